This design comes from an exercise in tuning for small area and a short achievable clock period on the open sky130 flow, not from production work. Only simulation tests tie the RTL to the original design; equivalence was not proved. The runs stand in the order in which they began. Some may have run side by side, so a run need not build on the results above it, and the first need not be the original design. Some runs may be left out. An edit can pass the tests and still lose a function that they never use.

--- config.mk ---
export PLATFORM = sky130hd
export DESIGN_NAME = alu_operations_five
export DESIGN_NICKNAME = alu_operations_five
export VERILOG_FILES = /design/flow/design.v
export SDC_FILE = /design/flow/constraint.sdc
export NUM_CORES = 4
export LEC_CHECK = 0
export CAP_MARGIN = 20
export CORE_MARGIN = 2
export CORE_UTILIZATION = 40
export SLEW_MARGIN = 20
--- constraint.sdc ---
create_clock -name core_clock -period 8.5 [get_ports {clk}]
set_input_delay 1.7000 -clock core_clock [delete_from_list [all_inputs] [get_ports {clk}]]
set_output_delay 1.7000 -clock core_clock [all_outputs]
set_load 0.01 [all_outputs]
--- design.v ---
`timescale 1ns / 1ps
module alu_operations_five (
    input  clk,
    input  rst_n,
    input  load,      
    input  signed [31:0]  ID_EX_A,
    input  signed [31:0]  ID_EX_B,
    input  signed [5:0]   opcode,
    output reg signed [31:0] ALU_result
);
    reg signed [31:0] rA;
    reg signed [31:0] rB;
    reg [5:0] rop;
    localparam ADD = 6'b000000;
    localparam SUB = 6'b000001;
    localparam AND = 6'b000010;
    localparam OR  = 6'b000011;
    localparam SLT = 6'b000100;
    localparam MUL = 6'b000101;
    wire valid_op = (opcode == ADD) || (opcode == SUB) || (opcode == AND) || (opcode == OR)  || (opcode == SLT) || (opcode == MUL);
    wire signed [31:0] gated_a = valid_op ? ID_EX_A : 32'sd0;
    wire signed [31:0] gated_b = valid_op ? ID_EX_B : 32'sd0;
    always @(posedge clk or negedge rst_n) 
    begin
        if (!rst_n) 
        begin
            rA  <= 32'sd0;
            rB  <= 32'sd0;
            rop <= 6'd0;
            ALU_result <= 32'sd0;
        end 
        else 
        begin
            if (load) 
            begin
                rA  <= gated_a;
                rB  <= gated_b;
                rop <= opcode;
            end
            if (load) 
            begin
                case (rop)
                    ADD: ALU_result <= rA + rB;
                    SUB: ALU_result <= rA - rB;
                    AND: ALU_result <= rA & rB;
                    OR : ALU_result <= rA | rB;
                    SLT: ALU_result <= ($signed(rA) < $signed(rB)) ? 32'sd1 : 32'sd0;
                    MUL: ALU_result <= $signed(rA) * $signed(rB);
                    default: ALU_result <= 32'sd0;
                endcase
            end
        end
    end
endmodule
--- run.sh ---
#!/bin/bash
# synth_recipe.tcl (not shown) runs the flow's synth.tcl, then flattens the netlist and writes it again
# the make line also repeats each setting of config.mk as NAME=value (left out here)
make -C /OpenROAD-flow-scripts/flow DESIGN_CONFIG=/design/flow/config.mk WORK_HOME=/design/flow/orfs CLKGATE_MAP_FILE= SYNTH_SCRIPT=/design/flow/synth_recipe.tcl finish
==> results.tsv, run 1 <==
stage	metric	value	unit
status	result of the run	no timing/DRC/antenna violations	
worst_setup_path	CP delay by family, top	adder cells	
global_route	largest net degree at the start of global routing	81	
logic_synthesis	cell with the most instances after synthesis	inv_1	
timing	Worst Max-Slew Pin Slew	1.01	ns
global_route	Tot GR Track Use	30.3	%
cts	H-tree lvl count	3	
logic_synthesis	Synth area leaders	fa_1 35%, ha_1 13%, dfrtp_1 11%	
logic_synthesis	Synth area leader	fa_1	
worst_setup_path	Worst Setup SP	rA[11]	
worst_setup_path	Worst R2R Path Depth	24	
logic_synthesis	Yosys warning total	1	
placed_design	Post-DP HPWL	73500	um
cells_and_area	share of cells above drive strength 1	4.73	%
worst_setup_path	CP endpoint	ALU_result[31]	
cts	Post-CTS Setup Bufs	0	
logic_synthesis	Post-synth EDFFs	0	
worst_setup_path	buffer and inverter count on the worst path	5	
cells_and_area	fin nets	3602	
timing	Final Critical Period	7.91	ns
floorplan	Starting Density	40.3	%
worst_setup_path	Slowest-stage cell, CP	dfrtp_1	
logic_synthesis	area share of the leading cell type in the synthesized netlist	34.7	%
logic_synthesis	sequential share of the synthesized area	10.8	%
placed_design	placed insts	3635	
floorplan	Die Span X	247	um
timing	slew margin rel.	32.9	%
timing	RSZ-0062 raised after global routing	false	
worst_setup_path	signal arrival time at the worst endpoint	8.18	ns
worst_setup_path	RR Endpoint	ALU_result[31]	
worst_setup_path	Required @ worst endpoint	8.77	ns
worst_setup_path	R2R setup slack	0.59	ns
placed_design	GP Congestion	1.01	
worst_setup_path	r2r startpoint	rA[11]	
cts	Num CTS Buffers	9	
worst_setup_path	Setup crit end kind	register	
worst_setup_path	maximum fanout along the worst path	10	
cts	cts hold-fix bufs	0	
routing	routed vias	20700	
worst_setup_path	WS Path Type	register to register	
cts	CTS resizes	0	
routing	WL/cell	24.7	um
cts	clk sinks	102	
logic_synthesis	syn avg cell area	8.43	sq um
worst_setup_path	CP max stage delay	0.81	ns
routing	# DRC	0	
logic_synthesis	ys async rst share	100	%
cts	Root Buffer	clkbuf_16	
global_route	grt ovf	0	
job	Max Cap Viol	0	
cells_and_area	synthesis-to-finish area growth	10.6	%
routing	DRT Pass-1 Iters	6	
routing	drt via density	5.68	
cts	CTS tree	done	
floorplan	io pins	105	
floorplan	Die Ht	247	um
timing	final setup vio count	0	
logic_synthesis	Syn Inst Count	2808	
timing	Max Slew Vio Count	0	
floorplan	FP Rows	89	
worst_setup_path	Critical Path Most Common Cell	fa_1	
logic_synthesis	Post-Syn Area	23700	sq um
worst_setup_path	crit-path cells	inv_1 > nor2_1 > fa_1 > fa_1 > fa_1 > inv_1 > fa_1 > inv_1 > fa_1 > inv_1 > fa_1 > inv_1 > fa_1 > fa_1 > ha_1 > a21oi_1 > o21ai_0 > a21o_1 > a31o_2 > a31o_2 > o21ai_0 > xnor2_1 > nor3_1 > nand4b_1	
timing	final hold viol count	0	
routing	Initial DRC Count	1923	
logic_synthesis	Top FF cell, synth	dfrtp_1	
cts	Reg clk slew, reported paths	0.10	ns
worst_setup_path	total stage count of the critical path	24	
placed_design	dpl ws	0.770	ns
timing	period utilization	93.0	%
cells_and_area	Final Util	44.6	%
global_route	first-pass GRT wire length	136000	um
logic_synthesis	Seq cells post-synth	102	
logic_synthesis	Yosys cell types	79	
timing	setup TNS	0	ns
cts	Clock Latency Late Sink	0.41	ns
worst_setup_path	crit path launch type	register	
timing	Final WS setup	0.593	ns
logic_synthesis	synth cell count leaders	503 x inv_1, 421 x nor2_1, 410 x fa_1	
routing	Total Routed Length	90200	um
timing	Max Fclk	126	MHz
floorplan	Die Area	61200	sq um
routing	remaining antenna violation count	0	
floorplan	core area	58800	sq um
cells_and_area	final std cells w/o fill	3652	
hold_path	worst hold path class	register to register	
cts	Max Buffers Root-to-Sink	2	
placed_design	Port Buffers	104	
global_route	initial antenna violation count	2	
global_route	vias in the first global route	21500	
timing	Layout Skew	0.0158	ns
[state kept, by name (all words and copies together), names as in the netlist]
signal,count
ALU_result,32
rA,32
rB,32
rop,6
[stage by stage]
step | hold WS [ns] | instance area, sq um
after detailed placement | 0.472 | 25900
final | 0.498 | 26200
after global routing | 0.509 | 26200
after global placement | 0.471 | 25900
after floorplan | 0.505 | 23700
after CTS | 0.497 | 26200
[cell usage in the layout, fill, tap and decap left out, types with 17 or more instances in the layout]
cell type        synthesis  final
nand3_1                 19     18
o21ai_0                129    129
o221ai_1                21     21
inv_1                  503    503
a21oi_1                 93     92
fa_1                   410    410
buf_4                    0     83
a211oi_1                17     17
a31oi_1                 17     17
ha_1                   246    246
a21o_1                  20     20
dfrtp_1                102    102
xnor2_1                 62     62
nor3_1                  22     20
nor2_1                 421    421
xor2_1                  24     24
clkdlybuf4s50_1          0    102
nand2_1                305    305
[cells by family (layout without fill, tap and decap cells)]
family | after synthesis | count (layout) | share of synthesized area (%)
other cells | 0 | 1 | 0
xor+xnor | 87 | 87 | 3.28
fa+ha+maj | 656 | 656 | 47.7
simple gates | 861 | 861 | 15.0
flops | 102 | 102 | 10.8
compound gates | 443 | 443 | 12.5
buf+inv | 650 | 720 | 10.3
mux | 9 | 9 | 0.407
[routing by layer]
| layer | vias to the layer above | global-route usage, % | share of wire (%) |
|---|---|---|---|
| li1 | 8955 | - | - |
| met1 | 10500 | 39.7 | 40 |
| met2 | 1084 | 48.3 | 46 |
| met3 | 214 | 5.72 | 8.8 |
| met4 | 0 | 14.4 | 5.6 |
| met5 | - | 0 | 0 |
[how the worst min path moves through the flow]
stage,from,endpoint,slack [ns],depth (start not counted)
6_report,ALU_result[10],ALU_result[10],0.50,1
5_1_grt,ALU_result[7],ALU_result[7],0.51,1
4_1_cts,ALU_result[7],ALU_result[7],0.50,1
3_5_place_dp,ALU_result[12],ALU_result[12],0.47,1
3_3_place_gp,ALU_result[16],ALU_result[16],0.47,1
2_1_floorplan,rop[3],rop[3],0.51,1
[cell type report]
cell class                      count  area, sq um
Timing Repair Buffer              188         1690
Sequential cell                   102         2550
Multi-Input combinational cell   2056        18700
Antenna cell                        1         2.50
Inverter                          516         1940
Fill cell                        5879        32600
Clock inverter                      7          109
Clock buffer                        9          225
Tap cell                          773          967
Power of run 1 is not shown: the default activity estimate is doubtful for this run.
==> run 2: too many edits to list; what changed since run 1 <==
design.v: 54 -> 2616 lines; modules unchanged: 0
  alu_operations_five: edited, 53 -> 2580 lines, shown in part
  alu_fa: new, 4 lines
  alu_ha: new, 4 lines
  alu_a21o: new, 3 lines
  alu_a221o: new, 3 lines
  alu_and2: new, 3 lines
  alu_inv: new, 3 lines
  alu_nand2: new, 3 lines
  alu_nor2: new, 3 lines
  alu_o22ai: new, 3 lines
  alu_xnor2: new, 3 lines
  alu_xor2: new, 3 lines
==> module alu_operations_five, changes in run 2, first 69 of 2622 lines <==
@@ -1,53 +1,2580 @@
 module alu_operations_five (
     input  clk,
     input  rst_n,
-    input  load,      
+    input  load,
     input  signed [31:0]  ID_EX_A,
     input  signed [31:0]  ID_EX_B,
     input  signed [5:0]   opcode,
     output reg signed [31:0] ALU_result
 );
-    reg signed [31:0] rA;
-    reg signed [31:0] rB;
-    reg [5:0] rop;
-    localparam ADD = 6'b000000;
-    localparam SUB = 6'b000001;
-    localparam AND = 6'b000010;
-    localparam OR  = 6'b000011;
-    localparam SLT = 6'b000100;
-    localparam MUL = 6'b000101;
-    wire valid_op = (opcode == ADD) || (opcode == SUB) || (opcode == AND) || (opcode == OR)  || (opcode == SLT) || (opcode == MUL);
-    wire signed [31:0] gated_a = valid_op ? ID_EX_A : 32'sd0;
-    wire signed [31:0] gated_b = valid_op ? ID_EX_B : 32'sd0;
-    always @(posedge clk or negedge rst_n) 
-    begin
-        if (!rst_n) 
-        begin
-            rA  <= 32'sd0;
-            rB  <= 32'sd0;
-            rop <= 6'd0;
+    wire [31:0] A = ID_EX_A;
+    wire [31:0] B = ID_EX_B;
+    wire [5:0]  op = opcode;
+    wire valid = (op[5:3] == 3'b000) && (op[2:1] != 2'b11);
+    wire m = op[2] & op[0];               
+    wire cAND = ~m & op[1] & ~op[0];
+    wire cOR = ~m & op[1] & op[0];
+    wire cAOR = ~m & (~op[1] | op[0]);
+    wire cC = ~m & ~op[1];
+    wire inv = op[0] | op[2];
+    wire [31:0] nAg;
+    wire g1;
+    wire g2;
+    wire g3;
+    wire neg0_4;
+    wire g5;
+    wire g6;
+    wire g7;
+    wire g8;
+    wire g9;
+    wire g10;
+    wire g11;
+    wire g12;
+    wire g13;
+    wire g14;
+    wire g15;
+    wire g16;
+    wire g17;
+    wire g18;
+    wire g19;
+    wire g20;
+    wire g21;
+    wire g22;
+    wire g23;
+    wire g24;
+    wire g25;
+    wire g26;
+    wire g27;
+    wire g28;
==> module alu_fa as of run 2 <==
module alu_fa (input a, input b, input c, output s, output co);
    assign s = a ^ b ^ c;
    assign co = (a & b) | (a & c) | (b & c);
endmodule
==> module alu_ha as of run 2 <==
module alu_ha (input a, input b, output s, output co);
    assign s = a ^ b;
    assign co = a & b;
endmodule
==> module alu_a21o as of run 2 <==
module alu_a21o (input a, input b, input c, output y);
    assign y = (a & b) | c;
endmodule
==> module alu_a221o as of run 2 <==
module alu_a221o (input a, input b, input c, input d, input e, output y);
    assign y = (a & b) | (c & d) | e;
endmodule
==> module alu_and2 as of run 2 <==
module alu_and2 (input a, input b, output y);
    assign y = a & b;
endmodule
==> module alu_inv as of run 2 <==
module alu_inv (input a, output y);
    assign y = ~a;
endmodule
==> module alu_nand2 as of run 2 <==
module alu_nand2 (input a, input b, output y);
    assign y = ~(a & b);
endmodule
==> module alu_nor2 as of run 2 <==
module alu_nor2 (input a, input b, output y);
    assign y = ~(a | b);
endmodule
==> module alu_o22ai as of run 2 <==
module alu_o22ai (input a, input b, input c, input d, output y);
    assign y = ~((a | b) & (c | d));
endmodule
==> module alu_xnor2 as of run 2 <==
module alu_xnor2 (input a, input b, output y);
    assign y = ~(a ^ b);
endmodule
==> module alu_xor2 as of run 2 <==
module alu_xor2 (input a, input b, output y);
    assign y = a ^ b;
endmodule
--- a/config.mk
+++ b/config.mk
@@ -9,3 +9,4 @@
 export CORE_MARGIN = 2
 export CORE_UTILIZATION = 40
 export SLEW_MARGIN = 20
+export SYNTH_HIERARCHICAL = 1
==> results.tsv, run 2 <==
stage	metric	value	unit	change
status	result of the run	no timing/DRC/antenna violations		
worst_setup_path	Setup crit end kind	register		
routing	routed vias	12300		-41%
floorplan	io pins	105		unchanged
logic_synthesis	Post-synth EDFFs	65		+65
cts	CTS resizes	0		unchanged
cts	Post-CTS Setup Bufs	0		unchanged
floorplan	Starting Density	40.7	%	+0.38 points
routing	drt via density	6.15		+8.3%
cts	Clock Latency Late Sink	0.37	ns	-0.04 ns
floorplan	core area	36700	sq um	-38%
global_route	first-pass GRT wire length	77600	um	-43%
timing	period utilization	82.4	%	-11 points
global_route	initial antenna violation count	0		-2
worst_setup_path	R2R setup slack	4.42	ns	+3.83 ns
cts	Num CTS Buffers	9		unchanged
logic_synthesis	Synth area leaders	fa_1 28%, xor2_1 21%, edfxtp_1 13%		
cts	clk sinks	99		-2.9%
timing	RSZ-0062 raised after global routing	false		
logic_synthesis	sequential share of the synthesized area	18.8	%	+8.0 points
logic_synthesis	cell with the most instances after synthesis	xor2_1		
timing	setup TNS	0	ns	unchanged
logic_synthesis	Seq cells post-synth	99		-2.9%
timing	Max Fclk	143	MHz	+13%
routing	WL/cell	24.9	um	+0.95%
placed_design	Post-DP HPWL	36600	um	-50%
global_route	largest net degree at the start of global routing	73		-9.9%
hold_path	worst hold path class	register to register		
worst_setup_path	CP delay by family, top	adder cells		
timing	Final Critical Period	7.01	ns	-0.899 ns
timing	final setup vio count	0		unchanged
cts	H-tree lvl count	3		unchanged
worst_setup_path	r2r startpoint	q0[1]		
worst_setup_path	Worst Setup SP	opcode[2]		
logic_synthesis	area share of the leading cell type in the synthesized netlist	28.2	%	-6.5 points
cells_and_area	fin nets	1876		-48%
logic_synthesis	syn avg cell area	10.9	sq um	+29%
timing	final hold viol count	0		unchanged
routing	remaining antenna violation count	0		unchanged
worst_setup_path	CP max stage delay	0.60	ns	-0.21 ns
cells_and_area	commonest cells after routing, fill and taps aside	352 x xor2_1, 256 x o22ai_1, 210 x fa_1, 116 x a21o_1, 102 x clkdlybuf4s50_1		
logic_synthesis	Top FF cell, synth	edfxtp_1		
global_route	grt ovf	0		unchanged
cells_and_area	synthesis-to-finish area growth	15.4	%	
timing	Max Slew Vio Count	0		unchanged
floorplan	Die Ht	197	um	-20%
cts	Max Buffers Root-to-Sink	2		unchanged
worst_setup_path	maximum fanout along the worst path	28		+18
worst_setup_path	crit-path cells	clkdlybuf4s50_1 > and2_2 > buf_4 > nand2_1 > o22ai_1 > xor2_1 > fa_1 > fa_1 > fa_1 > fa_1 > fa_1 > fa_1 > a221o_1		
floorplan	Die Span X	197	um	-20%
cts	Reg clk slew, reported paths	0.08	ns	-0.02 ns
logic_synthesis	Yosys cell types	30		-62%
worst_setup_path	Required @ worst endpoint	8.62	ns	-0.15 ns
routing	DRT Pass-1 Iters	5		-1
logic_synthesis	synth cell count leaders	352 x xor2_1, 256 x o22ai_1, 210 x fa_1		
worst_setup_path	crit path launch type	primary input		
global_route	Tot GR Track Use	26.2	%	-4.1 points
job	Max Cap Viol	0		unchanged
worst_setup_path	CP endpoint	q0[29]		
global_route	vias in the first global route	12600		-41%
timing	slew margin rel.	31.7	%	-1.2 points
logic_synthesis	Synth area leader	fa_1		
logic_synthesis	Post-Syn Area	14900	sq um	-37%
logic_synthesis	Syn Inst Count	1372		-51%
cells_and_area	Largest regs	ALU_result (32), q0 (32), q1 (32)		
cells_and_area	ant diodes	0		-1
logic_synthesis	ys async rst share	34.3	%	-66 points
placed_design	dpl ws	1.18	ns	+0.413 ns
routing	Total Routed Length	50000	um	-45%
timing	Layout Skew	0.0146	ns	-0.00120 ns
cts	Root Buffer	clkbuf_16		
timing	Worst Max-Slew Pin Slew	1.02	ns	+0.0156 ns
cts	cts hold-fix bufs	0		unchanged
worst_setup_path	Slowest-stage cell, CP	and2_2		
cts	CTS tree	done		
logic_synthesis	Yosys warning total	7		+6
worst_setup_path	signal arrival time at the worst endpoint	7.13	ns	-1.05 ns
placed_design	Port Buffers	104		unchanged
worst_setup_path	buffer and inverter count on the worst path	2		-3
cells_and_area	share of cells above drive strength 1	5.53	%	+0.81 points
placed_design	GP Congestion	0.910		-10%
worst_setup_path	WS Path Type	primary input to register		
timing	Final WS setup	1.49	ns	+0.899 ns
floorplan	Die Area	38900	sq um	-36%
worst_setup_path	total stage count of the critical path	13		-46%
worst_setup_path	RR Endpoint	ALU_result[0]		
worst_setup_path	Critical Path Most Common Cell	fa_1		
routing	Initial DRC Count	1365		-29%
floorplan	FP Rows	70		-21%
cells_and_area	commonest non-fill, non-tap cell in the layout	xor2_1		
routing	# DRC	0		unchanged
worst_setup_path	Worst R2R Path Depth	17		-29%
run 2: how the worst min path moves through the flow:
stage / start / endpoint / slack [ns] / cells after the start
3_3_place_gp: ALU_result[20] / ALU_result[20] / 0.50 / 2
6_report: ALU_result[20] / ALU_result[20] / 0.51 / 2
3_5_place_dp: ALU_result[20] / ALU_result[20] / 0.51 / 2
5_1_grt: ALU_result[14] / ALU_result[14] / 0.55 / 2
4_1_cts: ALU_result[20] / ALU_result[20] / 0.52 / 2
2_1_floorplan: ALU_result[20] / ALU_result[20] / 0.54 / 2
run 2: final cells by class:
cell class | count | area (sq um)
fill | 3482 | 19500
multi-input combinational | 1229 | 12000
sequential | 99 | 2800
timing repair buffer | 158 | 1440
tap | 468 | 586
clock buffer | 9 | 225
inverter | 34 | 128
clock inverter | 7 | 81.3
run 2: per-stage QoR:
stage          area (sq um)  hold slack [ns]  utilization [%]  cells
3_3_place_gp          16900            0.499             46.1   1988
2_1_floorplan         14900            0.540                -   1373
6_report              17200            0.511             46.9   2004
3_5_place_dp          16900            0.508             46.1   1988
5_1_grt               17200            0.547             46.9   2004
4_1_cts               17200            0.517             46.9   2004
run 2: kinds of logic after synthesis:
kind of cell | Yosys count | share of synthesized area, %
xor gates and xnor gates | 367 | 21.5
other | 1 | 0.0251
DFF | 99 | 18.8
AOI/OAI and AO/OA | 441 | 20.1
adders and majority gates | 272 | 33.4
buffers and inverters | 45 | 1.43
and+or+nand+nor | 147 | 4.78
run 2: tightest hold or removal path: cells and delay by family (launching register included):
kind	cells	cell delay, ns
AOI/OAI and AO/OA	1	0.05
buffers and inverters	1	0.05
DFF	1	0.37
run 2: modules after synthesis (local to each module, per instance), excerpt:
module	cells inside	flip-flops and latches	area [sq um]
alu_operations_five	227	99	3460
alu_fa	1	0	20.0
alu_xor2	1	0	8.76
alu_xnor2	1	0	8.76
alu_a21o	1	0	7.51
alu_o22ai	1	0	6.26
alu_and2	1	0	6.26
alu_inv	1	0	3.75
alu_nand2	1	0	3.75
alu_nor2	1	0	3.75
run 2: layer usage:
metal	track usage, %	wire [um]	vias to the layer above
met1	36.2	21800	6298
met3	4.37	3670	92
met2	42.4	23100	608
li1	-	-	5336
met5	0	0	-
met4	7.60	1360	0
Power of run 2 is not shown: the default activity estimate is doubtful for this run.
==> run 3, diff against run 2 <==
--- a/design.v
+++ b/design.v
@@ -991,122 +991,122 @@
     wire c970;
     wire s971;
     wire c972;
-    wire s973;
-    wire c974;
-    wire s975;
-    wire c976;
-    wire s977;
-    wire c978;
-    wire s979;
-    wire c980;
-    wire s981;
-    wire c982;
-    wire s983;
-    wire c984;
-    wire s985;
-    wire c986;
-    wire s987;
-    wire c988;
-    wire s989;
-    wire c990;
-    wire s991;
-    wire c992;
-    wire s993;
-    wire c994;
-    wire s995;
-    wire c996;
-    wire s997;
-    wire c998;
-    wire s999;
-    wire c1000;
-    wire s1001;
-    wire c1002;
-    wire s1003;
-    wire c1004;
-    wire s1005;
-    wire c1006;
-    wire s1007;
-    wire c1008;
-    wire s1009;
-    wire c1010;
-    wire s1011;
-    wire c1012;
-    wire s1013;
-    wire c1014;
-    wire s1015;
-    wire c1016;
-    wire s1017;
-    wire c1018;
-    wire s1019;
-    wire c1020;
-    wire s1021;
-    wire c1022;
-    wire s1023;
-    wire c1024;
-    wire s1025;
-    wire c1026;
-    wire s1027;
-    wire c1028;
-    wire s1029;
-    wire c1030;
-    wire s1031;
-    wire c1032;
-    wire s1033;
-    wire c1034;
-    wire s1035;
-    wire c1036;
-    wire s1037;
-    wire c1038;
-    wire s1039;
-    wire c1040;
-    wire s1041;
-    wire c1042;
-    wire s1043;
-    wire c1044;
-    wire s1045;
-    wire c1046;
-    wire s1047;
-    wire c1048;
-    wire s1049;
-    wire c1050;
-    wire s1051;
-    wire c1052;
-    wire s1053;
-    wire c1054;
-    wire s1055;
-    wire c1056;
-    wire s1057;
-    wire c1058;
-    wire s1059;
-    wire c1060;
-    wire s1061;
-    wire c1062;
-    wire s1063;
-    wire c1064;
-    wire s1065;
-    wire c1066;
-    wire s1067;
-    wire c1068;
-    wire s1069;
-    wire c1070;
-    wire s1071;
-    wire c1072;
-    wire s1073;
-    wire c1074;
-    wire s1075;
-    wire c1076;
-    wire s1077;
-    wire c1078;
-    wire s1079;
-    wire c1080;
-    wire s1081;
-    wire c1082;
-    wire s1083;
-    wire c1084;
-    wire s1085;
-    wire c1086;
-    wire s1087;
-    wire c1088;
+    wire g973;
+    wire g974;
+    wire g975;
+    wire g976;
+    wire g977;
+    wire g978;
+    wire g979;
+    wire g980;
+    wire g981;
+    wire g982;
+    wire g983;
+    wire g984;
+    wire g985;
+    wire g986;
+    wire g987;
+    wire g988;
+    wire g989;
+    wire g990;
+    wire g991;
+    wire g992;
+    wire g993;
+    wire g994;
+    wire g995;
+    wire g996;
+    wire g997;
+    wire g998;
+    wire g999;
+    wire g1000;
+    wire g1001;
+    wire g1002;
+    wire g1003;
+    wire g1004;
+    wire g1005;
+    wire g1006;
+    wire g1007;
+    wire g1008;
+    wire g1009;
+    wire g1010;
+    wire g1011;
+    wire g1012;
+    wire g1013;
+    wire g1014;
+    wire g1015;
+    wire g1016;
+    wire g1017;
+    wire g1018;
+    wire g1019;
+    wire g1020;
+    wire g1021;
+    wire g1022;
+    wire g1023;
+    wire g1024;
+    wire g1025;
+    wire g1026;
+    wire g1027;
+    wire g1028;
+    wire g1029;
+    wire g1030;
+    wire g1031;
+    wire g1032;
+    wire g1033;
+    wire g1034;
+    wire g1035;
+    wire g1036;
+    wire g1037;
+    wire g1038;
+    wire g1039;
+    wire g1040;
+    wire g1041;
+    wire g1042;
+    wire g1043;
+    wire g1044;
+    wire g1045;
+    wire g1046;
+    wire g1047;
+    wire g1048;
+    wire g1049;
+    wire g1050;
+    wire g1051;
+    wire g1052;
+    wire g1053;
+    wire g1054;
+    wire g1055;
+    wire g1056;
+    wire g1057;
+    wire g1058;
+    wire g1059;
+    wire g1060;
+    wire g1061;
+    wire g1062;
+    wire g1063;
+    wire g1064;
+    wire g1065;
+    wire g1066;
+    wire g1067;
+    wire g1068;
+    wire g1069;
+    wire g1070;
+    wire g1071;
+    wire g1072;
+    wire g1073;
+    wire g1074;
+    wire g1075;
+    wire g1076;
+    wire g1077;
+    wire g1078;
+    wire g1079;
+    wire g1080;
+    wire g1081;
+    wire g1082;
+    wire g1083;
+    wire g1084;
+    wire g1085;
+    wire g1086;
+    wire g1087;
+    wire g1088;
     wire g1089;
     wire g1090;
     wire g1091;
@@ -1119,158 +1119,42 @@
     wire g1098;
     wire g1099;
     wire g1100;
-    wire g1101;
-    wire g1102;
-    wire g1103;
-    wire g1104;
-    wire g1105;
-    wire g1106;
-    wire g1107;
-    wire g1108;
-    wire g1109;
-    wire g1110;
-    wire g1111;
-    wire g1112;
-    wire g1113;
-    wire g1114;
-    wire g1115;
-    wire g1116;
-    wire g1117;
-    wire g1118;
-    wire g1119;
-    wire g1120;
-    wire g1121;
-    wire g1122;
-    wire g1123;
-    wire g1124;
-    wire g1125;
-    wire g1126;
-    wire g1127;
-    wire g1128;
-    wire g1129;
-    wire g1130;
-    wire g1131;
-    wire g1132;
-    wire g1133;
-    wire g1134;
-    wire g1135;
-    wire g1136;
-    wire g1137;
-    wire g1138;
-    wire g1139;
-    wire g1140;
-    wire g1141;
-    wire g1142;
-    wire g1143;
-    wire g1144;
-    wire g1145;
-    wire g1146;
-    wire g1147;
-    wire g1148;
-    wire g1149;
-    wire g1150;
-    wire g1151;
-    wire g1152;
-    wire g1153;
-    wire g1154;
-    wire g1155;
-    wire g1156;
-    wire g1157;
-    wire g1158;
-    wire g1159;
-    wire g1160;
-    wire g1161;
-    wire g1162;
-    wire g1163;
-    wire g1164;
-    wire g1165;
-    wire g1166;
-    wire g1167;
-    wire g1168;
-    wire g1169;
-    wire g1170;
-    wire g1171;
-    wire g1172;
-    wire g1173;
-    wire g1174;
-    wire g1175;
-    wire g1176;
-    wire g1177;
-    wire g1178;
-    wire g1179;
-    wire g1180;
-    wire g1181;
-    wire g1182;
-    wire g1183;
-    wire g1184;
-    wire g1185;
-    wire g1186;
-    wire g1187;
-    wire g1188;
-    wire g1189;
-    wire g1190;
-    wire g1191;
-    wire g1192;
-    wire g1193;
-    wire g1194;
-    wire g1195;
-    wire g1196;
-    wire g1197;
-    wire g1198;
-    wire g1199;
-    wire g1200;
-    wire g1201;
-    wire g1202;
-    wire g1203;
-    wire g1204;
-    wire g1205;
-    wire g1206;
-    wire g1207;
-    wire g1208;
-    wire g1209;
-    wire g1210;
-    wire g1211;
-    wire g1212;
-    wire g1213;
-    wire g1214;
-    wire g1215;
-    wire g1216;
-    alu_nand2 u_nAg_0 (.a(A[0]), .b(m), .y(nAg[0]));
-    alu_nand2 u_nAg_1 (.a(A[1]), .b(m), .y(nAg[1]));
-    alu_nand2 u_nAg_2 (.a(A[2]), .b(m), .y(nAg[2]));
-    alu_nand2 u_nAg_3 (.a(A[3]), .b(m), .y(nAg[3]));
-    alu_nand2 u_nAg_4 (.a(A[4]), .b(m), .y(nAg[4]));
-    alu_nand2 u_nAg_5 (.a(A[5]), .b(m), .y(nAg[5]));
-    alu_nand2 u_nAg_6 (.a(A[6]), .b(m), .y(nAg[6]));
-    alu_nand2 u_nAg_7 (.a(A[7]), .b(m), .y(nAg[7]));
-    alu_nand2 u_nAg_8 (.a(A[8]), .b(m), .y(nAg[8]));
-    alu_nand2 u_nAg_9 (.a(A[9]), .b(m), .y(nAg[9]));
-    alu_nand2 u_nAg_10 (.a(A[10]), .b(m), .y(nAg[10]));
-    alu_nand2 u_nAg_11 (.a(A[11]), .b(m), .y(nAg[11]));
-    alu_nand2 u_nAg_12 (.a(A[12]), .b(m), .y(nAg[12]));
-    alu_nand2 u_nAg_13 (.a(A[13]), .b(m), .y(nAg[13]));
-    alu_nand2 u_nAg_14 (.a(A[14]), .b(m), .y(nAg[14]));
-    alu_nand2 u_nAg_15 (.a(A[15]), .b(m), .y(nAg[15]));
-    alu_nand2 u_nAg_16 (.a(A[16]), .b(m), .y(nAg[16]));
-    alu_nand2 u_nAg_17 (.a(A[17]), .b(m), .y(nAg[17]));
-    alu_nand2 u_nAg_18 (.a(A[18]), .b(m), .y(nAg[18]));
-    alu_nand2 u_nAg_19 (.a(A[19]), .b(m), .y(nAg[19]));
-    alu_nand2 u_nAg_20 (.a(A[20]), .b(m), .y(nAg[20]));
-    alu_nand2 u_nAg_21 (.a(A[21]), .b(m), .y(nAg[21]));
-    alu_nand2 u_nAg_22 (.a(A[22]), .b(m), .y(nAg[22]));
-    alu_nand2 u_nAg_23 (.a(A[23]), .b(m), .y(nAg[23]));
-    alu_nand2 u_nAg_24 (.a(A[24]), .b(m), .y(nAg[24]));
-    alu_nand2 u_nAg_25 (.a(A[25]), .b(m), .y(nAg[25]));
-    alu_nand2 u_nAg_26 (.a(A[26]), .b(m), .y(nAg[26]));
-    alu_nand2 u_nAg_27 (.a(A[27]), .b(m), .y(nAg[27]));
-    alu_nand2 u_nAg_28 (.a(A[28]), .b(m), .y(nAg[28]));
-    alu_nand2 u_nAg_29 (.a(A[29]), .b(m), .y(nAg[29]));
-    alu_nand2 u_nAg_30 (.a(A[30]), .b(m), .y(nAg[30]));
-    alu_nand2 u_nAg_31 (.a(A[31]), .b(m), .y(nAg[31]));
+    alu_nand3 u_nAg_0 (.a(A[0]), .b(op[0]), .c(op[2]), .y(nAg[0]));
+    alu_nand3 u_nAg_1 (.a(A[1]), .b(op[0]), .c(op[2]), .y(nAg[1]));
+    alu_nand3 u_nAg_2 (.a(A[2]), .b(op[0]), .c(op[2]), .y(nAg[2]));
+    alu_nand3 u_nAg_3 (.a(A[3]), .b(op[0]), .c(op[2]), .y(nAg[3]));
+    alu_nand3 u_nAg_4 (.a(A[4]), .b(op[0]), .c(op[2]), .y(nAg[4]));
+    alu_nand3 u_nAg_5 (.a(A[5]), .b(op[0]), .c(op[2]), .y(nAg[5]));
+    alu_nand3 u_nAg_6 (.a(A[6]), .b(op[0]), .c(op[2]), .y(nAg[6]));
+    alu_nand3 u_nAg_7 (.a(A[7]), .b(op[0]), .c(op[2]), .y(nAg[7]));
+    alu_nand3 u_nAg_8 (.a(A[8]), .b(op[0]), .c(op[2]), .y(nAg[8]));
+    alu_nand3 u_nAg_9 (.a(A[9]), .b(op[0]), .c(op[2]), .y(nAg[9]));
+    alu_nand3 u_nAg_10 (.a(A[10]), .b(op[0]), .c(op[2]), .y(nAg[10]));
+    alu_nand3 u_nAg_11 (.a(A[11]), .b(op[0]), .c(op[2]), .y(nAg[11]));
+    alu_nand3 u_nAg_12 (.a(A[12]), .b(op[0]), .c(op[2]), .y(nAg[12]));
+    alu_nand3 u_nAg_13 (.a(A[13]), .b(op[0]), .c(op[2]), .y(nAg[13]));
+    alu_nand3 u_nAg_14 (.a(A[14]), .b(op[0]), .c(op[2]), .y(nAg[14]));
+    alu_nand3 u_nAg_15 (.a(A[15]), .b(op[0]), .c(op[2]), .y(nAg[15]));
+    alu_nand3 u_nAg_16 (.a(A[16]), .b(op[0]), .c(op[2]), .y(nAg[16]));
+    alu_nand3 u_nAg_17 (.a(A[17]), .b(op[0]), .c(op[2]), .y(nAg[17]));
+    alu_nand3 u_nAg_18 (.a(A[18]), .b(op[0]), .c(op[2]), .y(nAg[18]));
+    alu_nand3 u_nAg_19 (.a(A[19]), .b(op[0]), .c(op[2]), .y(nAg[19]));
+    alu_nand3 u_nAg_20 (.a(A[20]), .b(op[0]), .c(op[2]), .y(nAg[20]));
+    alu_nand3 u_nAg_21 (.a(A[21]), .b(op[0]), .c(op[2]), .y(nAg[21]));
+    alu_nand3 u_nAg_22 (.a(A[22]), .b(op[0]), .c(op[2]), .y(nAg[22]));
+    alu_nand3 u_nAg_23 (.a(A[23]), .b(op[0]), .c(op[2]), .y(nAg[23]));
+    alu_nand3 u_nAg_24 (.a(A[24]), .b(op[0]), .c(op[2]), .y(nAg[24]));
+    alu_nand3 u_nAg_25 (.a(A[25]), .b(op[0]), .c(op[2]), .y(nAg[25]));
+    alu_nand3 u_nAg_26 (.a(A[26]), .b(op[0]), .c(op[2]), .y(nAg[26]));
+    alu_nand3 u_nAg_27 (.a(A[27]), .b(op[0]), .c(op[2]), .y(nAg[27]));
+    alu_nand3 u_nAg_28 (.a(A[28]), .b(op[0]), .c(op[2]), .y(nAg[28]));
+    alu_nand3 u_nAg_29 (.a(A[29]), .b(op[0]), .c(op[2]), .y(nAg[29]));
+    alu_nand3 u_nAg_30 (.a(A[30]), .b(op[0]), .c(op[2]), .y(nAg[30]));
+    alu_nand3 u_nAg_31 (.a(A[31]), .b(op[0]), .c(op[2]), .y(nAg[31]));
     alu_inv u_g1 (.a(B[0]), .y(g1));
     alu_xor2 u_g2 (.a(B[1]), .b(B[0]), .y(g2));
     alu_nand2 u_g3 (.a(g2), .b(g1), .y(g3));
-    alu_and2 u_neg0_4 (.a(B[1]), .b(m), .y(neg0_4));
+    alu_and3 u_neg0_4 (.a(B[1]), .b(op[0]), .c(op[2]), .y(neg0_4));
     alu_nor2 u_g5 (.a(g1), .b(nAg[0]), .y(g5));
     alu_xor2 u_g6 (.a(g5), .b(neg0_4), .y(g6));
     alu_o22ai u_g7 (.a(g1), .b(nAg[1]), .c(g3), .d(nAg[0]), .y(g7));
@@ -1338,7 +1222,7 @@
     alu_xnor2 u_g69 (.a(B[2]), .b(B[1]), .y(g69));
     alu_xor2 u_g70 (.a(B[3]), .b(B[2]), .y(g70));
     alu_nand2 u_g71 (.a(g70), .b(g69), .y(g71));
-    alu_and2 u_neg1_72 (.a(B[3]), .b(m), .y(neg1_72));
+    alu_and3 u_neg1_72 (.a(B[3]), .b(op[0]), .c(op[2]), .y(neg1_72));
     alu_nor2 u_g73 (.a(g69), .b(nAg[0]), .y(g73));
     alu_xor2 u_g74 (.a(g73), .b(neg1_72), .y(g74));
     alu_o22ai u_g75 (.a(g69), .b(nAg[1]), .c(g71), .d(nAg[0]), .y(g75));
@@ -1402,7 +1286,7 @@
     alu_xnor2 u_g133 (.a(B[4]), .b(B[3]), .y(g133));
     alu_xor2 u_g134 (.a(B[5]), .b(B[4]), .y(g134));
     alu_nand2 u_g135 (.a(g134), .b(g133), .y(g135));
-    alu_and2 u_neg2_136 (.a(B[5]), .b(m), .y(neg2_136));
+    alu_and3 u_neg2_136 (.a(B[5]), .b(op[0]), .c(op[2]), .y(neg2_136));
     alu_nor2 u_g137 (.a(g133), .b(nAg[0]), .y(g137));
     alu_xor2 u_g138 (.a(g137), .b(neg2_136), .y(g138));
     alu_o22ai u_g139 (.a(g133), .b(nAg[1]), .c(g135), .d(nAg[0]), .y(g139));
@@ -1462,7 +1346,7 @@
     alu_xnor2 u_g193 (.a(B[6]), .b(B[5]), .y(g193));
     alu_xor2 u_g194 (.a(B[7]), .b(B[6]), .y(g194));
     alu_nand2 u_g195 (.a(g194), .b(g193), .y(g195));
-    alu_and2 u_neg3_196 (.a(B[7]), .b(m), .y(neg3_196));
+    alu_and3 u_neg3_196 (.a(B[7]), .b(op[0]), .c(op[2]), .y(neg3_196));
     alu_nor2 u_g197 (.a(g193), .b(nAg[0]), .y(g197));
     alu_xor2 u_g198 (.a(g197), .b(neg3_196), .y(g198));
     alu_o22ai u_g199 (.a(g193), .b(nAg[1]), .c(g195), .d(nAg[0]), .y(g199));
@@ -1518,7 +1402,7 @@
     alu_xnor2 u_g249 (.a(B[8]), .b(B[7]), .y(g249));
     alu_xor2 u_g250 (.a(B[9]), .b(B[8]), .y(g250));
     alu_nand2 u_g251 (.a(g250), .b(g249), .y(g251));
-    alu_and2 u_neg4_252 (.a(B[9]), .b(m), .y(neg4_252));
+    alu_and3 u_neg4_252 (.a(B[9]), .b(op[0]), .c(op[2]), .y(neg4_252));
     alu_nor2 u_g253 (.a(g249), .b(nAg[0]), .y(g253));
     alu_xor2 u_g254 (.a(g253), .b(neg4_252), .y(g254));
     alu_o22ai u_g255 (.a(g249), .b(nAg[1]), .c(g251), .d(nAg[0]), .y(g255));
@@ -1570,7 +1454,7 @@
     alu_xnor2 u_g301 (.a(B[10]), .b(B[9]), .y(g301));
     alu_xor2 u_g302 (.a(B[11]), .b(B[10]), .y(g302));
     alu_nand2 u_g303 (.a(g302), .b(g301), .y(g303));
-    alu_and2 u_neg5_304 (.a(B[11]), .b(m), .y(neg5_304));
+    alu_and3 u_neg5_304 (.a(B[11]), .b(op[0]), .c(op[2]), .y(neg5_304));
     alu_nor2 u_g305 (.a(g301), .b(nAg[0]), .y(g305));
     alu_xor2 u_g306 (.a(g305), .b(neg5_304), .y(g306));
     alu_o22ai u_g307 (.a(g301), .b(nAg[1]), .c(g303), .d(nAg[0]), .y(g307));
@@ -1618,7 +1502,7 @@
     alu_xnor2 u_g349 (.a(B[12]), .b(B[11]), .y(g349));
     alu_xor2 u_g350 (.a(B[13]), .b(B[12]), .y(g350));
     alu_nand2 u_g351 (.a(g350), .b(g349), .y(g351));
-    alu_and2 u_neg6_352 (.a(B[13]), .b(m), .y(neg6_352));
+    alu_and3 u_neg6_352 (.a(B[13]), .b(op[0]), .c(op[2]), .y(neg6_352));
     alu_nor2 u_g353 (.a(g349), .b(nAg[0]), .y(g353));
     alu_xor2 u_g354 (.a(g353), .b(neg6_352), .y(g354));
     alu_o22ai u_g355 (.a(g349), .b(nAg[1]), .c(g351), .d(nAg[0]), .y(g355));
@@ -1662,7 +1546,7 @@
     alu_xnor2 u_g393 (.a(B[14]), .b(B[13]), .y(g393));
     alu_xor2 u_g394 (.a(B[15]), .b(B[14]), .y(g394));
     alu_nand2 u_g395 (.a(g394), .b(g393), .y(g395));
-    alu_and2 u_neg7_396 (.a(B[15]), .b(m), .y(neg7_396));
+    alu_and3 u_neg7_396 (.a(B[15]), .b(op[0]), .c(op[2]), .y(neg7_396));
     alu_nor2 u_g397 (.a(g393), .b(nAg[0]), .y(g397));
     alu_xor2 u_g398 (.a(g397), .b(neg7_396), .y(g398));
     alu_o22ai u_g399 (.a(g393), .b(nAg[1]), .c(g395), .d(nAg[0]), .y(g399));
@@ -1702,7 +1586,7 @@
     alu_xnor2 u_g433 (.a(B[16]), .b(B[15]), .y(g433));
     alu_xor2 u_g434 (.a(B[17]), .b(B[16]), .y(g434));
     alu_nand2 u_g435 (.a(g434), .b(g433), .y(g435));
-    alu_and2 u_neg8_436 (.a(B[17]), .b(m), .y(neg8_436));
+    alu_and3 u_neg8_436 (.a(B[17]), .b(op[0]), .c(op[2]), .y(neg8_436));
     alu_nor2 u_g437 (.a(g433), .b(nAg[0]), .y(g437));
     alu_xor2 u_g438 (.a(g437), .b(neg8_436), .y(g438));
     alu_o22ai u_g439 (.a(g433), .b(nAg[1]), .c(g435), .d(nAg[0]), .y(g439));
@@ -1738,7 +1622,7 @@
     alu_xnor2 u_g469 (.a(B[18]), .b(B[17]), .y(g469));
     alu_xor2 u_g470 (.a(B[19]), .b(B[18]), .y(g470));
     alu_nand2 u_g471 (.a(g470), .b(g469), .y(g471));
-    alu_and2 u_neg9_472 (.a(B[19]), .b(m), .y(neg9_472));
+    alu_and3 u_neg9_472 (.a(B[19]), .b(op[0]), .c(op[2]), .y(neg9_472));
     alu_nor2 u_g473 (.a(g469), .b(nAg[0]), .y(g473));
     alu_xor2 u_g474 (.a(g473), .b(neg9_472), .y(g474));
     alu_o22ai u_g475 (.a(g469), .b(nAg[1]), .c(g471), .d(nAg[0]), .y(g475));
@@ -1770,7 +1654,7 @@
     alu_xnor2 u_g501 (.a(B[20]), .b(B[19]), .y(g501));
     alu_xor2 u_g502 (.a(B[21]), .b(B[20]), .y(g502));
     alu_nand2 u_g503 (.a(g502), .b(g501), .y(g503));
-    alu_and2 u_neg10_504 (.a(B[21]), .b(m), .y(neg10_504));
+    alu_and3 u_neg10_504 (.a(B[21]), .b(op[0]), .c(op[2]), .y(neg10_504));
     alu_nor2 u_g505 (.a(g501), .b(nAg[0]), .y(g505));
     alu_xor2 u_g506 (.a(g505), .b(neg10_504), .y(g506));
     alu_o22ai u_g507 (.a(g501), .b(nAg[1]), .c(g503), .d(nAg[0]), .y(g507));
@@ -1798,7 +1682,7 @@
     alu_xnor2 u_g529 (.a(B[22]), .b(B[21]), .y(g529));
     alu_xor2 u_g530 (.a(B[23]), .b(B[22]), .y(g530));
     alu_nand2 u_g531 (.a(g530), .b(g529), .y(g531));
-    alu_and2 u_neg11_532 (.a(B[23]), .b(m), .y(neg11_532));
+    alu_and3 u_neg11_532 (.a(B[23]), .b(op[0]), .c(op[2]), .y(neg11_532));
     alu_nor2 u_g533 (.a(g529), .b(nAg[0]), .y(g533));
     alu_xor2 u_g534 (.a(g533), .b(neg11_532), .y(g534));
     alu_o22ai u_g535 (.a(g529), .b(nAg[1]), .c(g531), .d(nAg[0]), .y(g535));
@@ -1822,7 +1706,7 @@
     alu_xnor2 u_g553 (.a(B[24]), .b(B[23]), .y(g553));
     alu_xor2 u_g554 (.a(B[25]), .b(B[24]), .y(g554));
     alu_nand2 u_g555 (.a(g554), .b(g553), .y(g555));
-    alu_and2 u_neg12_556 (.a(B[25]), .b(m), .y(neg12_556));
+    alu_and3 u_neg12_556 (.a(B[25]), .b(op[0]), .c(op[2]), .y(neg12_556));
     alu_nor2 u_g557 (.a(g553), .b(nAg[0]), .y(g557));
     alu_xor2 u_g558 (.a(g557), .b(neg12_556), .y(g558));
     alu_o22ai u_g559 (.a(g553), .b(nAg[1]), .c(g555), .d(nAg[0]), .y(g559));
@@ -1842,7 +1726,7 @@
     alu_xnor2 u_g573 (.a(B[26]), .b(B[25]), .y(g573));
     alu_xor2 u_g574 (.a(B[27]), .b(B[26]), .y(g574));
     alu_nand2 u_g575 (.a(g574), .b(g573), .y(g575));
-    alu_and2 u_neg13_576 (.a(B[27]), .b(m), .y(neg13_576));
+    alu_and3 u_neg13_576 (.a(B[27]), .b(op[0]), .c(op[2]), .y(neg13_576));
     alu_nor2 u_g577 (.a(g573), .b(nAg[0]), .y(g577));
     alu_xor2 u_g578 (.a(g577), .b(neg13_576), .y(g578));
     alu_o22ai u_g579 (.a(g573), .b(nAg[1]), .c(g575), .d(nAg[0]), .y(g579));
@@ -1858,7 +1742,7 @@
     alu_xnor2 u_g589 (.a(B[28]), .b(B[27]), .y(g589));
     alu_xor2 u_g590 (.a(B[29]), .b(B[28]), .y(g590));
     alu_nand2 u_g591 (.a(g590), .b(g589), .y(g591));
-    alu_and2 u_neg14_592 (.a(B[29]), .b(m), .y(neg14_592));
+    alu_and3 u_neg14_592 (.a(B[29]), .b(op[0]), .c(op[2]), .y(neg14_592));
     alu_nor2 u_g593 (.a(g589), .b(nAg[0]), .y(g593));
     alu_xor2 u_g594 (.a(g593), .b(neg14_592), .y(g594));
     alu_o22ai u_g595 (.a(g589), .b(nAg[1]), .c(g591), .d(nAg[0]), .y(g595));
@@ -1870,7 +1754,7 @@
     alu_xnor2 u_g601 (.a(B[30]), .b(B[29]), .y(g601));
     alu_xor2 u_g602 (.a(B[31]), .b(B[30]), .y(g602));
     alu_nand2 u_g603 (.a(g602), .b(g601), .y(g603));
-    alu_and2 u_neg15_604 (.a(B[31]), .b(m), .y(neg15_604));
+    alu_and3 u_neg15_604 (.a(B[31]), .b(op[0]), .c(op[2]), .y(neg15_604));
     alu_nor2 u_g605 (.a(g601), .b(nAg[0]), .y(g605));
     alu_xor2 u_g606 (.a(g605), .b(neg15_604), .y(g606));
     alu_o22ai u_g607 (.a(g601), .b(nAg[1]), .c(g603), .d(nAg[0]), .y(g607));
@@ -2057,207 +1941,325 @@
     alu_fa u_s967 (.a(c860), .b(s863), .c(s865), .s(s967), .co(c968));
     alu_fa u_s969 (.a(c862), .b(s867), .c(c864), .s(s969), .co(c970));
     alu_fa u_s971 (.a(c866), .b(s869), .c(s871), .s(s971), .co(c972));
-    alu_ha u_s973 (.a(neg2_136), .b(g138), .s(s973), .co(c974));
-    alu_ha u_s975 (.a(g140), .b(g16), .s(s975), .co(c976));
-    alu_fa u_s977 (.a(g18), .b(g198), .c(g82), .s(s977), .co(c978));
-    alu_fa u_s979 (.a(g200), .b(g84), .c(c874), .s(s979), .co(c980));
-    alu_fa u_s981 (.a(g86), .b(c876), .c(s877), .s(s981), .co(c982));
-    alu_fa u_s983 (.a(c878), .b(c880), .c(s881), .s(s983), .co(c984));
-    alu_fa u_s985 (.a(c882), .b(c884), .c(s885), .s(s985), .co(c986));
-    alu_fa u_s987 (.a(c886), .b(s889), .c(c888), .s(s987), .co(c988));
-    alu_fa u_s989 (.a(c890), .b(s893), .c(c892), .s(s989), .co(c990));
-    alu_fa u_s991 (.a(c894), .b(c896), .c(s897), .s(s991), .co(c992));
-    alu_fa u_s993 (.a(c898), .b(c900), .c(s901), .s(s993), .co(c994));
-    alu_fa u_s995 (.a(c902), .b(c904), .c(s905), .s(s995), .co(c996));
-    alu_fa u_s997 (.a(c906), .b(c908), .c(s909), .s(s997), .co(c998));
-    alu_fa u_s999 (.a(c910), .b(s913), .c(c912), .s(s999), .co(c1000));
-    alu_fa u_s1001 (.a(c914), .b(s917), .c(c916), .s(s1001), .co(c1002));
-    alu_fa u_s1003 (.a(c918), .b(s921), .c(c920), .s(s1003), .co(c1004));
-    alu_fa u_s1005 (.a(c922), .b(c924), .c(s925), .s(s1005), .co(c1006));
-    alu_fa u_s1007 (.a(c926), .b(c928), .c(s929), .s(s1007), .co(c1008));
-    alu_fa u_s1009 (.a(c930), .b(c932), .c(s933), .s(s1009), .co(c1010));
-    alu_fa u_s1011 (.a(c934), .b(c936), .c(s937), .s(s1011), .co(c1012));
-    alu_fa u_s1013 (.a(c938), .b(c940), .c(s941), .s(s1013), .co(c1014));
-    alu_fa u_s1015 (.a(c942), .b(c944), .c(s945), .s(s1015), .co(c1016));
-    alu_fa u_s1017 (.a(c946), .b(s949), .c(c948), .s(s1017), .co(c1018));
-    alu_fa u_s1019 (.a(c950), .b(s953), .c(c952), .s(s1019), .co(c1020));
-    alu_fa u_s1021 (.a(c954), .b(s957), .c(c956), .s(s1021), .co(c1022));
-    alu_fa u_s1023 (.a(c958), .b(s961), .c(c960), .s(s1023), .co(c1024));
-    alu_fa u_s1025 (.a(c962), .b(c964), .c(s965), .s(s1025), .co(c1026));
-    alu_fa u_s1027 (.a(c966), .b(c968), .c(s969), .s(s1027), .co(c1028));
-    alu_ha u_s1029 (.a(neg1_72), .b(g10), .s(s1029), .co(c1030));
-    alu_ha u_s1031 (.a(g12), .b(g76), .s(s1031), .co(c1032));
-    alu_fa u_s1033 (.a(g14), .b(g78), .c(s973), .s(s1033), .co(c1034));
-    alu_fa u_s1035 (.a(g80), .b(c974), .c(s975), .s(s1035), .co(c1036));
-    alu_fa u_s1037 (.a(c976), .b(s873), .c(s977), .s(s1037), .co(c1038));
-    alu_fa u_s1039 (.a(c978), .b(s875), .c(s979), .s(s1039), .co(c1040));
-    alu_fa u_s1041 (.a(s879), .b(c980), .c(s981), .s(s1041), .co(c1042));
-    alu_fa u_s1043 (.a(s883), .b(c982), .c(s983), .s(s1043), .co(c1044));
-    alu_fa u_s1045 (.a(c984), .b(s887), .c(s985), .s(s1045), .co(c1046));
-    alu_fa u_s1047 (.a(c986), .b(s891), .c(s987), .s(s1047), .co(c1048));
-    alu_fa u_s1049 (.a(s895), .b(c988), .c(s989), .s(s1049), .co(c1050));
-    alu_fa u_s1051 (.a(s899), .b(c990), .c(s991), .s(s1051), .co(c1052));
-    alu_fa u_s1053 (.a(s903), .b(c992), .c(s993), .s(s1053), .co(c1054));
-    alu_fa u_s1055 (.a(s907), .b(c994), .c(s995), .s(s1055), .co(c1056));
-    alu_fa u_s1057 (.a(c996), .b(s911), .c(s997), .s(s1057), .co(c1058));
-    alu_fa u_s1059 (.a(c998), .b(s915), .c(s999), .s(s1059), .co(c1060));
-    alu_fa u_s1061 (.a(s919), .b(c1000), .c(s1001), .s(s1061), .co(c1062));
-    alu_fa u_s1063 (.a(s923), .b(c1002), .c(s1003), .s(s1063), .co(c1064));
-    alu_fa u_s1065 (.a(s927), .b(c1004), .c(s1005), .s(s1065), .co(c1066));
-    alu_fa u_s1067 (.a(s931), .b(c1006), .c(s1007), .s(s1067), .co(c1068));
-    alu_fa u_s1069 (.a(s935), .b(c1008), .c(s1009), .s(s1069), .co(c1070));
-    alu_fa u_s1071 (.a(s939), .b(c1010), .c(s1011), .s(s1071), .co(c1072));
-    alu_fa u_s1073 (.a(s943), .b(c1012), .c(s1013), .s(s1073), .co(c1074));
-    alu_fa u_s1075 (.a(c1014), .b(s1015), .c(s947), .s(s1075), .co(c1076));
-    alu_fa u_s1077 (.a(c1016), .b(s951), .c(s1017), .s(s1077), .co(c1078));
-    alu_fa u_s1079 (.a(s955), .b(c1018), .c(s1019), .s(s1079), .co(c1080));
-    alu_fa u_s1081 (.a(s959), .b(c1020), .c(s1021), .s(s1081), .co(c1082));
-    alu_fa u_s1083 (.a(s963), .b(c1022), .c(s1023), .s(s1083), .co(c1084));
-    alu_fa u_s1085 (.a(s967), .b(c1024), .c(s1025), .s(s1085), .co(c1086));
-    alu_fa u_s1087 (.a(s971), .b(c1026), .c(s1027), .s(s1087), .co(c1088));
-    alu_a21o u_g1089 (.a(cAND), .b(B[0]), .c(cAOR), .y(g1089));
-    alu_a221o u_g1090 (.a(A[0]), .b(g1089), .c(cOR), .d(B[0]), .e(g6), .y(g1090));
-    alu_xor2 u_g1091 (.a(B[0]), .b(inv), .y(g1091));
-    alu_a21o u_g1092 (.a(g1091), .b(cC), .c(1'b0), .y(g1092));
-    alu_a21o u_g1093 (.a(cAND), .b(B[1]), .c(cAOR), .y(g1093));
-    alu_a221o u_g1094 (.a(A[1]), .b(g1093), .c(cOR), .d(B[1]), .e(g8), .y(g1094));
-    alu_xor2 u_g1095 (.a(B[1]), .b(inv), .y(g1095));
-    alu_a21o u_g1096 (.a(g1095), .b(cC), .c(1'b0), .y(g1096));
-    alu_a21o u_g1097 (.a(cAND), .b(B[2]), .c(cAOR), .y(g1097));
-    alu_a221o u_g1098 (.a(A[2]), .b(g1097), .c(cOR), .d(B[2]), .e(g74), .y(g1098));
-    alu_xor2 u_g1099 (.a(B[2]), .b(inv), .y(g1099));
-    alu_a21o u_g1100 (.a(g1099), .b(cC), .c(s1029), .y(g1100));
-    alu_a21o u_g1101 (.a(cAND), .b(B[3]), .c(cAOR), .y(g1101));
-    alu_a221o u_g1102 (.a(A[3]), .b(g1101), .c(cOR), .d(B[3]), .e(c1030), .y(g1102));
-    alu_xor2 u_g1103 (.a(B[3]), .b(inv), .y(g1103));
-    alu_a21o u_g1104 (.a(g1103), .b(cC), .c(s1031), .y(g1104));
-    alu_a21o u_g1105 (.a(cAND), .b(B[4]), .c(cAOR), .y(g1105));
-    alu_a221o u_g1106 (.a(A[4]), .b(g1105), .c(cOR), .d(B[4]), .e(c1032), .y(g1106));
-    alu_xor2 u_g1107 (.a(B[4]), .b(inv), .y(g1107));
-    alu_a21o u_g1108 (.a(g1107), .b(cC), .c(s1033), .y(g1108));
-    alu_a21o u_g1109 (.a(cAND), .b(B[5]), .c(cAOR), .y(g1109));
-    alu_a221o u_g1110 (.a(A[5]), .b(g1109), .c(cOR), .d(B[5]), .e(c1034), .y(g1110));
-    alu_xor2 u_g1111 (.a(B[5]), .b(inv), .y(g1111));
-    alu_a21o u_g1112 (.a(g1111), .b(cC), .c(s1035), .y(g1112));
-    alu_a21o u_g1113 (.a(cAND), .b(B[6]), .c(cAOR), .y(g1113));
-    alu_a221o u_g1114 (.a(A[6]), .b(g1113), .c(cOR), .d(B[6]), .e(c1036), .y(g1114));
-    alu_xor2 u_g1115 (.a(B[6]), .b(inv), .y(g1115));
-    alu_a21o u_g1116 (.a(g1115), .b(cC), .c(s1037), .y(g1116));
-    alu_a21o u_g1117 (.a(cAND), .b(B[7]), .c(cAOR), .y(g1117));
-    alu_a221o u_g1118 (.a(A[7]), .b(g1117), .c(cOR), .d(B[7]), .e(c1038), .y(g1118));
-    alu_xor2 u_g1119 (.a(B[7]), .b(inv), .y(g1119));
-    alu_a21o u_g1120 (.a(g1119), .b(cC), .c(s1039), .y(g1120));
-    alu_a21o u_g1121 (.a(cAND), .b(B[8]), .c(cAOR), .y(g1121));
-    alu_a221o u_g1122 (.a(A[8]), .b(g1121), .c(cOR), .d(B[8]), .e(c1040), .y(g1122));
-    alu_xor2 u_g1123 (.a(B[8]), .b(inv), .y(g1123));
-    alu_a21o u_g1124 (.a(g1123), .b(cC), .c(s1041), .y(g1124));
-    alu_a21o u_g1125 (.a(cAND), .b(B[9]), .c(cAOR), .y(g1125));
-    alu_a221o u_g1126 (.a(A[9]), .b(g1125), .c(cOR), .d(B[9]), .e(c1042), .y(g1126));
-    alu_xor2 u_g1127 (.a(B[9]), .b(inv), .y(g1127));
-    alu_a21o u_g1128 (.a(g1127), .b(cC), .c(s1043), .y(g1128));
-    alu_a21o u_g1129 (.a(cAND), .b(B[10]), .c(cAOR), .y(g1129));
-    alu_a221o u_g1130 (.a(A[10]), .b(g1129), .c(cOR), .d(B[10]), .e(c1044), .y(g1130));
-    alu_xor2 u_g1131 (.a(B[10]), .b(inv), .y(g1131));
-    alu_a21o u_g1132 (.a(g1131), .b(cC), .c(s1045), .y(g1132));
-    alu_a21o u_g1133 (.a(cAND), .b(B[11]), .c(cAOR), .y(g1133));
-    alu_a221o u_g1134 (.a(A[11]), .b(g1133), .c(cOR), .d(B[11]), .e(c1046), .y(g1134));
-    alu_xor2 u_g1135 (.a(B[11]), .b(inv), .y(g1135));
-    alu_a21o u_g1136 (.a(g1135), .b(cC), .c(s1047), .y(g1136));
-    alu_a21o u_g1137 (.a(cAND), .b(B[12]), .c(cAOR), .y(g1137));
-    alu_a221o u_g1138 (.a(A[12]), .b(g1137), .c(cOR), .d(B[12]), .e(c1048), .y(g1138));
-    alu_xor2 u_g1139 (.a(B[12]), .b(inv), .y(g1139));
-    alu_a21o u_g1140 (.a(g1139), .b(cC), .c(s1049), .y(g1140));
-    alu_a21o u_g1141 (.a(cAND), .b(B[13]), .c(cAOR), .y(g1141));
-    alu_a221o u_g1142 (.a(A[13]), .b(g1141), .c(cOR), .d(B[13]), .e(c1050), .y(g1142));
-    alu_xor2 u_g1143 (.a(B[13]), .b(inv), .y(g1143));
-    alu_a21o u_g1144 (.a(g1143), .b(cC), .c(s1051), .y(g1144));
-    alu_a21o u_g1145 (.a(cAND), .b(B[14]), .c(cAOR), .y(g1145));
-    alu_a221o u_g1146 (.a(A[14]), .b(g1145), .c(cOR), .d(B[14]), .e(c1052), .y(g1146));
-    alu_xor2 u_g1147 (.a(B[14]), .b(inv), .y(g1147));
-    alu_a21o u_g1148 (.a(g1147), .b(cC), .c(s1053), .y(g1148));
-    alu_a21o u_g1149 (.a(cAND), .b(B[15]), .c(cAOR), .y(g1149));
-    alu_a221o u_g1150 (.a(A[15]), .b(g1149), .c(cOR), .d(B[15]), .e(c1054), .y(g1150));
-    alu_xor2 u_g1151 (.a(B[15]), .b(inv), .y(g1151));
-    alu_a21o u_g1152 (.a(g1151), .b(cC), .c(s1055), .y(g1152));
-    alu_a21o u_g1153 (.a(cAND), .b(B[16]), .c(cAOR), .y(g1153));
-    alu_a221o u_g1154 (.a(A[16]), .b(g1153), .c(cOR), .d(B[16]), .e(c1056), .y(g1154));
-    alu_xor2 u_g1155 (.a(B[16]), .b(inv), .y(g1155));
-    alu_a21o u_g1156 (.a(g1155), .b(cC), .c(s1057), .y(g1156));
-    alu_a21o u_g1157 (.a(cAND), .b(B[17]), .c(cAOR), .y(g1157));
-    alu_a221o u_g1158 (.a(A[17]), .b(g1157), .c(cOR), .d(B[17]), .e(c1058), .y(g1158));
-    alu_xor2 u_g1159 (.a(B[17]), .b(inv), .y(g1159));
-    alu_a21o u_g1160 (.a(g1159), .b(cC), .c(s1059), .y(g1160));
-    alu_a21o u_g1161 (.a(cAND), .b(B[18]), .c(cAOR), .y(g1161));
-    alu_a221o u_g1162 (.a(A[18]), .b(g1161), .c(cOR), .d(B[18]), .e(c1060), .y(g1162));
-    alu_xor2 u_g1163 (.a(B[18]), .b(inv), .y(g1163));
-    alu_a21o u_g1164 (.a(g1163), .b(cC), .c(s1061), .y(g1164));
-    alu_a21o u_g1165 (.a(cAND), .b(B[19]), .c(cAOR), .y(g1165));
-    alu_a221o u_g1166 (.a(A[19]), .b(g1165), .c(cOR), .d(B[19]), .e(c1062), .y(g1166));
-    alu_xor2 u_g1167 (.a(B[19]), .b(inv), .y(g1167));
-    alu_a21o u_g1168 (.a(g1167), .b(cC), .c(s1063), .y(g1168));
-    alu_a21o u_g1169 (.a(cAND), .b(B[20]), .c(cAOR), .y(g1169));
-    alu_a221o u_g1170 (.a(A[20]), .b(g1169), .c(cOR), .d(B[20]), .e(c1064), .y(g1170));
-    alu_xor2 u_g1171 (.a(B[20]), .b(inv), .y(g1171));
-    alu_a21o u_g1172 (.a(g1171), .b(cC), .c(s1065), .y(g1172));
-    alu_a21o u_g1173 (.a(cAND), .b(B[21]), .c(cAOR), .y(g1173));
-    alu_a221o u_g1174 (.a(A[21]), .b(g1173), .c(cOR), .d(B[21]), .e(c1066), .y(g1174));
-    alu_xor2 u_g1175 (.a(B[21]), .b(inv), .y(g1175));
-    alu_a21o u_g1176 (.a(g1175), .b(cC), .c(s1067), .y(g1176));
-    alu_a21o u_g1177 (.a(cAND), .b(B[22]), .c(cAOR), .y(g1177));
-    alu_a221o u_g1178 (.a(A[22]), .b(g1177), .c(cOR), .d(B[22]), .e(c1068), .y(g1178));
-    alu_xor2 u_g1179 (.a(B[22]), .b(inv), .y(g1179));
-    alu_a21o u_g1180 (.a(g1179), .b(cC), .c(s1069), .y(g1180));
-    alu_a21o u_g1181 (.a(cAND), .b(B[23]), .c(cAOR), .y(g1181));
-    alu_a221o u_g1182 (.a(A[23]), .b(g1181), .c(cOR), .d(B[23]), .e(c1070), .y(g1182));
-    alu_xor2 u_g1183 (.a(B[23]), .b(inv), .y(g1183));
-    alu_a21o u_g1184 (.a(g1183), .b(cC), .c(s1071), .y(g1184));
-    alu_a21o u_g1185 (.a(cAND), .b(B[24]), .c(cAOR), .y(g1185));
-    alu_a221o u_g1186 (.a(A[24]), .b(g1185), .c(cOR), .d(B[24]), .e(c1072), .y(g1186));
-    alu_xor2 u_g1187 (.a(B[24]), .b(inv), .y(g1187));
-    alu_a21o u_g1188 (.a(g1187), .b(cC), .c(s1073), .y(g1188));
-    alu_a21o u_g1189 (.a(cAND), .b(B[25]), .c(cAOR), .y(g1189));
-    alu_a221o u_g1190 (.a(A[25]), .b(g1189), .c(cOR), .d(B[25]), .e(c1074), .y(g1190));
-    alu_xor2 u_g1191 (.a(B[25]), .b(inv), .y(g1191));
-    alu_a21o u_g1192 (.a(g1191), .b(cC), .c(s1075), .y(g1192));
-    alu_a21o u_g1193 (.a(cAND), .b(B[26]), .c(cAOR), .y(g1193));
-    alu_a221o u_g1194 (.a(A[26]), .b(g1193), .c(cOR), .d(B[26]), .e(c1076), .y(g1194));
-    alu_xor2 u_g1195 (.a(B[26]), .b(inv), .y(g1195));
-    alu_a21o u_g1196 (.a(g1195), .b(cC), .c(s1077), .y(g1196));
-    alu_a21o u_g1197 (.a(cAND), .b(B[27]), .c(cAOR), .y(g1197));
-    alu_a221o u_g1198 (.a(A[27]), .b(g1197), .c(cOR), .d(B[27]), .e(c1078), .y(g1198));
-    alu_xor2 u_g1199 (.a(B[27]), .b(inv), .y(g1199));
-    alu_a21o u_g1200 (.a(g1199), .b(cC), .c(s1079), .y(g1200));
-    alu_a21o u_g1201 (.a(cAND), .b(B[28]), .c(cAOR), .y(g1201));
-    alu_a221o u_g1202 (.a(A[28]), .b(g1201), .c(cOR), .d(B[28]), .e(c1080), .y(g1202));
-    alu_xor2 u_g1203 (.a(B[28]), .b(inv), .y(g1203));
-    alu_a21o u_g1204 (.a(g1203), .b(cC), .c(s1081), .y(g1204));
-    alu_a21o u_g1205 (.a(cAND), .b(B[29]), .c(cAOR), .y(g1205));
-    alu_a221o u_g1206 (.a(A[29]), .b(g1205), .c(cOR), .d(B[29]), .e(c1082), .y(g1206));
-    alu_xor2 u_g1207 (.a(B[29]), .b(inv), .y(g1207));
-    alu_a21o u_g1208 (.a(g1207), .b(cC), .c(s1083), .y(g1208));
-    alu_a21o u_g1209 (.a(cAND), .b(B[30]), .c(cAOR), .y(g1209));
-    alu_a221o u_g1210 (.a(A[30]), .b(g1209), .c(cOR), .d(B[30]), .e(c1084), .y(g1210));
-    alu_xor2 u_g1211 (.a(B[30]), .b(inv), .y(g1211));
-    alu_a21o u_g1212 (.a(g1211), .b(cC), .c(s1085), .y(g1212));
-    alu_a21o u_g1213 (.a(cAND), .b(B[31]), .c(cAOR), .y(g1213));
-    alu_a221o u_g1214 (.a(A[31]), .b(g1213), .c(cOR), .d(B[31]), .e(c1086), .y(g1214));
-    alu_xor2 u_g1215 (.a(B[31]), .b(inv), .y(g1215));
-    alu_a21o u_g1216 (.a(g1215), .b(cC), .c(s1087), .y(g1216));
-    wire [31:0] n0 = {g1214, g1210, g1206, g1202, g1198, g1194, g1190, g1186, g1182, g1178, g1174, g1170, g1166, g1162, g1158, g1154, g1150, g1146, g1142, g1138, g1134, g1130, g1126, g1122, g1118, g1114, g1110, g1106, g1102, g1098, g1094, g1090};
-    wire [31:0] n1 = {g1216, g1212, g1208, g1204, g1200, g1196, g1192, g1188, g1184, g1180, g1176, g1172, g1168, g1164, g1160, g1156, g1152, g1148, g1144, g1140, g1136, g1132, g1128, g1124, g1120, g1116, g1112, g1108, g1104, g1100, g1096, g1092};
+    alu_a21o u_g973 (.a(cAND), .b(B[0]), .c(cAOR), .y(g973));
+    alu_a221o u_g974 (.a(A[0]), .b(g973), .c(cOR), .d(B[0]), .e(g6), .y(g974));
+    alu_xor2 u_g975 (.a(B[0]), .b(inv), .y(g975));
+    alu_a21o u_g976 (.a(g975), .b(cC), .c(1'b0), .y(g976));
+    alu_a21o u_g977 (.a(cAND), .b(B[1]), .c(cAOR), .y(g977));
+    alu_a221o u_g978 (.a(A[1]), .b(g977), .c(cOR), .d(B[1]), .e(g8), .y(g978));
+    alu_xor2 u_g979 (.a(B[1]), .b(inv), .y(g979));
+    alu_a21o u_g980 (.a(g979), .b(cC), .c(1'b0), .y(g980));
+    alu_a21o u_g981 (.a(cAND), .b(B[2]), .c(cAOR), .y(g981));
+    alu_a221o u_g982 (.a(A[2]), .b(g981), .c(cOR), .d(B[2]), .e(neg1_72), .y(g982));
+    alu_xor2 u_g983 (.a(B[2]), .b(inv), .y(g983));
+    alu_a21o u_g984 (.a(g983), .b(cC), .c(g10), .y(g984));
+    alu_a21o u_g985 (.a(cAND), .b(B[3]), .c(cAOR), .y(g985));
+    alu_a221o u_g986 (.a(A[3]), .b(g985), .c(cOR), .d(B[3]), .e(g12), .y(g986));
+    alu_xor2 u_g987 (.a(B[3]), .b(inv), .y(g987));
+    alu_a21o u_g988 (.a(g987), .b(cC), .c(g76), .y(g988));
+    alu_a21o u_g989 (.a(cAND), .b(B[4]), .c(cAOR), .y(g989));
+    alu_a221o u_g990 (.a(A[4]), .b(g989), .c(cOR), .d(B[4]), .e(neg2_136), .y(g990));
+    alu_xor2 u_g991 (.a(B[4]), .b(inv), .y(g991));
+    alu_a21o u_g992 (.a(g991), .b(cC), .c(g138), .y(g992));
+    alu_a21o u_g993 (.a(cAND), .b(B[5]), .c(cAOR), .y(g993));
+    alu_a221o u_g994 (.a(A[5]), .b(g993), .c(cOR), .d(B[5]), .e(g140), .y(g994));
+    alu_xor2 u_g995 (.a(B[5]), .b(inv), .y(g995));
+    alu_a21o u_g996 (.a(g995), .b(cC), .c(g16), .y(g996));
+    alu_a21o u_g997 (.a(cAND), .b(B[6]), .c(cAOR), .y(g997));
+    alu_a221o u_g998 (.a(A[6]), .b(g997), .c(cOR), .d(B[6]), .e(g18), .y(g998));
+    alu_xor2 u_g999 (.a(B[6]), .b(inv), .y(g999));
+    alu_a21o u_g1000 (.a(g999), .b(cC), .c(g198), .y(g1000));
+    alu_a21o u_g1001 (.a(cAND), .b(B[7]), .c(cAOR), .y(g1001));
+    alu_a221o u_g1002 (.a(A[7]), .b(g1001), .c(cOR), .d(B[7]), .e(g200), .y(g1002));
+    alu_xor2 u_g1003 (.a(B[7]), .b(inv), .y(g1003));
+    alu_a21o u_g1004 (.a(g1003), .b(cC), .c(g84), .y(g1004));
+    alu_a21o u_g1005 (.a(cAND), .b(B[8]), .c(cAOR), .y(g1005));
+    alu_a221o u_g1006 (.a(A[8]), .b(g1005), .c(cOR), .d(B[8]), .e(g86), .y(g1006));
+    alu_xor2 u_g1007 (.a(B[8]), .b(inv), .y(g1007));
+    alu_a21o u_g1008 (.a(g1007), .b(cC), .c(c876), .y(g1008));
+    alu_a21o u_g1009 (.a(cAND), .b(B[9]), .c(cAOR), .y(g1009));
+    alu_a221o u_g1010 (.a(A[9]), .b(g1009), .c(cOR), .d(B[9]), .e(c878), .y(g1010));
+    alu_xor2 u_g1011 (.a(B[9]), .b(inv), .y(g1011));
+    alu_a21o u_g1012 (.a(g1011), .b(cC), .c(c880), .y(g1012));
+    alu_a21o u_g1013 (.a(cAND), .b(B[10]), .c(cAOR), .y(g1013));
+    alu_a221o u_g1014 (.a(A[10]), .b(g1013), .c(cOR), .d(B[10]), .e(c882), .y(g1014));
+    alu_xor2 u_g1015 (.a(B[10]), .b(inv), .y(g1015));
+    alu_a21o u_g1016 (.a(g1015), .b(cC), .c(c884), .y(g1016));
+    alu_a21o u_g1017 (.a(cAND), .b(B[11]), .c(cAOR), .y(g1017));
+    alu_a221o u_g1018 (.a(A[11]), .b(g1017), .c(cOR), .d(B[11]), .e(c886), .y(g1018));
+    alu_xor2 u_g1019 (.a(B[11]), .b(inv), .y(g1019));
+    alu_a21o u_g1020 (.a(g1019), .b(cC), .c(s889), .y(g1020));
+    alu_a21o u_g1021 (.a(cAND), .b(B[12]), .c(cAOR), .y(g1021));
+    alu_a221o u_g1022 (.a(A[12]), .b(g1021), .c(cOR), .d(B[12]), .e(c890), .y(g1022));
+    alu_xor2 u_g1023 (.a(B[12]), .b(inv), .y(g1023));
+    alu_a21o u_g1024 (.a(g1023), .b(cC), .c(s893), .y(g1024));
+    alu_a21o u_g1025 (.a(cAND), .b(B[13]), .c(cAOR), .y(g1025));
+    alu_a221o u_g1026 (.a(A[13]), .b(g1025), .c(cOR), .d(B[13]), .e(c894), .y(g1026));
+    alu_xor2 u_g1027 (.a(B[13]), .b(inv), .y(g1027));
+    alu_a21o u_g1028 (.a(g1027), .b(cC), .c(c896), .y(g1028));
+    alu_a21o u_g1029 (.a(cAND), .b(B[14]), .c(cAOR), .y(g1029));
+    alu_a221o u_g1030 (.a(A[14]), .b(g1029), .c(cOR), .d(B[14]), .e(c898), .y(g1030));
+    alu_xor2 u_g1031 (.a(B[14]), .b(inv), .y(g1031));
+    alu_a21o u_g1032 (.a(g1031), .b(cC), .c(c900), .y(g1032));
+    alu_a21o u_g1033 (.a(cAND), .b(B[15]), .c(cAOR), .y(g1033));
+    alu_a221o u_g1034 (.a(A[15]), .b(g1033), .c(cOR), .d(B[15]), .e(c902), .y(g1034));
+    alu_xor2 u_g1035 (.a(B[15]), .b(inv), .y(g1035));
+    alu_a21o u_g1036 (.a(g1035), .b(cC), .c(c904), .y(g1036));
+    alu_a21o u_g1037 (.a(cAND), .b(B[16]), .c(cAOR), .y(g1037));
+    alu_a221o u_g1038 (.a(A[16]), .b(g1037), .c(cOR), .d(B[16]), .e(c906), .y(g1038));
+    alu_xor2 u_g1039 (.a(B[16]), .b(inv), .y(g1039));
+    alu_a21o u_g1040 (.a(g1039), .b(cC), .c(c908), .y(g1040));
+    alu_a21o u_g1041 (.a(cAND), .b(B[17]), .c(cAOR), .y(g1041));
+    alu_a221o u_g1042 (.a(A[17]), .b(g1041), .c(cOR), .d(B[17]), .e(c910), .y(g1042));
+    alu_xor2 u_g1043 (.a(B[17]), .b(inv), .y(g1043));
+    alu_a21o u_g1044 (.a(g1043), .b(cC), .c(s913), .y(g1044));
+    alu_a21o u_g1045 (.a(cAND), .b(B[18]), .c(cAOR), .y(g1045));
+    alu_a221o u_g1046 (.a(A[18]), .b(g1045), .c(cOR), .d(B[18]), .e(c914), .y(g1046));
+    alu_xor2 u_g1047 (.a(B[18]), .b(inv), .y(g1047));
+    alu_a21o u_g1048 (.a(g1047), .b(cC), .c(s917), .y(g1048));
+    alu_a21o u_g1049 (.a(cAND), .b(B[19]), .c(cAOR), .y(g1049));
+    alu_a221o u_g1050 (.a(A[19]), .b(g1049), .c(cOR), .d(B[19]), .e(c918), .y(g1050));
+    alu_xor2 u_g1051 (.a(B[19]), .b(inv), .y(g1051));
+    alu_a21o u_g1052 (.a(g1051), .b(cC), .c(s921), .y(g1052));
+    alu_a21o u_g1053 (.a(cAND), .b(B[20]), .c(cAOR), .y(g1053));
+    alu_a221o u_g1054 (.a(A[20]), .b(g1053), .c(cOR), .d(B[20]), .e(c922), .y(g1054));
+    alu_xor2 u_g1055 (.a(B[20]), .b(inv), .y(g1055));
+    alu_a21o u_g1056 (.a(g1055), .b(cC), .c(c924), .y(g1056));
+    alu_a21o u_g1057 (.a(cAND), .b(B[21]), .c(cAOR), .y(g1057));
+    alu_a221o u_g1058 (.a(A[21]), .b(g1057), .c(cOR), .d(B[21]), .e(c926), .y(g1058));
+    alu_xor2 u_g1059 (.a(B[21]), .b(inv), .y(g1059));
+    alu_a21o u_g1060 (.a(g1059), .b(cC), .c(c928), .y(g1060));
+    alu_a21o u_g1061 (.a(cAND), .b(B[22]), .c(cAOR), .y(g1061));
+    alu_a221o u_g1062 (.a(A[22]), .b(g1061), .c(cOR), .d(B[22]), .e(c930), .y(g1062));
+    alu_xor2 u_g1063 (.a(B[22]), .b(inv), .y(g1063));
+    alu_a21o u_g1064 (.a(g1063), .b(cC), .c(c932), .y(g1064));
+    alu_a21o u_g1065 (.a(cAND), .b(B[23]), .c(cAOR), .y(g1065));
+    alu_a221o u_g1066 (.a(A[23]), .b(g1065), .c(cOR), .d(B[23]), .e(c934), .y(g1066));
+    alu_xor2 u_g1067 (.a(B[23]), .b(inv), .y(g1067));
+    alu_a21o u_g1068 (.a(g1067), .b(cC), .c(c936), .y(g1068));
+    alu_a21o u_g1069 (.a(cAND), .b(B[24]), .c(cAOR), .y(g1069));
+    alu_a221o u_g1070 (.a(A[24]), .b(g1069), .c(cOR), .d(B[24]), .e(c938), .y(g1070));
+    alu_xor2 u_g1071 (.a(B[24]), .b(inv), .y(g1071));
+    alu_a21o u_g1072 (.a(g1071), .b(cC), .c(c940), .y(g1072));
+    alu_a21o u_g1073 (.a(cAND), .b(B[25]), .c(cAOR), .y(g1073));
+    alu_a221o u_g1074 (.a(A[25]), .b(g1073), .c(cOR), .d(B[25]), .e(c942), .y(g1074));
+    alu_xor2 u_g1075 (.a(B[25]), .b(inv), .y(g1075));
+    alu_a21o u_g1076 (.a(g1075), .b(cC), .c(c944), .y(g1076));
+    alu_a21o u_g1077 (.a(cAND), .b(B[26]), .c(cAOR), .y(g1077));
+    alu_a221o u_g1078 (.a(A[26]), .b(g1077), .c(cOR), .d(B[26]), .e(c946), .y(g1078));
+    alu_xor2 u_g1079 (.a(B[26]), .b(inv), .y(g1079));
+    alu_a21o u_g1080 (.a(g1079), .b(cC), .c(s949), .y(g1080));
+    alu_a21o u_g1081 (.a(cAND), .b(B[27]), .c(cAOR), .y(g1081));
+    alu_a221o u_g1082 (.a(A[27]), .b(g1081), .c(cOR), .d(B[27]), .e(c950), .y(g1082));
+    alu_xor2 u_g1083 (.a(B[27]), .b(inv), .y(g1083));
+    alu_a21o u_g1084 (.a(g1083), .b(cC), .c(s953), .y(g1084));
+    alu_a21o u_g1085 (.a(cAND), .b(B[28]), .c(cAOR), .y(g1085));
+    alu_a221o u_g1086 (.a(A[28]), .b(g1085), .c(cOR), .d(B[28]), .e(c954), .y(g1086));
+    alu_xor2 u_g1087 (.a(B[28]), .b(inv), .y(g1087));
+    alu_a21o u_g1088 (.a(g1087), .b(cC), .c(s957), .y(g1088));
+    alu_a21o u_g1089 (.a(cAND), .b(B[29]), .c(cAOR), .y(g1089));
+    alu_a221o u_g1090 (.a(A[29]), .b(g1089), .c(cOR), .d(B[29]), .e(c958), .y(g1090));
+    alu_xor2 u_g1091 (.a(B[29]), .b(inv), .y(g1091));
+    alu_a21o u_g1092 (.a(g1091), .b(cC), .c(s961), .y(g1092));
+    alu_a21o u_g1093 (.a(cAND), .b(B[30]), .c(cAOR), .y(g1093));
+    alu_a221o u_g1094 (.a(A[30]), .b(g1093), .c(cOR), .d(B[30]), .e(c962), .y(g1094));
+    alu_xor2 u_g1095 (.a(B[30]), .b(inv), .y(g1095));
+    alu_a21o u_g1096 (.a(g1095), .b(cC), .c(c964), .y(g1096));
+    alu_a21o u_g1097 (.a(cAND), .b(B[31]), .c(cAOR), .y(g1097));
+    alu_a221o u_g1098 (.a(A[31]), .b(g1097), .c(cOR), .d(B[31]), .e(c966), .y(g1098));
+    alu_xor2 u_g1099 (.a(B[31]), .b(inv), .y(g1099));
+    alu_a21o u_g1100 (.a(g1099), .b(cC), .c(c968), .y(g1100));
+    wire [31:0] n0 = {g1098, g1094, g1090, g1086, g1082, g1078, g1074, g1070, g1066, g1062, g1058, g1054, g1050, g1046, g1042, g1038, g1034, g1030, g1026, g1022, g1018, g1014, g1010, g1006, g1002, g998, g994, g990, g986, g982, g978, g974};
+    wire [31:0] n1 = {g1100, g1096, g1092, g1088, g1084, g1080, g1076, g1072, g1068, g1064, g1060, g1056, g1052, g1048, g1044, g1040, g1036, g1032, g1028, g1024, g1020, g1016, g1012, g1008, g1004, g1000, g996, g992, g988, g984, g980, g976};
+    wire [31:0] t2 = {s969, s965, c960, c956, c952, c948, s945, s941, s937, s933, s929, s925, c920, c916, c912, s909, s905, s901, s897, c892, c888, s885, s881, s877, c874, g82, g80, g14, 1'b0, g74, 1'b0, 1'b0};
+    wire [31:0] t3 = {s971, s967, s963, s959, s955, s951, s947, s943, s939, s935, s931, s927, s923, s919, s915, s911, s907, s903, s899, s895, s891, s887, s883, s879, s875, s873, 1'b0, g78, 1'b0, 1'b0, 1'b0, 1'b0};
     wire ncin = m ? neg0_4 : (~op[1] & (op[0] | op[2]));
     wire nkz = valid & ~(op[2] & ~op[0]);    
     wire nslt = valid & op[2] & ~op[0];
     reg [31:0] q0;
     reg [31:0] q1;
+    reg [31:0] q2;
+    reg [31:0] q3;
     reg qcin, qkz, qslt;
     always @(posedge clk) begin
         if (load) begin
             q0 <= n0;
             q1 <= n1;
+            q2[2] <= t2[2];
+            q2[4] <= t2[4];
+            q2[5] <= t2[5];
+            q2[6] <= t2[6];
+            q2[7] <= t2[7];
+            q2[8] <= t2[8];
+            q2[9] <= t2[9];
+            q2[10] <= t2[10];
+            q2[11] <= t2[11];
+            q2[12] <= t2[12];
+            q2[13] <= t2[13];
+            q2[14] <= t2[14];
+            q2[15] <= t2[15];
+            q2[16] <= t2[16];
+            q2[17] <= t2[17];
+            q2[18] <= t2[18];
+            q2[19] <= t2[19];
+            q2[20] <= t2[20];
+            q2[21] <= t2[21];
+            q2[22] <= t2[22];
+            q2[23] <= t2[23];
+            q2[24] <= t2[24];
+            q2[25] <= t2[25];
+            q2[26] <= t2[26];
+            q2[27] <= t2[27];
+            q2[28] <= t2[28];
+            q2[29] <= t2[29];
+            q2[30] <= t2[30];
+            q2[31] <= t2[31];
+            q3[4] <= t3[4];
+            q3[6] <= t3[6];
+            q3[7] <= t3[7];
+            q3[8] <= t3[8];
+            q3[9] <= t3[9];
+            q3[10] <= t3[10];
+            q3[11] <= t3[11];
+            q3[12] <= t3[12];
+            q3[13] <= t3[13];
+            q3[14] <= t3[14];
+            q3[15] <= t3[15];
+            q3[16] <= t3[16];
+            q3[17] <= t3[17];
+            q3[18] <= t3[18];
+            q3[19] <= t3[19];
+            q3[20] <= t3[20];
+            q3[21] <= t3[21];
+            q3[22] <= t3[22];
+            q3[23] <= t3[23];
+            q3[24] <= t3[24];
+            q3[25] <= t3[25];
+            q3[26] <= t3[26];
+            q3[27] <= t3[27];
+            q3[28] <= t3[28];
+            q3[29] <= t3[29];
+            q3[30] <= t3[30];
+            q3[31] <= t3[31];
             qcin <= ncin;
         end
     end
+    wire s1101;
+    wire c1102;
+    wire s1103;
+    wire c1104;
+    wire s1105;
+    wire c1106;
+    wire s1107;
+    wire c1108;
+    wire s1109;
+    wire c1110;
+    wire s1111;
+    wire c1112;
+    wire s1113;
+    wire c1114;
+    wire s1115;
+    wire c1116;
+    wire s1117;
+    wire c1118;
+    wire s1119;
+    wire c1120;
+    wire s1121;
+    wire c1122;
+    wire s1123;
+    wire c1124;
+    wire s1125;
+    wire c1126;
+    wire s1127;
+    wire c1128;
+    wire s1129;
+    wire c1130;
+    wire s1131;
+    wire c1132;
+    wire s1133;
+    wire c1134;
+    wire s1135;
+    wire c1136;
+    wire s1137;
+    wire c1138;
+    wire s1139;
+    wire c1140;
+    wire s1141;
+    wire c1142;
+    wire s1143;
+    wire c1144;
+    wire s1145;
+    wire c1146;
+    wire s1147;
+    wire c1148;
+    wire s1149;
+    wire c1150;
+    wire s1151;
+    wire c1152;
+    wire s1153;
+    wire c1154;
+    wire s1155;
+    wire c1156;
+    wire s1157;
+    wire c1158;
+    wire s1159;
+    wire c1160;
+    wire s1161;
+    wire c1162;
+    wire s1163;
+    wire c1164;
+    wire s1165;
+    wire c1166;
+    wire s1167;
+    wire c1168;
+    wire s1169;
+    wire c1170;
+    wire s1171;
+    wire c1172;
+    wire s1173;
+    wire c1174;
+    wire s1175;
+    wire c1176;
+    wire s1177;
+    wire c1178;
+    wire s1179;
+    wire c1180;
+    wire s1181;
+    wire c1182;
+    wire s1183;
+    wire c1184;
+    wire s1185;
+    wire c1186;
+    wire s1187;
+    wire c1188;
+    wire s1189;
+    wire c1190;
+    wire s1191;
+    wire c1192;
+    wire s1193;
+    wire c1194;
+    wire s1195;
+    wire c1196;
+    wire s1197;
+    wire c1198;
+    wire s1199;
+    wire c1200;
+    wire s1201;
+    wire c1202;
+    wire s1203;
+    wire c1204;
+    wire s1205;
+    wire c1206;
+    wire s1207;
+    wire c1208;
+    wire s1209;
+    wire c1210;
+    wire s1211;
+    wire c1212;
+    wire s1213;
+    wire c1214;
+    wire s1215;
+    wire c1216;
     wire s1217;
     wire c1218;
     wire s1219;
@@ -2427,38 +2429,96 @@
     wire g1383;
     wire g1384;
     wire g1385;
+    alu_ha u_s1101 (.a(q0[4]), .b(q1[4]), .s(s1101), .co(c1102));
+    alu_ha u_s1103 (.a(q0[5]), .b(q1[5]), .s(s1103), .co(c1104));
+    alu_fa u_s1105 (.a(q0[6]), .b(q1[6]), .c(q2[6]), .s(s1105), .co(c1106));
+    alu_fa u_s1107 (.a(q0[7]), .b(q1[7]), .c(q2[7]), .s(s1107), .co(c1108));
+    alu_fa u_s1109 (.a(q0[8]), .b(q1[8]), .c(q2[8]), .s(s1109), .co(c1110));
+    alu_fa u_s1111 (.a(q0[9]), .b(q1[9]), .c(q2[9]), .s(s1111), .co(c1112));
+    alu_fa u_s1113 (.a(q0[10]), .b(q1[10]), .c(q2[10]), .s(s1113), .co(c1114));
+    alu_fa u_s1115 (.a(q0[11]), .b(q1[11]), .c(q2[11]), .s(s1115), .co(c1116));
+    alu_fa u_s1117 (.a(q0[12]), .b(q1[12]), .c(q2[12]), .s(s1117), .co(c1118));
+    alu_fa u_s1119 (.a(q0[13]), .b(q1[13]), .c(q2[13]), .s(s1119), .co(c1120));
+    alu_fa u_s1121 (.a(q0[14]), .b(q1[14]), .c(q2[14]), .s(s1121), .co(c1122));
+    alu_fa u_s1123 (.a(q0[15]), .b(q1[15]), .c(q2[15]), .s(s1123), .co(c1124));
+    alu_fa u_s1125 (.a(q0[16]), .b(q1[16]), .c(q2[16]), .s(s1125), .co(c1126));
+    alu_fa u_s1127 (.a(q0[17]), .b(q1[17]), .c(q2[17]), .s(s1127), .co(c1128));
+    alu_fa u_s1129 (.a(q0[18]), .b(q1[18]), .c(q2[18]), .s(s1129), .co(c1130));
+    alu_fa u_s1131 (.a(q0[19]), .b(q1[19]), .c(q2[19]), .s(s1131), .co(c1132));
+    alu_fa u_s1133 (.a(q0[20]), .b(q1[20]), .c(q2[20]), .s(s1133), .co(c1134));
+    alu_fa u_s1135 (.a(q0[21]), .b(q1[21]), .c(q2[21]), .s(s1135), .co(c1136));
+    alu_fa u_s1137 (.a(q0[22]), .b(q1[22]), .c(q2[22]), .s(s1137), .co(c1138));
+    alu_fa u_s1139 (.a(q0[23]), .b(q1[23]), .c(q2[23]), .s(s1139), .co(c1140));
+    alu_fa u_s1141 (.a(q0[24]), .b(q1[24]), .c(q2[24]), .s(s1141), .co(c1142));
+    alu_fa u_s1143 (.a(q0[25]), .b(q1[25]), .c(q2[25]), .s(s1143), .co(c1144));
+    alu_fa u_s1145 (.a(q0[26]), .b(q1[26]), .c(q2[26]), .s(s1145), .co(c1146));
+    alu_fa u_s1147 (.a(q0[27]), .b(q1[27]), .c(q2[27]), .s(s1147), .co(c1148));
+    alu_fa u_s1149 (.a(q0[28]), .b(q1[28]), .c(q2[28]), .s(s1149), .co(c1150));
+    alu_fa u_s1151 (.a(q0[29]), .b(q1[29]), .c(q2[29]), .s(s1151), .co(c1152));
+    alu_fa u_s1153 (.a(q0[30]), .b(q1[30]), .c(q2[30]), .s(s1153), .co(c1154));
+    alu_fa u_s1155 (.a(q0[31]), .b(q1[31]), .c(q2[31]), .s(s1155), .co(c1156));
+    alu_ha u_s1157 (.a(q0[2]), .b(q1[2]), .s(s1157), .co(c1158));
+    alu_ha u_s1159 (.a(q0[3]), .b(q1[3]), .s(s1159), .co(c1160));
+    alu_fa u_s1161 (.a(q2[4]), .b(q3[4]), .c(s1101), .s(s1161), .co(c1162));
+    alu_fa u_s1163 (.a(q2[5]), .b(c1102), .c(s1103), .s(s1163), .co(c1164));
+    alu_fa u_s1165 (.a(q3[6]), .b(c1104), .c(s1105), .s(s1165), .co(c1166));
+    alu_fa u_s1167 (.a(q3[7]), .b(c1106), .c(s1107), .s(s1167), .co(c1168));
+    alu_fa u_s1169 (.a(q3[8]), .b(c1108), .c(s1109), .s(s1169), .co(c1170));
+    alu_fa u_s1171 (.a(q3[9]), .b(c1110), .c(s1111), .s(s1171), .co(c1172));
+    alu_fa u_s1173 (.a(q3[10]), .b(c1112), .c(s1113), .s(s1173), .co(c1174));
+    alu_fa u_s1175 (.a(q3[11]), .b(c1114), .c(s1115), .s(s1175), .co(c1176));
+    alu_fa u_s1177 (.a(q3[12]), .b(c1116), .c(s1117), .s(s1177), .co(c1178));
+    alu_fa u_s1179 (.a(q3[13]), .b(c1118), .c(s1119), .s(s1179), .co(c1180));
+    alu_fa u_s1181 (.a(q3[14]), .b(c1120), .c(s1121), .s(s1181), .co(c1182));
+    alu_fa u_s1183 (.a(q3[15]), .b(c1122), .c(s1123), .s(s1183), .co(c1184));
+    alu_fa u_s1185 (.a(q3[16]), .b(c1124), .c(s1125), .s(s1185), .co(c1186));
+    alu_fa u_s1187 (.a(q3[17]), .b(c1126), .c(s1127), .s(s1187), .co(c1188));
+    alu_fa u_s1189 (.a(q3[18]), .b(c1128), .c(s1129), .s(s1189), .co(c1190));
+    alu_fa u_s1191 (.a(q3[19]), .b(c1130), .c(s1131), .s(s1191), .co(c1192));
+    alu_fa u_s1193 (.a(q3[20]), .b(c1132), .c(s1133), .s(s1193), .co(c1194));
+    alu_fa u_s1195 (.a(q3[21]), .b(c1134), .c(s1135), .s(s1195), .co(c1196));
+    alu_fa u_s1197 (.a(q3[22]), .b(c1136), .c(s1137), .s(s1197), .co(c1198));
+    alu_fa u_s1199 (.a(q3[23]), .b(c1138), .c(s1139), .s(s1199), .co(c1200));
+    alu_fa u_s1201 (.a(q3[24]), .b(c1140), .c(s1141), .s(s1201), .co(c1202));
+    alu_fa u_s1203 (.a(q3[25]), .b(c1142), .c(s1143), .s(s1203), .co(c1204));
+    alu_fa u_s1205 (.a(q3[26]), .b(c1144), .c(s1145), .s(s1205), .co(c1206));
+    alu_fa u_s1207 (.a(q3[27]), .b(c1146), .c(s1147), .s(s1207), .co(c1208));
+    alu_fa u_s1209 (.a(q3[28]), .b(c1148), .c(s1149), .s(s1209), .co(c1210));
+    alu_fa u_s1211 (.a(q3[29]), .b(c1150), .c(s1151), .s(s1211), .co(c1212));
+    alu_fa u_s1213 (.a(q3[30]), .b(c1152), .c(s1153), .s(s1213), .co(c1214));
+    alu_fa u_s1215 (.a(q3[31]), .b(c1154), .c(s1155), .s(s1215), .co(c1216));
     alu_ha u_s1217 (.a(q0[0]), .b(q1[0]), .s(s1217), .co(c1218));
     alu_ha u_s1219 (.a(q0[1]), .b(q1[1]), .s(s1219), .co(c1220));
-    alu_ha u_s1221 (.a(q0[2]), .b(q1[2]), .s(s1221), .co(c1222));
-    alu_ha u_s1223 (.a(q0[3]), .b(q1[3]), .s(s1223), .co(c1224));
-    alu_ha u_s1225 (.a(q0[4]), .b(q1[4]), .s(s1225), .co(c1226));
-    alu_ha u_s1227 (.a(q0[5]), .b(q1[5]), .s(s1227), .co(c1228));
-    alu_ha u_s1229 (.a(q0[6]), .b(q1[6]), .s(s1229), .co(c1230));
-    alu_ha u_s1231 (.a(q0[7]), .b(q1[7]), .s(s1231), .co(c1232));
-    alu_ha u_s1233 (.a(q0[8]), .b(q1[8]), .s(s1233), .co(c1234));
-    alu_ha u_s1235 (.a(q0[9]), .b(q1[9]), .s(s1235), .co(c1236));
-    alu_ha u_s1237 (.a(q0[10]), .b(q1[10]), .s(s1237), .co(c1238));
-    alu_ha u_s1239 (.a(q0[11]), .b(q1[11]), .s(s1239), .co(c1240));
-    alu_ha u_s1241 (.a(q0[12]), .b(q1[12]), .s(s1241), .co(c1242));
-    alu_ha u_s1243 (.a(q0[13]), .b(q1[13]), .s(s1243), .co(c1244));
-    alu_ha u_s1245 (.a(q0[14]), .b(q1[14]), .s(s1245), .co(c1246));
-    alu_ha u_s1247 (.a(q0[15]), .b(q1[15]), .s(s1247), .co(c1248));
-    alu_ha u_s1249 (.a(q0[16]), .b(q1[16]), .s(s1249), .co(c1250));
-    alu_ha u_s1251 (.a(q0[17]), .b(q1[17]), .s(s1251), .co(c1252));
-    alu_ha u_s1253 (.a(q0[18]), .b(q1[18]), .s(s1253), .co(c1254));
-    alu_ha u_s1255 (.a(q0[19]), .b(q1[19]), .s(s1255), .co(c1256));
-    alu_ha u_s1257 (.a(q0[20]), .b(q1[20]), .s(s1257), .co(c1258));
-    alu_ha u_s1259 (.a(q0[21]), .b(q1[21]), .s(s1259), .co(c1260));
-    alu_ha u_s1261 (.a(q0[22]), .b(q1[22]), .s(s1261), .co(c1262));
-    alu_ha u_s1263 (.a(q0[23]), .b(q1[23]), .s(s1263), .co(c1264));
-    alu_ha u_s1265 (.a(q0[24]), .b(q1[24]), .s(s1265), .co(c1266));
-    alu_ha u_s1267 (.a(q0[25]), .b(q1[25]), .s(s1267), .co(c1268));
-    alu_ha u_s1269 (.a(q0[26]), .b(q1[26]), .s(s1269), .co(c1270));
-    alu_ha u_s1271 (.a(q0[27]), .b(q1[27]), .s(s1271), .co(c1272));
-    alu_ha u_s1273 (.a(q0[28]), .b(q1[28]), .s(s1273), .co(c1274));
-    alu_ha u_s1275 (.a(q0[29]), .b(q1[29]), .s(s1275), .co(c1276));
-    alu_ha u_s1277 (.a(q0[30]), .b(q1[30]), .s(s1277), .co(c1278));
-    alu_ha u_s1279 (.a(q0[31]), .b(q1[31]), .s(s1279), .co(c1280));
+    alu_ha u_s1221 (.a(q2[2]), .b(s1157), .s(s1221), .co(c1222));
+    alu_ha u_s1223 (.a(c1158), .b(s1159), .s(s1223), .co(c1224));
+    alu_ha u_s1225 (.a(c1160), .b(s1161), .s(s1225), .co(c1226));
+    alu_ha u_s1227 (.a(c1162), .b(s1163), .s(s1227), .co(c1228));
+    alu_ha u_s1229 (.a(c1164), .b(s1165), .s(s1229), .co(c1230));
+    alu_ha u_s1231 (.a(c1166), .b(s1167), .s(s1231), .co(c1232));
+    alu_ha u_s1233 (.a(c1168), .b(s1169), .s(s1233), .co(c1234));
+    alu_ha u_s1235 (.a(c1170), .b(s1171), .s(s1235), .co(c1236));
+    alu_ha u_s1237 (.a(c1172), .b(s1173), .s(s1237), .co(c1238));
+    alu_ha u_s1239 (.a(c1174), .b(s1175), .s(s1239), .co(c1240));
+    alu_ha u_s1241 (.a(c1176), .b(s1177), .s(s1241), .co(c1242));
+    alu_ha u_s1243 (.a(c1178), .b(s1179), .s(s1243), .co(c1244));
+    alu_ha u_s1245 (.a(c1180), .b(s1181), .s(s1245), .co(c1246));
+    alu_ha u_s1247 (.a(c1182), .b(s1183), .s(s1247), .co(c1248));
+    alu_ha u_s1249 (.a(c1184), .b(s1185), .s(s1249), .co(c1250));
+    alu_ha u_s1251 (.a(c1186), .b(s1187), .s(s1251), .co(c1252));
+    alu_ha u_s1253 (.a(c1188), .b(s1189), .s(s1253), .co(c1254));
+    alu_ha u_s1255 (.a(c1190), .b(s1191), .s(s1255), .co(c1256));
+    alu_ha u_s1257 (.a(c1192), .b(s1193), .s(s1257), .co(c1258));
+    alu_ha u_s1259 (.a(c1194), .b(s1195), .s(s1259), .co(c1260));
+    alu_ha u_s1261 (.a(c1196), .b(s1197), .s(s1261), .co(c1262));
+    alu_ha u_s1263 (.a(c1198), .b(s1199), .s(s1263), .co(c1264));
+    alu_ha u_s1265 (.a(c1200), .b(s1201), .s(s1265), .co(c1266));
+    alu_ha u_s1267 (.a(c1202), .b(s1203), .s(s1267), .co(c1268));
+    alu_ha u_s1269 (.a(c1204), .b(s1205), .s(s1269), .co(c1270));
+    alu_ha u_s1271 (.a(c1206), .b(s1207), .s(s1271), .co(c1272));
+    alu_ha u_s1273 (.a(c1208), .b(s1209), .s(s1273), .co(c1274));
+    alu_ha u_s1275 (.a(c1210), .b(s1211), .s(s1275), .co(c1276));
+    alu_ha u_s1277 (.a(c1212), .b(s1213), .s(s1277), .co(c1278));
+    alu_ha u_s1279 (.a(c1214), .b(s1215), .s(s1279), .co(c1280));
     alu_a21o u_g1281 (.a(s1219), .b(c1218), .c(c1220), .y(g1281));
     alu_a21o u_g1282 (.a(s1221), .b(g1281), .c(c1222), .y(g1282));
     alu_a21o u_g1283 (.a(s1223), .b(g1282), .c(c1224), .y(g1283));
@@ -2596,12 +2656,18 @@
 module alu_and2 (input a, input b, output y);
     assign y = a & b;
 endmodule
+module alu_and3 (input a, input b, input c, output y);
+    assign y = a & b & c;
+endmodule
 module alu_inv (input a, output y);
     assign y = ~a;
 endmodule
 module alu_nand2 (input a, input b, output y);
     assign y = ~(a & b);
 endmodule
+module alu_nand3 (input a, input b, input c, output y);
+    assign y = ~(a & b & c);
+endmodule
 module alu_nor2 (input a, input b, output y);
     assign y = ~(a | b);
 endmodule
==> results.tsv, run 3 <==
stage	metric	value	unit	change
cts	clk sinks	155		+57%
global_route	grt ovf	0		unchanged
worst_setup_path	Setup crit end kind	register		
worst_setup_path	Required @ worst endpoint	8.72	ns	+0.10 ns
routing	DRT Pass-1 Iters	6		+1
timing	setup TNS	0	ns	unchanged
timing	Final Critical Period	5.62	ns	-1.39 ns
cells_and_area	fin nets	1939		+3.4%
routing	drt via density	6.17		+0.21%
floorplan	Starting Density	40.6	%	about the same
global_route	Tot GR Track Use	25.3	%	-0.92 points
worst_setup_path	CP delay by family, top	adder cells		
global_route	GR Layer Usage met2	40.4	%	-1.9 points
routing	WL/cell	25.1	um	+0.84%
cells_and_area	share of cells above drive strength 1	6.35	%	+0.81 points
timing	final setup vio count	0		unchanged
global_route	most crowded layer after global routing	met2		
logic_synthesis	Seq cells post-synth	155		+57%
logic_synthesis	Yosys cell types	31		+3.3%
global_route	GRT met3 Usage	4.69	%	+0.32 points
worst_setup_path	crit path launch type	primary input		
floorplan	Die Area	43200	sq um	+11%
worst_setup_path	maximum fanout along the worst path	19		-32%
timing	final hold viol count	0		unchanged
cells_and_area	Fillers	3719		+6.8%
cells_and_area	commonest non-fill, non-tap cell in the layout	xor2_1		
placed_design	Post-DP HPWL	37700	um	+2.9%
worst_setup_path	Critical Path Most Common Cell	fa_1		
timing	slew margin rel.	23.4	%	-8.3 points
cts	Max Buffers Root-to-Sink	2		unchanged
timing	Layout Skew	0.0115	ns	-0.00308 ns
floorplan	io pins	105		unchanged
floorplan	core area	40900	sq um	+12%
timing	Max Slew Vio Count	0		unchanged
logic_synthesis	Synth area leaders	fa_1 25%, edfxtp_1 22%, xor2_1 19%		
logic_synthesis	Synth area leader	fa_1		
routing	# DRC	0		unchanged
logic_synthesis	synth cell count leaders	352 x xor2_1, 256 x o22ai_1, 210 x fa_1		
job	Max Cap Viol	0		unchanged
floorplan	Die Ht	208	um	+5.5%
worst_setup_path	Slowest-stage cell, CP	clkdlybuf4s50_1		
timing	Max Fclk	178	MHz	+25%
cts	Reg clk slew, reported paths	0.07	ns	about the same
cts	Num CTS Buffers	17		+8
logic_synthesis	Post-Syn Area	16600	sq um	+11%
routing	Total Routed Length	53800	um	+7.6%
logic_synthesis	sequential share of the synthesized area	27.0	%	+8.2 points
logic_synthesis	Syn Inst Count	1429		+4.2%
logic_synthesis	cell with the most instances after synthesis	xor2_1		
placed_design	GP Congestion	0.902		-0.94%
cts	H-tree lvl count	4		+1
logic_synthesis	Yosys warning total	7		unchanged
worst_setup_path	CP max stage delay	0.65	ns	+0.05 ns
floorplan	Die Span X	208	um	+5.5%
worst_setup_path	WS Path Type	primary input to register		
status	result of the run	no timing/DRC/antenna violations		
global_route	initial antenna violation count	0		unchanged
logic_synthesis	area share of the leading cell type in the synthesized netlist	25.3	%	-2.9 points
global_route	met1 usage	33.4	%	-2.8 points
placed_design	Port Buffers	104		unchanged
cts	cts hold-fix bufs	0		unchanged
cells_and_area	synthesis-to-finish area growth	16.4	%	
cts	CTS tree	done		
logic_synthesis	syn avg cell area	11.6	sq um	+7.0%
logic_synthesis	Post-synth EDFFs	121		+86%
timing	Worst Max-Slew Pin Slew	1.15	ns	+0.124 ns
logic_synthesis	ys async rst share	21.9	%	-12 points
cells_and_area	ant diodes	0		unchanged
timing	RSZ-0062 raised after global routing	false		
global_route	vias in the first global route	13600		+7.6%
worst_setup_path	crit-path cells	clkdlybuf4s50_1 > xnor2_1 > buf_4 > nand2_1 > o22ai_1 > xor2_1 > fa_1 > fa_1 > fa_1 > fa_1 > a21o_1		
cts	CTS resizes	0		unchanged
routing	remaining antenna violation count	0		unchanged
worst_setup_path	buffer and inverter count on the worst path	2		unchanged
cts	Post-CTS Setup Bufs	0		unchanged
logic_synthesis	Top FF cell, synth	edfxtp_1		
floorplan	FP Rows	74		+5.7%
cells_and_area	commonest cells after routing, fill and taps aside	352 x xor2_1, 256 x o22ai_1, 210 x fa_1, 121 x edfxtp_1, 116 x a21o_1		
routing	routed vias	13200		+7.0%
cts	Clock Latency Late Sink	0.46	ns	+0.09 ns
cts	Root Buffer	clkbuf_16		
timing	period utilization	66.1	%	-16 points
hold_path	worst hold path class	register to register		
global_route	first-pass GRT wire length	83100	um	+7.0%
worst_setup_path	signal arrival time at the worst endpoint	5.84	ns	-1.29 ns
global_route	largest net degree at the start of global routing	76		+4.1%
routing	Initial DRC Count	1461		+7.0%
cells_and_area	Largest regs	ALU_result (32), q0 (32), q1 (32)		
run 3: final timing paths:
path / from / to / slack [ns] / cells after the start
worst max-delay path: ID_EX_B[13] / q1[31] / 2.88 / 11
worst min-delay path: ALU_result[23] / ALU_result[23] / 0.51 / 2
worst max register to register: q0[6] / ALU_result[0] / 3.58 / 18
worst min register to register: ALU_result[23] / ALU_result[23] / 0.51 / 2
max in group asynchronous: rst_n / ALU_result[18] / 6.59 / 1
min in group asynchronous: rst_n / ALU_result[4] / 1.36 / 1
run 3: area by class of cell:
class                      count  area (sq um)  share of cell area (%)
inverter                      33           124                   0.640
clock inverter                13           190                   0.983
timing repair buffer         157          1430                    7.36
sequential                   155          4480                    23.2
tap                          532           666                    3.44
multi-input combinational   1230         12000                    62.1
clock buffer                  19           443                    2.29
run 3: metrics by stage:
stage	area, sq um	instances	utilization (%)	hold slack [ns]	setup WS (ns)
3_5_place_dp	18700	2107	45.8	0.502	2.49
2_1_floorplan	16600	1430	-	0.489	1.93
3_3_place_gp	18700	2107	45.8	0.492	2.53
6_report	19400	2139	47.3	0.507	2.88
5_1_grt	19400	2139	47.3	0.528	2.81
4_1_cts	19400	2139	47.3	0.513	2.98
run 3: Yosys stat by module, one instance, submodules excluded, a selection:
module / times used / cell area, sq um / cells
alu_nand3: 32 / 5.00 / 1
alu_xnor2: 15 / 8.76 / 1
alu_o22ai: 256 / 6.26 / 1
alu_a21o: 116 / 7.51 / 1
alu_and3: 16 / 6.26 / 1
alu_and2: 21 / 6.26 / 1
alu_inv: 1 / 3.75 / 1
alu_nor2: 16 / 3.75 / 1
alu_nand2: 16 / 3.75 / 1
alu_operations_five: 1 / 5130 / 284
alu_ha: 62 / 12.5 / 1
alu_a221o: 32 / 10.0 / 1
alu_xor2: 352 / 8.76 / 1
run 3: kinds of logic after synthesis:
kind of cell | share of synthesized area, %
compound gates | 18.1
xor+xnor | 19.3
fa+ha+maj | 29.9
buf+inv | 1.22
flops | 27.0
other cells | 0.0225
simple gates | 4.40
run 3: tightest hold or removal path: stages, from the launching register on:
cell and delay, ns:
dfrtp_1 0.37, inv_1 0.05, o21ai_1 0.05
run 3: metal layers:
layer  routed length (um)  up-vias  part of all wire [%]
li1                     -     5647                     -
met3                 4770      138                   8.9
met4                 2310        0                   4.3
met2                25400      769                    47
met1                21400     6639                    40
met5                    0        -                     0
Power of run 3 is not shown: the default activity estimate is doubtful for this run.
==> run 4, diff against run 3 <==
==> design.v: back to that of run 2 <==
--- a/config.mk
+++ b/config.mk
@@ -8,5 +8,6 @@
 export CAP_MARGIN = 20
 export CORE_MARGIN = 2
 export CORE_UTILIZATION = 40
+export SETUP_SLACK_MARGIN = 2.0
 export SLEW_MARGIN = 20
 export SYNTH_HIERARCHICAL = 1
==> results.tsv, run 4 <==
stage	metric	value	unit	change
status	result of the run	no timing/DRC/antenna violations		
cts	H-tree lvl count	3		-1
hold_path	min-delay src	ALU_result[21]		
logic_synthesis	Post-synth EDFFs	65		-46%
cts	Root Buffer	clkbuf_16		
timing	Max Fclk	156	MHz	-12%
floorplan	FP Rows	70		-5.4%
timing	setup TNS	0	ns	unchanged
routing	WL/cell	25.7	um	+2.4%
timing	final hold viol count	0		unchanged
hold_path	hold endpoint	ALU_result[21]		
routing	# DRC	0		unchanged
worst_setup_path	R2R setup slack	4.31	ns	+0.73 ns
floorplan	Die Ht	197	um	-5.2%
logic_synthesis	sequential share of the synthesized area	18.8	%	-8.2 points
timing	Worst Max-Slew Pin Slew	0.956	ns	-0.192 ns
cts	clk sinks	99		-36%
worst_setup_path	Required @ worst endpoint	8.63	ns	-0.09 ns
routing	drt via density	6.23		+1.0%
global_route	first-pass GRT wire length	79100	um	-4.8%
worst_setup_path	signal arrival time at the worst endpoint	6.54	ns	+0.70 ns
timing	RSZ-0062 raised after global routing	false		
routing	wl on met1	21400	um	+0.40%
worst_setup_path	Worst R2R Path Depth	17		-1
logic_synthesis	area share of the leading cell type in the synthesized netlist	28.2	%	+2.9 points
routing	routed vias	12500		-5.4%
global_route	largest net degree at the start of global routing	83		+9.2%
timing	final setup vio count	0		unchanged
floorplan	io pins	105		unchanged
floorplan	Starting Density	40.7	%	about the same
worst_setup_path	CP max stage delay	0.76	ns	+0.11 ns
placed_design	GP Congestion	0.951		+5.4%
worst_setup_path	maximum fanout along the worst path	30		+11
cells_and_area	commonest cells after routing, fill and taps aside	352 x xor2_1, 256 x o22ai_1, 210 x fa_1, 116 x a21o_1, 97 x clkdlybuf4s50_1		
cells_and_area	commonest non-fill, non-tap cell in the layout	xor2_1		
timing	Final WS setup	2.09	ns	-0.794 ns
cts	Post-CTS Setup Bufs	0		unchanged
worst_setup_path	Critical Path Most Common Cell	fa_1		
routing	remaining antenna violation count	0		unchanged
timing	Final Critical Period	6.41	ns	+0.794 ns
routing	metal2 WL	23400	um	-7.7%
cts	CTS tree	done		
logic_synthesis	cell with the most instances after synthesis	xor2_1		
logic_synthesis	Seq cells post-synth	99		-36%
floorplan	Die Span X	197	um	-5.2%
logic_synthesis	Yosys warning total	7		unchanged
global_route	grt ovf	0		unchanged
logic_synthesis	Top FF cell, synth	edfxtp_1		
routing	top sig layer	met4		
cts	cts hold-fix bufs	0		unchanged
worst_setup_path	RR Endpoint	ALU_result[0]		
cts	Max Buffers Root-to-Sink	2		unchanged
placed_design	Port Buffers	104		unchanged
logic_synthesis	syn avg cell area	10.9	sq um	-6.6%
cts	Clock Latency Late Sink	0.38	ns	-0.08 ns
logic_synthesis	Synth area leader	fa_1		
worst_setup_path	Slowest-stage cell, CP	clkdlybuf4s50_1		
cts	Reg clk slew, reported paths	0.08	ns	about the same
worst_setup_path	WS Path Type	primary input to register		
routing	DRT Pass-1 Iters	6		unchanged
routing	Total Routed Length	51600	um	-4.1%
placed_design	Post-DP HPWL	37400	um	-0.87%
job	Max Cap Viol	0		unchanged
timing	slew margin rel.	36.3	%	+13 points
logic_synthesis	synth cell count leaders	352 x xor2_1, 256 x o22ai_1, 210 x fa_1		
logic_synthesis	Synth area leaders	fa_1 28%, xor2_1 21%, edfxtp_1 13%		
logic_synthesis	Yosys cell types	30		-3.2%
global_route	Tot GR Track Use	27.1	%	+1.8 points
floorplan	core area	36700	sq um	-10%
cells_and_area	fin nets	1875		-3.3%
timing	period utilization	75.4	%	+9.3 points
worst_setup_path	r2r startpoint	q0[1]		
routing	met3 WL post-DR	4720	um	-0.94%
worst_setup_path	Setup crit end kind	register		
logic_synthesis	Post-Syn Area	14900	sq um	-10%
hold_path	worst hold path class	register to register		
global_route	initial antenna violation count	0		unchanged
timing	Layout Skew	0.0159	ns	+0.00438 ns
cells_and_area	Largest regs	ALU_result (32), q0 (32), q1 (32)		
logic_synthesis	ys async rst share	34.3	%	+12 points
worst_setup_path	crit path launch type	primary input		
routing	Initial DRC Count	1363		-6.7%
cells_and_area	Final Util	47.2	%	-0.086 points
hold_path	WHS Path Cells	2		unchanged
floorplan	Die Area	38900	sq um	-10%
cells_and_area	share of cells above drive strength 1	7.10	%	+0.75 points
logic_synthesis	Syn Inst Count	1372		-4.0%
cells_and_area	ant diodes	0		unchanged
global_route	vias in the first global route	12600		-7.2%
timing	Max Slew Vio Count	0		unchanged
placed_design	dpl ws	1.00	ns	-1.49 ns
worst_setup_path	crit-path cells	clkdlybuf4s50_1 > xnor2_4 > buf_4 > o22ai_1 > xor2_1 > fa_1 > fa_1 > fa_1 > fa_1 > fa_1 > fa_1 > a221o_1		
cts	Num CTS Buffers	9		-8
cells_and_area	synthesis-to-finish area growth	16.1	%	
## run 4: changes by cell type after synthesis, moves of 16 or more
cell	delta
edfxtp_1	-56
and2_1	+17
nand2_1	+31
nand3_1	-32
o21ai_0	+26
o21ai_1	-27
and3_1	-16
## run 4: area by class of cell
type | instances | area (sq um)
Clock inverter | 7 | 70.1
Sequential cell | 99 | 2800
Inverter | 34 | 128
Multi-Input combinational cell | 1231 | 12100
Fill cell | 3362 | 19400
Timing Repair Buffer | 155 | 1430
Clock buffer | 9 | 225
Tap cell | 468 | 586
## run 4: modules after synthesis, one instance, submodules excluded, excerpt
module | cells inside | times used | area [sq um] | flops+latches
alu_a221o | 1 | 32 | 10.0 | 0
alu_fa | 1 | 210 | 20.0 | 0
alu_nand2 | 1 | 48 | 3.75 | 0
alu_o22ai | 1 | 256 | 6.26 | 0
alu_operations_five | 227 | 1 | 3460 | 99
alu_xnor2 | 1 | 15 | 8.76 | 0
alu_xor2 | 1 | 352 | 8.76 | 0
## run 4: worst max-delay path, delay by kind of cell
kind | cells | cell delay (ns)
adders and majority gates | 6 | 2.87
buffers and inverters | 2 | 1.16
AOI/OAI and AO/OA | 2 | 0.42
xor gates and xnor gates | 2 | 0.36
## run 4: worst max path at each step
stage	slack, ns	depth (start not counted)	to	start
4_1_cts	1.99	13	q0[31]	ID_EX_B[8]
6_report	2.09	12	q0[31]	ID_EX_B[1]
5_1_grt	2.00	12	q0[31]	ID_EX_B[2]
2_1_floorplan	2.05	11	q1[31]	ID_EX_B[7]
3_3_place_gp	1.10	12	q0[31]	opcode[2]
3_5_place_dp	1.00	12	q0[31]	opcode[2]
## run 4: metal layers
| layer | vias to the layer above | track usage [%] |
|---|---|---|
| met5 | - | 0 |
| met4 | 0 | 9.69 |
| met3 | 156 | 6.42 |
| met2 | 724 | 42.1 |
| met1 | 6248 | 36.9 |
| li1 | 5351 | - |
## run 4: cells by family (layout without fill, tap and decap cells)
kind of cell / count (synthesis) / count (layout) / synth area share, %
buffers and inverters: 45 / 205 / 1.43
and+or+nand+nor: 147 / 149 / 4.78
xor gates and xnor gates: 367 / 367 / 21.5
other: 1 / 2 / 0.0251
adders and majority gates: 272 / 272 / 33.4
AOI/OAI and AO/OA: 441 / 441 / 20.1
DFF: 99 / 99 / 18.8
## run 4: stage by stage
stage | instance area (sq um) | hold slack [ns] | cells
after CTS | 17300 | 0.514 | 2003
after floorplan | 15000 | 0.540 | 1373
final | 17300 | 0.512 | 2003
after global placement | 16900 | 0.499 | 1985
after detailed placement | 16900 | 0.504 | 1985
after global routing | 17300 | 0.540 | 2003
## run 4: repair_timing
item	CTS	global route
endpoints found under the setup margin	37	23
resized for setup	13	15
gates cloned	2	0
pin swaps	1	0
Power of run 4 is not shown: the default activity estimate is doubtful for this run.
## Run 5: large edit since run 4, in outline
design.v: 2616 -> 2710 lines; modules unchanged: 11
  alu_operations_five: edited, 2580 -> 2668 lines, shown in part
  alu_and3: new, 3 lines
  alu_nand3: new, 3 lines
==> module alu_operations_five, changes in run 5, first 107 of 1447 lines <==
@@ -990,122 +990,122 @@
     wire c970;
     wire s971;
     wire c972;
-    wire s973;
-    wire c974;
-    wire s975;
-    wire c976;
-    wire s977;
-    wire c978;
-    wire s979;
-    wire c980;
-    wire s981;
-    wire c982;
-    wire s983;
-    wire c984;
-    wire s985;
-    wire c986;
-    wire s987;
-    wire c988;
-    wire s989;
-    wire c990;
-    wire s991;
-    wire c992;
-    wire s993;
-    wire c994;
-    wire s995;
-    wire c996;
-    wire s997;
-    wire c998;
-    wire s999;
-    wire c1000;
-    wire s1001;
-    wire c1002;
-    wire s1003;
-    wire c1004;
-    wire s1005;
-    wire c1006;
-    wire s1007;
-    wire c1008;
-    wire s1009;
-    wire c1010;
-    wire s1011;
-    wire c1012;
-    wire s1013;
-    wire c1014;
-    wire s1015;
-    wire c1016;
-    wire s1017;
-    wire c1018;
-    wire s1019;
-    wire c1020;
-    wire s1021;
-    wire c1022;
-    wire s1023;
-    wire c1024;
-    wire s1025;
-    wire c1026;
-    wire s1027;
-    wire c1028;
-    wire s1029;
-    wire c1030;
-    wire s1031;
-    wire c1032;
-    wire s1033;
-    wire c1034;
-    wire s1035;
-    wire c1036;
-    wire s1037;
-    wire c1038;
-    wire s1039;
-    wire c1040;
-    wire s1041;
-    wire c1042;
-    wire s1043;
-    wire c1044;
-    wire s1045;
-    wire c1046;
-    wire s1047;
-    wire c1048;
-    wire s1049;
-    wire c1050;
-    wire s1051;
-    wire c1052;
-    wire s1053;
-    wire c1054;
-    wire s1055;
-    wire c1056;
-    wire s1057;
-    wire c1058;
-    wire s1059;
-    wire c1060;
-    wire s1061;
-    wire c1062;
-    wire s1063;
-    wire c1064;
-    wire s1065;
-    wire c1066;
-    wire s1067;
-    wire c1068;
-    wire s1069;
-    wire c1070;
-    wire s1071;
-    wire c1072;
-    wire s1073;
-    wire c1074;
-    wire s1075;
==> module alu_and3 as of run 5 <==
module alu_and3 (input a, input b, input c, output y);
    assign y = a & b & c;
endmodule
==> module alu_nand3 as of run 5 <==
module alu_nand3 (input a, input b, input c, output y);
    assign y = ~(a & b & c);
endmodule
--- a/config.mk
+++ b/config.mk
@@ -8,6 +8,6 @@
 export CAP_MARGIN = 20
 export CORE_MARGIN = 2
 export CORE_UTILIZATION = 40
-export SETUP_SLACK_MARGIN = 2.0
+export SETUP_SLACK_MARGIN = 3.2
 export SLEW_MARGIN = 20
 export SYNTH_HIERARCHICAL = 1
==> results.tsv, run 5 <==
stage	metric	value	unit	change
routing	routed vias	13000		+3.9%
global_route	largest net degree at the start of global routing	119		+43%
worst_setup_path	Required @ worst endpoint	8.73	ns	+0.10 ns
placed_design	GP Congestion	0.918		-3.4%
status	result of the run	no timing/DRC/antenna violations		
logic_synthesis	syn avg cell area	11.6	sq um	+7.0%
placed_design	Port Buffers	104		unchanged
floorplan	core area	41000	sq um	+12%
logic_synthesis	area share of the leading cell type in the synthesized netlist	25.2	%	-3.0 points
cells_and_area	fin nets	1935		+3.2%
placed_design	Post-DP HPWL	37500	um	+0.37%
logic_synthesis	Synth area leader	fa_1		
logic_synthesis	Post-Syn Area	16700	sq um	+12%
routing	Initial DRC Count	1329		-2.5%
logic_synthesis	ys async rst share	21.9	%	-12 points
global_route	Tot GR Track Use	25.3	%	-1.8 points
cells_and_area	commonest non-fill, non-tap cell in the layout	xor2_1		
routing	Total Routed Length	53100	um	+2.9%
timing	Max Slew Vio Count	0		unchanged
logic_synthesis	cell with the most instances after synthesis	xor2_1		
cells_and_area	multi-input combinational cell area	12300	sq um	+1.6%
routing	remaining antenna violation count	0		unchanged
floorplan	io pins	105		unchanged
global_route	vias in the first global route	13300		+5.5%
cts	CTS tree	done		
routing	DRT Pass-1 Iters	5		-1
timing	final setup vio count	0		unchanged
cells_and_area	Fillers	3709		+10%
worst_setup_path	signal arrival time at the worst endpoint	5.47	ns	-1.07 ns
timing	final hold viol count	0		unchanged
floorplan	Starting Density	40.7	%	about the same
hold_path	worst hold path class	register to register		
cells_and_area	synthesis-to-finish area growth	17.0	%	
routing	# DRC	0		unchanged
cells_and_area	Largest regs	ALU_result (32), q0 (32), q1 (32)		
cts	Max Buffers Root-to-Sink	2		unchanged
cells_and_area	ant diodes	0		unchanged
global_route	first-pass GRT wire length	83200	um	+5.2%
logic_synthesis	sequential share of the synthesized area	26.9	%	+8.1 points
timing	Layout Skew	0.0105	ns	-0.00539 ns
logic_synthesis	Synth area leaders	fa_1 25%, edfxtp_1 22%, xor2_1 18%		
cells_and_area	share of cells above drive strength 1	7.49	%	+0.38 points
timing	setup TNS	0	ns	unchanged
timing	Worst Max-Slew Pin Slew	1.17	ns	+0.211 ns
worst_setup_path	WS Path Type	primary input to register		
routing	drt via density	6.07		-2.5%
timing	Final WS setup	3.26	ns	+1.17 ns
logic_synthesis	synth cell count leaders	352 x xor2_1, 257 x o22ai_1, 210 x fa_1		
timing	slew margin rel.	22.1	%	-14 points
worst_setup_path	Setup crit end kind	register		
cts	cts hold-fix bufs	0		unchanged
floorplan	Die Area	43300	sq um	+11%
global_route	initial antenna violation count	0		unchanged
cts	Num CTS Buffers	17		+8
floorplan	Die Span X	208	um	+5.6%
cts	clk sinks	155		+57%
worst_setup_path	maximum fanout along the worst path	9		-70%
logic_synthesis	Syn Inst Count	1433		+4.4%
timing	period utilization	61.6	%	-14 points
worst_setup_path	crit path launch type	primary input		
logic_synthesis	Yosys warning total	7		unchanged
logic_synthesis	Post-synth EDFFs	121		+86%
floorplan	Die Ht	208	um	+5.6%
cts	H-tree lvl count	4		+1
logic_synthesis	Yosys cell types	30		unchanged
cts	Root Buffer	clkbuf_16		
cts	Reg clk slew, reported paths	0.07	ns	about the same
cells_and_area	FF+latch area	4480	sq um	+60%
floorplan	FP Rows	74		+5.7%
timing	Max Fclk	191	MHz	+22%
cells_and_area	commonest cells after routing, fill and taps aside	352 x xor2_1, 257 x o22ai_1, 210 x fa_1, 121 x edfxtp_1, 119 x a21o_1		
timing	RSZ-0062 raised after global routing	true		
global_route	grt ovf	0		unchanged
logic_synthesis	Top FF cell, synth	edfxtp_1		
job	Max Cap Viol	0		unchanged
timing	Final Critical Period	5.24	ns	-1.17 ns
routing	WL/cell	24.9	um	-3.5%
logic_synthesis	Seq cells post-synth	155		+57%
placed_design	dpl ws	2.00	ns	+1.00 ns
cts	Clock Latency Late Sink	0.48	ns	+0.10 ns
[run 5: cell types whose count changed in the layout (fill, tap and decap cells not counted), moves of 6 or more]
| cell | before | now |
|---|---|---|
| nand2_2 | 13 | 5 |
| clkbuf_16 | 9 | 19 |
| nand3_2 | 0 | 9 |
| and3_1 | 0 | 10 |
| and3_2 | 0 | 6 |
| nand2_1 | 36 | 12 |
| and2_1 | 30 | 21 |
| clkdlybuf4s50_1 | 97 | 87 |
| nand3_1 | 32 | 55 |
| buf_4 | 51 | 40 |
| edfxtp_1 | 65 | 121 |
[run 5: timing repair]
item / in CTS / in global routing
endpoints found under the setup margin: 45 / 19
gates cloned: 3 / 0
gates resized for setup: 29 / 19
setup buffers: 2 / 1
pin swaps: 3 / 1
[run 5: path summary, 6_finish.rpt]
kind / slack, ns / cells past startpoint / end / start
max in group asynchronous: 6.54 / 1 / ALU_result[23] / rst_n
worst min register to register: 0.51 / 2 / ALU_result[15] / ALU_result[15]
worst max register to register: 4.27 / 15 / ALU_result[0] / q0[13]
worst max-delay path: 3.26 / 9 / q1[31] / ID_EX_B[24]
min in group asynchronous: 1.37 / 1 / ALU_result[3] / rst_n
worst min-delay path: 0.51 / 2 / ALU_result[15] / ALU_result[15]
[run 5: cells by family after synthesis]
logic type | count (synthesis) | synth area share [%]
and+or+nand+nor | 146 | 4.50
adders and majority gates | 272 | 29.9
other | 1 | 0.0225
xor gates and xnor gates | 367 | 19.3
buffers and inverters | 46 | 1.31
AOI/OAI and AO/OA | 446 | 18.1
DFF | 155 | 26.9
[run 5: layer usage]
layer	track usage (%)	up-vias	share of wire, %
li1	-	5654	-
met1	34.7	6658	42
met2	41.7	579	49
met3	3.53	74	6.6
met4	7.47	0	2.4
met5	0	-	0
[run 5: worst max-delay path, stage by stage]
cell and delay, ns:
clkdlybuf4s50_1 0.58, xnor2_1 0.70, nand2_1 0.33, o22ai_1 0.29, xor2_1 0.24, fa_1 0.52
fa_1 0.53, fa_1 0.41, a21o_1 0.16
[run 5: modules after synthesis (local to each module, per instance), a selection]
| module | cells inside | copies in the design |
|---|---|---|
| alu_operations_five | 285 | 1 |
| alu_fa | 1 | 210 |
| alu_ha | 1 | 62 |
| alu_xnor2 | 1 | 15 |
| alu_xor2 | 1 | 352 |
| alu_a21o | 1 | 119 |
| alu_o22ai | 1 | 256 |
| alu_and2 | 1 | 21 |
| alu_and3 | 1 | 16 |
| alu_nor2 | 1 | 16 |
[run 5: final cells by class]
| cell class | instances | area share [%] |
|---|---|---|
| Clock buffer | 22 | 2.60 |
| Clock inverter | 10 | 0.442 |
| Inverter | 34 | 0.654 |
| Multi-Input combinational cell | 1236 | 62.9 |
| Sequential cell | 155 | 23.0 |
| Tap cell | 532 | 3.41 |
| Timing Repair Buffer | 146 | 7.03 |
[run 5: stage by stage]
step,instances,cell area (sq um),util (%),hold slack [ns]
floorplan,1434,16800,-,0.532
global placement,2097,18700,45.7,0.500
detailed placement,2097,18700,45.7,0.504
CTS,2134,19500,47.5,0.515
global route,2135,19500,47.6,0.542
finish,2135,19500,47.6,0.507
Power of run 5 is not shown: the default activity estimate is doubtful for this run.
==> run 6, diff against run 5 <==
--- a/config.mk
+++ b/config.mk
@@ -8,6 +8,6 @@
 export CAP_MARGIN = 20
 export CORE_MARGIN = 2
 export CORE_UTILIZATION = 40
-export SETUP_SLACK_MARGIN = 3.2
+export SETUP_SLACK_MARGIN = 3.7
 export SLEW_MARGIN = 20
 export SYNTH_HIERARCHICAL = 1
==> results.tsv, run 6 <==
stage	metric	value	unit	change
timing	Layout Skew	0.0152	ns	+0.00470 ns
logic_synthesis	Synth area leader	fa_1		
logic_synthesis	Yosys warning total	7		unchanged
routing	remaining antenna violation count	0		unchanged
logic_synthesis	Syn Inst Count	1433		unchanged
cells_and_area	Fillers	3612		-2.6%
routing	Initial DRC Count	1304		-1.9%
worst_setup_path	crit-path cells	clkdlybuf4s50_1 > nand3_4 > o22ai_1 > xor2_1 > fa_1 > fa_1 > fa_1 > fa_1 > a21o_1		
floorplan	Starting Density	40.7	%	unchanged
logic_synthesis	syn avg cell area	11.6	sq um	unchanged
floorplan	io pins	105		unchanged
timing	Worst Max-Slew Pin Slew	0.933	ns	-0.233 ns
cts	cts hold-fix bufs	0		unchanged
worst_setup_path	Worst Setup SP	ID_EX_A[18]		
routing	routed vias	13300		+2.2%
logic_synthesis	Synth area leaders	fa_1 25%, edfxtp_1 22%, xor2_1 18%		
worst_setup_path	crit path launch type	primary input		
cells_and_area	commonest cells after routing, fill and taps aside	339 x xor2_1, 241 x o22ai_1, 206 x fa_1, 121 x edfxtp_1, 119 x a21o_1		
logic_synthesis	Post-Syn Area	16700	sq um	unchanged
routing	drt via density	6.09		+0.24%
global_route	grt ovf	0		unchanged
hold_path	worst hold path class	register to register		
logic_synthesis	sequential share of the synthesized area	26.9	%	unchanged
global_route	vias in the first global route	13500		+1.3%
worst_setup_path	Setup crit end kind	register		
routing	WL/cell	24.8	um	-0.30%
worst_setup_path	Required @ worst endpoint	8.73	ns	about the same
logic_synthesis	Seq cells post-synth	155		unchanged
placed_design	Port Buffers	104		unchanged
timing	slew margin rel.	37.8	%	+16 points
logic_synthesis	Yosys cell types	30		unchanged
logic_synthesis	Top FF cell, synth	edfxtp_1		
floorplan	core area	41000	sq um	unchanged
timing	setup TNS	0	ns	unchanged
timing	Final Critical Period	4.78	ns	-0.453 ns
timing	period utilization	56.3	%	-5.3 points
cts	CTS tree	done		
floorplan	Die Span X	208	um	unchanged
worst_setup_path	Critical Path Most Common Cell	fa_1		
global_route	met1 usage	34.1	%	-0.56 points
cells_and_area	commonest non-fill, non-tap cell in the layout	xor2_1		
logic_synthesis	Post-synth EDFFs	121		unchanged
worst_setup_path	CP delay by family, top	adder cells		
cts	Reg clk slew, reported paths	0.07	ns	about the same
routing	# DRC	0		unchanged
worst_setup_path	maximum fanout along the worst path	14		+5
global_route	largest net degree at the start of global routing	82		-31%
cts	Clock Latency Late Sink	0.47	ns	about the same
cts	clk sinks	155		unchanged
worst_setup_path	buffer and inverter count on the worst path	1		unchanged
global_route	initial antenna violation count	0		unchanged
logic_synthesis	area share of the leading cell type in the synthesized netlist	25.2	%	unchanged
logic_synthesis	ys async rst share	21.9	%	unchanged
timing	RSZ-0062 raised after global routing	true		
hold_path	min-delay src	ALU_result[15]		
routing	DRT Pass-1 Iters	5		unchanged
logic_synthesis	synth cell count leaders	352 x xor2_1, 257 x o22ai_1, 210 x fa_1		
worst_setup_path	CP max stage delay	0.57	ns	-0.13 ns
cts	Max Buffers Root-to-Sink	2		unchanged
timing	Max Fclk	209	MHz	+9.5%
floorplan	FP Rows	74		unchanged
status	result of the run	no timing/DRC/antenna violations		
timing	final setup vio count	0		unchanged
cts	H-tree lvl count	4		unchanged
worst_setup_path	WS Path Type	primary input to register		
job	Max Cap Viol	0		unchanged
timing	Max Slew Vio Count	0		unchanged
placed_design	GP Congestion	0.892		-2.9%
global_route	GRT met3 Usage	4.26	%	+0.72 points
floorplan	Die Area	43300	sq um	unchanged
global_route	Tot GR Track Use	25.3	%	+0.084 points
cells_and_area	Largest regs	ALU_result (32), q0 (32), q1 (32)		
floorplan	Die Ht	208	um	unchanged
logic_synthesis	cell with the most instances after synthesis	xor2_1		
cts	Num CTS Buffers	17		unchanged
global_route	GR Layer Usage met2	41.2	%	-0.54 points
cells_and_area	fin nets	1976		+2.1%
placed_design	Area after DPL	18800	sq um	+0.60%
worst_setup_path	Slowest-stage cell, CP	fa_1		
global_route	most crowded layer after global routing	met2		
global_route	first-pass GRT wire length	83300	um	+0.15%
cts	Root Buffer	clkbuf_16		
worst_setup_path	r2r startpoint	q0[6]		
timing	final hold viol count	0		unchanged
cells_and_area	post-route cell area	20500	sq um	+5.2%
worst_setup_path	signal arrival time at the worst endpoint	5.01	ns	-0.46 ns
cells_and_area	synthesis-to-finish area growth	23.2	%	
routing	Total Routed Length	54000	um	+1.7%
placed_design	Post-DP HPWL	37400	um	-0.39%
cells_and_area	share of cells above drive strength 1	13.5	%	+6.0 points
run 6: stage by stage:
step                util [%]  std cells  setup WS [ns]  hold slack [ns]
CTS                     48.7       2140           3.68            0.513
detailed placement      45.9       2094           2.31            0.503
finish                  50.1       2177           3.72            0.507
global route            50.1       2176           3.60            0.532
floorplan                  -       1434           3.52            0.532
global placement        45.9       2094           2.35            0.500
run 6: cell families after synthesis:
| family | synth area share (%) |
|---|---|
| AO/OA/AOI/OAI | 18.1 |
| other | 0.0225 |
| AND/OR/NAND/NOR | 4.50 |
| buffers and inverters | 1.31 |
| adder cells (fa/ha/maj) | 29.9 |
| XOR/XNOR | 19.3 |
| flip-flops | 26.9 |
run 6: path summary, 6_finish.rpt:
check	cells after the start	end	slack, ns
worst max-delay path	9	q1[31]	3.72
worst min-delay path	2	ALU_result[15]	0.51
worst max register to register	14	ALU_result[0]	4.20
worst min register to register	2	ALU_result[15]	0.51
max in group asynchronous	1	ALU_result[22]	6.54
min in group asynchronous	1	ALU_result[5]	1.36
run 6: cell type report:
cell class	count	area, sq um	area share, %
diodes	1	2.50	0.0122
clock buffers	23	510	2.49
clock inverters	9	109	0.530
inverters	34	128	0.621
multi-input cells	1241	12900	62.8
flip-flops and latches	155	4480	21.8
well taps	532	666	3.24
repair buffers	182	1740	8.49
run 6: modules after synthesis, one instance, submodules excluded, excerpt:
module / flip-flops and latches / times used / cell area (sq um)
alu_o22ai: 0 / 256 / 6.26
alu_nand2: 0 / 16 / 3.75
alu_operations_five: 155 / 1 / 5150
alu_and2: 0 / 21 / 6.26
alu_inv: 0 / 1 / 3.75
alu_xor2: 0 / 352 / 8.76
alu_fa: 0 / 210 / 20.0
alu_and3: 0 / 16 / 6.26
alu_nand3: 0 / 32 / 5.00
run 6: worst register-to-register path, delay by kind of cell (launching register included):
| family | cells | cell delay [ns] |
|---|---|---|
| xor+xnor | 1 | 0.23 |
| compound gates | 10 | 2.25 |
| fa+ha+maj | 3 | 1.34 |
| flops | 1 | 0.41 |
run 6: timing repair:
item,in CTS,in global routing
setup endpoints to repair,65,20
pin swaps,8,10
cloned,7,4
buffers inserted,7,32
resized for setup,109,68
run 6: per-layer routing:
metal,wire (um),part of all wire (%)
met1,22700,42
met2,26100,48
met3,3530,6.5
met4,1690,3.1
met5,0,0
Power of run 6 is not shown: the default activity estimate is doubtful for this run.
==> run 7, diff against run 6 <==
--- a/config.mk
+++ b/config.mk
@@ -7,7 +7,7 @@
 export LEC_CHECK = 0
 export CAP_MARGIN = 20
 export CORE_MARGIN = 2
-export CORE_UTILIZATION = 40
+export CORE_UTILIZATION = 55
 export SETUP_SLACK_MARGIN = 3.7
 export SLEW_MARGIN = 20
 export SYNTH_HIERARCHICAL = 1
==> results.tsv, run 7 <==
stage	metric	value	unit	change
cells_and_area	Fillers	2292		-37%
logic_synthesis	Post-synth EDFFs	121		unchanged
worst_setup_path	crit path launch type	primary input		
logic_synthesis	Yosys cell types	30		unchanged
timing	Layout Skew	0.0104	ns	-0.00479 ns
routing	Initial DRC Count	1491		+14%
routing	remaining antenna violation count	0		unchanged
cts	Clock Latency Late Sink	0.46	ns	about the same
placed_design	GP Congestion	0.933		+4.7%
timing	slew margin rel.	31.6	%	-6.2 points
cts	CTS tree	done		
floorplan	Starting Density	56.1	%	+15 points
logic_synthesis	Synth area leader	fa_1		
routing	routed vias	13200		-0.40%
logic_synthesis	ys async rst share	21.9	%	unchanged
worst_setup_path	r2r startpoint	q0[9]		
logic_synthesis	syn avg cell area	11.6	sq um	unchanged
logic_synthesis	cell with the most instances after synthesis	xor2_1		
status	result of the run	no timing/DRC/antenna violations		
worst_setup_path	Critical Path Most Common Cell	fa_1		
cts	Root Buffer	clkbuf_16		
hold_path	hold endpoint	ALU_result[15]		
cells_and_area	multi-input combinational cell area	12800	sq um	-0.68%
worst_setup_path	WS Path Type	primary input to register		
hold_path	WHS Path Cells	2		unchanged
logic_synthesis	Yosys warning total	7		unchanged
floorplan	Die Span X	178	um	-14%
global_route	GRT met3 Usage	6.20	%	+1.9 points
routing	WL/cell	26.2	um	+5.9%
timing	final setup vio count	0		unchanged
cts	Reg clk slew, reported paths	0.07	ns	about the same
cells_and_area	commonest cells after routing, fill and taps aside	344 x xor2_1, 251 x o22ai_1, 206 x fa_1, 121 x edfxtp_1, 119 x a21o_1		
logic_synthesis	sequential share of the synthesized area	26.9	%	unchanged
timing	final hold viol count	0		unchanged
worst_setup_path	Setup crit end kind	register		
logic_synthesis	Seq cells post-synth	155		unchanged
cts	clk sinks	155		unchanged
timing	Worst Max-Slew Pin Slew	1.03	ns	+0.0929 ns
global_route	met1 usage	49.4	%	+15 points
floorplan	Die Ht	178	um	-14%
timing	Final Critical Period	4.81	ns	+0.0303 ns
timing	Max Slew Vio Count	0		unchanged
hold_path	min-delay src	ALU_result[15]		
placed_design	Post-DP HPWL	36300	um	-2.8%
worst_setup_path	crit-path cells	clkdlybuf4s50_1 > xor2_1 > nand2_1 > o22ai_1 > xor2_1 > fa_1 > fa_1 > fa_1 > a21o_1		
global_route	vias in the first global route	13100		-2.5%
floorplan	Die Area	31700	sq um	-27%
worst_setup_path	RR Endpoint	ALU_result[0]		
cells_and_area	ant diodes	0		-1
worst_setup_path	signal arrival time at the worst endpoint	5.03	ns	+0.02 ns
routing	# DRC	0		unchanged
cts	cts hold-fix bufs	0		unchanged
cells_and_area	FF+latch area	4480	sq um	unchanged
cells_and_area	Final Util	67.9	%	+18 points
global_route	initial antenna violation count	0		unchanged
timing	Max Fclk	208	MHz	-0.63%
logic_synthesis	Post-Syn Area	16700	sq um	unchanged
worst_setup_path	Required @ worst endpoint	8.72	ns	about the same
floorplan	FP Rows	63		-15%
hold_path	worst hold path class	register to register		
global_route	GR Layer Usage met2	52.8	%	+12 points
placed_design	Port Buffers	104		unchanged
timing	RSZ-0062 raised after global routing	true		
logic_synthesis	Synth area leaders	fa_1 25%, edfxtp_1 22%, xor2_1 18%		
routing	drt via density	6.52		+7.1%
logic_synthesis	Compound-Gate Fraction of Synth Area	18.1	%	unchanged
cts	Num CTS Buffers	17		unchanged
global_route	largest net degree at the start of global routing	92		+12%
routing	Total Routed Length	53100	um	-1.5%
cells_and_area	fin nets	1966		-0.51%
global_route	most crowded layer after global routing	met2		
global_route	first-pass GRT wire length	80600	um	-3.3%
logic_synthesis	area share of the leading cell type in the synthesized netlist	25.2	%	unchanged
job	Max Cap Viol	0		unchanged
floorplan	core area	29700	sq um	-28%
cts	Max Buffers Root-to-Sink	2		unchanged
logic_synthesis	main combinational cell family by area after synthesis	adder cells		
cells_and_area	commonest non-fill, non-tap cell in the layout	xor2_1		
routing	DRT Pass-1 Iters	5		unchanged
timing	period utilization	56.6	%	+0.36 points
logic_synthesis	Top FF cell, synth	edfxtp_1		
logic_synthesis	Post-Synth XOR/XNOR Area	19.3	%	unchanged
logic_synthesis	synth cell count leaders	352 x xor2_1, 257 x o22ai_1, 210 x fa_1		
worst_setup_path	Worst R2R Path Depth	15		+1
worst_setup_path	CP max stage delay	0.70	ns	+0.13 ns
logic_synthesis	post-synthesis mux area share	0	%	unchanged
global_route	Tot GR Track Use	34.6	%	+9.3 points
logic_synthesis	post-synthesis adder-cell area fraction	29.9	%	unchanged
cts	H-tree lvl count	4		unchanged
cells_and_area	synthesis-to-finish area growth	21.0	%	
logic_synthesis	Synth Area in Simple Gates	4.50	%	unchanged
global_route	grt ovf	0		unchanged
cells_and_area	Largest regs	ALU_result (32), q0 (32), q1 (32)		
worst_setup_path	Slowest-stage cell, CP	clkdlybuf4s50_1		
timing	setup TNS	0	ns	unchanged
cells_and_area	share of cells above drive strength 1	12.2	%	-1.3 points
floorplan	io pins	105		unchanged
logic_synthesis	Syn Inst Count	1433		unchanged
worst_setup_path	R2R setup slack	4.17	ns	-0.03 ns
worst_setup_path	maximum fanout along the worst path	9		-5
run 7: layout make-up:
cell class / count / area share [%]
inverter: 34 / 0.633
tap: 390 / 2.42
clock buffer: 18 / 2.18
timing repair buffer: 173 / 8.34
clock inverter: 14 / 0.713
multi-input combinational: 1240 / 63.5
sequential: 155 / 22.2
run 7: worst max-delay path, delay by kind of cell:
family,cells,cell delay (ns)
buf+inv,1,0.70
simple gates,1,0.26
xor+xnor,2,0.54
compound gates,2,0.38
fa+ha+maj,3,1.45
run 7: how the worst max path moves through the flow:
stage | endpoint | from
2_1_floorplan | q1[31] | ID_EX_B[2]
3_3_place_gp | q1[31] | ID_EX_B[14]
3_5_place_dp | q1[31] | ID_EX_B[11]
4_1_cts | q1[31] | ID_EX_B[15]
5_1_grt | q1[31] | ID_EX_B[16]
6_report | q1[31] | ID_EX_B[22]
run 7: per-module statistics from Yosys, one instance, submodules excluded, a selection:
| module | cells | flip-flops and latches | cell area (sq um) |
|---|---|---|---|
| alu_a21o | 1 | 0 | 7.51 |
| alu_a221o | 1 | 0 | 10.0 |
| alu_and2 | 1 | 0 | 6.26 |
| alu_and3 | 1 | 0 | 6.26 |
| alu_inv | 1 | 0 | 3.75 |
| alu_nand2 | 1 | 0 | 3.75 |
| alu_nand3 | 1 | 0 | 5.00 |
| alu_nor2 | 1 | 0 | 3.75 |
| alu_operations_five | 285 | 155 | 5150 |
| alu_xnor2 | 1 | 0 | 8.76 |
| alu_xor2 | 1 | 0 | 8.76 |
run 7: repair_timing:
item,in CTS,in global routing
setup buffers,10,28
endpoints found under the setup margin,59,27
gates cloned,7,2
resized for setup,109,48
pin swaps,10,5
run 7: cells by family (layout without fill, tap and decap cells):
| group | count (synthesis) | after routing |
|---|---|---|
| DFF | 155 | 155 |
| and+or+nand+nor | 146 | 148 |
| buffers and inverters | 46 | 239 |
| xor gates and xnor gates | 367 | 372 |
| adders and majority gates | 272 | 272 |
| other | 1 | 2 |
| AOI/OAI and AO/OA | 446 | 446 |
run 7: per-layer routing:
metal | part of all wire (%) | vias up | routed length, um
li1 | - | 5724 | -
met1 | 42 | 6630 | 22300
met2 | 46 | 744 | 24300
met3 | 8.7 | 101 | 4620
met4 | 3.5 | 0 | 1860
met5 | 0 | - | 0
run 7: stage by stage:
stage / hold WS [ns] / worst slack (ns) / area (sq um) / instances
2_1_floorplan: 0.532 / 3.52 / 16900 / 1434
3_3_place_gp: 0.499 / 2.39 / 18600 / 1944
3_5_place_dp: 0.504 / 2.34 / 18600 / 1945
4_1_cts: 0.513 / 3.63 / 19700 / 1994
5_1_grt: 0.532 / 3.62 / 20200 / 2024
6_report: 0.509 / 3.69 / 20200 / 2024
Power of run 7 is not shown: the default activity estimate is doubtful for this run.
==> run 8, diff against run 7 <==
--- a/config.mk
+++ b/config.mk
@@ -7,7 +7,7 @@
 export LEC_CHECK = 0
 export CAP_MARGIN = 20
 export CORE_MARGIN = 2
-export CORE_UTILIZATION = 55
-export SETUP_SLACK_MARGIN = 3.7
+export CORE_UTILIZATION = 40
+export SETUP_SLACK_MARGIN = 4.1
 export SLEW_MARGIN = 20
 export SYNTH_HIERARCHICAL = 1
==> results.tsv, run 8 <==
stage	metric	value	unit	change
status	result of the run	no timing/DRC/antenna violations		
timing	Max Slew Vio Count	0		unchanged
cells_and_area	share of cells above drive strength 1	24.0	%	+12 points
global_route	initial antenna violation count	0		unchanged
worst_setup_path	signal arrival time at the worst endpoint	4.71	ns	-0.32 ns
floorplan	Starting Density	40.7	%	-15 points
timing	slew margin rel.	34.4	%	+2.9 points
routing	Initial DRC Count	1835		+23%
cells_and_area	fin nets	2071		+5.3%
cts	Root Buffer	clkbuf_16		
cells_and_area	commonest non-fill, non-tap cell in the layout	xor2_1		
routing	DRT Pass-1 Iters	6		+1
logic_synthesis	sequential share of the synthesized area	26.9	%	unchanged
routing	Total Routed Length	64400	um	+21%
cts	Max Buffers Root-to-Sink	2		unchanged
floorplan	Die Area	43300	sq um	+37%
logic_synthesis	ys async rst share	21.9	%	unchanged
job	Max Cap Viol	0		unchanged
routing	drt via density	6.37		-2.4%
placed_design	Port Buffers	104		unchanged
cts	CTS tree	done		
cts	cts hold-fix bufs	0		unchanged
floorplan	Die Span X	208	um	+17%
routing	wl on met1	25400	um	+14%
cts	clk sinks	155		unchanged
logic_synthesis	area share of the leading cell type in the synthesized netlist	25.2	%	unchanged
worst_setup_path	Worst Setup SP	opcode[0]		
routing	routed vias	14400		+9.5%
logic_synthesis	Yosys cell types	30		unchanged
cells_and_area	synthesis-to-finish area growth	35.5	%	
global_route	grt ovf	0		unchanged
global_route	first-pass GRT wire length	96600	um	+20%
cells_and_area	Largest regs	ALU_result (32), q0 (32), q1 (32)		
global_route	Tot GR Track Use	30.1	%	-4.5 points
timing	Max Fclk	222	MHz	+7.0%
timing	period utilization	52.9	%	-3.7 points
timing	Final Critical Period	4.50	ns	-0.313 ns
logic_synthesis	Seq cells post-synth	155		unchanged
logic_synthesis	Post-synth EDFFs	121		unchanged
timing	final hold viol count	0		unchanged
logic_synthesis	synth cell count leaders	352 x xor2_1, 257 x o22ai_1, 210 x fa_1		
global_route	vias in the first global route	15100		+15%
logic_synthesis	Synth area leader	fa_1		
worst_setup_path	crit path launch type	primary input		
placed_design	Post-DP HPWL	38400	um	+5.7%
placed_design	GP Congestion	0.924		-1.0%
logic_synthesis	Yosys warning total	7		unchanged
routing	WL/cell	28.4	um	+8.1%
worst_setup_path	Required @ worst endpoint	8.71	ns	about the same
hold_path	min-delay src	ALU_result[22]		
timing	Layout Skew	0.0112	ns	+0.000766 ns
routing	met3 WL post-DR	6900	um	+49%
routing	# DRC	0		unchanged
cells_and_area	ant diodes	0		unchanged
logic_synthesis	Top FF cell, synth	edfxtp_1		
cts	Reg clk slew, reported paths	0.07	ns	about the same
cells_and_area	Fillers	3504		+53%
cts	Clock Latency Late Sink	0.47	ns	about the same
global_route	largest net degree at the start of global routing	109		+18%
hold_path	worst hold path class	register to register		
worst_setup_path	Setup crit end kind	register		
cells_and_area	commonest cells after routing, fill and taps aside	321 x xor2_1, 213 x o22ai_1, 192 x fa_1, 121 x edfxtp_1, 118 x a21o_1		
worst_setup_path	WS Path Type	primary input to register		
worst_setup_path	r2r startpoint	q0[12]		
cts	Num CTS Buffers	17		unchanged
floorplan	Die Ht	208	um	+17%
routing	metal2 WL	28600	um	+18%
logic_synthesis	Syn Inst Count	1433		unchanged
routing	top sig layer	met5		
timing	final setup vio count	0		unchanged
worst_setup_path	maximum fanout along the worst path	7		-2
timing	RSZ-0062 raised after global routing	true		
logic_synthesis	cell with the most instances after synthesis	xor2_1		
timing	Worst Max-Slew Pin Slew	0.983	ns	-0.0429 ns
floorplan	io pins	105		unchanged
timing	setup TNS	0	ns	unchanged
routing	remaining antenna violation count	0		unchanged
logic_synthesis	syn avg cell area	11.6	sq um	unchanged
logic_synthesis	Post-Syn Area	16700	sq um	unchanged
cts	H-tree lvl count	4		unchanged
floorplan	FP Rows	74		+17%
logic_synthesis	Synth area leaders	fa_1 25%, edfxtp_1 22%, xor2_1 18%		
floorplan	core area	41000	sq um	+38%
## run 8: critical path, cell delays in order
cell and delay, ns:
buf_16 0.14, buf_16 0.17, nand3_4 0.16, buf_4 0.19, o22ai_1 0.20, xor2_1 0.20, fa_1 0.48, fa_2 0.57
fa_1 0.43, fa_1 0.44
## run 8: cell families (layout without fill, tap and decap cells)
family                     Yosys count  count (layout)  synth area share (%)
xor gates and xnor gates           367             369                  19.3
adders and majority gates          272             272                  29.9
buffers and inverters               46             329                  1.31
other                                1               2                0.0225
AOI/OAI and AO/OA                  446             446                  18.1
and+or+nand+nor                    146             165                  4.50
DFF                                155             155                  26.9
## run 8: worst paths after layout
check,end,slack [ns],cells past startpoint
worst max register to register,ALU_result[0],4.30,15
max in group asynchronous,ALU_result[1],6.58,1
worst min register to register,ALU_result[22],0.50,2
min in group asynchronous,ALU_result[14],1.36,1
worst min-delay path,ALU_result[22],0.50,2
worst max-delay path,q3[27],4.00,10
## run 8: metrics by stage
stage               cells  hold slack, ns  setup slack, ns  cell area [sq um]  util (%)
CTS                  2256           0.513             4.07              22200      54.1
detailed placement   2086           0.503             2.17              19000      46.2
finish               2270           0.505             4.00              22600      55.1
floorplan            1434           0.532             3.52              17100         -
global route         2270           0.531             3.99              22600      55.1
global placement     2085           0.497             2.22              18900      46.1
## run 8: final cells by class
type,instances,area [sq um],share of cell area [%]
multi-input combinational,1254,13700,60.7
tap,532,666,2.95
sequential,155,4480,19.9
clock inverter,13,225,0.997
inverter,34,131,0.582
clock buffer,18,429,1.90
timing repair buffer,264,2950,13.1
## run 8: layer usage
| layer | vias to the layer above | track usage, % |
|---|---|---|
| li1 | 5946 | - |
| met1 | 7280 | 39.9 |
| met2 | 956 | 45.5 |
| met3 | 265 | 8.44 |
| met4 | 2 | 14.6 |
| met5 | - | 0 |
## run 8: repair_timing
action / in CTS / in global routing
setup buffers: 107 / 13
setup endpoints to repair: 90 / 36
pin swaps: 75 / 35
cloned: 32 / 1
gates resized for setup: 361 / 75
## run 8: Yosys stat by module, one instance, submodules excluded
module	cells inside	flip-flops and latches	cell area, sq um	copies in the design
alu_operations_five	285	155	5150	1
alu_fa	1	0	20.0	210
alu_ha	1	0	12.5	62
alu_a221o	1	0	10.0	32
alu_xnor2	1	0	8.76	15
alu_xor2	1	0	8.76	352
alu_a21o	1	0	7.51	119
alu_and2	1	0	6.26	21
alu_and3	1	0	6.26	16
alu_o22ai	1	0	6.26	256
alu_nand3	1	0	5.00	32
alu_inv	1	0	3.75	1
alu_nand2	1	0	3.75	16
alu_nor2	1	0	3.75	16
Power of run 8 is not shown: the default activity estimate is doubtful for this run.
==> run 9: too many edits to list; what changed since run 8 <==
design.v: 2710 -> 2772 lines; modules unchanged: 13
  alu_operations_five: edited, 2668 -> 2730 lines, shown in part
==> module alu_operations_five, changes in run 9, first 108 of 2825 lines <==
@@ -25,7 +25,7 @@
     wire g5;
     wire g6;
     wire g7;
-    wire g8;
+    wire neg0_8;
     wire g9;
     wire g10;
     wire g11;
@@ -89,15 +89,15 @@
     wire g69;
     wire g70;
     wire g71;
-    wire neg1_72;
+    wire g72;
     wire g73;
     wire g74;
     wire g75;
-    wire g76;
+    wire neg1_76;
     wire g77;
     wire g78;
     wire g79;
-    wire g80;
+    wire neg1_80;
     wire g81;
     wire g82;
     wire g83;
@@ -153,7 +153,7 @@
     wire g133;
     wire g134;
     wire g135;
-    wire neg2_136;
+    wire g136;
     wire g137;
     wire g138;
     wire g139;
@@ -161,11 +161,11 @@
     wire g141;
     wire g142;
     wire g143;
-    wire g144;
+    wire neg2_144;
     wire g145;
     wire g146;
     wire g147;
-    wire g148;
+    wire neg2_148;
     wire g149;
     wire g150;
     wire g151;
@@ -213,7 +213,7 @@
     wire g193;
     wire g194;
     wire g195;
-    wire neg3_196;
+    wire g196;
     wire g197;
     wire g198;
     wire g199;
@@ -225,11 +225,11 @@
     wire g205;
     wire g206;
     wire g207;
-    wire g208;
+    wire neg3_208;
     wire g209;
     wire g210;
     wire g211;
-    wire g212;
+    wire neg3_212;
     wire g213;
     wire g214;
     wire g215;
@@ -269,7 +269,7 @@
     wire g249;
     wire g250;
     wire g251;
-    wire neg4_252;
+    wire g252;
     wire g253;
     wire g254;
     wire g255;
@@ -285,11 +285,11 @@
     wire g265;
     wire g266;
     wire g267;
-    wire g268;
+    wire neg4_268;
     wire g269;
     wire g270;
     wire g271;
-    wire g272;
+    wire neg4_272;
     wire g273;
     wire g274;
     wire g275;
@@ -321,7 +321,7 @@
     wire g301;
     wire g302;
     wire g303;
-    wire neg5_304;
+    wire g304;
     wire g305;
     wire g306;
     wire g307;
@@ -341,11 +341,11 @@
     wire g321;
--- a/config.mk
+++ b/config.mk
@@ -8,6 +8,6 @@
 export CAP_MARGIN = 20
 export CORE_MARGIN = 2
 export CORE_UTILIZATION = 40
-export SETUP_SLACK_MARGIN = 4.1
+export SETUP_SLACK_MARGIN = 3.7
 export SLEW_MARGIN = 20
 export SYNTH_HIERARCHICAL = 1
==> results.tsv, run 9 <==
stage	metric	value	unit	change
status	result of the run	no timing/DRC/antenna violations		
hold_path	worst hold path class	register to register		
routing	Initial DRC Count	1594		-13%
timing	worst hold margin	0.507	ns	+0.00203 ns
timing	final hold viol count	0		unchanged
routing	remaining antenna violation count	0		unchanged
timing	Layout Skew	0.0151	ns	+0.00386 ns
timing	setup TNS	0	ns	unchanged
logic_synthesis	synth cell count leaders	360 x xor2_1, 257 x o22ai_1, 210 x fa_1		
worst_setup_path	Slowest-stage cell, CP	clkdlybuf4s50_1		
timing	final setup vio count	0		unchanged
floorplan	io pins	105		unchanged
placed_design	Area after DPL	19000	sq um	+0.13%
job	Max Cap Viol	0		unchanged
global_route	vias in the first global route	13500		-10%
cts	Root Buffer	clkbuf_16		
cts	cts hold-fix bufs	0		unchanged
logic_synthesis	Synth area leaders	fa_1 25%, edfxtp_1 21%, xor2_1 19%		
timing	Max Slew Vio Count	0		unchanged
worst_setup_path	Critical Path Most Common Cell	fa_1		
cells_and_area	Largest regs	ALU_result (32), q0 (32), q1 (32)		
cells_and_area	fin nets	2016		-2.7%
worst_setup_path	crit-path cells	clkdlybuf4s50_1 > nand3_4 > o22ai_1 > xor2_1 > fa_1 > fa_1 > fa_1 > fa_1 > a221o_1		
routing	# DRC	0		unchanged
worst_setup_path	CP max stage delay	0.58	ns	about the same
global_route	met1 usage	36.3	%	-3.6 points
logic_synthesis	cell with the most instances after synthesis	xor2_1		
worst_setup_path	Setup crit end kind	register		
timing	RSZ-0062 raised after global routing	false		
timing	Worst Max-Slew Pin Slew	0.944	ns	-0.0398 ns
logic_synthesis	Seq cells post-synth	155		unchanged
logic_synthesis	Post-synth EDFFs	121		unchanged
floorplan	Die Area	44000	sq um	+1.5%
worst_setup_path	maximum fanout along the worst path	7		unchanged
worst_setup_path	crit path launch type	primary input		
cts	Reg clk slew, reported paths	0.07	ns	about the same
worst_setup_path	Required @ worst endpoint	8.71	ns	about the same
cts	H-tree lvl count	4		unchanged
routing	Total Routed Length	57600	um	-11%
logic_synthesis	Yosys warning total	7		unchanged
timing	slew margin rel.	37.1	%	+2.6 points
floorplan	core area	41900	sq um	+2.0%
global_route	most crowded layer after global routing	met2		
routing	routed vias	13500		-6.3%
logic_synthesis	sequential share of the synthesized area	26.5	%	-0.40 points
logic_synthesis	Synth area leader	fa_1		
placed_design	Post-DP HPWL	40900	um	+6.6%
global_route	first-pass GRT wire length	84900	um	-12%
routing	WL/cell	25.9	um	-8.8%
timing	period utilization	55.7	%	+2.7 points
placed_design	Port Buffers	104		unchanged
cts	clk sinks	155		unchanged
cts	CTS tree	done		
worst_setup_path	signal arrival time at the worst endpoint	4.94	ns	+0.23 ns
floorplan	FP Rows	75		+1.4%
cts	Clock Latency Late Sink	0.46	ns	about the same
cells_and_area	post-route cell area	20700	sq um	-8.3%
logic_synthesis	area share of the leading cell type in the synthesized netlist	24.8	%	-0.37 points
placed_design	GP Congestion	0.938		+1.6%
floorplan	Die Span X	210	um	+0.73%
logic_synthesis	Post-Syn Area	16900	sq um	+1.5%
cells_and_area	commonest cells after routing, fill and taps aside	354 x xor2_1, 252 x o22ai_1, 210 x fa_1, 121 x a21o_1, 121 x edfxtp_1		
timing	Final Critical Period	4.73	ns	+0.234 ns
cells_and_area	Fillers	3718		+6.1%
cts	Max Buffers Root-to-Sink	2		unchanged
global_route	largest net degree at the start of global routing	102		-6.4%
global_route	grt ovf	0		unchanged
global_route	Tot GR Track Use	25.9	%	-4.2 points
worst_setup_path	WS Path Type	primary input to register		
cells_and_area	commonest non-fill, non-tap cell in the layout	xor2_1		
global_route	GR Layer Usage met2	39.1	%	-6.4 points
logic_synthesis	Syn Inst Count	1470		+2.6%
floorplan	Starting Density	40.4	%	-0.22 points
timing	Max Fclk	211	MHz	-4.9%
logic_synthesis	syn avg cell area	11.5	sq um	-1.1%
floorplan	Die Ht	210	um	+0.73%
logic_synthesis	ys async rst share	21.9	%	unchanged
cells_and_area	synthesis-to-finish area growth	22.4	%	
global_route	GRT met3 Usage	6.69	%	-1.7 points
routing	drt via density	6.09		-4.3%
logic_synthesis	Top FF cell, synth	edfxtp_1		
logic_synthesis	Yosys cell types	30		unchanged
global_route	initial antenna violation count	1		+1
cells_and_area	share of cells above drive strength 1	12.9	%	-11 points
routing	DRT Pass-1 Iters	7		+1
cts	Num CTS Buffers	17		unchanged
[run 9: metal layers]
metal / part of all wire (%) / vias to the layer above
met1: 43 / 6851
met3: 8.8 / 126
met4: 3.5 / 0
li1: - / 5858
met2: 45 / 709
met5: 0 / -
[run 9: path summary, 6_finish.rpt]
check,start,endpoint,slack [ns],cells past startpoint
max,ID_EX_A[14],q0[31],3.77,9
min,ALU_result[22],ALU_result[22],0.51,2
min in group asynchronous,rst_n,ALU_result[28],1.33,1
min reg2reg,ALU_result[22],ALU_result[22],0.51,2
max in group asynchronous,rst_n,qkz,6.62,1
max reg2reg,q0[10],ALU_result[0],4.51,13
[run 9: cell families after synthesis]
logic type / after synthesis / synth area share [%]
buffers and inverters: 47 / 1.31
adders and majority gates: 272 / 29.4
other: 1 / 0.0222
DFF: 155 / 26.5
xor gates and xnor gates: 382 / 19.8
AOI/OAI and AO/OA: 448 / 18.0
and+or+nand+nor: 165 / 5.02
[run 9: final cells by class]
type / instances / area, sq um / area share, %
multi-input combinational: 1269 / 12900 / 62.5
clock inverter: 8 / 81.3 / 0.393
timing repair buffer: 193 / 1860 / 8.99
antenna: 1 / 2.50 / 0.0121
clock buffer: 24 / 524 / 2.53
sequential: 155 / 4490 / 21.7
inverter: 35 / 135 / 0.653
tap: 539 / 674 / 3.26
[run 9: modules after synthesis, one instance, submodules excluded, a selection]
module     cell area (sq um)  flip-flops and latches  cells
alu_nor2                3.75                       0      1
alu_nand2               3.75                       0      1
alu_xnor2               8.76                       0      1
alu_and2                6.26                       0      1
alu_fa                  20.0                       0      1
alu_ha                  12.5                       0      1
alu_nand3               5.00                       0      1
[run 9: stage by stage]
step,std cells,setup slack (ns),utilization (%)
after floorplan,1471,3.63,-
after global placement,2136,2.12,45.3
after detailed placement,2136,2.09,45.3
after CTS,2190,3.60,48.1
after global routing,2224,3.67,49.5
final,2224,3.77,49.5
[run 9: critical path: cells and delay by family]
family,cells,cell delay [ns]
adders and majority gates,4,1.82
AOI/OAI and AO/OA,2,0.48
and+or+nand+nor,1,0.14
buffers and inverters,1,0.58
xor gates and xnor gates,1,0.20
[run 9: repair_timing]
item / CTS / global route
setup buffers: 22 / 29
cloned: 0 / 4
pin swaps: 14 / 14
setup endpoints to repair: 72 / 31
gates resized for setup: 115 / 106
Power of run 9 is not shown: the default activity estimate is doubtful for this run.
==> run 10, diff against run 9 <==
==> flow/run.sh (new file) <==
#!/bin/bash
set -euo pipefail
bash standard.sh BUFFER_PORTS_ARGS="-buffer_cell sky130_fd_sc_hd__buf_1" finish > standard.log 2>&1
==> standard.sh (new file) <==
#!/bin/bash
# synth_recipe.tcl (not shown) runs the flow's synth.tcl, then flattens the netlist and writes it again
# the make line also repeats each setting of config.mk as NAME=value (left out here)
make -C /OpenROAD-flow-scripts/flow DESIGN_CONFIG=/design/flow/config.mk WORK_HOME=/design/flow/orfs CLKGATE_MAP_FILE= SYNTH_SCRIPT=/design/flow/synth_recipe.tcl "${@:-finish}"
removed: run.sh
==> results.tsv, run 10 <==
stage	metric	value	unit	change
floorplan	core area	41900	sq um	unchanged
logic_synthesis	Synth area leader	fa_1		
logic_synthesis	Synth area leaders	fa_1 25%, edfxtp_1 21%, xor2_1 19%		
timing	Layout Skew	0.0126	ns	-0.00247 ns
placed_design	Area after DPL	18400	sq um	-3.2%
routing	# DRC	0		unchanged
timing	period utilization	55.6	%	about the same
logic_synthesis	area share of the leading cell type in the synthesized netlist	24.8	%	unchanged
cells_and_area	share of cells above drive strength 1	11.9	%	-1.0 points
logic_synthesis	Post-synth EDFFs	121		unchanged
worst_setup_path	crit path launch type	primary input		
timing	final setup vio count	0		unchanged
global_route	initial antenna violation count	0		-1
worst_setup_path	Setup crit end kind	register		
floorplan	Die Span X	210	um	unchanged
global_route	first-pass GRT wire length	85200	um	+0.29%
hold_path	worst hold path class	register to register		
global_route	largest net degree at the start of global routing	92		-9.8%
routing	drt via density	6.03		-1.0%
worst_setup_path	signal arrival time at the worst endpoint	4.94	ns	about the same
timing	Final Critical Period	4.73	ns	-0.00299 ns
logic_synthesis	Top FF cell, synth	edfxtp_1		
timing	final hold viol count	0		unchanged
floorplan	Die Ht	210	um	unchanged
placed_design	Port Buffers	104		unchanged
cts	Num CTS Buffers	17		unchanged
placed_design	GP Congestion	0.907		-3.4%
timing	Max Slew Vio Count	0		unchanged
cells_and_area	ant diodes	0		-1
logic_synthesis	Seq cells post-synth	155		unchanged
logic_synthesis	sequential share of the synthesized area	26.5	%	unchanged
cts	CTS tree	done		
cells_and_area	post-route cell area	19900	sq um	-4.0%
cells_and_area	synthesis-to-finish area growth	17.5	%	
routing	Total Routed Length	55900	um	-2.9%
cts	H-tree lvl count	4		unchanged
cts	Reg clk slew, reported paths	0.07	ns	about the same
logic_synthesis	Yosys cell types	30		unchanged
global_route	Tot GR Track Use	25.7	%	-0.20 points
job	Max Cap Viol	0		unchanged
cells_and_area	Largest regs	ALU_result (32), q0 (32), q1 (32)		
cells_and_area	commonest non-fill, non-tap cell in the layout	xor2_1		
worst_setup_path	Required @ worst endpoint	8.71	ns	about the same
worst_setup_path	maximum fanout along the worst path	15		+8
routing	routed vias	13400		-1.3%
floorplan	io pins	105		unchanged
floorplan	Die Area	44000	sq um	unchanged
timing	setup TNS	0	ns	unchanged
timing	Max Fclk	211	MHz	about the same
logic_synthesis	synth cell count leaders	360 x xor2_1, 257 x o22ai_1, 210 x fa_1		
timing	Worst Max-Slew Pin Slew	1.05	ns	+0.106 ns
cts	Root Buffer	clkbuf_16		
routing	remaining antenna violation count	0		unchanged
logic_synthesis	Yosys warning total	7		unchanged
cells_and_area	fin nets	2010		-0.30%
timing	worst hold margin	0.505	ns	-0.00152 ns
cts	clk sinks	155		unchanged
logic_synthesis	syn avg cell area	11.5	sq um	unchanged
floorplan	Starting Density	40.4	%	unchanged
floorplan	FP Rows	75		unchanged
timing	slew margin rel.	30.0	%	-7.1 points
cts	Clock Latency Late Sink	0.46	ns	about the same
global_route	grt ovf	0		unchanged
logic_synthesis	Syn Inst Count	1470		unchanged
status	result of the run	no timing/DRC/antenna violations		
cells_and_area	commonest cells after routing, fill and taps aside	356 x xor2_1, 255 x o22ai_1, 210 x fa_1, 121 x a21o_1, 121 x edfxtp_1		
cells_and_area	Final Util	47.5	%	-2.0 points
logic_synthesis	ys async rst share	21.9	%	unchanged
routing	DRT Pass-1 Iters	5		-2
cts	Max Buffers Root-to-Sink	2		unchanged
timing	RSZ-0062 raised after global routing	false		
logic_synthesis	Post-Syn Area	16900	sq um	unchanged
routing	WL/cell	25.2	um	-2.6%
worst_setup_path	WS Path Type	primary input to register		
placed_design	Post-DP HPWL	41000	um	about the same
logic_synthesis	cell with the most instances after synthesis	xor2_1		
global_route	vias in the first global route	13500		-0.43%
routing	Initial DRC Count	1511		-5.2%
==> run 10: cell counts after synthesis <==
No cell type changed its count.
==> run 10: critical path, stage by stage <==
cell     delay [ns]
buf_1          0.07
buf_4          0.20
xnor2_4        0.16
buf_6          0.19
o22ai_1        0.22
xor2_1         0.20
fa_1           0.48
fa_1           0.57
fa_1           0.45
fa_1           0.39
a221o_1        0.29
==> run 10: cells by family after synthesis <==
logic type	after synthesis	synth area share, %
AND/OR/NAND/NOR	165	5.02
XOR/XNOR	382	19.8
adder cells (fa/ha/maj)	272	29.4
buffers and inverters	47	1.31
AO/OA/AOI/OAI	448	18.0
other	1	0.0222
flip-flops	155	26.5
==> run 10: timing repair <==
item	CTS	global route
hold buffers	0	0
resized for setup	68	45
pin swaps	11	8
setup endpoints to repair	69	4
cloned	0	4
setup buffers	11	32
==> run 10: path summary, 6_finish.rpt <==
check	slack (ns)	to	cells after the start	start
setup reg to reg	4.31	ALU_result[0]	13	q0[12]
max in group asynchronous	6.56	ALU_result[12]	1	rst_n
hold / removal	0.51	ALU_result[15]	2	ALU_result[15]
hold reg to reg	0.51	ALU_result[15]	2	ALU_result[15]
min in group asynchronous	1.36	ALU_result[30]	1	rst_n
setup / recovery	3.77	q0[31]	11	ID_EX_B[1]
==> run 10: layer usage <==
metal / vias to the layer above / GRT usage (%) / wire (um) / share of wire [%]
met5: - / 0 / 0 / 0
met4: 0 / 6.38 / 1110 / 2.0
met3: 67 / 4.35 / 4400 / 7.9
met2: 611 / 39.1 / 25300 / 45
met1: 6835 / 38.3 / 25100 / 45
li1: 5850 / - / - / -
==> run 10: Yosys stat by module (local to each module, per instance), excerpt <==
module | cells inside | cell area (sq um) | copies in the design
alu_fa | 1 | 20.0 | 210
alu_a221o | 1 | 10.0 | 32
alu_xor2 | 1 | 8.76 | 360
alu_xnor2 | 1 | 8.76 | 22
alu_and2 | 1 | 6.26 | 24
alu_and3 | 1 | 6.26 | 24
alu_nand2 | 1 | 3.75 | 24
alu_nor2 | 1 | 3.75 | 16
alu_inv | 1 | 3.75 | 2
==> run 10: stage by stage <==
stage	setup WS, ns	instances
floorplan	3.63	1471
global placement	2.21	2137
detailed placement	2.07	2138
CTS	3.71	2181
global route	3.70	2217
finish	3.77	2217
==> run 10: final cells by class <==
class / count / area, sq um
clock buffer: 17 / 425
clock inverter: 15 / 174
fill: 3823 / 22000
inverter: 35 / 135
multi-input combinational: 1271 / 12800
sequential: 155 / 4480
tap: 539 / 674
timing repair buffer: 185 / 1170
Power of run 10 is not shown: the default activity estimate is doubtful for this run.
--- run 11: outline of the changes from run 10 ---
design.v: 2772 -> 2752 lines; modules unchanged: 13
  alu_operations_five: edited, 2730 -> 2710 lines, shown in part
==> module alu_operations_five, changes in run 11, first 105 of 1451 lines <==
@@ -1022,82 +1022,82 @@
     wire c1002;
     wire s1003;
     wire c1004;
-    wire g1005;
-    wire g1006;
-    wire g1007;
-    wire g1008;
-    wire g1009;
-    wire g1010;
-    wire g1011;
-    wire g1012;
-    wire g1013;
-    wire g1014;
-    wire g1015;
-    wire g1016;
-    wire g1017;
-    wire g1018;
-    wire g1019;
-    wire g1020;
-    wire g1021;
-    wire g1022;
-    wire g1023;
-    wire g1024;
-    wire g1025;
-    wire g1026;
-    wire g1027;
-    wire g1028;
-    wire g1029;
-    wire g1030;
-    wire g1031;
-    wire g1032;
-    wire g1033;
-    wire g1034;
-    wire g1035;
-    wire g1036;
-    wire g1037;
-    wire g1038;
-    wire g1039;
-    wire g1040;
-    wire g1041;
-    wire g1042;
-    wire g1043;
-    wire g1044;
-    wire g1045;
-    wire g1046;
-    wire g1047;
-    wire g1048;
-    wire g1049;
-    wire g1050;
-    wire g1051;
-    wire g1052;
-    wire g1053;
-    wire g1054;
-    wire g1055;
-    wire g1056;
-    wire g1057;
-    wire g1058;
-    wire g1059;
-    wire g1060;
-    wire g1061;
-    wire g1062;
-    wire g1063;
-    wire g1064;
-    wire g1065;
-    wire g1066;
-    wire g1067;
-    wire g1068;
-    wire g1069;
-    wire g1070;
-    wire g1071;
-    wire g1072;
-    wire g1073;
-    wire g1074;
-    wire g1075;
-    wire g1076;
-    wire g1077;
-    wire g1078;
-    wire g1079;
-    wire g1080;
+    wire s1005;
+    wire c1006;
+    wire s1007;
+    wire c1008;
+    wire s1009;
+    wire c1010;
+    wire s1011;
+    wire c1012;
+    wire s1013;
+    wire c1014;
+    wire s1015;
+    wire c1016;
+    wire s1017;
+    wire c1018;
+    wire s1019;
+    wire c1020;
+    wire s1021;
+    wire c1022;
+    wire s1023;
+    wire c1024;
+    wire s1025;
+    wire c1026;
+    wire s1027;
+    wire c1028;
+    wire s1029;
==> results.tsv, run 11 <==
stage	metric	value	unit	change
global_route	largest net degree at the start of global routing	78		-15%
placed_design	GP Congestion	0.917		+1.2%
timing	Worst Max-Slew Pin Slew	0.932	ns	-0.118 ns
routing	routed vias	13600		+2.1%
cells_and_area	fin nets	1998		-0.60%
routing	drt via density	6.24		+3.5%
logic_synthesis	Syn Inst Count	1442		-1.9%
logic_synthesis	Post-synth EDFFs	89		-26%
logic_synthesis	Top FF cell, synth	edfxtp_1		
floorplan	Die Area	41600	sq um	-5.3%
routing	remaining antenna violation count	0		unchanged
timing	final hold viol count	0		unchanged
cells_and_area	FF+latch area	3520	sq um	-21%
logic_synthesis	ys async rst share	27.6	%	+5.7 points
routing	WL/cell	26.0	um	+3.3%
cells_and_area	Largest regs	ALU_result (32), q0 (32), q1 (32)		
worst_setup_path	Required @ worst endpoint	8.71	ns	about the same
placed_design	Area after DPL	17500	sq um	-5.0%
floorplan	io pins	105		unchanged
floorplan	core area	39600	sq um	-5.3%
logic_synthesis	Yosys warning total	7		unchanged
placed_design	Port Buffers	104		unchanged
cells_and_area	multi-input combinational cell area	13200	sq um	+3.0%
logic_synthesis	cell with the most instances after synthesis	xor2_1		
global_route	first-pass GRT wire length	85400	um	+0.23%
worst_setup_path	crit path launch type	primary input		
cts	H-tree lvl count	4		unchanged
cts	clk sinks	123		-21%
routing	Initial DRC Count	1583		+4.8%
cells_and_area	post-route cell area	19300	sq um	-2.8%
timing	period utilization	56.0	%	+0.32 points
job	Max Cap Viol	0		unchanged
cts	Clock Latency Late Sink	0.47	ns	about the same
logic_synthesis	Synth area leader	fa_1		
cells_and_area	share of cells above drive strength 1	14.6	%	+2.7 points
cts	Root Buffer	clkbuf_16		
global_route	vias in the first global route	13700		+1.7%
cts	Num CTS Buffers	17		unchanged
cts	Reg clk slew, reported paths	0.06	ns	about the same
timing	slew margin rel.	37.9	%	+7.9 points
logic_synthesis	area share of the leading cell type in the synthesized netlist	26.3	%	+1.4 points
status	result of the run	no timing/DRC/antenna violations		
cells_and_area	commonest non-fill, non-tap cell in the layout	xor2_1		
floorplan	Die Ht	204	um	-2.7%
cells_and_area	Final Util	48.7	%	+1.2 points
floorplan	FP Rows	73		-2.7%
routing	Total Routed Length	57000	um	+1.9%
global_route	Tot GR Track Use	27.5	%	+1.8 points
worst_setup_path	WS Path Type	primary input to register		
timing	final setup vio count	0		unchanged
worst_setup_path	signal arrival time at the worst endpoint	4.97	ns	+0.03 ns
logic_synthesis	synth cell count leaders	360 x xor2_1, 257 x o22ai_1, 210 x fa_1		
worst_setup_path	Setup crit end kind	register		
global_route	initial antenna violation count	2		+2
timing	Final Critical Period	4.76	ns	+0.0274 ns
routing	# DRC	0		unchanged
logic_synthesis	sequential share of the synthesized area	22.0	%	-4.5 points
timing	Max Fclk	210	MHz	-0.58%
logic_synthesis	syn avg cell area	11.1	sq um	-3.5%
timing	setup TNS	0	ns	unchanged
global_route	grt ovf	0		unchanged
logic_synthesis	Yosys cell types	30		unchanged
routing	DRT Pass-1 Iters	8		+3
worst_setup_path	maximum fanout along the worst path	25		+10
cts	CTS tree	done		
timing	RSZ-0062 raised after global routing	false		
hold_path	worst hold path class	register to register		
floorplan	Starting Density	40.4	%	-0.041 points
cts	Max Buffers Root-to-Sink	2		unchanged
logic_synthesis	Post-Syn Area	16000	sq um	-5.4%
timing	Max Slew Vio Count	0		unchanged
logic_synthesis	Seq cells post-synth	123		-21%
logic_synthesis	Synth area leaders	fa_1 26%, xor2_1 20%, edfxtp_1 17%		
timing	Layout Skew	0.0237	ns	+0.0111 ns
cells_and_area	Fillers	3662		-4.2%
floorplan	Die Span X	204	um	-2.7%
placed_design	Post-DP HPWL	38100	um	-6.9%
cells_and_area	synthesis-to-finish area growth	20.7	%	
cells_and_area	commonest cells after routing, fill and taps aside	358 x xor2_1, 253 x o22ai_1, 210 x fa_1, 121 x a21o_1, 89 x edfxtp_1		
run 11: cell count changes after synthesis, sizes merged:
cell    before  now
edfxtp     121   89
ha          62   66
run 11: area by class of cell:
type | count | area share, %
clock inverters | 13 | 0.602
clock buffers | 19 | 2.40
multi-input cells | 1284 | 68.3
repair buffers | 188 | 6.30
diodes | 1 | 0.0130
well taps | 525 | 3.40
inverters | 35 | 0.719
flip-flops and latches | 123 | 18.2
run 11: per-stage QoR:
step           hold slack, ns  std cells  worst slack (ns)
2_1_floorplan           0.532       1443              3.62
3_3_place_gp            0.496       2077              2.30
3_5_place_dp            0.501       2077              2.18
4_1_cts                 0.512       2137              3.69
5_1_grt                 0.532       2187              3.69
6_report                0.506       2188              3.74
run 11: cell families (layout without fill, tap and decap cells):
group,Yosys count,in the layout,share of synthesized area [%]
other,1,3,0.0234
xor gates and xnor gates,382,382,20.9
and+or+nand+nor,165,176,5.31
AOI/OAI and AO/OA,448,448,19.0
DFF,123,123,22.0
adders and majority gates,276,276,31.4
buffers and inverters,47,255,1.38
run 11: final timing paths:
kind	end	slack, ns	from	cells after the start
setup / recovery	q1[30]	3.74	opcode[2]	9
hold / removal	ALU_result[17]	0.51	ALU_result[17]	2
setup reg to reg	ALU_result[0]	4.78	q0[28]	11
hold reg to reg	ALU_result[17]	0.51	ALU_result[17]	2
max in group asynchronous	ALU_result[30]	6.52	rst_n	1
min in group asynchronous	ALU_result[14]	1.38	rst_n	1
run 11: per-module statistics from Yosys, one instance, submodules excluded, a selection:
module,times used,cell area [sq um],cells
alu_a21o,121,7.51,1
alu_o22ai,256,6.26,1
alu_and2,24,6.26,1
alu_operations_five,1,4190,253
alu_fa,210,20.0,1
alu_and3,24,6.26,1
alu_inv,2,3.75,1
alu_ha,66,12.5,1
run 11: repair_timing:
action	CTS	global route
endpoints found under the setup margin	75	46
hold endpoints to repair	0	0
hold buffers	0	0
gates resized for setup	112	34
buffers inserted	17	46
pin swaps	20	6
cloned	11	4
run 11: routing by layer:
metal  routed length, um  up-vias  track usage (%)
met4                2490        2             10.5
li1                    -     5793                -
met3                5250      192             6.09
met1               23500     6843             37.3
met5                  11        -                0
met2               25700      817             43.0
run 11: worst max-delay path: stages:
cell and delay [ns]:
buf_8 0.23, clkbuf_16 0.25, and3_2 0.47, xor2_1 0.25
fa_1 0.47, fa_1 0.56, fa_1 0.47, fa_1 0.38
a21o_1 0.16
Power of run 11 is not shown: the default activity estimate is doubtful for this run.
==> run 12, diff against run 11 <==
--- a/config.mk
+++ b/config.mk
@@ -8,6 +8,6 @@
 export CAP_MARGIN = 20
 export CORE_MARGIN = 2
 export CORE_UTILIZATION = 40
-export SETUP_SLACK_MARGIN = 3.7
+export SETUP_SLACK_MARGIN = 4.0
 export SLEW_MARGIN = 20
 export SYNTH_HIERARCHICAL = 1
==> results.tsv, run 12 <==
stage	metric	value	unit	change
status	result of the run	no timing/DRC/antenna violations		
cts	H-tree lvl count	4		unchanged
worst_setup_path	buffer and inverter count on the worst path	4		+2
worst_setup_path	Critical Path Most Common Cell	fa_2		
hold_path	WHS Path Cells	2		unchanged
routing	drt via density	6.50		+4.3%
timing	Max Slew Vio Count	0		unchanged
hold_path	min-delay src	ALU_result[17]		
hold_path	worst hold path class	register to register		
placed_design	GP Congestion	0.930		+1.4%
logic_synthesis	synth cell count leaders	360 x xor2_1, 257 x o22ai_1, 210 x fa_1		
job	Max Cap Viol	0		unchanged
timing	slew margin rel.	30.2	%	-7.7 points
placed_design	Post-DP HPWL	40200	um	+5.3%
cells_and_area	share of cells above drive strength 1	30.7	%	+16 points
global_route	vias in the first global route	14700		+7.3%
floorplan	Starting Density	40.4	%	unchanged
global_route	largest net degree at the start of global routing	90		+15%
logic_synthesis	Seq cells post-synth	123		unchanged
cts	Root Buffer	clkbuf_16		
floorplan	Die Area	41600	sq um	unchanged
logic_synthesis	Synth area leader	fa_1		
logic_synthesis	syn avg cell area	11.1	sq um	unchanged
cells_and_area	final std cells w/o fill	2318		+5.9%
logic_synthesis	cell with the most instances after synthesis	xor2_1		
cts	cts hold-fix bufs	0		unchanged
global_route	Tot GR Track Use	30.8	%	+3.3 points
worst_setup_path	Setup crit end kind	register		
timing	setup TNS	0	ns	unchanged
worst_setup_path	Slowest-stage cell, CP	fa_2		
floorplan	FP Rows	73		unchanged
worst_setup_path	signal arrival time at the worst endpoint	4.92	ns	-0.05 ns
cells_and_area	synthesis-to-finish area growth	37.7	%	
floorplan	io pins	105		unchanged
cells_and_area	Fillers	3165		-14%
worst_setup_path	r2r startpoint	q0[25]		
timing	final setup vio count	0		unchanged
logic_synthesis	Syn Inst Count	1442		unchanged
timing	period utilization	55.7	%	-0.31 points
worst_setup_path	Worst Setup SP	opcode[0]		
cts	Reg clk slew, reported paths	0.06	ns	about the same
cts	clk sinks	123		unchanged
cells_and_area	commonest non-fill, non-tap cell in the layout	xor2_1		
timing	final hold viol count	0		unchanged
timing	Layout Skew	0.0147	ns	-0.00899 ns
logic_synthesis	Post-synth EDFFs	89		unchanged
routing	Initial DRC Count	2212		+40%
logic_synthesis	sequential share of the synthesized area	22.0	%	unchanged
placed_design	placed insts	2073		-0.19%
worst_setup_path	R2R setup slack	5.16	ns	+0.38 ns
logic_synthesis	area share of the leading cell type in the synthesized netlist	26.3	%	unchanged
logic_synthesis	Synth area leaders	fa_1 26%, xor2_1 20%, edfxtp_1 17%		
cts	Num CTS Buffers	17		unchanged
worst_setup_path	Required @ worst endpoint	8.69	ns	-0.02 ns
routing	routed vias	15100		+10%
timing	Max Fclk	211	MHz	+0.55%
worst_setup_path	Worst R2R Path Depth	11		unchanged
floorplan	core area	39600	sq um	unchanged
global_route	grt ovf	0		unchanged
floorplan	Die Span X	204	um	unchanged
cells_and_area	Largest regs	ALU_result (32), q0 (32), q1 (32)		
cts	CTS tree	done		
global_route	first-pass GRT wire length	95000	um	+11%
cts	Clock Latency Late Sink	0.44	ns	-0.03 ns
routing	remaining antenna violation count	0		unchanged
logic_synthesis	Yosys cell types	30		unchanged
worst_setup_path	WS Path Type	primary input to register		
timing	Final Critical Period	4.73	ns	-0.0261 ns
worst_setup_path	maximum fanout along the worst path	8		-68%
placed_design	Area after DPL	17700	sq um	+1.2%
logic_synthesis	Post-Syn Area	16000	sq um	unchanged
cells_and_area	fin nets	2128		+6.5%
routing	DRT Pass-1 Iters	8		unchanged
cells_and_area	post-route cell area	22000	sq um	+14%
routing	# DRC	0		unchanged
logic_synthesis	ys async rst share	27.6	%	unchanged
global_route	initial antenna violation count	1		-1
routing	Total Routed Length	66500	um	+17%
hold_path	hold endpoint	ALU_result[17]		
timing	Worst Max-Slew Pin Slew	1.05	ns	+0.115 ns
worst_setup_path	RR Endpoint	ALU_result[0]		
placed_design	Port Buffers	104		unchanged
worst_setup_path	CP max stage delay	0.63	ns	+0.07 ns
cells_and_area	Final Util	55.6	%	+6.9 points
timing	RSZ-0062 raised after global routing	true		
cells_and_area	commonest cells after routing, fill and taps aside	314 x xor2_1, 196 x o22ai_1, 162 x fa_1, 146 x buf_4, 121 x a21o_1		
worst_setup_path	crit-path cells	clkbuf_16 > buf_16 > buf_12 > nand3_4 > buf_6 > o22ai_2 > xor2_1 > fa_2 > fa_2 > fa_1 > fa_2 > a221o_1		
worst_setup_path	crit path launch type	primary input		
floorplan	Die Ht	204	um	unchanged
cts	Max Buffers Root-to-Sink	2		unchanged
logic_synthesis	Top FF cell, synth	edfxtp_1		
routing	WL/cell	28.7	um	+10%
logic_synthesis	Yosys warning total	7		unchanged
worst_setup_path	CP delay by family, top	adder cells		
-- run 12: cell counts after synthesis --
No cell type changed its count.
-- run 12: cell families (layout without fill, tap and decap cells) --
| group | Yosys count | in the layout | synth area share (%) |
|---|---|---|---|
| other cells | 1 | 3 | 0.0234 |
| flops | 123 | 123 | 22.0 |
| fa+ha+maj | 276 | 276 | 31.4 |
| xor+xnor | 382 | 382 | 20.9 |
| simple gates | 165 | 192 | 5.31 |
| compound gates | 448 | 448 | 19.0 |
| buf+inv | 47 | 369 | 1.38 |
-- run 12: final cells by class --
class,instances,area [sq um],share of cell area (%)
Antenna cell,1,2.50,0.0114
Timing Repair Buffer,302,2660,12.1
Inverter,35,139,0.630
Sequential cell,123,3520,16.0
Clock buffer,18,429,1.95
Clock inverter,14,159,0.721
Tap cell,525,657,2.98
Multi-Input combinational cell,1300,14500,65.6
-- run 12: worst max path at each step --
stage	endpoint	slack, ns	cells past startpoint
after global placement	q1[15]	2.39	10
after floorplan	q1[31]	3.79	9
after detailed placement	q1[15]	2.36	10
after global routing	q0[14]	3.79	12
final	q0[14]	3.77	12
after CTS	q1[15]	3.95	11
-- run 12: tightest hold or removal path: cells and delay by family, from the launching register on --
kind | cells | cell delay (ns)
buffers and inverters | 1 | 0.05
DFF | 1 | 0.37
AOI/OAI and AO/OA | 1 | 0.05
-- run 12: timing repair --
item | in CTS | in global routing
gates cloned | 28 | 10
gates resized for setup | 253 | 143
buffers inserted | 111 | 63
endpoints found under the setup margin | 77 | 58
pin swaps | 66 | 52
-- run 12: stage by stage --
| step | hold slack (ns) | setup slack (ns) |
|---|---|---|
| 2_1_floorplan | 0.532 | 3.79 |
| 3_3_place_gp | 0.498 | 2.39 |
| 3_5_place_dp | 0.503 | 2.36 |
| 4_1_cts | 0.514 | 3.95 |
| 5_1_grt | 0.523 | 3.79 |
| 6_report | 0.505 | 3.77 |
-- run 12: routing by layer --
metal,vias to the layer above,global-route usage [%],share of wire [%]
li1,6066,-,-
met1,7404,39.9,37
met2,1231,45.3,42
met3,375,10.9,13
met4,0,16.3,7.6
met5,-,0,0
-- run 12: Yosys stat by module (local to each module, per instance), excerpt --
module / copies in the design / area (sq um) / cells
alu_a21o: 121 / 7.51 / 1
alu_a221o: 32 / 10.0 / 1
alu_and2: 24 / 6.26 / 1
alu_and3: 24 / 6.26 / 1
alu_fa: 210 / 20.0 / 1
alu_ha: 66 / 12.5 / 1
alu_nand3: 32 / 5.00 / 1
alu_o22ai: 256 / 6.26 / 1
alu_xnor2: 22 / 8.76 / 1
Power of run 12 is not shown: the default activity estimate is doubtful for this run.
==> run 13, diff against run 12 <==
--- a/config.mk
+++ b/config.mk
@@ -8,6 +8,7 @@
 export CAP_MARGIN = 20
 export CORE_MARGIN = 2
 export CORE_UTILIZATION = 40
-export SETUP_SLACK_MARGIN = 4.0
+export CTS_BUF_LIST = sky130_fd_sc_hd__clkbuf_4 sky130_fd_sc_hd__clkbuf_8
+export SETUP_SLACK_MARGIN = 3.7
 export SLEW_MARGIN = 20
 export SYNTH_HIERARCHICAL = 1
==> results.tsv, run 13 <==
stage	metric	value	unit	change
cells_and_area	Largest regs	ALU_result (32), q0 (32), q1 (32)		
cells_and_area	commonest non-fill, non-tap cell in the layout	xor2_1		
logic_synthesis	syn avg cell area	11.1	sq um	unchanged
cells_and_area	Fillers	3701		+17%
routing	DRT Pass-1 Iters	7		-1
timing	final hold viol count	0		unchanged
global_route	initial antenna violation count	3		+2
logic_synthesis	Yosys cell types	30		unchanged
worst_setup_path	Required @ worst endpoint	8.77	ns	+0.08 ns
cells_and_area	Final Util	47.8	%	-7.8 points
routing	top sig layer	met5		
cells_and_area	share of cells above drive strength 1	13.3	%	-17 points
floorplan	Starting Density	40.4	%	unchanged
timing	RSZ-0062 raised after global routing	true		
timing	Max Fclk	209	MHz	-1.0%
timing	Max Slew Vio Count	0		unchanged
worst_setup_path	signal arrival time at the worst endpoint	5.05	ns	+0.13 ns
cts	clk sinks	123		unchanged
timing	setup TNS	0	ns	unchanged
timing	slew margin rel.	38.1	%	+7.9 points
logic_synthesis	area share of the leading cell type in the synthesized netlist	26.3	%	unchanged
cts	CTS tree	done		
cells_and_area	ant diodes	0		-1
logic_synthesis	Post-Syn Area	16000	sq um	unchanged
cts	Max Buffers Root-to-Sink	2		unchanged
routing	wl on met1	23300	um	-5.1%
floorplan	io pins	105		unchanged
timing	Layout Skew	0.0148	ns	+0.000106 ns
worst_setup_path	Worst Setup SP	opcode[2]		
job	Max Cap Viol	0		unchanged
worst_setup_path	Setup crit end kind	register		
timing	final setup vio count	0		unchanged
routing	metal2 WL	25600	um	-8.0%
routing	Total Routed Length	56400	um	-15%
worst_setup_path	r2r startpoint	q0[28]		
routing	# DRC	0		unchanged
routing	Initial DRC Count	1344		-39%
cts	cts hold-fix bufs	0		unchanged
logic_synthesis	Top FF cell, synth	edfxtp_1		
logic_synthesis	Post-synth EDFFs	89		unchanged
timing	Final Critical Period	4.78	ns	+0.0495 ns
hold_path	min-delay src	ALU_result[17]		
logic_synthesis	sequential share of the synthesized area	22.0	%	unchanged
logic_synthesis	Synth area leader	fa_1		
worst_setup_path	crit path launch type	primary input		
worst_setup_path	maximum fanout along the worst path	25		+17
cts	Num CTS Buffers	17		unchanged
logic_synthesis	ys async rst share	27.6	%	unchanged
cts	Reg clk slew, reported paths	0.08	ns	+0.02 ns
placed_design	placed insts	2077		+0.19%
cells_and_area	final std cells w/o fill	2167		-6.5%
floorplan	core area	39600	sq um	unchanged
routing	remaining antenna violation count	0		unchanged
logic_synthesis	Seq cells post-synth	123		unchanged
cts	Root Buffer	clkbuf_8		
cells_and_area	multi-input combinational cell area	13200	sq um	-8.9%
timing	period utilization	56.2	%	+0.58 points
placed_design	Port Buffers	104		unchanged
logic_synthesis	cell with the most instances after synthesis	xor2_1		
floorplan	FP Rows	73		unchanged
timing	Worst Max-Slew Pin Slew	0.928	ns	-0.119 ns
global_route	Tot GR Track Use	27.2	%	-3.6 points
worst_setup_path	WS Path Type	primary input to register		
logic_synthesis	Syn Inst Count	1442		unchanged
global_route	grt ovf	0		unchanged
placed_design	Post-DP HPWL	38100	um	-5.1%
routing	WL/cell	26.0	um	-9.3%
logic_synthesis	Synth area leaders	fa_1 26%, xor2_1 20%, edfxtp_1 17%		
cts	Clock Latency Late Sink	0.52	ns	+0.08 ns
routing	met3 WL post-DR	5010	um	-44%
global_route	first-pass GRT wire length	84600	um	-11%
hold_path	worst hold path class	register to register		
status	result of the run	no timing/DRC/antenna violations		
placed_design	GP Congestion	0.917		-1.4%
floorplan	Die Span X	204	um	unchanged
cts	H-tree lvl count	4		unchanged
worst_setup_path	R2R setup slack	4.77	ns	-0.39 ns
routing	drt via density	6.21		-4.5%
logic_synthesis	Yosys warning total	7		unchanged
global_route	vias in the first global route	13600		-7.4%
floorplan	Die Area	41600	sq um	unchanged
cells_and_area	synthesis-to-finish area growth	18.3	%	
cells_and_area	FF+latch area	3520	sq um	unchanged
cells_and_area	commonest cells after routing, fill and taps aside	358 x xor2_1, 254 x o22ai_1, 210 x fa_1, 121 x a21o_1, 89 x edfxtp_1		
routing	routed vias	13500		-11%
global_route	largest net degree at the start of global routing	78		-13%
logic_synthesis	synth cell count leaders	360 x xor2_1, 257 x o22ai_1, 210 x fa_1		
cells_and_area	fin nets	1978		-7.0%
floorplan	Die Ht	204	um	unchanged
==> run 13: cell counts after synthesis <==
No cell type changed its count.
==> run 13: worst paths after layout <==
path,endpoint,cells past startpoint
worst max register to register,ALU_result[0],11
max in group asynchronous,ALU_result[30],1
worst max-delay path,q1[15],10
worst min-delay path,ALU_result[17],2
min in group asynchronous,ALU_result[17],1
worst min register to register,ALU_result[17],2
==> run 13: timing repair <==
| action | 4_1_cts | 5_1_grt |
|---|---|---|
| setup endpoints to repair | 74 | 41 |
| buffers inserted | 16 | 28 |
| pin swaps | 22 | 4 |
| resized for setup | 92 | 41 |
| gates cloned | 9 | 5 |
==> run 13: Yosys stat by module, one instance, submodules excluded, a selection <==
module | times used | cell area (sq um) | cells inside | flip-flops and latches
alu_a21o | 121 | 7.51 | 1 | 0
alu_o22ai | 256 | 6.26 | 1 | 0
alu_nor2 | 16 | 3.75 | 1 | 0
alu_and3 | 24 | 6.26 | 1 | 0
alu_ha | 66 | 12.5 | 1 | 0
alu_xor2 | 360 | 8.76 | 1 | 0
alu_a221o | 32 | 10.0 | 1 | 0
alu_and2 | 24 | 6.26 | 1 | 0
alu_fa | 210 | 20.0 | 1 | 0
alu_inv | 2 | 3.75 | 1 | 0
alu_nand3 | 32 | 5.00 | 1 | 0
alu_operations_five | 1 | 4190 | 253 | 123
alu_xnor2 | 22 | 8.76 | 1 | 0
==> run 13: per-stage QoR <==
stage          worst slack, ns  hold WS, ns  instance area, sq um
6_report                  3.72        0.509                 18900
5_1_grt                   3.66        0.535                 18900
4_1_cts                   3.67        0.515                 18500
3_5_place_dp              2.18        0.501                 17500
3_3_place_gp              2.30        0.496                 17500
2_1_floorplan             3.62        0.532                 16300
==> run 13: layout make-up <==
class                      instances  share of cell area (%)
multi-input combinational       1284                    69.6
sequential                       123                    18.6
timing repair buffer             168                    5.53
tap                              525                    3.47
clock buffer                      18                    1.31
clock inverter                    14                   0.773
inverter                          35                   0.733
==> run 13: cells by family (layout without fill, tap and decap cells) <==
| group | Yosys count | in the layout | synth area share (%) |
|---|---|---|---|
| compound gates | 448 | 448 | 19.0 |
| other cells | 1 | 2 | 0.0234 |
| buf+inv | 47 | 235 | 1.38 |
| xor+xnor | 382 | 382 | 20.9 |
| simple gates | 165 | 176 | 5.31 |
| fa+ha+maj | 276 | 276 | 31.4 |
| flops | 123 | 123 | 22.0 |
==> run 13: routing by layer <==
layer | GRT usage, % | vias to the layer above
met4 | 10.6 | 6
met5 | 0 | -
met1 | 36.9 | 6764
met2 | 42.3 | 783
li1 | - | 5750
met3 | 6.23 | 156
==> run 13: critical path, stage by stage <==
cell,delay (ns)
clkbuf_8,0.27
buf_16,0.24
nand3_4,0.23
o22ai_1,0.27
xor2_1,0.25
fa_1,0.48
fa_1,0.46
fa_1,0.54
fa_1,0.41
a21o_1,0.16
Power of run 13 is not shown: the default activity estimate is doubtful for this run.
--- run 14: outline of the changes from run 13 ---
design.v: 2752 -> 2804 lines; modules unchanged: 13
  alu_operations_five: edited, 2710 -> 2762 lines, shown in part
==> module alu_operations_five, changes in run 14, first 105 of 1342 lines <==
@@ -1050,54 +1050,54 @@
     wire c1030;
     wire s1031;
     wire c1032;
-    wire s1033;
-    wire c1034;
-    wire s1035;
-    wire c1036;
-    wire s1037;
-    wire c1038;
-    wire s1039;
-    wire c1040;
-    wire s1041;
-    wire c1042;
-    wire s1043;
-    wire c1044;
-    wire s1045;
-    wire c1046;
-    wire s1047;
-    wire c1048;
-    wire s1049;
-    wire c1050;
-    wire s1051;
-    wire c1052;
-    wire s1053;
-    wire c1054;
-    wire s1055;
-    wire c1056;
-    wire s1057;
-    wire c1058;
-    wire s1059;
-    wire c1060;
-    wire s1061;
-    wire c1062;
-    wire s1063;
-    wire c1064;
-    wire s1065;
-    wire c1066;
-    wire s1067;
-    wire c1068;
-    wire s1069;
-    wire c1070;
-    wire s1071;
-    wire c1072;
-    wire s1073;
-    wire c1074;
-    wire s1075;
-    wire c1076;
-    wire s1077;
-    wire c1078;
-    wire s1079;
-    wire c1080;
+    wire g1033;
+    wire g1034;
+    wire g1035;
+    wire g1036;
+    wire g1037;
+    wire g1038;
+    wire g1039;
+    wire g1040;
+    wire g1041;
+    wire g1042;
+    wire g1043;
+    wire g1044;
+    wire g1045;
+    wire g1046;
+    wire g1047;
+    wire g1048;
+    wire g1049;
+    wire g1050;
+    wire g1051;
+    wire g1052;
+    wire g1053;
+    wire g1054;
+    wire g1055;
+    wire g1056;
+    wire g1057;
+    wire g1058;
+    wire g1059;
+    wire g1060;
+    wire g1061;
+    wire g1062;
+    wire g1063;
+    wire g1064;
+    wire g1065;
+    wire g1066;
+    wire g1067;
+    wire g1068;
+    wire g1069;
+    wire g1070;
+    wire g1071;
+    wire g1072;
+    wire g1073;
+    wire g1074;
+    wire g1075;
+    wire g1076;
+    wire g1077;
+    wire g1078;
+    wire g1079;
+    wire g1080;
     wire g1081;
     wire g1082;
     wire g1083;
@@ -1178,54 +1178,6 @@
     wire g1158;
--- a/config.mk
+++ b/config.mk
@@ -8,7 +8,6 @@
 export CAP_MARGIN = 20
 export CORE_MARGIN = 2
 export CORE_UTILIZATION = 40
-export CTS_BUF_LIST = sky130_fd_sc_hd__clkbuf_4 sky130_fd_sc_hd__clkbuf_8
-export SETUP_SLACK_MARGIN = 3.7
+export SETUP_SLACK_MARGIN = 3.8
 export SLEW_MARGIN = 20
 export SYNTH_HIERARCHICAL = 1
==> results.tsv, run 14 <==
stage	metric	value	unit	change
status	result of the run	no timing/DRC/antenna violations		
placed_design	placed insts	2126		+2.4%
floorplan	Starting Density	40.8	%	+0.38 points
timing	period utilization	54.9	%	-1.3 points
job	Max Cap Viol	0		unchanged
logic_synthesis	syn avg cell area	11.4	sq um	+2.5%
placed_design	Post-DP HPWL	40400	um	+6.0%
worst_setup_path	WS Path Type	primary input to register		
logic_synthesis	Yosys cell types	30		unchanged
floorplan	core area	41100	sq um	+3.7%
routing	WL/cell	26.0	um	about the same
global_route	first-pass GRT wire length	85500	um	+1.0%
worst_setup_path	Required @ worst endpoint	8.71	ns	-0.06 ns
floorplan	Die Span X	209	um	+2.3%
worst_setup_path	crit path launch type	primary input		
timing	Final Critical Period	4.67	ns	-0.112 ns
worst_setup_path	Worst R2R Path Depth	13		+2
hold_path	worst hold path class	register to register		
floorplan	Die Area	43600	sq um	+4.6%
logic_synthesis	Syn Inst Count	1473		+2.1%
timing	Max Fclk	214	MHz	+2.4%
placed_design	Port Buffers	104		unchanged
logic_synthesis	Top FF cell, synth	edfxtp_1		
floorplan	FP Rows	74		+1.4%
routing	Initial DRC Count	1644		+22%
global_route	Tot GR Track Use	26.0	%	-1.2 points
timing	final hold viol count	0		unchanged
hold_path	min-delay src	ALU_result[16]		
timing	Layout Skew	0.00807	ns	-0.00670 ns
logic_synthesis	cell with the most instances after synthesis	xor2_1		
worst_setup_path	r2r startpoint	q0[26]		
cts	clk sinks	146		+19%
cells_and_area	synthesis-to-finish area growth	15.9	%	
logic_synthesis	area share of the leading cell type in the synthesized netlist	25.1	%	-1.2 points
global_route	grt ovf	0		unchanged
cells_and_area	commonest cells after routing, fill and taps aside	359 x xor2_1, 257 x o22ai_1, 210 x fa_1, 124 x a21o_1, 112 x edfxtp_1		
logic_synthesis	Yosys warning total	7		unchanged
routing	drt via density	6.18		-0.54%
cts	cts hold-fix bufs	0		unchanged
timing	Worst Max-Slew Pin Slew	1.00	ns	+0.0746 ns
logic_synthesis	post-synthesis mux area share	0	%	unchanged
routing	routed vias	13500		-0.037%
worst_setup_path	maximum fanout along the worst path	18		-28%
floorplan	io pins	105		unchanged
timing	final setup vio count	0		unchanged
placed_design	GP Congestion	0.954		+4.0%
logic_synthesis	Seq cells post-synth	146		+19%
timing	setup TNS	0	ns	unchanged
cells_and_area	commonest non-fill, non-tap cell in the layout	xor2_1		
hold_path	WHS Path Cells	2		unchanged
global_route	initial antenna violation count	1		-2
global_route	largest net degree at the start of global routing	91		+17%
logic_synthesis	ys async rst share	23.3	%	-4.4 points
cts	Clock Latency Late Sink	0.46	ns	-0.06 ns
cts	Max Buffers Root-to-Sink	2		unchanged
logic_synthesis	Synth Area in Simple Gates	5.22	%	-0.088 points
timing	RSZ-0062 raised after global routing	false		
cts	Root Buffer	clkbuf_16		
logic_synthesis	Post-Syn Area	16800	sq um	+4.7%
cells_and_area	Fillers	3852		+4.1%
logic_synthesis	Synth area leaders	fa_1 25%, edfxtp_1 20%, xor2_1 19%		
floorplan	Die Ht	209	um	+2.3%
worst_setup_path	Worst Setup SP	opcode[0]		
logic_synthesis	Compound-Gate Fraction of Synth Area	18.3	%	-0.72 points
worst_setup_path	Setup crit end kind	register		
cells_and_area	share of cells above drive strength 1	10.2	%	-3.1 points
cts	H-tree lvl count	4		unchanged
cells_and_area	post-route cell area	19400	sq um	+2.5%
routing	remaining antenna violation count	0		unchanged
logic_synthesis	synth cell count leaders	360 x xor2_1, 257 x o22ai_1, 210 x fa_1		
timing	Max Slew Vio Count	0		unchanged
cts	CTS tree	done		
logic_synthesis	Post-Synth XOR/XNOR Area	20.0	%	-0.94 points
logic_synthesis	Post-synth EDFFs	112		+26%
logic_synthesis	sequential share of the synthesized area	25.1	%	+3.1 points
cts	Num CTS Buffers	17		unchanged
logic_synthesis	post-synthesis adder-cell area fraction	30.1	%	-1.3 points
cells_and_area	final std cells w/o fill	2178		+0.51%
placed_design	Area after DPL	18100	sq um	+3.5%
cells_and_area	fin nets	1981		+0.15%
logic_synthesis	main combinational cell family by area after synthesis	adder cells		
routing	Total Routed Length	56700	um	+0.57%
logic_synthesis	Synth area leader	fa_1		
routing	DRT Pass-1 Iters	7		unchanged
routing	# DRC	0		unchanged
cts	Reg clk slew, reported paths	0.07	ns	about the same
timing	slew margin rel.	33.2	%	-5.0 points
global_route	vias in the first global route	13600		+0.24%
worst_setup_path	signal arrival time at the worst endpoint	4.88	ns	-0.17 ns
cells_and_area	Largest regs	ALU_result (32), q0 (32), q1 (32)		
==> run 14: changes by cell type after synthesis, sizes merged <==
| cell | before | now |
|---|---|---|
| a21o | 121 | 124 |
| ha | 66 | 67 |
| edfxtp | 89 | 112 |
| and2 | 24 | 28 |
==> run 14: logic make-up after synthesis <==
family | count (synthesis)
DFF | 146
buffers and inverters | 47
and+or+nand+nor | 169
xor gates and xnor gates | 382
adders and majority gates | 277
AOI/OAI and AO/OA | 451
other | 1
==> run 14: per-module statistics from Yosys, one instance, submodules excluded, a selection <==
module               cells inside  cell area, sq um  copies in the design
alu_xnor2                       1              8.76                    22
alu_inv                         1              3.75                     2
alu_nor2                        1              3.75                    16
alu_a221o                       1              10.0                    32
alu_fa                          1              20.0                   210
alu_o22ai                       1              6.26                   256
alu_and3                        1              6.26                    24
alu_operations_five           276              4880                     1
==> run 14: layout make-up <==
class                      count  area [sq um]  area share (%)
multi-input combinational   1281         13000            66.7
sequential                   146          4210            21.7
timing repair buffer         150           891            4.59
tap                          532           666            3.43
clock buffer                  20           447            2.30
inverter                      35           139           0.715
clock inverter                12           109           0.560
antenna                        2          5.00          0.0258
==> run 14: per-stage QoR <==
step                      util [%]  hold WS, ns  setup slack [ns]
after floorplan                  -        0.532              3.82
after global placement        44.0        0.497              2.55
after detailed placement      44.0        0.503              2.49
after CTS                     46.7        0.513              3.74
after global routing          47.2        0.531              3.80
final                         47.2        0.508              3.83
==> run 14: worst paths after layout <==
check                                  to  slack (ns)
max in group asynchronous            qslt        6.56
min in group asynchronous  ALU_result[15]        1.37
min reg2reg                ALU_result[16]        0.51
min                        ALU_result[16]        0.51
max                                q0[20]        3.83
max reg2reg                 ALU_result[0]        4.53
==> run 14: layer usage <==
layer,global-route usage [%],vias up,share of wire [%]
li1,-,5802,-
met1,35.0,6806,42
met2,40.7,734,46
met3,6.63,112,8.9
met4,9.33,0,2.9
met5,0,-,0
==> run 14: critical path, stage by stage <==
cell,delay [ns]
buf_2,0.27
buf_16,0.23
nand3_4,0.20
buf_4,0.30
o22ai_1,0.22
xor2_1,0.31
fa_1,0.47
fa_1,0.40
fa_1,0.44
a221o_1,0.27
==> run 14: timing repair <==
action,CTS,global route
setup buffers,11,4
resized for setup,97,26
setup endpoints to repair,98,40
pin swaps,11,1
gates cloned,0,3
Power of run 14 is not shown: the default activity estimate is doubtful for this run.
==> run 15, diff against run 14 <==
==> design.v: back to that of run 11 <==
--- a/config.mk
+++ b/config.mk
@@ -8,6 +8,7 @@
 export CAP_MARGIN = 20
 export CORE_MARGIN = 2
 export CORE_UTILIZATION = 40
-export SETUP_SLACK_MARGIN = 3.8
+export CTS_BUF_LIST = sky130_fd_sc_hd__clkbuf_4 sky130_fd_sc_hd__clkbuf_8
+export SETUP_SLACK_MARGIN = 3.4
 export SLEW_MARGIN = 20
 export SYNTH_HIERARCHICAL = 1
==> results.tsv, run 15 <==
stage	metric	value	unit	change
logic_synthesis	synth cell count leaders	360 x xor2_1, 257 x o22ai_1, 210 x fa_1		
logic_synthesis	area share of the leading cell type in the synthesized netlist	26.3	%	+1.2 points
timing	Max Fclk	197	MHz	-7.9%
worst_setup_path	WS Path Type	primary input to register		
logic_synthesis	Synth area leader	fa_1		
logic_synthesis	sequential share of the synthesized area	22.0	%	-3.1 points
cells_and_area	share of cells above drive strength 1	9.65	%	-0.57 points
cts	Num CTS Buffers	17		unchanged
timing	Max Slew Vio Count	0		unchanged
cts	clk sinks	123		-16%
cts	Root Buffer	clkbuf_8		
placed_design	GP Congestion	0.936		-1.8%
cells_and_area	ant diodes	0		-2
timing	slew margin rel.	34.7	%	+1.5 points
global_route	Tot GR Track Use	27.0	%	+1.0 points
routing	Initial DRC Count	1326		-19%
cts	Reg clk slew, reported paths	0.09	ns	+0.02 ns
logic_synthesis	post-synthesis mux area share	0	%	unchanged
cts	cts hold-fix bufs	0		unchanged
logic_synthesis	syn avg cell area	11.1	sq um	-2.4%
timing	final setup vio count	0		unchanged
logic_synthesis	Top FF cell, synth	edfxtp_1		
routing	Total Routed Length	55000	um	-3.0%
logic_synthesis	post-synthesis adder-cell area fraction	31.4	%	+1.3 points
logic_synthesis	Yosys warning total	7		unchanged
placed_design	Area after DPL	17300	sq um	-4.2%
floorplan	FP Rows	73		-1.4%
routing	WL/cell	25.8	um	-0.89%
floorplan	Die Ht	204	um	-2.2%
global_route	grt ovf	0		unchanged
logic_synthesis	Post-Syn Area	16000	sq um	-4.5%
logic_synthesis	Post-synth EDFFs	89		-21%
timing	worst hold margin	0.512	ns	+0.00370 ns
global_route	vias in the first global route	13500		-1.2%
timing	setup TNS	0	ns	unchanged
worst_setup_path	R2R setup slack	5.17	ns	+0.64 ns
floorplan	Die Span X	204	um	-2.2%
placed_design	Post-DP HPWL	39600	um	-2.1%
timing	period utilization	59.7	%	+4.7 points
cts	Max Buffers Root-to-Sink	2		unchanged
logic_synthesis	Synth area leaders	fa_1 26%, xor2_1 20%, edfxtp_1 17%		
logic_synthesis	Synth Area in Simple Gates	5.31	%	+0.088 points
routing	# DRC	0		unchanged
floorplan	Starting Density	40.4	%	-0.38 points
logic_synthesis	main combinational cell family by area after synthesis	adder cells		
floorplan	Die Area	41600	sq um	-4.4%
hold_path	WHS Path Cells	2		unchanged
routing	DRT Pass-1 Iters	5		-2
timing	Worst Max-Slew Pin Slew	0.980	ns	-0.0226 ns
logic_synthesis	Compound-Gate Fraction of Synth Area	19.0	%	+0.72 points
logic_synthesis	Yosys cell types	30		unchanged
global_route	initial antenna violation count	1		unchanged
global_route	largest net degree at the start of global routing	79		-13%
logic_synthesis	Seq cells post-synth	123		-16%
timing	Layout Skew	0.0166	ns	+0.00857 ns
worst_setup_path	crit path launch type	primary input		
worst_setup_path	signal arrival time at the worst endpoint	5.31	ns	+0.43 ns
cells_and_area	commonest non-fill, non-tap cell in the layout	xor2_1		
status	result of the run	no timing/DRC/antenna violations		
routing	drt via density	6.19		+0.28%
job	Max Cap Viol	0		unchanged
logic_synthesis	Post-Synth XOR/XNOR Area	20.9	%	+0.94 points
global_route	first-pass GRT wire length	84200	um	-1.6%
logic_synthesis	ys async rst share	27.6	%	+4.4 points
worst_setup_path	Worst R2R Path Depth	11		-2
cts	CTS tree	done		
timing	RSZ-0062 raised after global routing	true		
cells_and_area	synthesis-to-finish area growth	14.1	%	
floorplan	io pins	105		unchanged
cells_and_area	Largest regs	ALU_result (32), q0 (32), q1 (32)		
timing	Final Critical Period	5.07	ns	+0.401 ns
cells_and_area	post-route cell area	18300	sq um	-5.9%
cells_and_area	fin nets	1942		-2.0%
logic_synthesis	cell with the most instances after synthesis	xor2_1		
cts	Clock Latency Late Sink	0.50	ns	+0.04 ns
worst_setup_path	maximum fanout along the worst path	17		-1
floorplan	core area	39600	sq um	-3.6%
routing	routed vias	13200		-1.9%
placed_design	Port Buffers	104		unchanged
hold_path	worst hold path class	register to register		
timing	final hold viol count	0		unchanged
cts	H-tree lvl count	4		unchanged
cells_and_area	commonest cells after routing, fill and taps aside	360 x xor2_1, 257 x o22ai_1, 210 x fa_1, 121 x a21o_1, 89 x edfxtp_1		
worst_setup_path	Required @ worst endpoint	8.74	ns	+0.03 ns
worst_setup_path	Setup crit end kind	register		
logic_synthesis	Syn Inst Count	1442		-2.1%
routing	remaining antenna violation count	0		unchanged
-- run 15: cell types whose count changed after synthesis --
cell      delta
a21o_1       -3
edfxtp_1    -23
ha_1         -1
and2_1       -4
-- run 15: logic make-up after synthesis --
kind of cell / Yosys count
buffers and inverters: 47
AOI/OAI and AO/OA: 448
xor gates and xnor gates: 382
other: 1
adders and majority gates: 276
DFF: 123
and+or+nand+nor: 165
-- run 15: final cells by class --
| type | instances | area [sq um] |
|---|---|---|
| Clock buffer | 17 | 234 |
| Clock inverter | 15 | 158 |
| Fill cell | 3765 | 21400 |
| Inverter | 35 | 131 |
| Multi-Input combinational cell | 1273 | 12800 |
| Sequential cell | 123 | 3520 |
| Tap cell | 525 | 657 |
| Timing Repair Buffer | 143 | 773 |
-- run 15: routing by layer --
metal / vias to the layer above / global-route usage, % / part of all wire [%]
met3: 121 / 5.77 / 8.9
met1: 6731 / 37.1 / 42
met4: 2 / 9.32 / 3.1
met5: - / 0 / 0.024
li1: 5648 / - / -
met2: 698 / 42.3 / 46
-- run 15: final timing paths --
path | end | from
setup reg to reg | ALU_result[0] | q0[25]
setup / recovery | q0[25] | ID_EX_B[0]
max in group asynchronous | qkz | rst_n
min in group asynchronous | qslt | rst_n
hold / removal | ALU_result[22] | ALU_result[22]
hold reg to reg | ALU_result[22] | ALU_result[22]
-- run 15: critical path: stages --
cell	delay, ns
buf_1	0.19
inv_1	0.66
nand2_2	0.54
o22ai_1	0.29
xor2_1	0.18
ha_1	0.27
fa_1	0.39
fa_1	0.42
fa_1	0.39
a221o_1	0.27
-- run 15: timing repair --
action | CTS | global route
buffers inserted | 9 | 3
resized for setup | 65 | 34
setup endpoints to repair | 71 | 37
pin swaps | 9 | 2
-- run 15: modules after synthesis (local to each module, per instance), a selection --
module	cells	times used	area (sq um)
alu_xnor2	1	22	8.76
alu_and3	1	24	6.26
alu_inv	1	2	3.75
alu_fa	1	210	20.0
alu_xor2	1	360	8.76
alu_ha	1	66	12.5
alu_a221o	1	32	10.0
-- run 15: metrics by stage --
step,cells,util [%],setup slack [ns]
finish,2131,46.1,3.43
global route,2131,46.1,3.37
CTS,2128,45.6,3.40
detailed placement,2087,43.7,2.05
global placement,2087,43.6,2.07
floorplan,1443,-,3.34
Power of run 15 is not shown: the default activity estimate is doubtful for this run.
==> run 16, diff against run 15 <==
==> design.v: back to that of run 14 <==
--- a/config.mk
+++ b/config.mk
@@ -9,6 +9,6 @@
 export CORE_MARGIN = 2
 export CORE_UTILIZATION = 40
 export CTS_BUF_LIST = sky130_fd_sc_hd__clkbuf_4 sky130_fd_sc_hd__clkbuf_8
-export SETUP_SLACK_MARGIN = 3.4
+export SETUP_SLACK_MARGIN = 4.1
 export SLEW_MARGIN = 20
 export SYNTH_HIERARCHICAL = 1
==> results.tsv, run 16 <==
stage	metric	value	unit	change
job	Max Cap Viol	0		unchanged
logic_synthesis	sequential share of the synthesized area	25.1	%	+3.1 points
worst_setup_path	Worst Setup SP	opcode[0]		
routing	Initial DRC Count	1333		+0.53%
floorplan	Starting Density	40.8	%	+0.38 points
cells_and_area	share of cells above drive strength 1	10.6	%	+0.96 points
worst_setup_path	WS Path Type	primary input to register		
logic_synthesis	Yosys warning total	7		unchanged
logic_synthesis	Synth area leader	fa_1		
routing	# DRC	0		unchanged
routing	met3 WL post-DR	4760	um	-2.2%
cts	Num CTS Buffers	17		unchanged
logic_synthesis	Top FF cell, synth	edfxtp_1		
routing	remaining antenna violation count	0		unchanged
global_route	first-pass GRT wire length	84800	um	+0.82%
floorplan	Die Span X	209	um	+2.3%
timing	slew margin rel.	38.7	%	+4.0 points
logic_synthesis	synth cell count leaders	360 x xor2_1, 257 x o22ai_1, 210 x fa_1		
routing	Total Routed Length	54600	um	-0.67%
floorplan	core area	41100	sq um	+3.7%
logic_synthesis	cell with the most instances after synthesis	xor2_1		
timing	setup TNS	0	ns	unchanged
logic_synthesis	Yosys cell types	30		unchanged
logic_synthesis	Syn Inst Count	1473		+2.1%
cells_and_area	synthesis-to-finish area growth	14.4	%	
routing	DRT Pass-1 Iters	5		unchanged
timing	Max Fclk	226	MHz	+15%
cells_and_area	Largest regs	ALU_result (32), q0 (32), q1 (32)		
timing	Layout Skew	0.0203	ns	+0.00361 ns
routing	top sig layer	met5		
routing	WL/cell	25.2	um	-2.1%
cells_and_area	commonest non-fill, non-tap cell in the layout	xor2_1		
logic_synthesis	syn avg cell area	11.4	sq um	+2.5%
timing	worst hold margin	0.510	ns	-0.00209 ns
timing	Final Critical Period	4.43	ns	-0.644 ns
hold_path	worst hold path class	register to register		
cts	Reg clk slew, reported paths	0.08	ns	about the same
timing	final hold viol count	0		unchanged
floorplan	Die Ht	209	um	+2.3%
global_route	largest net degree at the start of global routing	77		-2.5%
floorplan	Die Area	43600	sq um	+4.6%
cells_and_area	fin nets	1967		+1.3%
global_route	initial antenna violation count	2		+1
global_route	vias in the first global route	13300		-1.3%
cts	clk sinks	146		+19%
worst_setup_path	maximum fanout along the worst path	39		+22
hold_path	min-delay src	ALU_result[22]		
logic_synthesis	Synth area leaders	fa_1 25%, edfxtp_1 20%, xor2_1 19%		
cells_and_area	Final Util	46.6	%	+0.53 points
placed_design	Port Buffers	104		unchanged
cts	H-tree lvl count	4		unchanged
placed_design	Post-DP HPWL	39700	um	+0.39%
floorplan	io pins	105		unchanged
routing	metal2 WL	25100	um	about the same
cts	cts hold-fix bufs	0		unchanged
global_route	grt ovf	0		unchanged
routing	wl on met1	23300	um	+0.30%
cts	CTS tree	done		
global_route	Tot GR Track Use	25.6	%	-1.4 points
timing	period utilization	52.1	%	-7.6 points
timing	final setup vio count	0		unchanged
cells_and_area	commonest cells after routing, fill and taps aside	360 x xor2_1, 257 x o22ai_1, 210 x fa_1, 124 x a21o_1, 112 x edfxtp_1		
timing	Max Slew Vio Count	0		unchanged
worst_setup_path	r2r startpoint	q0[27]		
timing	Worst Max-Slew Pin Slew	0.920	ns	-0.0601 ns
floorplan	FP Rows	74		+1.4%
worst_setup_path	Setup crit end kind	register		
cts	Root Buffer	clkbuf_8		
cts	Max Buffers Root-to-Sink	2		unchanged
worst_setup_path	crit path launch type	primary input		
logic_synthesis	area share of the leading cell type in the synthesized netlist	25.1	%	-1.2 points
cells_and_area	Fillers	3802		+0.98%
cts	Clock Latency Late Sink	0.52	ns	+0.02 ns
routing	routed vias	13200		+0.11%
logic_synthesis	Seq cells post-synth	146		+19%
logic_synthesis	Post-synth EDFFs	112		+26%
logic_synthesis	ys async rst share	23.3	%	-4.4 points
routing	drt via density	6.11		-1.4%
placed_design	GP Congestion	0.963		+2.8%
status	result of the run	no timing/DRC/antenna violations		
logic_synthesis	Post-Syn Area	16800	sq um	+4.7%
worst_setup_path	Required @ worst endpoint	8.78	ns	+0.04 ns
timing	RSZ-0062 raised after global routing	true		
worst_setup_path	signal arrival time at the worst endpoint	4.70	ns	-0.61 ns
[run 16: path summary, 6_finish.rpt]
kind                             endpoint  slack, ns  depth (start not counted)
max                                q1[24]       4.07                          8
min                        ALU_result[22]       0.51                          2
max reg2reg                 ALU_result[0]       4.36                         13
min reg2reg                ALU_result[22]       0.51                          2
max in group asynchronous  ALU_result[13]       6.61                          1
min in group asynchronous  ALU_result[25]       1.30                          1
[run 16: per-module statistics from Yosys (local to each module, per instance), a selection]
| module | area [sq um] | flip-flops and latches | copies in the design |
|---|---|---|---|
| alu_ha | 12.5 | 0 | 67 |
| alu_a221o | 10.0 | 0 | 32 |
| alu_xnor2 | 8.76 | 0 | 22 |
| alu_xor2 | 8.76 | 0 | 360 |
| alu_a21o | 7.51 | 0 | 124 |
| alu_o22ai | 6.26 | 0 | 256 |
| alu_and2 | 6.26 | 0 | 28 |
| alu_and3 | 6.26 | 0 | 24 |
| alu_nand3 | 5.00 | 0 | 32 |
| alu_inv | 3.75 | 0 | 2 |
| alu_nand2 | 3.75 | 0 | 24 |
[run 16: cell families after synthesis]
logic type	synth area share, %
buffers and inverters	1.32
adder cells (fa/ha/maj)	30.1
AND/OR/NAND/NOR	5.22
other	0.0224
XOR/XNOR	20.0
flip-flops	25.1
AO/OA/AOI/OAI	18.3
[run 16: final cells by class]
type | count | area [sq um] | area share (%)
clock buffers | 19 | 249 | 1.30
multi-input cells | 1281 | 13000 | 68.1
repair buffers | 136 | 712 | 3.71
flip-flops and latches | 146 | 4210 | 22.0
diodes | 1 | 2.50 | 0.0131
well taps | 532 | 666 | 3.47
clock inverters | 13 | 139 | 0.725
inverters | 35 | 139 | 0.725
[run 16: critical path, cell delays in order]
cell       delay [ns]
clkbuf_16        0.26
nand3_2          0.48
o22ai_1          0.39
xor2_1           0.21
fa_1             0.47
fa_1             0.55
fa_1             0.40
a21o_1           0.16
[run 16: timing repair]
action	4_1_cts	5_1_grt
endpoints found under the hold margin	0	0
setup endpoints to repair	102	35
buffers inserted	17	2
pin swaps	16	2
resized for setup	78	30
[run 16: through the flow]
step / setup WS [ns] / cells / instance area [sq um]
floorplan: 4.11 / 1474 / 17100
global route: 4.03 / 2163 / 19200
finish: 4.07 / 2163 / 19200
detailed placement: 2.52 / 2111 / 18200
CTS: 4.11 / 2160 / 19100
global placement: 2.60 / 2111 / 18200
[run 16: per-layer routing]
metal | vias up | global-route usage [%]
met2 | 636 | 40.1
met3 | 91 | 6.07
met5 | - | 0
li1 | 5777 | -
met4 | 2 | 7.32
met1 | 6708 | 35.6
Power of run 16 is not shown: the default activity estimate is doubtful for this run.
==> run 17, diff against run 16 <==
--- a/config.mk
+++ b/config.mk
@@ -9,6 +9,6 @@
 export CORE_MARGIN = 2
 export CORE_UTILIZATION = 40
 export CTS_BUF_LIST = sky130_fd_sc_hd__clkbuf_4 sky130_fd_sc_hd__clkbuf_8
-export SETUP_SLACK_MARGIN = 4.1
+export SETUP_SLACK_MARGIN = 3.8
 export SLEW_MARGIN = 20
 export SYNTH_HIERARCHICAL = 1
==> results.tsv, run 17 <==
stage	metric	value	unit	change
status	result of the run	no timing/DRC/antenna violations		
floorplan	Die Ht	209	um	unchanged
cts	Clock Latency Late Sink	0.52	ns	about the same
routing	DRT Pass-1 Iters	5		unchanged
global_route	initial antenna violation count	3		+1
logic_synthesis	ys async rst share	23.3	%	unchanged
floorplan	Die Area	43600	sq um	unchanged
timing	final setup vio count	0		unchanged
floorplan	Starting Density	40.8	%	unchanged
logic_synthesis	Seq cells post-synth	146		unchanged
timing	Layout Skew	0.0142	ns	-0.00606 ns
logic_synthesis	Yosys warning total	7		unchanged
cells_and_area	fin nets	1977		+0.51%
cts	Reg clk slew, reported paths	0.09	ns	about the same
cts	Num CTS Buffers	17		unchanged
floorplan	Die Span X	209	um	unchanged
worst_setup_path	Required @ worst endpoint	8.76	ns	-0.02 ns
timing	slew margin rel.	33.5	%	-5.2 points
worst_setup_path	maximum fanout along the worst path	64		+64%
cells_and_area	commonest cells after routing, fill and taps aside	360 x xor2_1, 257 x o22ai_1, 210 x fa_1, 124 x a21o_1, 112 x edfxtp_1		
logic_synthesis	sequential share of the synthesized area	25.1	%	unchanged
worst_setup_path	Setup crit end kind	register		
logic_synthesis	synth cell count leaders	360 x xor2_1, 257 x o22ai_1, 210 x fa_1		
global_route	first-pass GRT wire length	85200	um	+0.41%
job	Max Cap Viol	0		unchanged
logic_synthesis	Synth area leaders	fa_1 25%, edfxtp_1 20%, xor2_1 19%		
cells_and_area	share of cells above drive strength 1	9.57	%	-1.0 points
worst_setup_path	signal arrival time at the worst endpoint	5.09	ns	+0.39 ns
logic_synthesis	Syn Inst Count	1473		unchanged
cts	clk sinks	146		unchanged
hold_path	worst hold path class	register to register		
routing	routed vias	13400		+1.7%
placed_design	Port Buffers	104		unchanged
floorplan	io pins	105		unchanged
timing	setup TNS	0	ns	unchanged
logic_synthesis	cell with the most instances after synthesis	xor2_1		
timing	Max Slew Vio Count	0		unchanged
logic_synthesis	syn avg cell area	11.4	sq um	unchanged
global_route	Tot GR Track Use	25.9	%	+0.28 points
placed_design	Post-DP HPWL	40400	um	+1.7%
cts	H-tree lvl count	4		unchanged
routing	Initial DRC Count	1350		+1.3%
timing	Worst Max-Slew Pin Slew	0.997	ns	+0.0773 ns
cells_and_area	synthesis-to-finish area growth	13.2	%	
routing	remaining antenna violation count	0		unchanged
global_route	largest net degree at the start of global routing	91		+18%
placed_design	GP Congestion	0.954		-0.93%
logic_synthesis	Post-Syn Area	16800	sq um	unchanged
cts	cts hold-fix bufs	0		unchanged
cts	Max Buffers Root-to-Sink	2		unchanged
timing	Final Critical Period	4.83	ns	+0.402 ns
routing	Total Routed Length	55900	um	+2.3%
timing	Max Fclk	207	MHz	-8.3%
routing	drt via density	6.18		+1.1%
cells_and_area	commonest non-fill, non-tap cell in the layout	xor2_1		
cells_and_area	Largest regs	ALU_result (32), q0 (32), q1 (32)		
logic_synthesis	Post-synth EDFFs	112		unchanged
cells_and_area	Fillers	3896		+2.5%
cts	CTS tree	done		
worst_setup_path	crit path launch type	primary input		
routing	WL/cell	25.7	um	+1.8%
global_route	vias in the first global route	13600		+2.1%
logic_synthesis	Synth area leader	fa_1		
timing	period utilization	56.8	%	+4.7 points
worst_setup_path	WS Path Type	primary input to register		
routing	# DRC	0		unchanged
cts	Root Buffer	clkbuf_8		
floorplan	core area	41100	sq um	unchanged
floorplan	FP Rows	74		unchanged
logic_synthesis	area share of the leading cell type in the synthesized netlist	25.1	%	unchanged
logic_synthesis	Top FF cell, synth	edfxtp_1		
timing	final hold viol count	0		unchanged
global_route	grt ovf	0		unchanged
logic_synthesis	Yosys cell types	30		unchanged
timing	RSZ-0062 raised after global routing	true		
[run 17: cell types whose count changed in the layout (fill, tap and decap cells not counted), moves of 6 or more]
cell,previous run,this run
nand3_1,37,44
buf_4,30,40
nand2_2,17,6
nand3_4,19,6
clkbuf_2,3,12
nand3_2,8,14
buf_2,14,4
nand2_1,11,22
[run 17: stage by stage]
stage	std cells	cell area [sq um]	worst slack [ns]	hold WS (ns)	utilization, %
floorplan	1474	16900	3.82	0.532	-
detailed placement	2126	18100	2.49	0.503	44.0
CTS	2166	18900	3.74	0.517	46.0
global route	2174	19000	3.69	0.534	46.2
finish	2175	19000	3.67	0.511	46.2
global placement	2126	18100	2.55	0.497	44.0
[run 17: final timing paths]
path	end	cells after the start	start	slack [ns]
min	ALU_result[16]	2	ALU_result[16]	0.51
max in group asynchronous	qslt	1	rst_n	6.60
max reg2reg	ALU_result[0]	13	q0[26]	4.55
max	q0[20]	10	opcode[0]	3.67
min reg2reg	ALU_result[16]	2	ALU_result[16]	0.51
min in group asynchronous	ALU_result[3]	1	rst_n	1.32
[run 17: routing by layer]
layer  GRT usage [%]  wire length [um]  part of all wire [%]
met1            35.2             23600                    42
met5               0                 0                     0
met3            7.26              5210                   9.3
met4            8.08              1520                   2.7
met2            40.3             25600                    46
[run 17: cell families after synthesis]
group	synth area share [%]
compound gates	18.3
xor+xnor	20.0
fa+ha+maj	30.1
buf+inv	1.32
flops	25.1
other cells	0.0224
simple gates	5.22
[run 17: worst max-delay path: stages]
cell and delay (ns):
clkbuf_2 0.13, buf_16 0.31, nand3_2 0.35, buf_4 0.35, o22ai_1 0.23, xor2_1 0.34, fa_1 0.48, fa_1 0.40
fa_1 0.44, a221o_1 0.27
[run 17: Yosys stat by module (local to each module, per instance)]
module               cells  flip-flops and latches
alu_operations_five    276                     146
alu_o22ai                1                       0
alu_nand2                1                       0
alu_xor2                 1                       0
alu_and2                 1                       0
alu_a21o                 1                       0
alu_xnor2                1                       0
alu_fa                   1                       0
alu_a221o                1                       0
alu_ha                   1                       0
alu_nand3                1                       0
alu_inv                  1                       0
alu_nor2                 1                       0
alu_and3                 1                       0
[run 17: final cells by class]
class | instances | area (sq um) | area share (%)
Antenna cell | 3 | 7.51 | 0.0395
Clock buffer | 20 | 263 | 1.38
Clock inverter | 12 | 109 | 0.573
Inverter | 35 | 135 | 0.712
Multi-Input combinational cell | 1281 | 12800 | 67.5
Sequential cell | 146 | 4210 | 22.2
Tap cell | 532 | 666 | 3.51
Timing Repair Buffer | 146 | 766 | 4.03
[run 17: repair_timing]
action,CTS,global route
endpoints found under the setup margin,94,51
pin swaps,8,2
setup buffers,8,6
gates resized for setup,76,20
Power of run 17 is not shown: the default activity estimate is doubtful for this run.
==> run 18, diff against run 17 <==
--- a/config.mk
+++ b/config.mk
@@ -9,6 +9,6 @@
 export CORE_MARGIN = 2
 export CORE_UTILIZATION = 40
 export CTS_BUF_LIST = sky130_fd_sc_hd__clkbuf_4 sky130_fd_sc_hd__clkbuf_8
-export SETUP_SLACK_MARGIN = 3.8
+export SETUP_SLACK_MARGIN = 4.4
 export SLEW_MARGIN = 20
 export SYNTH_HIERARCHICAL = 1
==> results.tsv, run 18 <==
stage	metric	value	unit	change
floorplan	Die Area	43600	sq um	unchanged
cts	Clock Latency Late Sink	0.51	ns	about the same
logic_synthesis	sequential share of the synthesized area	25.1	%	unchanged
global_route	largest net degree at the start of global routing	119		+31%
logic_synthesis	syn avg cell area	11.4	sq um	unchanged
logic_synthesis	Synth area leaders	fa_1 25%, edfxtp_1 20%, xor2_1 19%		
timing	slew margin rel.	29.4	%	-4.1 points
cells_and_area	share of cells above drive strength 1	22.1	%	+12 points
logic_synthesis	Synth area leader	fa_1		
cts	H-tree lvl count	4		unchanged
cells_and_area	synthesis-to-finish area growth	27.1	%	
cts	Reg clk slew, reported paths	0.09	ns	about the same
hold_path	min-delay src	ALU_result[22]		
global_route	Tot GR Track Use	29.0	%	+3.1 points
status	result of the run	no timing/DRC/antenna violations		
timing	final setup vio count	0		unchanged
cts	Max Buffers Root-to-Sink	2		unchanged
routing	Total Routed Length	65300	um	+17%
placed_design	Port Buffers	104		unchanged
logic_synthesis	ys async rst share	23.3	%	unchanged
hold_path	WHS Path Cells	2		unchanged
cts	cts hold-fix bufs	0		unchanged
routing	routed vias	14600		+8.6%
logic_synthesis	Top FF cell, synth	edfxtp_1		
routing	remaining antenna violation count	0		unchanged
logic_synthesis	area share of the leading cell type in the synthesized netlist	25.1	%	unchanged
worst_setup_path	WS Path Type	primary input to register		
logic_synthesis	cell with the most instances after synthesis	xor2_1		
logic_synthesis	Yosys warning total	7		unchanged
logic_synthesis	Yosys cell types	30		unchanged
worst_setup_path	RR Endpoint	ALU_result[31]		
cells_and_area	commonest cells after routing, fill and taps aside	336 x xor2_1, 225 x o22ai_1, 189 x fa_1, 124 x a21o_1, 112 x edfxtp_1		
logic_synthesis	synth cell count leaders	360 x xor2_1, 257 x o22ai_1, 210 x fa_1		
timing	Max Slew Vio Count	0		unchanged
worst_setup_path	Worst R2R Path Depth	14		+1
cells_and_area	commonest non-fill, non-tap cell in the layout	xor2_1		
routing	# DRC	0		unchanged
worst_setup_path	crit path launch type	primary input		
timing	period utilization	49.0	%	-7.8 points
timing	Max Fclk	240	MHz	+16%
timing	RSZ-0062 raised after global routing	true		
cts	clk sinks	146		unchanged
floorplan	FP Rows	74		unchanged
worst_setup_path	R2R setup slack	4.59	ns	+0.04 ns
routing	WL/cell	28.8	um	+12%
logic_synthesis	Post-Syn Area	16800	sq um	unchanged
global_route	initial antenna violation count	1		-2
hold_path	hold endpoint	ALU_result[22]		
job	Max Cap Viol	0		unchanged
cells_and_area	fin nets	2073		+4.9%
routing	Initial DRC Count	1509		+12%
global_route	first-pass GRT wire length	94100	um	+10%
cells_and_area	Largest regs	ALU_result (32), q0 (32), q1 (32)		
floorplan	Die Span X	209	um	unchanged
global_route	grt ovf	0		unchanged
cts	Num CTS Buffers	17		unchanged
logic_synthesis	Seq cells post-synth	146		unchanged
floorplan	Die Ht	209	um	unchanged
cts	CTS tree	done		
worst_setup_path	signal arrival time at the worst endpoint	4.43	ns	-0.66 ns
global_route	vias in the first global route	14200		+4.1%
worst_setup_path	Required @ worst endpoint	8.76	ns	about the same
timing	Layout Skew	0.0185	ns	+0.00431 ns
worst_setup_path	maximum fanout along the worst path	8		-88%
routing	drt via density	6.43		+4.1%
timing	Final Critical Period	4.16	ns	-0.664 ns
worst_setup_path	r2r startpoint	q0[26]		
floorplan	io pins	105		unchanged
cts	Root Buffer	clkbuf_8		
hold_path	worst hold path class	register to register		
routing	DRT Pass-1 Iters	5		unchanged
timing	setup TNS	0	ns	unchanged
timing	Worst Max-Slew Pin Slew	1.06	ns	+0.0614 ns
cells_and_area	final std cells w/o fill	2269		+4.3%
worst_setup_path	Setup crit end kind	register		
timing	final hold viol count	0		unchanged
placed_design	placed insts	2108		-0.85%
floorplan	core area	41100	sq um	unchanged
logic_synthesis	Post-synth EDFFs	112		unchanged
placed_design	Post-DP HPWL	40500	um	+0.29%
floorplan	Starting Density	40.8	%	unchanged
placed_design	GP Congestion	0.914		-4.2%
logic_synthesis	Syn Inst Count	1473		unchanged
==> run 18: cell counts after synthesis <==
Identical to the previous run, type by type.
==> run 18: layout make-up <==
type | instances | area (sq um)
inverters | 35 | 139
clock buffers | 18 | 241
repair buffers | 220 | 1860
clock inverters | 14 | 158
well taps | 532 | 666
fillers | 3584 | 19800
flip-flops and latches | 146 | 4220
multi-input cells | 1303 | 14000
diodes | 1 | 2.50
==> run 18: critical path: stages <==
cell and delay, ns:
buf_2 0.25, nand3_4 0.31, buf_6 0.22, o22ai_2 0.12, xor2_1 0.23, fa_1 0.46, fa_1 0.47, fa_1 0.38
a221o_1 0.27
==> run 18: logic make-up (layout without fill, tap and decap cells) <==
kind of cell               Yosys count  count (layout)  synth area share [%]
buffers and inverters               47             287                  1.32
DFF                                146             146                  25.1
xor gates and xnor gates           382             382                  20.0
adders and majority gates          277             277                  30.1
AOI/OAI and AO/OA                  451             451                  18.3
other                                1               3                0.0224
and+or+nand+nor                    169             191                  5.22
==> run 18: per-module statistics from Yosys, one instance, submodules excluded, a selection <==
module	cells inside	area, sq um	copies in the design	flops+latches
alu_nor2	1	3.75	16	0
alu_and2	1	6.26	28	0
alu_o22ai	1	6.26	256	0
alu_and3	1	6.26	24	0
alu_fa	1	20.0	210	0
alu_xnor2	1	8.76	22	0
alu_ha	1	12.5	67	0
alu_xor2	1	8.76	360	0
alu_a221o	1	10.0	32	0
==> run 18: metrics by stage <==
step,setup slack [ns],utilization [%],cell area [sq um],hold WS [ns]
finish,4.34,51.8,21300,0.510
global route,4.34,51.8,21300,0.538
CTS,4.40,49.1,20200,0.515
detailed placement,2.54,45.1,18500,0.501
global placement,2.56,45.1,18500,0.497
floorplan,4.15,-,17400,0.532
==> run 18: worst max-delay path by stage <==
stage | from | to | slack, ns | depth (start not counted)
finish | ID_EX_A[3] | q0[9] | 4.34 | 9
global route | ID_EX_B[5] | q1[9] | 4.34 | 11
CTS | ID_EX_B[7] | q0[20] | 4.40 | 10
detailed placement | opcode[2] | q0[22] | 2.54 | 9
global placement | opcode[2] | q0[22] | 2.56 | 9
floorplan | ID_EX_B[4] | q0[20] | 4.15 | 8
==> run 18: metal layers <==
metal	routed length [um]	vias up	GRT usage (%)
met5	0	-	0
met4	3840	0	12.0
met3	7470	238	6.93
met2	28600	1041	44.1
met1	25400	7297	39.9
li1	-	6016	-
==> run 18: what timing repair did <==
action	4_1_cts	5_1_grt
setup buffers	43	54
pin swaps	37	38
cloned	19	12
setup endpoints to repair	105	47
gates resized for setup	160	102
Power of run 18 is not shown: the default activity estimate is doubtful for this run.
## Run 19: large edit since run 18, in outline
design.v: 2804 -> 2910 lines; modules unchanged: 10
  alu_operations_five: edited, 2762 -> 2874 lines, shown in part
  alu_a22o: new, 3 lines
  removed: alu_a221o, alu_and3, alu_nand3
==> module alu_operations_five, changes in run 19, first 108 of 3275 lines <==
@@ -21,11 +21,11 @@
     wire g1;
     wire g2;
     wire g3;
-    wire neg0_4;
+    wire g4;
     wire g5;
     wire g6;
     wire g7;
-    wire neg0_8;
+    wire g8;
     wire g9;
     wire g10;
     wire g11;
@@ -93,11 +93,11 @@
     wire g73;
     wire g74;
     wire g75;
-    wire neg1_76;
+    wire g76;
     wire g77;
     wire g78;
     wire g79;
-    wire neg1_80;
+    wire g80;
     wire g81;
     wire g82;
     wire g83;
@@ -161,11 +161,11 @@
     wire g141;
     wire g142;
     wire g143;
-    wire neg2_144;
+    wire g144;
     wire g145;
     wire g146;
     wire g147;
-    wire neg2_148;
+    wire g148;
     wire g149;
     wire g150;
     wire g151;
@@ -225,11 +225,11 @@
     wire g205;
     wire g206;
     wire g207;
-    wire neg3_208;
+    wire g208;
     wire g209;
     wire g210;
     wire g211;
-    wire neg3_212;
+    wire g212;
     wire g213;
     wire g214;
     wire g215;
@@ -285,11 +285,11 @@
     wire g265;
     wire g266;
     wire g267;
-    wire neg4_268;
+    wire g268;
     wire g269;
     wire g270;
     wire g271;
-    wire neg4_272;
+    wire g272;
     wire g273;
     wire g274;
     wire g275;
@@ -341,11 +341,11 @@
     wire g321;
     wire g322;
     wire g323;
-    wire neg5_324;
+    wire g324;
     wire g325;
     wire g326;
     wire g327;
-    wire neg5_328;
+    wire g328;
     wire g329;
     wire g330;
     wire g331;
@@ -393,11 +393,11 @@
     wire g373;
     wire g374;
     wire g375;
-    wire neg6_376;
+    wire g376;
     wire g377;
     wire g378;
     wire g379;
-    wire neg6_380;
+    wire g380;
     wire g381;
     wire g382;
     wire g383;
@@ -441,11 +441,11 @@
     wire g421;
     wire g422;
     wire g423;
-    wire neg7_424;
+    wire g424;
     wire g425;
     wire g426;
     wire g427;
-    wire neg7_428;
==> module alu_a22o as of run 19 <==
module alu_a22o (input a, input b, input c, input d, output y);
    assign y = (a & b) | (c & d);
endmodule
--- a/config.mk
+++ b/config.mk
@@ -9,6 +9,6 @@
 export CORE_MARGIN = 2
 export CORE_UTILIZATION = 40
 export CTS_BUF_LIST = sky130_fd_sc_hd__clkbuf_4 sky130_fd_sc_hd__clkbuf_8
-export SETUP_SLACK_MARGIN = 4.4
+export SETUP_SLACK_MARGIN = 4.3
 export SLEW_MARGIN = 20
 export SYNTH_HIERARCHICAL = 1
==> results.tsv, run 19 <==
stage	metric	value	unit	change
cells_and_area	share of cells above drive strength 1	21.5	%	-0.58 points
floorplan	Starting Density	40.6	%	-0.13 points
cts	Reg clk slew, reported paths	0.11	ns	+0.02 ns
logic_synthesis	cell with the most instances after synthesis	xor2_1		
cts	Root Buffer	clkbuf_8		
logic_synthesis	Yosys warning total	7		unchanged
timing	setup TNS	0	ns	unchanged
timing	period utilization	49.8	%	+0.81 points
floorplan	Die Area	44500	sq um	+2.1%
worst_setup_path	Worst R2R Path Depth	15		+1
cells_and_area	synthesis-to-finish area growth	26.1	%	
logic_synthesis	Post-synth EDFFs	113		+0.89%
timing	Worst Max-Slew Pin Slew	1.01	ns	-0.0462 ns
floorplan	FP Rows	75		+1.4%
timing	Final Critical Period	4.23	ns	+0.0691 ns
global_route	vias in the first global route	13900		-2.0%
routing	remaining antenna violation count	0		unchanged
cts	Clock Latency Late Sink	0.53	ns	+0.02 ns
logic_synthesis	Syn Inst Count	1526		+3.6%
timing	Max Slew Vio Count	0		unchanged
global_route	initial antenna violation count	6		+5
worst_setup_path	crit path launch type	primary input		
floorplan	core area	42100	sq um	+2.5%
hold_path	min-delay src	ALU_result[25]		
hold_path	hold endpoint	ALU_result[25]		
timing	Max Fclk	236	MHz	-1.6%
timing	final setup vio count	0		unchanged
routing	WL/cell	27.0	um	-6.2%
worst_setup_path	RR Endpoint	ALU_result[0]		
job	Max Cap Viol	0		unchanged
logic_synthesis	synth cell count leaders	360 x xor2_1, 256 x o22ai_1, 210 x fa_1		
status	result of the run	no timing/DRC/antenna violations		
logic_synthesis	area share of the leading cell type in the synthesized netlist	24.6	%	-0.53 points
logic_synthesis	syn avg cell area	11.2	sq um	-1.4%
worst_setup_path	Setup crit end kind	register		
routing	# DRC	0		unchanged
timing	Layout Skew	0.0150	ns	-0.00351 ns
floorplan	io pins	105		unchanged
routing	Total Routed Length	64500	um	-1.3%
floorplan	Die Span X	211	um	+1.1%
cells_and_area	multi-input combinational cell area	13500	sq um	-3.8%
placed_design	Port Buffers	104		unchanged
worst_setup_path	maximum fanout along the worst path	12		+4
cts	H-tree lvl count	4		unchanged
timing	slew margin rel.	32.5	%	+3.1 points
cells_and_area	Largest regs	ALU_result (32), q0 (32), q1 (32)		
worst_setup_path	r2r startpoint	qm		
global_route	first-pass GRT wire length	91100	um	-3.2%
logic_synthesis	Yosys cell types	30		unchanged
routing	Initial DRC Count	1789		+19%
logic_synthesis	Seq cells post-synth	147		+0.68%
routing	DRT Pass-1 Iters	6		+1
cells_and_area	commonest cells after routing, fill and taps aside	345 x xor2_1, 228 x o22ai_1, 186 x fa_1, 140 x buf_4, 124 x a21o_1		
cells_and_area	commonest non-fill, non-tap cell in the layout	xor2_1		
cts	CTS tree	done		
worst_setup_path	R2R setup slack	4.27	ns	-0.32 ns
placed_design	GP Congestion	0.907		-0.72%
placed_design	Post-DP HPWL	39600	um	-2.3%
cells_and_area	FF+latch area	4240	sq um	+0.68%
logic_synthesis	ys async rst share	23.1	%	-0.16 points
routing	routed vias	14700		+0.79%
hold_path	WHS Path Cells	2		unchanged
routing	drt via density	6.16		-4.3%
cts	Max Buffers Root-to-Sink	2		unchanged
cts	Num CTS Buffers	17		unchanged
logic_synthesis	Synth area leader	fa_1		
cells_and_area	fin nets	2185		+5.4%
timing	final hold viol count	0		unchanged
global_route	Tot GR Track Use	27.8	%	-1.2 points
logic_synthesis	Top FF cell, synth	edfxtp_1		
global_route	grt ovf	0		unchanged
cells_and_area	Fillers	3660		+2.1%
worst_setup_path	signal arrival time at the worst endpoint	4.53	ns	+0.10 ns
worst_setup_path	Worst Setup SP	ID_EX_B[5]		
logic_synthesis	Post-Syn Area	17100	sq um	+2.2%
hold_path	worst hold path class	register to register		
floorplan	Die Ht	211	um	+1.1%
cts	clk sinks	147		+0.68%
cts	cts hold-fix bufs	0		unchanged
global_route	largest net degree at the start of global routing	92		-23%
worst_setup_path	Required @ worst endpoint	8.80	ns	+0.04 ns
logic_synthesis	Synth area leaders	fa_1 25%, edfxtp_1 20%, xor2_1 18%		
logic_synthesis	sequential share of the synthesized area	24.8	%	-0.36 points
timing	RSZ-0062 raised after global routing	true		
worst_setup_path	WS Path Type	primary input to register		
==> run 19: area by class of cell <==
| cell class | count | area share, % |
|---|---|---|
| Clock inverter | 15 | 0.921 |
| Timing Repair Buffer | 284 | 10.8 |
| Inverter | 67 | 1.48 |
| Timing Repair inverter | 13 | 0.452 |
| Antenna cell | 2 | 0.0232 |
| Sequential cell | 147 | 19.7 |
| Multi-Input combinational cell | 1305 | 62.4 |
| Tap cell | 539 | 3.12 |
| Clock buffer | 17 | 1.08 |
==> run 19: logic make-up (layout without fill, tap and decap cells) <==
family                     after synthesis  in the layout  share of synthesized area (%)
other                                    0              2                              0
DFF                                    147            147                           24.8
adders and majority gates              277            277                           29.4
AOI/OAI and AO/OA                      479            479                           19.2
buffers and inverters                   78            396                           1.98
and+or+nand+nor                        163            167                           5.10
xor gates and xnor gates               382            382                           19.5
==> run 19: stage by stage <==
step / instance area (sq um) / setup WS, ns / util, % / instances / hold slack, ns
2_1_floorplan: 17700 / 4.14 / - / 1526 / 0.540
3_3_place_gp: 18900 / 3.18 / 44.9 / 2179 / 0.504
3_5_place_dp: 18900 / 3.05 / 44.9 / 2179 / 0.503
4_1_cts: 20500 / 4.23 / 48.7 / 2305 / 0.518
5_1_grt: 21600 / 4.09 / 51.3 / 2389 / 0.536
6_report: 21600 / 4.27 / 51.3 / 2389 / 0.510
==> run 19: timing repair <==
item                                   in CTS  in global routing
resized for setup                          84                 86
endpoints found under the hold margin       0                  0
setup endpoints to repair                  98                 51
cloned                                     13                 14
pin swaps                                  19                 38
buffers inserted                           81                 68
==> run 19: how the worst max path moves through the flow <==
stage,to,cells past startpoint
5_1_grt,ALU_result[0],15
6_report,q0[21],10
3_5_place_dp,q1[12],9
4_1_cts,ALU_result[0],15
2_1_floorplan,q1[8],8
3_3_place_gp,q1[12],9
==> run 19: worst max-delay path: stages <==
cell and delay [ns]:
clkbuf_4 0.19, buf_12 0.18, xnor2_4 0.15, buf_4 0.19
o22ai_1 0.31, xor2_1 0.16, fa_1 0.56, fa_1 0.45
fa_1 0.44, a21o_1 0.20
==> run 19: per-module statistics from Yosys, one instance, submodules excluded, a selection <==
module     flops+latches  copies in the design  cells inside  cell area, sq um
alu_a22o               0                    62             1              8.76
alu_and2               0                    77             1              6.26
alu_inv                0                    34             1              3.75
alu_nand2              0                    24             1              3.75
alu_o22ai              0                   256             1              6.26
alu_xor2               0                   360             1              8.76
==> run 19: per-layer routing <==
| layer | vias to the layer above | track usage [%] | part of all wire (%) |
|---|---|---|---|
| met1 | 7243 | 39.6 | 40 |
| li1 | 6183 | - | - |
| met2 | 1037 | 41.4 | 43 |
| met3 | 237 | 6.10 | 12 |
| met5 | - | 0 | 0.090 |
| met4 | 8 | 10.8 | 5.6 |
Power of run 19 is not shown: the default activity estimate is doubtful for this run.
==> run 20, diff against run 19 <==
--- a/config.mk
+++ b/config.mk
@@ -9,6 +9,6 @@
 export CORE_MARGIN = 2
 export CORE_UTILIZATION = 40
 export CTS_BUF_LIST = sky130_fd_sc_hd__clkbuf_4 sky130_fd_sc_hd__clkbuf_8
-export SETUP_SLACK_MARGIN = 4.3
+export SETUP_SLACK_MARGIN = 4.1
 export SLEW_MARGIN = 20
 export SYNTH_HIERARCHICAL = 1
==> results.tsv, run 20 <==
stage	metric	value	unit	change
status	result of the run	no timing/DRC/antenna violations		
logic_synthesis	Syn Inst Count	1526		unchanged
routing	WL/cell	25.7	um	-4.8%
global_route	vias in the first global route	13600		-1.6%
logic_synthesis	Synth area leader	fa_1		
routing	Total Routed Length	58700	um	-8.9%
floorplan	io pins	105		unchanged
worst_setup_path	signal arrival time at the worst endpoint	4.73	ns	+0.20 ns
timing	final hold viol count	0		unchanged
logic_synthesis	Yosys cell types	30		unchanged
floorplan	FP Rows	75		unchanged
global_route	first-pass GRT wire length	87400	um	-4.0%
worst_setup_path	RR Endpoint	ALU_result[0]		
cts	clk sinks	147		unchanged
worst_setup_path	crit path launch type	primary input		
cts	H-tree lvl count	4		unchanged
logic_synthesis	Yosys warning total	7		unchanged
logic_synthesis	syn avg cell area	11.2	sq um	unchanged
timing	final setup vio count	0		unchanged
floorplan	Starting Density	40.6	%	unchanged
routing	Initial DRC Count	1546		-14%
timing	Layout Skew	0.0233	ns	+0.00829 ns
placed_design	Post-DP HPWL	39800	um	+0.61%
routing	DRT Pass-1 Iters	5		-1
worst_setup_path	WS Path Type	primary input to register		
logic_synthesis	Synth area leaders	fa_1 25%, edfxtp_1 20%, xor2_1 18%		
cells_and_area	commonest cells after routing, fill and taps aside	353 x xor2_1, 255 x o22ai_1, 210 x fa_1, 124 x a21o_1, 113 x edfxtp_1		
cells_and_area	fin nets	2085		-4.6%
logic_synthesis	synth cell count leaders	360 x xor2_1, 256 x o22ai_1, 210 x fa_1		
cells_and_area	share of cells above drive strength 1	12.5	%	-9.0 points
cts	Reg clk slew, reported paths	0.10	ns	about the same
worst_setup_path	Worst R2R Path Depth	15		unchanged
timing	worst hold margin	0.512	ns	+0.00189 ns
worst_setup_path	maximum fanout along the worst path	16		+4
placed_design	Area after DPL	18600	sq um	-1.4%
cells_and_area	post-route cell area	20100	sq um	-6.9%
cells_and_area	Largest regs	ALU_result (32), q0 (32), q1 (32)		
logic_synthesis	ys async rst share	23.1	%	unchanged
timing	slew margin rel.	27.5	%	-5.1 points
cells_and_area	Fillers	3905		+6.7%
placed_design	Port Buffers	104		unchanged
timing	Worst Max-Slew Pin Slew	1.09	ns	+0.0760 ns
cts	CTS tree	done		
routing	remaining antenna violation count	0		unchanged
hold_path	WHS Path Cells	2		unchanged
logic_synthesis	cell with the most instances after synthesis	xor2_1		
logic_synthesis	sequential share of the synthesized area	24.8	%	unchanged
global_route	grt ovf	0		unchanged
job	Max Cap Viol	0		unchanged
global_route	largest net degree at the start of global routing	89		-3.3%
worst_setup_path	r2r startpoint	qm		
logic_synthesis	Post-synth EDFFs	113		unchanged
global_route	Tot GR Track Use	26.2	%	-1.6 points
worst_setup_path	Setup crit end kind	register		
timing	period utilization	52.9	%	+3.1 points
timing	Max Fclk	222	MHz	-5.8%
routing	routed vias	13800		-6.1%
timing	RSZ-0062 raised after global routing	true		
logic_synthesis	Top FF cell, synth	edfxtp_1		
routing	drt via density	6.04		-1.9%
cts	Clock Latency Late Sink	0.53	ns	about the same
cells_and_area	commonest non-fill, non-tap cell in the layout	xor2_1		
global_route	initial antenna violation count	0		-6
hold_path	hold endpoint	ALU_result[24]		
hold_path	worst hold path class	register to register		
cts	Root Buffer	clkbuf_8		
worst_setup_path	Required @ worst endpoint	8.74	ns	-0.06 ns
floorplan	Die Ht	211	um	unchanged
floorplan	core area	42100	sq um	unchanged
routing	# DRC	0		unchanged
worst_setup_path	R2R setup slack	4.29	ns	+0.02 ns
timing	setup TNS	0	ns	unchanged
cells_and_area	ant diodes	0		-2
logic_synthesis	area share of the leading cell type in the synthesized netlist	24.6	%	unchanged
floorplan	Die Span X	211	um	unchanged
timing	Max Slew Vio Count	0		unchanged
timing	Final Critical Period	4.49	ns	+0.261 ns
logic_synthesis	Seq cells post-synth	147		unchanged
floorplan	Die Area	44500	sq um	unchanged
placed_design	GP Congestion	0.927		+2.2%
hold_path	min-delay src	ALU_result[24]		
logic_synthesis	Post-Syn Area	17100	sq um	unchanged
cells_and_area	synthesis-to-finish area growth	17.4	%	
cts	Num CTS Buffers	17		unchanged
cts	Max Buffers Root-to-Sink	2		unchanged
[run 20: cell families (layout without fill, tap and decap cells)]
| logic type | after synthesis | after routing | synth area share [%] |
|---|---|---|---|
| fa+ha+maj | 277 | 277 | 29.4 |
| xor+xnor | 382 | 382 | 19.5 |
| compound gates | 479 | 479 | 19.2 |
| buf+inv | 78 | 300 | 1.98 |
| simple gates | 163 | 163 | 5.10 |
| flops | 147 | 147 | 24.8 |
[run 20: critical path: stages]
cell and delay [ns]:
buf_2 0.27, clkinvlp_4 0.20, buf_4 0.24, o22ai_1 0.23, xor2_1 0.32, fa_1 0.49, fa_1 0.43, fa_1 0.52
a22o_1 0.33
[run 20: area by class of cell]
type / count / area (sq um) / area share [%]
Inverter: 67 / 282 / 1.40
Timing Repair inverter: 4 / 30.0 / 0.149
Clock buffer: 17 / 234 / 1.16
Multi-Input combinational cell: 1301 / 13100 / 65.1
Sequential cell: 147 / 4240 / 21.1
Tap cell: 539 / 674 / 3.35
Timing Repair Buffer: 197 / 1340 / 6.68
Clock inverter: 15 / 215 / 1.07
[run 20: Yosys stat by module, one instance, submodules excluded]
module               flops+latches  cell area (sq um)  cells  copies in the design
alu_xor2                         0               8.76      1                   360
alu_a22o                         0               8.76      1                    62
alu_o22ai                        0               6.26      1                   256
alu_fa                           0               20.0      1                   210
alu_inv                          0               3.75      1                    34
alu_and2                         0               6.26      1                    77
alu_xnor2                        0               8.76      1                    22
alu_nand2                        0               3.75      1                    24
alu_a21o                         0               7.51      1                   124
alu_nor2                         0               3.75      1                    16
alu_ha                           0               12.5      1                    67
alu_operations_five            147               4900    274                     1
[run 20: how the worst max path moves through the flow]
stage | startpoint | end | slack, ns | depth (start not counted)
detailed placement | ID_EX_B[4] | q1[10] | 2.89 | 9
floorplan | ID_EX_B[9] | q1[24] | 4.07 | 8
finish | ID_EX_B[0] | q1[10] | 4.01 | 9
global route | ID_EX_B[0] | q1[10] | 4.02 | 9
CTS | ID_EX_A[8] | q1[10] | 4.05 | 8
global placement | ID_EX_B[1] | q1[23] | 2.99 | 10
[run 20: layer usage]
metal  wire length [um]  part of all wire, %  up-vias  GRT usage, %
met5                  0                    0        -             0
met4               2130                  3.6        0          8.91
met3               5860                   10      136          4.86
met2              25500                   43      788          38.5
met1              25300                   43     6916          38.9
li1                   -                    -     5975             -
[run 20: per-stage QoR]
step | worst slack (ns) | std cells | util (%)
after floorplan | 4.07 | 1526 | -
after detailed placement | 2.89 | 2184 | 44.2
final | 4.01 | 2287 | 47.7
after global placement | 2.99 | 2184 | 44.2
after CTS | 4.05 | 2231 | 46.1
after global routing | 4.02 | 2287 | 47.7
[run 20: what timing repair did]
item,in CTS,in global routing
resized for setup,59,45
hold buffers,0,0
cloned,1,7
pin swaps,11,12
buffers inserted,14,49
endpoints found under the hold margin,0,0
setup endpoints to repair,92,51
Power of run 20 is not shown: the default activity estimate is doubtful for this run.
## Run 21: large edit since run 20, in outline
design.v: 2910 -> 2848 lines; modules unchanged: 10
  alu_operations_five: edited, 2874 -> 2806 lines, shown in part
  alu_a221o: new, 3 lines
  alu_and3: new, 3 lines
  alu_nand3: new, 3 lines
  removed: alu_a22o
==> module alu_operations_five, changes in run 21, first 108 of 3346 lines <==
@@ -21,11 +21,11 @@
     wire g1;
     wire g2;
     wire g3;
-    wire g4;
+    wire neg0_4;
     wire g5;
     wire g6;
     wire g7;
-    wire g8;
+    wire neg0_8;
     wire g9;
     wire g10;
     wire g11;
@@ -94,12 +94,12 @@
     wire g74;
     wire g75;
     wire g76;
-    wire g77;
+    wire neg1_77;
     wire g78;
     wire g79;
     wire g80;
     wire g81;
-    wire g82;
+    wire neg1_82;
     wire g83;
     wire g84;
     wire g85;
@@ -164,12 +164,12 @@
     wire g144;
     wire g145;
     wire g146;
-    wire g147;
+    wire neg2_147;
     wire g148;
     wire g149;
     wire g150;
     wire g151;
-    wire g152;
+    wire neg2_152;
     wire g153;
     wire g154;
     wire g155;
@@ -230,12 +230,12 @@
     wire g210;
     wire g211;
     wire g212;
-    wire g213;
+    wire neg3_213;
     wire g214;
     wire g215;
     wire g216;
     wire g217;
-    wire g218;
+    wire neg3_218;
     wire g219;
     wire g220;
     wire g221;
@@ -292,12 +292,12 @@
     wire g272;
     wire g273;
     wire g274;
-    wire g275;
+    wire neg4_275;
     wire g276;
     wire g277;
     wire g278;
     wire g279;
-    wire g280;
+    wire neg4_280;
     wire g281;
     wire g282;
     wire g283;
@@ -350,12 +350,12 @@
     wire g330;
     wire g331;
     wire g332;
-    wire g333;
+    wire neg5_333;
     wire g334;
     wire g335;
     wire g336;
     wire g337;
-    wire g338;
+    wire neg5_338;
     wire g339;
     wire g340;
     wire g341;
@@ -404,12 +404,12 @@
     wire g384;
     wire g385;
     wire g386;
-    wire g387;
+    wire neg6_387;
     wire g388;
     wire g389;
     wire g390;
     wire g391;
-    wire g392;
+    wire neg6_392;
     wire g393;
     wire g394;
     wire g395;
@@ -454,12 +454,12 @@
     wire g434;
     wire g435;
     wire g436;
==> module alu_a221o as of run 21 <==
module alu_a221o (input a, input b, input c, input d, input e, output y);
    assign y = (a & b) | (c & d) | e;
endmodule
==> module alu_and3 as of run 21 <==
module alu_and3 (input a, input b, input c, output y);
    assign y = a & b & c;
endmodule
==> module alu_nand3 as of run 21 <==
module alu_nand3 (input a, input b, input c, output y);
    assign y = ~(a & b & c);
endmodule
--- a/config.mk
+++ b/config.mk
@@ -9,6 +9,6 @@
 export CORE_MARGIN = 2
 export CORE_UTILIZATION = 40
 export CTS_BUF_LIST = sky130_fd_sc_hd__clkbuf_4 sky130_fd_sc_hd__clkbuf_8
-export SETUP_SLACK_MARGIN = 4.1
+export SETUP_SLACK_MARGIN = 4.25
 export SLEW_MARGIN = 20
 export SYNTH_HIERARCHICAL = 1
==> results.tsv, run 21 <==
stage	metric	value	unit	change
status	result of the run	no timing/DRC/antenna violations		
worst_setup_path	crit-path cells	clkbuf_4 > xnor2_4 > o22ai_1 > xor2_1 > fa_1 > fa_1 > fa_1 > a221o_1		
timing	period utilization	50.6	%	-2.2 points
cells_and_area	final std cells w/o fill	2208		-3.5%
worst_setup_path	signal arrival time at the worst endpoint	4.59	ns	-0.14 ns
logic_synthesis	Syn Inst Count	1495		-2.0%
cells_and_area	post-route cell area	19900	sq um	-1.0%
floorplan	io pins	105		unchanged
routing	Initial DRC Count	1505		-2.7%
floorplan	FP Rows	75		unchanged
cells_and_area	Fillers	3831		-1.9%
logic_synthesis	area share of the leading cell type in the synthesized netlist	24.8	%	+0.24 points
routing	remaining antenna violation count	0		unchanged
logic_synthesis	cell with the most instances after synthesis	xor2_1		
floorplan	core area	41900	sq um	-0.67%
cells_and_area	commonest non-fill, non-tap cell in the layout	xor2_1		
global_route	largest net degree at the start of global routing	73		-18%
placed_design	Port Buffers	104		unchanged
worst_setup_path	buffer and inverter count on the worst path	1		-2
timing	Max Slew Vio Count	0		unchanged
global_route	met1 usage	37.9	%	-1.0 points
worst_setup_path	CP delay by family, top	adder cells		
worst_setup_path	CP max stage delay	0.56	ns	+0.04 ns
global_route	first-pass GRT wire length	87500	um	about the same
timing	slew margin rel.	32.2	%	+4.7 points
timing	final setup vio count	0		unchanged
floorplan	Die Area	44000	sq um	-0.97%
global_route	grt ovf	0		unchanged
routing	# DRC	0		unchanged
routing	WL/cell	27.1	um	+5.4%
timing	Final Critical Period	4.30	ns	-0.191 ns
logic_synthesis	Yosys cell types	30		unchanged
cts	Reg clk slew, reported paths	0.09	ns	about the same
timing	Max Fclk	232	MHz	+4.4%
cells_and_area	Largest regs	ALU_result (32), q0 (32), q1 (32)		
logic_synthesis	ys async rst share	23.3	%	+0.16 points
logic_synthesis	Top FF cell, synth	edfxtp_1		
logic_synthesis	synth cell count leaders	360 x xor2_1, 257 x o22ai_1, 210 x fa_1		
logic_synthesis	Synth area leader	fa_1		
placed_design	Area after DPL	18300	sq um	-1.7%
timing	final hold viol count	0		unchanged
global_route	initial antenna violation count	1		+1
logic_synthesis	syn avg cell area	11.3	sq um	+1.1%
global_route	vias in the first global route	13700		+0.65%
global_route	Tot GR Track Use	26.6	%	+0.38 points
routing	drt via density	6.25		+3.4%
job	Max Cap Viol	0		unchanged
cts	Root Buffer	clkbuf_8		
timing	worst hold margin	0.512	ns	+0.000138 ns
logic_synthesis	Post-Syn Area	17000	sq um	-0.99%
logic_synthesis	Yosys warning total	7		unchanged
worst_setup_path	crit path launch type	primary input		
worst_setup_path	Slowest-stage cell, CP	xnor2_4		
worst_setup_path	Critical Path Most Common Cell	fa_1		
cts	CTS tree	done		
cts	Clock Latency Late Sink	0.54	ns	about the same
cts	H-tree lvl count	4		unchanged
placed_design	placed insts	2137		-2.2%
timing	Layout Skew	0.0205	ns	-0.00274 ns
placed_design	GP Congestion	0.948		+2.3%
placed_design	Post-DP HPWL	40000	um	+0.49%
timing	Worst Max-Slew Pin Slew	1.02	ns	-0.0707 ns
worst_setup_path	Setup crit end kind	register		
routing	Total Routed Length	59800	um	+1.7%
logic_synthesis	Seq cells post-synth	146		-0.68%
cells_and_area	commonest cells after routing, fill and taps aside	353 x xor2_1, 252 x o22ai_1, 209 x fa_1, 124 x a21o_1, 112 x edfxtp_1		
floorplan	Die Span X	210	um	-0.49%
routing	DRT Pass-1 Iters	6		+1
global_route	most crowded layer after global routing	met2		
cells_and_area	FF+latch area	4220	sq um	-0.68%
hold_path	worst hold path class	register to register		
worst_setup_path	Required @ worst endpoint	8.79	ns	+0.05 ns
logic_synthesis	sequential share of the synthesized area	24.9	%	+0.070 points
cts	Max Buffers Root-to-Sink	2		unchanged
cells_and_area	share of cells above drive strength 1	12.8	%	+0.24 points
global_route	GR Layer Usage met2	40.7	%	+2.2 points
floorplan	Starting Density	40.5	%	-0.13 points
cts	Num CTS Buffers	17		unchanged
cts	clk sinks	146		-0.68%
cells_and_area	multi-input combinational cell area	13500	sq um	+3.3%
timing	RSZ-0062 raised after global routing	true		
floorplan	Die Ht	210	um	-0.49%
global_route	GRT met3 Usage	5.28	%	+0.42 points
timing	setup TNS	0	ns	unchanged
cells_and_area	fin nets	2005		-3.8%
logic_synthesis	Post-synth EDFFs	112		-0.88%
logic_synthesis	Synth area leaders	fa_1 25%, edfxtp_1 20%, xor2_1 19%		
worst_setup_path	maximum fanout along the worst path	15		-1
cells_and_area	synthesis-to-finish area growth	17.4	%	about the same
routing	routed vias	13800		-0.19%
worst_setup_path	WS Path Type	primary input to register		
## run 21: cell types whose count changed in the layout (fill, tap and decap cells not counted), moves of 7 or more
cell | before | now
inv_1 | 59 | 33
nand3_4 | 0 | 29
nand3_2 | 0 | 7
xnor2_1 | 2 | 25
a22o_1 | 62 | 1
clkbuf_4 | 2 | 12
and2_1 | 77 | 28
and3_2 | 0 | 10
a221o_1 | 0 | 32
clkinvlp_4 | 14 | 2
buf_4 | 79 | 33
and3_4 | 0 | 9
## run 21: through the flow
step                utilization, %  setup slack [ns]
floorplan                        -              4.25
global placement              43.8              2.50
detailed placement            43.8              2.38
CTS                           46.0              4.25
global route                  47.5              4.20
finish                        47.5              4.20
## run 21: timing repair
| item | 4_1_cts | 5_1_grt |
|---|---|---|
| cloned | 3 | 10 |
| pin swaps | 5 | 16 |
| resized for setup | 112 | 61 |
| endpoints found under the setup margin | 104 | 47 |
| hold buffers | 0 | 0 |
| setup buffers | 8 | 17 |
## run 21: worst min-delay path: stages (launching register included)
cell     delay [ns]
dfrtp_1        0.39
inv_1          0.05
o21ai_1        0.05
## run 21: routing by layer
metal  vias up  wire (um)
met1      6979      24800
met5         -          0
met3       165       5480
li1       5868          -
met2       777      27000
met4         0       2510
## run 21: final timing paths
check	start	to	slack, ns	cells past startpoint
min reg2reg	ALU_result[22]	ALU_result[22]	0.51	2
min in group asynchronous	rst_n	ALU_result[25]	1.28	1
max	ID_EX_B[1]	q0[20]	4.20	8
max in group asynchronous	rst_n	qkz	6.61	1
max reg2reg	q0[26]	ALU_result[0]	4.52	13
min	ALU_result[22]	ALU_result[22]	0.51	2
## run 21: area by class of cell
cell class	count	area share, %
Clock inverter	15	0.880
Multi-Input combinational cell	1313	67.9
Timing Repair Buffer	142	4.73
Sequential cell	146	21.2
Antenna cell	1	0.0126
Inverter	35	0.698
Tap cell	539	3.39
Clock buffer	17	1.18
## run 21: Yosys stat by module (local to each module, per instance)
module / cell area [sq um] / cells inside
alu_a21o: 7.51 / 1
alu_o22ai: 6.26 / 1
alu_nand3: 5.00 / 1
alu_xnor2: 8.76 / 1
alu_xor2: 8.76 / 1
alu_ha: 12.5 / 1
alu_and3: 6.26 / 1
alu_nor2: 3.75 / 1
alu_operations_five: 4880 / 276
alu_a221o: 10.0 / 1
alu_inv: 3.75 / 1
alu_and2: 6.26 / 1
alu_fa: 20.0 / 1
alu_nand2: 3.75 / 1
## run 21: logic make-up after synthesis
family	Yosys count	share of synthesized area, %
buffers and inverters	47	1.31
other	1	0.0221
DFF	146	24.9
and+or+nand+nor	169	5.16
xor gates and xnor gates	404	20.9
AOI/OAI and AO/OA	451	18.1
adders and majority gates	277	29.7
Power of run 21 is not shown: the default activity estimate is doubtful for this run.
==> run 22, diff against run 21 <==
--- a/config.mk
+++ b/config.mk
@@ -9,6 +9,6 @@
 export CORE_MARGIN = 2
 export CORE_UTILIZATION = 40
 export CTS_BUF_LIST = sky130_fd_sc_hd__clkbuf_4 sky130_fd_sc_hd__clkbuf_8
-export SETUP_SLACK_MARGIN = 4.25
+export SETUP_SLACK_MARGIN = 4.1
 export SLEW_MARGIN = 20
 export SYNTH_HIERARCHICAL = 1
==> results.tsv, run 22 <==
stage	metric	value	unit	change
cells_and_area	commonest cells after routing, fill and taps aside	358 x xor2_1, 255 x o22ai_1, 210 x fa_1, 124 x a21o_1, 112 x edfxtp_1		
cells_and_area	share of cells above drive strength 1	10.9	%	-1.9 points
routing	routed vias	13900		+0.47%
global_route	first-pass GRT wire length	89100	um	+1.9%
logic_synthesis	sequential share of the synthesized area	24.9	%	unchanged
routing	WL/cell	26.7	um	-1.3%
timing	period utilization	52.0	%	+1.3 points
floorplan	Die Ht	210	um	unchanged
global_route	vias in the first global route	14000		+1.8%
placed_design	placed insts	2141		+0.19%
logic_synthesis	Seq cells post-synth	146		unchanged
floorplan	FP Rows	75		unchanged
timing	Max Slew Vio Count	0		unchanged
cts	H-tree lvl count	4		unchanged
timing	setup TNS	0	ns	unchanged
routing	remaining antenna violation count	0		unchanged
routing	DRT Pass-1 Iters	6		unchanged
logic_synthesis	Synth area leader	fa_1		
routing	Total Routed Length	58700	um	-1.8%
worst_setup_path	maximum fanout along the worst path	35		+20
cells_and_area	final std cells w/o fill	2197		-0.50%
global_route	grt ovf	0		unchanged
worst_setup_path	crit path launch type	primary input		
logic_synthesis	Syn Inst Count	1495		unchanged
floorplan	core area	41900	sq um	unchanged
worst_setup_path	Worst R2R Path Depth	13		unchanged
cells_and_area	Largest regs	ALU_result (32), q0 (32), q1 (32)		
placed_design	Post-DP HPWL	40100	um	+0.13%
logic_synthesis	Yosys warning total	7		unchanged
global_route	initial antenna violation count	0		-1
floorplan	Die Area	44000	sq um	unchanged
status	result of the run	no timing/DRC/antenna violations		
routing	drt via density	6.31		+0.97%
worst_setup_path	signal arrival time at the worst endpoint	4.69	ns	+0.10 ns
cells_and_area	synthesis-to-finish area growth	15.1	%	
global_route	largest net degree at the start of global routing	75		+2.7%
timing	Final Critical Period	4.42	ns	+0.113 ns
timing	final setup vio count	0		unchanged
routing	# DRC	0		unchanged
worst_setup_path	Required @ worst endpoint	8.78	ns	about the same
logic_synthesis	area share of the leading cell type in the synthesized netlist	24.8	%	unchanged
cts	Max Buffers Root-to-Sink	2		unchanged
hold_path	WHS Path Cells	2		unchanged
placed_design	Port Buffers	104		unchanged
logic_synthesis	Yosys cell types	30		unchanged
cts	Reg clk slew, reported paths	0.09	ns	about the same
timing	Layout Skew	0.0157	ns	-0.00488 ns
floorplan	Starting Density	40.5	%	unchanged
cts	Root Buffer	clkbuf_8		
logic_synthesis	Top FF cell, synth	edfxtp_1		
hold_path	worst hold path class	register to register		
cells_and_area	fin nets	1995		-0.50%
cells_and_area	commonest non-fill, non-tap cell in the layout	xor2_1		
global_route	Tot GR Track Use	27.1	%	+0.49 points
cts	Num CTS Buffers	17		unchanged
timing	slew margin rel.	31.8	%	-0.36 points
worst_setup_path	Setup crit end kind	register		
logic_synthesis	synth cell count leaders	360 x xor2_1, 257 x o22ai_1, 210 x fa_1		
cells_and_area	ant diodes	0		-1
timing	Max Fclk	226	MHz	-2.6%
logic_synthesis	cell with the most instances after synthesis	xor2_1		
routing	Initial DRC Count	1525		+1.3%
logic_synthesis	Post-synth EDFFs	112		unchanged
cts	clk sinks	146		unchanged
cells_and_area	Final Util	46.6	%	-0.92 points
logic_synthesis	Synth area leaders	fa_1 25%, edfxtp_1 20%, xor2_1 19%		
cells_and_area	Fillers	3894		+1.6%
logic_synthesis	syn avg cell area	11.3	sq um	unchanged
placed_design	GP Congestion	0.929		-2.1%
logic_synthesis	Post-Syn Area	17000	sq um	unchanged
job	Max Cap Viol	0		unchanged
timing	final hold viol count	0		unchanged
logic_synthesis	ys async rst share	23.3	%	unchanged
cts	CTS tree	done		
floorplan	Die Span X	210	um	unchanged
timing	RSZ-0062 raised after global routing	true		
timing	Worst Max-Slew Pin Slew	1.02	ns	+0.00535 ns
worst_setup_path	WS Path Type	primary input to register		
floorplan	io pins	105		unchanged
timing	worst hold margin	0.509	ns	-0.00286 ns
cts	Clock Latency Late Sink	0.53	ns	about the same
-- run 22: cell counts after synthesis --
No cell type changed its count.
-- run 22: per-layer routing --
layer	global-route usage, %	share of wire (%)	vias to the layer above	routed length, um
met2	41.6	45	787	26500
met1	37.2	41	7049	24200
li1	-	-	5853	-
met5	0	0	-	0
met4	11.0	4.1	0	2420
met3	6.12	9.5	165	5580
-- run 22: final cells by class --
class | instances | area, sq um | share of cell area [%]
Tap cell | 539 | 674 | 3.46
Clock inverter | 13 | 181 | 0.930
Inverter | 35 | 139 | 0.712
Multi-Input combinational cell | 1314 | 13300 | 68.1
Clock buffer | 19 | 255 | 1.31
Sequential cell | 146 | 4220 | 21.6
Timing Repair Buffer | 131 | 752 | 3.85
-- run 22: per-stage QoR --
stage | cell area (sq um) | setup WS, ns
final | 19500 | 4.08
after global routing | 19500 | 4.07
after CTS | 19200 | 4.12
after detailed placement | 18200 | 2.44
after global placement | 18200 | 2.50
after floorplan | 17100 | 4.11
-- run 22: worst paths after layout --
check	start	to	slack, ns
max in group asynchronous	rst_n	qkz	6.57
min	ALU_result[23]	ALU_result[23]	0.51
max	opcode[2]	q0[20]	4.08
min reg2reg	ALU_result[23]	ALU_result[23]	0.51
min in group asynchronous	rst_n	ALU_result[9]	1.29
max reg2reg	q0[26]	ALU_result[0]	4.45
-- run 22: worst max-delay path: stages --
cell	delay [ns]
clkbuf_16	0.26
buf_16	0.24
and3_2	0.57
xor2_1	0.24
fa_1	0.48
fa_1	0.46
fa_1	0.42
a221o_1	0.28
-- run 22: kinds of logic after synthesis --
family | after synthesis | share of synthesized area, %
XOR/XNOR | 404 | 20.9
other | 1 | 0.0221
buffers and inverters | 47 | 1.31
AO/OA/AOI/OAI | 451 | 18.1
flip-flops | 146 | 24.9
AND/OR/NAND/NOR | 169 | 5.16
adder cells (fa/ha/maj) | 277 | 29.7
-- run 22: modules after synthesis (local to each module, per instance) --
module / cell area [sq um] / cells
alu_xnor2: 8.76 / 1
alu_a221o: 10.0 / 1
alu_nand3: 5.00 / 1
alu_inv: 3.75 / 1
alu_nor2: 3.75 / 1
alu_ha: 12.5 / 1
alu_a21o: 7.51 / 1
alu_and3: 6.26 / 1
alu_o22ai: 6.26 / 1
alu_xor2: 8.76 / 1
alu_nand2: 3.75 / 1
alu_fa: 20.0 / 1
alu_and2: 6.26 / 1
alu_operations_five: 4880 / 276
-- run 22: what timing repair did --
action,4_1_cts,5_1_grt
gates cloned,11,2
setup endpoints to repair,102,42
buffers inserted,3,8
hold buffers,0,0
gates resized for setup,100,38
pin swaps,7,2
Power of run 22 is not shown: the default activity estimate is doubtful for this run.
==> run 23, diff against run 22 <==
==> design.v: back to that of run 14 <==
--- a/config.mk
+++ b/config.mk
@@ -7,7 +7,7 @@
 export LEC_CHECK = 0
 export CAP_MARGIN = 20
 export CORE_MARGIN = 2
-export CORE_UTILIZATION = 40
+export CORE_UTILIZATION = 65
 export CTS_BUF_LIST = sky130_fd_sc_hd__clkbuf_4 sky130_fd_sc_hd__clkbuf_8
 export SETUP_SLACK_MARGIN = 4.1
 export SLEW_MARGIN = 20
==> results.tsv, run 23 <==
stage	metric	value	unit	change
cells_and_area	fin nets	1995		unchanged
timing	slew margin rel.	29.0	%	-2.8 points
timing	RSZ-0062 raised after global routing	true		
worst_setup_path	WS Path Type	primary input to register		
hold_path	worst hold path class	register to register		
logic_synthesis	Yosys warning total	7		unchanged
worst_setup_path	crit-path cells	clkbuf_16 > buf_16 > and3_2 > xor2_1 > fa_1 > fa_1 > fa_1 > a221o_1		
routing	routed vias	14300		+3.3%
cts	Root Buffer	clkbuf_8		
logic_synthesis	Post-synth EDFFs	112		unchanged
cts	cts hold-fix bufs	0		unchanged
cts	H-tree lvl count	4		unchanged
floorplan	Starting Density	66.4	%	+26 points
timing	Worst Max-Slew Pin Slew	1.06	ns	+0.0415 ns
floorplan	Die Span X	165	um	-22%
placed_design	Post-DP HPWL	36700	um	-8.5%
logic_synthesis	syn avg cell area	11.4	sq um	+0.34%
routing	DRT Pass-1 Iters	9		+3
cts	Reg clk slew, reported paths	0.10	ns	about the same
cells_and_area	commonest non-fill, non-tap cell in the layout	xor2_1		
routing	# DRC	0		unchanged
routing	remaining antenna violation count	0		unchanged
logic_synthesis	Seq cells post-synth	146		unchanged
logic_synthesis	sequential share of the synthesized area	25.1	%	+0.29 points
timing	Final Critical Period	4.48	ns	+0.0685 ns
global_route	first-pass GRT wire length	84200	um	-5.6%
logic_synthesis	Synth area leader	fa_1		
timing	final hold viol count	0		unchanged
cells_and_area	post-route cell area	19300	sq um	-1.0%
timing	final setup vio count	0		unchanged
floorplan	core area	25300	sq um	-40%
cells_and_area	ant diodes	0		unchanged
timing	Layout Skew	0.0267	ns	+0.0111 ns
floorplan	FP Rows	58		-23%
status	result of the run	no timing/DRC/antenna violations		
routing	Initial DRC Count	2226		+46%
cts	CTS tree	done		
logic_synthesis	synth cell count leaders	360 x xor2_1, 257 x o22ai_1, 210 x fa_1		
routing	drt via density	7.20		+14%
worst_setup_path	maximum fanout along the worst path	33		-5.7%
worst_setup_path	R2R setup slack	4.54	ns	+0.09 ns
worst_setup_path	total stage count of the critical path	8		unchanged
worst_setup_path	CP delay by family, top	adder cells		
routing	WL/cell	28.4	um	+6.4%
cells_and_area	Final Util	76.5	%	+30 points
logic_synthesis	ys async rst share	23.3	%	unchanged
worst_setup_path	buffer and inverter count on the worst path	2		unchanged
global_route	Tot GR Track Use	42.2	%	+15 points
cells_and_area	Fillers	1746		-55%
hold_path	WHS Path Cells	2		unchanged
worst_setup_path	Worst R2R Path Depth	13		unchanged
timing	setup TNS	0	ns	unchanged
logic_synthesis	Yosys cell types	30		unchanged
placed_design	GP Congestion	0.988		+6.3%
cells_and_area	commonest cells after routing, fill and taps aside	359 x xor2_1, 257 x o22ai_1, 210 x fa_1, 124 x a21o_1, 112 x edfxtp_1		
global_route	largest net degree at the start of global routing	93		+24%
cells_and_area	synthesis-to-finish area growth	15.2	%	
floorplan	io pins	105		unchanged
cts	clk sinks	146		unchanged
global_route	vias in the first global route	14100		+1.0%
cts	Max Buffers Root-to-Sink	2		unchanged
logic_synthesis	Syn Inst Count	1473		-1.5%
timing	period utilization	52.8	%	+0.81 points
floorplan	Die Ht	165	um	-22%
cts	Clock Latency Late Sink	0.50	ns	-0.03 ns
logic_synthesis	Synth area leaders	fa_1 25%, edfxtp_1 20%, xor2_1 19%		
global_route	grt ovf	0		unchanged
logic_synthesis	Post-Syn Area	16800	sq um	-1.1%
logic_synthesis	area share of the leading cell type in the synthesized netlist	25.1	%	+0.29 points
logic_synthesis	cell with the most instances after synthesis	xor2_1		
timing	Max Fclk	223	MHz	-1.5%
cells_and_area	Largest regs	ALU_result (32), q0 (32), q1 (32)		
worst_setup_path	signal arrival time at the worst endpoint	4.72	ns	+0.03 ns
worst_setup_path	Required @ worst endpoint	8.74	ns	-0.04 ns
cts	Num CTS Buffers	17		unchanged
cells_and_area	share of cells above drive strength 1	12.2	%	+1.3 points
worst_setup_path	Slowest-stage cell, CP	and3_2		
timing	Max Slew Vio Count	0		unchanged
job	Max Cap Viol	0		unchanged
global_route	initial antenna violation count	1		+1
floorplan	Die Area	27100	sq um	-39%
logic_synthesis	Top FF cell, synth	edfxtp_1		
worst_setup_path	crit path launch type	primary input		
worst_setup_path	CP max stage delay	0.57	ns	about the same
worst_setup_path	Setup crit end kind	register		
routing	Total Routed Length	56500	um	-3.7%
placed_design	Area after DPL	18000	sq um	-1.3%
placed_design	Port Buffers	104		unchanged
worst_setup_path	Critical Path Most Common Cell	fa_1		
run 23: changes by cell type in the layout (fill, tap and decap cells not counted), sizes merged:
cell / delta
inv: +6
buf: +22
xnor2: -22
clkbuf: -3
bufbuf: +1
nand3: +1
clkinvlp: -1
bufinv: -4
run 23: layer usage:
metal | vias to the layer above | wire length, um | GRT usage [%] | share of wire (%)
met5 | - | 12 | 1.14 | 0.021
met4 | 2 | 3240 | 18.9 | 5.7
met3 | 295 | 8150 | 16.3 | 14
met2 | 1215 | 23800 | 59.8 | 42
li1 | 5851 | - | - | -
met1 | 6944 | 21300 | 57.5 | 38
run 23: worst paths after layout:
check	startpoint	to
max	opcode[0]	q0[16]
min	ALU_result[17]	ALU_result[17]
max reg2reg	q0[27]	ALU_result[0]
min reg2reg	ALU_result[17]	ALU_result[17]
max in group asynchronous	rst_n	ALU_result[17]
min in group asynchronous	rst_n	ALU_result[28]
run 23: area by class of cell:
cell class / instances / area [sq um] / share of cell area, %
multi-input combinational: 1293 / 13200 / 68.5
sequential: 146 / 4210 / 21.8
clock buffer: 18 / 248 / 1.28
timing repair buffer: 152 / 928 / 4.81
clock inverter: 14 / 139 / 0.719
tap: 330 / 413 / 2.14
inverter: 35 / 139 / 0.719
run 23: cells by family after synthesis:
family | after synthesis | share of synthesized area [%]
compound gates | 451 | 18.3
xor+xnor | 382 | 20.0
fa+ha+maj | 277 | 30.1
buf+inv | 47 | 1.32
flops | 146 | 25.1
other cells | 1 | 0.0224
simple gates | 169 | 5.22
run 23: tightest hold or removal path: stages (launching register included):
cell	delay, ns
dfrtp_1	0.38
inv_1	0.05
o21ai_1	0.05
run 23: Yosys stat by module (local to each module, per instance), a selection:
module | area [sq um] | cells inside
alu_a21o | 7.51 | 1
alu_a221o | 10.0 | 1
alu_and3 | 6.26 | 1
alu_fa | 20.0 | 1
alu_ha | 12.5 | 1
alu_inv | 3.75 | 1
alu_nand2 | 3.75 | 1
alu_nand3 | 5.00 | 1
alu_nor2 | 3.75 | 1
alu_o22ai | 6.26 | 1
alu_operations_five | 4880 | 276
alu_xnor2 | 8.76 | 1
run 23: what timing repair did:
action                                  CTS  global route
pin swaps                                23             5
endpoints found under the setup margin  102            53
gates cloned                             10             5
setup buffers                            17            16
gates resized for setup                 102            34
run 23: stage by stage:
step	worst slack (ns)	hold WS [ns]	instances
finish	4.02	0.509	1988
CTS	4.08	0.515	1967
global route	4.03	0.539	1988
detailed placement	2.47	0.500	1908
global placement	2.58	0.497	1908
floorplan	4.11	0.532	1474
Power of run 23 is not shown: the default activity estimate is doubtful for this run.
==> run 24, diff against run 23 <==
--- a/config.mk
+++ b/config.mk
@@ -7,7 +7,7 @@
 export LEC_CHECK = 0
 export CAP_MARGIN = 20
 export CORE_MARGIN = 2
-export CORE_UTILIZATION = 65
+export CORE_UTILIZATION = 55
 export CTS_BUF_LIST = sky130_fd_sc_hd__clkbuf_4 sky130_fd_sc_hd__clkbuf_8
 export SETUP_SLACK_MARGIN = 4.1
 export SLEW_MARGIN = 20
==> results.tsv, run 24 <==
stage	metric	value	unit	change
global_route	initial antenna violation count	0		-1
worst_setup_path	WS Path Type	primary input to register		
cts	Reg clk slew, reported paths	0.09	ns	about the same
logic_synthesis	Yosys warning total	7		unchanged
global_route	grt ovf	0		unchanged
logic_synthesis	ys async rst share	23.3	%	unchanged
logic_synthesis	cell with the most instances after synthesis	xor2_1		
routing	WL/cell	28.1	um	-1.2%
timing	Worst Max-Slew Pin Slew	1.15	ns	+0.0883 ns
timing	final setup vio count	0		unchanged
hold_path	worst hold path class	register to register		
cts	Clock Latency Late Sink	0.51	ns	about the same
timing	slew margin rel.	23.2	%	-5.9 points
cells_and_area	fin nets	1995		unchanged
floorplan	Die Area	31900	sq um	+18%
cts	Root Buffer	clkbuf_8		
hold_path	min-delay src	ALU_result[22]		
cells_and_area	synthesis-to-finish area growth	15.7	%	
timing	Final Critical Period	4.41	ns	-0.0783 ns
worst_setup_path	Worst Setup SP	opcode[0]		
logic_synthesis	Syn Inst Count	1473		unchanged
timing	setup TNS	0	ns	unchanged
timing	Max Slew Vio Count	0		unchanged
routing	Initial DRC Count	1656		-26%
worst_setup_path	r2r startpoint	q0[27]		
cts	H-tree lvl count	4		unchanged
logic_synthesis	Synth area leaders	fa_1 25%, edfxtp_1 20%, xor2_1 19%		
cts	clk sinks	146		unchanged
logic_synthesis	syn avg cell area	11.4	sq um	unchanged
status	result of the run	no timing/DRC/antenna violations		
placed_design	Port Buffers	104		unchanged
timing	Max Fclk	227	MHz	+1.8%
routing	DRT Pass-1 Iters	5		-4
cells_and_area	commonest cells after routing, fill and taps aside	359 x xor2_1, 257 x o22ai_1, 210 x fa_1, 124 x a21o_1, 112 x edfxtp_1		
floorplan	core area	29800	sq um	+18%
job	Max Cap Viol	0		unchanged
routing	remaining antenna violation count	0		unchanged
logic_synthesis	synth cell count leaders	360 x xor2_1, 257 x o22ai_1, 210 x fa_1		
cts	CTS tree	done		
logic_synthesis	Yosys cell types	30		unchanged
timing	Layout Skew	0.0166	ns	-0.0101 ns
global_route	Tot GR Track Use	37.2	%	-5.0 points
timing	final hold viol count	0		unchanged
routing	Total Routed Length	57500	um	+1.8%
routing	routed vias	13900		-3.1%
logic_synthesis	Post-synth EDFFs	112		unchanged
floorplan	FP Rows	63		+8.6%
global_route	vias in the first global route	13600		-3.4%
worst_setup_path	Required @ worst endpoint	8.78	ns	+0.04 ns
worst_setup_path	signal arrival time at the worst endpoint	4.68	ns	-0.04 ns
cts	Max Buffers Root-to-Sink	2		unchanged
global_route	first-pass GRT wire length	86300	um	+2.5%
timing	period utilization	51.8	%	-0.92 points
worst_setup_path	crit path launch type	primary input		
placed_design	Post-DP HPWL	38000	um	+3.7%
cells_and_area	share of cells above drive strength 1	12.1	%	-0.18 points
cells_and_area	ant diodes	0		unchanged
logic_synthesis	Synth area leader	fa_1		
global_route	largest net degree at the start of global routing	180		+94%
cells_and_area	Largest regs	ALU_result (32), q0 (32), q1 (32)		
worst_setup_path	Setup crit end kind	register		
routing	drt via density	6.77		-5.9%
logic_synthesis	Top FF cell, synth	edfxtp_1		
placed_design	GP Congestion	0.952		-3.6%
floorplan	io pins	105		unchanged
routing	# DRC	0		unchanged
floorplan	Die Ht	179	um	+8.5%
logic_synthesis	sequential share of the synthesized area	25.1	%	unchanged
floorplan	Starting Density	56.3	%	-10 points
cells_and_area	commonest non-fill, non-tap cell in the layout	xor2_1		
floorplan	Die Span X	179	um	+8.5%
logic_synthesis	Post-Syn Area	16800	sq um	unchanged
timing	RSZ-0062 raised after global routing	true		
worst_setup_path	maximum fanout along the worst path	39		+18%
cts	Num CTS Buffers	17		unchanged
logic_synthesis	area share of the leading cell type in the synthesized netlist	25.1	%	unchanged
logic_synthesis	Seq cells post-synth	146		unchanged
run 24: cell counts after synthesis:
No cell type changed its count.
run 24: critical path, stage by stage:
cell	delay, ns
clkbuf_16	0.27
buf_16	0.26
nand3_2	0.43
o22ai_1	0.31
xor2_1	0.14
fa_1	0.44
fa_1	0.46
fa_1	0.49
a21o_1	0.16
run 24: area by class of cell:
type,instances,area [sq um]
clock inverters,14,158
clock buffers,18,241
fillers,2415,10400
flip-flops and latches,146,4210
repair buffers,154,942
multi-input cells,1291,13200
inverters,35,139
well taps,390,488
run 24: metrics by stage:
stage | cells | util, % | hold slack, ns | setup WS [ns] | area (sq um)
2_1_floorplan | 1474 | - | 0.532 | 4.11 | 17100
3_3_place_gp | 1969 | 60.6 | 0.497 | 2.35 | 18000
3_5_place_dp | 1969 | 60.6 | 0.500 | 2.49 | 18000
4_1_cts | 2025 | 64.1 | 0.515 | 4.10 | 19100
5_1_grt | 2048 | 65.1 | 0.540 | 4.08 | 19400
6_report | 2048 | 65.1 | 0.511 | 4.09 | 19400
run 24: layer usage:
metal	GRT usage (%)	wire (um)	up-vias
met5	0	0	-
met4	12.9	1940	0
met3	12.4	7230	146
met2	53.4	24600	976
met1	52.7	23800	6912
li1	-	-	5836
run 24: final timing paths:
check / end / slack, ns / cells after the start
hold reg to reg: ALU_result[22] / 0.51 / 2
setup reg to reg: ALU_result[0] / 4.54 / 13
hold / removal: ALU_result[22] / 0.51 / 2
min in group asynchronous: ALU_result[29] / 1.28 / 1
setup / recovery: q1[12] / 4.09 / 9
max in group asynchronous: ALU_result[8] / 6.68 / 1
run 24: cell families after synthesis:
| family | synth area share, % |
|---|---|
| compound gates | 18.3 |
| xor+xnor | 20.0 |
| fa+ha+maj | 30.1 |
| buf+inv | 1.32 |
| flops | 25.1 |
| other cells | 0.0224 |
| simple gates | 5.22 |
run 24: per-module statistics from Yosys, one instance, submodules excluded, a selection:
module / area, sq um / cells inside / flops+latches / copies in the design
alu_o22ai: 6.26 / 1 / 0 / 256
alu_xor2: 8.76 / 1 / 0 / 360
alu_a221o: 10.0 / 1 / 0 / 32
alu_ha: 12.5 / 1 / 0 / 67
alu_and3: 6.26 / 1 / 0 / 24
alu_nand3: 5.00 / 1 / 0 / 32
alu_nor2: 3.75 / 1 / 0 / 16
run 24: what timing repair did:
item | 4_1_cts | 5_1_grt
hold buffers | 0 | 0
setup endpoints to repair | 102 | 41
gates resized for setup | 98 | 21
gates cloned | 10 | 2
pin swaps | 23 | 8
buffers inserted | 14 | 21
Power of run 24 is not shown: the default activity estimate is doubtful for this run.
==> run 25, diff against run 24 <==
--- a/config.mk
+++ b/config.mk
@@ -5,10 +5,10 @@
 export SDC_FILE = /design/flow/constraint.sdc
 export NUM_CORES = 4
 export LEC_CHECK = 0
-export CAP_MARGIN = 20
+export CAP_MARGIN = 10
 export CORE_MARGIN = 2
-export CORE_UTILIZATION = 55
+export CORE_UTILIZATION = 40
 export CTS_BUF_LIST = sky130_fd_sc_hd__clkbuf_4 sky130_fd_sc_hd__clkbuf_8
 export SETUP_SLACK_MARGIN = 4.1
-export SLEW_MARGIN = 20
+export SLEW_MARGIN = 10
 export SYNTH_HIERARCHICAL = 1
==> results.tsv, run 25 <==
stage	metric	value	unit	change
logic_synthesis	Post-Synth XOR/XNOR Area	20.0	%	unchanged
logic_synthesis	cell with the most instances after synthesis	xor2_1		
timing	Final Critical Period	4.43	ns	+0.0201 ns
logic_synthesis	Top FF cell, synth	edfxtp_1		
global_route	first-pass GRT wire length	84800	um	-1.7%
worst_setup_path	buffer and inverter count on the worst path	1		-1
cts	clk sinks	146		unchanged
logic_synthesis	Post-synth EDFFs	112		unchanged
timing	final hold viol count	0		unchanged
logic_synthesis	Synth area leader	fa_1		
timing	Max Fclk	226	MHz	-0.45%
routing	Total Routed Length	54600	um	-5.1%
logic_synthesis	ys async rst share	23.3	%	unchanged
floorplan	Starting Density	40.8	%	-15 points
cells_and_area	Largest regs	ALU_result (32), q0 (32), q1 (32)		
hold_path	worst hold path class	register to register		
routing	WL/cell	25.2	um	-10%
routing	# DRC	0		unchanged
timing	Worst Max-Slew Pin Slew	0.920	ns	-0.233 ns
timing	RSZ-0062 raised after global routing	true		
worst_setup_path	CP delay by family, top	adder cells		
logic_synthesis	Compound-Gate Fraction of Synth Area	18.3	%	unchanged
global_route	vias in the first global route	13300		-2.5%
cells_and_area	commonest non-fill, non-tap cell in the layout	xor2_1		
logic_synthesis	synth cell count leaders	360 x xor2_1, 257 x o22ai_1, 210 x fa_1		
logic_synthesis	syn avg cell area	11.4	sq um	unchanged
logic_synthesis	main combinational cell family by area after synthesis	adder cells		
routing	DRT Pass-1 Iters	5		unchanged
floorplan	io pins	105		unchanged
global_route	grt ovf	0		unchanged
logic_synthesis	Post-Syn Area	16800	sq um	unchanged
floorplan	FP Rows	74		+17%
routing	remaining antenna violation count	0		unchanged
floorplan	Die Span X	209	um	+17%
cells_and_area	synthesis-to-finish area growth	14.4	%	
logic_synthesis	area share of the leading cell type in the synthesized netlist	25.1	%	unchanged
floorplan	core area	41100	sq um	+38%
worst_setup_path	signal arrival time at the worst endpoint	4.70	ns	+0.02 ns
timing	Layout Skew	0.0203	ns	+0.00368 ns
logic_synthesis	Yosys cell types	30		unchanged
logic_synthesis	post-synthesis mux area share	0	%	unchanged
worst_setup_path	Critical Path Most Common Cell	fa_1		
logic_synthesis	Synth Area in Simple Gates	5.22	%	unchanged
cells_and_area	fin nets	1967		-1.4%
worst_setup_path	WS Path Type	primary input to register		
cts	Root Buffer	clkbuf_8		
cts	Reg clk slew, reported paths	0.08	ns	about the same
cells_and_area	multi-input combinational cell area	13000	sq um	-1.2%
cells_and_area	share of cells above drive strength 1	10.6	%	-1.4 points
placed_design	Post-DP HPWL	39700	um	+4.4%
cts	Clock Latency Late Sink	0.52	ns	about the same
placed_design	GP Congestion	0.963		+1.1%
cells_and_area	FF+latch area	4210	sq um	unchanged
worst_setup_path	Required @ worst endpoint	8.78	ns	about the same
routing	Initial DRC Count	1333		-20%
global_route	initial antenna violation count	2		+2
logic_synthesis	sequential share of the synthesized area	25.1	%	unchanged
cells_and_area	commonest cells after routing, fill and taps aside	360 x xor2_1, 257 x o22ai_1, 210 x fa_1, 124 x a21o_1, 112 x edfxtp_1		
logic_synthesis	Synth area leaders	fa_1 25%, edfxtp_1 20%, xor2_1 19%		
routing	drt via density	6.11		-9.8%
worst_setup_path	Setup crit end kind	register		
cts	cts hold-fix bufs	0		unchanged
cts	H-tree lvl count	4		unchanged
status	result of the run	no timing/DRC/antenna violations		
global_route	largest net degree at the start of global routing	77		-57%
cts	Num CTS Buffers	17		unchanged
floorplan	Die Area	43600	sq um	+37%
timing	period utilization	52.1	%	+0.24 points
worst_setup_path	crit path launch type	primary input		
timing	Max Slew Vio Count	0		unchanged
worst_setup_path	crit-path cells	clkbuf_16 > nand3_2 > o22ai_1 > xor2_1 > fa_1 > fa_1 > fa_1 > a21o_1		
worst_setup_path	CP max stage delay	0.55	ns	+0.06 ns
logic_synthesis	Seq cells post-synth	146		unchanged
global_route	Tot GR Track Use	25.6	%	-12 points
cells_and_area	Fillers	3802		+57%
logic_synthesis	Yosys warning total	7		unchanged
worst_setup_path	maximum fanout along the worst path	39		unchanged
floorplan	Die Ht	209	um	+17%
timing	slew margin rel.	38.7	%	+16 points
cts	Max Buffers Root-to-Sink	2		unchanged
placed_design	Port Buffers	104		unchanged
job	Max Cap Viol	0		unchanged
logic_synthesis	Syn Inst Count	1473		unchanged
cts	CTS tree	done		
timing	setup TNS	0	ns	unchanged
worst_setup_path	Slowest-stage cell, CP	fa_1		
timing	final setup vio count	0		unchanged
logic_synthesis	post-synthesis adder-cell area fraction	30.1	%	unchanged
routing	routed vias	13200		-4.7%
==> run 25: cell counts after synthesis <==
Identical to the previous run, type by type.
==> run 25: cell type report <==
class / count / area share [%]
Clock buffer: 19 / 1.30
Antenna cell: 1 / 0.0131
Sequential cell: 146 / 22.0
Timing Repair Buffer: 136 / 3.71
Multi-Input combinational cell: 1281 / 68.1
Inverter: 35 / 0.725
Clock inverter: 13 / 0.725
Tap cell: 532 / 3.47
==> run 25: tightest hold or removal path: stages, from the launching register on <==
cell     delay, ns
dfrtp_1       0.38
inv_1         0.05
o21ai_1       0.05
==> run 25: cell families after synthesis <==
logic type / after synthesis
compound gates: 451
xor+xnor: 382
fa+ha+maj: 277
simple gates: 169
flops: 146
buf+inv: 47
other cells: 1
==> run 25: per-module statistics from Yosys, one instance, submodules excluded, a selection <==
module | flops+latches | cells inside | copies in the design
alu_a21o | 0 | 1 | 124
alu_and2 | 0 | 1 | 28
alu_and3 | 0 | 1 | 24
alu_ha | 0 | 1 | 67
alu_inv | 0 | 1 | 2
alu_nand2 | 0 | 1 | 24
alu_nand3 | 0 | 1 | 32
alu_nor2 | 0 | 1 | 16
alu_operations_five | 146 | 276 | 1
alu_xnor2 | 0 | 1 | 22
alu_xor2 | 0 | 1 | 360
==> run 25: final timing paths <==
kind | end | cells after the start | start | slack (ns)
worst max-delay path | q1[24] | 8 | opcode[0] | 4.07
worst min-delay path | ALU_result[22] | 2 | ALU_result[22] | 0.51
worst max register to register | ALU_result[0] | 13 | q0[27] | 4.36
worst min register to register | ALU_result[22] | 2 | ALU_result[22] | 0.51
max in group asynchronous | ALU_result[13] | 1 | rst_n | 6.61
min in group asynchronous | ALU_result[25] | 1 | rst_n | 1.30
==> run 25: through the flow <==
| stage | cells | hold WS [ns] | util [%] | instance area, sq um | setup WS, ns |
|---|---|---|---|---|---|
| 6_report | 2163 | 0.510 | 46.6 | 19200 | 4.07 |
| 4_1_cts | 2160 | 0.517 | 46.4 | 19100 | 4.11 |
| 3_3_place_gp | 2111 | 0.499 | 44.3 | 18200 | 2.60 |
| 3_5_place_dp | 2111 | 0.504 | 44.3 | 18200 | 2.52 |
| 5_1_grt | 2163 | 0.533 | 46.6 | 19200 | 4.03 |
| 2_1_floorplan | 1474 | 0.532 | - | 17100 | 4.11 |
==> run 25: what timing repair did <==
item / in CTS / in global routing
endpoints found under the setup margin: 102 / 35
buffers inserted: 17 / 2
gates resized for setup: 78 / 30
pin swaps: 16 / 2
==> run 25: routing by layer <==
metal  routed length (um)  up-vias  global-route usage [%]
li1                     -     5777                       -
met1                23300     6708                    35.6
met2                25100      636                    40.1
met3                 4760       91                    6.07
met4                 1400        2                    7.32
met5                    7        -                       0
Power of run 25 is not shown: the default activity estimate is doubtful for this run.
--- run 26: outline of the changes from run 25 ---
design.v: 2804 -> 2740 lines; modules unchanged: 13
  alu_operations_five: edited, 2762 -> 2698 lines, shown in part
==> module alu_operations_five, changes in run 26, first 108 of 2886 lines <==
@@ -25,7 +25,7 @@
     wire g5;
     wire g6;
     wire g7;
-    wire neg0_8;
+    wire g8;
     wire g9;
     wire g10;
     wire g11;
@@ -89,15 +89,15 @@
     wire g69;
     wire g70;
     wire g71;
-    wire g72;
+    wire neg1_72;
     wire g73;
     wire g74;
     wire g75;
-    wire neg1_76;
+    wire g76;
     wire g77;
     wire g78;
     wire g79;
-    wire neg1_80;
+    wire g80;
     wire g81;
     wire g82;
     wire g83;
@@ -153,7 +153,7 @@
     wire g133;
     wire g134;
     wire g135;
-    wire g136;
+    wire neg2_136;
     wire g137;
     wire g138;
     wire g139;
@@ -161,11 +161,11 @@
     wire g141;
     wire g142;
     wire g143;
-    wire neg2_144;
+    wire g144;
     wire g145;
     wire g146;
     wire g147;
-    wire neg2_148;
+    wire g148;
     wire g149;
     wire g150;
     wire g151;
@@ -213,7 +213,7 @@
     wire g193;
     wire g194;
     wire g195;
-    wire g196;
+    wire neg3_196;
     wire g197;
     wire g198;
     wire g199;
@@ -225,11 +225,11 @@
     wire g205;
     wire g206;
     wire g207;
-    wire neg3_208;
+    wire g208;
     wire g209;
     wire g210;
     wire g211;
-    wire neg3_212;
+    wire g212;
     wire g213;
     wire g214;
     wire g215;
@@ -269,7 +269,7 @@
     wire g249;
     wire g250;
     wire g251;
-    wire g252;
+    wire neg4_252;
     wire g253;
     wire g254;
     wire g255;
@@ -285,11 +285,11 @@
     wire g265;
     wire g266;
     wire g267;
-    wire neg4_268;
+    wire g268;
     wire g269;
     wire g270;
     wire g271;
-    wire neg4_272;
+    wire g272;
     wire g273;
     wire g274;
     wire g275;
@@ -321,7 +321,7 @@
     wire g301;
     wire g302;
     wire g303;
-    wire g304;
+    wire neg5_304;
     wire g305;
     wire g306;
     wire g307;
@@ -341,11 +341,11 @@
     wire g321;
--- a/config.mk
+++ b/config.mk
@@ -5,10 +5,10 @@
 export SDC_FILE = /design/flow/constraint.sdc
 export NUM_CORES = 4
 export LEC_CHECK = 0
-export CAP_MARGIN = 10
+export CAP_MARGIN = 20
 export CORE_MARGIN = 2
 export CORE_UTILIZATION = 40
 export CTS_BUF_LIST = sky130_fd_sc_hd__clkbuf_4 sky130_fd_sc_hd__clkbuf_8
 export SETUP_SLACK_MARGIN = 4.1
-export SLEW_MARGIN = 10
+export SLEW_MARGIN = 20
 export SYNTH_HIERARCHICAL = 1
==> results.tsv, run 26 <==
stage	metric	value	unit	change
status	result of the run	no timing/DRC/antenna violations		
timing	RSZ-0062 raised after global routing	true		
placed_design	Port Buffers	104		unchanged
logic_synthesis	Synth area leader	fa_1		
logic_synthesis	Post-Syn Area	16500	sq um	-1.3%
worst_setup_path	CP max stage delay	0.54	ns	about the same
timing	Max Slew Vio Count	0		unchanged
logic_synthesis	Syn Inst Count	1441		-2.2%
global_route	grt ovf	0		unchanged
logic_synthesis	Post-synth EDFFs	112		unchanged
cells_and_area	fin nets	1947		-1.0%
floorplan	Die Area	43000	sq um	-1.3%
timing	Layout Skew	0.0225	ns	+0.00226 ns
cts	Max Buffers Root-to-Sink	2		unchanged
logic_synthesis	Synth Area in Simple Gates	4.80	%	-0.42 points
global_route	Tot GR Track Use	25.8	%	+0.13 points
logic_synthesis	Synth area leaders	fa_1 25%, edfxtp_1 20%, xor2_1 19%		
cts	Clock Latency Late Sink	0.52	ns	about the same
routing	WL/cell	25.9	um	+2.7%
worst_setup_path	crit path launch type	primary input		
routing	routed vias	13200		+0.19%
global_route	largest net degree at the start of global routing	93		+21%
routing	DRT Pass-1 Iters	9		+4
cells_and_area	commonest cells after routing, fill and taps aside	349 x xor2_1, 243 x o22ai_1, 185 x fa_1, 124 x a21o_1, 112 x edfxtp_1		
logic_synthesis	Post-Synth XOR/XNOR Area	19.4	%	-0.53 points
logic_synthesis	post-synthesis mux area share	0	%	unchanged
timing	setup TNS	0	ns	unchanged
placed_design	Post-DP HPWL	37700	um	-5.0%
worst_setup_path	Setup crit end kind	register		
routing	# DRC	0		unchanged
worst_setup_path	maximum fanout along the worst path	13		-67%
routing	Initial DRC Count	1216		-8.8%
placed_design	GP Congestion	0.924		-4.1%
cts	cts hold-fix bufs	0		unchanged
cells_and_area	share of cells above drive strength 1	12.9	%	+2.2 points
floorplan	Die Ht	207	um	-0.63%
timing	Max Fclk	227	MHz	+0.69%
global_route	first-pass GRT wire length	84600	um	-0.32%
cells_and_area	Largest regs	ALU_result (32), q0 (32), q1 (32)		
cells_and_area	post-route cell area	19200	sq um	+0.27%
logic_synthesis	post-synthesis adder-cell area fraction	30.5	%	+0.39 points
cts	Reg clk slew, reported paths	0.09	ns	about the same
worst_setup_path	buffer and inverter count on the worst path	1		unchanged
logic_synthesis	ys async rst share	23.3	%	unchanged
cts	Num CTS Buffers	17		unchanged
worst_setup_path	Critical Path Most Common Cell	fa_2		
hold_path	worst hold path class	register to register		
logic_synthesis	sequential share of the synthesized area	25.5	%	+0.33 points
floorplan	Starting Density	40.5	%	-0.25 points
timing	period utilization	51.7	%	-0.36 points
timing	Worst Max-Slew Pin Slew	1.03	ns	+0.111 ns
logic_synthesis	Compound-Gate Fraction of Synth Area	18.5	%	+0.24 points
logic_synthesis	Yosys cell types	30		unchanged
logic_synthesis	synth cell count leaders	352 x xor2_1, 257 x o22ai_1, 210 x fa_1		
global_route	vias in the first global route	13600		+2.3%
timing	final hold viol count	0		unchanged
logic_synthesis	Top FF cell, synth	edfxtp_1		
floorplan	Die Span X	207	um	-0.63%
worst_setup_path	Required @ worst endpoint	8.77	ns	about the same
global_route	initial antenna violation count	2		unchanged
cts	CTS tree	done		
routing	Total Routed Length	55600	um	+1.8%
placed_design	Area after DPL	18200	sq um	-0.25%
routing	drt via density	6.17		+1.1%
routing	remaining antenna violation count	0		unchanged
logic_synthesis	cell with the most instances after synthesis	xor2_1		
job	Max Cap Viol	0		unchanged
floorplan	FP Rows	74		unchanged
worst_setup_path	crit-path cells	buf_2 > xor2_4 > nand2_2 > o22ai_2 > xor2_1 > fa_2 > fa_2 > fa_1 > a21o_1		
logic_synthesis	syn avg cell area	11.5	sq um	+0.91%
floorplan	core area	40800	sq um	-0.68%
timing	Final Critical Period	4.40	ns	-0.0305 ns
floorplan	io pins	105		unchanged
logic_synthesis	Yosys warning total	7		unchanged
worst_setup_path	CP delay by family, top	adder cells		
worst_setup_path	Slowest-stage cell, CP	fa_2		
timing	final setup vio count	0		unchanged
timing	slew margin rel.	31.3	%	-7.4 points
worst_setup_path	signal arrival time at the worst endpoint	4.66	ns	-0.04 ns
cells_and_area	Final Util	47.1	%	+0.44 points
cts	clk sinks	146		unchanged
cts	H-tree lvl count	4		unchanged
cts	Root Buffer	clkbuf_8		
cells_and_area	commonest non-fill, non-tap cell in the layout	xor2_1		
cells_and_area	Fillers	3715		-2.3%
logic_synthesis	Seq cells post-synth	146		unchanged
logic_synthesis	area share of the leading cell type in the synthesized netlist	25.4	%	+0.33 points
worst_setup_path	WS Path Type	primary input to register		
cells_and_area	synthesis-to-finish area growth	16.2	%	
logic_synthesis	main combinational cell family by area after synthesis	adder cells		
## run 26: cells by family (layout without fill, tap and decap cells)
family	after synthesis	in the layout
XOR/XNOR	367	372
other	1	4
AND/OR/NAND/NOR	153	156
flip-flops	146	146
adder cells (fa/ha/maj)	277	277
AO/OA/AOI/OAI	451	451
buffers and inverters	46	206
## run 26: worst paths after layout
path / start / endpoint / slack (ns) / cells past startpoint
max: ID_EX_B[5] / q1[9] / 4.10 / 9
min: ALU_result[16] / ALU_result[16] / 0.51 / 2
max reg2reg: q0[27] / ALU_result[0] / 4.44 / 13
min reg2reg: ALU_result[16] / ALU_result[16] / 0.51 / 2
max in group asynchronous: rst_n / ALU_result[4] / 6.57 / 1
min in group asynchronous: rst_n / ALU_result[28] / 1.31 / 1
## run 26: timing repair
| action | in CTS | in global routing |
|---|---|---|
| endpoints found under the setup margin | 99 | 48 |
| pin swaps | 8 | 6 |
| gates cloned | 6 | 3 |
| gates resized for setup | 69 | 36 |
| buffers inserted | 9 | 6 |
## run 26: through the flow
step / instances / hold WS, ns / worst slack [ns]
floorplan: 1442 / 0.532 / 3.86
global placement: 2085 / 0.496 / 2.81
detailed placement: 2086 / 0.501 / 2.77
CTS: 2133 / 0.516 / 4.03
global route: 2143 / 0.537 / 4.09
finish: 2144 / 0.510 / 4.10
## run 26: per-layer routing
| metal | routed length, um | GRT usage (%) | up-vias |
|---|---|---|---|
| li1 | - | - | 5696 |
| met2 | 25100 | 40.0 | 747 |
| met4 | 2280 | 10.2 | 0 |
| met3 | 5180 | 6.14 | 137 |
| met5 | 0 | 0 | - |
| met1 | 23000 | 34.9 | 6659 |
## run 26: area by class of cell
class	count	area, sq um	area share [%]
clock inverters	10	62.6	0.325
repair inverters	1	7.51	0.0391
diodes	2	5.00	0.0260
inverters	34	131	0.684
multi-input cells	1258	13100	68.0
flip-flops and latches	146	4210	21.9
repair buffers	139	795	4.13
well taps	532	666	3.46
clock buffers	22	278	1.45
## run 26: per-module statistics from Yosys, one instance, submodules excluded, excerpt
module / flip-flops and latches / cells
alu_a21o: 0 / 1
alu_o22ai: 0 / 1
alu_nand3: 0 / 1
alu_a221o: 0 / 1
alu_and2: 0 / 1
alu_operations_five: 146 / 276
alu_fa: 0 / 1
alu_nor2: 0 / 1
alu_nand2: 0 / 1
alu_xor2: 0 / 1
alu_inv: 0 / 1
## run 26: worst min-delay path, delay by kind of cell (launching register included)
family | cells | cell delay (ns)
buffers and inverters | 1 | 0.05
AOI/OAI and AO/OA | 1 | 0.05
DFF | 1 | 0.38
Power of run 26 is not shown: the default activity estimate is doubtful for this run.
## Run 27: large edit since run 26, in outline
design.v: 2740 -> 2784 lines; modules unchanged: 13
  alu_operations_five: edited, 2698 -> 2742 lines, shown in part
==> module alu_operations_five, changes in run 27, first 108 of 2865 lines <==
@@ -25,7 +25,7 @@
     wire g5;
     wire g6;
     wire g7;
-    wire g8;
+    wire neg0_8;
     wire g9;
     wire g10;
     wire g11;
@@ -89,15 +89,15 @@
     wire g69;
     wire g70;
     wire g71;
-    wire neg1_72;
+    wire g72;
     wire g73;
     wire g74;
     wire g75;
-    wire g76;
+    wire neg1_76;
     wire g77;
     wire g78;
     wire g79;
-    wire g80;
+    wire neg1_80;
     wire g81;
     wire g82;
     wire g83;
@@ -153,7 +153,7 @@
     wire g133;
     wire g134;
     wire g135;
-    wire neg2_136;
+    wire g136;
     wire g137;
     wire g138;
     wire g139;
@@ -161,11 +161,11 @@
     wire g141;
     wire g142;
     wire g143;
-    wire g144;
+    wire neg2_144;
     wire g145;
     wire g146;
     wire g147;
-    wire g148;
+    wire neg2_148;
     wire g149;
     wire g150;
     wire g151;
@@ -213,7 +213,7 @@
     wire g193;
     wire g194;
     wire g195;
-    wire neg3_196;
+    wire g196;
     wire g197;
     wire g198;
     wire g199;
@@ -225,11 +225,11 @@
     wire g205;
     wire g206;
     wire g207;
-    wire g208;
+    wire neg3_208;
     wire g209;
     wire g210;
     wire g211;
-    wire g212;
+    wire neg3_212;
     wire g213;
     wire g214;
     wire g215;
@@ -269,7 +269,7 @@
     wire g249;
     wire g250;
     wire g251;
-    wire neg4_252;
+    wire g252;
     wire g253;
     wire g254;
     wire g255;
@@ -285,11 +285,11 @@
     wire g265;
     wire g266;
     wire g267;
-    wire g268;
+    wire neg4_268;
     wire g269;
     wire g270;
     wire g271;
-    wire g272;
+    wire neg4_272;
     wire g273;
     wire g274;
     wire g275;
@@ -321,7 +321,7 @@
     wire g301;
     wire g302;
     wire g303;
-    wire neg5_304;
+    wire g304;
     wire g305;
     wire g306;
     wire g307;
@@ -341,11 +341,11 @@
     wire g321;
==> results.tsv, run 27 <==
stage	metric	value	unit	change
cts	CTS tree	done		
floorplan	Starting Density	40.7	%	+0.14 points
logic_synthesis	Synth area leaders	fa_1 25%, edfxtp_1 20%, xor2_1 19%		
routing	WL/cell	27.6	um	+6.5%
logic_synthesis	Top FF cell, synth	edfxtp_1		
cells_and_area	Largest regs	ALU_result (32), q0 (32), q1 (32)		
placed_design	Post-DP HPWL	41000	um	+8.7%
timing	RSZ-0062 raised after global routing	true		
placed_design	Port Buffers	104		unchanged
placed_design	dpl ws	2.42	ns	-0.344 ns
floorplan	Die Ht	208	um	+0.40%
cts	clk sinks	146		unchanged
worst_setup_path	signal arrival time at the worst endpoint	4.70	ns	+0.04 ns
timing	Final WS setup	4.10	ns	-0.00786 ns
timing	Layout Skew	0.0207	ns	-0.00183 ns
routing	Total Routed Length	59700	um	+7.5%
floorplan	FP Rows	74		unchanged
worst_setup_path	WS Path Type	primary input to register		
routing	routed vias	13700		+3.2%
global_route	grt ovf	0		unchanged
placed_design	GP Congestion	0.936		+1.3%
global_route	first-pass GRT wire length	87000	um	+2.9%
timing	Worst Max-Slew Pin Slew	1.04	ns	+0.0134 ns
timing	Max Fclk	227	MHz	-0.18%
worst_setup_path	Setup crit end kind	register		
logic_synthesis	sequential share of the synthesized area	25.3	%	-0.20 points
timing	Max Slew Vio Count	0		unchanged
cells_and_area	commonest non-fill, non-tap cell in the layout	xor2_1		
cts	Max Buffers Root-to-Sink	2		unchanged
worst_setup_path	maximum fanout along the worst path	27		+14
logic_synthesis	Post-synth EDFFs	112		unchanged
global_route	vias in the first global route	13600		+0.095%
cts	H-tree lvl count	4		unchanged
job	Max Cap Viol	0		unchanged
routing	remaining antenna violation count	0		unchanged
global_route	largest net degree at the start of global routing	80		-14%
timing	period utilization	51.8	%	+0.092 points
routing	# DRC	0		unchanged
timing	Final Critical Period	4.40	ns	+0.00786 ns
routing	DRT Pass-1 Iters	6		-3
floorplan	Die Span X	208	um	+0.40%
worst_setup_path	Required @ worst endpoint	8.79	ns	+0.02 ns
timing	final setup vio count	0		unchanged
floorplan	io pins	105		unchanged
logic_synthesis	Seq cells post-synth	146		unchanged
logic_synthesis	Yosys cell types	30		unchanged
cts	Clock Latency Late Sink	0.53	ns	about the same
floorplan	core area	41000	sq um	+0.45%
logic_synthesis	Synth area leader	fa_1		
routing	drt via density	6.32		+2.3%
cells_and_area	share of cells above drive strength 1	11.8	%	-1.1 points
status	result of the run	no timing/DRC/antenna violations		
cts	Root Buffer	clkbuf_8		
cts	Reg clk slew, reported paths	0.10	ns	about the same
routing	Initial DRC Count	1771		+46%
cts	cts hold-fix bufs	0		unchanged
global_route	Tot GR Track Use	26.9	%	+1.1 points
cells_and_area	synthesis-to-finish area growth	16.3	%	
timing	final hold viol count	0		unchanged
timing	slew margin rel.	30.4	%	-0.89 points
logic_synthesis	Yosys warning total	7		unchanged
logic_synthesis	area share of the leading cell type in the synthesized netlist	25.2	%	-0.20 points
floorplan	Die Area	43400	sq um	+0.79%
logic_synthesis	ys async rst share	23.3	%	unchanged
logic_synthesis	synth cell count leaders	360 x xor2_1, 257 x o22ai_1, 210 x fa_1		
cells_and_area	fin nets	1968		+1.1%
cts	Num CTS Buffers	17		unchanged
hold_path	worst hold path class	register to register		
timing	setup TNS	0	ns	unchanged
logic_synthesis	syn avg cell area	11.4	sq um	-0.57%
logic_synthesis	Post-Syn Area	16700	sq um	+0.81%
logic_synthesis	Syn Inst Count	1461		+1.4%
global_route	initial antenna violation count	1		-1
worst_setup_path	crit path launch type	primary input		
cells_and_area	commonest cells after routing, fill and taps aside	357 x xor2_1, 257 x o22ai_1, 210 x fa_1, 119 x a21o_1, 112 x edfxtp_1		
logic_synthesis	cell with the most instances after synthesis	xor2_1		
[run 27: changes by cell type in the layout (fill, tap and decap cells not counted), sizes merged, moves of 3 or more]
cell    previous run  this run
a21o             124       119
and2              28        21
and3              16        24
clkbuf            30        27
clkinv             8         4
inv               33        41
nand2             23        29
nand3             65        71
xor2             352       360
[run 27: path summary, 6_finish.rpt]
kind	endpoint	from	slack [ns]	depth (start not counted)
min in group asynchronous	ALU_result[29]	rst_n	1.29	1
max	q0[20]	opcode[0]	4.10	8
min	ALU_result[22]	ALU_result[22]	0.52	2
max in group asynchronous	qkz	rst_n	6.59	1
min reg2reg	ALU_result[22]	ALU_result[22]	0.52	2
max reg2reg	ALU_result[0]	q0[26]	4.37	15
[run 27: what timing repair did]
item                                    in CTS  in global routing
gates cloned                                 1                  9
setup buffers                               17                  5
pin swaps                                   16                 13
resized for setup                          108                 37
endpoints found under the setup margin     104                 49
[run 27: per-module statistics from Yosys, one instance, submodules excluded, a selection]
| module | cell area, sq um | flops+latches |
|---|---|---|
| alu_a21o | 7.51 | 0 |
| alu_o22ai | 6.26 | 0 |
| alu_operations_five | 4880 | 146 |
| alu_xor2 | 8.76 | 0 |
| alu_and2 | 6.26 | 0 |
| alu_a221o | 10.0 | 0 |
| alu_nand3 | 5.00 | 0 |
[run 27: critical path, cell delays in order]
cell and delay (ns):
buf_12 0.23, buf_16 0.23, and3_2 0.48, xor2_1 0.29
fa_1 0.53, fa_1 0.45, fa_1 0.45, a221o_1 0.27
[run 27: through the flow]
stage	cell area [sq um]	util, %	instances	hold slack (ns)
final	19400	47.3	2164	0.517
after global routing	19400	47.3	2163	0.549
after CTS	19200	46.7	2149	0.520
after detailed placement	18100	44.2	2099	0.506
after global placement	18100	44.2	2099	0.496
after floorplan	17000	-	1462	0.532
[run 27: metal layers]
layer	wire length, um	GRT usage [%]	vias up
li1	-	-	5757
met1	24200	37.4	6838
met2	26200	40.2	893
met3	6790	6.81	181
met4	2480	10.7	0
met5	0	0	-
[run 27: cells by family after synthesis]
group	share of synthesized area (%)
other	0.0225
flip-flops	25.3
AO/OA/AOI/OAI	18.1
buffers and inverters	1.33
adder cells (fa/ha/maj)	30.2
XOR/XNOR	20.1
AND/OR/NAND/NOR	4.98
[run 27: area by class of cell]
cell class              instances  area, sq um
repair buffers                142          853
multi-input cells            1276        13100
clock buffers                  17          234
fillers                      3795        21600
diodes                          1         2.50
flip-flops and latches        146         4220
well taps                     532          666
clock inverters                15          166
inverters                      35          139
Power of run 27 is not shown: the default activity estimate is doubtful for this run.
==> run 28: too many edits to list; what changed since run 27 <==
design.v: 2784 -> 2770 lines; modules unchanged: 13
  alu_operations_five: edited, 2742 -> 2728 lines, shown in part
==> module alu_operations_five, changes in run 28, first 108 of 3797 lines <==
@@ -25,7 +25,7 @@
     wire g5;
     wire g6;
     wire g7;
-    wire neg0_8;
+    wire g8;
     wire g9;
     wire g10;
     wire g11;
@@ -90,14 +90,14 @@
     wire g70;
     wire g71;
     wire g72;
-    wire g73;
+    wire neg1_73;
     wire g74;
     wire g75;
-    wire neg1_76;
+    wire g76;
     wire g77;
     wire g78;
     wire g79;
-    wire neg1_80;
+    wire g80;
     wire g81;
     wire g82;
     wire g83;
@@ -155,17 +155,17 @@
     wire g135;
     wire g136;
     wire g137;
-    wire g138;
+    wire neg2_138;
     wire g139;
     wire g140;
     wire g141;
     wire g142;
     wire g143;
-    wire neg2_144;
+    wire g144;
     wire g145;
     wire g146;
     wire g147;
-    wire neg2_148;
+    wire g148;
     wire g149;
     wire g150;
     wire g151;
@@ -216,7 +216,7 @@
     wire g196;
     wire g197;
     wire g198;
-    wire g199;
+    wire neg3_199;
     wire g200;
     wire g201;
     wire g202;
@@ -225,11 +225,11 @@
     wire g205;
     wire g206;
     wire g207;
-    wire neg3_208;
+    wire g208;
     wire g209;
     wire g210;
     wire g211;
-    wire neg3_212;
+    wire g212;
     wire g213;
     wire g214;
     wire g215;
@@ -273,7 +273,7 @@
     wire g253;
     wire g254;
     wire g255;
-    wire g256;
+    wire neg4_256;
     wire g257;
     wire g258;
     wire g259;
@@ -285,11 +285,11 @@
     wire g265;
     wire g266;
     wire g267;
-    wire neg4_268;
+    wire g268;
     wire g269;
     wire g270;
     wire g271;
-    wire neg4_272;
+    wire g272;
     wire g273;
     wire g274;
     wire g275;
@@ -326,7 +326,7 @@
     wire g306;
     wire g307;
     wire g308;
-    wire g309;
+    wire neg5_309;
     wire g310;
     wire g311;
     wire g312;
@@ -341,11 +341,11 @@
     wire g321;
     wire g322;
     wire g323;
-    wire neg5_324;
==> results.tsv, run 28 <==
stage	metric	value	unit	change
worst_setup_path	Setup crit end kind	register		
cells_and_area	commonest cells after routing, fill and taps aside	348 x xor2_1, 257 x o22ai_1, 207 x fa_1, 124 x a21o_1, 112 x edfxtp_1		
timing	final setup vio count	0		unchanged
logic_synthesis	Top FF cell, synth	edfxtp_1		
timing	Worst Max-Slew Pin Slew	1.12	ns	+0.0725 ns
timing	setup TNS	0	ns	unchanged
cts	Max Buffers Root-to-Sink	2		unchanged
worst_setup_path	Slowest-stage cell, CP	fa_1		
worst_setup_path	Critical Path Most Common Cell	fa_1		
status	result of the run	no timing/DRC/antenna violations		
cts	CTS tree	done		
timing	RSZ-0062 raised after global routing	false		
logic_synthesis	synth cell count leaders	352 x xor2_1, 257 x o22ai_1, 210 x fa_1		
floorplan	core area	41000	sq um	unchanged
logic_synthesis	Synth area leaders	fa_1 25%, edfxtp_1 20%, xor2_1 18%		
logic_synthesis	syn avg cell area	11.5	sq um	+0.33%
cells_and_area	FF+latch area	4210	sq um	about the same
cts	cts hold-fix bufs	0		unchanged
cts	H-tree lvl count	4		unchanged
placed_design	GP Congestion	0.913		-2.4%
logic_synthesis	sequential share of the synthesized area	25.3	%	about the same
cells_and_area	Fillers	3779		-0.42%
logic_synthesis	Syn Inst Count	1456		-0.34%
routing	DRT Pass-1 Iters	5		-1
timing	Layout Skew	0.0253	ns	+0.00462 ns
global_route	largest net degree at the start of global routing	88		+10%
floorplan	Die Span X	208	um	about the same
cells_and_area	share of cells above drive strength 1	9.56	%	-2.2 points
timing	period utilization	51.6	%	-0.25 points
cts	Clock Latency Late Sink	0.52	ns	about the same
routing	drt via density	6.30		-0.31%
worst_setup_path	crit-path cells	buf_2 > xor2_4 > nand2_2 > o22ai_1 > xor2_1 > fa_1 > fa_1 > fa_1 > a21o_1		
cells_and_area	multi-input combinational cell area	13100	sq um	-0.33%
global_route	grt ovf	0		unchanged
timing	Max Slew Vio Count	0		unchanged
timing	slew margin rel.	25.0	%	-5.4 points
floorplan	Starting Density	40.7	%	about the same
logic_synthesis	Yosys warning total	7		unchanged
timing	Final Critical Period	4.38	ns	-0.0214 ns
placed_design	Port Buffers	104		unchanged
cells_and_area	synthesis-to-finish area growth	15.1	%	
cts	Num CTS Buffers	17		unchanged
cells_and_area	commonest non-fill, non-tap cell in the layout	xor2_1		
global_route	initial antenna violation count	0		-1
logic_synthesis	Synth area leader	fa_1		
logic_synthesis	Post-synth EDFFs	112		unchanged
logic_synthesis	cell with the most instances after synthesis	xor2_1		
worst_setup_path	buffer and inverter count on the worst path	1		-1
global_route	first-pass GRT wire length	86100	um	-1.1%
timing	Max Fclk	228	MHz	+0.49%
worst_setup_path	WS Path Type	primary input to register		
cells_and_area	ant diodes	0		-1
floorplan	io pins	105		unchanged
routing	remaining antenna violation count	0		unchanged
worst_setup_path	CP max stage delay	0.48	ns	-0.05 ns
routing	# DRC	0		unchanged
routing	Initial DRC Count	1576		-11%
cts	clk sinks	146		unchanged
hold_path	worst hold path class	register to register		
logic_synthesis	ys async rst share	23.3	%	unchanged
cts	Root Buffer	clkbuf_8		
worst_setup_path	signal arrival time at the worst endpoint	4.65	ns	-0.05 ns
cells_and_area	Largest regs	ALU_result (32), q0 (32), q1 (32)		
global_route	Tot GR Track Use	26.2	%	-0.62 points
routing	WL/cell	26.5	um	-4.1%
worst_setup_path	CP delay by family, top	adder cells		
cells_and_area	fin nets	1948		-1.0%
placed_design	Post-DP HPWL	37500	um	-8.4%
logic_synthesis	Post-Syn Area	16700	sq um	about the same
logic_synthesis	Seq cells post-synth	146		unchanged
logic_synthesis	Yosys cell types	30		unchanged
job	Max Cap Viol	0		unchanged
worst_setup_path	Required @ worst endpoint	8.77	ns	-0.02 ns
floorplan	FP Rows	74		unchanged
floorplan	Die Area	43300	sq um	about the same
global_route	vias in the first global route	13700		+0.85%
routing	Total Routed Length	56700	um	-5.1%
timing	final hold viol count	0		unchanged
routing	routed vias	13500		-1.3%
cts	Reg clk slew, reported paths	0.08	ns	-0.02 ns
floorplan	Die Ht	208	um	about the same
worst_setup_path	maximum fanout along the worst path	12		-56%
worst_setup_path	crit path launch type	primary input		
logic_synthesis	area share of the leading cell type in the synthesized netlist	25.2	%	about the same
run 28: cell types whose count changed in the layout (fill, tap and decap cells not counted), moves of 5 or more:
cell and change:
clkbuf_4 +7, nand2_4 +6, xnor2_1 +15, xor2_1 -9
nand2_2 -12, a21o_1 +5, inv_6 -6, xnor2_4 -5
and2_1 +7, and3_2 -7, buf_4 -14
run 28: stage by stage:
stage	cell area [sq um]	hold WS [ns]	setup slack [ns]	util, %	std cells
after detailed placement	18000	0.502	2.69	44.0	2098
after CTS	18900	0.515	4.10	46.1	2139
after floorplan	16900	0.532	4.09	-	1457
after global routing	19200	0.550	4.10	46.8	2143
after global placement	18000	0.497	2.78	43.9	2097
final	19200	0.508	4.12	46.8	2143
run 28: modules after synthesis, one instance, submodules excluded, a selection:
module / flip-flops and latches / cells / area (sq um)
alu_a21o: 0 / 1 / 7.51
alu_a221o: 0 / 1 / 10.0
alu_and2: 0 / 1 / 6.26
alu_and3: 0 / 1 / 6.26
alu_fa: 0 / 1 / 20.0
alu_inv: 0 / 1 / 3.75
alu_nand2: 0 / 1 / 3.75
alu_nand3: 0 / 1 / 5.00
alu_o22ai: 0 / 1 / 6.26
alu_operations_five: 146 / 276 / 4880
alu_xnor2: 0 / 1 / 8.76
alu_xor2: 0 / 1 / 8.76
run 28: layout make-up:
| type | instances | share of cell area, % |
|---|---|---|
| clock buffer | 21 | 1.41 |
| clock inverter | 11 | 0.717 |
| inverter | 34 | 0.684 |
| multi-input combinational | 1274 | 68.1 |
| sequential | 146 | 22.0 |
| tap | 532 | 3.47 |
| timing repair buffer | 124 | 3.62 |
| timing repair inverter | 1 | 0.0391 |
run 28: tightest hold or removal path, delay by kind of cell (launching register included):
family                 cells  cell delay, ns
AOI/OAI and AO/OA          1            0.05
buffers and inverters      1            0.05
DFF                        1            0.38
run 28: repair_timing:
| action | 4_1_cts | 5_1_grt |
|---|---|---|
| pin swaps | 5 | 5 |
| setup buffers | 3 | 0 |
| gates resized for setup | 76 | 42 |
| setup endpoints to repair | 102 | 37 |
| gates cloned | 6 | 4 |
run 28: final timing paths:
kind,to,startpoint,slack (ns),depth (start not counted)
max,q1[24],ID_EX_B[7],4.12,9
min reg2reg,ALU_result[17],ALU_result[17],0.51,2
min in group asynchronous,ALU_result[7],rst_n,1.33,1
min,ALU_result[17],ALU_result[17],0.51,2
max reg2reg,ALU_result[0],q0[26],4.40,13
max in group asynchronous,ALU_result[30],rst_n,6.54,1
run 28: layer usage:
layer | share of wire, % | vias up | track usage, %
li1 | - | 5709 | -
met1 | 41 | 6833 | 35.7
met2 | 45 | 763 | 40.2
met3 | 10 | 189 | 6.70
met4 | 4.3 | 0 | 10.3
met5 | 0 | - | 0
run 28: cell families (layout without fill, tap and decap cells):
logic type	count (synthesis)	count (layout)	share of synthesized area (%)
other	1	2	0.0225
xor gates and xnor gates	382	386	20.1
adders and majority gates	277	277	30.2
buffers and inverters	46	191	1.31
and+or+nand+nor	153	158	4.76
DFF	146	146	25.3
AOI/OAI and AO/OA	451	451	18.3
Power of run 28 is not shown: the default activity estimate is doubtful for this run.
==> run 29, diff against run 28 <==
==> design.v: back to that of run 26 <==
--- a/config.mk
+++ b/config.mk
@@ -9,6 +9,6 @@
 export CORE_MARGIN = 2
 export CORE_UTILIZATION = 40
 export CTS_BUF_LIST = sky130_fd_sc_hd__clkbuf_4 sky130_fd_sc_hd__clkbuf_8
-export SETUP_SLACK_MARGIN = 4.1
+export SETUP_SLACK_MARGIN = 4.25
 export SLEW_MARGIN = 20
 export SYNTH_HIERARCHICAL = 1
==> results.tsv, run 29 <==
stage	metric	value	unit	change
routing	Total Routed Length	61900	um	+9.2%
worst_setup_path	Required @ worst endpoint	8.78	ns	about the same
floorplan	Die Span X	207	um	-0.39%
cells_and_area	ant diodes	0		unchanged
timing	Max Fclk	231	MHz	+1.2%
global_route	initial antenna violation count	0		unchanged
logic_synthesis	Post-Synth XOR/XNOR Area	19.4	%	-0.63 points
logic_synthesis	sequential share of the synthesized area	25.5	%	+0.20 points
logic_synthesis	area share of the leading cell type in the synthesized netlist	25.4	%	+0.20 points
cts	Reg clk slew, reported paths	0.09	ns	about the same
routing	WL/cell	28.4	um	+7.2%
logic_synthesis	Syn Inst Count	1441		-1.0%
logic_synthesis	Compound-Gate Fraction of Synth Area	18.5	%	+0.15 points
floorplan	Starting Density	40.5	%	-0.14 points
cells_and_area	final std cells w/o fill	2183		+1.9%
global_route	largest net degree at the start of global routing	89		+1.1%
hold_path	hold endpoint	ALU_result[22]		
cells_and_area	synthesis-to-finish area growth	21.6	%	
placed_design	Post-DP HPWL	37000	um	-1.4%
hold_path	worst hold path class	register to register		
worst_setup_path	R2R setup slack	4.51	ns	+0.11 ns
logic_synthesis	post-synthesis mux area share	0	%	unchanged
cts	Num CTS Buffers	17		unchanged
cells_and_area	fin nets	1988		+2.1%
routing	drt via density	6.45		+2.4%
job	Max Cap Viol	0		unchanged
logic_synthesis	synth cell count leaders	352 x xor2_1, 257 x o22ai_1, 210 x fa_1		
worst_setup_path	Setup crit end kind	register		
cells_and_area	Final Util	49.3	%	+2.5 points
logic_synthesis	Yosys warning total	7		unchanged
hold_path	WHS Path Cells	2		unchanged
timing	setup TNS	0	ns	unchanged
timing	period utilization	51.0	%	-0.59 points
floorplan	io pins	105		unchanged
worst_setup_path	r2r startpoint	q0[27]		
cells_and_area	Largest regs	ALU_result (32), q0 (32), q1 (32)		
cts	Root Buffer	clkbuf_8		
timing	RSZ-0062 raised after global routing	true		
placed_design	placed insts	2086		-0.57%
cells_and_area	commonest non-fill, non-tap cell in the layout	xor2_1		
placed_design	Port Buffers	104		unchanged
timing	Final WS setup	4.17	ns	+0.0501 ns
logic_synthesis	Synth area leader	fa_1		
worst_setup_path	crit path launch type	primary input		
worst_setup_path	Worst Setup SP	ID_EX_B[6]		
global_route	first-pass GRT wire length	91400	um	+6.2%
placed_design	dpl ws	2.59	ns	-0.0915 ns
logic_synthesis	Synth area leaders	fa_1 25%, edfxtp_1 20%, xor2_1 19%		
global_route	Tot GR Track Use	28.2	%	+1.9 points
cells_and_area	commonest cells after routing, fill and taps aside	343 x xor2_1, 239 x o22ai_1, 182 x fa_1, 124 x a21o_1, 112 x edfxtp_1		
cells_and_area	Fillers	3652		-3.4%
logic_synthesis	Seq cells post-synth	146		unchanged
hold_path	min-delay src	ALU_result[22]		
routing	Initial DRC Count	1857		+18%
timing	final hold viol count	0		unchanged
logic_synthesis	main combinational cell family by area after synthesis	adder cells		
logic_synthesis	Top FF cell, synth	edfxtp_1		
timing	Worst Max-Slew Pin Slew	1.01	ns	-0.108 ns
worst_setup_path	signal arrival time at the worst endpoint	4.61	ns	-0.04 ns
timing	final setup vio count	0		unchanged
logic_synthesis	Yosys cell types	30		unchanged
status	result of the run	no timing/DRC/antenna violations		
timing	Max Slew Vio Count	0		unchanged
cts	Max Buffers Root-to-Sink	2		unchanged
cts	Clock Latency Late Sink	0.52	ns	about the same
floorplan	core area	40800	sq um	-0.45%
timing	Layout Skew	0.0158	ns	-0.00950 ns
worst_setup_path	maximum fanout along the worst path	13		+1
logic_synthesis	syn avg cell area	11.5	sq um	+0.25%
routing	routed vias	14100		+4.4%
cts	CTS tree	done		
logic_synthesis	cell with the most instances after synthesis	xor2_1		
routing	# DRC	0		unchanged
routing	remaining antenna violation count	0		unchanged
floorplan	FP Rows	74		unchanged
timing	slew margin rel.	32.8	%	+7.7 points
logic_synthesis	Post-Syn Area	16500	sq um	-0.79%
worst_setup_path	WS Path Type	primary input to register		
routing	DRT Pass-1 Iters	7		+2
worst_setup_path	RR Endpoint	ALU_result[0]		
logic_synthesis	ys async rst share	23.3	%	unchanged
cells_and_area	share of cells above drive strength 1	16.2	%	+6.7 points
cts	clk sinks	146		unchanged
logic_synthesis	Post-synth EDFFs	112		unchanged
worst_setup_path	Worst R2R Path Depth	13		unchanged
logic_synthesis	post-synthesis adder-cell area fraction	30.5	%	+0.24 points
cts	H-tree lvl count	4		unchanged
global_route	vias in the first global route	14200		+3.6%
timing	Final Critical Period	4.33	ns	-0.0501 ns
floorplan	Die Ht	207	um	-0.39%
logic_synthesis	Synth Area in Simple Gates	4.80	%	+0.038 points
global_route	grt ovf	0		unchanged
placed_design	GP Congestion	0.884		-3.2%
floorplan	Die Area	43000	sq um	-0.77%
## run 29: logic make-up after synthesis
group	after synthesis
xor+xnor	367
other cells	1
buf+inv	46
compound gates	451
simple gates	153
fa+ha+maj	277
flops	146
## run 29: through the flow
step           hold WS (ns)  area, sq um
6_report              0.509        20100
5_1_grt               0.529        20100
4_1_cts               0.516        19600
3_5_place_dp          0.503        18200
3_3_place_gp          0.498        18200
2_1_floorplan         0.532        17000
## run 29: modules after synthesis (local to each module, per instance), excerpt
module     copies in the design  area [sq um]
alu_a221o                    32          10.0
alu_nor2                     16          3.75
alu_nand3                    32          5.00
alu_inv                       1          3.75
alu_fa                      210          20.0
alu_xor2                    352          8.76
## run 29: layout make-up
type	instances	area, sq um	area share [%]
timing repair inverter	1	7.51	0.0373
clock inverter	14	213	1.06
multi-input combinational	1272	13400	66.7
timing repair buffer	166	1220	6.09
inverter	34	131	0.653
sequential	146	4210	20.9
clock buffer	18	241	1.20
tap	532	666	3.31
## run 29: worst max-delay path, stage by stage
cell,delay [ns]
clkbuf_4,0.21
xnor2_4,0.31
buf_4,0.35
o22ai_1,0.14
xor2_1,0.18
fa_1,0.47
fa_1,0.50
fa_1,0.46
a221o_1,0.27
## run 29: per-layer routing
metal | share of wire, % | track usage [%]
met1 | 39 | 37.0
met2 | 44 | 42.3
met3 | 11 | 8.43
met4 | 5.9 | 14.0
met5 | 0 | 1.00
## run 29: how the worst max path moves through the flow
stage,endpoint,slack (ns),depth (start not counted)
after detailed placement,q1[12],2.59,9
final,q0[20],4.17,9
after CTS,q0[20],4.22,9
after global routing,q0[20],4.18,9
after global placement,q1[9],2.65,9
after floorplan,q1[24],3.86,8
## run 29: repair_timing
item                                    CTS  global route
pin swaps                                16             8
gates cloned                             21             8
gates resized for setup                 114            51
endpoints found under the setup margin  102            61
setup buffers                            15            21
hold buffers                              0             0
Power of run 29 is not shown: the default activity estimate is doubtful for this run.
==> run 30, diff against run 29 <==
==> design.v: back to that of run 28 <==
--- a/config.mk
+++ b/config.mk
@@ -9,6 +9,6 @@
 export CORE_MARGIN = 2
 export CORE_UTILIZATION = 40
 export CTS_BUF_LIST = sky130_fd_sc_hd__clkbuf_4 sky130_fd_sc_hd__clkbuf_8
-export SETUP_SLACK_MARGIN = 4.25
+export SETUP_SLACK_MARGIN = 4.0
 export SLEW_MARGIN = 20
 export SYNTH_HIERARCHICAL = 1
==> results.tsv, run 30 <==
stage	metric	value	unit	change
logic_synthesis	cell with the most instances after synthesis	xor2_1		
routing	# DRC	0		unchanged
cells_and_area	synthesis-to-finish area growth	14.2	%	
timing	Max Slew Vio Count	0		unchanged
logic_synthesis	synth cell count leaders	352 x xor2_1, 257 x o22ai_1, 210 x fa_1		
timing	final hold viol count	0		unchanged
worst_setup_path	CP max stage delay	0.62	ns	+0.12 ns
worst_setup_path	r2r startpoint	q0[27]		
logic_synthesis	Synth area leaders	fa_1 25%, edfxtp_1 20%, xor2_1 18%		
global_route	largest net degree at the start of global routing	74		-17%
timing	Worst Max-Slew Pin Slew	0.973	ns	-0.0354 ns
hold_path	min-delay src	ALU_result[22]		
routing	routed vias	13400		-5.1%
routing	Initial DRC Count	1319		-29%
timing	Final Critical Period	4.46	ns	+0.129 ns
job	Max Cap Viol	0		unchanged
logic_synthesis	Post-synth EDFFs	112		unchanged
worst_setup_path	Required @ worst endpoint	8.77	ns	about the same
cells_and_area	commonest non-fill, non-tap cell in the layout	xor2_1		
floorplan	Die Area	43300	sq um	+0.78%
cts	H-tree lvl count	4		unchanged
placed_design	Port Buffers	104		unchanged
global_route	Tot GR Track Use	25.7	%	-2.5 points
cells_and_area	Final Util	46.4	%	-2.9 points
timing	slew margin rel.	34.7	%	+1.9 points
cts	clk sinks	146		unchanged
routing	remaining antenna violation count	0		unchanged
routing	drt via density	6.21		-3.7%
hold_path	worst hold path class	register to register		
routing	DRT Pass-1 Iters	5		-2
global_route	initial antenna violation count	2		+2
cts	Root Buffer	clkbuf_8		
worst_setup_path	Worst R2R Path Depth	13		unchanged
worst_setup_path	signal arrival time at the worst endpoint	4.73	ns	+0.12 ns
floorplan	FP Rows	74		unchanged
worst_setup_path	Critical Path Most Common Cell	fa_1		
cts	Max Buffers Root-to-Sink	2		unchanged
timing	final setup vio count	0		unchanged
timing	Final WS setup	4.04	ns	-0.129 ns
status	result of the run	no timing/DRC/antenna violations		
logic_synthesis	ys async rst share	23.3	%	unchanged
worst_setup_path	RR Endpoint	ALU_result[0]		
placed_design	GP Congestion	0.886		+0.32%
cts	Num CTS Buffers	17		unchanged
worst_setup_path	crit path launch type	primary input		
logic_synthesis	Seq cells post-synth	146		unchanged
timing	Max Fclk	224	MHz	-2.9%
global_route	first-pass GRT wire length	84300	um	-7.8%
timing	period utilization	52.5	%	+1.5 points
logic_synthesis	area share of the leading cell type in the synthesized netlist	25.2	%	-0.20 points
timing	Layout Skew	0.0196	ns	+0.00375 ns
routing	Total Routed Length	55300	um	-11%
timing	setup TNS	0	ns	unchanged
routing	WL/cell	25.7	um	-9.3%
floorplan	Die Span X	208	um	+0.39%
worst_setup_path	R2R setup slack	4.46	ns	-0.05 ns
logic_synthesis	sequential share of the synthesized area	25.3	%	-0.20 points
cts	CTS tree	done		
cells_and_area	fin nets	1954		-1.7%
global_route	grt ovf	0		unchanged
cells_and_area	Largest regs	ALU_result (32), q0 (32), q1 (32)		
floorplan	Die Ht	208	um	+0.39%
worst_setup_path	maximum fanout along the worst path	37		+24
logic_synthesis	Synth area leader	fa_1		
logic_synthesis	Yosys warning total	7		unchanged
logic_synthesis	Post-Syn Area	16700	sq um	+0.79%
cts	Reg clk slew, reported paths	0.08	ns	about the same
worst_setup_path	crit-path cells	clkbuf_8 > buf_12 > nand3_2 > o22ai_1 > xor2_1 > fa_1 > fa_1 > fa_1 > a21o_1		
logic_synthesis	syn avg cell area	11.5	sq um	-0.24%
worst_setup_path	buffer and inverter count on the worst path	2		unchanged
worst_setup_path	WS Path Type	primary input to register		
floorplan	io pins	105		unchanged
placed_design	Post-DP HPWL	37200	um	+0.53%
cells_and_area	share of cells above drive strength 1	8.97	%	-7.3 points
placed_design	dpl ws	2.64	ns	+0.0447 ns
worst_setup_path	CP delay by family, top	adder cells		
worst_setup_path	Slowest-stage cell, CP	fa_1		
logic_synthesis	Yosys cell types	30		unchanged
cts	Clock Latency Late Sink	0.52	ns	about the same
floorplan	Starting Density	40.7	%	+0.14 points
global_route	vias in the first global route	13500		-5.5%
floorplan	core area	41000	sq um	+0.45%
hold_path	WHS Path Cells	2		unchanged
cells_and_area	Fillers	3779		+3.5%
worst_setup_path	Setup crit end kind	register		
cells_and_area	commonest cells after routing, fill and taps aside	350 x xor2_1, 257 x o22ai_1, 210 x fa_1, 124 x a21o_1, 112 x edfxtp_1		
logic_synthesis	Syn Inst Count	1456		+1.0%
logic_synthesis	Top FF cell, synth	edfxtp_1		
hold_path	hold endpoint	ALU_result[22]		
timing	RSZ-0062 raised after global routing	true		
-- run 30: changes by cell type after synthesis --
cell	previous run	this run
xnor2_1	15	30
-- run 30: worst max-delay path by stage --
stage	to	cells past startpoint	from	slack, ns
floorplan	q0[10]	8	ID_EX_B[4]	4.02
global placement	q1[12]	9	opcode[2]	2.74
detailed placement	q1[12]	9	opcode[2]	2.64
CTS	q0[10]	9	ID_EX_B[1]	4.00
global route	q0[23]	9	opcode[0]	3.98
finish	q1[24]	9	opcode[0]	4.04
-- run 30: cell families after synthesis --
logic type | after synthesis | synth area share, %
AOI/OAI and AO/OA | 451 | 18.3
xor gates and xnor gates | 382 | 20.1
adders and majority gates | 277 | 30.2
buffers and inverters | 46 | 1.31
DFF | 146 | 25.3
other | 1 | 0.0225
and+or+nand+nor | 153 | 4.76
-- run 30: routing by layer --
metal | global-route usage (%) | wire (um) | vias up
met5 | 0 | 0 | -
met4 | 7.99 | 1740 | 0
met3 | 6.57 | 5200 | 130
met2 | 40.8 | 25500 | 709
met1 | 34.4 | 22800 | 6799
li1 | - | - | 5720
-- run 30: metrics by stage --
| step | hold WS [ns] | instance area (sq um) | std cells |
|---|---|---|---|
| detailed placement | 0.501 | 18000 | 2104 |
| CTS | 0.514 | 18800 | 2145 |
| global route | 0.522 | 19000 | 2150 |
| floorplan | 0.532 | 16800 | 1457 |
| finish | 0.507 | 19000 | 2150 |
| global placement | 0.497 | 18000 | 2103 |
-- run 30: tightest hold or removal path: stages (launching register included) --
cell and delay [ns]:
dfrtp_1 0.38, inv_1 0.05, o21ai_1 0.05
-- run 30: modules after synthesis, one instance, submodules excluded, a selection --
module / times used / flops+latches / area, sq um
alu_nor2: 16 / 0 / 3.75
alu_a221o: 32 / 0 / 10.0
alu_fa: 210 / 0 / 20.0
alu_inv: 1 / 0 / 3.75
alu_and2: 28 / 0 / 6.26
alu_nand2: 16 / 0 / 3.75
alu_and3: 16 / 0 / 6.26
alu_operations_five: 1 / 146 / 4880
alu_xor2: 352 / 0 / 8.76
alu_o22ai: 256 / 0 / 6.26
alu_ha: 67 / 0 / 12.5
alu_xnor2: 30 / 0 / 8.76
-- run 30: area by class of cell --
type | count | area [sq um] | area share (%)
Sequential cell | 146 | 4210 | 22.1
Timing Repair inverter | 1 | 7.51 | 0.0394
Inverter | 34 | 131 | 0.690
Antenna cell | 1 | 2.50 | 0.0131
Clock buffer | 18 | 241 | 1.27
Tap cell | 532 | 666 | 3.50
Timing Repair Buffer | 132 | 743 | 3.90
Multi-Input combinational cell | 1272 | 12800 | 67.5
Clock inverter | 14 | 188 | 0.986
-- run 30: repair_timing --
action	CTS	global route
buffers inserted	3	0
gates resized for setup	58	34
hold buffers	0	0
pin swaps	5	2
endpoints found under the hold margin	0	0
endpoints found under the setup margin	101	46
cloned	6	2
Power of run 30 is not shown: the default activity estimate is doubtful for this run.
==> run 31, diff against run 30 <==
--- a/config.mk
+++ b/config.mk
@@ -9,6 +9,7 @@
 export CORE_MARGIN = 2
 export CORE_UTILIZATION = 40
 export CTS_BUF_LIST = sky130_fd_sc_hd__clkbuf_4 sky130_fd_sc_hd__clkbuf_8
-export SETUP_SLACK_MARGIN = 4.0
+export GPL_ROUTABILITY_DRIVEN = 0
+export SETUP_SLACK_MARGIN = 4.1
 export SLEW_MARGIN = 20
 export SYNTH_HIERARCHICAL = 1
==> results.tsv, run 31 <==
stage	metric	value	unit	change
routing	DRT Pass-1 Iters	5		unchanged
logic_synthesis	Synth area leaders	fa_1 25%, edfxtp_1 20%, xor2_1 18%		
global_route	initial antenna violation count	0		-2
worst_setup_path	signal arrival time at the worst endpoint	4.65	ns	-0.08 ns
worst_setup_path	WS Path Type	primary input to register		
floorplan	FP Rows	74		unchanged
cts	Root Buffer	clkbuf_8		
floorplan	io pins	105		unchanged
cells_and_area	Fillers	3779		unchanged
logic_synthesis	Syn Inst Count	1456		unchanged
timing	Final Critical Period	4.38	ns	-0.0792 ns
logic_synthesis	Post-Syn Area	16700	sq um	unchanged
routing	remaining antenna violation count	0		unchanged
timing	Max Slew Vio Count	0		unchanged
global_route	Tot GR Track Use	26.2	%	+0.58 points
cts	CTS tree	done		
hold_path	hold endpoint	ALU_result[17]		
logic_synthesis	synth cell count leaders	352 x xor2_1, 257 x o22ai_1, 210 x fa_1		
cts	Clock Latency Late Sink	0.52	ns	about the same
timing	Max Fclk	228	MHz	+1.8%
placed_design	Port Buffers	104		unchanged
worst_setup_path	Slowest-stage cell, CP	fa_1		
floorplan	Starting Density	40.7	%	unchanged
worst_setup_path	maximum fanout along the worst path	12		-68%
cells_and_area	synthesis-to-finish area growth	15.1	%	
timing	Layout Skew	0.0253	ns	+0.00575 ns
worst_setup_path	crit-path cells	buf_2 > xor2_4 > nand2_2 > o22ai_1 > xor2_1 > fa_1 > fa_1 > fa_1 > a21o_1		
cts	Num CTS Buffers	17		unchanged
logic_synthesis	Yosys warning total	7		unchanged
hold_path	WHS Path Cells	2		unchanged
global_route	first-pass GRT wire length	86100	um	+2.1%
logic_synthesis	syn avg cell area	11.5	sq um	unchanged
timing	RSZ-0062 raised after global routing	false		
worst_setup_path	Worst R2R Path Depth	13		unchanged
worst_setup_path	RR Endpoint	ALU_result[0]		
logic_synthesis	cell with the most instances after synthesis	xor2_1		
cells_and_area	fin nets	1948		-0.31%
global_route	vias in the first global route	13700		+2.1%
routing	# DRC	0		unchanged
cells_and_area	ant diodes	0		-1
cells_and_area	Largest regs	ALU_result (32), q0 (32), q1 (32)		
logic_synthesis	Synth area leader	fa_1		
cts	Max Buffers Root-to-Sink	2		unchanged
cells_and_area	commonest non-fill, non-tap cell in the layout	xor2_1		
cts	cts hold-fix bufs	0		unchanged
cells_and_area	share of cells above drive strength 1	9.56	%	+0.59 points
timing	final hold viol count	0		unchanged
timing	setup TNS	0	ns	unchanged
hold_path	min-delay src	ALU_result[17]		
worst_setup_path	CP max stage delay	0.48	ns	-0.14 ns
logic_synthesis	Post-synth EDFFs	112		unchanged
routing	Total Routed Length	56700	um	+2.6%
routing	routed vias	13500		+1.0%
global_route	largest net degree at the start of global routing	88		+19%
logic_synthesis	sequential share of the synthesized area	25.3	%	unchanged
worst_setup_path	R2R setup slack	4.40	ns	-0.06 ns
cells_and_area	commonest cells after routing, fill and taps aside	348 x xor2_1, 257 x o22ai_1, 207 x fa_1, 124 x a21o_1, 112 x edfxtp_1		
status	result of the run	no timing/DRC/antenna violations		
placed_design	Post-DP HPWL	37500	um	+0.88%
floorplan	Die Span X	208	um	unchanged
worst_setup_path	Setup crit end kind	register		
timing	final setup vio count	0		unchanged
floorplan	Die Area	43300	sq um	unchanged
cts	H-tree lvl count	4		unchanged
worst_setup_path	crit path launch type	primary input		
worst_setup_path	Critical Path Most Common Cell	fa_1		
global_route	grt ovf	0		unchanged
logic_synthesis	Yosys cell types	30		unchanged
worst_setup_path	r2r startpoint	q0[26]		
hold_path	worst hold path class	register to register		
floorplan	Die Ht	208	um	unchanged
routing	drt via density	6.30		+1.3%
timing	Worst Max-Slew Pin Slew	1.12	ns	+0.143 ns
timing	period utilization	51.6	%	-0.93 points
cts	clk sinks	146		unchanged
logic_synthesis	Top FF cell, synth	edfxtp_1		
floorplan	core area	41000	sq um	unchanged
logic_synthesis	area share of the leading cell type in the synthesized netlist	25.2	%	unchanged
routing	Initial DRC Count	1576		+19%
routing	WL/cell	26.5	um	+2.9%
cells_and_area	final std cells w/o fill	2143		-0.33%
job	Max Cap Viol	0		unchanged
placed_design	placed insts	2098		-0.29%
worst_setup_path	Required @ worst endpoint	8.77	ns	about the same
logic_synthesis	ys async rst share	23.3	%	unchanged
timing	slew margin rel.	25.0	%	-9.6 points
cts	Reg clk slew, reported paths	0.08	ns	about the same
logic_synthesis	Seq cells post-synth	146		unchanged
-- run 31: cell families after synthesis --
logic type	share of synthesized area (%)
buf+inv	1.31
compound gates	18.3
fa+ha+maj	30.2
xor+xnor	20.1
simple gates	4.76
flops	25.3
other cells	0.0225
-- run 31: layer usage --
| metal | track usage (%) | vias up | wire length, um |
|---|---|---|---|
| li1 | - | 5709 | - |
| met1 | 35.7 | 6833 | 23000 |
| met2 | 40.2 | 763 | 25600 |
| met3 | 6.70 | 189 | 5670 |
| met4 | 10.3 | 0 | 2450 |
| met5 | 0 | - | 0 |
-- run 31: worst max-delay path by stage --
stage / to / slack, ns / startpoint
after global routing: q0[16] / 4.10 / ID_EX_B[3]
final: q1[24] / 4.12 / ID_EX_B[7]
after global placement: q0[9] / 2.78 / opcode[2]
after detailed placement: q0[9] / 2.69 / opcode[2]
after floorplan: q0[10] / 4.09 / ID_EX_B[0]
after CTS: q1[24] / 4.10 / opcode[0]
-- run 31: repair_timing --
action	in CTS	in global routing
buffers inserted	3	0
cloned	6	4
pin swaps	5	5
resized for setup	76	42
endpoints found under the setup margin	102	37
-- run 31: per-stage QoR --
stage          hold WS (ns)  setup WS [ns]  utilization (%)  cell area (sq um)
2_1_floorplan         0.532           4.09                -              16900
3_3_place_gp          0.497           2.78             43.9              18000
3_5_place_dp          0.502           2.69             44.0              18000
4_1_cts               0.515           4.10             46.1              18900
5_1_grt               0.550           4.10             46.8              19200
6_report              0.508           4.12             46.8              19200
-- run 31: critical path, delay by kind of cell --
family	cells	cell delay, ns
xor gates and xnor gates	2	0.50
buffers and inverters	1	0.32
adders and majority gates	3	1.39
and+or+nand+nor	1	0.32
AOI/OAI and AO/OA	2	0.40
-- run 31: cell type report --
class / instances / area (sq um) / area share (%)
clock buffer: 21 / 270 / 1.41
multi-input combinational: 1274 / 13100 / 68.1
clock inverter: 11 / 138 / 0.717
timing repair buffer: 124 / 694 / 3.62
inverter: 34 / 131 / 0.684
timing repair inverter: 1 / 7.51 / 0.0391
sequential: 146 / 4210 / 22.0
tap: 532 / 666 / 3.47
-- run 31: per-module statistics from Yosys, one instance, submodules excluded, a selection --
module,flip-flops and latches,copies in the design,cell area (sq um)
alu_a21o,0,124,7.51
alu_a221o,0,32,10.0
alu_and3,0,16,6.26
alu_fa,0,210,20.0
alu_ha,0,67,12.5
alu_inv,0,1,3.75
alu_nand2,0,16,3.75
alu_nor2,0,16,3.75
alu_operations_five,146,1,4880
alu_xor2,0,352,8.76
Power of run 31 is not shown: the default activity estimate is doubtful for this run.
==> run 32, diff against run 31 <==
--- a/design.v
+++ b/design.v
@@ -1034,10 +1034,10 @@
     wire c1013;
     wire s1014;
     wire c1015;
-    wire g1016;
-    wire g1017;
-    wire g1018;
-    wire g1019;
+    wire s1016;
+    wire c1017;
+    wire s1018;
+    wire c1019;
     wire g1020;
     wire g1021;
     wire g1022;
@@ -1162,6 +1162,10 @@
     wire g1141;
     wire g1142;
     wire g1143;
+    wire g1144;
+    wire g1145;
+    wire g1146;
+    wire g1147;
     alu_nand3 u_nAg_0 (.a(A[0]), .b(op[0]), .c(op[2]), .y(nAg[0]));
     alu_nand3 u_nAg_1 (.a(A[1]), .b(op[0]), .c(op[2]), .y(nAg[1]));
     alu_nand3 u_nAg_2 (.a(A[2]), .b(op[0]), .c(op[2]), .y(nAg[2]));
@@ -1879,274 +1883,276 @@
     alu_fa u_s742 (.a(neg13_589), .b(g123), .c(g184), .s(s742), .co(c743));
     alu_fa u_s744 (.a(g241), .b(g294), .c(g343), .s(s744), .co(c745));
     alu_fa u_s746 (.a(g388), .b(g429), .c(g466), .s(s746), .co(c747));
-    alu_fa u_s748 (.a(g125), .b(g186), .c(g243), .s(s748), .co(c749));
-    alu_fa u_s750 (.a(g296), .b(g345), .c(g390), .s(s750), .co(c751));
-    alu_fa u_s752 (.a(neg14_606), .b(g127), .c(g188), .s(s752), .co(c753));
-    alu_fa u_s754 (.a(g245), .b(g298), .c(g347), .s(s754), .co(c755));
-    alu_ha u_s756 (.a(g392), .b(g433), .s(s756), .co(c757));
-    alu_fa u_s758 (.a(g129), .b(g190), .c(g247), .s(s758), .co(c759));
-    alu_fa u_s760 (.a(g300), .b(g349), .c(g394), .s(s760), .co(c761));
-    alu_ha u_s762 (.a(g435), .b(g472), .s(s762), .co(c763));
-    alu_fa u_s764 (.a(neg15_619), .b(g131), .c(g192), .s(s764), .co(c765));
-    alu_fa u_s766 (.a(g249), .b(g302), .c(g351), .s(s766), .co(c767));
-    alu_fa u_s768 (.a(g396), .b(g437), .c(g474), .s(s768), .co(c769));
-    alu_ha u_s770 (.a(g507), .b(g536), .s(s770), .co(c771));
-    alu_fa u_s772 (.a(g133), .b(g194), .c(g251), .s(s772), .co(c773));
-    alu_fa u_s774 (.a(g304), .b(g353), .c(g398), .s(s774), .co(c775));
-    alu_fa u_s776 (.a(g439), .b(g476), .c(g509), .s(s776), .co(c777));
-    alu_ha u_s778 (.a(g538), .b(g563), .s(s778), .co(c779));
-    alu_ha u_s780 (.a(neg2_138), .b(g14), .s(s780), .co(c781));
-    alu_ha u_s782 (.a(g142), .b(g16), .s(s782), .co(c783));
-    alu_fa u_s784 (.a(g18), .b(g201), .c(g83), .s(s784), .co(c785));
-    alu_fa u_s786 (.a(g203), .b(g85), .c(c625), .s(s786), .co(c787));
-    alu_fa u_s788 (.a(g87), .b(c627), .c(s628), .s(s788), .co(c789));
-    alu_fa u_s790 (.a(c629), .b(c631), .c(s632), .s(s790), .co(c791));
-    alu_fa u_s792 (.a(g91), .b(c633), .c(c635), .s(s792), .co(c793));
-    alu_ha u_s794 (.a(s636), .b(s638), .s(s794), .co(c795));
-    alu_fa u_s796 (.a(c637), .b(c639), .c(s640), .s(s796), .co(c797));
-    alu_fa u_s798 (.a(c641), .b(c643), .c(s644), .s(s798), .co(c799));
-    alu_ha u_s800 (.a(s646), .b(s648), .s(s800), .co(c801));
-    alu_fa u_s802 (.a(g97), .b(c645), .c(c647), .s(s802), .co(c803));
-    alu_fa u_s804 (.a(c649), .b(s650), .c(s652), .s(s804), .co(c805));
-    alu_fa u_s806 (.a(c651), .b(c653), .c(s654), .s(s806), .co(c807));
-    alu_ha u_s808 (.a(s656), .b(s658), .s(s808), .co(c809));
-    alu_fa u_s810 (.a(c655), .b(c657), .c(c659), .s(s810), .co(c811));
-    alu_fa u_s812 (.a(s660), .b(s662), .c(s664), .s(s812), .co(c813));
-    alu_fa u_s814 (.a(g446), .b(c661), .c(c663), .s(s814), .co(c815));
-    alu_fa u_s816 (.a(c665), .b(s666), .c(s668), .s(s816), .co(c817));
-    alu_fa u_s818 (.a(c667), .b(c669), .c(c671), .s(s818), .co(c819));
-    alu_fa u_s820 (.a(s672), .b(s674), .c(s676), .s(s820), .co(c821));
-    alu_fa u_s822 (.a(c673), .b(c675), .c(c677), .s(s822), .co(c823));
-    alu_fa u_s824 (.a(s678), .b(s680), .c(s682), .s(s824), .co(c825));
-    alu_fa u_s826 (.a(g485), .b(c679), .c(c681), .s(s826), .co(c827));
-    alu_fa u_s828 (.a(c683), .b(c685), .c(s686), .s(s828), .co(c829));
-    alu_ha u_s830 (.a(s688), .b(s690), .s(s830), .co(c831));
-    alu_fa u_s832 (.a(c687), .b(c689), .c(c691), .s(s832), .co(c833));
-    alu_fa u_s834 (.a(s692), .b(s694), .c(s696), .s(s834), .co(c835));
-    alu_fa u_s836 (.a(c693), .b(c695), .c(c697), .s(s836), .co(c837));
-    alu_fa u_s838 (.a(c699), .b(s700), .c(s702), .s(s838), .co(c839));
-    alu_ha u_s840 (.a(s704), .b(s706), .s(s840), .co(c841));
-    alu_fa u_s842 (.a(g545), .b(c701), .c(c703), .s(s842), .co(c843));
-    alu_fa u_s844 (.a(c705), .b(c707), .c(s708), .s(s844), .co(c845));
-    alu_fa u_s846 (.a(s710), .b(s712), .c(s714), .s(s846), .co(c847));
-    alu_fa u_s848 (.a(g547), .b(c709), .c(c711), .s(s848), .co(c849));
-    alu_fa u_s850 (.a(c713), .b(c715), .c(s716), .s(s850), .co(c851));
-    alu_fa u_s852 (.a(s718), .b(s720), .c(s722), .s(s852), .co(c853));
-    alu_fa u_s854 (.a(c717), .b(c719), .c(c721), .s(s854), .co(c855));
-    alu_fa u_s856 (.a(c723), .b(s724), .c(s726), .s(s856), .co(c857));
-    alu_fa u_s858 (.a(s728), .b(s730), .c(s732), .s(s858), .co(c859));
-    alu_fa u_s860 (.a(g572), .b(c725), .c(c727), .s(s860), .co(c861));
-    alu_fa u_s862 (.a(c729), .b(c731), .c(c733), .s(s862), .co(c863));
-    alu_fa u_s864 (.a(s734), .b(s736), .c(s738), .s(s864), .co(c865));
-    alu_fa u_s866 (.a(g499), .b(g528), .c(g553), .s(s866), .co(c867));
-    alu_fa u_s868 (.a(g574), .b(g58), .c(g591), .s(s868), .co(c869));
-    alu_fa u_s870 (.a(c735), .b(c737), .c(c739), .s(s870), .co(c871));
-    alu_ha u_s872 (.a(c741), .b(s742), .s(s872), .co(c873));
-    alu_fa u_s874 (.a(g431), .b(g468), .c(g501), .s(s874), .co(c875));
-    alu_fa u_s876 (.a(g530), .b(g555), .c(g576), .s(s876), .co(c877));
-    alu_fa u_s878 (.a(g593), .b(g60), .c(c743), .s(s878), .co(c879));
-    alu_fa u_s880 (.a(c745), .b(c747), .c(s748), .s(s880), .co(c881));
-    alu_fa u_s882 (.a(g470), .b(g503), .c(g532), .s(s882), .co(c883));
-    alu_fa u_s884 (.a(g557), .b(g578), .c(g595), .s(s884), .co(c885));
-    alu_fa u_s886 (.a(g608), .b(g62), .c(c749), .s(s886), .co(c887));
-    alu_fa u_s888 (.a(c751), .b(s752), .c(s754), .s(s888), .co(c889));
-    alu_fa u_s890 (.a(g505), .b(g534), .c(g559), .s(s890), .co(c891));
-    alu_fa u_s892 (.a(g580), .b(g597), .c(g610), .s(s892), .co(c893));
-    alu_fa u_s894 (.a(g64), .b(c753), .c(c755), .s(s894), .co(c895));
-    alu_fa u_s896 (.a(c757), .b(s758), .c(s760), .s(s896), .co(c897));
-    alu_fa u_s898 (.a(g561), .b(g582), .c(g599), .s(s898), .co(c899));
-    alu_fa u_s900 (.a(g612), .b(g621), .c(g66), .s(s900), .co(c901));
-    alu_fa u_s902 (.a(c759), .b(c761), .c(c763), .s(s902), .co(c903));
-    alu_fa u_s904 (.a(s764), .b(s766), .c(s768), .s(s904), .co(c905));
-    alu_fa u_s906 (.a(g584), .b(g601), .c(g614), .s(s906), .co(c907));
-    alu_fa u_s908 (.a(g623), .b(g68), .c(c765), .s(s908), .co(c909));
-    alu_fa u_s910 (.a(c767), .b(c769), .c(c771), .s(s910), .co(c911));
-    alu_fa u_s912 (.a(s772), .b(s774), .c(s776), .s(s912), .co(c913));
-    alu_ha u_s914 (.a(neg1_73), .b(g10), .s(s914), .co(c915));
-    alu_ha u_s916 (.a(g12), .b(g77), .s(s916), .co(c917));
-    alu_fa u_s918 (.a(g140), .b(g79), .c(s780), .s(s918), .co(c919));
-    alu_fa u_s920 (.a(g81), .b(c781), .c(s782), .s(s920), .co(c921));
-    alu_fa u_s922 (.a(c783), .b(s624), .c(s784), .s(s922), .co(c923));
-    alu_fa u_s924 (.a(c785), .b(s626), .c(s786), .s(s924), .co(c925));
-    alu_fa u_s926 (.a(s630), .b(c787), .c(s788), .s(s926), .co(c927));
-    alu_fa u_s928 (.a(s634), .b(c789), .c(s790), .s(s928), .co(c929));
-    alu_fa u_s930 (.a(c791), .b(s792), .c(s794), .s(s930), .co(c931));
-    alu_fa u_s932 (.a(s642), .b(c793), .c(c795), .s(s932), .co(c933));
-    alu_fa u_s934 (.a(c797), .b(s798), .c(s800), .s(s934), .co(c935));
-    alu_fa u_s936 (.a(c799), .b(c801), .c(s802), .s(s936), .co(c937));
-    alu_fa u_s938 (.a(c803), .b(c805), .c(s806), .s(s938), .co(c939));
-    alu_fa u_s940 (.a(c807), .b(c809), .c(s810), .s(s940), .co(c941));
-    alu_fa u_s942 (.a(s670), .b(c811), .c(c813), .s(s942), .co(c943));
-    alu_ha u_s944 (.a(s814), .b(s816), .s(s944), .co(c945));
+    alu_fa u_s748 (.a(g499), .b(g528), .c(g553), .s(s748), .co(c749));
+    alu_fa u_s750 (.a(g574), .b(g58), .c(g591), .s(s750), .co(c751));
+    alu_fa u_s752 (.a(g125), .b(g186), .c(g243), .s(s752), .co(c753));
+    alu_fa u_s754 (.a(g296), .b(g345), .c(g390), .s(s754), .co(c755));
+    alu_fa u_s756 (.a(g431), .b(g468), .c(g501), .s(s756), .co(c757));
+    alu_fa u_s758 (.a(g530), .b(g555), .c(g576), .s(s758), .co(c759));
+    alu_ha u_s760 (.a(g593), .b(g60), .s(s760), .co(c761));
+    alu_fa u_s762 (.a(neg14_606), .b(g127), .c(g188), .s(s762), .co(c763));
+    alu_fa u_s764 (.a(g245), .b(g298), .c(g347), .s(s764), .co(c765));
+    alu_fa u_s766 (.a(g392), .b(g433), .c(g470), .s(s766), .co(c767));
+    alu_fa u_s768 (.a(g503), .b(g532), .c(g557), .s(s768), .co(c769));
+    alu_fa u_s770 (.a(g129), .b(g190), .c(g247), .s(s770), .co(c771));
+    alu_fa u_s772 (.a(g300), .b(g349), .c(g394), .s(s772), .co(c773));
+    alu_fa u_s774 (.a(g435), .b(g472), .c(g505), .s(s774), .co(c775));
+    alu_fa u_s776 (.a(neg15_619), .b(g131), .c(g192), .s(s776), .co(c777));
+    alu_fa u_s778 (.a(g249), .b(g302), .c(g351), .s(s778), .co(c779));
+    alu_fa u_s780 (.a(g396), .b(g437), .c(g474), .s(s780), .co(c781));
+    alu_ha u_s782 (.a(g507), .b(g536), .s(s782), .co(c783));
+    alu_fa u_s784 (.a(g133), .b(g194), .c(g251), .s(s784), .co(c785));
+    alu_fa u_s786 (.a(g304), .b(g353), .c(g398), .s(s786), .co(c787));
+    alu_fa u_s788 (.a(g439), .b(g476), .c(g509), .s(s788), .co(c789));
+    alu_ha u_s790 (.a(g538), .b(g563), .s(s790), .co(c791));
+    alu_ha u_s792 (.a(neg2_138), .b(g14), .s(s792), .co(c793));
+    alu_ha u_s794 (.a(g142), .b(g16), .s(s794), .co(c795));
+    alu_fa u_s796 (.a(g18), .b(g201), .c(g83), .s(s796), .co(c797));
+    alu_fa u_s798 (.a(g203), .b(g85), .c(c625), .s(s798), .co(c799));
+    alu_fa u_s800 (.a(g87), .b(c627), .c(s628), .s(s800), .co(c801));
+    alu_fa u_s802 (.a(c629), .b(c631), .c(s632), .s(s802), .co(c803));
+    alu_fa u_s804 (.a(g91), .b(c633), .c(c635), .s(s804), .co(c805));
+    alu_ha u_s806 (.a(s636), .b(s638), .s(s806), .co(c807));
+    alu_fa u_s808 (.a(c637), .b(c639), .c(s640), .s(s808), .co(c809));
+    alu_fa u_s810 (.a(c641), .b(c643), .c(s644), .s(s810), .co(c811));
+    alu_ha u_s812 (.a(s646), .b(s648), .s(s812), .co(c813));
+    alu_fa u_s814 (.a(g97), .b(c645), .c(c647), .s(s814), .co(c815));
+    alu_fa u_s816 (.a(c649), .b(s650), .c(s652), .s(s816), .co(c817));
+    alu_fa u_s818 (.a(c651), .b(c653), .c(s654), .s(s818), .co(c819));
+    alu_ha u_s820 (.a(s656), .b(s658), .s(s820), .co(c821));
+    alu_fa u_s822 (.a(c655), .b(c657), .c(c659), .s(s822), .co(c823));
+    alu_fa u_s824 (.a(s660), .b(s662), .c(s664), .s(s824), .co(c825));
+    alu_fa u_s826 (.a(g446), .b(c661), .c(c663), .s(s826), .co(c827));
+    alu_fa u_s828 (.a(c665), .b(s666), .c(s668), .s(s828), .co(c829));
+    alu_fa u_s830 (.a(c667), .b(c669), .c(c671), .s(s830), .co(c831));
+    alu_fa u_s832 (.a(s672), .b(s674), .c(s676), .s(s832), .co(c833));
+    alu_fa u_s834 (.a(c673), .b(c675), .c(c677), .s(s834), .co(c835));
+    alu_fa u_s836 (.a(s678), .b(s680), .c(s682), .s(s836), .co(c837));
+    alu_fa u_s838 (.a(g485), .b(c679), .c(c681), .s(s838), .co(c839));
+    alu_fa u_s840 (.a(c683), .b(c685), .c(s686), .s(s840), .co(c841));
+    alu_ha u_s842 (.a(s688), .b(s690), .s(s842), .co(c843));
+    alu_fa u_s844 (.a(c687), .b(c689), .c(c691), .s(s844), .co(c845));
+    alu_fa u_s846 (.a(s692), .b(s694), .c(s696), .s(s846), .co(c847));
+    alu_fa u_s848 (.a(c693), .b(c695), .c(c697), .s(s848), .co(c849));
+    alu_fa u_s850 (.a(c699), .b(s700), .c(s702), .s(s850), .co(c851));
+    alu_ha u_s852 (.a(s704), .b(s706), .s(s852), .co(c853));
+    alu_fa u_s854 (.a(g545), .b(c701), .c(c703), .s(s854), .co(c855));
+    alu_fa u_s856 (.a(c705), .b(c707), .c(s708), .s(s856), .co(c857));
+    alu_fa u_s858 (.a(s710), .b(s712), .c(s714), .s(s858), .co(c859));
+    alu_fa u_s860 (.a(g547), .b(c709), .c(c711), .s(s860), .co(c861));
+    alu_fa u_s862 (.a(c713), .b(c715), .c(s716), .s(s862), .co(c863));
+    alu_fa u_s864 (.a(s718), .b(s720), .c(s722), .s(s864), .co(c865));
+    alu_fa u_s866 (.a(c717), .b(c719), .c(c721), .s(s866), .co(c867));
+    alu_fa u_s868 (.a(c723), .b(s724), .c(s726), .s(s868), .co(c869));
+    alu_fa u_s870 (.a(s728), .b(s730), .c(s732), .s(s870), .co(c871));
+    alu_fa u_s872 (.a(g572), .b(c725), .c(c727), .s(s872), .co(c873));
+    alu_fa u_s874 (.a(c729), .b(c731), .c(c733), .s(s874), .co(c875));
+    alu_fa u_s876 (.a(s734), .b(s736), .c(s738), .s(s876), .co(c877));
+    alu_fa u_s878 (.a(c735), .b(c737), .c(c739), .s(s878), .co(c879));
+    alu_fa u_s880 (.a(c741), .b(s742), .c(s744), .s(s880), .co(c881));
+    alu_fa u_s882 (.a(s746), .b(s748), .c(s750), .s(s882), .co(c883));
+    alu_fa u_s884 (.a(c743), .b(c745), .c(c747), .s(s884), .co(c885));
+    alu_fa u_s886 (.a(c749), .b(c751), .c(s752), .s(s886), .co(c887));
+    alu_fa u_s888 (.a(s754), .b(s756), .c(s758), .s(s888), .co(c889));
+    alu_fa u_s890 (.a(g578), .b(g595), .c(g608), .s(s890), .co(c891));
+    alu_fa u_s892 (.a(g62), .b(c753), .c(c755), .s(s892), .co(c893));
+    alu_fa u_s894 (.a(c757), .b(c759), .c(c761), .s(s894), .co(c895));
+    alu_ha u_s896 (.a(s762), .b(s764), .s(s896), .co(c897));
+    alu_fa u_s898 (.a(g534), .b(g559), .c(g580), .s(s898), .co(c899));
+    alu_fa u_s900 (.a(g597), .b(g610), .c(g64), .s(s900), .co(c901));
+    alu_fa u_s902 (.a(c763), .b(c765), .c(c767), .s(s902), .co(c903));
+    alu_fa u_s904 (.a(c769), .b(s770), .c(s772), .s(s904), .co(c905));
+    alu_fa u_s906 (.a(g561), .b(g582), .c(g599), .s(s906), .co(c907));
+    alu_fa u_s908 (.a(g612), .b(g621), .c(g66), .s(s908), .co(c909));
+    alu_fa u_s910 (.a(c771), .b(c773), .c(c775), .s(s910), .co(c911));
+    alu_fa u_s912 (.a(s776), .b(s778), .c(s780), .s(s912), .co(c913));
+    alu_fa u_s914 (.a(g584), .b(g601), .c(g614), .s(s914), .co(c915));
+    alu_fa u_s916 (.a(g623), .b(g68), .c(c777), .s(s916), .co(c917));
+    alu_fa u_s918 (.a(c779), .b(c781), .c(c783), .s(s918), .co(c919));
+    alu_fa u_s920 (.a(s784), .b(s786), .c(s788), .s(s920), .co(c921));
+    alu_ha u_s922 (.a(neg1_73), .b(g10), .s(s922), .co(c923));
+    alu_ha u_s924 (.a(g12), .b(g77), .s(s924), .co(c925));
+    alu_fa u_s926 (.a(g140), .b(g79), .c(s792), .s(s926), .co(c927));
+    alu_fa u_s928 (.a(g81), .b(c793), .c(s794), .s(s928), .co(c929));
+    alu_fa u_s930 (.a(c795), .b(s624), .c(s796), .s(s930), .co(c931));
+    alu_fa u_s932 (.a(c797), .b(s626), .c(s798), .s(s932), .co(c933));
+    alu_fa u_s934 (.a(s630), .b(c799), .c(s800), .s(s934), .co(c935));
+    alu_fa u_s936 (.a(s634), .b(c801), .c(s802), .s(s936), .co(c937));
+    alu_fa u_s938 (.a(c803), .b(s804), .c(s806), .s(s938), .co(c939));
+    alu_fa u_s940 (.a(s642), .b(c805), .c(c807), .s(s940), .co(c941));
+    alu_fa u_s942 (.a(c809), .b(s810), .c(s812), .s(s942), .co(c943));
+    alu_fa u_s944 (.a(c811), .b(c813), .c(s814), .s(s944), .co(c945));
     alu_fa u_s946 (.a(c815), .b(c817), .c(s818), .s(s946), .co(c947));
-    alu_fa u_s948 (.a(s684), .b(c819), .c(c821), .s(s948), .co(c949));
-    alu_ha u_s950 (.a(s822), .b(s824), .s(s950), .co(c951));
-    alu_fa u_s952 (.a(c823), .b(c825), .c(s826), .s(s952), .co(c953));
-    alu_ha u_s954 (.a(s828), .b(s830), .s(s954), .co(c955));
-    alu_fa u_s956 (.a(s698), .b(c827), .c(c829), .s(s956), .co(c957));
-    alu_fa u_s958 (.a(c831), .b(s832), .c(s834), .s(s958), .co(c959));
-    alu_fa u_s960 (.a(c833), .b(c835), .c(s836), .s(s960), .co(c961));
-    alu_ha u_s962 (.a(s838), .b(s840), .s(s962), .co(c963));
-    alu_fa u_s964 (.a(c837), .b(c839), .c(c841), .s(s964), .co(c965));
-    alu_fa u_s966 (.a(s842), .b(s844), .c(s846), .s(s966), .co(c967));
-    alu_fa u_s968 (.a(c843), .b(c845), .c(c847), .s(s968), .co(c969));
-    alu_fa u_s970 (.a(s848), .b(s850), .c(s852), .s(s970), .co(c971));
+    alu_fa u_s948 (.a(c819), .b(c821), .c(s822), .s(s948), .co(c949));
+    alu_fa u_s950 (.a(s670), .b(c823), .c(c825), .s(s950), .co(c951));
+    alu_ha u_s952 (.a(s826), .b(s828), .s(s952), .co(c953));
+    alu_fa u_s954 (.a(c827), .b(c829), .c(s830), .s(s954), .co(c955));
+    alu_fa u_s956 (.a(s684), .b(c831), .c(c833), .s(s956), .co(c957));
+    alu_ha u_s958 (.a(s834), .b(s836), .s(s958), .co(c959));
+    alu_fa u_s960 (.a(c835), .b(c837), .c(s838), .s(s960), .co(c961));
+    alu_ha u_s962 (.a(s840), .b(s842), .s(s962), .co(c963));
+    alu_fa u_s964 (.a(s698), .b(c839), .c(c841), .s(s964), .co(c965));
+    alu_fa u_s966 (.a(c843), .b(s844), .c(s846), .s(s966), .co(c967));
+    alu_fa u_s968 (.a(c845), .b(c847), .c(s848), .s(s968), .co(c969));
+    alu_ha u_s970 (.a(s850), .b(s852), .s(s970), .co(c971));
     alu_fa u_s972 (.a(c849), .b(c851), .c(c853), .s(s972), .co(c973));
     alu_fa u_s974 (.a(s854), .b(s856), .c(s858), .s(s974), .co(c975));
-    alu_fa u_s976 (.a(s740), .b(c855), .c(c857), .s(s976), .co(c977));
-    alu_fa u_s978 (.a(c859), .b(s860), .c(s862), .s(s978), .co(c979));
-    alu_fa u_s980 (.a(s744), .b(s746), .c(s866), .s(s980), .co(c981));
-    alu_fa u_s982 (.a(s868), .b(c861), .c(c863), .s(s982), .co(c983));
-    alu_ha u_s984 (.a(c865), .b(s870), .s(s984), .co(c985));
-    alu_fa u_s986 (.a(c867), .b(c869), .c(s750), .s(s986), .co(c987));
-    alu_fa u_s988 (.a(s874), .b(s876), .c(c871), .s(s988), .co(c989));
-    alu_fa u_s990 (.a(c873), .b(s878), .c(s880), .s(s990), .co(c991));
-    alu_fa u_s992 (.a(c875), .b(c877), .c(s756), .s(s992), .co(c993));
-    alu_fa u_s994 (.a(s882), .b(s884), .c(c879), .s(s994), .co(c995));
-    alu_fa u_s996 (.a(c881), .b(s886), .c(s888), .s(s996), .co(c997));
-    alu_fa u_s998 (.a(c883), .b(c885), .c(s762), .s(s998), .co(c999));
-    alu_fa u_s1000 (.a(s890), .b(s892), .c(c887), .s(s1000), .co(c1001));
-    alu_fa u_s1002 (.a(c889), .b(s894), .c(s896), .s(s1002), .co(c1003));
-    alu_fa u_s1004 (.a(c891), .b(c893), .c(s770), .s(s1004), .co(c1005));
-    alu_fa u_s1006 (.a(s898), .b(s900), .c(c895), .s(s1006), .co(c1007));
-    alu_fa u_s1008 (.a(c897), .b(s902), .c(s904), .s(s1008), .co(c1009));
-    alu_fa u_s1010 (.a(c899), .b(c901), .c(s778), .s(s1010), .co(c1011));
-    alu_fa u_s1012 (.a(s906), .b(c903), .c(c905), .s(s1012), .co(c1013));
-    alu_fa u_s1014 (.a(s908), .b(s910), .c(s912), .s(s1014), .co(c1015));
-    alu_a21o u_g1016 (.a(cAND), .b(B[0]), .c(cAOR), .y(g1016));
-    alu_xor2 u_g1017 (.a(B[0]), .b(inv), .y(g1017));
-    alu_a221o u_g1018 (.a(A[0]), .b(g1016), .c(cOR), .d(B[0]), .e(g6), .y(g1018));
-    alu_a21o u_g1019 (.a(g1017), .b(cC), .c(1'b0), .y(g1019));
-    alu_a21o u_g1020 (.a(cAND), .b(B[1]), .c(cAOR), .y(g1020));
-    alu_xor2 u_g1021 (.a(B[1]), .b(inv), .y(g1021));
-    alu_a221o u_g1022 (.a(A[1]), .b(g1020), .c(cOR), .d(B[1]), .e(g8), .y(g1022));
+    alu_fa u_s976 (.a(c855), .b(c857), .c(c859), .s(s976), .co(c977));
+    alu_fa u_s978 (.a(s860), .b(s862), .c(s864), .s(s978), .co(c979));
+    alu_fa u_s980 (.a(c861), .b(c863), .c(c865), .s(s980), .co(c981));
+    alu_fa u_s982 (.a(s866), .b(s868), .c(s870), .s(s982), .co(c983));
+    alu_fa u_s984 (.a(s740), .b(c867), .c(c869), .s(s984), .co(c985));
+    alu_fa u_s986 (.a(c871), .b(s872), .c(s874), .s(s986), .co(c987));
+    alu_fa u_s988 (.a(c873), .b(c875), .c(c877), .s(s988), .co(c989));
+    alu_fa u_s990 (.a(s878), .b(s880), .c(s882), .s(s990), .co(c991));
+    alu_fa u_s992 (.a(s760), .b(c879), .c(c881), .s(s992), .co(c993));
+    alu_fa u_s994 (.a(c883), .b(s884), .c(s886), .s(s994), .co(c995));
+    alu_fa u_s996 (.a(s766), .b(s768), .c(s890), .s(s996), .co(c997));
+    alu_fa u_s998 (.a(c885), .b(c887), .c(c889), .s(s998), .co(c999));
+    alu_ha u_s1000 (.a(s892), .b(s894), .s(s1000), .co(c1001));
+    alu_fa u_s1002 (.a(c891), .b(s774), .c(s898), .s(s1002), .co(c1003));
+    alu_fa u_s1004 (.a(s900), .b(c893), .c(c895), .s(s1004), .co(c1005));
+    alu_fa u_s1006 (.a(c897), .b(s902), .c(s904), .s(s1006), .co(c1007));
+    alu_fa u_s1008 (.a(c899), .b(c901), .c(s782), .s(s1008), .co(c1009));
+    alu_fa u_s1010 (.a(s906), .b(s908), .c(c903), .s(s1010), .co(c1011));
+    alu_fa u_s1012 (.a(c905), .b(s910), .c(s912), .s(s1012), .co(c1013));
+    alu_fa u_s1014 (.a(c907), .b(c909), .c(s790), .s(s1014), .co(c1015));
+    alu_fa u_s1016 (.a(s914), .b(c911), .c(c913), .s(s1016), .co(c1017));
+    alu_fa u_s1018 (.a(s916), .b(s918), .c(s920), .s(s1018), .co(c1019));
+    alu_a21o u_g1020 (.a(cAND), .b(B[0]), .c(cAOR), .y(g1020));
+    alu_xor2 u_g1021 (.a(B[0]), .b(inv), .y(g1021));
+    alu_a221o u_g1022 (.a(A[0]), .b(g1020), .c(cOR), .d(B[0]), .e(g6), .y(g1022));
     alu_a21o u_g1023 (.a(g1021), .b(cC), .c(1'b0), .y(g1023));
-    alu_a21o u_g1024 (.a(cAND), .b(B[2]), .c(cAOR), .y(g1024));
-    alu_xor2 u_g1025 (.a(B[2]), .b(inv), .y(g1025));
-    alu_a221o u_g1026 (.a(A[2]), .b(g1024), .c(cOR), .d(B[2]), .e(g75), .y(g1026));
-    alu_a21o u_g1027 (.a(g1025), .b(cC), .c(s914), .y(g1027));
-    alu_a21o u_g1028 (.a(cAND), .b(B[3]), .c(cAOR), .y(g1028));
-    alu_xor2 u_g1029 (.a(B[3]), .b(inv), .y(g1029));
-    alu_a221o u_g1030 (.a(A[3]), .b(g1028), .c(cOR), .d(B[3]), .e(c915), .y(g1030));
-    alu_a21o u_g1031 (.a(g1029), .b(cC), .c(s916), .y(g1031));
-    alu_a21o u_g1032 (.a(cAND), .b(B[4]), .c(cAOR), .y(g1032));
-    alu_xor2 u_g1033 (.a(B[4]), .b(inv), .y(g1033));
-    alu_a221o u_g1034 (.a(A[4]), .b(g1032), .c(cOR), .d(B[4]), .e(c917), .y(g1034));
-    alu_a21o u_g1035 (.a(g1033), .b(cC), .c(s918), .y(g1035));
-    alu_a21o u_g1036 (.a(cAND), .b(B[5]), .c(cAOR), .y(g1036));
-    alu_xor2 u_g1037 (.a(B[5]), .b(inv), .y(g1037));
-    alu_a221o u_g1038 (.a(A[5]), .b(g1036), .c(cOR), .d(B[5]), .e(c919), .y(g1038));
-    alu_a21o u_g1039 (.a(g1037), .b(cC), .c(s920), .y(g1039));
-    alu_a21o u_g1040 (.a(cAND), .b(B[6]), .c(cAOR), .y(g1040));
-    alu_xor2 u_g1041 (.a(B[6]), .b(inv), .y(g1041));
-    alu_a221o u_g1042 (.a(A[6]), .b(g1040), .c(cOR), .d(B[6]), .e(c921), .y(g1042));
-    alu_a21o u_g1043 (.a(g1041), .b(cC), .c(s922), .y(g1043));
-    alu_a21o u_g1044 (.a(cAND), .b(B[7]), .c(cAOR), .y(g1044));
-    alu_xor2 u_g1045 (.a(B[7]), .b(inv), .y(g1045));
-    alu_a221o u_g1046 (.a(A[7]), .b(g1044), .c(cOR), .d(B[7]), .e(c923), .y(g1046));
-    alu_a21o u_g1047 (.a(g1045), .b(cC), .c(s924), .y(g1047));
-    alu_a21o u_g1048 (.a(cAND), .b(B[8]), .c(cAOR), .y(g1048));
-    alu_xor2 u_g1049 (.a(B[8]), .b(inv), .y(g1049));
-    alu_a221o u_g1050 (.a(A[8]), .b(g1048), .c(cOR), .d(B[8]), .e(c925), .y(g1050));
-    alu_a21o u_g1051 (.a(g1049), .b(cC), .c(s926), .y(g1051));
-    alu_a21o u_g1052 (.a(cAND), .b(B[9]), .c(cAOR), .y(g1052));
-    alu_xor2 u_g1053 (.a(B[9]), .b(inv), .y(g1053));
-    alu_a221o u_g1054 (.a(A[9]), .b(g1052), .c(cOR), .d(B[9]), .e(c927), .y(g1054));
-    alu_a21o u_g1055 (.a(g1053), .b(cC), .c(s928), .y(g1055));
-    alu_a21o u_g1056 (.a(cAND), .b(B[10]), .c(cAOR), .y(g1056));
-    alu_xor2 u_g1057 (.a(B[10]), .b(inv), .y(g1057));
-    alu_a221o u_g1058 (.a(A[10]), .b(g1056), .c(cOR), .d(B[10]), .e(c929), .y(g1058));
-    alu_a21o u_g1059 (.a(g1057), .b(cC), .c(s930), .y(g1059));
-    alu_a21o u_g1060 (.a(cAND), .b(B[11]), .c(cAOR), .y(g1060));
-    alu_xor2 u_g1061 (.a(B[11]), .b(inv), .y(g1061));
-    alu_a221o u_g1062 (.a(A[11]), .b(g1060), .c(cOR), .d(B[11]), .e(s796), .y(g1062));
-    alu_a21o u_g1063 (.a(g1061), .b(cC), .c(c931), .y(g1063));
-    alu_a21o u_g1064 (.a(cAND), .b(B[12]), .c(cAOR), .y(g1064));
-    alu_xor2 u_g1065 (.a(B[12]), .b(inv), .y(g1065));
-    alu_a221o u_g1066 (.a(A[12]), .b(g1064), .c(cOR), .d(B[12]), .e(c933), .y(g1066));
-    alu_a21o u_g1067 (.a(g1065), .b(cC), .c(s934), .y(g1067));
-    alu_a21o u_g1068 (.a(cAND), .b(B[13]), .c(cAOR), .y(g1068));
-    alu_xor2 u_g1069 (.a(B[13]), .b(inv), .y(g1069));
-    alu_a221o u_g1070 (.a(A[13]), .b(g1068), .c(cOR), .d(B[13]), .e(s804), .y(g1070));
-    alu_a21o u_g1071 (.a(g1069), .b(cC), .c(c935), .y(g1071));
-    alu_a21o u_g1072 (.a(cAND), .b(B[14]), .c(cAOR), .y(g1072));
-    alu_xor2 u_g1073 (.a(B[14]), .b(inv), .y(g1073));
-    alu_a221o u_g1074 (.a(A[14]), .b(g1072), .c(cOR), .d(B[14]), .e(s808), .y(g1074));
-    alu_a21o u_g1075 (.a(g1073), .b(cC), .c(c937), .y(g1075));
-    alu_a21o u_g1076 (.a(cAND), .b(B[15]), .c(cAOR), .y(g1076));
-    alu_xor2 u_g1077 (.a(B[15]), .b(inv), .y(g1077));
-    alu_a221o u_g1078 (.a(A[15]), .b(g1076), .c(cOR), .d(B[15]), .e(s812), .y(g1078));
-    alu_a21o u_g1079 (.a(g1077), .b(cC), .c(c939), .y(g1079));
-    alu_a21o u_g1080 (.a(cAND), .b(B[16]), .c(cAOR), .y(g1080));
-    alu_xor2 u_g1081 (.a(B[16]), .b(inv), .y(g1081));
-    alu_a221o u_g1082 (.a(A[16]), .b(g1080), .c(cOR), .d(B[16]), .e(c941), .y(g1082));
-    alu_a21o u_g1083 (.a(g1081), .b(cC), .c(s942), .y(g1083));
-    alu_a21o u_g1084 (.a(cAND), .b(B[17]), .c(cAOR), .y(g1084));
-    alu_xor2 u_g1085 (.a(B[17]), .b(inv), .y(g1085));
-    alu_a221o u_g1086 (.a(A[17]), .b(g1084), .c(cOR), .d(B[17]), .e(s820), .y(g1086));
-    alu_a21o u_g1087 (.a(g1085), .b(cC), .c(c943), .y(g1087));
-    alu_a21o u_g1088 (.a(cAND), .b(B[18]), .c(cAOR), .y(g1088));
-    alu_xor2 u_g1089 (.a(B[18]), .b(inv), .y(g1089));
-    alu_a221o u_g1090 (.a(A[18]), .b(g1088), .c(cOR), .d(B[18]), .e(c947), .y(g1090));
-    alu_a21o u_g1091 (.a(g1089), .b(cC), .c(s948), .y(g1091));
-    alu_a21o u_g1092 (.a(cAND), .b(B[19]), .c(cAOR), .y(g1092));
-    alu_xor2 u_g1093 (.a(B[19]), .b(inv), .y(g1093));
-    alu_a221o u_g1094 (.a(A[19]), .b(g1092), .c(cOR), .d(B[19]), .e(c949), .y(g1094));
-    alu_a21o u_g1095 (.a(g1093), .b(cC), .c(c951), .y(g1095));
-    alu_a21o u_g1096 (.a(cAND), .b(B[20]), .c(cAOR), .y(g1096));
-    alu_xor2 u_g1097 (.a(B[20]), .b(inv), .y(g1097));
-    alu_a221o u_g1098 (.a(A[20]), .b(g1096), .c(cOR), .d(B[20]), .e(c953), .y(g1098));
-    alu_a21o u_g1099 (.a(g1097), .b(cC), .c(c955), .y(g1099));
-    alu_a21o u_g1100 (.a(cAND), .b(B[21]), .c(cAOR), .y(g1100));
-    alu_xor2 u_g1101 (.a(B[21]), .b(inv), .y(g1101));
-    alu_a221o u_g1102 (.a(A[21]), .b(g1100), .c(cOR), .d(B[21]), .e(c957), .y(g1102));
-    alu_a21o u_g1103 (.a(g1101), .b(cC), .c(c959), .y(g1103));
-    alu_a21o u_g1104 (.a(cAND), .b(B[22]), .c(cAOR), .y(g1104));
-    alu_xor2 u_g1105 (.a(B[22]), .b(inv), .y(g1105));
-    alu_a221o u_g1106 (.a(A[22]), .b(g1104), .c(cOR), .d(B[22]), .e(c961), .y(g1106));
-    alu_a21o u_g1107 (.a(g1105), .b(cC), .c(c963), .y(g1107));
-    alu_a21o u_g1108 (.a(cAND), .b(B[23]), .c(cAOR), .y(g1108));
-    alu_xor2 u_g1109 (.a(B[23]), .b(inv), .y(g1109));
-    alu_a221o u_g1110 (.a(A[23]), .b(g1108), .c(cOR), .d(B[23]), .e(c965), .y(g1110));
-    alu_a21o u_g1111 (.a(g1109), .b(cC), .c(c967), .y(g1111));
-    alu_a21o u_g1112 (.a(cAND), .b(B[24]), .c(cAOR), .y(g1112));
-    alu_xor2 u_g1113 (.a(B[24]), .b(inv), .y(g1113));
-    alu_a221o u_g1114 (.a(A[24]), .b(g1112), .c(cOR), .d(B[24]), .e(c969), .y(g1114));
-    alu_a21o u_g1115 (.a(g1113), .b(cC), .c(c971), .y(g1115));
-    alu_a21o u_g1116 (.a(cAND), .b(B[25]), .c(cAOR), .y(g1116));
-    alu_xor2 u_g1117 (.a(B[25]), .b(inv), .y(g1117));
-    alu_a221o u_g1118 (.a(A[25]), .b(g1116), .c(cOR), .d(B[25]), .e(s864), .y(g1118));
-    alu_a21o u_g1119 (.a(g1117), .b(cC), .c(c973), .y(g1119));
-    alu_a21o u_g1120 (.a(cAND), .b(B[26]), .c(cAOR), .y(g1120));
-    alu_xor2 u_g1121 (.a(B[26]), .b(inv), .y(g1121));
-    alu_a221o u_g1122 (.a(A[26]), .b(g1120), .c(cOR), .d(B[26]), .e(s872), .y(g1122));
-    alu_a21o u_g1123 (.a(g1121), .b(cC), .c(s980), .y(g1123));
-    alu_a21o u_g1124 (.a(cAND), .b(B[27]), .c(cAOR), .y(g1124));
-    alu_xor2 u_g1125 (.a(B[27]), .b(inv), .y(g1125));
-    alu_a221o u_g1126 (.a(A[27]), .b(g1124), .c(cOR), .d(B[27]), .e(c981), .y(g1126));
-    alu_a21o u_g1127 (.a(g1125), .b(cC), .c(s986), .y(g1127));
-    alu_a21o u_g1128 (.a(cAND), .b(B[28]), .c(cAOR), .y(g1128));
-    alu_xor2 u_g1129 (.a(B[28]), .b(inv), .y(g1129));
-    alu_a221o u_g1130 (.a(A[28]), .b(g1128), .c(cOR), .d(B[28]), .e(c987), .y(g1130));
-    alu_a21o u_g1131 (.a(g1129), .b(cC), .c(s992), .y(g1131));
-    alu_a21o u_g1132 (.a(cAND), .b(B[29]), .c(cAOR), .y(g1132));
-    alu_xor2 u_g1133 (.a(B[29]), .b(inv), .y(g1133));
-    alu_a221o u_g1134 (.a(A[29]), .b(g1132), .c(cOR), .d(B[29]), .e(c993), .y(g1134));
-    alu_a21o u_g1135 (.a(g1133), .b(cC), .c(s998), .y(g1135));
-    alu_a21o u_g1136 (.a(cAND), .b(B[30]), .c(cAOR), .y(g1136));
-    alu_xor2 u_g1137 (.a(B[30]), .b(inv), .y(g1137));
-    alu_a221o u_g1138 (.a(A[30]), .b(g1136), .c(cOR), .d(B[30]), .e(c999), .y(g1138));
-    alu_a21o u_g1139 (.a(g1137), .b(cC), .c(s1004), .y(g1139));
-    alu_a21o u_g1140 (.a(cAND), .b(B[31]), .c(cAOR), .y(g1140));
-    alu_xor2 u_g1141 (.a(B[31]), .b(inv), .y(g1141));
-    alu_a221o u_g1142 (.a(A[31]), .b(g1140), .c(cOR), .d(B[31]), .e(c1005), .y(g1142));
-    alu_a21o u_g1143 (.a(g1141), .b(cC), .c(s1010), .y(g1143));
-    wire [31:0] n0 = {g1142, g1138, g1134, g1130, g1126, g1122, g1118, g1114, g1110, g1106, g1102, g1098, g1094, g1090, g1086, g1082, g1078, g1074, g1070, g1066, g1062, g1058, g1054, g1050, g1046, g1042, g1038, g1034, g1030, g1026, g1022, g1018};
-    wire [31:0] n1 = {g1143, g1139, g1135, g1131, g1127, g1123, g1119, g1115, g1111, g1107, g1103, g1099, g1095, g1091, g1087, g1083, g1079, g1075, g1071, g1067, g1063, g1059, g1055, g1051, g1047, g1043, g1039, g1035, g1031, g1027, g1023, g1019};
-    wire [31:0] t2 = {c1007, c1001, c995, c989, c983, c977, c975, s972, s968, s964, s960, s956, s952, s950, c945, s944, s940, s938, s936, 1'b0, s932, 1'b0, 1'b0, 1'b0, 1'b0, 1'b0, 1'b0, 1'b0, 1'b0, 1'b0, 1'b0, 1'b0};
-    wire [31:0] t3 = {c1009, c1003, c997, c991, c985, c979, s976, s974, s970, s966, s962, s958, s954, 1'b0, s946, 1'b0, 1'b0, 1'b0, 1'b0, 1'b0, 1'b0, 1'b0, 1'b0, 1'b0, 1'b0, 1'b0, 1'b0, 1'b0, 1'b0, 1'b0, 1'b0, 1'b0};
-    wire [31:0] t4 = {s1012, s1006, s1000, s994, s988, s982, s978, 1'b0, 1'b0, 1'b0, 1'b0, 1'b0, 1'b0, 1'b0, 1'b0, 1'b0, 1'b0, 1'b0, 1'b0, 1'b0, 1'b0, 1'b0, 1'b0, 1'b0, 1'b0, 1'b0, 1'b0, 1'b0, 1'b0, 1'b0, 1'b0, 1'b0};
-    wire [31:0] t5 = {s1014, s1008, s1002, s996, s990, s984, 1'b0, 1'b0, 1'b0, 1'b0, 1'b0, 1'b0, 1'b0, 1'b0, 1'b0, 1'b0, 1'b0, 1'b0, 1'b0, 1'b0, 1'b0, 1'b0, 1'b0, 1'b0, 1'b0, 1'b0, 1'b0, 1'b0, 1'b0, 1'b0, 1'b0, 1'b0};
+    alu_a21o u_g1024 (.a(cAND), .b(B[1]), .c(cAOR), .y(g1024));
+    alu_xor2 u_g1025 (.a(B[1]), .b(inv), .y(g1025));
+    alu_a221o u_g1026 (.a(A[1]), .b(g1024), .c(cOR), .d(B[1]), .e(g8), .y(g1026));
+    alu_a21o u_g1027 (.a(g1025), .b(cC), .c(1'b0), .y(g1027));
+    alu_a21o u_g1028 (.a(cAND), .b(B[2]), .c(cAOR), .y(g1028));
+    alu_xor2 u_g1029 (.a(B[2]), .b(inv), .y(g1029));
+    alu_a221o u_g1030 (.a(A[2]), .b(g1028), .c(cOR), .d(B[2]), .e(g75), .y(g1030));
+    alu_a21o u_g1031 (.a(g1029), .b(cC), .c(s922), .y(g1031));
+    alu_a21o u_g1032 (.a(cAND), .b(B[3]), .c(cAOR), .y(g1032));
+    alu_xor2 u_g1033 (.a(B[3]), .b(inv), .y(g1033));
+    alu_a221o u_g1034 (.a(A[3]), .b(g1032), .c(cOR), .d(B[3]), .e(c923), .y(g1034));
+    alu_a21o u_g1035 (.a(g1033), .b(cC), .c(s924), .y(g1035));
+    alu_a21o u_g1036 (.a(cAND), .b(B[4]), .c(cAOR), .y(g1036));
+    alu_xor2 u_g1037 (.a(B[4]), .b(inv), .y(g1037));
+    alu_a221o u_g1038 (.a(A[4]), .b(g1036), .c(cOR), .d(B[4]), .e(c925), .y(g1038));
+    alu_a21o u_g1039 (.a(g1037), .b(cC), .c(s926), .y(g1039));
+    alu_a21o u_g1040 (.a(cAND), .b(B[5]), .c(cAOR), .y(g1040));
+    alu_xor2 u_g1041 (.a(B[5]), .b(inv), .y(g1041));
+    alu_a221o u_g1042 (.a(A[5]), .b(g1040), .c(cOR), .d(B[5]), .e(c927), .y(g1042));
+    alu_a21o u_g1043 (.a(g1041), .b(cC), .c(s928), .y(g1043));
+    alu_a21o u_g1044 (.a(cAND), .b(B[6]), .c(cAOR), .y(g1044));
+    alu_xor2 u_g1045 (.a(B[6]), .b(inv), .y(g1045));
+    alu_a221o u_g1046 (.a(A[6]), .b(g1044), .c(cOR), .d(B[6]), .e(c929), .y(g1046));
+    alu_a21o u_g1047 (.a(g1045), .b(cC), .c(s930), .y(g1047));
+    alu_a21o u_g1048 (.a(cAND), .b(B[7]), .c(cAOR), .y(g1048));
+    alu_xor2 u_g1049 (.a(B[7]), .b(inv), .y(g1049));
+    alu_a221o u_g1050 (.a(A[7]), .b(g1048), .c(cOR), .d(B[7]), .e(c931), .y(g1050));
+    alu_a21o u_g1051 (.a(g1049), .b(cC), .c(s932), .y(g1051));
+    alu_a21o u_g1052 (.a(cAND), .b(B[8]), .c(cAOR), .y(g1052));
+    alu_xor2 u_g1053 (.a(B[8]), .b(inv), .y(g1053));
+    alu_a221o u_g1054 (.a(A[8]), .b(g1052), .c(cOR), .d(B[8]), .e(c933), .y(g1054));
+    alu_a21o u_g1055 (.a(g1053), .b(cC), .c(s934), .y(g1055));
+    alu_a21o u_g1056 (.a(cAND), .b(B[9]), .c(cAOR), .y(g1056));
+    alu_xor2 u_g1057 (.a(B[9]), .b(inv), .y(g1057));
+    alu_a221o u_g1058 (.a(A[9]), .b(g1056), .c(cOR), .d(B[9]), .e(c935), .y(g1058));
+    alu_a21o u_g1059 (.a(g1057), .b(cC), .c(s936), .y(g1059));
+    alu_a21o u_g1060 (.a(cAND), .b(B[10]), .c(cAOR), .y(g1060));
+    alu_xor2 u_g1061 (.a(B[10]), .b(inv), .y(g1061));
+    alu_a221o u_g1062 (.a(A[10]), .b(g1060), .c(cOR), .d(B[10]), .e(c937), .y(g1062));
+    alu_a21o u_g1063 (.a(g1061), .b(cC), .c(s938), .y(g1063));
+    alu_a21o u_g1064 (.a(cAND), .b(B[11]), .c(cAOR), .y(g1064));
+    alu_xor2 u_g1065 (.a(B[11]), .b(inv), .y(g1065));
+    alu_a221o u_g1066 (.a(A[11]), .b(g1064), .c(cOR), .d(B[11]), .e(s808), .y(g1066));
+    alu_a21o u_g1067 (.a(g1065), .b(cC), .c(c939), .y(g1067));
+    alu_a21o u_g1068 (.a(cAND), .b(B[12]), .c(cAOR), .y(g1068));
+    alu_xor2 u_g1069 (.a(B[12]), .b(inv), .y(g1069));
+    alu_a221o u_g1070 (.a(A[12]), .b(g1068), .c(cOR), .d(B[12]), .e(c941), .y(g1070));
+    alu_a21o u_g1071 (.a(g1069), .b(cC), .c(s942), .y(g1071));
+    alu_a21o u_g1072 (.a(cAND), .b(B[13]), .c(cAOR), .y(g1072));
+    alu_xor2 u_g1073 (.a(B[13]), .b(inv), .y(g1073));
+    alu_a221o u_g1074 (.a(A[13]), .b(g1072), .c(cOR), .d(B[13]), .e(s816), .y(g1074));
+    alu_a21o u_g1075 (.a(g1073), .b(cC), .c(c943), .y(g1075));
+    alu_a21o u_g1076 (.a(cAND), .b(B[14]), .c(cAOR), .y(g1076));
+    alu_xor2 u_g1077 (.a(B[14]), .b(inv), .y(g1077));
+    alu_a221o u_g1078 (.a(A[14]), .b(g1076), .c(cOR), .d(B[14]), .e(s820), .y(g1078));
+    alu_a21o u_g1079 (.a(g1077), .b(cC), .c(c945), .y(g1079));
+    alu_a21o u_g1080 (.a(cAND), .b(B[15]), .c(cAOR), .y(g1080));
+    alu_xor2 u_g1081 (.a(B[15]), .b(inv), .y(g1081));
+    alu_a221o u_g1082 (.a(A[15]), .b(g1080), .c(cOR), .d(B[15]), .e(s824), .y(g1082));
+    alu_a21o u_g1083 (.a(g1081), .b(cC), .c(c947), .y(g1083));
+    alu_a21o u_g1084 (.a(cAND), .b(B[16]), .c(cAOR), .y(g1084));
+    alu_xor2 u_g1085 (.a(B[16]), .b(inv), .y(g1085));
+    alu_a221o u_g1086 (.a(A[16]), .b(g1084), .c(cOR), .d(B[16]), .e(c949), .y(g1086));
+    alu_a21o u_g1087 (.a(g1085), .b(cC), .c(s950), .y(g1087));
+    alu_a21o u_g1088 (.a(cAND), .b(B[17]), .c(cAOR), .y(g1088));
+    alu_xor2 u_g1089 (.a(B[17]), .b(inv), .y(g1089));
+    alu_a221o u_g1090 (.a(A[17]), .b(g1088), .c(cOR), .d(B[17]), .e(s832), .y(g1090));
+    alu_a21o u_g1091 (.a(g1089), .b(cC), .c(c951), .y(g1091));
+    alu_a21o u_g1092 (.a(cAND), .b(B[18]), .c(cAOR), .y(g1092));
+    alu_xor2 u_g1093 (.a(B[18]), .b(inv), .y(g1093));
+    alu_a221o u_g1094 (.a(A[18]), .b(g1092), .c(cOR), .d(B[18]), .e(c955), .y(g1094));
+    alu_a21o u_g1095 (.a(g1093), .b(cC), .c(s956), .y(g1095));
+    alu_a21o u_g1096 (.a(cAND), .b(B[19]), .c(cAOR), .y(g1096));
+    alu_xor2 u_g1097 (.a(B[19]), .b(inv), .y(g1097));
+    alu_a221o u_g1098 (.a(A[19]), .b(g1096), .c(cOR), .d(B[19]), .e(c957), .y(g1098));
+    alu_a21o u_g1099 (.a(g1097), .b(cC), .c(c959), .y(g1099));
+    alu_a21o u_g1100 (.a(cAND), .b(B[20]), .c(cAOR), .y(g1100));
+    alu_xor2 u_g1101 (.a(B[20]), .b(inv), .y(g1101));
+    alu_a221o u_g1102 (.a(A[20]), .b(g1100), .c(cOR), .d(B[20]), .e(c961), .y(g1102));
+    alu_a21o u_g1103 (.a(g1101), .b(cC), .c(c963), .y(g1103));
+    alu_a21o u_g1104 (.a(cAND), .b(B[21]), .c(cAOR), .y(g1104));
+    alu_xor2 u_g1105 (.a(B[21]), .b(inv), .y(g1105));
+    alu_a221o u_g1106 (.a(A[21]), .b(g1104), .c(cOR), .d(B[21]), .e(c965), .y(g1106));
+    alu_a21o u_g1107 (.a(g1105), .b(cC), .c(c967), .y(g1107));
+    alu_a21o u_g1108 (.a(cAND), .b(B[22]), .c(cAOR), .y(g1108));
+    alu_xor2 u_g1109 (.a(B[22]), .b(inv), .y(g1109));
+    alu_a221o u_g1110 (.a(A[22]), .b(g1108), .c(cOR), .d(B[22]), .e(c969), .y(g1110));
+    alu_a21o u_g1111 (.a(g1109), .b(cC), .c(c971), .y(g1111));
+    alu_a21o u_g1112 (.a(cAND), .b(B[23]), .c(cAOR), .y(g1112));
+    alu_xor2 u_g1113 (.a(B[23]), .b(inv), .y(g1113));
+    alu_a221o u_g1114 (.a(A[23]), .b(g1112), .c(cOR), .d(B[23]), .e(c973), .y(g1114));
+    alu_a21o u_g1115 (.a(g1113), .b(cC), .c(c975), .y(g1115));
+    alu_a21o u_g1116 (.a(cAND), .b(B[24]), .c(cAOR), .y(g1116));
+    alu_xor2 u_g1117 (.a(B[24]), .b(inv), .y(g1117));
+    alu_a221o u_g1118 (.a(A[24]), .b(g1116), .c(cOR), .d(B[24]), .e(c977), .y(g1118));
+    alu_a21o u_g1119 (.a(g1117), .b(cC), .c(c979), .y(g1119));
+    alu_a21o u_g1120 (.a(cAND), .b(B[25]), .c(cAOR), .y(g1120));
+    alu_xor2 u_g1121 (.a(B[25]), .b(inv), .y(g1121));
+    alu_a221o u_g1122 (.a(A[25]), .b(g1120), .c(cOR), .d(B[25]), .e(s876), .y(g1122));
+    alu_a21o u_g1123 (.a(g1121), .b(cC), .c(c981), .y(g1123));
+    alu_a21o u_g1124 (.a(cAND), .b(B[26]), .c(cAOR), .y(g1124));
+    alu_xor2 u_g1125 (.a(B[26]), .b(inv), .y(g1125));
+    alu_a221o u_g1126 (.a(A[26]), .b(g1124), .c(cOR), .d(B[26]), .e(c985), .y(g1126));
+    alu_a21o u_g1127 (.a(g1125), .b(cC), .c(c987), .y(g1127));
+    alu_a21o u_g1128 (.a(cAND), .b(B[27]), .c(cAOR), .y(g1128));
+    alu_xor2 u_g1129 (.a(B[27]), .b(inv), .y(g1129));
+    alu_a221o u_g1130 (.a(A[27]), .b(g1128), .c(cOR), .d(B[27]), .e(s888), .y(g1130));
+    alu_a21o u_g1131 (.a(g1129), .b(cC), .c(c989), .y(g1131));
+    alu_a21o u_g1132 (.a(cAND), .b(B[28]), .c(cAOR), .y(g1132));
+    alu_xor2 u_g1133 (.a(B[28]), .b(inv), .y(g1133));
+    alu_a221o u_g1134 (.a(A[28]), .b(g1132), .c(cOR), .d(B[28]), .e(s896), .y(g1134));
+    alu_a21o u_g1135 (.a(g1133), .b(cC), .c(s996), .y(g1135));
+    alu_a21o u_g1136 (.a(cAND), .b(B[29]), .c(cAOR), .y(g1136));
+    alu_xor2 u_g1137 (.a(B[29]), .b(inv), .y(g1137));
+    alu_a221o u_g1138 (.a(A[29]), .b(g1136), .c(cOR), .d(B[29]), .e(c997), .y(g1138));
+    alu_a21o u_g1139 (.a(g1137), .b(cC), .c(s1002), .y(g1139));
+    alu_a21o u_g1140 (.a(cAND), .b(B[30]), .c(cAOR), .y(g1140));
+    alu_xor2 u_g1141 (.a(B[30]), .b(inv), .y(g1141));
+    alu_a221o u_g1142 (.a(A[30]), .b(g1140), .c(cOR), .d(B[30]), .e(c1003), .y(g1142));
+    alu_a21o u_g1143 (.a(g1141), .b(cC), .c(s1008), .y(g1143));
+    alu_a21o u_g1144 (.a(cAND), .b(B[31]), .c(cAOR), .y(g1144));
+    alu_xor2 u_g1145 (.a(B[31]), .b(inv), .y(g1145));
+    alu_a221o u_g1146 (.a(A[31]), .b(g1144), .c(cOR), .d(B[31]), .e(c1009), .y(g1146));
+    alu_a21o u_g1147 (.a(g1145), .b(cC), .c(s1014), .y(g1147));
+    wire [31:0] n0 = {g1146, g1142, g1138, g1134, g1130, g1126, g1122, g1118, g1114, g1110, g1106, g1102, g1098, g1094, g1090, g1086, g1082, g1078, g1074, g1070, g1066, g1062, g1058, g1054, g1050, g1046, g1042, g1038, g1034, g1030, g1026, g1022};
+    wire [31:0] n1 = {g1147, g1143, g1139, g1135, g1131, g1127, g1123, g1119, g1115, g1111, g1107, g1103, g1099, g1095, g1091, g1087, g1083, g1079, g1075, g1071, g1067, g1063, g1059, g1055, g1051, g1047, g1043, g1039, g1035, g1031, g1027, g1023};
+    wire [31:0] t2 = {c1011, c1005, c1001, c993, c991, s988, c983, s980, s976, s972, s968, s964, s960, s958, c953, s952, s948, s946, s944, 1'b0, s940, 1'b0, 1'b0, 1'b0, 1'b0, 1'b0, 1'b0, 1'b0, 1'b0, 1'b0, 1'b0, 1'b0};
+    wire [31:0] t3 = {c1013, c1007, c999, c995, s992, s990, s984, s982, s978, s974, s970, s966, s962, 1'b0, s954, 1'b0, 1'b0, 1'b0, 1'b0, 1'b0, 1'b0, 1'b0, 1'b0, 1'b0, 1'b0, 1'b0, 1'b0, 1'b0, 1'b0, 1'b0, 1'b0, 1'b0};
+    wire [31:0] t4 = {s1016, s1010, s1004, s1000, s994, 1'b0, s986, 1'b0, 1'b0, 1'b0, 1'b0, 1'b0, 1'b0, 1'b0, 1'b0, 1'b0, 1'b0, 1'b0, 1'b0, 1'b0, 1'b0, 1'b0, 1'b0, 1'b0, 1'b0, 1'b0, 1'b0, 1'b0, 1'b0, 1'b0, 1'b0, 1'b0};
+    wire [31:0] t5 = {s1018, s1012, s1006, s998, 1'b0, 1'b0, 1'b0, 1'b0, 1'b0, 1'b0, 1'b0, 1'b0, 1'b0, 1'b0, 1'b0, 1'b0, 1'b0, 1'b0, 1'b0, 1'b0, 1'b0, 1'b0, 1'b0, 1'b0, 1'b0, 1'b0, 1'b0, 1'b0, 1'b0, 1'b0, 1'b0, 1'b0};
     wire ncin = m ? neg0_4 : (~op[1] & (op[0] | op[2]));
     wire nkz = valid & ~(op[2] & ~op[0]);    
     wire nslt = valid & op[2] & ~op[0];
@@ -2196,14 +2202,11 @@
             q3[30] <= t3[30];
             q3[31] <= t3[31];
             q4[25] <= t4[25];
-            q4[26] <= t4[26];
             q4[27] <= t4[27];
             q4[28] <= t4[28];
             q4[29] <= t4[29];
             q4[30] <= t4[30];
             q4[31] <= t4[31];
-            q5[26] <= t5[26];
-            q5[27] <= t5[27];
             q5[28] <= t5[28];
             q5[29] <= t5[29];
             q5[30] <= t5[30];
@@ -2211,10 +2214,6 @@
             qcin <= ncin;
         end
     end
-    wire s1144;
-    wire c1145;
-    wire s1146;
-    wire c1147;
     wire s1148;
     wire c1149;
     wire s1150;
@@ -2502,13 +2501,11 @@
     wire g1432;
     wire g1433;
     wire g1434;
-    alu_ha u_s1144 (.a(q0[25]), .b(q1[25]), .s(s1144), .co(c1145));
-    alu_fa u_s1146 (.a(q0[26]), .b(q1[26]), .c(q2[26]), .s(s1146), .co(c1147));
-    alu_ha u_s1148 (.a(q3[26]), .b(q4[26]), .s(s1148), .co(c1149));
-    alu_fa u_s1150 (.a(q0[27]), .b(q1[27]), .c(q2[27]), .s(s1150), .co(c1151));
-    alu_fa u_s1152 (.a(q3[27]), .b(q4[27]), .c(q5[27]), .s(s1152), .co(c1153));
+    alu_ha u_s1148 (.a(q0[25]), .b(q1[25]), .s(s1148), .co(c1149));
+    alu_ha u_s1150 (.a(q0[26]), .b(q1[26]), .s(s1150), .co(c1151));
+    alu_fa u_s1152 (.a(q0[27]), .b(q1[27]), .c(q2[27]), .s(s1152), .co(c1153));
     alu_fa u_s1154 (.a(q0[28]), .b(q1[28]), .c(q2[28]), .s(s1154), .co(c1155));
-    alu_fa u_s1156 (.a(q3[28]), .b(q4[28]), .c(q5[28]), .s(s1156), .co(c1157));
+    alu_ha u_s1156 (.a(q3[28]), .b(q4[28]), .s(s1156), .co(c1157));
     alu_fa u_s1158 (.a(q0[29]), .b(q1[29]), .c(q2[29]), .s(s1158), .co(c1159));
     alu_fa u_s1160 (.a(q3[29]), .b(q4[29]), .c(q5[29]), .s(s1160), .co(c1161));
     alu_fa u_s1162 (.a(q0[30]), .b(q1[30]), .c(q2[30]), .s(s1162), .co(c1163));
@@ -2524,9 +2521,9 @@
     alu_fa u_s1182 (.a(q0[23]), .b(q1[23]), .c(q2[23]), .s(s1182), .co(c1183));
     alu_fa u_s1184 (.a(q0[24]), .b(q1[24]), .c(q2[24]), .s(s1184), .co(c1185));
     alu_fa u_s1186 (.a(q2[25]), .b(q3[25]), .c(q4[25]), .s(s1186), .co(c1187));
-    alu_fa u_s1188 (.a(q5[26]), .b(c1145), .c(s1146), .s(s1188), .co(c1189));
-    alu_fa u_s1190 (.a(c1147), .b(c1149), .c(s1150), .s(s1190), .co(c1191));
-    alu_fa u_s1192 (.a(c1151), .b(c1153), .c(s1154), .s(s1192), .co(c1193));
+    alu_fa u_s1188 (.a(q2[26]), .b(q3[26]), .c(c1149), .s(s1188), .co(c1189));
+    alu_fa u_s1190 (.a(q3[27]), .b(q4[27]), .c(c1151), .s(s1190), .co(c1191));
+    alu_fa u_s1192 (.a(q5[28]), .b(c1153), .c(s1154), .s(s1192), .co(c1193));
     alu_fa u_s1194 (.a(c1155), .b(c1157), .c(s1158), .s(s1194), .co(c1195));
     alu_fa u_s1196 (.a(c1159), .b(c1161), .c(s1162), .s(s1196), .co(c1197));
     alu_fa u_s1198 (.a(c1163), .b(c1165), .c(s1166), .s(s1198), .co(c1199));
@@ -2544,8 +2541,8 @@
     alu_fa u_s1222 (.a(q3[22]), .b(c1179), .c(s1180), .s(s1222), .co(c1223));
     alu_fa u_s1224 (.a(q3[23]), .b(c1181), .c(s1182), .s(s1224), .co(c1225));
     alu_fa u_s1226 (.a(q3[24]), .b(c1183), .c(s1184), .s(s1226), .co(c1227));
-    alu_fa u_s1228 (.a(c1185), .b(s1144), .c(s1186), .s(s1228), .co(c1229));
-    alu_fa u_s1230 (.a(c1187), .b(s1148), .c(s1188), .s(s1230), .co(c1231));
+    alu_fa u_s1228 (.a(c1185), .b(s1148), .c(s1186), .s(s1228), .co(c1229));
+    alu_fa u_s1230 (.a(c1187), .b(s1150), .c(s1188), .s(s1230), .co(c1231));
     alu_fa u_s1232 (.a(s1152), .b(c1189), .c(s1190), .s(s1232), .co(c1233));
     alu_fa u_s1234 (.a(s1156), .b(c1191), .c(s1192), .s(s1234), .co(c1235));
     alu_fa u_s1236 (.a(s1160), .b(c1193), .c(s1194), .s(s1236), .co(c1237));
--- a/config.mk
+++ b/config.mk
@@ -9,7 +9,6 @@
 export CORE_MARGIN = 2
 export CORE_UTILIZATION = 40
 export CTS_BUF_LIST = sky130_fd_sc_hd__clkbuf_4 sky130_fd_sc_hd__clkbuf_8
-export GPL_ROUTABILITY_DRIVEN = 0
 export SETUP_SLACK_MARGIN = 4.1
 export SLEW_MARGIN = 20
 export SYNTH_HIERARCHICAL = 1
==> results.tsv, run 32 <==
stage	metric	value	unit	change
logic_synthesis	syn avg cell area	11.4	sq um	-0.36%
worst_setup_path	crit-path cells	buf_1 > nand3_2 > o22ai_1 > xor2_1 > fa_1 > fa_1 > fa_1 > a21o_1		
logic_synthesis	area share of the leading cell type in the synthesized netlist	25.3	%	+0.14 points
floorplan	Starting Density	40.5	%	-0.14 points
worst_setup_path	CP max stage delay	0.56	ns	+0.08 ns
placed_design	Port Buffers	104		unchanged
routing	Total Routed Length	62700	um	+11%
logic_synthesis	Post-Syn Area	16600	sq um	-0.56%
cts	Reg clk slew, reported paths	0.09	ns	about the same
logic_synthesis	Seq cells post-synth	143		-2.1%
cells_and_area	synthesis-to-finish area growth	19.0	%	
global_route	vias in the first global route	14100		+2.6%
worst_setup_path	maximum fanout along the worst path	7		-5
worst_setup_path	R2R setup slack	4.42	ns	+0.02 ns
routing	drt via density	6.51		+3.4%
timing	setup TNS	0	ns	unchanged
worst_setup_path	WS Path Type	primary input to register		
logic_synthesis	main combinational cell family by area after synthesis	adder cells		
routing	Initial DRC Count	2120		+35%
cts	H-tree lvl count	4		unchanged
worst_setup_path	Required @ worst endpoint	8.79	ns	+0.02 ns
cts	Max Buffers Root-to-Sink	2		unchanged
routing	# DRC	0		unchanged
placed_design	GP Congestion	0.883		
logic_synthesis	Synth area leaders	fa_1 25%, edfxtp_1 20%, xor2_1 19%		
timing	Final Critical Period	4.52	ns	+0.133 ns
cells_and_area	commonest cells after routing, fill and taps aside	350 x xor2_1, 253 x o22ai_1, 207 x fa_1, 124 x a21o_1, 109 x edfxtp_1		
cells_and_area	commonest non-fill, non-tap cell in the layout	xor2_1		
cells_and_area	post-route cell area	19700	sq um	+2.8%
hold_path	WHS Path Cells	2		unchanged
worst_setup_path	RR Endpoint	ALU_result[0]		
timing	slew margin rel.	39.8	%	+15 points
worst_setup_path	signal arrival time at the worst endpoint	4.80	ns	+0.15 ns
cts	CTS tree	done		
routing	DRT Pass-1 Iters	7		+2
cts	Root Buffer	clkbuf_8		
routing	routed vias	14300		+5.8%
logic_synthesis	synth cell count leaders	352 x xor2_1, 257 x o22ai_1, 210 x fa_1		
floorplan	FP Rows	74		unchanged
timing	RSZ-0062 raised after global routing	true		
worst_setup_path	crit path launch type	primary input		
timing	Max Slew Vio Count	0		unchanged
floorplan	Die Span X	208	um	-0.28%
hold_path	worst hold path class	register to register		
worst_setup_path	r2r startpoint	q0[28]		
timing	final hold viol count	0		unchanged
timing	period utilization	53.1	%	+1.6 points
placed_design	Post-DP HPWL	37300	um	-0.70%
timing	Max Fclk	221	MHz	-3.0%
status	result of the run	no timing/DRC/antenna violations		
global_route	largest net degree at the start of global routing	73		-17%
logic_synthesis	Yosys cell types	31		+3.3%
worst_setup_path	Slowest-stage cell, CP	buf_1		
worst_setup_path	Setup crit end kind	register		
routing	remaining antenna violation count	0		unchanged
timing	final setup vio count	0		unchanged
cells_and_area	share of cells above drive strength 1	12.7	%	+3.2 points
logic_synthesis	Syn Inst Count	1453		-0.21%
logic_synthesis	Post-Synth XOR/XNOR Area	20.2	%	+0.11 points
logic_synthesis	Synth Area in Simple Gates	4.79	%	+0.027 points
timing	Worst Max-Slew Pin Slew	0.898	ns	-0.218 ns
global_route	initial antenna violation count	1		+1
global_route	first-pass GRT wire length	90500	um	+5.1%
worst_setup_path	Worst R2R Path Depth	12		-1
logic_synthesis	ys async rst share	23.8	%	+0.49 points
cells_and_area	fin nets	1996		+2.5%
timing	Layout Skew	0.0187	ns	-0.00663 ns
floorplan	Die Area	43100	sq um	-0.55%
logic_synthesis	Compound-Gate Fraction of Synth Area	18.5	%	+0.10 points
hold_path	hold endpoint	ALU_result[25]		
global_route	Tot GR Track Use	27.9	%	+1.6 points
floorplan	Die Ht	208	um	-0.28%
job	Max Cap Viol	0		unchanged
worst_setup_path	Critical Path Most Common Cell	fa_1		
logic_synthesis	Yosys warning total	7		unchanged
cts	clk sinks	143		-2.1%
cts	Clock Latency Late Sink	0.53	ns	about the same
logic_synthesis	sequential share of the synthesized area	24.9	%	-0.40 points
cells_and_area	Largest regs	ALU_result (32), q0 (32), q1 (32)		
placed_design	Area after DPL	17900	sq um	-0.69%
logic_synthesis	Synth area leader	fa_1		
logic_synthesis	Post-synth EDFFs	109		-2.7%
logic_synthesis	Top FF cell, synth	edfxtp_1		
cts	Num CTS Buffers	17		unchanged
logic_synthesis	cell with the most instances after synthesis	xor2_1		
floorplan	io pins	105		unchanged
routing	WL/cell	28.6	um	+8.1%
hold_path	min-delay src	ALU_result[25]		
global_route	grt ovf	0		unchanged
logic_synthesis	post-synthesis mux area share	0	%	unchanged
floorplan	core area	40900	sq um	-0.23%
logic_synthesis	post-synthesis adder-cell area fraction	30.4	%	+0.17 points
[run 32: cell types whose count changed in the layout (fill, tap and decap cells not counted), moves of 6 or more]
cell,previous run,this run
buf_4,14,32
nand3_4,20,31
buf_12,3,12
inv_8,0,7
and3_4,7,13
[run 32: worst max-delay path, delay by kind of cell]
family          cells  cell delay (ns)
fa+ha+maj           3             1.40
buf+inv             1             0.56
simple gates        1             0.48
compound gates      2             0.45
xor+xnor            1             0.20
[run 32: timing repair]
| item | CTS | global route |
|---|---|---|
| pin swaps | 21 | 13 |
| gates resized for setup | 81 | 46 |
| cloned | 20 | 14 |
| buffers inserted | 10 | 21 |
| setup endpoints to repair | 97 | 56 |
| hold buffers | 0 | 0 |
[run 32: layout make-up]
cell class                      count  area (sq um)
Clock buffer                       17           234
Fill cell                        3716         21200
Timing Repair inverter              1          7.51
Inverter                           34           131
Multi-Input combinational cell   1290         13300
Tap cell                          532           666
Antenna cell                        1          2.50
Sequential cell                   143          4130
Timing Repair Buffer              159          1160
Clock inverter                     15           156
[run 32: Yosys stat by module, one instance, submodules excluded, excerpt]
module	cells inside	flops+latches	cell area (sq um)	times used
alu_fa	1	0	20.0	210
alu_and2	1	0	6.26	28
alu_xor2	1	0	8.76	352
alu_nand3	1	0	5.00	32
alu_nand2	1	0	3.75	16
alu_and3	1	0	6.26	16
alu_operations_five	273	143	4780	1
alu_ha	1	0	12.5	67
alu_a21o	1	0	7.51	124
alu_xnor2	1	0	8.76	30
[run 32: routing by layer]
layer,share of wire (%),global-route usage [%],wire length (um),vias up
met1,38,36.0,23700,7004
met2,42,41.7,26600,1082
met5,0,0,0,-
met4,7.3,13.5,4550,0
met3,13,9.74,7880,351
li1,-,-,-,5836
[run 32: cell families after synthesis]
group                      Yosys count
xor gates and xnor gates           382
DFF                                143
and+or+nand+nor                    153
adders and majority gates          277
other                                1
AOI/OAI and AO/OA                  451
buffers and inverters               46
[run 32: through the flow]
stage          setup slack [ns]  hold slack, ns  utilization, %  instances
2_1_floorplan              4.09           0.532               -       1454
3_3_place_gp               2.79           0.504            43.8       2094
3_5_place_dp               2.71           0.507            43.8       2094
4_1_cts                    4.09           0.522            46.5       2156
5_1_grt                    3.99           0.544            48.2       2192
6_report                   3.98           0.517            48.2       2192
[run 32: how the worst max path moves through the flow]
| stage | slack (ns) | cells after the start | end | start |
|---|---|---|---|---|
| 6_report | 3.98 | 8 | q1[12] | ID_EX_A[5] |
| 4_1_cts | 4.09 | 9 | q0[24] | ID_EX_B[16] |
| 3_3_place_gp | 2.79 | 9 | q0[23] | opcode[0] |
| 2_1_floorplan | 4.09 | 8 | q0[10] | ID_EX_B[0] |
| 5_1_grt | 3.99 | 8 | q0[24] | ID_EX_A[4] |
| 3_5_place_dp | 2.71 | 9 | q0[24] | opcode[0] |
Power of run 32 is not shown: the default activity estimate is doubtful for this run.

==> separate check: timing with driven ports <==
In the flow no input, the clock included, has a driving cell. The finished layouts below were timed again as built, in two steps. Step 1 sets driving cells, clkbuf_16 on the clock port and buf_2 on the other inputs (assumed; they add their load-dependent delay and slew). Step 2 moves the port delays by t, midway between the first and last clock arrival at a register: inputs arrive t later, outputs are due t later. That takes back most of the time a late clock gives input paths. Slacks: no drivers / after step 1 / after step 2; pairs: no drivers / after step 1.
| run | t (ns) | setup WS [ns] | clock arrival spread, ns |
|---|---|---|---|
| run 1 | 0.454 | 0.593 / 0.593 / 0.593 | 0.018 / 0.017 |
| run 2 | 0.408 | 1.493 / 1.504 / 1.096 | 0.015 / 0.015 |
| run 3 | 0.505 | 2.884 / 2.914 / 2.409 | 0.016 / 0.016 |
| run 4 | 0.421 | 2.090 / 2.089 / 1.667 | 0.020 / 0.019 |
| run 5 | 0.522 | 3.265 / 3.269 / 2.747 | 0.015 / 0.015 |
| run 6 | 0.523 | 3.718 / 3.725 / 3.202 | 0.020 / 0.020 |
| run 7 | 0.510 | 3.688 / 3.719 / 3.210 | 0.010 / 0.011 |
| run 8 | 0.515 | 4.001 / 3.784 / 3.269 | 0.016 / 0.016 |
| run 9 | 0.507 | 3.767 / 3.631 / 3.124 | 0.018 / 0.018 |
| run 10 | 0.506 | 3.770 / 3.792 / 3.285 | 0.013 / 0.013 |
| run 11 | 0.516 | 3.743 / 3.653 / 3.137 | 0.024 / 0.024 |
| run 12 | 0.482 | 3.769 / 3.615 / 3.133 | 0.015 / 0.014 |
| run 13 | 0.560 | 3.719 / 3.696 / 3.136 | 0.015 / 0.016 |
| run 14 | 0.513 | 3.831 / 3.864 / 3.351 | 0.009 / 0.008 |
| run 15 | 0.534 | 3.429 / 3.424 / 2.890 | 0.022 / 0.022 |
| run 16 | 0.560 | 4.074 / 4.067 / 3.506 | 0.021 / 0.021 |
| run 17 | 0.561 | 3.672 / 3.701 / 3.140 | 0.015 / 0.016 |
| run 18 | 0.553 | 4.336 / 4.105 / 3.552 | 0.019 / 0.019 |
| run 19 | 0.575 | 4.267 / 4.267 / 3.720 | 0.019 / 0.020 |
| run 20 | 0.566 | 4.006 / 4.037 / 3.471 | 0.023 / 0.024 |
| run 21 | 0.585 | 4.197 / 4.018 / 3.434 | 0.025 / 0.025 |
| run 22 | 0.573 | 4.084 / 4.065 / 3.492 | 0.018 / 0.017 |
| run 23 | 0.530 | 4.016 / 3.989 / 3.459 | 0.030 / 0.029 |
| run 24 | 0.550 | 4.094 / 3.947 / 3.397 | 0.019 / 0.019 |
| run 25 | 0.560 | 4.074 / 4.067 / 3.506 | 0.021 / 0.021 |
| run 26 | 0.558 | 4.104 / 4.117 / 3.559 | 0.022 / 0.022 |
| run 27 | 0.569 | 4.096 / 4.059 / 3.491 | 0.021 / 0.021 |
| run 28 | 0.557 | 4.118 / 4.092 / 3.534 | 0.029 / 0.029 |
| run 29 | 0.568 | 4.168 / 4.056 / 3.489 | 0.019 / 0.019 |
| run 30 | 0.558 | 4.039 / 4.036 / 3.478 | 0.023 / 0.022 |
| run 31 | 0.557 | 4.118 / 4.092 / 3.534 | 0.029 / 0.029 |
| run 32 | 0.573 | 3.984 / 4.014 / 3.441 | 0.019 / 0.019 |
After both steps setup and hold are still met in every run listed. The setup slack of run 18, which loses most, moves by -0.231 ns with the drivers and by -0.784 ns with both steps.
